From an optimization exercise on the open Yosys and OpenROAD flow, aimed at small area and a short achievable clock period; shortcuts taken in it are not production practice.
Function was checked by simulation only, so behaviour that the tests miss may differ from the original.
Runs are listed by start time; runs that overlapped did not see each other's results, and the first one shown may already differ from the original design.
The series may have gaps, and a smaller design here may also do less where the tests do not look.

===== flow/run.sh =====
#!/bin/bash
# synth_recipe.tcl (not shown) runs the flow's synth.tcl, then flattens the netlist and writes it again
# the make line also repeats each setting of config.mk as NAME=value (left out here)
make -C /OpenROAD-flow-scripts/flow DESIGN_CONFIG=/design/flow/config.mk WORK_HOME=/design/flow/orfs CLKGATE_MAP_FILE= SYNTH_SCRIPT=/design/flow/synth_recipe.tcl finish

===== flow/config.mk =====
export PLATFORM = sky130hd
export DESIGN_NAME = iir_filter
export DESIGN_NICKNAME = iir_filter
export VERILOG_FILES = /design/flow/design.v
export SDC_FILE = /design/flow/constraint.sdc
export NUM_CORES = 4
export LEC_CHECK = 0
export CAP_MARGIN = 20
export CORE_MARGIN = 2
export CORE_UTILIZATION = 40
export PLACE_DENSITY = 0.6
export SLEW_MARGIN = 20

===== flow/constraint.sdc =====
create_clock -name core_clock -period 14.5 [get_ports {clk}]
set_input_delay 2.9000 -clock core_clock [delete_from_list [all_inputs] [get_ports {clk}]]
set_output_delay 2.9000 -clock core_clock [all_outputs]
set_load 0.01 [all_outputs]

===== flow/design.v =====
module mult_gen_0 (
    input  signed [11:0] A,
    input  signed [11:0] B,
    output signed [23:0] P
);
assign P = A * B;
endmodule
module ZeroParallel (
    input clk,
    input rst,
    input  [11:0] Xin,
    output [20:0] Xout  
);
reg signed [11:0] Xin_d;
reg signed [11:0] Xin_Reg [6:0];
wire signed [11:0] coe[3:0];
assign coe[0]= 9'd26 ;
assign coe[1]= 9'd129;
assign coe[2]= 9'd316;
assign coe[3]= 9'd478;
always @(posedge clk or posedge rst) begin:yiwei
    integer i,j;
    if(rst) begin
        Xin_d <= 'd0;
        for(i = 0;i<7;i=i+1 ) begin
            Xin_Reg[i] <= 'd0;
        end
    end
    else begin
        Xin_d <= Xin;                
        for(j = 0;j<6;j=j+1)begin
            Xin_Reg[j+1] <= Xin_Reg[j];
        end
        Xin_Reg[0] <= Xin_d;
    end
end
wire signed [12:0]Add_Reg [3:0];
assign Add_Reg[0]  = {Xin_d[11],Xin_d}+{Xin_Reg[6][11],Xin_Reg[6]};
assign Add_Reg[1]  = {Xin_Reg[0][11],Xin_Reg[0]}+{Xin_Reg[5][11],Xin_Reg[5]};
assign Add_Reg[2]  = {Xin_Reg[1][11],Xin_Reg[1]}+{Xin_Reg[4][11],Xin_Reg[4]};
assign Add_Reg[3]  = {Xin_Reg[2][11],Xin_Reg[2]}+{Xin_Reg[3][11],Xin_Reg[3]};
wire signed [20:0] Mult_Reg[3:0];
assign Mult_Reg[0] = Add_Reg[0] * coe[0]; 
assign Mult_Reg[1] = Add_Reg[1] * coe[1];
assign Mult_Reg[2] = Add_Reg[2] * coe[2];
assign Mult_Reg[3] = Add_Reg[3] * coe[3];
assign Xout = Mult_Reg[0]+Mult_Reg[1]+Mult_Reg[2]+Mult_Reg[3];
endmodule
module PoleParallel (
    input clk,
    input rst,
    input signed [11:0] Yin,
    output signed [25:0] Yout   
);
wire signed [11:0] coe[6:0];
wire signed [23:0] Mult_Reg[6:0];
assign coe[0]= 12'd272;
assign coe[1]= 12'd609;
assign coe[2]= 12'd250;
assign coe[3]= 12'd189;
assign coe[4]= 12'd49;
assign coe[5]= 12'd13;
assign coe[6]= 12'd1;
reg signed [11:0] Yin_Reg [6:0];
always @(posedge clk or posedge rst) begin:Y_pole
    integer m,n;
    if(rst) begin
        for (m = 0; m<7; m=m+1) begin
            Yin_Reg[m] <= 'd0;
        end
    end
    else begin
        for (n = 0; n<6; n=n+1) begin
            Yin_Reg[n+1] <= Yin_Reg[n];
        end
        Yin_Reg[0] <= Yin;
    end
end
genvar h;
generate
    for (h = 0; h<7; h=h+1) begin
        mult_gen_0 u0 (
        .A(Yin_Reg[h]),   
        .B(coe[h]),   
        .P(Mult_Reg[h])   
        );
    end
endgenerate
assign Yout = {{2{Mult_Reg[0][23]}},Mult_Reg[0]} 
            + {{2{Mult_Reg[1][23]}},Mult_Reg[1]}
            + {{2{Mult_Reg[2][23]}},Mult_Reg[2]}
            + {{2{Mult_Reg[3][23]}},Mult_Reg[3]}
            + {{2{Mult_Reg[4][23]}},Mult_Reg[4]}
            + {{2{Mult_Reg[5][23]}},Mult_Reg[5]}
            + {{2{Mult_Reg[6][23]}},Mult_Reg[6]};       
endmodule
`timescale 1ns / 1ps
module iir_filter(
    input clk,
    input rst,
    input signed [11:0] signal_i,
    output signed [11:0] signal_o 
    );
wire signed [11:0] Xin;   
wire signed [20:0] Xout; 
assign Xin = signal_i;
ZeroParallel ZeroParallel_initial (
    .clk (clk),
    .rst (rst),
    .Xin (Xin),
    .Xout(Xout)  
);
wire signed [11:0] Yin;
wire signed [25:0] Yout;
PoleParallel PoleParallel_initial (
    .clk  (clk),
    .rst  (rst),
    .Yin  (Yin),
    .Yout (Yout)  
);
wire signed [25:0] Ysum;
wire signed [25:0] Ydiv;
assign Ysum = {{5{Xout[20]}},Xout}-Yout;
assign Ydiv = {{9{Ysum[25]}},Ysum[25:9]};
assign Yin = rst?12'd0:Ydiv[11:0];
assign signal_o = Yin;
endmodule

==> flow_summary.toml, run 1 <==
[timing]
fin_crit_sh_pct = 96.4
slew-limit-headroom_pct = 40.3
slew_viol_final = 0
final_hold_viol_count = 0
clock.fmax_mhz = 71.5
period_minus_slack_ps = 13990
skew_ps = 17.0
setup_violations = 0
worstMarginPinSlew_ps = 896

[die]
start_util_pct = 40.2
io_pins = 26
fp.dieH_um = 266
core_area_mm2 = 0.0682
fp.dieArea_mm2 = 0.0707
num_rows = 96
die_w_um = 266

[place]
gp_congestion = 0.901
portBuffers = 25
dp_hpwl_mm = 52.2
dp_cells = 3562
placed_area_mm2 = 0.0290

[min_path]
min_to = "ZeroParallel_initial.Xin_Reg[2][11]$_DFF_PP0_"
whs_path_depth = 0
holdCritPathClass = "register to register"
hold_start = "ZeroParallel_initial.Xin_Reg[1][11]$_DFF_PP0_"

[synth]
netlist_area_mm2 = 0.0274
synth_edf_count = 0
synth_most_common_cell = "inv_1"
synth_area_leader_cell = "fa_1"
synth.top_cell.area_share_pct = 32.0
syn_area_per_cell_um2 = 10.4
ys_async_sr_fraction_pct = 100
synth_nets = 3607
synthFlopType = "dfrtp_1"
seq_area_frac_synth_pct = 16.4
yosys-top-cells-count = "793 x inv_1, 527 x ha_1, 438 x fa_1"
synth_cell_type_count = 67
synth_cells = 2628
yosys-top-cells-area = "fa_1 32%, ha_1 24%, dfrtp_1 16%"
ys_ff_latch = 180
yosys_warnings = 5

[critical_path]
cp_data_required_time_ps = 11600
critical-path-slowest-cell = "fa_1"
cp_common_cell = "fa_1"
reg2reg_to = "PoleParallel_initial.Yin_Reg[0][11]$_DFF_PP0_"
path_max_fanout = 4
max_stage_delay_ps = 540
cp-end-kind = "primary output"
reg2reg_from = "ZeroParallel_initial.Xin_Reg[1][0]$_DFF_PP0_"
ff2ff_setup_slack_ps = 3860
ff2ff_path_depth = 42
worstSetupPathType = "register to primary output"
critPathLaunchType = "register"
arrival_ps = 11090

[layout]
drive_gt1_share_pct = 5.83
synthToLayoutAreaGrowth_pct = 9.66
finalInstanceArea_mm2 = 0.0301
num-fill-cells = 6421
layout.cells.non_filler = 3613
finalNetCount = 3694
final_core_util_pct = 44.1

[clock_network]
clock_sinks = 180
path_clk_slew_ps = 90
htree_levels = 4
holdBufCountCts = 0
cts_buffer_depth = 2
cts_tree = "yes"
cts_buffers = 17
root_buffer = "clkbuf_16"
clk_latency_ps = 500

[global_route]
antenna_found_initial = 1
grt_overflow = 0
grt_first_pass_wirelength_mm = 100
gr-usage-all-layers_pct = 18.3
grt_max_degree = 120
grt_pass1_vias = 19379

[drt]
drcViolationCount = 0
wire_per_inst_um = 16.5
vias_per_cell = 4.76
drtPass1Iterations = 5
routed_wl_mm = 59.7
dr_total_vias = 17197
drtAntennaViolNets = 0
drtIter0Drc = 661

[job]
cap_violations = 0

[run_status]
status = "finished clean"
==> worst max path at each step <==
stage	startpoint	to	slack (ps)	cells after the start
2_1_floorplan	ZeroParallel_initial.Xin_Reg[3][1]$_DFF_PP0_	signal_o[11]	1230	42
6_report	ZeroParallel_initial.Xin_Reg[1][0]$_DFF_PP0_	signal_o[11]	510	42
3_3_place_gp	ZeroParallel_initial.Xin_Reg[3][0]$_DFF_PP0_	signal_o[11]	170	47
3_5_place_dp	ZeroParallel_initial.Xin_Reg[3][0]$_DFF_PP0_	signal_o[11]	-160	47
4_1_cts	ZeroParallel_initial.Xin_Reg[3][1]$_DFF_PP0_	signal_o[10]	30	45
5_1_grt	ZeroParallel_initial.Xin_Reg[3][0]$_DFF_PP0_	signal_o[11]	-100	46
==> repair_timing <==
action / in CTS / in global routing
setup buffers: 2 / 14
resized for setup: 14 / 62
pin swaps: 7 / 39
endpoints found under the setup margin: 3 / 6
==> kinds of logic after synthesis <==
group / share of synthesized area [%]
fa+ha+maj: 56.0
flops: 16.4
mux: 0.0730
simple gates: 4.22
compound gates: 6.06
buf+inv: 11.0
xor+xnor: 6.27
==> per-layer routing <==
layer | share of wire (%) | GRT usage, % | wire length [µm] | vias up
met1 | 45 | 23.9 | 26800 | 8662
met5 | 0 | 0 | 0 | -
met3 | 2.6 | 2.51 | 1540 | 80
li1 | - | - | - | 8248
met2 | 50 | 31.8 | 29900 | 207
met4 | 2.7 | 5.15 | 1590 | 0
==> worst max-delay path: cells and delay by family, from the launching register on <==
kind / cells / cell delay [ps]
AOI/OAI and AO/OA: 9 / 1520
adders and majority gates: 12 / 5030
buffers and inverters: 8 / 840
DFF: 1 / 450
and+or+nand+nor: 3 / 760
xor gates and xnor gates: 10 / 1990
==> cell usage in the layout, fill, tap and decap left out, drive strengths merged, types with 4 or more instances in the layout <==
| master | Yosys | final |
|---|---|---|
| ha | 527 | 527 |
| and2 | 9 | 9 |
| nand2 | 50 | 50 |
| a31oi | 12 | 12 |
| nand3 | 10 | 10 |
| nor2b | 13 | 13 |
| or2 | 5 | 5 |
| xnor2 | 136 | 136 |
| a21boi | 8 | 8 |
| or3 | 9 | 9 |
| nand4 | 4 | 4 |
| o21bai | 24 | 24 |
| clkbuf | 4 | 18 |
| dfrtp | 180 | 180 |
| o21a | 10 | 10 |
| a21o | 35 | 35 |
| inv | 794 | 802 |
| a21oi | 75 | 75 |
| and3 | 9 | 9 |
| buf | 2 | 50 |
| o21ai | 60 | 60 |
| nor4 | 4 | 4 |
| fa | 438 | 438 |
| nor3 | 23 | 23 |
| a211oi | 11 | 11 |
| clkdlybuf4s50 | 0 | 23 |
| nand2b | 16 | 16 |
| nor2 | 70 | 70 |
| xor2 | 48 | 48 |
==> registers in the layout, indices dropped and copies added (netlist names) <==
signal and flops:
PoleParallel_initial.Yin_Reg 84, ZeroParallel_initial.Xin_Reg 84, ZeroParallel_initial.Xin_d 12
==> final cells by class <==
class | count | area [µm²] | area share, %
tap | 882 | 1100 | 3.67
antenna | 3 | 7.51 | 0.0249
clock buffer | 18 | 439 | 1.46
clock inverter | 14 | 181 | 0.603
timing repair buffer | 74 | 622 | 2.07
sequential | 180 | 4510 | 15.0
multi-input combinational | 1648 | 20200 | 67.3
inverter | 794 | 2990 | 9.93
==> stage by stage <==
step / setup TNS (ps) / worst slack (ps) / hold WS (ps)
after global routing: -240 / -103 / 394
final: 0 / 515 / 382
after floorplan: 0 / 1230 / 357
after detailed placement: -165 / -165 / 367
after CTS: 0 / 32.1 / 384
after global placement: 0 / 167 / 363
Power of run 1 is not shown: default switching activity piles up to over one toggle a cycle in this logic, so the estimate is an artifact.
==> run 2, diff against run 1 <==
==> flow/design.v (replaced) <==
module iir_filter(
    input clk,
    input rst,
    input signed [11:0] signal_i,
    output signed [11:0] signal_o
    );
reg [11:0] yr, y1, y2, y3, y4, y5;    
reg [11:0] x1, x2, x3, x4, x5, x6;    
reg [20:0] q;
wire [12:0] p1 = {x1[11], x1} + {x4[11], x4};
wire [12:0] p2 = {x2[11], x2} + {x3[11], x3};
wire ya1, ya2;
iir_fa uya1 (.a(q[3]), .b(signal_i[0]), .c(signal_i[2]), .s(ya1), .co(ya2));
wire ya3, ya4;
assign ya3 = ~(q[4] ^ ~yr[0]);
assign ya4 = q[4] | ~yr[0];
wire ya5, ya6;
iir_fa uya5 (.a(ya3), .b(signal_i[0]), .c(signal_i[1]), .s(ya5), .co(ya6));
wire ya7, ya8;
iir_fa uya7 (.a(signal_i[3]), .b(ya2), .c(ya5), .s(ya7), .co(ya8));
wire ya9, ya10;
iir_fa uya9 (.a(q[5]), .b(~yr[1]), .c(ya4), .s(ya9), .co(ya10));
wire ya11, ya12;
iir_fa uya11 (.a(ya9), .b(signal_i[1]), .c(signal_i[2]), .s(ya11), .co(ya12));
wire ya13, ya14;
iir_fa uya13 (.a(signal_i[4]), .b(ya6), .c(ya11), .s(ya13), .co(ya14));
wire ya15, ya16;
iir_fa uya15 (.a(q[6]), .b(~yr[2]), .c(ya10), .s(ya15), .co(ya16));
wire ya17, ya18;
iir_fa uya17 (.a(ya15), .b(signal_i[2]), .c(signal_i[3]), .s(ya17), .co(ya18));
wire ya19, ya20;
iir_fa uya19 (.a(signal_i[5]), .b(ya12), .c(ya17), .s(ya19), .co(ya20));
wire ya21, ya22;
iir_fa uya21 (.a(q[7]), .b(~yr[3]), .c(ya16), .s(ya21), .co(ya22));
wire ya23, ya24;
iir_fa uya23 (.a(ya21), .b(signal_i[3]), .c(signal_i[4]), .s(ya23), .co(ya24));
wire ya25, ya26;
iir_fa uya25 (.a(signal_i[6]), .b(ya18), .c(ya23), .s(ya25), .co(ya26));
wire ya27, ya28;
assign ya27 = ~(q[8] ^ ~yr[0]);
assign ya28 = q[8] | ~yr[0];
wire ya29, ya30;
iir_fa uya29 (.a(~yr[4]), .b(ya27), .c(ya22), .s(ya29), .co(ya30));
wire ya31, ya32;
iir_fa uya31 (.a(ya29), .b(signal_i[4]), .c(signal_i[5]), .s(ya31), .co(ya32));
wire ya33, ya34;
iir_fa uya33 (.a(signal_i[7]), .b(ya24), .c(ya31), .s(ya33), .co(ya34));
wire ya35, ya36;
iir_fa uya35 (.a(~q[9]), .b(yr[1]), .c(yr[5]), .s(ya35), .co(ya36));
wire ya37, ya38;
iir_fa uya37 (.a(ya28), .b(~ya35), .c(ya30), .s(ya37), .co(ya38));
wire ya39, ya40;
iir_fa uya39 (.a(ya37), .b(signal_i[5]), .c(signal_i[6]), .s(ya39), .co(ya40));
wire ya41, ya42;
iir_fa uya41 (.a(signal_i[8]), .b(ya32), .c(ya39), .s(ya41), .co(ya42));
wire ya43, ya44;
iir_fa uya43 (.a(yr[2]), .b(yr[6]), .c(ya36), .s(ya43), .co(ya44));
wire ya45, ya46;
iir_fa uya45 (.a(q[10]), .b(ya38), .c(signal_i[6]), .s(ya45), .co(ya46));
wire ya47, ya48;
iir_fa uya47 (.a(signal_i[7]), .b(signal_i[9]), .c(ya40), .s(ya47), .co(ya48));
wire ya49, ya50;
iir_fa uya49 (.a(ya45), .b(ya42), .c(ya47), .s(ya49), .co(ya50));
wire ya51, ya52;
iir_fa uya51 (.a(~q[11]), .b(yr[3]), .c(yr[7]), .s(ya51), .co(ya52));
wire ya53, ya54;
iir_fa uya53 (.a(signal_i[7]), .b(signal_i[8]), .c(signal_i[10]), .s(ya53), .co(ya54));
wire ya55, ya56;
iir_fa uya55 (.a(ya46), .b(ya53), .c(ya48), .s(ya55), .co(ya56));
wire ya57, ya58;
iir_fa uya57 (.a(ya51), .b(ya44), .c(~ya55), .s(ya57), .co(ya58));
wire ya59, ya60;
assign ya59 = ~(q[12] ^ ~yr[4]);
assign ya60 = q[12] | ~yr[4];
wire ya61, ya62;
iir_fa uya61 (.a(yr[8]), .b(~ya59), .c(ya52), .s(ya61), .co(ya62));
wire ya63, ya64;
iir_fa uya63 (.a(signal_i[8]), .b(signal_i[9]), .c(ya54), .s(ya63), .co(ya64));
wire ya65, ya66;
iir_fa uya65 (.a(ya61), .b(signal_i[11]), .c(~ya63), .s(ya65), .co(ya66));
wire ya67, ya68;
iir_fa uya67 (.a(~ya56), .b(ya65), .c(ya58), .s(ya67), .co(ya68));
wire ya69, ya70;
assign ya69 = ~(q[13] ^ ~yr[5]);
assign ya70 = q[13] | ~yr[5];
wire ya71, ya72;
iir_fa uya71 (.a(~yr[9]), .b(ya60), .c(ya69), .s(ya71), .co(ya72));
wire ya73, ya74;
iir_fa uya73 (.a(ya71), .b(signal_i[9]), .c(signal_i[10]), .s(ya73), .co(ya74));
wire ya75, ya76;
iir_fa uya75 (.a(~ya62), .b(ya73), .c(ya64), .s(ya75), .co(ya76));
wire ya77, ya78;
iir_fa uya77 (.a(~ya75), .b(ya66), .c(ya68), .s(ya77), .co(ya78));
wire ya79, ya80;
iir_fa uya79 (.a(~q[14]), .b(yr[6]), .c(yr[10]), .s(ya79), .co(ya80));
wire ya81, ya82;
iir_fa uya81 (.a(ya70), .b(~ya79), .c(ya72), .s(ya81), .co(ya82));
wire ya83, ya84;
iir_fa uya83 (.a(ya81), .b(signal_i[10]), .c(ya74), .s(ya83), .co(ya84));
wire ya85, ya86;
iir_fa uya85 (.a(~signal_i[11]), .b(ya83), .c(ya76), .s(ya85), .co(ya86));
wire ya87, ya88;
assign ya87 = ~(q[15] ^ ~yr[7]);
assign ya88 = q[15] | ~yr[7];
wire ya89, ya90;
iir_fa uya89 (.a(yr[11]), .b(ya87), .c(~ya80), .s(ya89), .co(ya90));
wire ya91, ya92;
iir_fa uya91 (.a(ya89), .b(ya82), .c(~signal_i[11]), .s(ya91), .co(ya92));
wire ya93, ya94;
iir_fa uya93 (.a(ya91), .b(ya84), .c(ya86), .s(ya93), .co(ya94));
wire ya95, ya96;
iir_fa uya95 (.a(q[16]), .b(~yr[8]), .c(ya88), .s(ya95), .co(ya96));
wire ya97, ya98;
iir_fa uya97 (.a(ya95), .b(ya90), .c(ya92), .s(ya97), .co(ya98));
wire ya99, ya100;
assign ya99 = ~(q[17] ^ ~yr[9]);
assign ya100 = q[17] | ~yr[9];
wire ya101, ya102;
iir_fa uya101 (.a(ya99), .b(ya96), .c(ya98), .s(ya101), .co(ya102));
wire ya103, ya104;
assign ya103 = ~(q[18] ^ ~yr[10]);
assign ya104 = q[18] | ~yr[10];
wire ya105, ya106;
iir_fa uya105 (.a(ya100), .b(ya103), .c(ya102), .s(ya105), .co(ya106));
wire ya107, ya108;
iir_fa uya107 (.a(q[19]), .b(yr[11]), .c(ya104), .s(ya107), .co(ya108));
wire ya109, ya110;
assign ya109 = ~(q[20] ^ ya108);
assign ya110 = q[20] | ya108;
wire [20:0] ysum = {ya109, ya106, ya105, ya101, ya94, ya93, ~ya78, ~ya77, ~ya67, ya50, ~ya43, ya34, ya26, ya20, ya14, ya8, ya7, ya1, q[2], q[1], q[0]} + {1'b0, ya107, 1'b0, 1'b0, ya97, 1'b0, ya85, 1'b0, 1'b0, ~ya57, ya49, ya41, ya33, ya25, ya19, ya13, 1'b0, 1'b0, signal_i[1], signal_i[0], 1'b0};
wire qa1, qa2;
assign qa1 = ~(x5[0] ^ ~yr[0]);
assign qa2 = x5[0] | ~yr[0];
wire qa3, qa4;
iir_fa uqa3 (.a(y2[0]), .b(y3[0]), .c(y4[0]), .s(qa3), .co(qa4));
wire qa5, qa6;
iir_fa uqa5 (.a(y5[0]), .b(~qa1), .c(qa3), .s(qa5), .co(qa6));
wire qa7, qa8;
assign qa7 = ~(x5[1] ^ x6[0]);
assign qa8 = x5[1] | x6[0];
wire qa9, qa10;
iir_fa uqa9 (.a(yr[1]), .b(y2[1]), .c(y3[1]), .s(qa9), .co(qa10));
wire qa11, qa12;
iir_fa uqa11 (.a(y1[0]), .b(qa2), .c(qa7), .s(qa11), .co(qa12));
wire qa13, qa14;
iir_fa uqa13 (.a(y4[1]), .b(y5[1]), .c(qa4), .s(qa13), .co(qa14));
wire qa15, qa16;
iir_fa uqa15 (.a(qa9), .b(qa6), .c(qa13), .s(qa15), .co(qa16));
wire qa17, qa18;
iir_fa uqa17 (.a(~qa11), .b(p2[0]), .c(qa15), .s(qa17), .co(qa18));
wire qa19, qa20;
assign qa19 = ~(x5[2] ^ x6[1]);
assign qa20 = x5[2] | x6[1];
wire qa21, qa22;
iir_fa uqa21 (.a(yr[2]), .b(y2[2]), .c(y3[2]), .s(qa21), .co(qa22));
wire qa23, qa24;
iir_fa uqa23 (.a(y1[0]), .b(y1[1]), .c(y2[0]), .s(qa23), .co(qa24));
wire qa25, qa26;
iir_fa uqa25 (.a(y4[0]), .b(y4[2]), .c(y5[2]), .s(qa25), .co(qa26));
wire qa27, qa28;
iir_fa uqa27 (.a(qa8), .b(qa19), .c(qa23), .s(qa27), .co(qa28));
wire qa29, qa30;
iir_fa uqa29 (.a(qa10), .b(qa21), .c(qa25), .s(qa29), .co(qa30));
wire qa31, qa32;
iir_fa uqa31 (.a(qa14), .b(qa29), .c(p1[0]), .s(qa31), .co(qa32));
wire qa33, qa34;
iir_fa uqa33 (.a(p2[1]), .b(qa16), .c(qa31), .s(qa33), .co(qa34));
wire qa35, qa36;
iir_fa uqa35 (.a(qa12), .b(qa27), .c(~qa18), .s(qa35), .co(qa36));
wire qa37, qa38;
iir_fa uqa37 (.a(~qa33), .b(qa35), .c(signal_i[2]), .s(qa37), .co(qa38));
wire qa39, qa40;
iir_fa uqa39 (.a(x5[3]), .b(x6[0]), .c(x6[2]), .s(qa39), .co(qa40));
wire qa41, qa42;
iir_fa uqa41 (.a(yr[3]), .b(y2[3]), .c(y3[3]), .s(qa41), .co(qa42));
wire qa43, qa44;
iir_fa uqa43 (.a(y1[1]), .b(y1[2]), .c(y2[1]), .s(qa43), .co(qa44));
wire qa45, qa46;
iir_fa uqa45 (.a(y4[0]), .b(y4[1]), .c(y4[3]), .s(qa45), .co(qa46));
wire qa47, qa48;
iir_fa uqa47 (.a(y5[3]), .b(qa22), .c(qa26), .s(qa47), .co(qa48));
wire qa49, qa50;
iir_fa uqa49 (.a(qa20), .b(qa24), .c(qa39), .s(qa49), .co(qa50));
wire qa51, qa52;
iir_fa uqa51 (.a(qa41), .b(qa45), .c(qa30), .s(qa51), .co(qa52));
wire qa53, qa54;
iir_fa uqa53 (.a(qa43), .b(qa28), .c(qa49), .s(qa53), .co(qa54));
wire qa55, qa56;
iir_fa uqa55 (.a(qa47), .b(p1[1]), .c(p2[2]), .s(qa55), .co(qa56));
wire qa57, qa58;
iir_fa uqa57 (.a(qa51), .b(qa32), .c(qa55), .s(qa57), .co(qa58));
wire qa59, qa60;
iir_fa uqa59 (.a(qa53), .b(~qa34), .c(qa36), .s(qa59), .co(qa60));
wire qa61, qa62;
iir_fa uqa61 (.a(qa59), .b(signal_i[3]), .c(qa38), .s(qa61), .co(qa62));
wire qa63, qa64;
iir_fa uqa63 (.a(x5[4]), .b(x6[0]), .c(x6[1]), .s(qa63), .co(qa64));
wire qa65, qa66;
iir_fa uqa65 (.a(x6[3]), .b(y1[2]), .c(y1[3]), .s(qa65), .co(qa66));
wire qa67, qa68;
iir_fa uqa67 (.a(yr[4]), .b(y2[4]), .c(y3[0]), .s(qa67), .co(qa68));
wire qa69, qa70;
iir_fa uqa69 (.a(y3[4]), .b(y4[1]), .c(y4[2]), .s(qa69), .co(qa70));
wire qa71, qa72;
iir_fa uqa71 (.a(y2[2]), .b(qa40), .c(qa44), .s(qa71), .co(qa72));
wire qa73, qa74;
iir_fa uqa73 (.a(y4[4]), .b(y5[4]), .c(qa42), .s(qa73), .co(qa74));
wire qa75, qa76;
iir_fa uqa75 (.a(qa46), .b(qa67), .c(qa69), .s(qa75), .co(qa76));
wire qa77, qa78;
iir_fa uqa77 (.a(qa63), .b(qa65), .c(qa50), .s(qa77), .co(qa78));
wire qa79, qa80;
iir_fa uqa79 (.a(qa48), .b(qa73), .c(qa75), .s(qa79), .co(qa80));
wire qa81, qa82;
iir_fa uqa81 (.a(p1[2]), .b(p2[3]), .c(qa52), .s(qa81), .co(qa82));
wire qa83, qa84;
iir_fa uqa83 (.a(qa71), .b(qa77), .c(qa54), .s(qa83), .co(qa84));
wire qa85, qa86;
iir_fa uqa85 (.a(qa79), .b(qa56), .c(qa81), .s(qa85), .co(qa86));
wire qa87, qa88;
iir_fa uqa87 (.a(~qa83), .b(qa58), .c(qa85), .s(qa87), .co(qa88));
wire qa89, qa90;
iir_fa uqa89 (.a(qa60), .b(~qa87), .c(signal_i[4]), .s(qa89), .co(qa90));
wire qa91, qa92;
iir_fa uqa91 (.a(x5[5]), .b(x6[1]), .c(x6[2]), .s(qa91), .co(qa92));
wire qa93, qa94;
iir_fa uqa93 (.a(x6[4]), .b(y1[3]), .c(y1[4]), .s(qa93), .co(qa94));
wire qa95, qa96;
iir_fa uqa95 (.a(yr[0]), .b(yr[5]), .c(y2[5]), .s(qa95), .co(qa96));
wire qa97, qa98;
iir_fa uqa97 (.a(y3[0]), .b(y3[1]), .c(y3[5]), .s(qa97), .co(qa98));
wire qa99, qa100;
iir_fa uqa99 (.a(y4[2]), .b(y4[3]), .c(y4[5]), .s(qa99), .co(qa100));
wire qa101, qa102;
iir_fa uqa101 (.a(y2[3]), .b(qa64), .c(qa66), .s(qa101), .co(qa102));
wire qa103, qa104;
iir_fa uqa103 (.a(y5[5]), .b(qa68), .c(qa70), .s(qa103), .co(qa104));
wire qa105, qa106;
iir_fa uqa105 (.a(qa95), .b(qa97), .c(qa99), .s(qa105), .co(qa106));
wire qa107, qa108;
iir_fa uqa107 (.a(qa91), .b(qa93), .c(qa72), .s(qa107), .co(qa108));
wire qa109, qa110;
iir_fa uqa109 (.a(qa74), .b(qa76), .c(qa103), .s(qa109), .co(qa110));
wire qa111, qa112;
iir_fa uqa111 (.a(qa105), .b(p1[3]), .c(p2[0]), .s(qa111), .co(qa112));
wire qa113, qa114;
iir_fa uqa113 (.a(qa101), .b(qa78), .c(qa107), .s(qa113), .co(qa114));
wire qa115, qa116;
iir_fa uqa115 (.a(p2[4]), .b(qa109), .c(qa80), .s(qa115), .co(qa116));
wire qa117, qa118;
iir_fa uqa117 (.a(qa82), .b(qa111), .c(qa115), .s(qa117), .co(qa118));
wire qa119, qa120;
iir_fa uqa119 (.a(qa86), .b(qa117), .c(qa88), .s(qa119), .co(qa120));
wire qa121, qa122;
iir_fa uqa121 (.a(qa84), .b(qa113), .c(signal_i[5]), .s(qa121), .co(qa122));
wire qa123, qa124;
iir_fa uqa123 (.a(~qa119), .b(qa90), .c(qa121), .s(qa123), .co(qa124));
wire qa125, qa126;
iir_fa uqa125 (.a(x5[6]), .b(x6[2]), .c(x6[3]), .s(qa125), .co(qa126));
wire qa127, qa128;
iir_fa uqa127 (.a(x6[5]), .b(y1[4]), .c(y1[5]), .s(qa127), .co(qa128));
wire qa129, qa130;
iir_fa uqa129 (.a(yr[0]), .b(yr[1]), .c(yr[6]), .s(qa129), .co(qa130));
wire qa131, qa132;
iir_fa uqa131 (.a(y2[0]), .b(y2[6]), .c(y3[1]), .s(qa131), .co(qa132));
wire qa133, qa134;
iir_fa uqa133 (.a(y3[2]), .b(y3[6]), .c(y4[3]), .s(qa133), .co(qa134));
wire qa135, qa136;
iir_fa uqa135 (.a(y4[4]), .b(y4[6]), .c(y5[6]), .s(qa135), .co(qa136));
wire qa137, qa138;
iir_fa uqa137 (.a(y2[4]), .b(qa92), .c(qa94), .s(qa137), .co(qa138));
wire qa139, qa140;
iir_fa uqa139 (.a(qa96), .b(qa98), .c(qa100), .s(qa139), .co(qa140));
wire qa141, qa142;
iir_fa uqa141 (.a(qa129), .b(qa131), .c(qa133), .s(qa141), .co(qa142));
wire qa143, qa144;
iir_fa uqa143 (.a(qa125), .b(qa127), .c(qa102), .s(qa143), .co(qa144));
wire qa145, qa146;
iir_fa uqa145 (.a(qa135), .b(qa104), .c(qa106), .s(qa145), .co(qa146));
wire qa147, qa148;
iir_fa uqa147 (.a(qa137), .b(p1[0]), .c(qa108), .s(qa147), .co(qa148));
wire qa149, qa150;
iir_fa uqa149 (.a(qa139), .b(qa141), .c(p1[4]), .s(qa149), .co(qa150));
wire qa151, qa152;
iir_fa uqa151 (.a(p2[1]), .b(p2[5]), .c(qa110), .s(qa151), .co(qa152));
wire qa153, qa154;
iir_fa uqa153 (.a(qa143), .b(qa114), .c(qa147), .s(qa153), .co(qa154));
wire qa155, qa156;
iir_fa uqa155 (.a(qa145), .b(qa112), .c(qa149), .s(qa155), .co(qa156));
wire qa157, qa158;
iir_fa uqa157 (.a(qa116), .b(qa151), .c(qa155), .s(qa157), .co(qa158));
wire qa159, qa160;
iir_fa uqa159 (.a(qa118), .b(qa157), .c(qa120), .s(qa159), .co(qa160));
wire qa161, qa162;
iir_fa uqa161 (.a(qa153), .b(signal_i[6]), .c(qa122), .s(qa161), .co(qa162));
wire qa163, qa164;
iir_fa uqa163 (.a(~qa159), .b(qa124), .c(qa161), .s(qa163), .co(qa164));
wire qa165, qa166;
assign qa165 = ~(x5[0] ^ x5[7]);
assign qa166 = x5[0] | x5[7];
wire qa167, qa168;
iir_fa uqa167 (.a(x6[3]), .b(x6[4]), .c(x6[6]), .s(qa167), .co(qa168));
wire qa169, qa170;
iir_fa uqa169 (.a(yr[1]), .b(yr[2]), .c(yr[7]), .s(qa169), .co(qa170));
wire qa171, qa172;
iir_fa uqa171 (.a(y1[5]), .b(y1[6]), .c(y2[5]), .s(qa171), .co(qa172));
wire qa173, qa174;
iir_fa uqa173 (.a(y2[0]), .b(y2[1]), .c(y2[7]), .s(qa173), .co(qa174));
wire qa175, qa176;
iir_fa uqa175 (.a(y3[2]), .b(y3[3]), .c(y3[7]), .s(qa175), .co(qa176));
wire qa177, qa178;
iir_fa uqa177 (.a(y4[4]), .b(y4[5]), .c(y4[7]), .s(qa177), .co(qa178));
wire qa179, qa180;
iir_fa uqa179 (.a(y5[7]), .b(qa130), .c(qa132), .s(qa179), .co(qa180));
wire qa181, qa182;
iir_fa uqa181 (.a(qa165), .b(qa126), .c(qa128), .s(qa181), .co(qa182));
wire qa183, qa184;
iir_fa uqa183 (.a(qa134), .b(qa136), .c(qa169), .s(qa183), .co(qa184));
wire qa185, qa186;
iir_fa uqa185 (.a(qa173), .b(qa175), .c(qa177), .s(qa185), .co(qa186));
wire qa187, qa188;
iir_fa uqa187 (.a(qa167), .b(qa171), .c(qa138), .s(qa187), .co(qa188));
wire qa189, qa190;
iir_fa uqa189 (.a(qa140), .b(qa142), .c(qa179), .s(qa189), .co(qa190));
wire qa191, qa192;
iir_fa uqa191 (.a(qa181), .b(p1[1]), .c(qa144), .s(qa191), .co(qa192));
wire qa193, qa194;
iir_fa uqa193 (.a(qa183), .b(qa185), .c(p1[5]), .s(qa193), .co(qa194));
wire qa195, qa196;
iir_fa uqa195 (.a(p2[2]), .b(p2[6]), .c(qa146), .s(qa195), .co(qa196));
wire qa197, qa198;
iir_fa uqa197 (.a(qa187), .b(qa148), .c(qa191), .s(qa197), .co(qa198));
wire qa199, qa200;
iir_fa uqa199 (.a(qa189), .b(qa150), .c(qa152), .s(qa199), .co(qa200));
wire qa201, qa202;
iir_fa uqa201 (.a(qa193), .b(qa195), .c(qa156), .s(qa201), .co(qa202));
wire qa203, qa204;
iir_fa uqa203 (.a(qa199), .b(qa158), .c(qa201), .s(qa203), .co(qa204));
wire qa205, qa206;
iir_fa uqa205 (.a(qa154), .b(qa197), .c(signal_i[0]), .s(qa205), .co(qa206));
wire qa207, qa208;
iir_fa uqa207 (.a(signal_i[7]), .b(qa205), .c(qa162), .s(qa207), .co(qa208));
wire qa209, qa210;
iir_fa uqa209 (.a(qa203), .b(qa160), .c(~qa207), .s(qa209), .co(qa210));
wire qa211, qa212;
iir_fa uqa211 (.a(x5[1]), .b(x5[8]), .c(x6[4]), .s(qa211), .co(qa212));
wire qa213, qa214;
iir_fa uqa213 (.a(x6[5]), .b(x6[7]), .c(y1[6]), .s(qa213), .co(qa214));
wire qa215, qa216;
iir_fa uqa215 (.a(yr[2]), .b(yr[3]), .c(yr[8]), .s(qa215), .co(qa216));
wire qa217, qa218;
iir_fa uqa217 (.a(y1[0]), .b(y2[1]), .c(y2[2]), .s(qa217), .co(qa218));
wire qa219, qa220;
iir_fa uqa219 (.a(y2[8]), .b(y3[3]), .c(y3[4]), .s(qa219), .co(qa220));
wire qa221, qa222;
iir_fa uqa221 (.a(y3[8]), .b(y4[5]), .c(y4[6]), .s(qa221), .co(qa222));
wire qa223, qa224;
iir_fa uqa223 (.a(y1[7]), .b(y2[6]), .c(qa166), .s(qa223), .co(qa224));
wire qa225, qa226;
iir_fa uqa225 (.a(y4[8]), .b(y5[8]), .c(qa170), .s(qa225), .co(qa226));
wire qa227, qa228;
iir_fa uqa227 (.a(qa174), .b(qa176), .c(qa178), .s(qa227), .co(qa228));
wire qa229, qa230;
iir_fa uqa229 (.a(qa168), .b(qa172), .c(qa211), .s(qa229), .co(qa230));
wire qa231, qa232;
iir_fa uqa231 (.a(qa215), .b(qa217), .c(qa219), .s(qa231), .co(qa232));
wire qa233, qa234;
iir_fa uqa233 (.a(qa213), .b(qa223), .c(qa182), .s(qa233), .co(qa234));
wire qa235, qa236;
iir_fa uqa235 (.a(qa221), .b(qa180), .c(qa184), .s(qa235), .co(qa236));
wire qa237, qa238;
iir_fa uqa237 (.a(qa186), .b(qa225), .c(qa227), .s(qa237), .co(qa238));
wire qa239, qa240;
iir_fa uqa239 (.a(qa229), .b(p1[0]), .c(p1[2]), .s(qa239), .co(qa240));
wire qa241, qa242;
iir_fa uqa241 (.a(qa231), .b(p1[6]), .c(p2[3]), .s(qa241), .co(qa242));
wire qa243, qa244;
iir_fa uqa243 (.a(p2[7]), .b(qa190), .c(qa235), .s(qa243), .co(qa244));
wire qa245, qa246;
iir_fa uqa245 (.a(qa188), .b(qa233), .c(qa192), .s(qa245), .co(qa246));
wire qa247, qa248;
iir_fa uqa247 (.a(qa237), .b(qa194), .c(qa196), .s(qa247), .co(qa248));
wire qa249, qa250;
iir_fa uqa249 (.a(qa239), .b(qa198), .c(qa245), .s(qa249), .co(qa250));
wire qa251, qa252;
iir_fa uqa251 (.a(qa241), .b(qa243), .c(qa200), .s(qa251), .co(qa252));
wire qa253, qa254;
iir_fa uqa253 (.a(qa247), .b(qa202), .c(qa251), .s(qa253), .co(qa254));
wire qa255, qa256;
iir_fa uqa255 (.a(qa249), .b(signal_i[1]), .c(signal_i[8]), .s(qa255), .co(qa256));
wire qa257, qa258;
iir_fa uqa257 (.a(qa204), .b(qa253), .c(~qa206), .s(qa257), .co(qa258));
wire qa259, qa260;
iir_fa uqa259 (.a(qa255), .b(~qa257), .c(qa208), .s(qa259), .co(qa260));
wire qa261, qa262;
iir_fa uqa261 (.a(x5[2]), .b(x5[9]), .c(x6[5]), .s(qa261), .co(qa262));
wire qa263, qa264;
iir_fa uqa263 (.a(x6[6]), .b(x6[8]), .c(y1[7]), .s(qa263), .co(qa264));
wire qa265, qa266;
iir_fa uqa265 (.a(yr[0]), .b(yr[3]), .c(yr[4]), .s(qa265), .co(qa266));
wire qa267, qa268;
iir_fa uqa267 (.a(yr[9]), .b(y1[1]), .c(y2[2]), .s(qa267), .co(qa268));
wire qa269, qa270;
iir_fa uqa269 (.a(y2[3]), .b(y2[9]), .c(y3[4]), .s(qa269), .co(qa270));
wire qa271, qa272;
iir_fa uqa271 (.a(y3[5]), .b(y3[9]), .c(y4[6]), .s(qa271), .co(qa272));
wire qa273, qa274;
iir_fa uqa273 (.a(y4[7]), .b(y4[9]), .c(y5[9]), .s(qa273), .co(qa274));
wire qa275, qa276;
iir_fa uqa275 (.a(y1[8]), .b(y2[7]), .c(qa212), .s(qa275), .co(qa276));
wire qa277, qa278;
iir_fa uqa277 (.a(qa216), .b(qa218), .c(qa220), .s(qa277), .co(qa278));
wire qa279, qa280;
iir_fa uqa279 (.a(qa214), .b(qa261), .c(qa263), .s(qa279), .co(qa280));
wire qa281, qa282;
iir_fa uqa281 (.a(qa222), .b(qa265), .c(qa267), .s(qa281), .co(qa282));
wire qa283, qa284;
iir_fa uqa283 (.a(qa269), .b(qa271), .c(qa273), .s(qa283), .co(qa284));
wire qa285, qa286;
iir_fa uqa285 (.a(qa224), .b(qa230), .c(qa275), .s(qa285), .co(qa286));
wire qa287, qa288;
iir_fa uqa287 (.a(qa226), .b(qa228), .c(qa232), .s(qa287), .co(qa288));
wire qa289, qa290;
iir_fa uqa289 (.a(qa277), .b(qa281), .c(qa283), .s(qa289), .co(qa290));
wire qa291, qa292;
iir_fa uqa291 (.a(qa279), .b(p1[1]), .c(p1[3]), .s(qa291), .co(qa292));
wire qa293, qa294;
iir_fa uqa293 (.a(p1[7]), .b(p2[4]), .c(p2[8]), .s(qa293), .co(qa294));
wire qa295, qa296;
iir_fa uqa295 (.a(p2[0]), .b(qa234), .c(qa285), .s(qa295), .co(qa296));
wire qa297, qa298;
iir_fa uqa297 (.a(qa236), .b(qa238), .c(qa287), .s(qa297), .co(qa298));
wire qa299, qa300;
iir_fa uqa299 (.a(qa289), .b(qa242), .c(qa293), .s(qa299), .co(qa300));
wire qa301, qa302;
iir_fa uqa301 (.a(qa240), .b(qa291), .c(qa295), .s(qa301), .co(qa302));
wire qa303, qa304;
iir_fa uqa303 (.a(qa244), .b(qa297), .c(qa248), .s(qa303), .co(qa304));
wire qa305, qa306;
iir_fa uqa305 (.a(qa246), .b(qa301), .c(qa250), .s(qa305), .co(qa306));
wire qa307, qa308;
iir_fa uqa307 (.a(qa299), .b(qa252), .c(qa303), .s(qa307), .co(qa308));
wire qa309, qa310;
iir_fa uqa309 (.a(signal_i[2]), .b(signal_i[9]), .c(qa305), .s(qa309), .co(qa310));
wire qa311, qa312;
iir_fa uqa311 (.a(qa254), .b(qa307), .c(qa258), .s(qa311), .co(qa312));
wire qa313, qa314;
iir_fa uqa313 (.a(qa256), .b(qa309), .c(qa260), .s(qa313), .co(qa314));
wire qa315, qa316;
assign qa315 = ~(x5[3] ^ x5[10]);
assign qa316 = x5[3] | x5[10];
wire qa317, qa318;
iir_fa uqa317 (.a(x6[6]), .b(x6[7]), .c(x6[9]), .s(qa317), .co(qa318));
wire qa319, qa320;
iir_fa uqa319 (.a(yr[1]), .b(yr[4]), .c(yr[5]), .s(qa319), .co(qa320));
wire qa321, qa322;
iir_fa uqa321 (.a(yr[10]), .b(y1[2]), .c(y2[3]), .s(qa321), .co(qa322));
wire qa323, qa324;
iir_fa uqa323 (.a(y1[8]), .b(y1[9]), .c(y2[8]), .s(qa323), .co(qa324));
wire qa325, qa326;
iir_fa uqa325 (.a(y2[4]), .b(y2[10]), .c(y3[5]), .s(qa325), .co(qa326));
wire qa327, qa328;
iir_fa uqa327 (.a(y3[6]), .b(y3[10]), .c(y4[7]), .s(qa327), .co(qa328));
wire qa329, qa330;
iir_fa uqa329 (.a(y4[8]), .b(y4[10]), .c(y5[10]), .s(qa329), .co(qa330));
wire qa331, qa332;
iir_fa uqa331 (.a(qa315), .b(qa262), .c(qa264), .s(qa331), .co(qa332));
wire qa333, qa334;
iir_fa uqa333 (.a(qa266), .b(qa268), .c(qa270), .s(qa333), .co(qa334));
wire qa335, qa336;
iir_fa uqa335 (.a(qa272), .b(qa274), .c(qa319), .s(qa335), .co(qa336));
wire qa337, qa338;
iir_fa uqa337 (.a(qa321), .b(qa325), .c(qa327), .s(qa337), .co(qa338));
wire qa339, qa340;
iir_fa uqa339 (.a(qa317), .b(qa323), .c(qa276), .s(qa339), .co(qa340));
wire qa341, qa342;
iir_fa uqa341 (.a(qa329), .b(qa278), .c(qa282), .s(qa341), .co(qa342));
wire qa343, qa344;
iir_fa uqa343 (.a(qa284), .b(qa333), .c(qa335), .s(qa343), .co(qa344));
wire qa345, qa346;
iir_fa uqa345 (.a(qa280), .b(qa331), .c(p1[2]), .s(qa345), .co(qa346));
wire qa347, qa348;
iir_fa uqa347 (.a(qa337), .b(p1[8]), .c(p2[5]), .s(qa347), .co(qa348));
wire qa349, qa350;
iir_fa uqa349 (.a(p1[4]), .b(p2[1]), .c(qa286), .s(qa349), .co(qa350));
wire qa351, qa352;
iir_fa uqa351 (.a(p2[9]), .b(qa288), .c(qa341), .s(qa351), .co(qa352));
wire qa353, qa354;
iir_fa uqa353 (.a(qa290), .b(qa343), .c(qa294), .s(qa353), .co(qa354));
wire qa355, qa356;
iir_fa uqa355 (.a(qa339), .b(qa292), .c(qa345), .s(qa355), .co(qa356));
wire qa357, qa358;
iir_fa uqa357 (.a(qa347), .b(qa298), .c(qa351), .s(qa357), .co(qa358));
wire qa359, qa360;
iir_fa uqa359 (.a(qa296), .b(qa349), .c(qa355), .s(qa359), .co(qa360));
wire qa361, qa362;
iir_fa uqa361 (.a(qa300), .b(qa353), .c(qa357), .s(qa361), .co(qa362));
wire qa363, qa364;
iir_fa uqa363 (.a(qa302), .b(qa359), .c(signal_i[3]), .s(qa363), .co(qa364));
wire qa365, qa366;
iir_fa uqa365 (.a(qa304), .b(qa361), .c(qa308), .s(qa365), .co(qa366));
wire qa367, qa368;
iir_fa uqa367 (.a(signal_i[10]), .b(qa306), .c(qa363), .s(qa367), .co(qa368));
wire qa369, qa370;
iir_fa uqa369 (.a(qa310), .b(~qa365), .c(qa367), .s(qa369), .co(qa370));
wire qa371, qa372;
iir_fa uqa371 (.a(~qa312), .b(qa369), .c(qa314), .s(qa371), .co(qa372));
wire qa373, qa374;
assign qa373 = ~(x5[4] ^ ~x5[11]);
assign qa374 = x5[4] | ~x5[11];
wire qa375, qa376;
iir_fa uqa375 (.a(x6[7]), .b(x6[8]), .c(x6[10]), .s(qa375), .co(qa376));
wire qa377, qa378;
iir_fa uqa377 (.a(yr[2]), .b(yr[5]), .c(yr[6]), .s(qa377), .co(qa378));
wire qa379, qa380;
iir_fa uqa379 (.a(yr[11]), .b(y1[9]), .c(y1[10]), .s(qa379), .co(qa380));
wire qa381, qa382;
iir_fa uqa381 (.a(y1[3]), .b(y2[4]), .c(y2[5]), .s(qa381), .co(qa382));
wire qa383, qa384;
iir_fa uqa383 (.a(y2[9]), .b(y2[11]), .c(y3[11]), .s(qa383), .co(qa384));
wire qa385, qa386;
iir_fa uqa385 (.a(y3[6]), .b(y3[7]), .c(y4[8]), .s(qa385), .co(qa386));
wire qa387, qa388;
iir_fa uqa387 (.a(y4[11]), .b(y5[11]), .c(qa316), .s(qa387), .co(qa388));
wire qa389, qa390;
iir_fa uqa389 (.a(y4[9]), .b(qa320), .c(qa322), .s(qa389), .co(qa390));
wire qa391, qa392;
iir_fa uqa391 (.a(qa373), .b(qa318), .c(qa324), .s(qa391), .co(qa392));
wire qa393, qa394;
iir_fa uqa393 (.a(qa326), .b(qa328), .c(qa330), .s(qa393), .co(qa394));
wire qa395, qa396;
iir_fa uqa395 (.a(qa375), .b(qa379), .c(qa383), .s(qa395), .co(qa396));
wire qa397, qa398;
iir_fa uqa397 (.a(qa377), .b(qa381), .c(qa385), .s(qa397), .co(qa398));
wire qa399, qa400;
iir_fa uqa399 (.a(qa387), .b(qa332), .c(qa391), .s(qa399), .co(qa400));
wire qa401, qa402;
iir_fa uqa401 (.a(qa334), .b(qa336), .c(qa338), .s(qa401), .co(qa402));
wire qa403, qa404;
iir_fa uqa403 (.a(qa389), .b(qa393), .c(qa397), .s(qa403), .co(qa404));
wire qa405, qa406;
iir_fa uqa405 (.a(qa395), .b(p1[3]), .c(p1[5]), .s(qa405), .co(qa406));
wire qa407, qa408;
iir_fa uqa407 (.a(p1[9]), .b(p2[6]), .c(p2[10]), .s(qa407), .co(qa408));
wire qa409, qa410;
iir_fa uqa409 (.a(p2[2]), .b(qa340), .c(qa399), .s(qa409), .co(qa410));
wire qa411, qa412;
iir_fa uqa411 (.a(qa342), .b(qa401), .c(qa344), .s(qa411), .co(qa412));
wire qa413, qa414;
iir_fa uqa413 (.a(qa403), .b(qa348), .c(qa407), .s(qa413), .co(qa414));
wire qa415, qa416;
iir_fa uqa415 (.a(qa346), .b(qa350), .c(qa405), .s(qa415), .co(qa416));
wire qa417, qa418;
iir_fa uqa417 (.a(qa352), .b(qa411), .c(qa354), .s(qa417), .co(qa418));
wire qa419, qa420;
iir_fa uqa419 (.a(qa409), .b(qa356), .c(qa415), .s(qa419), .co(qa420));
wire qa421, qa422;
iir_fa uqa421 (.a(qa413), .b(qa358), .c(qa417), .s(qa421), .co(qa422));
wire qa423, qa424;
iir_fa uqa423 (.a(qa360), .b(qa419), .c(signal_i[4]), .s(qa423), .co(qa424));
wire qa425, qa426;
iir_fa uqa425 (.a(qa362), .b(signal_i[11]), .c(qa421), .s(qa425), .co(qa426));
wire qa427, qa428;
iir_fa uqa427 (.a(qa364), .b(qa423), .c(qa368), .s(qa427), .co(qa428));
wire qa429, qa430;
iir_fa uqa429 (.a(qa366), .b(qa425), .c(~qa370), .s(qa429), .co(qa430));
wire qa431, qa432;
iir_fa uqa431 (.a(qa427), .b(~qa429), .c(qa372), .s(qa431), .co(qa432));
wire qa433, qa434;
iir_fa uqa433 (.a(x5[5]), .b(x6[8]), .c(x6[9]), .s(qa433), .co(qa434));
wire qa435, qa436;
iir_fa uqa435 (.a(x6[11]), .b(yr[3]), .c(yr[6]), .s(qa435), .co(qa436));
wire qa437, qa438;
iir_fa uqa437 (.a(yr[7]), .b(y1[4]), .c(y1[11]), .s(qa437), .co(qa438));
wire qa439, qa440;
iir_fa uqa439 (.a(y2[5]), .b(y2[6]), .c(y3[7]), .s(qa439), .co(qa440));
wire qa441, qa442;
iir_fa uqa441 (.a(y3[8]), .b(y4[9]), .c(y4[10]), .s(qa441), .co(qa442));
wire qa443, qa444;
iir_fa uqa443 (.a(y1[10]), .b(y2[10]), .c(qa374), .s(qa443), .co(qa444));
wire qa445, qa446;
iir_fa uqa445 (.a(qa376), .b(qa380), .c(qa384), .s(qa445), .co(qa446));
wire qa447, qa448;
iir_fa uqa447 (.a(qa378), .b(qa382), .c(qa386), .s(qa447), .co(qa448));
wire qa449, qa450;
iir_fa uqa449 (.a(qa435), .b(qa437), .c(qa439), .s(qa449), .co(qa450));
wire qa451, qa452;
iir_fa uqa451 (.a(qa433), .b(qa388), .c(qa443), .s(qa451), .co(qa452));
wire qa453, qa454;
iir_fa uqa453 (.a(qa441), .b(qa390), .c(qa394), .s(qa453), .co(qa454));
wire qa455, qa456;
iir_fa uqa455 (.a(qa392), .b(qa396), .c(qa445), .s(qa455), .co(qa456));
wire qa457, qa458;
iir_fa uqa457 (.a(qa398), .b(qa447), .c(qa449), .s(qa457), .co(qa458));
wire qa459, qa460;
iir_fa uqa459 (.a(qa451), .b(p1[4]), .c(p1[6]), .s(qa459), .co(qa460));
wire qa461, qa462;
iir_fa uqa461 (.a(p1[10]), .b(p2[7]), .c(p2[11]), .s(qa461), .co(qa462));
wire qa463, qa464;
iir_fa uqa463 (.a(p2[3]), .b(qa400), .c(qa455), .s(qa463), .co(qa464));
wire qa465, qa466;
iir_fa uqa465 (.a(qa402), .b(qa453), .c(qa404), .s(qa465), .co(qa466));
wire qa467, qa468;
iir_fa uqa467 (.a(qa457), .b(qa408), .c(qa461), .s(qa467), .co(qa468));
wire qa469, qa470;
iir_fa uqa469 (.a(qa406), .b(qa459), .c(qa410), .s(qa469), .co(qa470));
wire qa471, qa472;
iir_fa uqa471 (.a(qa412), .b(qa465), .c(qa414), .s(qa471), .co(qa472));
wire qa473, qa474;
iir_fa uqa473 (.a(qa463), .b(qa416), .c(qa469), .s(qa473), .co(qa474));
wire qa475, qa476;
iir_fa uqa475 (.a(qa467), .b(qa418), .c(qa471), .s(qa475), .co(qa476));
wire qa477, qa478;
iir_fa uqa477 (.a(qa420), .b(qa473), .c(signal_i[5]), .s(qa477), .co(qa478));
wire qa479, qa480;
iir_fa uqa479 (.a(qa422), .b(qa475), .c(qa426), .s(qa479), .co(qa480));
wire qa481, qa482;
iir_fa uqa481 (.a(qa424), .b(qa477), .c(qa428), .s(qa481), .co(qa482));
wire qa483, qa484;
iir_fa uqa483 (.a(qa479), .b(qa430), .c(~qa481), .s(qa483), .co(qa484));
wire qa485, qa486;
assign qa485 = ~(x5[6] ^ x6[9]);
assign qa486 = x5[6] | x6[9];
wire qa487, qa488;
iir_fa uqa487 (.a(yr[4]), .b(yr[7]), .c(yr[8]), .s(qa487), .co(qa488));
wire qa489, qa490;
iir_fa uqa489 (.a(y1[5]), .b(y1[11]), .c(y2[6]), .s(qa489), .co(qa490));
wire qa491, qa492;
iir_fa uqa491 (.a(y2[7]), .b(y2[11]), .c(y3[8]), .s(qa491), .co(qa492));
wire qa493, qa494;
iir_fa uqa493 (.a(x6[10]), .b(y4[11]), .c(qa485), .s(qa493), .co(qa494));
wire qa495, qa496;
iir_fa uqa495 (.a(y3[9]), .b(y4[10]), .c(qa436), .s(qa495), .co(qa496));
wire qa497, qa498;
iir_fa uqa497 (.a(qa438), .b(qa440), .c(qa442), .s(qa497), .co(qa498));
wire qa499, qa500;
iir_fa uqa499 (.a(qa487), .b(qa489), .c(qa491), .s(qa499), .co(qa500));
wire qa501, qa502;
iir_fa uqa501 (.a(qa434), .b(qa444), .c(qa493), .s(qa501), .co(qa502));
wire qa503, qa504;
iir_fa uqa503 (.a(qa448), .b(qa450), .c(qa495), .s(qa503), .co(qa504));
wire qa505, qa506;
iir_fa uqa505 (.a(qa446), .b(qa452), .c(qa501), .s(qa505), .co(qa506));
wire qa507, qa508;
iir_fa uqa507 (.a(qa497), .b(qa499), .c(p1[11]), .s(qa507), .co(qa508));
wire qa509, qa510;
iir_fa uqa509 (.a(p1[5]), .b(p1[7]), .c(p2[4]), .s(qa509), .co(qa510));
wire qa511, qa512;
iir_fa uqa511 (.a(p2[8]), .b(qa454), .c(qa503), .s(qa511), .co(qa512));
wire qa513, qa514;
iir_fa uqa513 (.a(p2[12]), .b(qa456), .c(qa460), .s(qa513), .co(qa514));
wire qa515, qa516;
iir_fa uqa515 (.a(qa458), .b(qa462), .c(qa507), .s(qa515), .co(qa516));
wire qa517, qa518;
iir_fa uqa517 (.a(qa505), .b(qa509), .c(qa464), .s(qa517), .co(qa518));
wire qa519, qa520;
iir_fa uqa519 (.a(qa466), .b(qa511), .c(qa468), .s(qa519), .co(qa520));
wire qa521, qa522;
iir_fa uqa521 (.a(qa513), .b(qa470), .c(qa517), .s(qa521), .co(qa522));
wire qa523, qa524;
iir_fa uqa523 (.a(qa515), .b(qa472), .c(qa519), .s(qa523), .co(qa524));
wire qa525, qa526;
iir_fa uqa525 (.a(qa474), .b(qa521), .c(signal_i[6]), .s(qa525), .co(qa526));
wire qa527, qa528;
iir_fa uqa527 (.a(qa476), .b(qa523), .c(~qa478), .s(qa527), .co(qa528));
wire qa529, qa530;
iir_fa uqa529 (.a(~qa525), .b(qa527), .c(qa480), .s(qa529), .co(qa530));
wire qa531, qa532;
iir_fa uqa531 (.a(qa529), .b(~qa482), .c(qa484), .s(qa531), .co(qa532));
wire qa533, qa534;
assign qa533 = ~(x5[7] ^ x6[10]);
assign qa534 = x5[7] | x6[10];
wire qa535, qa536;
iir_fa uqa535 (.a(x6[11]), .b(yr[5]), .c(yr[8]), .s(qa535), .co(qa536));
wire qa537, qa538;
iir_fa uqa537 (.a(yr[9]), .b(y1[6]), .c(y2[7]), .s(qa537), .co(qa538));
wire qa539, qa540;
iir_fa uqa539 (.a(y2[8]), .b(y3[9]), .c(y3[10]), .s(qa539), .co(qa540));
wire qa541, qa542;
iir_fa uqa541 (.a(y4[11]), .b(qa486), .c(qa533), .s(qa541), .co(qa542));
wire qa543, qa544;
iir_fa uqa543 (.a(qa488), .b(qa490), .c(qa492), .s(qa543), .co(qa544));
wire qa545, qa546;
iir_fa uqa545 (.a(qa535), .b(qa537), .c(qa539), .s(qa545), .co(qa546));
wire qa547, qa548;
iir_fa uqa547 (.a(qa496), .b(qa498), .c(qa500), .s(qa547), .co(qa548));
wire qa549, qa550;
iir_fa uqa549 (.a(qa494), .b(qa541), .c(qa502), .s(qa549), .co(qa550));
wire qa551, qa552;
iir_fa uqa551 (.a(qa543), .b(qa545), .c(p2[9]), .s(qa551), .co(qa552));
wire qa553, qa554;
iir_fa uqa553 (.a(p1[6]), .b(p1[8]), .c(p1[12]), .s(qa553), .co(qa554));
wire qa555, qa556;
iir_fa uqa555 (.a(p2[5]), .b(qa549), .c(qa506), .s(qa555), .co(qa556));
wire qa557, qa558;
iir_fa uqa557 (.a(qa504), .b(qa547), .c(qa508), .s(qa557), .co(qa558));
wire qa559, qa560;
iir_fa uqa559 (.a(qa510), .b(qa553), .c(qa514), .s(qa559), .co(qa560));
wire qa561, qa562;
iir_fa uqa561 (.a(qa551), .b(qa512), .c(qa516), .s(qa561), .co(qa562));
wire qa563, qa564;
iir_fa uqa563 (.a(qa555), .b(qa518), .c(qa559), .s(qa563), .co(qa564));
wire qa565, qa566;
iir_fa uqa565 (.a(qa557), .b(qa520), .c(qa561), .s(qa565), .co(qa566));
wire qa567, qa568;
iir_fa uqa567 (.a(qa522), .b(signal_i[7]), .c(qa563), .s(qa567), .co(qa568));
wire qa569, qa570;
iir_fa uqa569 (.a(qa524), .b(qa565), .c(qa528), .s(qa569), .co(qa570));
wire qa571, qa572;
iir_fa uqa571 (.a(qa526), .b(qa567), .c(~qa569), .s(qa571), .co(qa572));
wire qa573, qa574;
iir_fa uqa573 (.a(qa530), .b(~qa571), .c(qa532), .s(qa573), .co(qa574));
wire qa575, qa576;
iir_fa uqa575 (.a(x6[11]), .b(yr[6]), .c(yr[9]), .s(qa575), .co(qa576));
wire qa577, qa578;
iir_fa uqa577 (.a(yr[10]), .b(y1[7]), .c(y2[8]), .s(qa577), .co(qa578));
wire qa579, qa580;
iir_fa uqa579 (.a(x5[8]), .b(y3[11]), .c(qa534), .s(qa579), .co(qa580));
wire qa581, qa582;
iir_fa uqa581 (.a(y2[9]), .b(y3[10]), .c(qa536), .s(qa581), .co(qa582));
wire qa583, qa584;
iir_fa uqa583 (.a(qa538), .b(qa540), .c(qa575), .s(qa583), .co(qa584));
wire qa585, qa586;
iir_fa uqa585 (.a(qa577), .b(qa544), .c(qa546), .s(qa585), .co(qa586));
wire qa587, qa588;
iir_fa uqa587 (.a(qa542), .b(qa579), .c(p1[7]), .s(qa587), .co(qa588));
wire qa589, qa590;
iir_fa uqa589 (.a(qa581), .b(qa583), .c(p2[10]), .s(qa589), .co(qa590));
wire qa591, qa592;
iir_fa uqa591 (.a(p1[9]), .b(p2[6]), .c(qa550), .s(qa591), .co(qa592));
wire qa593, qa594;
iir_fa uqa593 (.a(qa548), .b(qa585), .c(qa552), .s(qa593), .co(qa594));
wire qa595, qa596;
iir_fa uqa595 (.a(qa554), .b(qa587), .c(qa556), .s(qa595), .co(qa596));
wire qa597, qa598;
iir_fa uqa597 (.a(qa589), .b(qa558), .c(qa593), .s(qa597), .co(qa598));
wire qa599, qa600;
iir_fa uqa599 (.a(qa591), .b(qa560), .c(qa595), .s(qa599), .co(qa600));
wire qa601, qa602;
iir_fa uqa601 (.a(qa562), .b(qa597), .c(qa566), .s(qa601), .co(qa602));
wire qa603, qa604;
iir_fa uqa603 (.a(signal_i[8]), .b(qa564), .c(qa599), .s(qa603), .co(qa604));
wire qa605, qa606;
iir_fa uqa605 (.a(qa568), .b(~qa601), .c(qa603), .s(qa605), .co(qa606));
wire qa607, qa608;
iir_fa uqa607 (.a(qa605), .b(~qa570), .c(qa572), .s(qa607), .co(qa608));
wire qa609, qa610;
assign qa609 = ~(x5[9] ^ ~yr[7]);
assign qa610 = x5[9] | ~yr[7];
wire qa611, qa612;
iir_fa uqa611 (.a(yr[10]), .b(y1[8]), .c(y2[9]), .s(qa611), .co(qa612));
wire qa613, qa614;
iir_fa uqa613 (.a(yr[11]), .b(y3[11]), .c(qa609), .s(qa613), .co(qa614));
wire qa615, qa616;
iir_fa uqa615 (.a(y2[10]), .b(qa576), .c(qa578), .s(qa615), .co(qa616));
wire qa617, qa618;
iir_fa uqa617 (.a(qa611), .b(qa582), .c(qa584), .s(qa617), .co(qa618));
wire qa619, qa620;
iir_fa uqa619 (.a(qa580), .b(qa613), .c(p1[8]), .s(qa619), .co(qa620));
wire qa621, qa622;
iir_fa uqa621 (.a(qa615), .b(p2[11]), .c(qa586), .s(qa621), .co(qa622));
wire qa623, qa624;
iir_fa uqa623 (.a(p1[10]), .b(p2[7]), .c(qa588), .s(qa623), .co(qa624));
wire qa625, qa626;
iir_fa uqa625 (.a(qa617), .b(qa590), .c(qa621), .s(qa625), .co(qa626));
wire qa627, qa628;
iir_fa uqa627 (.a(qa619), .b(qa592), .c(qa623), .s(qa627), .co(qa628));
wire qa629, qa630;
iir_fa uqa629 (.a(qa594), .b(qa625), .c(qa598), .s(qa629), .co(qa630));
wire qa631, qa632;
iir_fa uqa631 (.a(qa596), .b(qa627), .c(signal_i[9]), .s(qa631), .co(qa632));
wire qa633, qa634;
iir_fa uqa633 (.a(qa600), .b(qa631), .c(qa604), .s(qa633), .co(qa634));
wire qa635, qa636;
iir_fa uqa635 (.a(qa629), .b(qa602), .c(~qa606), .s(qa635), .co(qa636));
wire qa637, qa638;
iir_fa uqa637 (.a(qa633), .b(~qa635), .c(qa608), .s(qa637), .co(qa638));
wire qa639, qa640;
iir_fa uqa639 (.a(x5[10]), .b(yr[11]), .c(y2[11]), .s(qa639), .co(qa640));
wire qa641, qa642;
iir_fa uqa641 (.a(yr[8]), .b(y1[9]), .c(y2[10]), .s(qa641), .co(qa642));
wire qa643, qa644;
iir_fa uqa643 (.a(qa610), .b(qa639), .c(qa614), .s(qa643), .co(qa644));
wire qa645, qa646;
iir_fa uqa645 (.a(qa612), .b(qa641), .c(qa616), .s(qa645), .co(qa646));
wire qa647, qa648;
iir_fa uqa647 (.a(qa643), .b(p1[9]), .c(p1[11]), .s(qa647), .co(qa648));
wire qa649, qa650;
iir_fa uqa649 (.a(p2[8]), .b(p2[12]), .c(qa620), .s(qa649), .co(qa650));
wire qa651, qa652;
iir_fa uqa651 (.a(qa618), .b(qa645), .c(qa622), .s(qa651), .co(qa652));
wire qa653, qa654;
iir_fa uqa653 (.a(qa647), .b(qa624), .c(qa649), .s(qa653), .co(qa654));
wire qa655, qa656;
iir_fa uqa655 (.a(qa628), .b(qa653), .c(signal_i[10]), .s(qa655), .co(qa656));
wire qa657, qa658;
iir_fa uqa657 (.a(qa626), .b(qa651), .c(qa630), .s(qa657), .co(qa658));
wire qa659, qa660;
iir_fa uqa659 (.a(qa632), .b(qa655), .c(qa634), .s(qa659), .co(qa660));
wire qa661, qa662;
iir_fa uqa661 (.a(qa657), .b(qa636), .c(~qa659), .s(qa661), .co(qa662));
wire qa663, qa664;
assign qa663 = ~(~x5[11] ^ ~yr[9]);
assign qa664 = ~x5[11] | ~yr[9];
wire qa665, qa666;
iir_fa uqa665 (.a(y2[11]), .b(qa663), .c(qa640), .s(qa665), .co(qa666));
wire qa667, qa668;
iir_fa uqa667 (.a(y1[10]), .b(qa642), .c(p1[12]), .s(qa667), .co(qa668));
wire qa669, qa670;
iir_fa uqa669 (.a(qa665), .b(qa644), .c(p1[10]), .s(qa669), .co(qa670));
wire qa671, qa672;
iir_fa uqa671 (.a(p2[9]), .b(qa648), .c(qa669), .s(qa671), .co(qa672));
wire qa673, qa674;
iir_fa uqa673 (.a(qa646), .b(qa667), .c(qa652), .s(qa673), .co(qa674));
wire qa675, qa676;
iir_fa uqa675 (.a(qa650), .b(qa671), .c(qa654), .s(qa675), .co(qa676));
wire qa677, qa678;
iir_fa uqa677 (.a(qa673), .b(signal_i[11]), .c(qa658), .s(qa677), .co(qa678));
wire qa679, qa680;
iir_fa uqa679 (.a(qa675), .b(qa656), .c(qa660), .s(qa679), .co(qa680));
wire qa681, qa682;
iir_fa uqa681 (.a(qa677), .b(qa662), .c(~qa679), .s(qa681), .co(qa682));
wire qa683, qa684;
assign qa683 = ~(~yr[10] ^ y1[11]);
assign qa684 = ~yr[10] | y1[11];
wire qa685, qa686;
iir_fa uqa685 (.a(qa664), .b(qa683), .c(qa666), .s(qa685), .co(qa686));
wire qa687, qa688;
iir_fa uqa687 (.a(p1[11]), .b(p2[10]), .c(qa685), .s(qa687), .co(qa688));
wire qa689, qa690;
iir_fa uqa689 (.a(qa670), .b(qa687), .c(qa672), .s(qa689), .co(qa690));
wire qa691, qa692;
iir_fa uqa691 (.a(qa668), .b(qa674), .c(~qa689), .s(qa691), .co(qa692));
wire qa693, qa694;
iir_fa uqa693 (.a(~qa676), .b(qa691), .c(qa678), .s(qa693), .co(qa694));
wire qa695, qa696;
iir_fa uqa695 (.a(qa693), .b(~qa680), .c(qa682), .s(qa695), .co(qa696));
wire qa697, qa698;
assign qa697 = ~(yr[11] ^ qa684);
assign qa698 = yr[11] | qa684;
wire qa699, qa700;
iir_fa uqa699 (.a(qa697), .b(p2[11]), .c(qa686), .s(qa699), .co(qa700));
wire qa701, qa702;
iir_fa uqa701 (.a(~p1[12]), .b(qa688), .c(qa699), .s(qa701), .co(qa702));
wire qa703, qa704;
iir_fa uqa703 (.a(qa701), .b(qa690), .c(~qa692), .s(qa703), .co(qa704));
wire qa705, qa706;
iir_fa uqa705 (.a(~qa703), .b(qa694), .c(qa696), .s(qa705), .co(qa706));
wire [20:0] qsum = {~qa705, ~qa695, ~qa681, qa638, qa637, ~qa574, ~qa573, ~qa531, qa432, qa431, qa371, ~qa311, ~qa210, qa164, qa163, qa123, qa62, ~qa57, qa37, signal_i[1], signal_i[0]} + {1'b0, 1'b0, 1'b0, ~qa661, 1'b0, qa607, 1'b0, 1'b0, ~qa483, 1'b0, 1'b0, qa313, qa259, ~qa209, 1'b0, 1'b0, qa89, qa61, 1'b0, ~qa17, ~qa5};
always @(posedge clk or posedge rst) begin
    if (rst) begin
        yr <= 12'd0; y1 <= 12'd0; y2 <= 12'd0; y3 <= 12'd0; y4 <= 12'd0; y5 <= 12'd0;
        x1 <= 12'd0; x2 <= 12'd0; x3 <= 12'd0; x4 <= 12'd0; x5 <= 12'd0; x6 <= 12'd0;
        q <= 21'd0;
    end else begin
        yr <= ysum[20:9]; y1 <= yr; y2 <= y1; y3 <= y2; y4 <= y3; y5 <= y4;
        x1 <= signal_i; x2 <= x1; x3 <= x2; x4 <= x3; x5 <= x4; x6 <= x5;
        q <= qsum;
    end
end
assign signal_o = rst ? 12'd0 : yr;
endmodule
module iir_fa(input a, input b, input c, output s, output co);
assign s = a ^ b ^ c;
assign co = (a & b) | (c & (a ^ b));
endmodule
--- a/flow/config.mk
+++ b/flow/config.mk
@@ -10,3 +10,4 @@
 export CORE_UTILIZATION = 40
 export PLACE_DENSITY = 0.6
 export SLEW_MARGIN = 20
+export SYNTH_HIERARCHICAL = 1
==> run 2 against run 1 <==
  * Clock-buffer cell count up 2
  * Clock skew decreased by 6.7 ps
  * Final cell count decreased by 58%
  * Highest routed layer unchanged
  * Register-to-register slack better by 2900 ps
  * Via count is 56% lower
  * Area after synthesis down 47%
  * Utilization increased by 0.42 points
==> flow_summary.toml, run 2 <==
[global_route]
grt_first_pass_wirelength_mm = 53.7
grt_overflow = 0
antenna_found_initial = 1
grt_pass1_vias = 8865
gr-usage-all-layers_pct = 19.7
grt_max_degree = 92

[drt]
drtAntennaViolNets = 0
vias_per_cell = 5.01
routed_wl_mm = 33.5
drtIter0Drc = 434
wire_per_inst_um = 22.2
drtPass1Iterations = 5
drcViolationCount = 0
dr_total_vias = 7544

[timing]
final_hold_viol_count = 0
whs_ps = 381
fin_crit_sh_pct = 53.6
worstMarginPinSlew_ps = 1050
clock.fmax_mhz = 129
slew-limit-headroom_pct = 29.8
fin_setup_tns_ps = 0
slew_viol_final = 0
skew_ps = 10.3
period_minus_slack_ps = 7770
setup_violations = 0
rsz0062_at_grt = "no"

[critical_path]
critPathLaunchType = "register"
reg2reg_from = "x2[0]$_DFF_PP0_"
cp_data_required_time_ps = 14820
cp-end-kind = "register"
worstSetupPathType = "register to register"
crit_path_start = "x2[0]$_DFF_PP0_"
arrival_ps = 8090
path_max_fanout = 4

[run_status]
status = "finished clean"

[clock_network]
clock_sinks = 164
post-cts-setup-buffers = 0
htree_levels = 4
cts_tree = "yes"
cts_buffer_depth = 2
clk_latency_ps = 440
holdBufCountCts = 0
cts_buffers = 17
cts_resized = 0
path_clk_slew_ps = 70
root_buffer = "clkbuf_16"

[synth]
synthFlopType = "dfrtp_1"
synth_area_leader_cell = "fa_1"
yosys.area_share.simple_pct = 3.73
synth_top_family_by_area = "adder cells"
seq_area_frac_synth_pct = 28.0
synthAdderAreaFrac_pct = 58.6
yosys-top-cells-count = "391 x fa_1, 164 x dfrtp_1, 125 x inv_1"
synth_mux_area_share_pct = 0.136
syn_area_per_cell_um2 = 15.1
yosys_warnings = 7
synth_most_common_cell = "fa_1"
synth_cells = 974
synth_nets = 1441
synth.top_cell.area_share_pct = 53.3
synth_edf_count = 0
netlist_area_mm2 = 0.0147
synth_cell_type_count = 41
ys_async_sr_fraction_pct = 100
ys_ff_latch = 164
yosys-top-cells-area = "fa_1 53%, dfrtp_1 28%, ha_1 5.3%"
synth-compound-area-share_pct = 3.52
synthXorXnorAreaFrac_pct = 2.80

[die]
io_pins = 26
fp.dieArea_mm2 = 0.0382
start_util_pct = 40.4
die_w_um = 196
core_area_mm2 = 0.0363
num_rows = 70
fp.dieH_um = 196

[layout]
layout_commonest_cell = "fa_1"
top_register = "q"
final_cell_mix = "391 x fa_1, 164 x dfrtp_1, 124 x inv_1"
diodes = 0
largest_reg_flops = 20
finalNetCount = 1493
synthToLayoutAreaGrowth_pct = 10.3
num-fill-cells = 3187
drive_gt1_share_pct = 4.72
layout.cells.non_filler = 1507

[min_path]
holdCritPathClass = "register to register"
hold_start = "x1[0]$_DFF_PP0_"

[place]
dp_cells = 1475
gp_congestion = 0.879
dp_hpwl_mm = 28.0
portBuffers = 25

[job]
cap_violations = 0
run 2: logic make-up (layout without fill, tap and decap cells):
group	Yosys count	after routing
AO/OA/AOI/OAI	73	73
XOR/XNOR	47	47
adder cells (fa/ha/maj)	453	453
buffers and inverters	126	191
flip-flops	164	164
multiplexers	2	2
AND/OR/NAND/NOR	109	109
run 2: per-module statistics from Yosys (local to each module, per instance):
module	cells inside	times used
iir_fa	1	388
iir_filter	586	1
run 2: final timing paths:
| check | endpoint | depth (start not counted) | slack (ps) |
|---|---|---|---|
| hold reg to reg | x2[0]$_DFF_PP0_ | 0 | 380 |
| min in group asynchronous | q[5]$_DFF_PP0_ | 2 | 3460 |
| max in group asynchronous | x3[9]$_DFF_PP0_ | 3 | 9570 |
| setup / recovery | q[20]$_DFF_PP0_ | 25 | 6730 |
| hold / removal | x2[0]$_DFF_PP0_ | 0 | 380 |
| setup reg to reg | q[20]$_DFF_PP0_ | 25 | 6730 |
run 2: layout make-up:
type,instances,area [µm²],area share (%)
Sequential cell,164,4100,25.4
Clock inverter,12,145,0.897
Inverter,125,474,2.93
Tap cell,468,586,3.62
Multi-Input combinational cell,684,10100,62.4
Timing Repair Buffer,34,318,1.96
Clock buffer,20,457,2.82
run 2: per-layer routing:
layer	track usage [%]	vias to the layer above	wire length, µm
met1	26.7	4210	14100
met4	6.39	0	907
li1	-	3147	-
met3	2.80	34	1190
met2	32.9	153	17300
met5	0	-	0
run 2: worst max-delay path: stages (launching register included):
cell	delay (ps)
dfrtp_1	380
ha_1	230
fa_1	410
a21o_1	180
a21oi_1	220
nor2b_1	90
o21a_1	210
o211ai_1	250
or4b_1	450
o311ai_0	120
buf_4	240
fa_1	470
fa_1	410
fa_1	410
fa_1	500
fa_1	430
fa_1	500
inv_1	50
fa_1	390
fa_1	450
ha_1	200
nor3_1	340
o211ai_1	180
a31oi_1	300
nor3_1	100
xnor2_1	130
run 2: per-stage QoR:
step / util [%] / area, µm² / worst slack [ps]
final: 44.5 / 16200 / 6730
after global routing: 44.5 / 16200 / 6250
after floorplan: - / 14700 / 6970
after CTS: 44.5 / 16200 / 6700
after detailed placement: 42.9 / 15600 / 6550
after global placement: 42.9 / 15600 / 6590
Power of run 2 is left out for the same reason.
--- run 3: outline of the changes from run 2 ---
flow/design.v: 866 -> 924 lines; modules unchanged: 1
  iir_filter: edited, 862 -> 920 lines, shown in part
==> module iir_filter, changes in run 3, first 49 of 1579 lines <==
@@ -4,859 +4,917 @@
     input signed [11:0] signal_i,
     output signed [11:0] signal_o
     );
-reg [11:0] yr, y1, y2, y3, y4, y5;    
-reg [11:0] x1, x2, x3, x4, x5, x6;    
-reg [20:0] q;
-wire [12:0] p1 = {x1[11], x1} + {x4[11], x4};
-wire [12:0] p2 = {x2[11], x2} + {x3[11], x3};
+reg [11:0] yr, y1, y2, y3, y4;    
+reg [11:0] x1, x2, x3, x4, x5;    
+reg [20:0] q, r;
+wire [12:0] p = {x1[11], x1} + {x2[11], x2};
+wire wa1, wa2;
+assign wa1 = ~(q[4] ^ x1[4]);
+assign wa2 = q[4] | x1[4];
+wire wa3, wa4;
+iir_fa uwa3 (.a(q[5]), .b(x1[5]), .c(wa2), .s(wa3), .co(wa4));
+wire wa5, wa6;
+iir_fa uwa5 (.a(q[6]), .b(x1[6]), .c(~yr[2]), .s(wa5), .co(wa6));
+wire wa7, wa8;
+iir_fa uwa7 (.a(q[7]), .b(x1[0]), .c(x1[7]), .s(wa7), .co(wa8));
+wire wa9, wa10;
+iir_fa uwa9 (.a(~yr[3]), .b(wa6), .c(wa7), .s(wa9), .co(wa10));
+wire wa11, wa12;
+assign wa11 = ~(q[8] ^ x1[1]);
+assign wa12 = q[8] | x1[1];
+wire wa13, wa14;
+iir_fa uwa13 (.a(x1[8]), .b(wa11), .c(wa8), .s(wa13), .co(wa14));
+wire wa15, wa16;
+iir_fa uwa15 (.a(yr[0]), .b(yr[4]), .c(~wa10), .s(wa15), .co(wa16));
+wire wa17, wa18;
+iir_fa uwa17 (.a(q[9]), .b(x1[2]), .c(x1[9]), .s(wa17), .co(wa18));
+wire wa19, wa20;
+iir_fa uwa19 (.a(yr[1]), .b(yr[5]), .c(~wa12), .s(wa19), .co(wa20));
+wire wa21, wa22;
+iir_fa uwa21 (.a(wa17), .b(~wa19), .c(wa14), .s(wa21), .co(wa22));
+wire wa23, wa24;
+iir_fa uwa23 (.a(q[10]), .b(x1[3]), .c(x1[10]), .s(wa23), .co(wa24));
+wire wa25, wa26;
+iir_fa uwa25 (.a(yr[2]), .b(yr[6]), .c(wa20), .s(wa25), .co(wa26));
+wire wa27, wa28;
+iir_fa uwa27 (.a(wa18), .b(wa23), .c(wa22), .s(wa27), .co(wa28));
+wire wa29, wa30;
+assign wa29 = ~(q[11] ^ x1[4]);
+assign wa30 = q[11] | x1[4];
+wire wa31, wa32;
+iir_fa uwa31 (.a(x1[11]), .b(yr[3]), .c(yr[7]), .s(wa31), .co(wa32));
+wire wa33, wa34;
==> run 3 against run 2 <==
  * Register-to-register slack worse by 220 ps
  * Utilization increased by 0.17 points
  * Sequential cell count shrank 2
  * Maximum frequency is 2.7% lower
==> flow_summary.toml, run 3 <==
[run_status]
status = "finished clean"

[die]
core_area_mm2 = 0.0388
io_pins = 26
fp.dieH_um = 203
num_rows = 72
die_w_um = 203
fp.dieArea_mm2 = 0.0412
start_util_pct = 40.8

[critical_path]
path_delay_family = "adder cells"
cp-end-kind = "register"
path_max_fanout = 8
max_stage_delay_ps = 570
path_buf_inv = 1
ff2ff_path_depth = 23
crit_chain = "ha_1, inv_1, fa_1, nor2b_1, o21ai_0, a21boi_0, o21a_1, nor2_1, xnor2_1, fa_1, fa_1, fa_1, fa_1, fa_1, fa_1, fa_1, fa_1, fa_1, fa_1, nor4_1, nand2_1, o31a_1, xnor2_1"
reg2reg_from = "x1[0]$_DFF_PP0_"
cp_data_required_time_ps = 14870
reg2reg_to = "r[20]$_DFF_PP0_"
critical-path-slowest-cell = "dfrtp_1"
critPathLaunchType = "register"
worstSetupPathType = "register to register"
ff2ff_setup_slack_ps = 6520
critical_path_cell_count = 23
cp_common_cell = "fa_1"
arrival_ps = 8350

[timing]
fin_crit_sh_pct = 55.0
clock.fmax_mhz = 125
final_hold_viol_count = 0
slew_viol_final = 0
rsz0062_at_grt = "no"
worstMarginPinSlew_ps = 815
skew_ps = 15.9
slew-limit-headroom_pct = 45.6
setup_violations = 0
fin_setup_tns_ps = 0
period_minus_slack_ps = 7980

[synth]
synth_area_leader_cell = "fa_1"
synth_cells = 1140
ys_async_sr_fraction_pct = 100
synthFlopType = "dfrtp_1"
synth_cell_type_count = 49
synth.top_cell.area_share_pct = 50.7
seq_area_frac_synth_pct = 25.6
yosys-top-cells-count = "401 x fa_1, 196 x inv_1, 162 x dfrtp_1"
netlist_area_mm2 = 0.0158
synth_edf_count = 0
ys_ff_latch = 162
synth_most_common_cell = "fa_1"
syn_area_per_cell_um2 = 13.9
synth_nets = 1640
yosys-top-cells-area = "fa_1 51%, dfrtp_1 26%, ha_1 6.7%"
yosys_warnings = 7

[min_path]
min_to = "x3[3]$_DFF_PP0_"
holdCritPathClass = "register to register"
hold_start = "x2[3]$_DFF_PP0_"
whs_path_depth = 0

[place]
gp_congestion = 0.825
portBuffers = 25
dp_hpwl_mm = 27.9

[job]
cap_violations = 0

[drt]
routed_wl_mm = 33.6
drtAntennaViolNets = 0
drcViolationCount = 0
wire_per_inst_um = 19.6
vias_per_cell = 4.93
dr_total_vias = 8457
drtPass1Iterations = 7
drtIter0Drc = 463

[clock_network]
root_buffer = "clkbuf_16"
htree_levels = 4
post-cts-setup-buffers = 0
holdBufCountCts = 0
cts_buffer_depth = 2
clock_sinks = 162
path_clk_slew_ps = 80
clk_latency_ps = 440
cts_buffers = 17
cts_resized = 0
cts_tree = "yes"

[layout]
diodes = 0
synthToLayoutAreaGrowth_pct = 9.56
final_cell_mix = "401 x fa_1, 195 x inv_1, 162 x dfrtp_1"
finalNetCount = 1685
top_regs = "q x21, r x21"
drive_gt1_share_pct = 3.76
layout_commonest_cell = "fa_1"
num-fill-cells = 3487

[global_route]
grt_first_pass_wirelength_mm = 57.4
grt_pass1_vias = 10154
grt_max_degree = 84
grt_overflow = 0
gr-usage-all-layers_pct = 18.8
antenna_found_initial = 1
run 3: how the worst max path moves through the flow:
stage | from | to | slack (ps)
after detailed placement | x1[0]$_DFF_PP0_ | r[20]$_DFF_PP0_ | 6420
after floorplan | rst | q[0]$_DFF_PP0_ | 7220
after CTS | x1[0]$_DFF_PP0_ | r[20]$_DFF_PP0_ | 6400
after global routing | x1[0]$_DFF_PP0_ | r[20]$_DFF_PP0_ | 5950
after global placement | x1[0]$_DFF_PP0_ | r[20]$_DFF_PP0_ | 6580
final | x1[0]$_DFF_PP0_ | r[20]$_DFF_PP0_ | 6520
run 3: metal layers:
metal  up-vias  global-route usage, %  part of all wire [%]
li1       3637                      -                     -
met1      4641                   25.3                    44
met2       145                   31.7                    51
met3        32                   3.11                   3.6
met4         2                   4.95                   1.8
met5         -                      0                 0.027
run 3: modules after synthesis (local to each module, per instance):
module	flops+latches	copies in the design	cell area (µm²)
iir_fa	0	397	20.0
iir_filter	162	1	7890
run 3: final cells by class:
cell class	count	area [µm²]	share of cell area, %
Multi-Input combinational cell	782	11100	63.7
Tap cell	518	648	3.73
Sequential cell	162	4050	23.4
Timing Repair Buffer	26	262	1.51
Clock inverter	14	160	0.923
Clock buffer	18	439	2.53
Inverter	196	741	4.27
run 3: kinds of logic after synthesis:
| family | synth area share [%] |
|---|---|
| adders and majority gates | 57.4 |
| and+or+nand+nor | 3.61 |
| AOI/OAI and AO/OA | 4.60 |
| buffers and inverters | 4.64 |
| muxes | 0.0632 |
| DFF | 25.6 |
| xor gates and xnor gates | 4.09 |
run 3: metrics by stage:
| step | instance area [µm²] | hold slack, ps | cells | util (%) | setup slack, ps |
|---|---|---|---|---|---|
| 2_1_floorplan | 15800 | 357 | 1140 | - | 7220 |
| 3_3_place_gp | 16800 | 364 | 1684 | 43.1 | 6580 |
| 3_5_place_dp | 16800 | 365 | 1684 | 43.1 | 6420 |
| 4_1_cts | 17400 | 382 | 1716 | 44.7 | 6400 |
| 5_1_grt | 17400 | 396 | 1716 | 44.7 | 5950 |
| 6_report | 17400 | 380 | 1716 | 44.7 | 6520 |
Power of run 3 is left out for the same reason.
--- run 4: outline of the changes from run 3 ---
flow/design.v: 924 -> 892 lines; modules unchanged: 1
  iir_filter: edited, 920 -> 888 lines, shown in part
==> module iir_filter as of run 4, first 45 of 888 lines <==
module iir_filter(
    input clk,
    input rst,
    input signed [11:0] signal_i,
    output signed [11:0] signal_o
    );
reg [11:0] y0, y1, y2, y3, y4;    
reg [11:0] x1, x2, x3, x4, x5;    
reg [20:0] q, r;
wire [12:0] p = x1 + x2;
wire ws_1, ws_2;
iir_fa u_ws_1 (.a(x1[1]), .b(x1[8]), .c(y0[0]), .s(ws_1), .co(ws_2));
wire ws_3, ws_4;
iir_fa u_ws_3 (.a(x1[2]), .b(x1[9]), .c(y0[1]), .s(ws_3), .co(ws_4));
wire ws_5, ws_6;
iir_fa u_ws_5 (.a(x1[3]), .b(x1[10]), .c(y0[2]), .s(ws_5), .co(ws_6));
wire ws_7, ws_8;
iir_fa u_ws_7 (.a(x1[4]), .b(x1[11]), .c(y0[3]), .s(ws_7), .co(ws_8));
wire ws_9, ws_10;
iir_fa u_ws_9 (.a(x1[5]), .b(y0[4]), .c(y0[8]), .s(ws_9), .co(ws_10));
wire ws_11, ws_12;
iir_fa u_ws_11 (.a(x1[6]), .b(y0[5]), .c(y0[9]), .s(ws_11), .co(ws_12));
wire ws_13, ws_14;
iir_fa u_ws_13 (.a(x1[7]), .b(y0[6]), .c(y0[10]), .s(ws_13), .co(ws_14));
wire ws_15, ws_16;
iir_fa u_ws_15 (.a(x1[8]), .b(y0[7]), .c(y0[11]), .s(ws_15), .co(ws_16));
wire ws_17, ws_18;
iir_fa u_ws_17 (.a(x1[0]), .b(x1[7]), .c(y0[3]), .s(ws_17), .co(ws_18));
wire ws_19, ws_20;
iir_fa u_ws_19 (.a(y0[4]), .b(q[8]), .c(ws_1), .s(ws_19), .co(ws_20));
wire ws_21, ws_22;
iir_fa u_ws_21 (.a(y0[5]), .b(q[9]), .c(ws_2), .s(ws_21), .co(ws_22));
wire ws_23, ws_24;
iir_fa u_ws_23 (.a(y0[6]), .b(q[10]), .c(ws_4), .s(ws_23), .co(ws_24));
wire ws_25, ws_26;
iir_fa u_ws_25 (.a(y0[7]), .b(q[11]), .c(ws_6), .s(ws_25), .co(ws_26));
wire ws_27, ws_28;
iir_fa u_ws_27 (.a(q[12]), .b(ws_8), .c(ws_9), .s(ws_27), .co(ws_28));
wire ws_29, ws_30;
iir_fa u_ws_29 (.a(q[13]), .b(ws_10), .c(ws_11), .s(ws_29), .co(ws_30));
wire ws_31, ws_32;
iir_fa u_ws_31 (.a(q[14]), .b(ws_12), .c(ws_13), .s(ws_31), .co(ws_32));
wire ws_33, ws_34;
iir_fa u_ws_33 (.a(q[15]), .b(ws_14), .c(ws_15), .s(ws_33), .co(ws_34));
wire ws_35, ws_36;
==> run 4 against run 3 <==
  * Still clean on timing, DRC and antenna
  * Utilization fell by 0.60 points
  * Via count up 10%
  * Setup slack improved by 990 ps
  * Critical path type unchanged
==> flow_summary.toml, run 4 <==
[critical_path]
critical_path_cell_count = 24
max_stage_delay_ps = 660
path_buf_inv = 2
arrival_ps = 7370
cp_data_required_time_ps = 14880
ff2ff_path_depth = 24
path_max_fanout = 8
critical-path-slowest-cell = "dfrtp_1"
worstSetupPathType = "register to register"
reg2reg_from = "x1[0]$_DFF_PP0_"
crit_path_start = "x1[0]$_DFF_PP0_"
reg2reg_to = "r[18]$_DFF_PP1_"
crit_chain = "ha_1, inv_1, fa_1, nor2b_1, o21ai_0, a21boi_0, o21ai_0, nand2_1, nor2_1, nor2_1, inv_1, fa_1, fa_1, fa_1, fa_1, ha_1, a2111oi_0, o211ai_1, a2111oi_2, o21ai_0, o211ai_1, o21bai_1, a21oi_1, xnor2_1"
ff2ff_setup_slack_ps = 7510
crit_end = "r[18]$_DFF_PP1_"
cp-end-kind = "register"
cp_common_cell = "fa_1"
critPathLaunchType = "register"
path_delay_family = "adder cells"

[drt]
routed_wl_mm = 37.7
dr_total_vias = 9332
drtPass1Iterations = 5
drcViolationCount = 0
drtAntennaViolNets = 0
vias_per_cell = 5.17
drtIter0Drc = 707
wire_per_inst_um = 20.9

[die]
core_area_mm2 = 0.0406
fp.dieH_um = 206
fp.dieArea_mm2 = 0.0424
num_rows = 74
io_pins = 26
die_w_um = 206
start_util_pct = 40.2

[synth]
netlist_area_mm2 = 0.0163
synth.top_cell.area_share_pct = 46.0
syn_area_per_cell_um2 = 13.5
yosys-top-cells-area = "fa_1 46%, dfrtp_1 13%, dfstp_2 12%"
synth_cell_type_count = 60
synth_area_leader_cell = "fa_1"
seq_area_frac_synth_pct = 25.4
ys_ff_latch = 162
synthFlopType = "dfrtp_1"
ys_async_sr_fraction_pct = 100
synth_most_common_cell = "fa_1"
synth_nets = 1720
synth_cells = 1211
yosys_warnings = 7
synth_edf_count = 0
yosys-top-cells-count = "375 x fa_1, 143 x inv_1, 120 x ha_1"

[layout]
final_cell_mix = "375 x fa_1, 142 x inv_1, 120 x ha_1"
finalNetCount = 1770
diodes = 0
synthToLayoutAreaGrowth_pct = 9.55
layout_commonest_cell = "fa_1"
top_regs = "q x21, r x21"
finalInstanceArea_mm2 = 0.0179
drive_gt1_share_pct = 10.2

[clock_network]
cts_tree = "yes"
cts_buffer_depth = 2
holdBufCountCts = 0
post-cts-setup-buffers = 0
htree_levels = 4
path_clk_slew_ps = 70
clk_latency_ps = 450
clock_sinks = 162
cts_buffers = 17
cts_resized = 0
root_buffer = "clkbuf_16"

[timing]
rsz0062_at_grt = "no"
period_minus_slack_ps = 6990
setup_violations = 0
worstMarginPinSlew_ps = 748
final_hold_viol_count = 0
slew-limit-headroom_pct = 49.7
fin_setup_tns_ps = 0
clock.fmax_mhz = 143
slew_viol_final = 0
skew_ps = 8.37
fin_crit_sh_pct = 48.2

[global_route]
gr-usage-all-layers_pct = 19.8
grt_overflow = 0
grt_pass1_vias = 10540
grt_first_pass_wirelength_mm = 61.0
antenna_found_initial = 0
grt_max_degree = 61

[place]
placed_area_mm2 = 0.0173
dp_hpwl_mm = 31.0
portBuffers = 25
gp_congestion = 0.856

[job]
cap_violations = 0

[run_status]
status = "finished clean"

[min_path]
holdCritPathClass = "register to register"
## run 4: per-module statistics from Yosys (local to each module, per instance)
| module | cells | times used | flip-flops and latches |
|---|---|---|---|
| iir_fa | 1 | 372 | 0 |
| iir_filter | 839 | 1 | 162 |
## run 4: kinds of logic (layout without fill, tap and decap cells)
logic type,count (synthesis),count (layout),synth area share (%)
adder cells (fa/ha/maj),495,495,55.2
AND/OR/NAND/NOR,159,159,4.83
AO/OA/AOI/OAI,179,179,7.38
flip-flops,162,162,25.4
multiplexers,1,1,0.0613
buffers and inverters,145,208,3.36
XOR/XNOR,70,70,3.76
## run 4: worst min path at each step
stage,start,endpoint,slack [ps],cells past startpoint
finish,y3[11]$_DFF_PP0_,y4[11]$_DFF_PP0_,360,0
global route,y3[1]$_DFF_PP1_,y4[1]$_DFF_PP1_,360,0
CTS,y3[1]$_DFF_PP1_,y4[1]$_DFF_PP1_,360,0
detailed placement,y3[11]$_DFF_PP0_,y4[11]$_DFF_PP0_,340,0
global placement,y3[11]$_DFF_PP0_,y4[11]$_DFF_PP0_,330,0
floorplan,y3[11]$_DFF_PP0_,y4[11]$_DFF_PP0_,330,0
## run 4: metal layers
layer  vias to the layer above  share of wire [%]  global-route usage [%]
met3                        42                4.8                    3.31
met1                      5029                 43                    27.7
met4                         0                1.9                    4.97
met5                         -                  0                       0
li1                       4067                  -                       -
met2                       194                 50                    32.4
## run 4: layout make-up
cell class | count | area (µm²)
Timing Repair Buffer | 33 | 310
Inverter | 143 | 542
Tap cell | 532 | 666
Sequential cell | 162 | 4150
Clock buffer | 20 | 479
Fill cell | 3706 | 22700
Multi-Input combinational cell | 904 | 11600
Clock inverter | 12 | 110
## run 4: per-stage QoR
step | hold slack [ps] | util (%) | cells | setup slack [ps]
6_report | 355 | 44.1 | 1806 | 7510
5_1_grt | 359 | 44.1 | 1806 | 6930
4_1_cts | 357 | 44.1 | 1806 | 7550
3_5_place_dp | 345 | 42.6 | 1774 | 7610
3_3_place_gp | 333 | 42.6 | 1774 | 7680
2_1_floorplan | 331 | - | 1211 | 7350
Power of run 4 is left out for the same reason.
==> run 5, diff against run 4 <==
--- a/flow/design.v
+++ b/flow/design.v
@@ -7,7 +7,6 @@
 reg [11:0] y0, y1, y2, y3, y4;    
 reg [11:0] x1, x2, x3, x4, x5;    
 reg [20:0] q, r;
-wire [12:0] p = x1 + x2;
 wire ws_1, ws_2;
 iir_fa u_ws_1 (.a(x1[1]), .b(x1[8]), .c(y0[0]), .s(ws_1), .co(ws_2));
 wire ws_3, ws_4;
@@ -534,345 +533,411 @@
 iir_fa u_qs_381 (.a(qs_302), .b(qs_342), .c(qs_343), .s(qs_381), .co(qs_382));
 wire [20:0] qn = {qs_380, qs_378, qs_376, qs_374, qs_372, qs_370, qs_368, qs_366, qs_364, qs_362, qs_360, qs_358, qs_356, qs_354, qs_352, qs_350, qs_348, qs_346, qs_345, qs_304, r[0]} + {qs_381, qs_379, qs_377, qs_375, qs_373, qs_371, qs_369, qs_367, qs_365, qs_363, qs_361, qs_359, qs_357, qs_355, qs_353, qs_351, qs_349, qs_347, 1'b0, qs_305, qs_303};
 wire rs_1, rs_2;
-iir_fa u_rs_1 (.a(x3[1]), .b(x4[0]), .c(x4[7]), .s(rs_1), .co(rs_2));
+iir_fa u_rs_1 (.a(x4[5]), .b(x5[1]), .c(x5[2]), .s(rs_1), .co(rs_2));
 wire rs_3, rs_4;
-iir_fa u_rs_3 (.a(x3[0]), .b(x3[2]), .c(x4[1]), .s(rs_3), .co(rs_4));
+iir_fa u_rs_3 (.a(x3[0]), .b(x4[6]), .c(x5[2]), .s(rs_3), .co(rs_4));
 wire rs_5, rs_6;
-iir_fa u_rs_5 (.a(x4[8]), .b(x5[4]), .c(x5[5]), .s(rs_5), .co(rs_6));
+iir_fa u_rs_5 (.a(x3[1]), .b(x4[0]), .c(x4[7]), .s(rs_5), .co(rs_6));
 wire rs_7, rs_8;
-iir_fa u_rs_7 (.a(x3[1]), .b(x3[3]), .c(x4[2]), .s(rs_7), .co(rs_8));
+iir_fa u_rs_7 (.a(x5[3]), .b(x5[4]), .c(x5[6]), .s(rs_7), .co(rs_8));
 wire rs_9, rs_10;
-iir_fa u_rs_9 (.a(x4[9]), .b(x5[5]), .c(x5[6]), .s(rs_9), .co(rs_10));
+iir_fa u_rs_9 (.a(x3[0]), .b(x3[2]), .c(x4[1]), .s(rs_9), .co(rs_10));
 wire rs_11, rs_12;
-iir_fa u_rs_11 (.a(x3[2]), .b(x3[4]), .c(x4[3]), .s(rs_11), .co(rs_12));
+iir_fa u_rs_11 (.a(x4[8]), .b(x5[4]), .c(x5[5]), .s(rs_11), .co(rs_12));
 wire rs_13, rs_14;
-iir_fa u_rs_13 (.a(x4[10]), .b(x5[6]), .c(x5[7]), .s(rs_13), .co(rs_14));
+iir_fa u_rs_13 (.a(x1[3]), .b(x1[7]), .c(x2[3]), .s(rs_13), .co(rs_14));
 wire rs_15, rs_16;
-iir_fa u_rs_15 (.a(x5[9]), .b(y2[5]), .c(y2[6]), .s(rs_15), .co(rs_16));
+iir_fa u_rs_15 (.a(x1[0]), .b(x2[0]), .c(x3[1]), .s(rs_15), .co(rs_16));
 wire rs_17, rs_18;
-iir_fa u_rs_17 (.a(x3[3]), .b(x3[5]), .c(x4[4]), .s(rs_17), .co(rs_18));
+iir_fa u_rs_17 (.a(x3[3]), .b(x4[2]), .c(x4[9]), .s(rs_17), .co(rs_18));
 wire rs_19, rs_20;
-iir_fa u_rs_19 (.a(x4[11]), .b(x5[7]), .c(x5[8]), .s(rs_19), .co(rs_20));
+iir_fa u_rs_19 (.a(x5[5]), .b(x5[6]), .c(x5[8]), .s(rs_19), .co(rs_20));
 wire rs_21, rs_22;
-iir_fa u_rs_21 (.a(x5[10]), .b(y2[6]), .c(y2[7]), .s(rs_21), .co(rs_22));
+iir_fa u_rs_21 (.a(x1[4]), .b(x1[8]), .c(x2[4]), .s(rs_21), .co(rs_22));
 wire rs_23, rs_24;
-iir_fa u_rs_23 (.a(x3[4]), .b(x3[6]), .c(x4[5]), .s(rs_23), .co(rs_24));
+iir_fa u_rs_23 (.a(x1[1]), .b(x2[1]), .c(x3[2]), .s(rs_23), .co(rs_24));
 wire rs_25, rs_26;
-iir_fa u_rs_25 (.a(x5[8]), .b(x5[9]), .c(x5[11]), .s(rs_25), .co(rs_26));
+iir_fa u_rs_25 (.a(x3[4]), .b(x4[3]), .c(x4[10]), .s(rs_25), .co(rs_26));
 wire rs_27, rs_28;
-iir_fa u_rs_27 (.a(x4[4]), .b(x5[0]), .c(x5[1]), .s(rs_27), .co(rs_28));
+iir_fa u_rs_27 (.a(x5[6]), .b(x5[7]), .c(x5[9]), .s(rs_27), .co(rs_28));
 wire rs_29, rs_30;
-iir_fa u_rs_29 (.a(x4[5]), .b(x5[1]), .c(x5[2]), .s(rs_29), .co(rs_30));
+iir_fa u_rs_29 (.a(x1[5]), .b(x1[9]), .c(x2[5]), .s(rs_29), .co(rs_30));
 wire rs_31, rs_32;
-iir_fa u_rs_31 (.a(x5[4]), .b(y2[0]), .c(y2[1]), .s(rs_31), .co(rs_32));
+iir_fa u_rs_31 (.a(y2[5]), .b(y2[6]), .c(y2[10]), .s(rs_31), .co(rs_32));
 wire rs_33, rs_34;
-iir_fa u_rs_33 (.a(x3[0]), .b(x4[6]), .c(x5[2]), .s(rs_33), .co(rs_34));
+iir_fa u_rs_33 (.a(x1[2]), .b(x2[2]), .c(x3[3]), .s(rs_33), .co(rs_34));
 wire rs_35, rs_36;
-iir_fa u_rs_35 (.a(x5[3]), .b(x5[5]), .c(y2[1]), .s(rs_35), .co(rs_36));
+iir_fa u_rs_35 (.a(x3[5]), .b(x4[4]), .c(x4[11]), .s(rs_35), .co(rs_36));
 wire rs_37, rs_38;
-iir_fa u_rs_37 (.a(y2[2]), .b(y2[6]), .c(y4[6]), .s(rs_37), .co(rs_38));
+iir_fa u_rs_37 (.a(x5[7]), .b(x5[8]), .c(x5[10]), .s(rs_37), .co(rs_38));
 wire rs_39, rs_40;
-iir_fa u_rs_39 (.a(x5[3]), .b(x5[4]), .c(x5[6]), .s(rs_39), .co(rs_40));
+iir_fa u_rs_39 (.a(x1[6]), .b(x1[10]), .c(x2[6]), .s(rs_39), .co(rs_40));
 wire rs_41, rs_42;
-iir_fa u_rs_41 (.a(y2[2]), .b(y2[3]), .c(y2[7]), .s(rs_41), .co(rs_42));
+iir_fa u_rs_41 (.a(y2[6]), .b(y2[7]), .c(y2[11]), .s(rs_41), .co(rs_42));
 wire rs_43, rs_44;
-assign rs_43 = y4[7] ^ rs_1;
-assign rs_44 = y4[7] | rs_1;
+assign rs_43 = x2[10] ^ x3[9];
+assign rs_44 = x2[10] & x3[9];
 wire rs_45, rs_46;
-iir_fa u_rs_45 (.a(x5[7]), .b(y2[3]), .c(y2[4]), .s(rs_45), .co(rs_46));
+iir_fa u_rs_45 (.a(x1[3]), .b(x2[3]), .c(x3[4]), .s(rs_45), .co(rs_46));
 wire rs_47, rs_48;
-iir_fa u_rs_47 (.a(y2[8]), .b(y4[8]), .c(rs_2), .s(rs_47), .co(rs_48));
+iir_fa u_rs_47 (.a(x3[6]), .b(x4[5]), .c(x5[8]), .s(rs_47), .co(rs_48));
 wire rs_49, rs_50;
-assign rs_49 = rs_3 ^ rs_5;
-assign rs_50 = rs_3 | rs_5;
+iir_fa u_rs_49 (.a(x1[7]), .b(x1[11]), .c(x2[7]), .s(rs_49), .co(rs_50));
 wire rs_51, rs_52;
-iir_fa u_rs_51 (.a(x5[8]), .b(y2[4]), .c(y2[5]), .s(rs_51), .co(rs_52));
+iir_fa u_rs_51 (.a(x5[9]), .b(x5[11]), .c(y2[7]), .s(rs_51), .co(rs_52));
 wire rs_53, rs_54;
-iir_fa u_rs_53 (.a(y2[9]), .b(y4[9]), .c(rs_4), .s(rs_53), .co(rs_54));
+assign rs_53 = x2[11] ^ x3[10];
+assign rs_54 = x2[11] & x3[10];
 wire rs_55, rs_56;
-iir_fa u_rs_55 (.a(rs_6), .b(rs_7), .c(rs_9), .s(rs_55), .co(rs_56));
+iir_fa u_rs_55 (.a(x1[4]), .b(x2[4]), .c(x3[5]), .s(rs_55), .co(rs_56));
 wire rs_57, rs_58;
-iir_fa u_rs_57 (.a(y2[10]), .b(y4[10]), .c(rs_8), .s(rs_57), .co(rs_58));
+iir_fa u_rs_57 (.a(x3[7]), .b(x4[6]), .c(x5[9]), .s(rs_57), .co(rs_58));
 wire rs_59, rs_60;
-iir_fa u_rs_59 (.a(rs_10), .b(rs_11), .c(rs_13), .s(rs_59), .co(rs_60));
+iir_fa u_rs_59 (.a(x4[4]), .b(x5[0]), .c(x5[1]), .s(rs_59), .co(rs_60));
 wire rs_61, rs_62;
-assign rs_61 = rs_15 ^ x3[8];
-assign rs_62 = rs_15 | ~x3[8];
+iir_fa u_rs_61 (.a(x5[4]), .b(y2[0]), .c(y2[1]), .s(rs_61), .co(rs_62));
 wire rs_63, rs_64;
-iir_fa u_rs_63 (.a(y2[11]), .b(y4[11]), .c(rs_12), .s(rs_63), .co(rs_64));
+iir_fa u_rs_63 (.a(x1[0]), .b(x1[4]), .c(x2[0]), .s(rs_63), .co(rs_64));
 wire rs_65, rs_66;
-iir_fa u_rs_65 (.a(rs_14), .b(rs_16), .c(rs_17), .s(rs_65), .co(rs_66));
+iir_fa u_rs_65 (.a(x5[3]), .b(x5[5]), .c(y2[1]), .s(rs_65), .co(rs_66));
 wire rs_67, rs_68;
-assign rs_67 = rs_19 ^ rs_21;
-assign rs_68 = rs_19 | rs_21;
+iir_fa u_rs_67 (.a(x1[1]), .b(x1[5]), .c(x2[1]), .s(rs_67), .co(rs_68));
 wire rs_69, rs_70;
-iir_fa u_rs_69 (.a(y2[7]), .b(y2[8]), .c(rs_18), .s(rs_69), .co(rs_70));
+iir_fa u_rs_69 (.a(y2[2]), .b(y2[6]), .c(y4[6]), .s(rs_69), .co(rs_70));
 wire rs_71, rs_72;
-iir_fa u_rs_71 (.a(rs_20), .b(rs_22), .c(rs_23), .s(rs_71), .co(rs_72));
+iir_fa u_rs_71 (.a(y2[2]), .b(y2[3]), .c(y2[7]), .s(rs_71), .co(rs_72));
 wire rs_73, rs_74;
-assign rs_73 = rs_25 ^ x3[10];
-assign rs_74 = rs_25 | ~x3[10];
+iir_fa u_rs_73 (.a(x1[2]), .b(x1[6]), .c(x2[2]), .s(rs_73), .co(rs_74));
 wire rs_75, rs_76;
-iir_fa u_rs_75 (.a(x3[5]), .b(x3[7]), .c(x4[6]), .s(rs_75), .co(rs_76));
+iir_fa u_rs_75 (.a(y4[7]), .b(rs_4), .c(rs_5), .s(rs_75), .co(rs_76));
 wire rs_77, rs_78;
-iir_fa u_rs_77 (.a(x5[9]), .b(x5[10]), .c(y2[8]), .s(rs_77), .co(rs_78));
+assign rs_77 = x2[6] ^ x3[5];
+assign rs_78 = x2[6] & x3[5];
 wire rs_79, rs_80;
-iir_fa u_rs_79 (.a(y2[9]), .b(rs_24), .c(rs_26), .s(rs_79), .co(rs_80));
+iir_fa u_rs_79 (.a(x5[7]), .b(y2[3]), .c(y2[4]), .s(rs_79), .co(rs_80));
 wire rs_81, rs_82;
-iir_fa u_rs_81 (.a(x3[6]), .b(x3[8]), .c(x4[7]), .s(rs_81), .co(rs_82));
+iir_fa u_rs_81 (.a(y2[8]), .b(y4[8]), .c(rs_6), .s(rs_81), .co(rs_82));
 wire rs_83, rs_84;
-iir_fa u_rs_83 (.a(x5[10]), .b(x5[11]), .c(y2[9]), .s(rs_83), .co(rs_84));
+iir_fa u_rs_83 (.a(x2[7]), .b(x3[6]), .c(rs_13), .s(rs_83), .co(rs_84));
 wire rs_85, rs_86;
-iir_fa u_rs_85 (.a(x3[7]), .b(x3[9]), .c(x4[8]), .s(rs_85), .co(rs_86));
+iir_fa u_rs_85 (.a(rs_8), .b(rs_9), .c(rs_11), .s(rs_85), .co(rs_86));
 wire rs_87, rs_88;
-iir_fa u_rs_87 (.a(rs_46), .b(rs_48), .c(rs_50), .s(rs_87), .co(rs_88));
+iir_fa u_rs_87 (.a(y2[4]), .b(y2[5]), .c(y2[9]), .s(rs_87), .co(rs_88));
 wire rs_89, rs_90;
-iir_fa u_rs_89 (.a(rs_52), .b(rs_54), .c(rs_56), .s(rs_89), .co(rs_90));
+iir_fa u_rs_89 (.a(y4[9]), .b(rs_10), .c(rs_12), .s(rs_89), .co(rs_90));
 wire rs_91, rs_92;
-iir_fa u_rs_91 (.a(rs_58), .b(rs_60), .c(rs_62), .s(rs_91), .co(rs_92));
+iir_fa u_rs_91 (.a(x2[8]), .b(x3[7]), .c(rs_14), .s(rs_91), .co(rs_92));
 wire rs_93, rs_94;
-iir_fa u_rs_93 (.a(rs_64), .b(rs_66), .c(rs_68), .s(rs_93), .co(rs_94));
+iir_fa u_rs_93 (.a(rs_15), .b(rs_17), .c(rs_19), .s(rs_93), .co(rs_94));
 wire rs_95, rs_96;
-iir_fa u_rs_95 (.a(rs_70), .b(rs_72), .c(rs_74), .s(rs_95), .co(rs_96));
+iir_fa u_rs_95 (.a(y4[10]), .b(rs_16), .c(rs_18), .s(rs_95), .co(rs_96));
 wire rs_97, rs_98;
-iir_fa u_rs_97 (.a(x4[3]), .b(x5[0]), .c(x5[2]), .s(rs_97), .co(rs_98));
+iir_fa u_rs_97 (.a(rs_20), .b(rs_23), .c(rs_25), .s(rs_97), .co(rs_98));
 wire rs_99, rs_100;
-iir_fa u_rs_99 (.a(x5[3]), .b(y2[0]), .c(y2[4]), .s(rs_99), .co(rs_100));
+iir_fa u_rs_99 (.a(x2[9]), .b(x3[8]), .c(rs_22), .s(rs_99), .co(rs_100));
 wire rs_101, rs_102;
-assign rs_101 = x3[2] ^ p[3];
-assign rs_102 = x3[2] & p[3];
+assign rs_101 = rs_27 ^ rs_31;
+assign rs_102 = rs_27 | rs_31;
 wire rs_103, rs_104;
-iir_fa u_rs_103 (.a(y2[5]), .b(y4[5]), .c(rs_28), .s(rs_103), .co(rs_104));
+iir_fa u_rs_103 (.a(y4[11]), .b(rs_24), .c(rs_26), .s(rs_103), .co(rs_104));
 wire rs_105, rs_106;
-iir_fa u_rs_105 (.a(x3[3]), .b(p[0]), .c(p[4]), .s(rs_105), .co(rs_106));
+iir_fa u_rs_105 (.a(rs_28), .b(rs_32), .c(rs_33), .s(rs_105), .co(rs_106));
 wire rs_107, rs_108;
-iir_fa u_rs_107 (.a(rs_30), .b(rs_32), .c(rs_33), .s(rs_107), .co(rs_108));
+iir_fa u_rs_107 (.a(rs_30), .b(rs_39), .c(rs_43), .s(rs_107), .co(rs_108));
 wire rs_109, rs_110;
-iir_fa u_rs_109 (.a(x3[4]), .b(p[1]), .c(p[5]), .s(rs_109), .co(rs_110));
+iir_fa u_rs_109 (.a(rs_35), .b(rs_37), .c(rs_41), .s(rs_109), .co(rs_110));
 wire rs_111, rs_112;
-iir_fa u_rs_111 (.a(rs_34), .b(rs_36), .c(rs_38), .s(rs_111), .co(rs_112));
+iir_fa u_rs_111 (.a(y2[8]), .b(rs_34), .c(rs_36), .s(rs_111), .co(rs_112));
 wire rs_113, rs_114;
-iir_fa u_rs_113 (.a(x3[5]), .b(rs_43), .c(p[2]), .s(rs_113), .co(rs_114));
+iir_fa u_rs_113 (.a(rs_38), .b(rs_42), .c(rs_45), .s(rs_113), .co(rs_114));
 wire rs_115, rs_116;
-iir_fa u_rs_115 (.a(rs_39), .b(rs_41), .c(~p[6]), .s(rs_115), .co(rs_116));
+iir_fa u_rs_115 (.a(rs_40), .b(rs_44), .c(rs_49), .s(rs_115), .co(rs_116));
 wire rs_117, rs_118;
-iir_fa u_rs_117 (.a(rs_40), .b(rs_42), .c(rs_44), .s(rs_117), .co(rs_118));
+iir_fa u_rs_117 (.a(rs_47), .b(rs_51), .c(~rs_53), .s(rs_117), .co(rs_118));
 wire rs_119, rs_120;
-iir_fa u_rs_119 (.a(x3[6]), .b(rs_49), .c(p[3]), .s(rs_119), .co(rs_120));
+iir_fa u_rs_119 (.a(x5[10]), .b(y2[8]), .c(y2[9]), .s(rs_119), .co(rs_120));
 wire rs_121, rs_122;
-iir_fa u_rs_121 (.a(rs_45), .b(rs_47), .c(~p[7]), .s(rs_121), .co(rs_122));
+iir_fa u_rs_121 (.a(x1[8]), .b(x2[8]), .c(x3[11]), .s(rs_121), .co(rs_122));
 wire rs_123, rs_124;
-iir_fa u_rs_123 (.a(rs_51), .b(rs_53), .c(rs_55), .s(rs_123), .co(rs_124));
+iir_fa u_rs_123 (.a(rs_46), .b(rs_48), .c(rs_52), .s(rs_123), .co(rs_124));
 wire rs_125, rs_126;
-iir_fa u_rs_125 (.a(x3[7]), .b(p[4]), .c(p[8]), .s(rs_125), .co(rs_126));
+iir_fa u_rs_125 (.a(rs_55), .b(rs_57), .c(~rs_50), .s(rs_125), .co(rs_126));
 wire rs_127, rs_128;
-assign rs_127 = p[0] ^ rs_87;
-assign rs_128 = p[0] & rs_87;
+iir_fa u_rs_127 (.a(x1[5]), .b(x2[5]), .c(x3[6]), .s(rs_127), .co(rs_128));
 wire rs_129, rs_130;
-iir_fa u_rs_129 (.a(rs_57), .b(rs_59), .c(rs_61), .s(rs_129), .co(rs_130));
+iir_fa u_rs_129 (.a(x3[8]), .b(x4[7]), .c(x5[10]), .s(rs_129), .co(rs_130));
 wire rs_131, rs_132;
-iir_fa u_rs_131 (.a(p[1]), .b(rs_88), .c(rs_89), .s(rs_131), .co(rs_132));
+iir_fa u_rs_131 (.a(x5[11]), .b(y2[9]), .c(y2[10]), .s(rs_131), .co(rs_132));
 wire rs_133, rs_134;
-assign rs_133 = p[5] ^ p[9];
-assign rs_134 = p[5] | p[9];
+iir_fa u_rs_133 (.a(x1[9]), .b(x2[9]), .c(~rs_56), .s(rs_133), .co(rs_134));
 wire rs_135, rs_136;
-iir_fa u_rs_135 (.a(rs_63), .b(rs_65), .c(p[2]), .s(rs_135), .co(rs_136));
+iir_fa u_rs_135 (.a(x1[6]), .b(x2[6]), .c(x3[7]), .s(rs_135), .co(rs_136));
 wire rs_137, rs_138;
-iir_fa u_rs_137 (.a(x3[9]), .b(rs_67), .c(p[6]), .s(rs_137), .co(rs_138));
+iir_fa u_rs_137 (.a(x3[9]), .b(x4[8]), .c(x5[11]), .s(rs_137), .co(rs_138));
 wire rs_139, rs_140;
-iir_fa u_rs_139 (.a(~p[10]), .b(rs_90), .c(rs_91), .s(rs_139), .co(rs_140));
+iir_fa u_rs_139 (.a(y2[10]), .b(y2[11]), .c(~x1[10]), .s(rs_139), .co(rs_140));
 wire rs_141, rs_142;
-iir_fa u_rs_141 (.a(rs_69), .b(rs_71), .c(rs_73), .s(rs_141), .co(rs_142));
+iir_fa u_rs_141 (.a(x1[7]), .b(x2[7]), .c(x3[8]), .s(rs_141), .co(rs_142));
 wire rs_143, rs_144;
-iir_fa u_rs_143 (.a(p[3]), .b(rs_92), .c(rs_93), .s(rs_143), .co(rs_144));
+iir_fa u_rs_143 (.a(x4[2]), .b(x5[1]), .c(y2[2]), .s(rs_143), .co(rs_144));
 wire rs_145, rs_146;
-assign rs_145 = p[7] ^ p[11];
-assign rs_146 = p[7] | p[11];
+iir_fa u_rs_145 (.a(x4[3]), .b(x5[0]), .c(x5[2]), .s(rs_145), .co(rs_146));
 wire rs_147, rs_148;
-iir_fa u_rs_147 (.a(rs_75), .b(rs_77), .c(rs_79), .s(rs_147), .co(rs_148));
+iir_fa u_rs_147 (.a(x1[2]), .b(x2[2]), .c(x3[1]), .s(rs_147), .co(rs_148));
 wire rs_149, rs_150;
-iir_fa u_rs_149 (.a(x3[11]), .b(p[8]), .c(p[12]), .s(rs_149), .co(rs_150));
+iir_fa u_rs_149 (.a(x5[3]), .b(y2[0]), .c(y2[4]), .s(rs_149), .co(rs_150));
 wire rs_151, rs_152;
-iir_fa u_rs_151 (.a(p[4]), .b(rs_94), .c(rs_95), .s(rs_151), .co(rs_152));
+iir_fa u_rs_151 (.a(x1[3]), .b(x2[3]), .c(x3[2]), .s(rs_151), .co(rs_152));
 wire rs_153, rs_154;
-iir_fa u_rs_153 (.a(y2[10]), .b(rs_76), .c(rs_78), .s(rs_153), .co(rs_154));
+assign rs_153 = y4[4] ^ rs_59;
+assign rs_154 = y4[4] | rs_59;
 wire rs_155, rs_156;
-iir_fa u_rs_155 (.a(rs_80), .b(rs_81), .c(rs_83), .s(rs_155), .co(rs_156));
+iir_fa u_rs_155 (.a(y2[5]), .b(y4[5]), .c(rs_1), .s(rs_155), .co(rs_156));
 wire rs_157, rs_158;
-iir_fa u_rs_157 (.a(p[5]), .b(~p[9]), .c(rs_96), .s(rs_157), .co(rs_158));
+iir_fa u_rs_157 (.a(x2[4]), .b(x3[3]), .c(rs_63), .s(rs_157), .co(rs_158));
 wire rs_159, rs_160;
-iir_fa u_rs_159 (.a(x5[11]), .b(y2[10]), .c(y2[11]), .s(rs_159), .co(rs_160));
+assign rs_159 = rs_60 ^ rs_61;
+assign rs_160 = rs_60 | rs_61;
 wire rs_161, rs_162;
-iir_fa u_rs_161 (.a(rs_82), .b(rs_84), .c(rs_85), .s(rs_161), .co(rs_162));
+iir_fa u_rs_161 (.a(rs_2), .b(rs_3), .c(rs_62), .s(rs_161), .co(rs_162));
 wire rs_163, rs_164;
-assign rs_163 = p[6] ^ ~p[10];
-assign rs_164 = p[6] & ~p[10];
+iir_fa u_rs_163 (.a(x2[5]), .b(x3[4]), .c(rs_64), .s(rs_163), .co(rs_164));
 wire rs_165, rs_166;
-iir_fa u_rs_165 (.a(x3[8]), .b(x3[10]), .c(x4[9]), .s(rs_165), .co(rs_166));
+iir_fa u_rs_165 (.a(rs_65), .b(rs_69), .c(~rs_67), .s(rs_165), .co(rs_166));
 wire rs_167, rs_168;
-iir_fa u_rs_167 (.a(y2[11]), .b(rs_86), .c(p[7]), .s(rs_167), .co(rs_168));
+iir_fa u_rs_167 (.a(rs_7), .b(rs_66), .c(rs_70), .s(rs_167), .co(rs_168));
 wire rs_169, rs_170;
-iir_fa u_rs_169 (.a(x3[9]), .b(x3[11]), .c(x4[10]), .s(rs_169), .co(rs_170));
+iir_fa u_rs_169 (.a(rs_68), .b(rs_73), .c(rs_77), .s(rs_169), .co(rs_170));
 wire rs_171, rs_172;
-iir_fa u_rs_171 (.a(x4[1]), .b(x5[0]), .c(y2[1]), .s(rs_171), .co(rs_172));
+assign rs_171 = rs_71 ^ rs_75;
+assign rs_172 = rs_71 & rs_75;
 wire rs_173, rs_174;
-iir_fa u_rs_173 (.a(x4[2]), .b(x5[1]), .c(y2[2]), .s(rs_173), .co(rs_174));
+iir_fa u_rs_173 (.a(rs_72), .b(rs_76), .c(rs_79), .s(rs_173), .co(rs_174));
 wire rs_175, rs_176;
-iir_fa u_rs_175 (.a(~y4[2]), .b(x3[0]), .c(p[1]), .s(rs_175), .co(rs_176));
+iir_fa u_rs_175 (.a(rs_74), .b(rs_78), .c(rs_83), .s(rs_175), .co(rs_176));
 wire rs_177, rs_178;
-iir_fa u_rs_177 (.a(y2[3]), .b(y4[3]), .c(rs_97), .s(rs_177), .co(rs_178));
+assign rs_177 = rs_81 ^ rs_85;
+assign rs_178 = rs_81 | rs_85;
 wire rs_179, rs_180;
-assign rs_179 = x3[1] ^ p[2];
-assign rs_180 = x3[1] & p[2];
+iir_fa u_rs_179 (.a(rs_80), .b(rs_82), .c(rs_86), .s(rs_179), .co(rs_180));
 wire rs_181, rs_182;
-iir_fa u_rs_181 (.a(y4[4]), .b(rs_27), .c(rs_98), .s(rs_181), .co(rs_182));
+iir_fa u_rs_181 (.a(rs_21), .b(rs_84), .c(rs_91), .s(rs_181), .co(rs_182));
 wire rs_183, rs_184;
-assign rs_183 = rs_99 ^ ~rs_101;
-assign rs_184 = rs_99 & ~rs_101;
+iir_fa u_rs_183 (.a(rs_87), .b(rs_89), .c(rs_93), .s(rs_183), .co(rs_184));
 wire rs_185, rs_186;
-iir_fa u_rs_185 (.a(rs_29), .b(rs_31), .c(rs_100), .s(rs_185), .co(rs_186));
+iir_fa u_rs_185 (.a(rs_88), .b(rs_90), .c(rs_94), .s(rs_185), .co(rs_186));
 wire rs_187, rs_188;
-iir_fa u_rs_187 (.a(~rs_103), .b(rs_102), .c(rs_105), .s(rs_187), .co(rs_188));
+iir_fa u_rs_187 (.a(rs_29), .b(rs_92), .c(rs_99), .s(rs_187), .co(rs_188));
 wire rs_189, rs_190;
-iir_fa u_rs_189 (.a(rs_35), .b(rs_37), .c(rs_104), .s(rs_189), .co(rs_190));
+iir_fa u_rs_189 (.a(rs_95), .b(rs_97), .c(~rs_101), .s(rs_189), .co(rs_190));
 wire rs_191, rs_192;
-iir_fa u_rs_191 (.a(~rs_107), .b(rs_106), .c(rs_109), .s(rs_191), .co(rs_192));
+iir_fa u_rs_191 (.a(rs_96), .b(rs_98), .c(rs_102), .s(rs_191), .co(rs_192));
 wire rs_193, rs_194;
-iir_fa u_rs_193 (.a(rs_108), .b(rs_111), .c(rs_115), .s(rs_193), .co(rs_194));
+iir_fa u_rs_193 (.a(rs_103), .b(rs_105), .c(rs_109), .s(rs_193), .co(rs_194));
 wire rs_195, rs_196;
-assign rs_195 = rs_110 ^ rs_113;
-assign rs_196 = rs_110 | rs_113;
+assign rs_195 = rs_100 ^ rs_107;
+assign rs_196 = rs_100 | rs_107;
 wire rs_197, rs_198;
-iir_fa u_rs_197 (.a(rs_112), .b(rs_116), .c(rs_117), .s(rs_197), .co(rs_198));
+iir_fa u_rs_197 (.a(rs_104), .b(rs_106), .c(rs_110), .s(rs_197), .co(rs_198));
 wire rs_199, rs_200;
-iir_fa u_rs_199 (.a(~rs_121), .b(rs_114), .c(rs_119), .s(rs_199), .co(rs_200));
+iir_fa u_rs_199 (.a(rs_111), .b(rs_113), .c(rs_117), .s(rs_199), .co(rs_200));
 wire rs_201, rs_202;
-iir_fa u_rs_201 (.a(rs_118), .b(rs_122), .c(rs_123), .s(rs_201), .co(rs_202));
+assign rs_201 = rs_108 ^ rs_115;
+assign rs_202 = rs_108 | rs_115;
 wire rs_203, rs_204;
-iir_fa u_rs_203 (.a(~rs_127), .b(rs_120), .c(rs_125), .s(rs_203), .co(rs_204));
+iir_fa u_rs_203 (.a(rs_112), .b(rs_114), .c(rs_118), .s(rs_203), .co(rs_204));
 wire rs_205, rs_206;
-iir_fa u_rs_205 (.a(rs_124), .b(rs_128), .c(rs_129), .s(rs_205), .co(rs_206));
+iir_fa u_rs_205 (.a(rs_54), .b(rs_116), .c(rs_121), .s(rs_205), .co(rs_206));
 wire rs_207, rs_208;
-iir_fa u_rs_207 (.a(rs_131), .b(rs_133), .c(~rs_126), .s(rs_207), .co(rs_208));
+iir_fa u_rs_207 (.a(rs_119), .b(rs_123), .c(rs_125), .s(rs_207), .co(rs_208));
 wire rs_209, rs_210;
-iir_fa u_rs_209 (.a(rs_130), .b(rs_132), .c(rs_135), .s(rs_209), .co(rs_210));
+iir_fa u_rs_209 (.a(rs_58), .b(rs_120), .c(rs_124), .s(rs_209), .co(rs_210));
 wire rs_211, rs_212;
-iir_fa u_rs_211 (.a(~rs_139), .b(rs_134), .c(rs_137), .s(rs_211), .co(rs_212));
+iir_fa u_rs_211 (.a(rs_126), .b(rs_127), .c(rs_129), .s(rs_211), .co(rs_212));
 wire rs_213, rs_214;
-iir_fa u_rs_213 (.a(rs_136), .b(rs_140), .c(rs_141), .s(rs_213), .co(rs_214));
+iir_fa u_rs_213 (.a(~rs_131), .b(rs_122), .c(rs_133), .s(rs_213), .co(rs_214));
 wire rs_215, rs_216;
-iir_fa u_rs_215 (.a(rs_143), .b(rs_145), .c(~rs_138), .s(rs_215), .co(rs_216));
+iir_fa u_rs_215 (.a(rs_128), .b(rs_130), .c(rs_132), .s(rs_215), .co(rs_216));
 wire rs_217, rs_218;
-iir_fa u_rs_217 (.a(rs_142), .b(rs_144), .c(rs_147), .s(rs_217), .co(rs_218));
+iir_fa u_rs_217 (.a(rs_135), .b(rs_137), .c(rs_139), .s(rs_217), .co(rs_218));
 wire rs_219, rs_220;
-iir_fa u_rs_219 (.a(~rs_151), .b(rs_146), .c(rs_149), .s(rs_219), .co(rs_220));
+assign rs_219 = x2[10] ^ rs_134;
+assign rs_220 = x2[10] | rs_134;
 wire rs_221, rs_222;
-iir_fa u_rs_221 (.a(rs_148), .b(rs_152), .c(rs_153), .s(rs_221), .co(rs_222));
+iir_fa u_rs_221 (.a(x3[10]), .b(x4[9]), .c(y2[11]), .s(rs_221), .co(rs_222));
 wire rs_223, rs_224;
-iir_fa u_rs_223 (.a(rs_155), .b(rs_157), .c(~rs_150), .s(rs_223), .co(rs_224));
+iir_fa u_rs_223 (.a(rs_136), .b(rs_138), .c(rs_140), .s(rs_223), .co(rs_224));
 wire rs_225, rs_226;
-iir_fa u_rs_225 (.a(rs_154), .b(rs_156), .c(rs_158), .s(rs_225), .co(rs_226));
+iir_fa u_rs_225 (.a(x1[11]), .b(x2[11]), .c(~rs_141), .s(rs_225), .co(rs_226));
 wire rs_227, rs_228;
-iir_fa u_rs_227 (.a(rs_159), .b(rs_161), .c(rs_163), .s(rs_227), .co(rs_228));
+iir_fa u_rs_227 (.a(x1[8]), .b(x2[8]), .c(x3[9]), .s(rs_227), .co(rs_228));
 wire rs_229, rs_230;
-iir_fa u_rs_229 (.a(rs_160), .b(rs_162), .c(rs_164), .s(rs_229), .co(rs_230));
+iir_fa u_rs_229 (.a(x3[11]), .b(x4[10]), .c(rs_142), .s(rs_229), .co(rs_230));
 wire rs_231, rs_232;
-iir_fa u_rs_231 (.a(~p[11]), .b(rs_165), .c(rs_167), .s(rs_231), .co(rs_232));
+iir_fa u_rs_231 (.a(x1[9]), .b(x2[9]), .c(x3[10]), .s(rs_231), .co(rs_232));
 wire rs_233, rs_234;
-iir_fa u_rs_233 (.a(p[8]), .b(rs_166), .c(rs_168), .s(rs_233), .co(rs_234));
+iir_fa u_rs_233 (.a(x4[1]), .b(x5[0]), .c(y2[1]), .s(rs_233), .co(rs_234));
 wire rs_235, rs_236;
-assign rs_235 = rs_169 ^ ~p[12];
-assign rs_236 = rs_169 & ~p[12];
+iir_fa u_rs_235 (.a(x1[1]), .b(x2[1]), .c(x3[0]), .s(rs_235), .co(rs_236));
 wire rs_237, rs_238;
-iir_fa u_rs_237 (.a(x3[10]), .b(x4[11]), .c(p[9]), .s(rs_237), .co(rs_238));
+assign rs_237 = y4[2] ^ rs_143;
+assign rs_238 = y4[2] | rs_143;
 wire rs_239, rs_240;
-iir_fa u_rs_239 (.a(rs_170), .b(rs_234), .c(rs_236), .s(rs_239), .co(rs_240));
+iir_fa u_rs_239 (.a(y2[3]), .b(y4[3]), .c(rs_144), .s(rs_239), .co(rs_240));
 wire rs_241, rs_242;
-iir_fa u_rs_241 (.a(x4[0]), .b(y2[0]), .c(y4[0]), .s(rs_241), .co(rs_242));
+assign rs_241 = rs_145 ^ rs_147;
+assign rs_242 = rs_145 | ~rs_147;
 wire rs_243, rs_244;
-assign rs_243 = y4[1] ^ rs_171;
-assign rs_244 = y4[1] | rs_171;
+iir_fa u_rs_243 (.a(rs_148), .b(rs_151), .c(rs_153), .s(rs_243), .co(rs_244));
 wire rs_245, rs_246;
-iir_fa u_rs_245 (.a(rs_172), .b(rs_173), .c(~rs_175), .s(rs_245), .co(rs_246));
+assign rs_245 = rs_146 ^ rs_149;
+assign rs_246 = rs_146 & rs_149;
 wire rs_247, rs_248;
-iir_fa u_rs_247 (.a(rs_174), .b(rs_177), .c(~rs_176), .s(rs_247), .co(rs_248));
+iir_fa u_rs_247 (.a(rs_152), .b(rs_157), .c(rs_159), .s(rs_247), .co(rs_248));
 wire rs_249, rs_250;
-iir_fa u_rs_249 (.a(rs_178), .b(rs_181), .c(rs_183), .s(rs_249), .co(rs_250));
+iir_fa u_rs_249 (.a(rs_150), .b(rs_154), .c(rs_155), .s(rs_249), .co(rs_250));
 wire rs_251, rs_252;
-iir_fa u_rs_251 (.a(rs_182), .b(rs_184), .c(rs_185), .s(rs_251), .co(rs_252));
+iir_fa u_rs_251 (.a(rs_156), .b(rs_160), .c(rs_161), .s(rs_251), .co(rs_252));
 wire rs_253, rs_254;
-iir_fa u_rs_253 (.a(rs_186), .b(rs_189), .c(~rs_188), .s(rs_253), .co(rs_254));
+iir_fa u_rs_253 (.a(~rs_165), .b(rs_158), .c(rs_163), .s(rs_253), .co(rs_254));
 wire rs_255, rs_256;
-iir_fa u_rs_255 (.a(rs_190), .b(rs_193), .c(rs_195), .s(rs_255), .co(rs_256));
+iir_fa u_rs_255 (.a(rs_162), .b(rs_166), .c(rs_167), .s(rs_255), .co(rs_256));
 wire rs_257, rs_258;
-iir_fa u_rs_257 (.a(rs_194), .b(rs_197), .c(~rs_196), .s(rs_257), .co(rs_258));
+iir_fa u_rs_257 (.a(~rs_171), .b(rs_164), .c(rs_169), .s(rs_257), .co(rs_258));
 wire rs_259, rs_260;
-iir_fa u_rs_259 (.a(rs_198), .b(rs_201), .c(~rs_200), .s(rs_259), .co(rs_260));
+iir_fa u_rs_259 (.a(rs_170), .b(rs_175), .c(rs_177), .s(rs_259), .co(rs_260));
 wire rs_261, rs_262;
-iir_fa u_rs_261 (.a(rs_202), .b(rs_205), .c(rs_207), .s(rs_261), .co(rs_262));
+iir_fa u_rs_261 (.a(rs_168), .b(rs_172), .c(rs_173), .s(rs_261), .co(rs_262));
 wire rs_263, rs_264;
-iir_fa u_rs_263 (.a(rs_206), .b(rs_208), .c(rs_209), .s(rs_263), .co(rs_264));
+iir_fa u_rs_263 (.a(rs_174), .b(rs_178), .c(rs_179), .s(rs_263), .co(rs_264));
 wire rs_265, rs_266;
-iir_fa u_rs_265 (.a(rs_210), .b(rs_213), .c(rs_215), .s(rs_265), .co(rs_266));
+iir_fa u_rs_265 (.a(~rs_183), .b(rs_176), .c(rs_181), .s(rs_265), .co(rs_266));
 wire rs_267, rs_268;
-iir_fa u_rs_267 (.a(rs_214), .b(rs_216), .c(rs_217), .s(rs_267), .co(rs_268));
+iir_fa u_rs_267 (.a(rs_180), .b(rs_184), .c(rs_185), .s(rs_267), .co(rs_268));
 wire rs_269, rs_270;
-iir_fa u_rs_269 (.a(rs_218), .b(rs_221), .c(rs_223), .s(rs_269), .co(rs_270));
+iir_fa u_rs_269 (.a(~rs_189), .b(rs_182), .c(rs_187), .s(rs_269), .co(rs_270));
 wire rs_271, rs_272;
-iir_fa u_rs_271 (.a(rs_222), .b(rs_224), .c(rs_225), .s(rs_271), .co(rs_272));
+iir_fa u_rs_271 (.a(rs_186), .b(rs_190), .c(rs_191), .s(rs_271), .co(rs_272));
 wire rs_273, rs_274;
-iir_fa u_rs_273 (.a(rs_226), .b(rs_228), .c(rs_229), .s(rs_273), .co(rs_274));
+iir_fa u_rs_273 (.a(rs_193), .b(rs_195), .c(~rs_188), .s(rs_273), .co(rs_274));
 wire rs_275, rs_276;
-iir_fa u_rs_275 (.a(rs_230), .b(rs_232), .c(rs_233), .s(rs_275), .co(rs_276));
+iir_fa u_rs_275 (.a(rs_192), .b(rs_194), .c(rs_197), .s(rs_275), .co(rs_276));
 wire rs_277, rs_278;
-assign rs_277 = rs_237 ^ rs_239;
-assign rs_278 = rs_237 | rs_239;
+iir_fa u_rs_277 (.a(rs_199), .b(rs_201), .c(~rs_196), .s(rs_277), .co(rs_278));
 wire rs_279, rs_280;
-iir_fa u_rs_279 (.a(x3[11]), .b(p[10]), .c(rs_238), .s(rs_279), .co(rs_280));
+iir_fa u_rs_279 (.a(rs_198), .b(rs_200), .c(rs_203), .s(rs_279), .co(rs_280));
 wire rs_281, rs_282;
-iir_fa u_rs_281 (.a(p[0]), .b(~rs_242), .c(rs_243), .s(rs_281), .co(rs_282));
+iir_fa u_rs_281 (.a(~rs_207), .b(rs_202), .c(rs_205), .s(rs_281), .co(rs_282));
 wire rs_283, rs_284;
-assign rs_283 = rs_244 ^ rs_245;
-assign rs_284 = rs_244 & rs_245;
+iir_fa u_rs_283 (.a(rs_204), .b(rs_208), .c(rs_209), .s(rs_283), .co(rs_284));
 wire rs_285, rs_286;
-iir_fa u_rs_285 (.a(~rs_179), .b(rs_246), .c(rs_247), .s(rs_285), .co(rs_286));
+iir_fa u_rs_285 (.a(~rs_211), .b(rs_206), .c(rs_213), .s(rs_285), .co(rs_286));
 wire rs_287, rs_288;
-iir_fa u_rs_287 (.a(~rs_180), .b(rs_248), .c(rs_249), .s(rs_287), .co(rs_288));
+iir_fa u_rs_287 (.a(rs_210), .b(rs_212), .c(rs_215), .s(rs_287), .co(rs_288));
 wire rs_289, rs_290;
-iir_fa u_rs_289 (.a(~rs_187), .b(rs_250), .c(rs_251), .s(rs_289), .co(rs_290));
+iir_fa u_rs_289 (.a(rs_217), .b(rs_219), .c(~rs_214), .s(rs_289), .co(rs_290));
 wire rs_291, rs_292;
-iir_fa u_rs_291 (.a(~rs_191), .b(rs_252), .c(rs_253), .s(rs_291), .co(rs_292));
+iir_fa u_rs_291 (.a(rs_216), .b(rs_218), .c(rs_221), .s(rs_291), .co(rs_292));
 wire rs_293, rs_294;
-iir_fa u_rs_293 (.a(~rs_192), .b(rs_254), .c(rs_255), .s(rs_293), .co(rs_294));
+iir_fa u_rs_293 (.a(~rs_223), .b(rs_220), .c(rs_225), .s(rs_293), .co(rs_294));
 wire rs_295, rs_296;
-iir_fa u_rs_295 (.a(~rs_199), .b(rs_256), .c(rs_257), .s(rs_295), .co(rs_296));
+iir_fa u_rs_295 (.a(rs_222), .b(rs_224), .c(rs_227), .s(rs_295), .co(rs_296));
 wire rs_297, rs_298;
-iir_fa u_rs_297 (.a(~rs_203), .b(rs_258), .c(rs_259), .s(rs_297), .co(rs_298));
+assign rs_297 = rs_229 ^ ~rs_226;
+assign rs_298 = rs_229 & ~rs_226;
 wire rs_299, rs_300;
-iir_fa u_rs_299 (.a(~rs_204), .b(rs_260), .c(rs_261), .s(rs_299), .co(rs_300));
+iir_fa u_rs_299 (.a(x4[11]), .b(rs_228), .c(rs_230), .s(rs_299), .co(rs_300));
 wire rs_301, rs_302;
-iir_fa u_rs_301 (.a(~rs_211), .b(rs_262), .c(rs_263), .s(rs_301), .co(rs_302));
+iir_fa u_rs_301 (.a(x1[10]), .b(x2[10]), .c(x3[11]), .s(rs_301), .co(rs_302));
 wire rs_303, rs_304;
-iir_fa u_rs_303 (.a(~rs_212), .b(rs_264), .c(rs_265), .s(rs_303), .co(rs_304));
+iir_fa u_rs_303 (.a(rs_231), .b(rs_296), .c(rs_298), .s(rs_303), .co(rs_304));
 wire rs_305, rs_306;
-iir_fa u_rs_305 (.a(~rs_219), .b(rs_266), .c(rs_267), .s(rs_305), .co(rs_306));
+iir_fa u_rs_305 (.a(x4[0]), .b(y2[0]), .c(y4[0]), .s(rs_305), .co(rs_306));
 wire rs_307, rs_308;
-iir_fa u_rs_307 (.a(~rs_220), .b(rs_268), .c(rs_269), .s(rs_307), .co(rs_308));
+iir_fa u_rs_307 (.a(~y4[1]), .b(x1[0]), .c(x2[0]), .s(rs_307), .co(rs_308));
 wire rs_309, rs_310;
-iir_fa u_rs_309 (.a(rs_227), .b(rs_270), .c(rs_271), .s(rs_309), .co(rs_310));
+iir_fa u_rs_309 (.a(~rs_234), .b(rs_235), .c(rs_237), .s(rs_309), .co(rs_310));
 wire rs_311, rs_312;
-iir_fa u_rs_311 (.a(rs_231), .b(rs_272), .c(rs_273), .s(rs_311), .co(rs_312));
+iir_fa u_rs_311 (.a(rs_238), .b(rs_239), .c(rs_241), .s(rs_311), .co(rs_312));
 wire rs_313, rs_314;
-iir_fa u_rs_313 (.a(rs_235), .b(rs_274), .c(rs_275), .s(rs_313), .co(rs_314));
+iir_fa u_rs_313 (.a(rs_240), .b(rs_242), .c(rs_245), .s(rs_313), .co(rs_314));
 wire rs_315, rs_316;
-assign rs_315 = rs_276 ^ ~rs_277;
-assign rs_316 = rs_276 & ~rs_277;
+iir_fa u_rs_315 (.a(rs_246), .b(rs_249), .c(~rs_244), .s(rs_315), .co(rs_316));
 wire rs_317, rs_318;
-iir_fa u_rs_317 (.a(rs_240), .b(rs_278), .c(rs_279), .s(rs_317), .co(rs_318));
+iir_fa u_rs_317 (.a(rs_250), .b(rs_251), .c(~rs_248), .s(rs_317), .co(rs_318));
 wire rs_319, rs_320;
-assign rs_319 = p[11] ^ rs_280;
-assign rs_320 = p[11] | rs_280;
-wire [20:0] rn = {rs_318, rs_316, rs_314, rs_312, rs_310, rs_308, rs_306, rs_304, rs_302, rs_300, rs_298, rs_296, rs_294, rs_292, rs_290, rs_288, rs_286, rs_284, ~rs_282, ~rs_281, rs_241} + {~rs_319, rs_317, rs_315, rs_313, rs_311, rs_309, rs_307, rs_305, rs_303, rs_301, rs_299, rs_297, rs_295, rs_293, rs_291, rs_289, rs_287, rs_285, rs_283, 1'b0, 1'b1};
+iir_fa u_rs_319 (.a(rs_252), .b(rs_255), .c(~rs_254), .s(rs_319), .co(rs_320));
+wire rs_321, rs_322;
+iir_fa u_rs_321 (.a(rs_256), .b(rs_261), .c(~rs_258), .s(rs_321), .co(rs_322));
+wire rs_323, rs_324;
+iir_fa u_rs_323 (.a(rs_262), .b(rs_263), .c(~rs_260), .s(rs_323), .co(rs_324));
+wire rs_325, rs_326;
+iir_fa u_rs_325 (.a(rs_264), .b(rs_267), .c(~rs_266), .s(rs_325), .co(rs_326));
+wire rs_327, rs_328;
+iir_fa u_rs_327 (.a(rs_268), .b(rs_271), .c(rs_273), .s(rs_327), .co(rs_328));
+wire rs_329, rs_330;
+iir_fa u_rs_329 (.a(rs_272), .b(rs_274), .c(rs_275), .s(rs_329), .co(rs_330));
+wire rs_331, rs_332;
+iir_fa u_rs_331 (.a(rs_276), .b(rs_278), .c(rs_279), .s(rs_331), .co(rs_332));
+wire rs_333, rs_334;
+iir_fa u_rs_333 (.a(rs_280), .b(rs_283), .c(~rs_282), .s(rs_333), .co(rs_334));
+wire rs_335, rs_336;
+iir_fa u_rs_335 (.a(rs_284), .b(rs_287), .c(rs_289), .s(rs_335), .co(rs_336));
+wire rs_337, rs_338;
+iir_fa u_rs_337 (.a(rs_288), .b(rs_290), .c(rs_291), .s(rs_337), .co(rs_338));
+wire rs_339, rs_340;
+iir_fa u_rs_339 (.a(rs_292), .b(rs_295), .c(rs_297), .s(rs_339), .co(rs_340));
+wire rs_341, rs_342;
+assign rs_341 = rs_299 ^ rs_303;
+assign rs_342 = rs_299 | rs_303;
+wire rs_343, rs_344;
+iir_fa u_rs_343 (.a(rs_232), .b(rs_300), .c(rs_301), .s(rs_343), .co(rs_344));
+wire rs_345, rs_346;
+iir_fa u_rs_345 (.a(x1[11]), .b(x2[11]), .c(rs_302), .s(rs_345), .co(rs_346));
+wire rs_347, rs_348;
+iir_fa u_rs_347 (.a(rs_233), .b(rs_306), .c(~rs_307), .s(rs_347), .co(rs_348));
+wire rs_349, rs_350;
+assign rs_349 = rs_308 ^ rs_309;
+assign rs_350 = rs_308 | rs_309;
+wire rs_351, rs_352;
+iir_fa u_rs_351 (.a(rs_236), .b(~rs_311), .c(rs_310), .s(rs_351), .co(rs_352));
+wire rs_353, rs_354;
+iir_fa u_rs_353 (.a(~rs_243), .b(rs_312), .c(rs_313), .s(rs_353), .co(rs_354));
+wire rs_355, rs_356;
+iir_fa u_rs_355 (.a(~rs_247), .b(rs_314), .c(rs_315), .s(rs_355), .co(rs_356));
+wire rs_357, rs_358;
+iir_fa u_rs_357 (.a(~rs_253), .b(rs_316), .c(rs_317), .s(rs_357), .co(rs_358));
+wire rs_359, rs_360;
+iir_fa u_rs_359 (.a(~rs_257), .b(rs_318), .c(rs_319), .s(rs_359), .co(rs_360));
+wire rs_361, rs_362;
+iir_fa u_rs_361 (.a(~rs_259), .b(rs_320), .c(rs_321), .s(rs_361), .co(rs_362));
+wire rs_363, rs_364;
+iir_fa u_rs_363 (.a(~rs_265), .b(rs_322), .c(rs_323), .s(rs_363), .co(rs_364));
+wire rs_365, rs_366;
+iir_fa u_rs_365 (.a(~rs_269), .b(rs_324), .c(rs_325), .s(rs_365), .co(rs_366));
+wire rs_367, rs_368;
+iir_fa u_rs_367 (.a(~rs_270), .b(rs_326), .c(rs_327), .s(rs_367), .co(rs_368));
+wire rs_369, rs_370;
+iir_fa u_rs_369 (.a(rs_277), .b(rs_328), .c(rs_329), .s(rs_369), .co(rs_370));
+wire rs_371, rs_372;
+iir_fa u_rs_371 (.a(~rs_281), .b(rs_330), .c(rs_331), .s(rs_371), .co(rs_372));
+wire rs_373, rs_374;
+iir_fa u_rs_373 (.a(~rs_285), .b(rs_332), .c(rs_333), .s(rs_373), .co(rs_374));
+wire rs_375, rs_376;
+iir_fa u_rs_375 (.a(~rs_286), .b(rs_334), .c(rs_335), .s(rs_375), .co(rs_376));
+wire rs_377, rs_378;
+iir_fa u_rs_377 (.a(~rs_293), .b(rs_336), .c(rs_337), .s(rs_377), .co(rs_378));
+wire rs_379, rs_380;
+iir_fa u_rs_379 (.a(~rs_294), .b(rs_338), .c(rs_339), .s(rs_379), .co(rs_380));
+wire rs_381, rs_382;
+assign rs_381 = rs_340 ^ ~rs_341;
+assign rs_382 = rs_340 & ~rs_341;
+wire rs_383, rs_384;
+iir_fa u_rs_383 (.a(rs_304), .b(rs_342), .c(rs_343), .s(rs_383), .co(rs_384));
+wire rs_385, rs_386;
+assign rs_385 = rs_344 ^ rs_345;
+assign rs_386 = rs_344 | rs_345;
+wire [20:0] rn = {rs_384, rs_382, rs_380, rs_378, rs_376, rs_374, rs_372, rs_370, rs_368, rs_366, rs_364, rs_362, rs_360, rs_358, rs_356, rs_354, ~rs_352, ~rs_350, rs_348, rs_347, rs_305} + {~rs_385, rs_383, rs_381, rs_379, rs_377, rs_375, rs_373, rs_371, rs_369, rs_367, rs_365, rs_363, rs_361, rs_359, rs_357, rs_355, rs_353, ~rs_351, rs_349, 1'b0, 1'b1};
 always @(posedge clk or posedge rst) begin
     if (rst) begin
         y0 <= 12'h7ff; y1 <= 12'h7ff; y2 <= 12'h7ff; y3 <= 12'h7ff; y4 <= 12'h7ff;
==> run 5 against run 4 <==
  * Final area is 0.11% higher
  * Largest cell class unchanged
  * Sequential share of layout area hardly changed
  * Hold slack worse by 9.4 ps
  * Routed wire length is 7.2% lower
  * Global-route usage is 0.88 points lower
  * Clock skew is 3.3 ps higher
  * Final cell count is 4.5% lower
  * Setup slack better by 670 ps
  * Die area hardly changed
  * First-iteration DRC count is 36% lower
  * Synthesized cell count is 6.4% lower
==> flow_summary.toml, run 5 <==
[min_path]
hold_start = "y3[5]$_DFF_PP1_"
holdCritPathClass = "register to register"
min_to = "y4[5]$_DFF_PP1_"
whs_path_depth = 0

[clock_network]
cts_buffers = 17
clk_latency_ps = 450
cts_resized = 0
clock_sinks = 162
holdBufCountCts = 0
post-cts-setup-buffers = 0
htree_levels = 4
cts_tree = "yes"
root_buffer = "clkbuf_16"
path_clk_slew_ps = 80
cts_buffer_depth = 2

[layout]
final_cell_mix = "407 x fa_1, 146 x inv_1, 108 x ha_1"
top_regs = "q x21, r x21"
layout_commonest_cell = "fa_1"
synthToLayoutAreaGrowth_pct = 9.73
finalNetCount = 1715
diodes = 0
drive_gt1_share_pct = 11.4

[synth]
synth_nets = 1662
synth_edf_count = 0
syn_area_per_cell_um2 = 14.4
seq_area_frac_synth_pct = 25.4
synthFlopType = "dfrtp_1"
yosys_warnings = 7
synth_most_common_cell = "fa_1"
synth.top_cell.area_share_pct = 49.9
netlist_area_mm2 = 0.0163
synth_cell_type_count = 61
synth_cells = 1133
ys_ff_latch = 162
ys_async_sr_fraction_pct = 100
yosys-top-cells-count = "407 x fa_1, 147 x inv_1, 108 x ha_1"
synth_area_leader_cell = "fa_1"
yosys-top-cells-area = "fa_1 50%, dfrtp_1 13%, dfstp_2 12%"

[timing]
rsz0062_at_grt = "no"
skew_ps = 11.7
slew_viol_final = 0
worstMarginPinSlew_ps = 963
fin_crit_sh_pct = 43.6
fin_setup_tns_ps = 0
final_hold_viol_count = 0
period_minus_slack_ps = 6320
whs_ps = 346
slew-limit-headroom_pct = 35.8
clock.fmax_mhz = 158
setup_violations = 0

[drt]
drcViolationCount = 0
wire_per_inst_um = 20.3
routed.top_layer = "met4"
drtIter0Drc = 455
vias_per_cell = 5.00
wl_met3_mm = 2.17
wl_met1_mm = 15.1
drtPass1Iterations = 4
routed_wl_mm = 35.0
drtAntennaViolNets = 0
met2_length_mm = 17.3
dr_total_vias = 8623

[die]
fp.dieArea_mm2 = 0.0424
fp.dieH_um = 206
start_util_pct = 40.8
core_area_mm2 = 0.0400
num_rows = 73
io_pins = 26
die_w_um = 206

[critical_path]
reg2reg_to = "y0[11]$_DFF_PP0_"
arrival_ps = 6660
path_delay_family = "adder cells"
ff2ff_path_depth = 20
cp_data_required_time_ps = 14830
cp-end-kind = "register"
path_buf_inv = 1
max_stage_delay_ps = 610
worstSetupPathType = "primary input to register"
critPathLaunchType = "primary input"
critical-path-slowest-cell = "fa_1"
crit_chain = "clkdlybuf4s50_1, fa_1, fa_1, ha_1, and2_1, a221o_1, and2_0, a31oi_1, a21oi_1, a41o_1, o21ai_2, nor3_2, xor2_1"
cp_common_cell = "fa_1"
reg2reg_from = "x1[9]$_DFF_PP0_"
ff2ff_setup_slack_ps = 8510
path_max_fanout = 4

[job]
cap_violations = 0

[global_route]
antenna_found_initial = 0
grt_max_degree = 105
grt_first_pass_wirelength_mm = 58.1
grt_overflow = 0
gr-usage-all-layers_pct = 18.9
grt_pass1_vias = 10117

[place]
portBuffers = 25
gp_congestion = 0.891
dp_hpwl_mm = 28.8

[run_status]
status = "finished clean"
[run 5: changes by cell type after synthesis, sizes merged, moves of 6 or more]
cell    previous run  this run
fa               375       407
o21ai             38        19
a21oi             52        39
nand2             32        19
xnor2             51        38
ha               120       108
nor3              20         8
nor2              43        35
a211oi             9         2
nand3             12         6
xor2              19        25
[run 5: kinds of logic after synthesis]
group / count (synthesis) / synth area share [%]
adders and majority gates: 515 / 58.2
AOI/OAI and AO/OA: 135 / 6.09
and+or+nand+nor: 110 / 3.44
xor gates and xnor gates: 63 / 3.38
buffers and inverters: 148 / 3.43
DFF: 162 / 25.4
[run 5: how the worst max path moves through the flow]
| stage | from | endpoint | cells after the start |
|---|---|---|---|
| CTS | signal_i[5] | y0[11]$_DFF_PP0_ | 13 |
| floorplan | rst | q[0]$_DFF_PP0_ | 1 |
| finish | signal_i[5] | y0[11]$_DFF_PP0_ | 13 |
| global route | signal_i[5] | y0[11]$_DFF_PP0_ | 13 |
| global placement | signal_i[5] | y0[11]$_DFF_PP0_ | 13 |
| detailed placement | signal_i[5] | y0[11]$_DFF_PP0_ | 13 |
[run 5: area by class of cell]
cell class	instances	area (µm²)
flip-flops and latches	162	4150
clock buffers	17	425
inverters	147	557
multi-input cells	823	11600
fillers	3587	22100
clock inverters	15	181
well taps	525	657
repair buffers	35	325
[run 5: per-stage QoR]
| step | instance area, µm² | setup slack (ps) | utilization (%) | cells |
|---|---|---|---|---|
| 6_report | 17900 | 8180 | 44.7 | 1724 |
| 5_1_grt | 17900 | 8000 | 44.7 | 1724 |
| 4_1_cts | 17900 | 8200 | 44.7 | 1724 |
| 3_5_place_dp | 17300 | 7700 | 43.2 | 1692 |
| 3_3_place_gp | 17300 | 7780 | 43.2 | 1692 |
| 2_1_floorplan | 16300 | 7350 | - | 1133 |
[run 5: per-module statistics from Yosys (local to each module, per instance)]
| module | flops+latches | cells | copies in the design | cell area (µm²) |
|---|---|---|---|---|
| iir_filter | 162 | 728 | 1 | 8210 |
| iir_fa | 0 | 1 | 405 | 20.0 |
[run 5: metal layers]
metal / global-route usage [%] / up-vias
met3: 4.87 / 29
met5: 0 / -
met1: 26.4 / 4684
met4: 4.03 / 0
li1: - / 3730
met2: 30.0 / 180
Power of run 5 is left out for the same reason.
==> run 6, diff against run 5 <==
--- a/flow/config.mk
+++ b/flow/config.mk
@@ -7,7 +7,8 @@
 export LEC_CHECK = 0
 export CAP_MARGIN = 20
 export CORE_MARGIN = 2
-export CORE_UTILIZATION = 40
-export PLACE_DENSITY = 0.6
+export CORE_UTILIZATION = 60
+export CTS_BUF_LIST = sky130_fd_sc_hd__clkbuf_4 sky130_fd_sc_hd__clkbuf_8
+export PLACE_DENSITY = 0.8
 export SLEW_MARGIN = 20
 export SYNTH_HIERARCHICAL = 1
==> run 6 against run 5 <==
  * First-iteration DRC count rose by 46%
  * Die area shrank 33%
  * Sequential share of layout area grew 0.55 points
  * Critical path depth stayed put
  * Critical endpoint unchanged
  * Largest cell class unchanged
  * Highest routed layer unchanged
==> flow_summary.toml, run 6 <==
[run_status]
status = "finished clean"

[synth]
ys_ff_latch = 162
synthFlopType = "dfrtp_1"
syn_area_per_cell_um2 = 14.4
netlist_area_mm2 = 0.0163
ys_async_sr_fraction_pct = 100
yosys_warnings = 7
synth-compound-area-share_pct = 6.09
synth_cells = 1133
yosys-top-cells-area = "fa_1 50%, dfrtp_1 13%, dfstp_2 12%"
synth_edf_count = 0
yosys.area_share.simple_pct = 3.44
seq_area_frac_synth_pct = 25.4
yosys-top-cells-count = "407 x fa_1, 147 x inv_1, 108 x ha_1"
synth_top_family_by_area = "adder cells"
synthAdderAreaFrac_pct = 58.2
synth.top_cell.area_share_pct = 49.9
synthXorXnorAreaFrac_pct = 3.38
synth_most_common_cell = "fa_1"
synth_area_leader_cell = "fa_1"
synth_cell_type_count = 61
synth_mux_area_share_pct = 0
synth_nets = 1662

[place]
dp_hpwl_mm = 29.5
dp_cells = 1508
gp_congestion = 0.951
placed_area_mm2 = 0.0171
portBuffers = 25

[global_route]
antenna_found_initial = 0
grt_first_pass_wirelength_mm = 59.7
grt_overflow = 0
grt_pass1_vias = 10784
grt_max_degree = 87
gr-usage-all-layers_pct = 28.9

[job]
cap_violations = 0

[layout]
drive_gt1_share_pct = 11.4
top_regs = "q x21, r x21"
finalNetCount = 1715
synthToLayoutAreaGrowth_pct = 7.16
final_cell_mix = "407 x fa_1, 146 x inv_1, 108 x ha_1"
layout_commonest_cell = "fa_1"
layout.cells.non_filler = 1540
finalInstanceArea_mm2 = 0.0175
diodes = 0

[clock_network]
post-cts-setup-buffers = 0
holdBufCountCts = 0
cts_resized = 0
cts_tree = "yes"
clk_latency_ps = 490
clock_sinks = 162
cts_buffers = 17
cts_buffer_depth = 2
path_clk_slew_ps = 120
root_buffer = "clkbuf_8"
htree_levels = 4

[drt]
drcViolationCount = 0
vias_per_cell = 5.87
dr_total_vias = 9039
drtAntennaViolNets = 0
routed_wl_mm = 36.2
wire_per_inst_um = 23.5
drtIter0Drc = 664
drtPass1Iterations = 4

[timing]
final_hold_viol_count = 0
slew-limit-headroom_pct = 34.8
skew_ps = 28.6
setup_violations = 0
period_minus_slack_ps = 6340
clock.fmax_mhz = 158
fin_crit_sh_pct = 43.7
fin_setup_tns_ps = 0
rsz0062_at_grt = "no"
worstMarginPinSlew_ps = 971
slew_viol_final = 0

[critical_path]
path_max_fanout = 4
path_buf_inv = 1
worstSetupPathType = "primary input to register"
max_stage_delay_ps = 600
cp-end-kind = "register"
cp_data_required_time_ps = 14870
path_delay_family = "adder cells"
arrival_ps = 6710
crit_chain = "clkdlybuf4s50_1, fa_1, fa_1, ha_1, and2_1, a221o_1, and2_0, a31oi_1, a21oi_1, a41o_1, o21ai_2, nor3_2, xor2_1"
critical-path-slowest-cell = "fa_1"
critPathLaunchType = "primary input"
cp_common_cell = "fa_1"

[die]
start_util_pct = 60.9
die_w_um = 169
num_rows = 60
fp.dieArea_mm2 = 0.0285
core_area_mm2 = 0.0268
io_pins = 26
fp.dieH_um = 169

[min_path]
holdCritPathClass = "register to register"
==> run 6: cell types whose count changed in the layout (fill, tap and decap cells not counted) <==
cell       before  now
clkbuf_8        0   17
bufinv_16       0    1
clkinv_4        0    1
inv_8           3    2
inv_6           5    6
clkbuf_16      17    0
clkinv_8        6    4
==> run 6: metal layers <==
| metal | GRT usage (%) | share of wire [%] | routed length [µm] |
|---|---|---|---|
| met1 | 38.4 | 38 | 13800 |
| met2 | 47.9 | 52 | 18800 |
| met3 | 5.70 | 6.4 | 2320 |
| met4 | 10.8 | 3.5 | 1270 |
| met5 | 0 | 0 | 0 |
==> run 6: area by class of cell <==
class,instances,area [µm²]
multi-input cells,823,11600
inverters,147,557
repair buffers,35,325
clock inverters,15,185
clock buffers,17,234
flip-flops and latches,162,4150
fillers,1835,9320
well taps,341,427
==> run 6: path summary, 6_finish.rpt <==
check,startpoint,to,slack [ps],cells past startpoint
max,signal_i[5],y0[11]$_DFF_PP0_,8160,13
min,y3[3]$_DFF_PP1_,y4[3]$_DFF_PP1_,350,0
max reg2reg,x1[1]$_DFF_PP0_,y0[11]$_DFF_PP0_,8290,19
min reg2reg,y3[3]$_DFF_PP1_,y4[3]$_DFF_PP1_,350,0
max in group asynchronous,rst,x2[7]$_DFF_PP0_,10100,3
min in group asynchronous,rst,x1[2]$_DFF_PP0_,2930,2
==> run 6: cell families (layout without fill, tap and decap cells) <==
group,count (synthesis),in the layout
adders and majority gates,515,515
DFF,162,162
AOI/OAI and AO/OA,135,135
buffers and inverters,148,214
xor gates and xnor gates,63,63
and+or+nand+nor,110,110
==> run 6: per-module statistics from Yosys, one instance, submodules excluded <==
module / cell area (µm²) / times used / cells inside / flops+latches
iir_filter: 8210 / 1 / 728 / 162
iir_fa: 20.0 / 405 / 1 / 0
==> run 6: per-stage QoR <==
| step | util [%] | setup slack [ps] | hold WS, ps |
|---|---|---|---|
| floorplan | - | 7350 | 331 |
| global placement | 63.7 | 7810 | 332 |
| detailed placement | 63.7 | 7690 | 340 |
| CTS | 65.2 | 8210 | 354 |
| global route | 65.2 | 7900 | 355 |
| finish | 65.2 | 8160 | 347 |
Power of run 6 is left out for the same reason.
==> run 7, diff against run 6 <==
--- a/flow/design.v
+++ b/flow/design.v
@@ -139,7 +139,310 @@
 assign ys_46 = ys_20 & ys_21;
 wire ys_47, ys_48;
 iir_fa u_ys_47 (.a(w[15]), .b(~signal_i[11]), .c(ys_22), .s(ys_47), .co(ys_48));
-wire [20:0] ysum = {w[20], w[19], w[18], w[17], ys_48, ys_46, ys_44, ys_42, ys_40, ys_38, ys_36, ys_34, ys_32, ys_30, ys_28, ys_26, ys_24, ys_23, signal_i[1], signal_i[0], w[0]} + {1'b0, 1'b0, 1'b0, 1'b0, w[16], ys_47, ys_45, ys_43, ys_41, ys_39, ys_37, ys_35, ys_33, ys_31, ys_29, ys_27, ys_25, 1'b0, w[2], w[1], 1'b0};
+wire ysum_c1, ysum_c2;
+assign ysum_c1 = signal_i[0] ^ w[1];
+assign ysum_c2 = signal_i[0] & w[1];
+wire ysum_c3, ysum_c4;
+assign ysum_c3 = signal_i[1] ^ w[2];
+assign ysum_c4 = signal_i[1] & w[2];
+wire ysum_c5, ysum_c6;
+assign ysum_c5 = ys_24 ^ ys_25;
+assign ysum_c6 = ys_24 & ys_25;
+wire ysum_c7, ysum_c8;
+assign ysum_c7 = ys_26 ^ ys_27;
+assign ysum_c8 = ys_26 & ys_27;
+wire ysum_c9, ysum_c10;
+assign ysum_c9 = ys_28 ^ ys_29;
+assign ysum_c10 = ys_28 & ys_29;
+wire ysum_c11, ysum_c12;
+assign ysum_c11 = ys_30 ^ ys_31;
+assign ysum_c12 = ys_30 & ys_31;
+wire ysum_c13, ysum_c14;
+assign ysum_c13 = ys_32 ^ ys_33;
+assign ysum_c14 = ys_32 & ys_33;
+wire ysum_c15, ysum_c16;
+assign ysum_c15 = ys_34 ^ ys_35;
+assign ysum_c16 = ys_34 & ys_35;
+wire ysum_c17, ysum_c18;
+assign ysum_c17 = ys_36 ^ ys_37;
+assign ysum_c18 = ys_36 & ys_37;
+wire ysum_c19, ysum_c20;
+assign ysum_c19 = ys_38 ^ ys_39;
+assign ysum_c20 = ys_38 & ys_39;
+wire ysum_c21, ysum_c22;
+assign ysum_c21 = ys_40 ^ ys_41;
+assign ysum_c22 = ys_40 & ys_41;
+wire ysum_c23, ysum_c24;
+assign ysum_c23 = ys_42 ^ ys_43;
+assign ysum_c24 = ys_42 & ys_43;
+wire ysum_c25, ysum_c26;
+assign ysum_c25 = ys_44 ^ ys_45;
+assign ysum_c26 = ys_44 & ys_45;
+wire ysum_c27, ysum_c28;
+assign ysum_c27 = ys_46 ^ ys_47;
+assign ysum_c28 = ys_46 & ys_47;
+wire ysum_c29, ysum_c30;
+assign ysum_c29 = ys_48 ^ w[16];
+assign ysum_c30 = ys_48 & w[16];
+wire ysum_c31;
+iir_gc u_ysum_c31 (.gh(ysum_c14), .ph(ysum_c13), .gl(ysum_c12), .g(ysum_c31));
+wire ysum_c32;
+assign ysum_c32 = ysum_c13 & ysum_c11;
+wire ysum_c33;
+iir_gc u_ysum_c33 (.gh(ysum_c10), .ph(ysum_c9), .gl(ysum_c8), .g(ysum_c33));
+wire ysum_c34;
+assign ysum_c34 = ysum_c9 & ysum_c7;
+wire ysum_c35;
+iir_gc u_ysum_c35 (.gh(ysum_c31), .ph(ysum_c32), .gl(ysum_c33), .g(ysum_c35));
+wire ysum_c36;
+assign ysum_c36 = ysum_c32 & ysum_c34;
+wire ysum_c37;
+assign ysum_c37 = ysum_c5 & ys_23;
+wire ysum_c38;
+iir_gc u_ysum_c38 (.gh(ysum_c4), .ph(ysum_c3), .gl(ysum_c2), .g(ysum_c38));
+wire ysum_c39;
+assign ysum_c39 = ysum_c3 & ysum_c1;
+wire ysum_c40;
+iir_gc u_ysum_c40 (.gh(ysum_c6), .ph(ysum_c37), .gl(ysum_c38), .g(ysum_c40));
+wire ysum_c41;
+assign ysum_c41 = ysum_c37 & ysum_c39;
+wire ysum_c42;
+iir_gc u_ysum_c42 (.gh(ysum_c35), .ph(ysum_c36), .gl(ysum_c40), .g(ysum_c42));
+wire ysum_c43;
+assign ysum_c43 = ysum_c36 & ysum_c41;
+wire ysum_c44;
+iir_gc u_ysum_c44 (.gh(ysum_c16), .ph(ysum_c15), .gl(ysum_c14), .g(ysum_c44));
+wire ysum_c45;
+assign ysum_c45 = ysum_c15 & ysum_c13;
+wire ysum_c46;
+iir_gc u_ysum_c46 (.gh(ysum_c12), .ph(ysum_c11), .gl(ysum_c10), .g(ysum_c46));
+wire ysum_c47;
+assign ysum_c47 = ysum_c11 & ysum_c9;
+wire ysum_c48;
+iir_gc u_ysum_c48 (.gh(ysum_c44), .ph(ysum_c45), .gl(ysum_c46), .g(ysum_c48));
+wire ysum_c49;
+assign ysum_c49 = ysum_c45 & ysum_c47;
+wire ysum_c50;
+iir_gc u_ysum_c50 (.gh(ysum_c8), .ph(ysum_c7), .gl(ysum_c6), .g(ysum_c50));
+wire ysum_c51;
+assign ysum_c51 = ysum_c7 & ysum_c5;
+wire ysum_c52;
+assign ysum_c52 = ys_23 & ysum_c4;
+wire ysum_c53;
+assign ysum_c53 = ys_23 & ysum_c3;
+wire ysum_c54;
+iir_gc u_ysum_c54 (.gh(ysum_c50), .ph(ysum_c51), .gl(ysum_c52), .g(ysum_c54));
+wire ysum_c55;
+assign ysum_c55 = ysum_c51 & ysum_c53;
+wire ysum_c56;
+iir_gc u_ysum_c56 (.gh(ysum_c48), .ph(ysum_c49), .gl(ysum_c54), .g(ysum_c56));
+wire ysum_c57;
+assign ysum_c57 = ysum_c49 & ysum_c55;
+wire ysum_c58;
+iir_gc u_ysum_c58 (.gh(ysum_c56), .ph(ysum_c57), .gl(ysum_c2), .g(ysum_c58));
+wire ysum_c59;
+iir_gc u_ysum_c59 (.gh(ysum_c18), .ph(ysum_c17), .gl(ysum_c16), .g(ysum_c59));
+wire ysum_c60;
+assign ysum_c60 = ysum_c17 & ysum_c15;
+wire ysum_c61;
+iir_gc u_ysum_c61 (.gh(ysum_c59), .ph(ysum_c60), .gl(ysum_c31), .g(ysum_c61));
+wire ysum_c62;
+assign ysum_c62 = ysum_c60 & ysum_c32;
+wire ysum_c63;
+iir_gc u_ysum_c63 (.gh(ysum_c33), .ph(ysum_c34), .gl(ysum_c6), .g(ysum_c63));
+wire ysum_c64;
+assign ysum_c64 = ysum_c34 & ysum_c37;
+wire ysum_c65;
+iir_gc u_ysum_c65 (.gh(ysum_c61), .ph(ysum_c62), .gl(ysum_c63), .g(ysum_c65));
+wire ysum_c66;
+assign ysum_c66 = ysum_c62 & ysum_c64;
+wire ysum_c67;
+iir_gc u_ysum_c67 (.gh(ysum_c65), .ph(ysum_c66), .gl(ysum_c38), .g(ysum_c67));
+wire ysum_c68;
+iir_gc u_ysum_c68 (.gh(ysum_c20), .ph(ysum_c19), .gl(ysum_c18), .g(ysum_c68));
+wire ysum_c69;
+assign ysum_c69 = ysum_c19 & ysum_c17;
+wire ysum_c70;
+iir_gc u_ysum_c70 (.gh(ysum_c68), .ph(ysum_c69), .gl(ysum_c44), .g(ysum_c70));
+wire ysum_c71;
+assign ysum_c71 = ysum_c69 & ysum_c45;
+wire ysum_c72;
+iir_gc u_ysum_c72 (.gh(ysum_c46), .ph(ysum_c47), .gl(ysum_c50), .g(ysum_c72));
+wire ysum_c73;
+assign ysum_c73 = ysum_c47 & ysum_c51;
+wire ysum_c74;
+iir_gc u_ysum_c74 (.gh(ysum_c70), .ph(ysum_c71), .gl(ysum_c72), .g(ysum_c74));
+wire ysum_c75;
+assign ysum_c75 = ysum_c71 & ysum_c73;
+wire ysum_c76;
+iir_gc u_ysum_c76 (.gh(ysum_c52), .ph(ysum_c53), .gl(ysum_c2), .g(ysum_c76));
+wire ysum_c77;
+iir_gc u_ysum_c77 (.gh(ysum_c74), .ph(ysum_c75), .gl(ysum_c76), .g(ysum_c77));
+wire ysum_c78;
+iir_gc u_ysum_c78 (.gh(ysum_c22), .ph(ysum_c21), .gl(ysum_c20), .g(ysum_c78));
+wire ysum_c79;
+assign ysum_c79 = ysum_c21 & ysum_c19;
+wire ysum_c80;
+iir_gc u_ysum_c80 (.gh(ysum_c78), .ph(ysum_c79), .gl(ysum_c59), .g(ysum_c80));
+wire ysum_c81;
+assign ysum_c81 = ysum_c79 & ysum_c60;
+wire ysum_c82;
+iir_gc u_ysum_c82 (.gh(ysum_c80), .ph(ysum_c81), .gl(ysum_c35), .g(ysum_c82));
+wire ysum_c83;
+assign ysum_c83 = ysum_c81 & ysum_c36;
+wire ysum_c84;
+iir_gc u_ysum_c84 (.gh(ysum_c82), .ph(ysum_c83), .gl(ysum_c40), .g(ysum_c84));
+wire ysum_c85;
+iir_gc u_ysum_c85 (.gh(ysum_c24), .ph(ysum_c23), .gl(ysum_c22), .g(ysum_c85));
+wire ysum_c86;
+assign ysum_c86 = ysum_c23 & ysum_c21;
+wire ysum_c87;
+iir_gc u_ysum_c87 (.gh(ysum_c85), .ph(ysum_c86), .gl(ysum_c68), .g(ysum_c87));
+wire ysum_c88;
+assign ysum_c88 = ysum_c86 & ysum_c69;
+wire ysum_c89;
+iir_gc u_ysum_c89 (.gh(ysum_c87), .ph(ysum_c88), .gl(ysum_c48), .g(ysum_c89));
+wire ysum_c90;
+assign ysum_c90 = ysum_c88 & ysum_c49;
+wire ysum_c91;
+iir_gc u_ysum_c91 (.gh(ysum_c54), .ph(ysum_c55), .gl(ysum_c2), .g(ysum_c91));
+wire ysum_c92;
+iir_gc u_ysum_c92 (.gh(ysum_c89), .ph(ysum_c90), .gl(ysum_c91), .g(ysum_c92));
+wire ysum_c93;
+iir_gc u_ysum_c93 (.gh(ysum_c26), .ph(ysum_c25), .gl(ysum_c24), .g(ysum_c93));
+wire ysum_c94;
+assign ysum_c94 = ysum_c25 & ysum_c23;
+wire ysum_c95;
+iir_gc u_ysum_c95 (.gh(ysum_c93), .ph(ysum_c94), .gl(ysum_c78), .g(ysum_c95));
+wire ysum_c96;
+assign ysum_c96 = ysum_c94 & ysum_c79;
+wire ysum_c97;
+iir_gc u_ysum_c97 (.gh(ysum_c95), .ph(ysum_c96), .gl(ysum_c61), .g(ysum_c97));
+wire ysum_c98;
+assign ysum_c98 = ysum_c96 & ysum_c62;
+wire ysum_c99;
+iir_gc u_ysum_c99 (.gh(ysum_c63), .ph(ysum_c64), .gl(ysum_c38), .g(ysum_c99));
+wire ysum_c100;
+iir_gc u_ysum_c100 (.gh(ysum_c97), .ph(ysum_c98), .gl(ysum_c99), .g(ysum_c100));
+wire ysum_c101;
+iir_gc u_ysum_c101 (.gh(ysum_c28), .ph(ysum_c27), .gl(ysum_c26), .g(ysum_c101));
+wire ysum_c102;
+assign ysum_c102 = ysum_c27 & ysum_c25;
+wire ysum_c103;
+iir_gc u_ysum_c103 (.gh(ysum_c101), .ph(ysum_c102), .gl(ysum_c85), .g(ysum_c103));
+wire ysum_c104;
+assign ysum_c104 = ysum_c102 & ysum_c86;
+wire ysum_c105;
+iir_gc u_ysum_c105 (.gh(ysum_c103), .ph(ysum_c104), .gl(ysum_c70), .g(ysum_c105));
+wire ysum_c106;
+assign ysum_c106 = ysum_c104 & ysum_c71;
+wire ysum_c107;
+iir_gc u_ysum_c107 (.gh(ysum_c72), .ph(ysum_c73), .gl(ysum_c76), .g(ysum_c107));
+wire ysum_c108;
+iir_gc u_ysum_c108 (.gh(ysum_c105), .ph(ysum_c106), .gl(ysum_c107), .g(ysum_c108));
+wire ysum_c109;
+iir_gc u_ysum_c109 (.gh(ysum_c30), .ph(ysum_c29), .gl(ysum_c28), .g(ysum_c109));
+wire ysum_c110;
+assign ysum_c110 = ysum_c29 & ysum_c27;
+wire ysum_c111;
+iir_gc u_ysum_c111 (.gh(ysum_c109), .ph(ysum_c110), .gl(ysum_c93), .g(ysum_c111));
+wire ysum_c112;
+assign ysum_c112 = ysum_c110 & ysum_c94;
+wire ysum_c113;
+iir_gc u_ysum_c113 (.gh(ysum_c111), .ph(ysum_c112), .gl(ysum_c80), .g(ysum_c113));
+wire ysum_c114;
+assign ysum_c114 = ysum_c112 & ysum_c81;
+wire ysum_c115;
+iir_gc u_ysum_c115 (.gh(ysum_c113), .ph(ysum_c114), .gl(ysum_c42), .g(ysum_c115));
+wire ysum_c116;
+assign ysum_c116 = ysum_c114 & ysum_c43;
+wire ysum_c117;
+assign ysum_c117 = w[17] & ysum_c30;
+wire ysum_c118;
+assign ysum_c118 = w[17] & ysum_c29;
+wire ysum_c119;
+iir_gc u_ysum_c119 (.gh(ysum_c117), .ph(ysum_c118), .gl(ysum_c101), .g(ysum_c119));
+wire ysum_c120;
+assign ysum_c120 = ysum_c118 & ysum_c102;
+wire ysum_c121;
+iir_gc u_ysum_c121 (.gh(ysum_c119), .ph(ysum_c120), .gl(ysum_c87), .g(ysum_c121));
+wire ysum_c122;
+assign ysum_c122 = ysum_c120 & ysum_c88;
+wire ysum_c123;
+iir_gc u_ysum_c123 (.gh(ysum_c121), .ph(ysum_c122), .gl(ysum_c56), .g(ysum_c123));
+wire ysum_c124;
+assign ysum_c124 = ysum_c122 & ysum_c57;
+wire ysum_c125;
+iir_gc u_ysum_c125 (.gh(ysum_c123), .ph(ysum_c124), .gl(ysum_c2), .g(ysum_c125));
+wire ysum_c126;
+assign ysum_c126 = w[18] & w[17];
+wire ysum_c127;
+assign ysum_c127 = ysum_c126 & ysum_c109;
+wire ysum_c128;
+assign ysum_c128 = ysum_c126 & ysum_c110;
+wire ysum_c129;
+iir_gc u_ysum_c129 (.gh(ysum_c127), .ph(ysum_c128), .gl(ysum_c95), .g(ysum_c129));
+wire ysum_c130;
+assign ysum_c130 = ysum_c128 & ysum_c96;
+wire ysum_c131;
+iir_gc u_ysum_c131 (.gh(ysum_c129), .ph(ysum_c130), .gl(ysum_c65), .g(ysum_c131));
+wire ysum_c132;
+assign ysum_c132 = ysum_c130 & ysum_c66;
+wire ysum_c133;
+iir_gc u_ysum_c133 (.gh(ysum_c131), .ph(ysum_c132), .gl(ysum_c38), .g(ysum_c133));
+wire ysum_c134;
+assign ysum_c134 = w[19] & w[18];
+wire ysum_c135;
+assign ysum_c135 = ysum_c134 & ysum_c117;
+wire ysum_c136;
+assign ysum_c136 = ysum_c134 & ysum_c118;
+wire ysum_c137;
+iir_gc u_ysum_c137 (.gh(ysum_c135), .ph(ysum_c136), .gl(ysum_c103), .g(ysum_c137));
+wire ysum_c138;
+assign ysum_c138 = ysum_c136 & ysum_c104;
+wire ysum_c139;
+iir_gc u_ysum_c139 (.gh(ysum_c137), .ph(ysum_c138), .gl(ysum_c74), .g(ysum_c139));
+wire ysum_c140;
+assign ysum_c140 = ysum_c138 & ysum_c75;
+wire ysum_c141;
+iir_gc u_ysum_c141 (.gh(ysum_c139), .ph(ysum_c140), .gl(ysum_c76), .g(ysum_c141));
+wire ysum_c142;
+iir_xn u_ysum_c142 (.a(ysum_c15), .b(ysum_c42), .y(ysum_c142));
+wire ysum_c143;
+iir_xn u_ysum_c143 (.a(ysum_c17), .b(ysum_c58), .y(ysum_c143));
+wire ysum_c144;
+iir_xn u_ysum_c144 (.a(ysum_c19), .b(ysum_c67), .y(ysum_c144));
+wire ysum_c145;
+iir_xn u_ysum_c145 (.a(ysum_c21), .b(ysum_c77), .y(ysum_c145));
+wire ysum_c146;
+iir_xn u_ysum_c146 (.a(ysum_c23), .b(ysum_c84), .y(ysum_c146));
+wire ysum_c147;
+iir_xn u_ysum_c147 (.a(ysum_c25), .b(ysum_c92), .y(ysum_c147));
+wire ysum_c148;
+iir_xn u_ysum_c148 (.a(ysum_c27), .b(ysum_c100), .y(ysum_c148));
+wire ysum_c149;
+iir_xn u_ysum_c149 (.a(ysum_c29), .b(ysum_c108), .y(ysum_c149));
+wire ysum_c150;
+iir_xn u_ysum_c150 (.a(w[17]), .b(ysum_c115), .y(ysum_c150));
+wire ysum_c151;
+iir_xn u_ysum_c151 (.a(w[18]), .b(ysum_c125), .y(ysum_c151));
+wire ysum_c152;
+iir_xn u_ysum_c152 (.a(w[19]), .b(ysum_c133), .y(ysum_c152));
+wire ysum_c153;
+iir_x2 u_ysum_c153 (.a(w[20]), .b(ysum_c141), .y(ysum_c153));
+wire [20:9] ysum;
+assign ysum[9] = ysum_c142;
+assign ysum[10] = ysum_c143;
+assign ysum[11] = ysum_c144;
+assign ysum[12] = ysum_c145;
+assign ysum[13] = ysum_c146;
+assign ysum[14] = ysum_c147;
+assign ysum[15] = ysum_c148;
+assign ysum[16] = ysum_c149;
+assign ysum[17] = ysum_c150;
+assign ysum[18] = ysum_c151;
+assign ysum[19] = ysum_c152;
+assign ysum[20] = ysum_c153;
 wire qs_1, qs_2;
 iir_fa u_qs_1 (.a(x1[0]), .b(y0[0]), .c(y0[1]), .s(qs_1), .co(qs_2));
 wire qs_3, qs_4;
@@ -944,13 +1247,22 @@
         x1 <= 12'h800; x2 <= 12'h800; x3 <= 12'h800; x4 <= 12'h800; x5 <= 12'h800;
         q <= 21'h12a910; r <= 21'h6c543;
     end else begin
-        y0 <= {ysum[20], ~ysum[19:9]}; y1 <= y0; y2 <= y1; y3 <= y2; y4 <= y3;
+        y0 <= ysum[20:9]; y1 <= y0; y2 <= y1; y3 <= y2; y4 <= y3;
         x1 <= {~signal_i[11], signal_i[10:0]}; x2 <= x1; x3 <= x2; x4 <= x3; x5 <= x4;
         q <= qn; r <= rn;
     end
 end
 assign signal_o = {y0[11], ~y0[10:0]};
 endmodule
+module iir_x2(input a, input b, output y);
+assign y = a ^ b;
+endmodule
+module iir_xn(input a, input b, output y);
+assign y = ~(a ^ b);
+endmodule
+module iir_gc(input gh, input ph, input gl, output g);
+assign g = gh | (ph & gl);
+endmodule
 module iir_fa(input a, input b, input c, output s, output co);
 assign s = a ^ b ^ c;
 assign co = (a & b) | (c & (a ^ b));
--- a/flow/config.mk
+++ b/flow/config.mk
@@ -7,8 +7,8 @@
 export LEC_CHECK = 0
 export CAP_MARGIN = 20
 export CORE_MARGIN = 2
-export CORE_UTILIZATION = 60
+export CORE_UTILIZATION = 40
 export CTS_BUF_LIST = sky130_fd_sc_hd__clkbuf_4 sky130_fd_sc_hd__clkbuf_8
-export PLACE_DENSITY = 0.8
+export PLACE_DENSITY = 0.6
 export SLEW_MARGIN = 20
 export SYNTH_HIERARCHICAL = 1
==> run 7 against run 6 <==
  * Still clean
  * Clock-buffer cell count is 2 higher
  * Non-clock buffer count is 1 lower
  * Sequential cell count stayed put
==> flow_summary.toml, run 7 <==
[die]
fp.dieH_um = 211
die_w_um = 211
io_pins = 26
start_util_pct = 40.7
fp.dieArea_mm2 = 0.0444
core_area_mm2 = 0.0420
num_rows = 75

[timing]
worstMarginPinSlew_ps = 914
clock.fmax_mhz = 163
slew-limit-headroom_pct = 39.1
setup_violations = 0
skew_ps = 17.9
period_minus_slack_ps = 6130
fin_crit_sh_pct = 42.3
fin_setup_tns_ps = 0
slew_viol_final = 0
final_hold_viol_count = 0
whs_ps = 358
rsz0062_at_grt = "no"
worst_slack_ps = 8370

[global_route]
grt_pass1_vias = 11212
gr-usage-all-layers_pct = 20.5
antenna_found_initial = 0
grt_overflow = 0
grt_first_pass_wirelength_mm = 66.5
grt_max_degree = 74

[synth]
yosys_warnings = 7
seq_area_frac_synth_pct = 24.3
synth_nets = 1799
syn_area_per_cell_um2 = 13.5
ys_async_sr_fraction_pct = 100
synth_cells = 1270
yosys-top-cells-count = "407 x fa_1, 169 x inv_1, 108 x ha_1"
synth_area_leader_cell = "fa_1"
synth_edf_count = 0
synth_most_common_cell = "fa_1"
yosys-top-cells-area = "fa_1 48%, dfrtp_1 13%, dfstp_2 12%"
ys_ff_latch = 162
synth.top_cell.area_share_pct = 47.7
synthFlopType = "dfrtp_1"
netlist_area_mm2 = 0.0171
synth_cell_type_count = 55

[layout]
top_regs = "q x21, r x21"
final_cell_mix = "407 x fa_1, 168 x inv_1, 108 x ha_1"
diodes = 0
drive_gt1_share_pct = 10.1
synthToLayoutAreaGrowth_pct = 8.22
finalNetCount = 1850
layout.cells.non_filler = 1873
layout_commonest_cell = "fa_1"

[run_status]
status = "finished clean"

[critical_path]
cp_data_required_time_ps = 14860
arrival_ps = 6490
path_max_fanout = 9
worstSetupPathType = "register to register"
cp-end-kind = "register"
critPathLaunchType = "register"

[clock_network]
path_clk_slew_ps = 110
post-cts-setup-buffers = 0
holdBufCountCts = 0
root_buffer = "clkbuf_8"
clock_sinks = 162
cts_buffer_depth = 2
cts_buffers = 17
htree_levels = 4
clk_latency_ps = 490
cts_resized = 0
cts_tree = "yes"

[place]
dp_hpwl_mm = 33.2
portBuffers = 25
pre_cts_ws_ps = 8380
gp_congestion = 0.889
dp_cells = 1841

[drt]
drtIter0Drc = 627
wire_per_inst_um = 21.4
vias_per_cell = 5.15
dr_total_vias = 9644
routed_wl_mm = 40.1
drtAntennaViolNets = 0
drcViolationCount = 0
drtPass1Iterations = 5

[job]
cap_violations = 0

[min_path]
holdCritPathClass = "register to register"
==> run 7: changes by cell type after synthesis, moves of 5 or more <==
cell / previous run / this run
nor2b_1: 9 / 15
inv_1: 147 / 169
nand2_1: 19 / 42
xnor2_1: 38 / 45
o21ai_0: 12 / 23
a21o_1: 20 / 83
o21a_1: 12 / 5
o21ai_1: 5 / 0
xor2_1: 25 / 18
a21oi_1: 38 / 50
==> run 7: through the flow <==
stage / util [%] / instance area [µm²]
floorplan: - / 17100
global placement: 43.0 / 18100
detailed placement: 43.0 / 18100
CTS: 44.0 / 18500
global route: 44.0 / 18500
finish: 44.0 / 18500
==> run 7: cell type report <==
type | count | area [µm²]
clock buffer | 19 | 262
tap | 539 | 674
inverter | 169 | 639
fill | 3848 | 23500
clock inverter | 13 | 161
timing repair buffer | 34 | 318
multi-input combinational | 937 | 12300
sequential | 162 | 4150
==> run 7: final timing paths <==
kind / from / endpoint / slack (ps) / cells after the start
worst max-delay path: x1[8]$_DFF_PP0_ / y0[11]$_DFF_PP0_ / 8370 / 19
worst min-delay path: y3[5]$_DFF_PP1_ / y4[5]$_DFF_PP1_ / 360 / 0
worst max register to register: x1[8]$_DFF_PP0_ / y0[11]$_DFF_PP0_ / 8370 / 19
worst min register to register: y3[5]$_DFF_PP1_ / y4[5]$_DFF_PP1_ / 360 / 0
max in group asynchronous: rst / y4[11]$_DFF_PP0_ / 10490 / 3
min in group asynchronous: rst / x1[3]$_DFF_PP0_ / 2750 / 2
==> run 7: metal layers <==
layer | global-route usage (%) | vias up | wire length (µm)
met5 | 0 | - | 0
met2 | 32.0 | 176 | 18900
met3 | 3.48 | 24 | 1630
met1 | 30.5 | 5225 | 19100
met4 | 3.76 | 0 | 442
li1 | - | 4219 | -
==> run 7: worst max-delay path: stages, from the launching register on <==
cell      delay (ps)
dfrtp_1          870
fa_1             560
fa_1             400
fa_1             470
ha_1             390
a21oi_1          180
o211ai_1         110
o211a_1          310
o21a_1           200
nor2_1           130
xnor2_1          100
fa_1             410
fa_1             450
ha_1             380
and2_1           210
a21o_1           200
a21o_1           160
a21o_1           150
a21o_1           160
xor2_1           160
==> run 7: Yosys stat by module, one instance, submodules excluded <==
module	cells	flops+latches	copies in the design	area, µm²
iir_fa	1	0	405	20.0
iir_filter	796	162	1	8450
iir_gc	1	0	57	7.51
iir_x2	1	0	1	8.76
iir_xn	1	0	11	8.76
==> run 7: logic make-up after synthesis <==
group,synth area share [%]
compound gates,8.35
flops,24.3
simple gates,4.56
buf+inv,3.80
mux,0.0586
xor+xnor,3.39
fa+ha+maj,55.6
Power of run 7 is left out for the same reason.
==> run 8, diff against run 7 <==
==> flow/design.v: back to that of run 5 <==
==> run 8 against run 7 <==
  * Still clean on timing, DRC and antenna
  * Maximum frequency is 2.4% lower
  * Final area decreased by 4.3%
  * Synthesized cell count shrank 11%
  * Final cell count fell by 8.0%
  * Critical path type is now primary input to register
  * Critical endpoint unchanged
==> flow_summary.toml, run 8 <==
[run_status]
status = "finished clean"

[critical_path]
cp-end-kind = "register"
critical-path-slowest-cell = "fa_1"
path_max_fanout = 4
crit_chain = "clkdlybuf4s50_1, fa_1, fa_1, ha_1, and2_1, a221o_1, and2_0, a31oi_1, a21oi_1, a41o_1, o21ai_2, nor3_2, xor2_1"
cp_data_required_time_ps = 14880
worstSetupPathType = "primary input to register"
critPathLaunchType = "primary input"
arrival_ps = 6660
max_stage_delay_ps = 610
cp_common_cell = "fa_1"

[clock_network]
cts_buffer_depth = 2
clk_latency_ps = 500
cts_tree = "yes"
root_buffer = "clkbuf_8"
post-cts-setup-buffers = 0
path_clk_slew_ps = 110
cts_buffers = 17
htree_levels = 4
holdBufCountCts = 0
clock_sinks = 162
cts_resized = 0

[synth]
ys_ff_latch = 162
ys_async_sr_fraction_pct = 100
seq_area_frac_synth_pct = 25.4
synth_nets = 1662
synth_edf_count = 0
synth_mux_area_share_pct = 0
yosys-top-cells-area = "fa_1 50%, dfrtp_1 13%, dfstp_2 12%"
synth_top_family_by_area = "adder cells"
synthXorXnorAreaFrac_pct = 3.38
synth.top_cell.area_share_pct = 49.9
synth_cells = 1133
synth_area_leader_cell = "fa_1"
synth-compound-area-share_pct = 6.09
synth_cell_type_count = 61
synth_most_common_cell = "fa_1"
synthFlopType = "dfrtp_1"
synthAdderAreaFrac_pct = 58.2
yosys.area_share.simple_pct = 3.44
yosys_warnings = 7
syn_area_per_cell_um2 = 14.4
yosys-top-cells-count = "407 x fa_1, 147 x inv_1, 108 x ha_1"
netlist_area_mm2 = 0.0163

[die]
start_util_pct = 40.8
num_rows = 73
fp.dieH_um = 206
fp.dieArea_mm2 = 0.0424
io_pins = 26
die_w_um = 206
core_area_mm2 = 0.0400

[drt]
drtIter0Drc = 457
dr_total_vias = 8652
drtPass1Iterations = 4
wire_per_inst_um = 20.2
wl_met3_mm = 2.24
drtAntennaViolNets = 0
drcViolationCount = 0
routed.top_layer = "met4"
wl_met1_mm = 15.0
vias_per_cell = 5.02
met2_length_mm = 17.1
routed_wl_mm = 34.8

[timing]
worstMarginPinSlew_ps = 973
fin_setup_tns_ps = 0
final_hold_viol_count = 0
rsz0062_at_grt = "no"
slew-limit-headroom_pct = 35.1
fin_crit_sh_pct = 43.3
period_minus_slack_ps = 6280
slew_viol_final = 0
skew_ps = 19.6
setup_violations = 0
clock.fmax_mhz = 159

[layout]
top_regs = "q x21, r x21"
num-fill-cells = 3607
synthToLayoutAreaGrowth_pct = 8.55
drive_gt1_share_pct = 11.4
diodes = 0
layout_commonest_cell = "fa_1"
final_cell_mix = "407 x fa_1, 146 x inv_1, 108 x ha_1"
finalNetCount = 1715
finalInstanceArea_mm2 = 0.0177

[job]
cap_violations = 0

[place]
portBuffers = 25
dp_hpwl_mm = 28.8
gp_congestion = 0.891
placed_area_mm2 = 0.0173

[global_route]
grt_first_pass_wirelength_mm = 57.8
grt_max_degree = 105
grt_overflow = 0
grt_pass1_vias = 10038
antenna_found_initial = 0
gr-usage-all-layers_pct = 18.8

[min_path]
holdCritPathClass = "register to register"
==> run 8: per-stage QoR <==
stage	util, %	hold slack, ps	std cells	setup slack (ps)
finish	44.3	341	1724	8220
global route	44.3	339	1724	8060
CTS	44.3	342	1724	8260
detailed placement	43.2	336	1692	7700
global placement	43.2	332	1692	7780
floorplan	-	331	1133	7350
==> run 8: final cells by class <==
type | count | area (µm²) | share of cell area (%)
multi-input combinational | 823 | 11600 | 65.5
sequential | 162 | 4150 | 23.4
tap | 525 | 657 | 3.71
inverter | 147 | 557 | 3.14
timing repair buffer | 35 | 325 | 1.84
clock buffer | 17 | 234 | 1.32
clock inverter | 15 | 181 | 1.02
==> run 8: metal layers <==
metal  track usage, %  vias to the layer above
met4             3.85                        0
met2             29.9                      187
met3             4.71                       28
met5                0                        -
li1                 -                     3729
met1             26.4                     4708
==> run 8: logic make-up (layout without fill, tap and decap cells) <==
kind of cell | count (synthesis) | after routing
adders and majority gates | 515 | 515
DFF | 162 | 162
buffers and inverters | 148 | 214
AOI/OAI and AO/OA | 135 | 135
and+or+nand+nor | 110 | 110
xor gates and xnor gates | 63 | 63
==> run 8: worst max-delay path, delay by kind of cell <==
kind,cells,cell delay (ps)
adder cells (fa/ha/maj),3,1360
XOR/XNOR,1,140
buffers and inverters,1,550
AO/OA/AOI/OAI,5,1280
AND/OR/NAND/NOR,3,430
==> run 8: path summary, 6_finish.rpt <==
kind	from	slack, ps	depth (start not counted)	endpoint
max	signal_i[5]	8220	13	y0[11]$_DFF_PP0_
min	y3[5]$_DFF_PP1_	340	0	y4[5]$_DFF_PP1_
max reg2reg	x1[9]$_DFF_PP0_	8480	20	y0[11]$_DFF_PP0_
min reg2reg	y3[5]$_DFF_PP1_	340	0	y4[5]$_DFF_PP1_
max in group asynchronous	rst	10180	3	x3[6]$_DFF_PP0_
min in group asynchronous	rst	2960	2	x1[2]$_DFF_PP0_
==> run 8: per-module statistics from Yosys, one instance, submodules excluded <==
module,cells inside,times used
iir_fa,1,405
iir_filter,728,1
Power of run 8 is left out for the same reason.
==> run 9, diff against run 8 <==
--- a/flow/config.mk
+++ b/flow/config.mk
@@ -5,10 +5,10 @@
 export SDC_FILE = /design/flow/constraint.sdc
 export NUM_CORES = 4
 export LEC_CHECK = 0
-export CAP_MARGIN = 20
+export CAP_MARGIN = 0
 export CORE_MARGIN = 2
 export CORE_UTILIZATION = 40
 export CTS_BUF_LIST = sky130_fd_sc_hd__clkbuf_4 sky130_fd_sc_hd__clkbuf_8
 export PLACE_DENSITY = 0.6
-export SLEW_MARGIN = 20
+export SLEW_MARGIN = 0
 export SYNTH_HIERARCHICAL = 1
==> run 9 against run 8 <==
  * Clock-buffer cell count did not move
  * Final area did not move
  * Hold slack unchanged
  * Setup slack stayed put
  * Critical endpoint unchanged
  * Sequential share of layout area is the same
  * Global-route usage is the same
  * Highest routed layer unchanged
  * Sequential cell count stayed put
  * Final cell count did not move
  * Maximum frequency is the same
==> flow_summary.toml, run 9 <==
[synth]
synth_most_common_cell = "fa_1"
yosys-top-cells-count = "407 x fa_1, 147 x inv_1, 108 x ha_1"
syn_area_per_cell_um2 = 14.4
synth.top_cell.area_share_pct = 49.9
seq_area_frac_synth_pct = 25.4
synth_cell_type_count = 61
synth_edf_count = 0
synth_nets = 1662
ys_async_sr_fraction_pct = 100
yosys_warnings = 7
synthFlopType = "dfrtp_1"
yosys-top-cells-area = "fa_1 50%, dfrtp_1 13%, dfstp_2 12%"
netlist_area_mm2 = 0.0163
ys_ff_latch = 162
synth_area_leader_cell = "fa_1"
synth_cells = 1133

[timing]
fin_crit_sh_pct = 43.3
fin_setup_tns_ps = 0
slew_viol_final = 0
setup_violations = 0
slew-limit-headroom_pct = 35.1
skew_ps = 19.6
final_hold_viol_count = 0
rsz0062_at_grt = "no"
period_minus_slack_ps = 6280
worstMarginPinSlew_ps = 973
clock.fmax_mhz = 159

[drt]
drtPass1Iterations = 4
routed_wl_mm = 34.8
drtIter0Drc = 457
dr_total_vias = 8652
vias_per_cell = 5.02
wire_per_inst_um = 20.2
drcViolationCount = 0
drtAntennaViolNets = 0

[layout]
finalNetCount = 1715
final_cell_mix = "407 x fa_1, 146 x inv_1, 108 x ha_1"
top_regs = "q x21, r x21"
diodes = 0
drive_gt1_share_pct = 11.4
synthToLayoutAreaGrowth_pct = 8.55
layout_commonest_cell = "fa_1"
final_core_util_pct = 44.3

[place]
portBuffers = 25
dp_hpwl_mm = 28.8
gp_congestion = 0.891

[critical_path]
ff2ff_path_depth = 20
crit_chain = "clkdlybuf4s50_1, fa_1, fa_1, ha_1, and2_1, a221o_1, and2_0, a31oi_1, a21oi_1, a41o_1, o21ai_2, nor3_2, xor2_1"
max_stage_delay_ps = 610
worstSetupPathType = "primary input to register"
path_max_fanout = 4
cp_common_cell = "fa_1"
critPathLaunchType = "primary input"
cp_data_required_time_ps = 14880
arrival_ps = 6660
cp-end-kind = "register"
critical-path-slowest-cell = "fa_1"

[die]
fp.dieArea_mm2 = 0.0424
io_pins = 26
fp.dieH_um = 206
num_rows = 73
core_area_mm2 = 0.0400
die_w_um = 206
start_util_pct = 40.8

[min_path]
whs_path_depth = 0
holdCritPathClass = "register to register"

[clock_network]
htree_levels = 4
clock_sinks = 162
holdBufCountCts = 0
post-cts-setup-buffers = 0
clk_latency_ps = 500
cts_tree = "yes"
root_buffer = "clkbuf_8"
cts_resized = 0
path_clk_slew_ps = 110
cts_buffers = 17
cts_buffer_depth = 2

[global_route]
use_met1_pct = 26.4
grt_max_degree = 105
grt_first_pass_wirelength_mm = 57.8
gr-usage-all-layers_pct = 18.8
grt_use_met2_pct = 29.9
antenna_found_initial = 0
top_usage_layer = "met2"
grt_overflow = 0
use_met3_pct = 4.71
grt_pass1_vias = 10038

[job]
cap_violations = 0

[run_status]
status = "finished clean"
==> run 9: cell families (layout without fill, tap and decap cells) <==
group	after synthesis	in the layout	synth area share (%)
adders and majority gates	515	515	58.2
xor gates and xnor gates	63	63	3.38
and+or+nand+nor	110	110	3.44
buffers and inverters	148	214	3.43
DFF	162	162	25.4
AOI/OAI and AO/OA	135	135	6.09
==> run 9: worst paths after layout <==
path / endpoint / slack [ps] / from
worst max-delay path: y0[11]$_DFF_PP0_ / 8220 / signal_i[5]
worst min-delay path: y4[5]$_DFF_PP1_ / 340 / y3[5]$_DFF_PP1_
worst max register to register: y0[11]$_DFF_PP0_ / 8480 / x1[9]$_DFF_PP0_
worst min register to register: y4[5]$_DFF_PP1_ / 340 / y3[5]$_DFF_PP1_
max in group asynchronous: x3[6]$_DFF_PP0_ / 10180 / rst
min in group asynchronous: x1[2]$_DFF_PP0_ / 2960 / rst
==> run 9: worst max-delay path, delay by kind of cell <==
| kind | cells | cell delay (ps) |
|---|---|---|
| xor gates and xnor gates | 1 | 140 |
| adders and majority gates | 3 | 1360 |
| and+or+nand+nor | 3 | 430 |
| AOI/OAI and AO/OA | 5 | 1280 |
| buffers and inverters | 1 | 550 |
==> run 9: routing by layer <==
metal	part of all wire, %	up-vias
li1	-	3729
met4	1.3	0
met2	49	187
met1	43	4708
met5	0	-
met3	6.4	28
==> run 9: modules after synthesis (local to each module, per instance) <==
| module | cell area, µm² | times used |
|---|---|---|
| iir_fa | 20.0 | 405 |
| iir_filter | 8210 | 1 |
==> run 9: area by class of cell <==
type / count / area (µm²)
clock buffer: 17 / 234
clock inverter: 15 / 181
fill: 3607 / 22300
inverter: 147 / 557
multi-input combinational: 823 / 11600
sequential: 162 / 4150
tap: 525 / 657
timing repair buffer: 35 / 325
==> run 9: stage by stage <==
stage | std cells | instance area (µm²) | worst slack [ps] | hold slack (ps)
2_1_floorplan | 1133 | 16300 | 7350 | 331
3_3_place_gp | 1692 | 17300 | 7780 | 332
3_5_place_dp | 1692 | 17300 | 7700 | 336
4_1_cts | 1724 | 17700 | 8260 | 342
5_1_grt | 1724 | 17700 | 8060 | 339
6_report | 1724 | 17700 | 8220 | 341
Power of run 9 is left out for the same reason.
==> run 10, diff against run 9 <==
--- a/flow/config.mk
+++ b/flow/config.mk
@@ -5,10 +5,12 @@
 export SDC_FILE = /design/flow/constraint.sdc
 export NUM_CORES = 4
 export LEC_CHECK = 0
-export CAP_MARGIN = 0
+export CAP_MARGIN = 20
 export CORE_MARGIN = 2
 export CORE_UTILIZATION = 40
 export CTS_BUF_LIST = sky130_fd_sc_hd__clkbuf_4 sky130_fd_sc_hd__clkbuf_8
+export CTS_CLUSTER_DIAMETER = 150
+export CTS_CLUSTER_SIZE = 40
 export PLACE_DENSITY = 0.6
-export SLEW_MARGIN = 0
+export SLEW_MARGIN = 20
 export SYNTH_HIERARCHICAL = 1
==> run 10 against run 9 <==
  * Clock skew unchanged
  * Setup slack stayed put
  * Sequential cell count did not move
  * Critical path type unchanged
  * Utilization stayed put
  * Highest routed layer unchanged
  * Sequential share of layout area is the same
==> flow_summary.toml, run 10 <==
[critical_path]
arrival_ps = 6660
path_buf_inv = 1
worstSetupPathType = "primary input to register"
max_stage_delay_ps = 610
critPathLaunchType = "primary input"
cp_common_cell = "fa_1"
crit_path_start = "signal_i[5]"
reg2reg_from = "x1[9]$_DFF_PP0_"
path_delay_family = "adder cells"
crit_chain = "clkdlybuf4s50_1, fa_1, fa_1, ha_1, and2_1, a221o_1, and2_0, a31oi_1, a21oi_1, a41o_1, o21ai_2, nor3_2, xor2_1"
path_max_fanout = 4
cp_data_required_time_ps = 14880
cp-end-kind = "register"
critical-path-slowest-cell = "fa_1"

[die]
core_area_mm2 = 0.0400
die_w_um = 206
num_rows = 73
io_pins = 26
fp.dieH_um = 206
start_util_pct = 40.8
fp.dieArea_mm2 = 0.0424

[global_route]
grt_pass1_vias = 10038
grt_first_pass_wirelength_mm = 57.8
antenna_found_initial = 0
grt_overflow = 0
gr-usage-all-layers_pct = 18.8
grt_max_degree = 105

[clock_network]
clk_latency_ps = 500
root_buffer = "clkbuf_8"
cts_resized = 0
holdBufCountCts = 0
cts_buffers = 17
cts_buffer_depth = 2
clock_sinks = 162
post-cts-setup-buffers = 0
cts_tree = "yes"
htree_levels = 4
path_clk_slew_ps = 110

[timing]
worst_slack_ps = 8220
skew_ps = 19.6
worstMarginPinSlew_ps = 973
fin_setup_tns_ps = 0
final_hold_viol_count = 0
setup_violations = 0
slew_viol_final = 0
fin_crit_sh_pct = 43.3
clock.fmax_mhz = 159
slew-limit-headroom_pct = 35.1
period_minus_slack_ps = 6280
rsz0062_at_grt = "no"

[layout]
num-fill-cells = 3607
synthToLayoutAreaGrowth_pct = 8.55
drive_gt1_share_pct = 11.4
finalNetCount = 1715
top_regs = "q x21, r x21"
multiInputGateArea_mm2 = 0.0116
regArea_mm2 = 0.00415
final_cell_mix = "407 x fa_1, 146 x inv_1, 108 x ha_1"
layout_commonest_cell = "fa_1"
diodes = 0

[drt]
drcViolationCount = 0
drtIter0Drc = 457
wl_met3_mm = 2.24
drtAntennaViolNets = 0
routed.top_layer = "met4"
met2_length_mm = 17.1
drtPass1Iterations = 4
dr_total_vias = 8652
vias_per_cell = 5.02
routed_wl_mm = 34.8
wl_met1_mm = 15.0
wire_per_inst_um = 20.2

[synth]
ys_async_sr_fraction_pct = 100
yosys_warnings = 7
seq_area_frac_synth_pct = 25.4
synth_nets = 1662
syn_area_per_cell_um2 = 14.4
synth_cell_type_count = 61
synth_cells = 1133
synth_area_leader_cell = "fa_1"
synth.top_cell.area_share_pct = 49.9
yosys-top-cells-count = "407 x fa_1, 147 x inv_1, 108 x ha_1"
yosys-top-cells-area = "fa_1 50%, dfrtp_1 13%, dfstp_2 12%"
synth_edf_count = 0
netlist_area_mm2 = 0.0163
synthFlopType = "dfrtp_1"
ys_ff_latch = 162
synth_most_common_cell = "fa_1"

[job]
cap_violations = 0

[place]
pre_cts_ws_ps = 7700
portBuffers = 25
gp_congestion = 0.891
dp_hpwl_mm = 28.8

[run_status]
status = "finished clean"

[min_path]
hold_start = "y3[5]$_DFF_PP1_"
holdCritPathClass = "register to register"
==> run 10: Yosys stat by module, one instance, submodules excluded <==
module / flops+latches / cells inside / area (µm²)
iir_fa: 0 / 1 / 20.0
iir_filter: 162 / 728 / 8210
==> run 10: final timing paths <==
path	endpoint	cells past startpoint	slack [ps]
max in group asynchronous	x3[6]$_DFF_PP0_	3	10180
min	y4[5]$_DFF_PP1_	0	340
max	y0[11]$_DFF_PP0_	13	8220
max reg2reg	y0[11]$_DFF_PP0_	20	8480
min reg2reg	y4[5]$_DFF_PP1_	0	340
min in group asynchronous	x1[2]$_DFF_PP0_	2	2960
==> run 10: kinds of logic (layout without fill, tap and decap cells) <==
| logic type | Yosys count | after routing | synth area share (%) |
|---|---|---|---|
| compound gates | 135 | 135 | 6.09 |
| xor+xnor | 63 | 63 | 3.38 |
| fa+ha+maj | 515 | 515 | 58.2 |
| buf+inv | 148 | 214 | 3.43 |
| flops | 162 | 162 | 25.4 |
| simple gates | 110 | 110 | 3.44 |
==> run 10: per-layer routing <==
metal,global-route usage [%],up-vias
met5,0,-
met4,3.85,0
met3,4.71,28
met2,29.9,187
met1,26.4,4708
li1,-,3729
==> run 10: final cells by class <==
cell class | instances | area share, %
Clock buffer | 17 | 1.32
Timing Repair Buffer | 35 | 1.84
Clock inverter | 15 | 1.02
Multi-Input combinational cell | 823 | 65.5
Sequential cell | 162 | 23.4
Inverter | 147 | 3.14
Tap cell | 525 | 3.71
==> run 10: through the flow <==
step	util, %	cells	area, µm²	hold slack, ps
after global routing	44.3	1724	17700	339
after floorplan	-	1133	16300	331
after global placement	43.2	1692	17300	332
after detailed placement	43.2	1692	17300	336
after CTS	44.3	1724	17700	342
final	44.3	1724	17700	341
Power of run 10 is left out for the same reason.
==> run 11, diff against run 10 <==
--- a/flow/design.v
+++ b/flow/design.v
@@ -942,13 +942,14 @@
     if (rst) begin
         y0 <= 12'h7ff; y1 <= 12'h7ff; y2 <= 12'h7ff; y3 <= 12'h7ff; y4 <= 12'h7ff;
         x1 <= 12'h800; x2 <= 12'h800; x3 <= 12'h800; x4 <= 12'h800; x5 <= 12'h800;
-        q <= 21'h12a910; r <= 21'h6c543;
+        q <= 21'h12a910;
     end else begin
         y0 <= {ysum[20], ~ysum[19:9]}; y1 <= y0; y2 <= y1; y3 <= y2; y4 <= y3;
         x1 <= {~signal_i[11], signal_i[10:0]}; x2 <= x1; x3 <= x2; x4 <= x3; x5 <= x4;
-        q <= qn; r <= rn;
+        q <= qn;
     end
 end
+always @(posedge clk) r <= rn;
 assign signal_o = {y0[11], ~y0[10:0]};
 endmodule
 module iir_fa(input a, input b, input c, output s, output co);
--- a/flow/config.mk
+++ b/flow/config.mk
@@ -9,8 +9,6 @@
 export CORE_MARGIN = 2
 export CORE_UTILIZATION = 40
 export CTS_BUF_LIST = sky130_fd_sc_hd__clkbuf_4 sky130_fd_sc_hd__clkbuf_8
-export CTS_CLUSTER_DIAMETER = 150
-export CTS_CLUSTER_SIZE = 40
 export PLACE_DENSITY = 0.6
 export SLEW_MARGIN = 20
 export SYNTH_HIERARCHICAL = 1
==> run 11 against run 10 <==
  * Still clean on timing, DRC and antenna
  * Final cell count did not move
  * First-iteration DRC count down 4.4%
  * Sequential share of layout area shrank 0.48 points
  * Synthesized cell count did not move
  * Die area is 0.70% lower
  * Global-route usage is 0.074 points higher
  * Maximum frequency rose by 0.21%
  * Hold slack got worse by 1.6 ps
  * Clock-buffer cell count rose by 2
  * Non-clock buffer count unchanged
  * Critical path depth unchanged
  * Critical endpoint unchanged
  * Largest cell class unchanged
==> flow_summary.toml, run 11 <==
[global_route]
grt_overflow = 0
antenna_found_initial = 0
grt_pass1_vias = 10029
grt_max_degree = 82
grt_first_pass_wirelength_mm = 58.1
gr-usage-all-layers_pct = 18.9

[critical_path]
cp_data_required_time_ps = 14870
arrival_ps = 6640
ff2ff_setup_slack_ps = 8420
reg2reg_to = "y0[11]$_DFF_PP0_"
critPathLaunchType = "primary input"
cp-end-kind = "register"
path_max_fanout = 4
ff2ff_path_depth = 19
reg2reg_from = "x1[9]$_DFF_PP0_"
worstSetupPathType = "primary input to register"

[clock_network]
cts_buffer_depth = 2
holdBufCountCts = 0
clk_latency_ps = 500
cts_tree = "yes"
post-cts-setup-buffers = 0
path_clk_slew_ps = 110
root_buffer = "clkbuf_8"
cts_resized = 0
htree_levels = 4
clock_sinks = 162
cts_buffers = 17

[drt]
drtAntennaViolNets = 0
drtIter0Drc = 437
routed_wl_mm = 34.9
dr_total_vias = 8571
vias_per_cell = 4.97
wire_per_inst_um = 20.2
drtPass1Iterations = 7
drcViolationCount = 0

[place]
portBuffers = 25
gp_congestion = 0.883
pre_cts_ws_ps = 7700
dp_hpwl_mm = 28.8

[run_status]
status = "finished clean"

[synth]
netlist_area_mm2 = 0.0162
synth_edf_count = 0
ys_async_sr_fraction_pct = 87.0
synth_most_common_cell = "fa_1"
yosys_warnings = 7
syn_area_per_cell_um2 = 14.3
synth.top_cell.area_share_pct = 50.3
yosys-top-cells-count = "407 x fa_1, 147 x inv_1, 108 x ha_1"
synth_area_leader_cell = "fa_1"
synthFlopType = "dfrtp_1"
seq_area_frac_synth_pct = 24.9
synth_cells = 1133
yosys-top-cells-area = "fa_1 50%, dfrtp_1 11%, dfstp_2 11%"
synth_cell_type_count = 62
ys_ff_latch = 162
synth_nets = 1662

[timing]
fin_setup_tns_ps = 0
setup_violations = 0
worstMarginPinSlew_ps = 961
period_minus_slack_ps = 6260
worst_slack_ps = 8240
fin_crit_sh_pct = 43.2
slew-limit-headroom_pct = 35.5
rsz0062_at_grt = "no"
final_hold_viol_count = 0
slew_viol_final = 0
skew_ps = 19.9
clock.fmax_mhz = 160
whs_ps = 339

[layout]
synthToLayoutAreaGrowth_pct = 8.50
drive_gt1_share_pct = 10.7
layout_commonest_cell = "fa_1"
final_core_util_pct = 44.1
final_cell_mix = "407 x fa_1, 146 x inv_1, 108 x ha_1"
finalNetCount = 1715
top_regs = "q x21, r x21"
diodes = 0

[min_path]
holdCritPathClass = "register to register"
hold_start = "y3[6]$_DFF_PP1_"
whs_path_depth = 0
min_to = "y4[6]$_DFF_PP1_"

[die]
io_pins = 26
core_area_mm2 = 0.0398
die_w_um = 205
fp.dieH_um = 205
fp.dieArea_mm2 = 0.0421
start_util_pct = 40.7
num_rows = 73

[job]
cap_violations = 0
-- run 11: area by class of cell --
class | instances | area [µm²]
clock inverter | 13 | 141
multi-input combinational | 823 | 11600
sequential | 162 | 4030
fill | 3627 | 22300
clock buffer | 19 | 255
tap | 525 | 657
inverter | 147 | 557
timing repair buffer | 35 | 325
-- run 11: per-module statistics from Yosys, one instance, submodules excluded --
| module | flops+latches | area (µm²) | copies in the design | cells |
|---|---|---|---|---|
| iir_filter | 162 | 8090 | 1 | 728 |
| iir_fa | 0 | 20.0 | 405 | 1 |
-- run 11: metrics by stage --
step                instances  area (µm²)
global route             1724       17600
global placement         1692       17200
CTS                      1724       17600
floorplan                1133       16200
finish                   1724       17600
detailed placement       1692       17200
-- run 11: metal layers --
layer	track usage, %	up-vias	wire [µm]
li1	-	3720	-
met5	0	-	0
met1	27.0	4667	15900
met2	30.3	155	17100
met3	3.69	29	1440
met4	3.88	0	457
-- run 11: worst max-delay path, cell delays in order --
cell and delay (ps):
clkdlybuf4s50_1 540, fa_1 600, fa_1 430, ha_1 320, and2_1 200, a221o_1 340
and2_0 160, a31oi_1 220, a21oi_1 190, a41o_1 310, o21ai_2 210, nor3_2 70
xor2_1 150
-- run 11: how the worst max path moves through the flow --
stage / from / endpoint / slack, ps
global route: x1[9]$_DFF_PP0_ / y0[11]$_DFF_PP0_ / 8070
global placement: signal_i[5] / y0[11]$_DFF_PP0_ / 7800
detailed placement: signal_i[5] / y0[11]$_DFF_PP0_ / 7700
finish: signal_i[5] / y0[11]$_DFF_PP0_ / 8240
CTS: signal_i[5] / y0[11]$_DFF_PP0_ / 8240
floorplan: rst / q[0]$_DFF_PP0_ / 7930
-- run 11: cells by family (layout without fill, tap and decap cells) --
group	after synthesis	after routing	synth area share, %
AOI/OAI and AO/OA	135	135	6.13
buffers and inverters	148	214	3.45
adders and majority gates	515	515	58.6
xor gates and xnor gates	63	63	3.41
DFF	162	162	24.9
and+or+nand+nor	110	110	3.46
Power of run 11 is left out for the same reason.
==> run 12, diff against run 11 <==
--- a/flow/config.mk
+++ b/flow/config.mk
@@ -5,6 +5,7 @@
 export SDC_FILE = /design/flow/constraint.sdc
 export NUM_CORES = 4
 export LEC_CHECK = 0
+export ABC_AREA = 1
 export CAP_MARGIN = 20
 export CORE_MARGIN = 2
 export CORE_UTILIZATION = 40
==> run 12 against run 11 <==
  * Final area increased by 5.1%
  * Still clean
  * Setup slack gained 410 ps
  * Maximum frequency is 7.0% higher
  * Register-to-register slack improved by 230 ps
  * Highest routed layer unchanged
  * Sequential cell count is the same
  * Via count grew 23%
  * Area after synthesis up 5.6%
  * Die area is 5.5% higher
  * Critical path depth up 2
  * Clock-buffer cell count decreased by 2
  * First-iteration DRC count up 92%
  * Global-route usage is 2.8 points higher
==> flow_summary.toml, run 12 <==
[run_status]
status = "finished clean"

[synth]
synth_cells = 1435
seq_area_frac_synth_pct = 23.6
yosys-top-cells-area = "fa_1 48%, dfrtp_1 11%, dfstp_2 10%"
ys_ff_latch = 162
yosys-top-cells-count = "407 x fa_1, 215 x inv_1, 198 x nand2_1"
syn_area_per_cell_um2 = 11.9
synth_nets = 1964
synth_most_common_cell = "fa_1"
synth_cell_type_count = 35
yosys_warnings = 7
netlist_area_mm2 = 0.0171
synth_area_leader_cell = "fa_1"
synthFlopType = "dfrtp_1"
synth.top_cell.area_share_pct = 47.7
ys_async_sr_fraction_pct = 87.0
synth_edf_count = 0

[drt]
vias_per_cell = 5.19
wire_per_inst_um = 21.4
drtPass1Iterations = 8
routed_wl_mm = 43.7
drtAntennaViolNets = 0
dr_total_vias = 10578
drcViolationCount = 0
drtIter0Drc = 840

[global_route]
grt_overflow = 0
grt_pass1_vias = 11917
antenna_found_initial = 0
grt_first_pass_wirelength_mm = 69.9
gr-usage-all-layers_pct = 21.7
grt_max_degree = 80

[critical_path]
ff2ff_setup_slack_ps = 8650
arrival_ps = 6230
path_max_fanout = 9
cp_common_cell = "fa_1"
critPathLaunchType = "register"
path_delay_family = "adder cells"
crit_end = "r[16]$_DFF_P_"
reg2reg_to = "r[16]$_DFF_P_"
crit_chain = "fa_1, fa_1, inv_1, ha_1, fa_1, fa_1, fa_1, ha_1, a21oi_1, o21ai_0, nor2_1, o21ai_1, nand2_1, nand2_1, xor2_1"
crit_path_start = "x1[6]$_DFF_PP0_"
worstSetupPathType = "register to register"
cp-end-kind = "register"
ff2ff_path_depth = 15
reg2reg_from = "x1[6]$_DFF_PP0_"
path_buf_inv = 1
max_stage_delay_ps = 1040
cp_data_required_time_ps = 14870
critical_path_cell_count = 15
critical-path-slowest-cell = "dfrtp_1"

[layout]
diodes = 0
regArea_mm2 = 0.00403
finalNetCount = 2015
final_cell_mix = "407 x fa_1, 214 x inv_1, 198 x nand2_1"
final_core_util_pct = 44.0
top_regs = "q x21, r x21"
num-fill-cells = 3925
layout_commonest_cell = "fa_1"
multiInputGateArea_mm2 = 0.0122
finalInstanceArea_mm2 = 0.0185
synthToLayoutAreaGrowth_pct = 8.06
drive_gt1_share_pct = 8.61

[clock_network]
path_clk_slew_ps = 110
cts_tree = "yes"
post-cts-setup-buffers = 0
cts_buffers = 17
root_buffer = "clkbuf_8"
cts_resized = 0
holdBufCountCts = 0
cts_buffer_depth = 2
clock_sinks = 162
clk_latency_ps = 480
htree_levels = 4

[timing]
slew_viol_final = 0
slew-limit-headroom_pct = 28.7
period_minus_slack_ps = 5850
final_hold_viol_count = 0
fin_setup_tns_ps = 0
skew_ps = 18.7
fin_crit_sh_pct = 40.4
clock.fmax_mhz = 171
setup_violations = 0
worstMarginPinSlew_ps = 1070
rsz0062_at_grt = "no"

[place]
gp_congestion = 0.925
portBuffers = 25
dp_hpwl_mm = 36.9
placed_area_mm2 = 0.0181

[die]
die_w_um = 211
fp.dieArea_mm2 = 0.0444
io_pins = 26
num_rows = 75
core_area_mm2 = 0.0420
start_util_pct = 40.7
fp.dieH_um = 211

[min_path]
holdCritPathClass = "register to register"
whs_path_depth = 0

[job]
cap_violations = 0
==> run 12: cell count changes after synthesis, sizes merged, moves of 7 or more <==
cell   previous run  this run
nand4             3        12
o21a             12         0
o21ai            19        41
inv             147       216
xor2             25        39
a21o             21         5
xnor2            38        24
nand3             6        39
nand2            19       204
nor2             35        69
and3              7         0
nor2b            10         0
a21oi            39        70
==> run 12: routing by layer <==
| metal | vias up | global-route usage (%) | wire, µm |
|---|---|---|---|
| met3 | 69 | 5.90 | 3200 |
| met5 | - | 0 | 0 |
| li1 | 4569 | - | - |
| met1 | 5590 | 30.2 | 19100 |
| met4 | 0 | 6.75 | 1210 |
| met2 | 350 | 33.2 | 20100 |
==> run 12: cells by family after synthesis <==
kind of cell,after synthesis,synth area share (%)
adders and majority gates,515,55.6
xor gates and xnor gates,63,3.23
and+or+nand+nor,339,8.28
AOI/OAI and AO/OA,138,4.54
DFF,162,23.6
buffers and inverters,218,4.81
==> run 12: worst min path at each step <==
stage | start | end | slack [ps]
finish | y3[1]$_DFF_PP1_ | y4[1]$_DFF_PP1_ | 360
global route | y3[0]$_DFF_PP1_ | y4[0]$_DFF_PP1_ | 370
CTS | y3[1]$_DFF_PP1_ | y4[1]$_DFF_PP1_ | 360
detailed placement | y3[7]$_DFF_PP1_ | y4[7]$_DFF_PP1_ | 350
global placement | y3[11]$_DFF_PP0_ | y4[11]$_DFF_PP0_ | 330
floorplan | y3[11]$_DFF_PP0_ | y4[11]$_DFF_PP0_ | 330
==> run 12: final cells by class <==
cell class                 count  area share (%)
clock buffer                  17            1.27
clock inverter                15           0.867
inverter                     216            4.41
multi-input combinational   1055            66.3
sequential                   162            21.8
tap                          539            3.65
timing repair buffer          34            1.72
==> run 12: through the flow <==
step,cells,setup WS [ps],hold WS [ps]
final,2038,8650,359
after CTS,2038,8640,360
after global placement,2006,8580,334
after floorplan,1435,7930,331
after global routing,2038,8310,365
after detailed placement,2006,8460,347
==> run 12: Yosys stat by module (local to each module, per instance) <==
module | cells inside | cell area [µm²] | flops+latches
iir_fa | 1 | 20.0 | 0
iir_filter | 1030 | 8990 | 162
Power of run 12 is left out for the same reason.
--- run 13: outline of the changes from run 12 ---
flow/design.v: 958 -> 965 lines; modules unchanged: 1
  iir_filter: edited, 954 -> 961 lines, shown in part
==> module iir_filter, changes in run 13, first 36 of 1289 lines <==
@@ -105,839 +105,846 @@
 wire ys_15, ys_16;
 iir_fa u_ys_15 (.a(signal_i[7]), .b(signal_i[8]), .c(signal_i[10]), .s(ys_15), .co(ys_16));
 wire ys_17, ys_18;
-iir_fa u_ys_17 (.a(signal_i[8]), .b(signal_i[9]), .c(w[12]), .s(ys_17), .co(ys_18));
+iir_fa u_ys_17 (.a(signal_i[8]), .b(signal_i[9]), .c(~signal_i[11]), .s(ys_17), .co(ys_18));
 wire ys_19, ys_20;
-iir_fa u_ys_19 (.a(signal_i[9]), .b(signal_i[10]), .c(w[13]), .s(ys_19), .co(ys_20));
+assign ys_19 = signal_i[9] ^ signal_i[10];
+assign ys_20 = signal_i[9] & signal_i[10];
 wire ys_21, ys_22;
-iir_fa u_ys_21 (.a(signal_i[10]), .b(w[14]), .c(~signal_i[11]), .s(ys_21), .co(ys_22));
+assign ys_21 = signal_i[10] ^ ~signal_i[11];
+assign ys_22 = signal_i[10] & ~signal_i[11];
 wire ys_23, ys_24;
 iir_fa u_ys_23 (.a(signal_i[0]), .b(signal_i[2]), .c(w[3]), .s(ys_23), .co(ys_24));
 wire ys_25, ys_26;
-assign ys_25 = w[4] ^ ys_1;
-assign ys_26 = w[4] & ys_1;
+assign ys_25 = ys_1 ^ w[4];
+assign ys_26 = ys_1 & w[4];
 wire ys_27, ys_28;
-iir_fa u_ys_27 (.a(w[5]), .b(ys_2), .c(ys_3), .s(ys_27), .co(ys_28));
+iir_fa u_ys_27 (.a(ys_2), .b(ys_3), .c(w[5]), .s(ys_27), .co(ys_28));
 wire ys_29, ys_30;
-iir_fa u_ys_29 (.a(w[6]), .b(ys_4), .c(ys_5), .s(ys_29), .co(ys_30));
+iir_fa u_ys_29 (.a(ys_4), .b(ys_5), .c(w[6]), .s(ys_29), .co(ys_30));
 wire ys_31, ys_32;
-iir_fa u_ys_31 (.a(w[7]), .b(ys_6), .c(ys_7), .s(ys_31), .co(ys_32));
+iir_fa u_ys_31 (.a(ys_6), .b(ys_7), .c(w[7]), .s(ys_31), .co(ys_32));
 wire ys_33, ys_34;
-iir_fa u_ys_33 (.a(w[8]), .b(ys_8), .c(ys_9), .s(ys_33), .co(ys_34));
+iir_fa u_ys_33 (.a(ys_8), .b(ys_9), .c(w[8]), .s(ys_33), .co(ys_34));
 wire ys_35, ys_36;
-iir_fa u_ys_35 (.a(w[9]), .b(ys_10), .c(ys_11), .s(ys_35), .co(ys_36));
+iir_fa u_ys_35 (.a(ys_10), .b(ys_11), .c(w[9]), .s(ys_35), .co(ys_36));
==> run 13 against run 12 <==
  * Die area down 0.45%
  * Area after synthesis decreased by 0.46%
  * Maximum frequency down 1.4%
  * Critical path type unchanged
  * Sequential share of layout area increased by 0.17 points
  * Clock skew rose by 1.0 ps
  * Via count is 2.3% lower
==> flow_summary.toml, run 13 <==
[run_status]
status = "finished clean"

[synth]
netlist_area_mm2 = 0.0170
synth_cell_type_count = 38
synth_cells = 1395
synth_area_leader_cell = "fa_1"
synth_most_common_cell = "fa_1"
synth_edf_count = 0
synth.top_cell.area_share_pct = 47.8
ys_async_sr_fraction_pct = 87.0
ys_ff_latch = 162
yosys_warnings = 7
syn_area_per_cell_um2 = 12.2
seq_area_frac_synth_pct = 23.7
yosys-top-cells-count = "406 x fa_1, 193 x inv_1, 185 x nand2_1"
synth_nets = 1927
synthFlopType = "dfrtp_1"
yosys-top-cells-area = "fa_1 48%, dfrtp_1 11%, dfstp_2 10%"

[timing]
setup_violations = 0
final_hold_viol_count = 0
rsz0062_at_grt = "no"
fin_setup_tns_ps = 0
skew_ps = 19.8
slew-limit-headroom_pct = 38.1
fin_crit_sh_pct = 40.9
worstMarginPinSlew_ps = 929
slew_viol_final = 0
period_minus_slack_ps = 5940
clock.fmax_mhz = 168

[min_path]
holdCritPathClass = "register to register"
hold_start = "y3[10]$_DFF_PP1_"
min_to = "y4[10]$_DFF_PP1_"
whs_path_depth = 0

[critical_path]
crit_path_start = "y1[6]$_DFF_PP1_"
cp_data_required_time_ps = 14900
critical_path_cell_count = 12
arrival_ps = 6340
cp_common_cell = "fa_1"
max_stage_delay_ps = 770
cp-end-kind = "register"
ff2ff_path_depth = 12
reg2reg_to = "r[18]$_DFF_P_"
ff2ff_setup_slack_ps = 8560
path_max_fanout = 8
worstSetupPathType = "register to register"
path_buf_inv = 0
critPathLaunchType = "register"
critical-path-slowest-cell = "dfstp_2"
reg2reg_from = "y1[6]$_DFF_PP1_"
path_delay_family = "adder cells"
crit_chain = "fa_1, fa_1, fa_1, fa_1, fa_1, fa_1, ha_1, nand2_1, nor3_1, nand4_1, o2111ai_1, xor2_1"

[clock_network]
holdBufCountCts = 0
cts_resized = 0
cts_buffers = 17
clk_latency_ps = 530
path_clk_slew_ps = 100
cts_buffer_depth = 2
cts_tree = "yes"
clock_sinks = 162
root_buffer = "clkbuf_8"
post-cts-setup-buffers = 0
htree_levels = 4

[die]
core_area_mm2 = 0.0419
fp.dieH_um = 210
start_util_pct = 40.6
io_pins = 26
fp.dieArea_mm2 = 0.0442
num_rows = 75
die_w_um = 210

[layout]
synthToLayoutAreaGrowth_pct = 7.73
top_regs = "q x21, r x21"
final_core_util_pct = 43.7
drive_gt1_share_pct = 8.67
layout.cells.non_filler = 1992
finalNetCount = 1972
diodes = 0
layout_commonest_cell = "fa_1"
final_cell_mix = "406 x fa_1, 192 x inv_1, 185 x nand2_1"

[global_route]
gr-usage-all-layers_pct = 22.4
grt_pass1_vias = 11548
grt_first_pass_wirelength_mm = 71.1
antenna_found_initial = 0
grt_max_degree = 76
grt_overflow = 0

[drt]
wire_per_inst_um = 22.3
dr_total_vias = 10338
drtPass1Iterations = 8
routed_wl_mm = 44.4
drcViolationCount = 0
vias_per_cell = 5.19
drtIter0Drc = 839
drtAntennaViolNets = 0

[place]
dp_hpwl_mm = 36.3
dp_cells = 1960
portBuffers = 25
gp_congestion = 0.933

[job]
cap_violations = 0
## run 13: how the worst max path moves through the flow
stage	to	slack, ps
after floorplan	q[0]$_DFF_PP0_	7930
after global placement	y0[11]$_DFF_PP0_	8370
after detailed placement	y0[11]$_DFF_PP0_	8370
after CTS	r[18]$_DFF_P_	8730
after global routing	y0[11]$_DFF_PP0_	8400
final	r[18]$_DFF_P_	8560
## run 13: Yosys stat by module (local to each module, per instance)
module,area [µm²],copies in the design
iir_filter,8930,1
iir_fa,20.0,404
## run 13: per-stage QoR
stage / hold WS [ps] / setup WS [ps] / area (µm²)
floorplan: 331 / 7930 / 17000
global placement: 332 / 8370 / 18000
detailed placement: 335 / 8370 / 18000
CTS: 353 / 8730 / 18300
global route: 362 / 8400 / 18300
finish: 351 / 8560 / 18300
## run 13: per-layer routing
layer	routed length (µm)	global-route usage [%]	share of wire (%)
met5	0	0	0
met4	694	4.87	1.6
met3	3570	5.72	8.0
met2	19900	33.2	45
met1	20200	33.3	45
## run 13: layout make-up
class,instances,area [µm²]
inverters,193,729
flip-flops and latches,162,4030
well taps,539,674
clock buffers,18,241
repair buffers,28,273
fillers,3875,23600
multi-input cells,1038,12300
clock inverters,14,135
## run 13: kinds of logic after synthesis
logic type | after synthesis | synth area share, %
AND/OR/NAND/NOR | 310 | 7.71
flip-flops | 162 | 23.7
adder cells (fa/ha/maj) | 518 | 56.0
XOR/XNOR | 65 | 3.34
buffers and inverters | 195 | 4.33
AO/OA/AOI/OAI | 145 | 4.93
Power of run 13 is left out for the same reason.
## Run 14: large edit since run 13, in outline
flow/design.v: 965 -> 957 lines; modules unchanged: 1
  iir_filter: edited, 961 -> 953 lines, shown in part
==> module iir_filter, changes in run 14, first 37 of 1388 lines <==
@@ -4,9 +4,9 @@
     input signed [11:0] signal_i,
     output signed [11:0] signal_o
     );
-reg [11:0] y0, y1, y2, y3, y4;    
-reg [11:0] x1, x2, x3, x4, x5;    
-reg [20:0] q, r;
+reg [11:0] y0, y1, y2, y3;    
+reg [11:0] x1, x2, x3, x4;    
+reg [20:0] q, r, s;
 wire ws_1, ws_2;
 iir_fa u_ws_1 (.a(x1[1]), .b(x1[8]), .c(y0[0]), .s(ws_1), .co(ws_2));
 wire ws_3, ws_4;
@@ -141,821 +141,813 @@
 iir_fa u_ys_47 (.a(~signal_i[11]), .b(ys_22), .c(w[15]), .s(ys_47), .co(ys_48));
 wire [20:0] ysum = {w[20], w[19], w[18], w[17], ys_48, ys_46, ys_44, ys_42, ys_40, ys_38, ys_36, ys_34, ys_32, ys_30, ys_28, ys_26, ys_24, ys_23, signal_i[1], signal_i[0], w[0]} + {1'b0, 1'b0, 1'b0, 1'b0, w[16], ys_47, ys_45, ys_43, ys_41, ys_39, ys_37, ys_35, ys_33, ys_31, ys_29, ys_27, ys_25, 1'b0, w[2], w[1], 1'b0};
 wire qs_1, qs_2;
-iir_fa u_qs_1 (.a(x1[0]), .b(x5[6]), .c(y0[0]), .s(qs_1), .co(qs_2));
+assign qs_1 = x1[6] ^ y1[6];
+assign qs_2 = x1[6] & y1[6];
 wire qs_3, qs_4;
-iir_fa u_qs_3 (.a(x1[1]), .b(x5[0]), .c(x5[7]), .s(qs_3), .co(qs_4));
+iir_fa u_qs_3 (.a(x1[1]), .b(x1[3]), .c(y0[0]), .s(qs_3), .co(qs_4));
 wire qs_5, qs_6;
-iir_fa u_qs_5 (.a(y0[1]), .b(y0[2]), .c(y0[7]), .s(qs_5), .co(qs_6));
+iir_fa u_qs_5 (.a(y0[3]), .b(y0[4]), .c(y0[9]), .s(qs_5), .co(qs_6));
 wire qs_7, qs_8;
-iir_fa u_qs_7 (.a(x1[0]), .b(x1[2]), .c(x5[1]), .s(qs_7), .co(qs_8));
+assign qs_7 = x1[8] ^ y1[8];
+assign qs_8 = x1[8] & y1[8];
 wire qs_9, qs_10;
-iir_fa u_qs_9 (.a(x5[8]), .b(y0[2]), .c(y0[3]), .s(qs_9), .co(qs_10));
+iir_fa u_qs_9 (.a(x1[2]), .b(x1[4]), .c(y0[1]), .s(qs_9), .co(qs_10));
 wire qs_11, qs_12;
-iir_fa u_qs_11 (.a(y0[8]), .b(y1[0]), .c(y4[5]), .s(qs_11), .co(qs_12));
+iir_fa u_qs_11 (.a(y0[4]), .b(y0[5]), .c(y0[10]), .s(qs_11), .co(qs_12));
 wire qs_13, qs_14;
==> run 14 against run 13 <==
  * Routed wire length fell by 5.0%
  * Clock skew rose by 0.61 ps
  * Maximum frequency up 3.5%
  * Setup slack gained 200 ps
  * Sequential share of layout area decreased by 1.1 points
  * Via count grew 4.7%
  * Critical path depth up 9
  * Register-to-register slack better by 200 ps
  * Clock-buffer cell count is the same
  * Final cell count rose by 6.9%
  * Non-clock buffer count up 1
  * First-iteration DRC count fell by 6.1%
==> flow_summary.toml, run 14 <==
[synth]
netlist_area_mm2 = 0.0175
synthXorXnorAreaFrac_pct = 4.00
synth_top_family_by_area = "adder cells"
synth-compound-area-share_pct = 5.89
yosys-top-cells-count = "390 x fa_1, 197 x inv_1, 179 x nand2_1"
yosys-top-cells-area = "fa_1 45%, dfrtp_1 10%, ha_1 9.9%"
seq_area_frac_synth_pct = 22.6
synthFlopType = "dfrtp_1"
synth_cells = 1485
yosys_warnings = 7
synth_cell_type_count = 42
synthAdderAreaFrac_pct = 54.5
synth_mux_area_share_pct = 0
syn_area_per_cell_um2 = 11.8
synth_edf_count = 0
ys_ff_latch = 159
synth.top_cell.area_share_pct = 44.5
ys_async_sr_fraction_pct = 86.8
synth_most_common_cell = "fa_1"
yosys.area_share.simple_pct = 8.66
synth_area_leader_cell = "fa_1"
synth_nets = 2028

[clock_network]
cts_buffer_depth = 2
cts_tree = "yes"
htree_levels = 4
clock_sinks = 159
root_buffer = "clkbuf_8"
holdBufCountCts = 0
cts_buffers = 17
clk_latency_ps = 510
cts_resized = 0
path_clk_slew_ps = 110
post-cts-setup-buffers = 0

[place]
placed_area_mm2 = 0.0185
gp_congestion = 1.04
portBuffers = 25
dp_hpwl_mm = 34.2

[critical_path]
crit_chain = "fa_1, fa_1, fa_1, ha_1, nand2_2, nor2_2, inv_2, o21ai_1, a31oi_1, xnor2_1, fa_1, ha_1, nand2_1, nor4_1, nand2_1, nand2_2, inv_1, nor2_2, nand3_2, nand2_1, nand2_1"
cp-end-kind = "register"
max_stage_delay_ps = 950
critical-path-slowest-cell = "dfrtp_1"
critical_path_cell_count = 21
crit_end = "y0[11]$_DFF_PP0_"
ff2ff_path_depth = 21
critPathLaunchType = "register"
worstSetupPathType = "register to register"
reg2reg_from = "x1[8]$_DFF_PP0_"
path_buf_inv = 2
cp_data_required_time_ps = 14890
path_delay_family = "adder cells"
ff2ff_setup_slack_ps = 8760
arrival_ps = 6130
path_max_fanout = 9
reg2reg_to = "y0[11]$_DFF_PP0_"
crit_path_start = "x1[8]$_DFF_PP0_"

[drt]
wire_per_inst_um = 19.8
vias_per_cell = 5.08
routed_wl_mm = 42.2
dr_total_vias = 10819
drtAntennaViolNets = 0
drtIter0Drc = 788
drcViolationCount = 0
drtPass1Iterations = 8

[die]
start_util_pct = 40.6
fp.dieH_um = 213
die_w_um = 213
fp.dieArea_mm2 = 0.0455
core_area_mm2 = 0.0432
num_rows = 76
io_pins = 26

[layout]
finalNetCount = 2075
top_regs = "q x21, r x21, s x21"
num-fill-cells = 4063
drive_gt1_share_pct = 10.0
layout_commonest_cell = "fa_1"
finalInstanceArea_mm2 = 0.0189
synthToLayoutAreaGrowth_pct = 8.00
final_cell_mix = "390 x fa_1, 196 x inv_1, 179 x nand2_1"
diodes = 0

[global_route]
grt_max_degree = 80
gr-usage-all-layers_pct = 20.4
antenna_found_initial = 0
grt_first_pass_wirelength_mm = 67.4
grt_overflow = 0
grt_pass1_vias = 11270

[timing]
setup_violations = 0
slew_viol_final = 0
clock.fmax_mhz = 174
worstMarginPinSlew_ps = 963
final_hold_viol_count = 0
period_minus_slack_ps = 5740
fin_setup_tns_ps = 0
slew-limit-headroom_pct = 35.8
rsz0062_at_grt = "no"
skew_ps = 20.4
whs_ps = 338
fin_crit_sh_pct = 39.6

[min_path]
holdCritPathClass = "register to register"

[job]
cap_violations = 0

[run_status]
status = "finished clean"
[run 14: cell types whose count changed in the layout (fill, tap and decap cells not counted), sizes merged, moves of 8 or more]
cell	before	now
o21ai	39	47
xor2	39	47
fa	406	390
nand3	28	49
a21oi	71	86
ha	112	139
[run 14: kinds of logic (layout without fill, tap and decap cells)]
logic type / Yosys count / in the layout
compound gates: 175 / 175
xor+xnor: 80 / 80
fa+ha+maj: 529 / 529
buf+inv: 206 / 266
flops: 159 / 159
simple gates: 336 / 336
[run 14: routing by layer]
layer | global-route usage, % | share of wire [%] | vias up
met5 | 0 | 0 | -
met4 | 3.23 | 0.72 | 0
met3 | 4.69 | 6.2 | 20
met2 | 30.2 | 46 | 291
met1 | 31.1 | 47 | 5704
li1 | - | - | 4804
[run 14: per-module statistics from Yosys, one instance, submodules excluded]
| module | times used | cell area [µm²] | cells inside |
|---|---|---|---|
| iir_fa | 386 | 20.0 | 1 |
| iir_filter | 1 | 9800 | 1099 |
[run 14: worst min-delay path by stage]
stage | to | cells after the start | from
after CTS | x4[3]$_DFF_PP0_ | 0 | x3[3]$_DFF_PP0_
after floorplan | x4[0]$_DFF_PP0_ | 0 | x3[0]$_DFF_PP0_
final | x4[3]$_DFF_PP0_ | 0 | x3[3]$_DFF_PP0_
after global routing | x4[3]$_DFF_PP0_ | 0 | x3[3]$_DFF_PP0_
after detailed placement | x4[7]$_DFF_PP0_ | 0 | x3[7]$_DFF_PP0_
after global placement | x4[10]$_DFF_PP0_ | 0 | x3[10]$_DFF_PP0_
[run 14: through the flow]
step                std cells  utilization (%)  setup slack (ps)
floorplan                1485                -              8010
global placement         2098             42.9              8520
detailed placement       2098             42.9              8480
CTS                      2130             43.9              8730
global route             2130             43.9              8370
finish                   2130             43.9              8760
[run 14: area by class of cell]
class	instances	area, µm²	area share [%]
clock buffers	18	248	1.31
flip-flops and latches	159	3960	20.9
repair buffers	29	280	1.48
well taps	585	732	3.87
multi-input cells	1120	12800	67.6
clock inverters	14	145	0.767
inverters	205	774	4.09
[run 14: worst reg2reg max path: stages, from the launching register on]
cell	delay, ps
dfrtp_1	950
fa_1	590
fa_1	400
fa_1	460
ha_1	380
nand2_2	90
nor2_2	150
inv_2	70
o21ai_1	250
a31oi_1	150
xnor2_1	260
fa_1	470
ha_1	400
nand2_1	120
nor4_1	280
nand2_1	110
nand2_2	110
inv_1	70
nor2_2	130
nand3_2	80
nand2_1	60
nand2_1	40
Power of run 14 is left out for the same reason.
==> run 15, diff against run 14 <==
--- a/flow/design.v
+++ b/flow/design.v
@@ -7,67 +7,68 @@
 reg [11:0] y0, y1, y2, y3;    
 reg [11:0] x1, x2, x3, x4;    
 reg [20:0] q, r, s;
+reg [11:0] x1w;    
 wire ws_1, ws_2;
-iir_fa u_ws_1 (.a(x1[1]), .b(x1[8]), .c(y0[0]), .s(ws_1), .co(ws_2));
+iir_fa u_ws_1 (.a(y0[0]), .b(y0[4]), .c(q[8]), .s(ws_1), .co(ws_2));
 wire ws_3, ws_4;
-iir_fa u_ws_3 (.a(x1[2]), .b(x1[9]), .c(y0[1]), .s(ws_3), .co(ws_4));
+iir_fa u_ws_3 (.a(y0[1]), .b(y0[5]), .c(q[9]), .s(ws_3), .co(ws_4));
 wire ws_5, ws_6;
-iir_fa u_ws_5 (.a(x1[3]), .b(x1[10]), .c(y0[2]), .s(ws_5), .co(ws_6));
+iir_fa u_ws_5 (.a(y0[2]), .b(y0[6]), .c(q[10]), .s(ws_5), .co(ws_6));
 wire ws_7, ws_8;
-iir_fa u_ws_7 (.a(x1[4]), .b(x1[11]), .c(y0[3]), .s(ws_7), .co(ws_8));
+iir_fa u_ws_7 (.a(y0[3]), .b(y0[7]), .c(q[11]), .s(ws_7), .co(ws_8));
 wire ws_9, ws_10;
-iir_fa u_ws_9 (.a(x1[5]), .b(y0[4]), .c(y0[8]), .s(ws_9), .co(ws_10));
+iir_fa u_ws_9 (.a(y0[4]), .b(y0[8]), .c(q[12]), .s(ws_9), .co(ws_10));
 wire ws_11, ws_12;
-iir_fa u_ws_11 (.a(x1[6]), .b(y0[5]), .c(y0[9]), .s(ws_11), .co(ws_12));
+iir_fa u_ws_11 (.a(y0[5]), .b(y0[9]), .c(q[13]), .s(ws_11), .co(ws_12));
 wire ws_13, ws_14;
-iir_fa u_ws_13 (.a(x1[7]), .b(y0[6]), .c(y0[10]), .s(ws_13), .co(ws_14));
+iir_fa u_ws_13 (.a(y0[6]), .b(y0[10]), .c(q[14]), .s(ws_13), .co(ws_14));
 wire ws_15, ws_16;
-iir_fa u_ws_15 (.a(x1[8]), .b(y0[7]), .c(y0[11]), .s(ws_15), .co(ws_16));
+iir_fa u_ws_15 (.a(y0[7]), .b(y0[11]), .c(q[15]), .s(ws_15), .co(ws_16));
 wire ws_17, ws_18;
-iir_fa u_ws_17 (.a(x1[0]), .b(x1[7]), .c(y0[3]), .s(ws_17), .co(ws_18));
+iir_fa u_ws_17 (.a(y0[3]), .b(q[7]), .c(~x1w[0]), .s(ws_17), .co(ws_18));
 wire ws_19, ws_20;
-iir_fa u_ws_19 (.a(y0[4]), .b(q[8]), .c(ws_1), .s(ws_19), .co(ws_20));
+iir_fa u_ws_19 (.a(x1w[1]), .b(x1w[8]), .c(~ws_1), .s(ws_19), .co(ws_20));
 wire ws_21, ws_22;
-iir_fa u_ws_21 (.a(y0[5]), .b(q[9]), .c(ws_2), .s(ws_21), .co(ws_22));
+iir_fa u_ws_21 (.a(x1w[2]), .b(x1w[9]), .c(~ws_2), .s(ws_21), .co(ws_22));
 wire ws_23, ws_24;
-iir_fa u_ws_23 (.a(y0[6]), .b(q[10]), .c(ws_4), .s(ws_23), .co(ws_24));
+iir_fa u_ws_23 (.a(x1w[3]), .b(x1w[10]), .c(~ws_4), .s(ws_23), .co(ws_24));
 wire ws_25, ws_26;
-iir_fa u_ws_25 (.a(y0[7]), .b(q[11]), .c(ws_6), .s(ws_25), .co(ws_26));
+iir_fa u_ws_25 (.a(x1w[4]), .b(x1w[11]), .c(~ws_6), .s(ws_25), .co(ws_26));
 wire ws_27, ws_28;
-iir_fa u_ws_27 (.a(q[12]), .b(ws_8), .c(ws_9), .s(ws_27), .co(ws_28));
+iir_fa u_ws_27 (.a(~x1w[5]), .b(ws_8), .c(ws_9), .s(ws_27), .co(ws_28));
 wire ws_29, ws_30;
-iir_fa u_ws_29 (.a(q[13]), .b(ws_10), .c(ws_11), .s(ws_29), .co(ws_30));
+iir_fa u_ws_29 (.a(~x1w[6]), .b(ws_10), .c(ws_11), .s(ws_29), .co(ws_30));
 wire ws_31, ws_32;
-iir_fa u_ws_31 (.a(q[14]), .b(ws_12), .c(ws_13), .s(ws_31), .co(ws_32));
+iir_fa u_ws_31 (.a(~x1w[7]), .b(ws_12), .c(ws_13), .s(ws_31), .co(ws_32));
 wire ws_33, ws_34;
-iir_fa u_ws_33 (.a(q[15]), .b(ws_14), .c(ws_15), .s(ws_33), .co(ws_34));
+iir_fa u_ws_33 (.a(~x1w[8]), .b(ws_14), .c(ws_15), .s(ws_33), .co(ws_34));
 wire ws_35, ws_36;
-iir_fa u_ws_35 (.a(x1[9]), .b(y0[8]), .c(q[16]), .s(ws_35), .co(ws_36));
+iir_fa u_ws_35 (.a(y0[8]), .b(q[16]), .c(ws_16), .s(ws_35), .co(ws_36));
 wire ws_37, ws_38;
-iir_fa u_ws_37 (.a(x1[10]), .b(y0[9]), .c(q[17]), .s(ws_37), .co(ws_38));
+iir_fa u_ws_37 (.a(y0[9]), .b(q[17]), .c(~x1w[10]), .s(ws_37), .co(ws_38));
 wire ws_39, ws_40;
-iir_fa u_ws_39 (.a(x1[11]), .b(y0[10]), .c(q[18]), .s(ws_39), .co(ws_40));
+iir_fa u_ws_39 (.a(y0[10]), .b(q[18]), .c(~x1w[11]), .s(ws_39), .co(ws_40));
 wire ws_41, ws_42;
-iir_fa u_ws_41 (.a(x1[4]), .b(y0[0]), .c(q[4]), .s(ws_41), .co(ws_42));
+iir_fa u_ws_41 (.a(y0[0]), .b(q[4]), .c(~x1w[4]), .s(ws_41), .co(ws_42));
 wire ws_43, ws_44;
-iir_fa u_ws_43 (.a(x1[5]), .b(y0[1]), .c(q[5]), .s(ws_43), .co(ws_44));
+iir_fa u_ws_43 (.a(y0[1]), .b(q[5]), .c(~x1w[5]), .s(ws_43), .co(ws_44));
 wire ws_45, ws_46;
-iir_fa u_ws_45 (.a(x1[6]), .b(y0[2]), .c(q[6]), .s(ws_45), .co(ws_46));
+iir_fa u_ws_45 (.a(y0[2]), .b(q[6]), .c(~x1w[6]), .s(ws_45), .co(ws_46));
 wire ws_47, ws_48;
-assign ws_47 = q[7] ^ ws_17;
-assign ws_48 = q[7] & ws_17;
+assign ws_47 = ws_17 ^ ~x1w[7];
+assign ws_48 = ws_17 & ~x1w[7];
 wire ws_49, ws_50;
-assign ws_49 = ws_18 ^ ws_19;
-assign ws_50 = ws_18 & ws_19;
+assign ws_49 = ws_18 ^ ~ws_19;
+assign ws_50 = ws_18 & ~ws_19;
 wire ws_51, ws_52;
-iir_fa u_ws_51 (.a(ws_3), .b(ws_20), .c(ws_21), .s(ws_51), .co(ws_52));
+iir_fa u_ws_51 (.a(~ws_3), .b(ws_20), .c(ws_21), .s(ws_51), .co(ws_52));
 wire ws_53, ws_54;
-iir_fa u_ws_53 (.a(ws_5), .b(ws_22), .c(ws_23), .s(ws_53), .co(ws_54));
+iir_fa u_ws_53 (.a(~ws_5), .b(ws_22), .c(ws_23), .s(ws_53), .co(ws_54));
 wire ws_55, ws_56;
-iir_fa u_ws_55 (.a(ws_7), .b(ws_24), .c(ws_25), .s(ws_55), .co(ws_56));
+iir_fa u_ws_55 (.a(~ws_7), .b(ws_24), .c(ws_25), .s(ws_55), .co(ws_56));
 wire ws_57, ws_58;
-assign ws_57 = ws_26 ^ ws_27;
-assign ws_58 = ws_26 & ws_27;
+assign ws_57 = ws_27 ^ ~ws_26;
+assign ws_58 = ws_27 & ~ws_26;
 wire ws_59, ws_60;
 assign ws_59 = ws_28 ^ ws_29;
 assign ws_60 = ws_28 & ws_29;
@@ -78,7 +79,7 @@
 assign ws_63 = ws_32 ^ ws_33;
 assign ws_64 = ws_32 & ws_33;
 wire ws_65, ws_66;
-iir_fa u_ws_65 (.a(ws_16), .b(ws_34), .c(ws_35), .s(ws_65), .co(ws_66));
+iir_fa u_ws_65 (.a(~x1w[9]), .b(ws_34), .c(ws_35), .s(ws_65), .co(ws_66));
 wire ws_67, ws_68;
 assign ws_67 = ws_36 ^ ws_37;
 assign ws_68 = ws_36 & ws_37;
@@ -87,7 +88,7 @@
 assign ws_70 = ws_38 & ws_39;
 wire ws_71, ws_72;
 iir_fa u_ws_71 (.a(y0[11]), .b(q[19]), .c(ws_40), .s(ws_71), .co(ws_72));
-wire [20:0] w = {ws_72, ws_70, ws_68, ws_66, ws_64, ws_62, ws_60, ws_58, ws_56, ws_54, ws_52, ws_50, ws_48, ws_46, ws_44, ws_42, ws_41, x1[3], x1[2], x1[1], x1[0]} + {q[20], ws_71, ws_69, ws_67, ws_65, ws_63, ws_61, ws_59, ws_57, ws_55, ws_53, ws_51, ws_49, ws_47, ws_45, ws_43, 1'b0, q[3], q[2], q[1], q[0]};
+wire [20:0] w = {ws_72, ws_70, ws_68, ws_66, ws_64, ws_62, ws_60, ws_58, ~ws_56, ~ws_54, ~ws_52, ws_50, ws_48, ws_46, ws_44, ws_42, ws_41, q[3], q[2], q[1], q[0]} + {q[20], ws_71, ws_69, ws_67, ws_65, ws_63, ws_61, ws_59, ws_57, ~ws_55, ~ws_53, ~ws_51, ws_49, ws_47, ws_45, ws_43, 1'b0, ~x1w[3], ~x1w[2], ~x1w[1], ~x1w[0]};
 wire ys_1, ys_2;
 iir_fa u_ys_1 (.a(signal_i[0]), .b(signal_i[1]), .c(signal_i[3]), .s(ys_1), .co(ys_2));
 wire ys_3, ys_4;
@@ -940,11 +941,12 @@
 always @(posedge clk or posedge rst) begin
     if (rst) begin
         y0 <= 12'h7ff; y1 <= 12'h7ff; y2 <= 12'h7ff; y3 <= 12'h7ff;
-        x1 <= 12'h800; x2 <= 12'h800; x3 <= 12'h800; x4 <= 12'h800;
+        x1 <= 12'h800; x2 <= 12'h800; x3 <= 12'h800; x4 <= 12'h800; x1w <= 12'h7ff;
         q <= 21'h12a910; r <= 21'h1936b8;
     end else begin
         y0 <= {ysum[20], ~ysum[19:9]}; y1 <= y0; y2 <= y1; y3 <= y2;
         x1 <= {~signal_i[11], signal_i[10:0]}; x2 <= x1; x3 <= x2; x4 <= x3;
+        x1w <= {signal_i[11], ~signal_i[10:0]};
         q <= qn; r <= rn;
     end
 end
==> run 15 against run 14 <==
  * Still clean
  * Critical path depth decreased by 7
  * Hold slack better by 18 ps
  * Clock-buffer cell count unchanged
  * Largest cell class unchanged
==> flow_summary.toml, run 15 <==
[critical_path]
cp-end-kind = "register"
path_max_fanout = 5
critPathLaunchType = "primary input"
worstSetupPathType = "primary input to register"
cp_data_required_time_ps = 14980
arrival_ps = 6120
ff2ff_setup_slack_ps = 8970
reg2reg_from = "y0[1]$_DFF_PP1_"
crit_path_start = "signal_i[2]"

[drt]
routed_wl_mm = 45.6
drtPass1Iterations = 5
vias_per_cell = 5.12
wire_per_inst_um = 20.6
drcViolationCount = 0
drtAntennaViolNets = 0
drtIter0Drc = 998
dr_total_vias = 11349

[clock_network]
cts_buffers = 17
clock_sinks = 171
clk_latency_ps = 530
post-cts-setup-buffers = 0
cts_buffer_depth = 2
root_buffer = "clkbuf_8"
cts_resized = 0
path_clk_slew_ps = 100
htree_levels = 4
cts_tree = "yes"
holdBufCountCts = 0

[synth]
synth_nets = 2113
synth.top_cell.area_share_pct = 43.4
synth_cell_type_count = 38
syn_area_per_cell_um2 = 11.5
ys_async_sr_fraction_pct = 87.7
yosys-top-cells-count = "390 x fa_1, 248 x inv_1, 222 x nand2_1"
synthFlopType = "dfstp_2"
synth_most_common_cell = "fa_1"
synth_area_leader_cell = "fa_1"
synth_cells = 1569
yosys-top-cells-area = "fa_1 43%, dfstp_2 11%, dfrtp_1 10%"
seq_area_frac_synth_pct = 23.7
netlist_area_mm2 = 0.0180
synth_edf_count = 0
ys_ff_latch = 171
yosys_warnings = 7

[die]
start_util_pct = 40.6
fp.dieH_um = 216
core_area_mm2 = 0.0443
die_w_um = 216
fp.dieArea_mm2 = 0.0467
num_rows = 77
io_pins = 26

[global_route]
grt_overflow = 0
grt_first_pass_wirelength_mm = 71.9
grt_max_degree = 97
antenna_found_initial = 0
gr-usage-all-layers_pct = 21.0
grt_pass1_vias = 12025

[place]
portBuffers = 25
gp_congestion = 0.940
dp_cells = 2186
dp_hpwl_mm = 37.2

[timing]
rsz0062_at_grt = "no"
fin_setup_tns_ps = 0
setup_violations = 0
fin_crit_sh_pct = 38.9
final_hold_viol_count = 0
skew_ps = 13.6
period_minus_slack_ps = 5650
clock.fmax_mhz = 177
whs_ps = 356
slew-limit-headroom_pct = 37.0
worstMarginPinSlew_ps = 944
slew_viol_final = 0

[layout]
synthToLayoutAreaGrowth_pct = 7.88
diodes = 0
layout.cells.non_filler = 2218
layout_commonest_cell = "fa_1"
final_cell_mix = "390 x fa_1, 247 x inv_1, 222 x nand2_1"
top_regs = "q x21, r x21, s x21"
num-fill-cells = 4203
drive_gt1_share_pct = 8.55
finalNetCount = 2157

[min_path]
holdCritPathClass = "register to register"
hold_start = "x3[10]$_DFF_PP0_"

[job]
cap_violations = 0

[run_status]
status = "finished clean"
==> run 15: routing by layer <==
| layer | track usage [%] | vias to the layer above | part of all wire, % |
|---|---|---|---|
| met4 | 5.57 | 0 | 1.8 |
| met1 | 31.5 | 5979 | 47 |
| met2 | 30.9 | 312 | 45 |
| met5 | 0 | - | 0 |
| met3 | 4.56 | 33 | 6.1 |
| li1 | - | 5025 | - |
==> run 15: cells by family after synthesis <==
family	Yosys count	share of synthesized area (%)
AND/OR/NAND/NOR	372	8.86
AO/OA/AOI/OAI	172	5.50
adder cells (fa/ha/maj)	530	53.1
flip-flops	171	23.7
XOR/XNOR	75	3.65
buffers and inverters	249	5.21
==> run 15: worst paths after layout <==
path                                          to  cells past startpoint
worst max-delay path             y0[5]$_DFF_PP1_                     14
worst max register to register   y0[9]$_DFF_PP1_                     21
min in group asynchronous        x1[1]$_DFF_PP0_                      2
worst min register to register  x4[10]$_DFF_PP0_                      0
worst min-delay path            x4[10]$_DFF_PP0_                      0
max in group asynchronous        x2[7]$_DFF_PP0_                      3
==> run 15: critical path, stage by stage <==
cell and delay, ps:
clkdlybuf4s50_1 680, fa_1 510, fa_1 470, ha_1 330, inv_1 50, nor2_1 120
a21boi_0 90, o21ai_0 440, nand3_1 130, nand2_1 150, nand2_1 90, nand2_1 60
nand2_1 40, nand2_1 60
==> run 15: area by class of cell <==
| cell class | count | area [µm²] | share of cell area (%) |
|---|---|---|---|
| Timing Repair Buffer | 26 | 258 | 1.33 |
| Clock buffer | 18 | 248 | 1.28 |
| Sequential cell | 171 | 4270 | 22.0 |
| Multi-Input combinational cell | 1149 | 12800 | 65.9 |
| Inverter | 248 | 936 | 4.82 |
| Clock inverter | 14 | 175 | 0.902 |
| Tap cell | 592 | 741 | 3.81 |
==> run 15: stage by stage <==
stage | worst slack (ps) | cell area [µm²] | utilization [%]
floorplan | 7690 | 18000 | -
global placement | 8330 | 19000 | 42.9
detailed placement | 8320 | 19000 | 42.9
CTS | 8900 | 19400 | 43.8
global route | 8660 | 19400 | 43.8
finish | 8850 | 19400 | 43.8
==> run 15: Yosys stat by module, one instance, submodules excluded <==
module      flip-flops and latches  copies in the design  cells inside
iir_filter                     171                     1          1183
iir_fa                           0                   386             1
Power of run 15 is left out for the same reason.
--- run 16: outline of the changes from run 15 ---
flow/design.v: 959 -> 979 lines; modules unchanged: 1
  iir_filter: edited, 955 -> 975 lines, shown in part
==> module iir_filter, changes in run 16, first 44 of 1000 lines <==
@@ -7,7 +7,6 @@
 reg [11:0] y0, y1, y2, y3;    
 reg [11:0] x1, x2, x3, x4;    
 reg [20:0] q, r, s;
-reg [11:0] x1w;    
 wire ws_1, ws_2;
 iir_fa u_ws_1 (.a(y0[0]), .b(y0[4]), .c(q[8]), .s(ws_1), .co(ws_2));
 wire ws_3, ws_4;
@@ -25,70 +24,18 @@
 wire ws_15, ws_16;
 iir_fa u_ws_15 (.a(y0[7]), .b(y0[11]), .c(q[15]), .s(ws_15), .co(ws_16));
 wire ws_17, ws_18;
-iir_fa u_ws_17 (.a(y0[3]), .b(q[7]), .c(~x1w[0]), .s(ws_17), .co(ws_18));
+assign ws_17 = y0[8] ^ q[16];
+assign ws_18 = y0[8] & q[16];
 wire ws_19, ws_20;
-iir_fa u_ws_19 (.a(x1w[1]), .b(x1w[8]), .c(~ws_1), .s(ws_19), .co(ws_20));
+assign ws_19 = y0[9] ^ q[17];
+assign ws_20 = y0[9] & q[17];
 wire ws_21, ws_22;
-iir_fa u_ws_21 (.a(x1w[2]), .b(x1w[9]), .c(~ws_2), .s(ws_21), .co(ws_22));
+assign ws_21 = y0[10] ^ q[18];
+assign ws_22 = y0[10] & q[18];
 wire ws_23, ws_24;
-iir_fa u_ws_23 (.a(x1w[3]), .b(x1w[10]), .c(~ws_4), .s(ws_23), .co(ws_24));
-wire ws_25, ws_26;
-iir_fa u_ws_25 (.a(x1w[4]), .b(x1w[11]), .c(~ws_6), .s(ws_25), .co(ws_26));
-wire ws_27, ws_28;
-iir_fa u_ws_27 (.a(~x1w[5]), .b(ws_8), .c(ws_9), .s(ws_27), .co(ws_28));
-wire ws_29, ws_30;
-iir_fa u_ws_29 (.a(~x1w[6]), .b(ws_10), .c(ws_11), .s(ws_29), .co(ws_30));
-wire ws_31, ws_32;
-iir_fa u_ws_31 (.a(~x1w[7]), .b(ws_12), .c(ws_13), .s(ws_31), .co(ws_32));
-wire ws_33, ws_34;
-iir_fa u_ws_33 (.a(~x1w[8]), .b(ws_14), .c(ws_15), .s(ws_33), .co(ws_34));
-wire ws_35, ws_36;
-iir_fa u_ws_35 (.a(y0[8]), .b(q[16]), .c(ws_16), .s(ws_35), .co(ws_36));
-wire ws_37, ws_38;
-iir_fa u_ws_37 (.a(y0[9]), .b(q[17]), .c(~x1w[10]), .s(ws_37), .co(ws_38));
-wire ws_39, ws_40;
-iir_fa u_ws_39 (.a(y0[10]), .b(q[18]), .c(~x1w[11]), .s(ws_39), .co(ws_40));
-wire ws_41, ws_42;
-iir_fa u_ws_41 (.a(y0[0]), .b(q[4]), .c(~x1w[4]), .s(ws_41), .co(ws_42));
-wire ws_43, ws_44;
==> run 16 against run 15 <==
  * Still clean on timing, DRC and antenna
  * Setup slack worse by 120 ps
  * Routed wire length is 3.9% lower
  * Non-clock buffer count stayed put
  * Area after synthesis is 3.1% lower
  * Critical path type is now register to register
  * Critical endpoint is now q[19]$_DFF_PP0_
  * Highest routed layer unchanged
==> flow_summary.toml, run 16 <==
[layout]
regArea_mm2 = 0.00393
drive_gt1_share_pct = 7.93
diodes = 0
finalNetCount = 2096
layout_commonest_cell = "fa_1"
layout.cells.non_filler = 2149
num-fill-cells = 4008
top_regs = "r x21, s x21, q x20"
final_cell_mix = "392 x fa_1, 224 x nand2_1, 186 x inv_1"
multiInputGateArea_mm2 = 0.0128
synthToLayoutAreaGrowth_pct = 7.84

[synth]
synthFlopType = "dfrtp_1"
synth.top_cell.area_share_pct = 45.0
synth_edf_count = 0
synth_cell_type_count = 39
synth_area_leader_cell = "fa_1"
netlist_area_mm2 = 0.0175
seq_area_frac_synth_pct = 22.5
ys_async_sr_fraction_pct = 86.7
synth_nets = 2052
yosys-top-cells-count = "392 x fa_1, 224 x nand2_1, 187 x inv_1"
yosys-top-cells-area = "fa_1 45%, dfstp_2 10%, dfrtp_1 10%"
synth_cells = 1507
ys_ff_latch = 158
yosys_warnings = 7
synth_most_common_cell = "fa_1"
syn_area_per_cell_um2 = 11.6

[critical_path]
ff2ff_setup_slack_ps = 8740
ff2ff_path_depth = 14
critical-path-slowest-cell = "dfrtp_1"
worstSetupPathType = "register to register"
arrival_ps = 6160
reg2reg_to = "q[19]$_DFF_PP0_"
critPathLaunchType = "register"
cp_data_required_time_ps = 14900
path_max_fanout = 7
max_stage_delay_ps = 800
crit_chain = "fa_1, fa_1, fa_1, fa_1, fa_1, fa_1, fa_1, ha_1, a21oi_1, a21boi_0, nand2_1, nand2_1, nand3_1, xor2_1"
reg2reg_from = "x1[4]$_DFF_PP0_"
cp-end-kind = "register"
cp_common_cell = "fa_1"

[drt]
routed_wl_mm = 43.8
drtPass1Iterations = 5
wire_per_inst_um = 20.4
vias_per_cell = 5.13
drtIter0Drc = 893
drtAntennaViolNets = 0
drcViolationCount = 0
dr_total_vias = 11031

[die]
core_area_mm2 = 0.0431
die_w_um = 213
fp.dieH_um = 213
num_rows = 76
io_pins = 26
start_util_pct = 40.5
fp.dieArea_mm2 = 0.0453

[clock_network]
htree_levels = 4
cts_tree = "yes"
path_clk_slew_ps = 90
clk_latency_ps = 520
post-cts-setup-buffers = 0
root_buffer = "clkbuf_8"
cts_buffer_depth = 2
clock_sinks = 158
cts_resized = 0
cts_buffers = 17
holdBufCountCts = 0

[timing]
final_hold_viol_count = 0
skew_ps = 13.6
clock.fmax_mhz = 174
worstMarginPinSlew_ps = 851
whs_ps = 350
fin_crit_sh_pct = 39.7
rsz0062_at_grt = "no"
fin_setup_tns_ps = 0
slew_viol_final = 0
period_minus_slack_ps = 5760
slew-limit-headroom_pct = 43.2
setup_violations = 0

[min_path]
whs_path_depth = 0
min_to = "x4[7]$_DFF_PP0_"
hold_start = "x3[7]$_DFF_PP0_"
holdCritPathClass = "register to register"

[place]
portBuffers = 25
dp_hpwl_mm = 35.1
dp_cells = 2117
gp_congestion = 0.880

[global_route]
grt_overflow = 0
grt_max_degree = 72
antenna_found_initial = 0
grt_first_pass_wirelength_mm = 70.2
gr-usage-all-layers_pct = 21.4
grt_pass1_vias = 11501

[run_status]
status = "finished clean"

[job]
cap_violations = 0
## run 16: metal layers
metal	routed length (µm)	track usage, %	share of wire (%)
met1	20700	32.9	47
met2	19600	31.0	45
met3	2890	4.69	6.6
met4	569	4.73	1.3
met5	0	0	0
## run 16: logic make-up after synthesis
family / share of synthesized area (%)
AOI/OAI and AO/OA: 5.38
DFF: 22.5
adders and majority gates: 54.9
and+or+nand+nor: 9.33
xor gates and xnor gates: 3.66
buffers and inverters: 4.17
## run 16: how the worst max path moves through the flow
stage                         start               end  cells after the start
global placement        signal_i[4]  y0[11]$_DFF_PP0_                     15
floorplan                       rst   q[10]$_DFF_PP0_                      1
global route        x1[4]$_DFF_PP0_   q[19]$_DFF_PP0_                     14
detailed placement      signal_i[5]  y0[11]$_DFF_PP0_                     15
CTS                 x1[4]$_DFF_PP0_   q[19]$_DFF_PP0_                     14
finish              x1[4]$_DFF_PP0_   q[19]$_DFF_PP0_                     14
## run 16: stage by stage
step	instance area (µm²)	util (%)	setup slack, ps
floorplan	17500	-	8040
global placement	18400	42.8	8330
detailed placement	18400	42.8	8300
CTS	18800	43.7	8720
global route	18800	43.7	8470
finish	18800	43.7	8740
## run 16: cell type report
type / instances / area share (%)
sequential: 158 / 20.9
clock inverter: 11 / 0.592
multi-input combinational: 1156 / 68.0
timing repair buffer: 26 / 1.37
inverter: 192 / 3.86
clock buffer: 21 / 1.44
tap: 585 / 3.89
## run 16: critical path: cells and delay by family, from the launching register on
kind / cells / cell delay (ps)
adder cells (fa/ha/maj): 8 / 3870
AND/OR/NAND/NOR: 3 / 300
AO/OA/AOI/OAI: 2 / 500
XOR/XNOR: 1 / 170
flip-flops: 1 / 800
## run 16: Yosys stat by module (local to each module, per instance)
| module | flip-flops and latches | area, µm² |
|---|---|---|
| iir_filter | 158 | 9690 |
| iir_fa | 0 | 20.0 |
Power of run 16 is left out for the same reason.
==> run 17, diff against run 16 <==
--- a/flow/design.v
+++ b/flow/design.v
@@ -8,34 +8,110 @@
 reg [11:0] x1, x2, x3, x4;    
 reg [20:0] q, r, s;
 wire ws_1, ws_2;
-iir_fa u_ws_1 (.a(y0[0]), .b(y0[4]), .c(q[8]), .s(ws_1), .co(ws_2));
+iir_fa u_ws_1 (.a(y0[0]), .b(y0[4]), .c(y2[0]), .s(ws_1), .co(ws_2));
 wire ws_3, ws_4;
-iir_fa u_ws_3 (.a(y0[1]), .b(y0[5]), .c(q[9]), .s(ws_3), .co(ws_4));
+iir_fa u_ws_3 (.a(y0[1]), .b(y0[5]), .c(y2[1]), .s(ws_3), .co(ws_4));
 wire ws_5, ws_6;
-iir_fa u_ws_5 (.a(y0[2]), .b(y0[6]), .c(q[10]), .s(ws_5), .co(ws_6));
+iir_fa u_ws_5 (.a(~q[9]), .b(y2[7]), .c(y2[8]), .s(ws_5), .co(ws_6));
 wire ws_7, ws_8;
-iir_fa u_ws_7 (.a(y0[3]), .b(y0[7]), .c(q[11]), .s(ws_7), .co(ws_8));
+iir_fa u_ws_7 (.a(y0[2]), .b(y0[6]), .c(y2[2]), .s(ws_7), .co(ws_8));
 wire ws_9, ws_10;
-iir_fa u_ws_9 (.a(y0[4]), .b(y0[8]), .c(q[12]), .s(ws_9), .co(ws_10));
+iir_fa u_ws_9 (.a(~q[10]), .b(y2[8]), .c(y2[9]), .s(ws_9), .co(ws_10));
 wire ws_11, ws_12;
-iir_fa u_ws_11 (.a(y0[5]), .b(y0[9]), .c(q[13]), .s(ws_11), .co(ws_12));
+iir_fa u_ws_11 (.a(y0[3]), .b(y0[7]), .c(y2[3]), .s(ws_11), .co(ws_12));
 wire ws_13, ws_14;
-iir_fa u_ws_13 (.a(y0[6]), .b(y0[10]), .c(q[14]), .s(ws_13), .co(ws_14));
+iir_fa u_ws_13 (.a(~q[11]), .b(y2[9]), .c(y2[10]), .s(ws_13), .co(ws_14));
 wire ws_15, ws_16;
-iir_fa u_ws_15 (.a(y0[7]), .b(y0[11]), .c(q[15]), .s(ws_15), .co(ws_16));
+iir_fa u_ws_15 (.a(y0[4]), .b(y0[8]), .c(y2[4]), .s(ws_15), .co(ws_16));
 wire ws_17, ws_18;
-assign ws_17 = y0[8] ^ q[16];
-assign ws_18 = y0[8] & q[16];
+iir_fa u_ws_17 (.a(~q[12]), .b(y2[10]), .c(y2[11]), .s(ws_17), .co(ws_18));
 wire ws_19, ws_20;
-assign ws_19 = y0[9] ^ q[17];
-assign ws_20 = y0[9] & q[17];
+iir_fa u_ws_19 (.a(y0[5]), .b(y0[9]), .c(y2[5]), .s(ws_19), .co(ws_20));
 wire ws_21, ws_22;
-assign ws_21 = y0[10] ^ q[18];
-assign ws_22 = y0[10] & q[18];
+assign ws_21 = q[13] ^ ~y2[11];
+assign ws_22 = q[13] & ~y2[11];
 wire ws_23, ws_24;
-assign ws_23 = y0[11] ^ q[19];
-assign ws_24 = y0[11] & q[19];
-wire [20:0] w = {ws_24, ws_22, ws_20, ws_18, ws_16, ws_14, ws_12, ws_10, ws_8, ws_6, ws_4, ws_2, ws_1, y0[3], y0[2], y0[1], y0[0], q[3], q[2], q[1], q[0]} + {q[20], ws_23, ws_21, ws_19, ws_17, ws_15, ws_13, ws_11, ws_9, ws_7, ws_5, ws_3, 1'b0, q[7], q[6], q[5], q[4], 1'b0, 1'b0, 1'b0, 1'b0};
+iir_fa u_ws_23 (.a(y0[6]), .b(y0[10]), .c(y2[6]), .s(ws_23), .co(ws_24));
+wire ws_25, ws_26;
+iir_fa u_ws_25 (.a(y0[7]), .b(y0[11]), .c(y2[7]), .s(ws_25), .co(ws_26));
+wire ws_27, ws_28;
+iir_fa u_ws_27 (.a(y0[0]), .b(q[4]), .c(~y2[2]), .s(ws_27), .co(ws_28));
+wire ws_29, ws_30;
+iir_fa u_ws_29 (.a(y0[1]), .b(q[5]), .c(~y2[3]), .s(ws_29), .co(ws_30));
+wire ws_31, ws_32;
+iir_fa u_ws_31 (.a(y0[2]), .b(q[6]), .c(~y2[4]), .s(ws_31), .co(ws_32));
+wire ws_33, ws_34;
+iir_fa u_ws_33 (.a(y0[3]), .b(q[7]), .c(~y2[5]), .s(ws_33), .co(ws_34));
+wire ws_35, ws_36;
+iir_fa u_ws_35 (.a(~q[8]), .b(y2[6]), .c(y2[7]), .s(ws_35), .co(ws_36));
+wire ws_37, ws_38;
+iir_fa u_ws_37 (.a(ws_2), .b(ws_3), .c(~ws_5), .s(ws_37), .co(ws_38));
+wire ws_39, ws_40;
+iir_fa u_ws_39 (.a(ws_4), .b(ws_7), .c(~ws_6), .s(ws_39), .co(ws_40));
+wire ws_41, ws_42;
+iir_fa u_ws_41 (.a(ws_8), .b(ws_11), .c(~ws_10), .s(ws_41), .co(ws_42));
+wire ws_43, ws_44;
+iir_fa u_ws_43 (.a(ws_12), .b(ws_15), .c(~ws_14), .s(ws_43), .co(ws_44));
+wire ws_45, ws_46;
+iir_fa u_ws_45 (.a(ws_16), .b(ws_19), .c(ws_21), .s(ws_45), .co(ws_46));
+wire ws_47, ws_48;
+iir_fa u_ws_47 (.a(q[14]), .b(ws_20), .c(ws_22), .s(ws_47), .co(ws_48));
+wire ws_49, ws_50;
+iir_fa u_ws_49 (.a(q[15]), .b(ws_24), .c(ws_25), .s(ws_49), .co(ws_50));
+wire ws_51, ws_52;
+iir_fa u_ws_51 (.a(y0[8]), .b(y2[8]), .c(q[16]), .s(ws_51), .co(ws_52));
+wire ws_53, ws_54;
+iir_fa u_ws_53 (.a(y0[9]), .b(y2[9]), .c(q[17]), .s(ws_53), .co(ws_54));
+wire ws_55, ws_56;
+iir_fa u_ws_55 (.a(y0[10]), .b(y2[10]), .c(q[18]), .s(ws_55), .co(ws_56));
+wire ws_57, ws_58;
+iir_fa u_ws_57 (.a(y0[11]), .b(y2[11]), .c(q[19]), .s(ws_57), .co(ws_58));
+wire ws_59, ws_60;
+iir_fa u_ws_59 (.a(~q[2]), .b(y2[0]), .c(y2[1]), .s(ws_59), .co(ws_60));
+wire ws_61, ws_62;
+iir_fa u_ws_61 (.a(~q[3]), .b(y2[1]), .c(y2[2]), .s(ws_61), .co(ws_62));
+wire ws_63, ws_64;
+assign ws_63 = ws_27 ^ ~y2[3];
+assign ws_64 = ws_27 & ~y2[3];
+wire ws_65, ws_66;
+iir_fa u_ws_65 (.a(~y2[4]), .b(ws_28), .c(ws_29), .s(ws_65), .co(ws_66));
+wire ws_67, ws_68;
+iir_fa u_ws_67 (.a(~y2[5]), .b(ws_30), .c(ws_31), .s(ws_67), .co(ws_68));
+wire ws_69, ws_70;
+iir_fa u_ws_69 (.a(~y2[6]), .b(ws_32), .c(ws_33), .s(ws_69), .co(ws_70));
+wire ws_71, ws_72;
+iir_fa u_ws_71 (.a(ws_1), .b(ws_34), .c(~ws_35), .s(ws_71), .co(ws_72));
+wire ws_73, ws_74;
+assign ws_73 = ws_37 ^ ~ws_36;
+assign ws_74 = ws_37 & ~ws_36;
+wire ws_75, ws_76;
+iir_fa u_ws_75 (.a(~ws_9), .b(ws_38), .c(ws_39), .s(ws_75), .co(ws_76));
+wire ws_77, ws_78;
+iir_fa u_ws_77 (.a(~ws_13), .b(ws_40), .c(ws_41), .s(ws_77), .co(ws_78));
+wire ws_79, ws_80;
+iir_fa u_ws_79 (.a(~ws_17), .b(ws_42), .c(ws_43), .s(ws_79), .co(ws_80));
+wire ws_81, ws_82;
+iir_fa u_ws_81 (.a(~ws_18), .b(ws_44), .c(ws_45), .s(ws_81), .co(ws_82));
+wire ws_83, ws_84;
+iir_fa u_ws_83 (.a(ws_23), .b(ws_46), .c(ws_47), .s(ws_83), .co(ws_84));
+wire ws_85, ws_86;
+assign ws_85 = ws_48 ^ ws_49;
+assign ws_86 = ws_48 & ws_49;
+wire ws_87, ws_88;
+iir_fa u_ws_87 (.a(ws_26), .b(ws_50), .c(ws_51), .s(ws_87), .co(ws_88));
+wire ws_89, ws_90;
+assign ws_89 = ws_52 ^ ws_53;
+assign ws_90 = ws_52 & ws_53;
+wire ws_91, ws_92;
+assign ws_91 = ws_54 ^ ws_55;
+assign ws_92 = ws_54 & ws_55;
+wire ws_93, ws_94;
+assign ws_93 = ws_56 ^ ws_57;
+assign ws_94 = ws_56 & ws_57;
+wire ws_95, ws_96;
+assign ws_95 = q[20] ^ ws_58;
+assign ws_96 = q[20] & ws_58;
+wire [20:0] w = {ws_94, ws_92, ws_90, ws_88, ws_86, ws_84, ws_82, ws_80, ws_78, ws_76, ws_74, ws_72, ws_70, ws_68, ws_66, ws_64, ~ws_62, ~ws_60, ~ws_59, q[1], q[0]} + {ws_95, ws_93, ws_91, ws_89, ws_87, ws_85, ws_83, ws_81, ws_79, ws_77, ws_75, ws_73, ws_71, ws_69, ws_67, ws_65, ws_63, ~ws_61, 1'b0, ~y2[0], 1'b0};
 wire ys_1, ys_2;
 iir_fa u_ys_1 (.a(signal_i[0]), .b(signal_i[1]), .c(signal_i[3]), .s(ys_1), .co(ys_2));
 wire ys_3, ys_4;
@@ -105,289 +181,219 @@
 wire qs_15, qs_16;
 iir_fa u_qs_15 (.a(x1[4]), .b(x1[6]), .c(y0[3]), .s(qs_15), .co(qs_16));
 wire qs_17, qs_18;
-iir_fa u_qs_17 (.a(y0[6]), .b(y0[7]), .c(y1[4]), .s(qs_17), .co(qs_18));
+iir_fa u_qs_17 (.a(y0[6]), .b(y0[7]), .c(r[12]), .s(qs_17), .co(qs_18));
 wire qs_19, qs_20;
 iir_fa u_qs_19 (.a(x1[5]), .b(x1[7]), .c(y0[4]), .s(qs_19), .co(qs_20));
 wire qs_21, qs_22;
-iir_fa u_qs_21 (.a(x1[0]), .b(y0[0]), .c(y0[1]), .s(qs_21), .co(qs_22));
+iir_fa u_qs_21 (.a(y0[7]), .b(y0[8]), .c(r[13]), .s(qs_21), .co(qs_22));
 wire qs_23, qs_24;
-iir_fa u_qs_23 (.a(x1[1]), .b(y0[1]), .c(y0[2]), .s(qs_23), .co(qs_24));
+iir_fa u_qs_23 (.a(x1[6]), .b(x1[8]), .c(y0[5]), .s(qs_23), .co(qs_24));
 wire qs_25, qs_26;
-iir_fa u_qs_25 (.a(x1[5]), .b(y1[5]), .c(y1[6]), .s(qs_25), .co(qs_26));
+iir_fa u_qs_25 (.a(x1[7]), .b(x1[9]), .c(y0[6]), .s(qs_25), .co(qs_26));
 wire qs_27, qs_28;
-iir_fa u_qs_27 (.a(y0[3]), .b(y0[8]), .c(y1[0]), .s(qs_27), .co(qs_28));
+iir_fa u_qs_27 (.a(x1[8]), .b(x1[10]), .c(y0[7]), .s(qs_27), .co(qs_28));
 wire qs_29, qs_30;
-iir_fa u_qs_29 (.a(x1[6]), .b(y1[6]), .c(y1[7]), .s(qs_29), .co(qs_30));
+iir_fa u_qs_29 (.a(x1[0]), .b(y0[0]), .c(y0[1]), .s(qs_29), .co(qs_30));
 wire qs_31, qs_32;
-iir_fa u_qs_31 (.a(y1[1]), .b(r[9]), .c(qs_2), .s(qs_31), .co(qs_32));
+iir_fa u_qs_31 (.a(x1[1]), .b(y0[1]), .c(y0[2]), .s(qs_31), .co(qs_32));
 wire qs_33, qs_34;
-iir_fa u_qs_33 (.a(x1[7]), .b(y1[7]), .c(y1[8]), .s(qs_33), .co(qs_34));
+iir_fa u_qs_33 (.a(y0[7]), .b(r[7]), .c(~x1[5]), .s(qs_33), .co(qs_34));
 wire qs_35, qs_36;
-iir_fa u_qs_35 (.a(y1[2]), .b(r[10]), .c(qs_4), .s(qs_35), .co(qs_36));
+iir_fa u_qs_35 (.a(y0[3]), .b(y0[8]), .c(r[8]), .s(qs_35), .co(qs_36));
 wire qs_37, qs_38;
-iir_fa u_qs_37 (.a(x1[8]), .b(y1[8]), .c(y1[9]), .s(qs_37), .co(qs_38));
+assign qs_37 = qs_1 ^ ~x1[6];
+assign qs_38 = qs_1 & ~x1[6];
 wire qs_39, qs_40;
-iir_fa u_qs_39 (.a(qs_6), .b(qs_7), .c(qs_9), .s(qs_39), .co(qs_40));
+iir_fa u_qs_39 (.a(r[9]), .b(qs_2), .c(qs_3), .s(qs_39), .co(qs_40));
 wire qs_41, qs_42;
-iir_fa u_qs_41 (.a(y1[3]), .b(r[11]), .c(qs_8), .s(qs_41), .co(qs_42));
+assign qs_41 = qs_5 ^ ~x1[7];
+assign qs_42 = qs_5 & ~x1[7];
 wire qs_43, qs_44;
-iir_fa u_qs_43 (.a(x1[9]), .b(y1[9]), .c(y1[10]), .s(qs_43), .co(qs_44));
+iir_fa u_qs_43 (.a(r[10]), .b(qs_4), .c(qs_6), .s(qs_43), .co(qs_44));
 wire qs_45, qs_46;
-iir_fa u_qs_45 (.a(qs_10), .b(qs_11), .c(qs_13), .s(qs_45), .co(qs_46));
+iir_fa u_qs_45 (.a(~x1[8]), .b(qs_7), .c(qs_9), .s(qs_45), .co(qs_46));
 wire qs_47, qs_48;
-iir_fa u_qs_47 (.a(r[12]), .b(qs_12), .c(qs_14), .s(qs_47), .co(qs_48));
+iir_fa u_qs_47 (.a(r[11]), .b(qs_8), .c(qs_10), .s(qs_47), .co(qs_48));
 wire qs_49, qs_50;
-iir_fa u_qs_49 (.a(x1[10]), .b(y1[10]), .c(y1[11]), .s(qs_49), .co(qs_50));
+iir_fa u_qs_49 (.a(~x1[9]), .b(qs_11), .c(qs_13), .s(qs_49), .co(qs_50));
 wire qs_51, qs_52;
-assign qs_51 = qs_15 ^ qs_17;
-assign qs_52 = qs_15 & qs_17;
+iir_fa u_qs_51 (.a(qs_12), .b(qs_14), .c(qs_15), .s(qs_51), .co(qs_52));
 wire qs_53, qs_54;
-iir_fa u_qs_53 (.a(y0[7]), .b(y0[8]), .c(y1[5]), .s(qs_53), .co(qs_54));
+assign qs_53 = qs_17 ^ ~x1[10];
+assign qs_54 = qs_17 & ~x1[10];
 wire qs_55, qs_56;
-iir_fa u_qs_55 (.a(r[13]), .b(qs_16), .c(qs_18), .s(qs_55), .co(qs_56));
+iir_fa u_qs_55 (.a(qs_16), .b(qs_18), .c(qs_19), .s(qs_55), .co(qs_56));
 wire qs_57, qs_58;
-iir_fa u_qs_57 (.a(x1[11]), .b(y1[11]), .c(~qs_19), .s(qs_57), .co(qs_58));
+assign qs_57 = qs_21 ^ ~x1[11];
+assign qs_58 = qs_21 & ~x1[11];
 wire qs_59, qs_60;
-iir_fa u_qs_59 (.a(x1[6]), .b(x1[8]), .c(y0[5]), .s(qs_59), .co(qs_60));
+iir_fa u_qs_59 (.a(y0[8]), .b(y0[9]), .c(r[14]), .s(qs_59), .co(qs_60));
 wire qs_61, qs_62;
-iir_fa u_qs_61 (.a(y0[8]), .b(y0[9]), .c(y1[6]), .s(qs_61), .co(qs_62));
+iir_fa u_qs_61 (.a(qs_20), .b(qs_22), .c(qs_23), .s(qs_61), .co(qs_62));
 wire qs_63, qs_64;
-assign qs_63 = r[14] ^ qs_20;
-assign qs_64 = r[14] & qs_20;
+iir_fa u_qs_63 (.a(y0[9]), .b(y0[10]), .c(r[15]), .s(qs_63), .co(qs_64));
 wire qs_65, qs_66;
-iir_fa u_qs_65 (.a(x1[7]), .b(x1[9]), .c(y0[6]), .s(qs_65), .co(qs_66));
+assign qs_65 = qs_24 ^ qs_25;
+assign qs_66 = qs_24 & qs_25;
 wire qs_67, qs_68;
-iir_fa u_qs_67 (.a(y0[9]), .b(y0[10]), .c(y1[7]), .s(qs_67), .co(qs_68));
+iir_fa u_qs_67 (.a(y0[10]), .b(y0[11]), .c(r[16]), .s(qs_67), .co(qs_68));
 wire qs_69, qs_70;
-iir_fa u_qs_69 (.a(x1[8]), .b(x1[10]), .c(y0[7]), .s(qs_69), .co(qs_70));
+assign qs_69 = qs_26 ^ qs_27;
+assign qs_70 = qs_26 & qs_27;
 wire qs_71, qs_72;
-iir_fa u_qs_71 (.a(y0[10]), .b(y0[11]), .c(y1[8]), .s(qs_71), .co(qs_72));
+iir_fa u_qs_71 (.a(x1[9]), .b(x1[11]), .c(y0[8]), .s(qs_71), .co(qs_72));
 wire qs_73, qs_74;
-iir_fa u_qs_73 (.a(x1[9]), .b(x1[11]), .c(y0[8]), .s(qs_73), .co(qs_74));
+iir_fa u_qs_73 (.a(y0[11]), .b(r[17]), .c(qs_28), .s(qs_73), .co(qs_74));
 wire qs_75, qs_76;
-iir_fa u_qs_75 (.a(x1[0]), .b(y1[0]), .c(y1[1]), .s(qs_75), .co(qs_76));
+iir_fa u_qs_75 (.a(x1[10]), .b(y0[9]), .c(r[18]), .s(qs_75), .co(qs_76));
 wire qs_77, qs_78;
-iir_fa u_qs_77 (.a(x1[1]), .b(y1[1]), .c(y1[2]), .s(qs_77), .co(qs_78));
+iir_fa u_qs_77 (.a(y0[0]), .b(y0[5]), .c(r[5]), .s(qs_77), .co(qs_78));
 wire qs_79, qs_80;
-iir_fa u_qs_79 (.a(x1[2]), .b(y1[2]), .c(y1[3]), .s(qs_79), .co(qs_80));
+iir_fa u_qs_79 (.a(y0[6]), .b(r[6]), .c(qs_29), .s(qs_79), .co(qs_80));
 wire qs_81, qs_82;
-iir_fa u_qs_81 (.a(x1[3]), .b(y1[3]), .c(y1[4]), .s(qs_81), .co(qs_82));
+iir_fa u_qs_81 (.a(qs_30), .b(qs_31), .c(qs_33), .s(qs_81), .co(qs_82));
 wire qs_83, qs_84;
-iir_fa u_qs_83 (.a(y0[0]), .b(y0[5]), .c(r[5]), .s(qs_83), .co(qs_84));
+iir_fa u_qs_83 (.a(qs_32), .b(qs_34), .c(qs_35), .s(qs_83), .co(qs_84));
 wire qs_85, qs_86;
-iir_fa u_qs_85 (.a(x1[4]), .b(y1[4]), .c(y1[5]), .s(qs_85), .co(qs_86));
+iir_fa u_qs_85 (.a(qs_36), .b(qs_38), .c(qs_39), .s(qs_85), .co(qs_86));
 wire qs_87, qs_88;
-iir_fa u_qs_87 (.a(y0[6]), .b(r[6]), .c(qs_21), .s(qs_87), .co(qs_88));
+iir_fa u_qs_87 (.a(qs_40), .b(qs_42), .c(qs_43), .s(qs_87), .co(qs_88));
 wire qs_89, qs_90;
-iir_fa u_qs_89 (.a(y0[7]), .b(r[7]), .c(qs_22), .s(qs_89), .co(qs_90));
+iir_fa u_qs_89 (.a(qs_44), .b(qs_46), .c(qs_47), .s(qs_89), .co(qs_90));
 wire qs_91, qs_92;
-assign qs_91 = qs_23 ^ ~qs_25;
-assign qs_92 = qs_23 & ~qs_25;
+iir_fa u_qs_91 (.a(qs_48), .b(qs_50), .c(qs_51), .s(qs_91), .co(qs_92));
 wire qs_93, qs_94;
-iir_fa u_qs_93 (.a(r[8]), .b(qs_1), .c(qs_24), .s(qs_93), .co(qs_94));
+iir_fa u_qs_93 (.a(qs_52), .b(qs_54), .c(qs_55), .s(qs_93), .co(qs_94));
 wire qs_95, qs_96;
-iir_fa u_qs_95 (.a(~qs_27), .b(qs_26), .c(qs_29), .s(qs_95), .co(qs_96));
+iir_fa u_qs_95 (.a(qs_56), .b(qs_58), .c(qs_59), .s(qs_95), .co(qs_96));
 wire qs_97, qs_98;
-iir_fa u_qs_97 (.a(qs_3), .b(qs_5), .c(qs_28), .s(qs_97), .co(qs_98));
+iir_fa u_qs_97 (.a(qs_60), .b(qs_62), .c(qs_63), .s(qs_97), .co(qs_98));
 wire qs_99, qs_100;
-iir_fa u_qs_99 (.a(~qs_31), .b(qs_30), .c(qs_33), .s(qs_99), .co(qs_100));
+iir_fa u_qs_99 (.a(qs_64), .b(qs_66), .c(qs_67), .s(qs_99), .co(qs_100));
 wire qs_101, qs_102;
-iir_fa u_qs_101 (.a(qs_32), .b(qs_35), .c(qs_39), .s(qs_101), .co(qs_102));
+iir_fa u_qs_101 (.a(qs_68), .b(qs_70), .c(qs_71), .s(qs_101), .co(qs_102));
 wire qs_103, qs_104;
-assign qs_103 = qs_34 ^ qs_37;
-assign qs_104 = qs_34 | qs_37;
+iir_fa u_qs_103 (.a(qs_72), .b(qs_74), .c(qs_75), .s(qs_103), .co(qs_104));
 wire qs_105, qs_106;
-iir_fa u_qs_105 (.a(qs_36), .b(qs_40), .c(qs_41), .s(qs_105), .co(qs_106));
+iir_fa u_qs_105 (.a(x1[11]), .b(y0[10]), .c(r[19]), .s(qs_105), .co(qs_106));
 wire qs_107, qs_108;
-iir_fa u_qs_107 (.a(~qs_45), .b(qs_38), .c(qs_43), .s(qs_107), .co(qs_108));
+iir_fa u_qs_107 (.a(y0[2]), .b(r[2]), .c(~x1[0]), .s(qs_107), .co(qs_108));
 wire qs_109, qs_110;
-iir_fa u_qs_109 (.a(qs_42), .b(qs_46), .c(qs_47), .s(qs_109), .co(qs_110));
+iir_fa u_qs_109 (.a(y0[3]), .b(r[3]), .c(~x1[1]), .s(qs_109), .co(qs_110));
 wire qs_111, qs_112;
-iir_fa u_qs_111 (.a(~qs_51), .b(qs_44), .c(qs_49), .s(qs_111), .co(qs_112));
+iir_fa u_qs_111 (.a(y0[4]), .b(r[4]), .c(~x1[2]), .s(qs_111), .co(qs_112));
 wire qs_113, qs_114;
-iir_fa u_qs_113 (.a(qs_48), .b(qs_52), .c(qs_53), .s(qs_113), .co(qs_114));
+assign qs_113 = qs_77 ^ ~x1[3];
+assign qs_114 = qs_77 & ~x1[3];
 wire qs_115, qs_116;
-iir_fa u_qs_115 (.a(~qs_55), .b(qs_50), .c(qs_57), .s(qs_115), .co(qs_116));
+iir_fa u_qs_115 (.a(~x1[4]), .b(qs_78), .c(qs_79), .s(qs_115), .co(qs_116));
 wire qs_117, qs_118;
-iir_fa u_qs_117 (.a(qs_54), .b(qs_56), .c(qs_59), .s(qs_117), .co(qs_118));
+assign qs_117 = qs_80 ^ qs_81;
+assign qs_118 = qs_80 & qs_81;
 wire qs_119, qs_120;
-iir_fa u_qs_119 (.a(qs_61), .b(qs_63), .c(~qs_58), .s(qs_119), .co(qs_120));
+iir_fa u_qs_119 (.a(qs_37), .b(qs_82), .c(qs_83), .s(qs_119), .co(qs_120));
 wire qs_121, qs_122;
-iir_fa u_qs_121 (.a(r[15]), .b(qs_60), .c(qs_62), .s(qs_121), .co(qs_122));
+iir_fa u_qs_121 (.a(qs_41), .b(qs_84), .c(qs_85), .s(qs_121), .co(qs_122));
 wire qs_123, qs_124;
-iir_fa u_qs_123 (.a(qs_64), .b(qs_65), .c(qs_67), .s(qs_123), .co(qs_124));
+iir_fa u_qs_123 (.a(qs_45), .b(qs_86), .c(qs_87), .s(qs_123), .co(qs_124));
 wire qs_125, qs_126;
-iir_fa u_qs_125 (.a(r[16]), .b(qs_66), .c(qs_68), .s(qs_125), .co(qs_126));
+iir_fa u_qs_125 (.a(qs_49), .b(qs_88), .c(qs_89), .s(qs_125), .co(qs_126));
 wire qs_127, qs_128;
-assign qs_127 = qs_69 ^ qs_71;
-assign qs_128 = qs_69 & qs_71;
+iir_fa u_qs_127 (.a(qs_53), .b(qs_90), .c(qs_91), .s(qs_127), .co(qs_128));
 wire qs_129, qs_130;
-iir_fa u_qs_129 (.a(y0[11]), .b(y1[9]), .c(r[17]), .s(qs_129), .co(qs_130));
+iir_fa u_qs_129 (.a(qs_57), .b(qs_92), .c(qs_93), .s(qs_129), .co(qs_130));
 wire qs_131, qs_132;
-iir_fa u_qs_131 (.a(qs_70), .b(qs_72), .c(qs_73), .s(qs_131), .co(qs_132));
+iir_fa u_qs_131 (.a(qs_61), .b(qs_94), .c(qs_95), .s(qs_131), .co(qs_132));
 wire qs_133, qs_134;
-iir_fa u_qs_133 (.a(x1[10]), .b(y0[9]), .c(y1[10]), .s(qs_133), .co(qs_134));
+iir_fa u_qs_133 (.a(qs_65), .b(qs_96), .c(qs_97), .s(qs_133), .co(qs_134));
 wire qs_135, qs_136;
-assign qs_135 = r[18] ^ qs_74;
-assign qs_136 = r[18] & qs_74;
+iir_fa u_qs_135 (.a(qs_69), .b(qs_98), .c(qs_99), .s(qs_135), .co(qs_136));
 wire qs_137, qs_138;
-iir_fa u_qs_137 (.a(x1[11]), .b(y0[10]), .c(y1[11]), .s(qs_137), .co(qs_138));
+iir_fa u_qs_137 (.a(qs_73), .b(qs_100), .c(qs_101), .s(qs_137), .co(qs_138));
 wire qs_139, qs_140;
-iir_fa u_qs_139 (.a(y0[3]), .b(r[3]), .c(~qs_76), .s(qs_139), .co(qs_140));
+assign qs_139 = qs_102 ^ qs_103;
+assign qs_140 = qs_102 & qs_103;
 wire qs_141, qs_142;
-iir_fa u_qs_141 (.a(y0[4]), .b(r[4]), .c(~qs_78), .s(qs_141), .co(qs_142));
+iir_fa u_qs_141 (.a(qs_76), .b(qs_104), .c(qs_105), .s(qs_141), .co(qs_142));
 wire qs_143, qs_144;
-iir_fa u_qs_143 (.a(~qs_83), .b(qs_80), .c(qs_81), .s(qs_143), .co(qs_144));
+iir_fa u_qs_143 (.a(y0[11]), .b(r[20]), .c(qs_106), .s(qs_143), .co(qs_144));
 wire qs_145, qs_146;
-iir_fa u_qs_145 (.a(qs_84), .b(qs_87), .c(~qs_82), .s(qs_145), .co(qs_146));
+iir_fa u_qs_145 (.a(qs_116), .b(qs_117), .c(signal_i[0]), .s(qs_145), .co(qs_146));
 wire qs_147, qs_148;
-iir_fa u_qs_147 (.a(qs_88), .b(qs_89), .c(qs_91), .s(qs_147), .co(qs_148));
+iir_fa u_qs_147 (.a(qs_118), .b(qs_119), .c(signal_i[1]), .s(qs_147), .co(qs_148));
 wire qs_149, qs_150;
-iir_fa u_qs_149 (.a(qs_90), .b(qs_92), .c(qs_93), .s(qs_149), .co(qs_150));
+iir_fa u_qs_149 (.a(qs_120), .b(qs_121), .c(signal_i[2]), .s(qs_149), .co(qs_150));
 wire qs_151, qs_152;
-iir_fa u_qs_151 (.a(qs_94), .b(qs_97), .c(~qs_96), .s(qs_151), .co(qs_152));
+iir_fa u_qs_151 (.a(qs_122), .b(qs_123), .c(signal_i[3]), .s(qs_151), .co(qs_152));
 wire qs_153, qs_154;
-iir_fa u_qs_153 (.a(qs_98), .b(qs_101), .c(qs_103), .s(qs_153), .co(qs_154));
+iir_fa u_qs_153 (.a(qs_124), .b(qs_125), .c(signal_i[4]), .s(qs_153), .co(qs_154));
 wire qs_155, qs_156;
-iir_fa u_qs_155 (.a(qs_102), .b(qs_105), .c(~qs_104), .s(qs_155), .co(qs_156));
+iir_fa u_qs_155 (.a(qs_126), .b(qs_127), .c(signal_i[5]), .s(qs_155), .co(qs_156));
 wire qs_157, qs_158;
-iir_fa u_qs_157 (.a(qs_106), .b(qs_109), .c(~qs_108), .s(qs_157), .co(qs_158));
+iir_fa u_qs_157 (.a(qs_128), .b(qs_129), .c(signal_i[6]), .s(qs_157), .co(qs_158));
 wire qs_159, qs_160;
-iir_fa u_qs_159 (.a(qs_110), .b(qs_113), .c(~qs_112), .s(qs_159), .co(qs_160));
+iir_fa u_qs_159 (.a(qs_130), .b(qs_131), .c(signal_i[7]), .s(qs_159), .co(qs_160));
 wire qs_161, qs_162;
-iir_fa u_qs_161 (.a(qs_114), .b(qs_117), .c(qs_119), .s(qs_161), .co(qs_162));
+iir_fa u_qs_161 (.a(qs_132), .b(qs_133), .c(signal_i[8]), .s(qs_161), .co(qs_162));
 wire qs_163, qs_164;
-iir_fa u_qs_163 (.a(qs_118), .b(qs_120), .c(qs_121), .s(qs_163), .co(qs_164));
+iir_fa u_qs_163 (.a(qs_134), .b(qs_135), .c(signal_i[9]), .s(qs_163), .co(qs_164));
 wire qs_165, qs_166;
-iir_fa u_qs_165 (.a(qs_122), .b(qs_124), .c(qs_125), .s(qs_165), .co(qs_166));
+iir_fa u_qs_165 (.a(qs_136), .b(qs_137), .c(signal_i[10]), .s(qs_165), .co(qs_166));
 wire qs_167, qs_168;
-iir_fa u_qs_167 (.a(qs_126), .b(qs_128), .c(qs_129), .s(qs_167), .co(qs_168));
+iir_fa u_qs_167 (.a(qs_138), .b(qs_139), .c(~signal_i[11]), .s(qs_167), .co(qs_168));
 wire qs_169, qs_170;
-iir_fa u_qs_169 (.a(qs_130), .b(qs_132), .c(qs_133), .s(qs_169), .co(qs_170));
+iir_fa u_qs_169 (.a(y0[0]), .b(r[0]), .c(signal_i[0]), .s(qs_169), .co(qs_170));
 wire qs_171, qs_172;
-iir_fa u_qs_171 (.a(r[19]), .b(qs_134), .c(qs_136), .s(qs_171), .co(qs_172));
+iir_fa u_qs_171 (.a(y0[1]), .b(r[1]), .c(signal_i[1]), .s(qs_171), .co(qs_172));
 wire qs_173, qs_174;
-iir_fa u_qs_173 (.a(y0[11]), .b(r[20]), .c(qs_138), .s(qs_173), .co(qs_174));
+assign qs_173 = qs_107 ^ signal_i[2];
+assign qs_174 = qs_107 & signal_i[2];
 wire qs_175, qs_176;
-iir_fa u_qs_175 (.a(y0[1]), .b(r[1]), .c(~y1[0]), .s(qs_175), .co(qs_176));
+iir_fa u_qs_175 (.a(qs_108), .b(qs_109), .c(signal_i[3]), .s(qs_175), .co(qs_176));
 wire qs_177, qs_178;
-iir_fa u_qs_177 (.a(y0[2]), .b(r[2]), .c(~qs_75), .s(qs_177), .co(qs_178));
+iir_fa u_qs_177 (.a(qs_110), .b(qs_111), .c(signal_i[4]), .s(qs_177), .co(qs_178));
 wire qs_179, qs_180;
-assign qs_179 = qs_139 ^ ~qs_77;
-assign qs_180 = qs_139 & ~qs_77;
+iir_fa u_qs_179 (.a(qs_112), .b(qs_113), .c(signal_i[5]), .s(qs_179), .co(qs_180));
 wire qs_181, qs_182;
-iir_fa u_qs_181 (.a(~qs_79), .b(qs_140), .c(qs_141), .s(qs_181), .co(qs_182));
+iir_fa u_qs_181 (.a(qs_114), .b(qs_115), .c(signal_i[6]), .s(qs_181), .co(qs_182));
 wire qs_183, qs_184;
-assign qs_183 = qs_142 ^ ~qs_143;
-assign qs_184 = qs_142 & ~qs_143;
+assign qs_183 = signal_i[7] ^ qs_145;
+assign qs_184 = signal_i[7] & qs_145;
 wire qs_185, qs_186;
-iir_fa u_qs_185 (.a(qs_85), .b(~qs_145), .c(qs_144), .s(qs_185), .co(qs_186));
+iir_fa u_qs_185 (.a(signal_i[8]), .b(qs_146), .c(qs_147), .s(qs_185), .co(qs_186));
 wire qs_187, qs_188;
-iir_fa u_qs_187 (.a(~qs_86), .b(qs_146), .c(qs_147), .s(qs_187), .co(qs_188));
+iir_fa u_qs_187 (.a(signal_i[9]), .b(qs_148), .c(qs_149), .s(qs_187), .co(qs_188));
 wire qs_189, qs_190;
-iir_fa u_qs_189 (.a(~qs_95), .b(qs_148), .c(qs_149), .s(qs_189), .co(qs_190));
+iir_fa u_qs_189 (.a(signal_i[10]), .b(qs_150), .c(qs_151), .s(qs_189), .co(qs_190));
 wire qs_191, qs_192;
-iir_fa u_qs_191 (.a(~qs_99), .b(qs_150), .c(qs_151), .s(qs_191), .co(qs_192));
+iir_fa u_qs_191 (.a(~signal_i[11]), .b(qs_152), .c(qs_153), .s(qs_191), .co(qs_192));
 wire qs_193, qs_194;
-iir_fa u_qs_193 (.a(~qs_100), .b(qs_152), .c(qs_153), .s(qs_193), .co(qs_194));
+assign qs_193 = qs_154 ^ qs_155;
+assign qs_194 = qs_154 & qs_155;
 wire qs_195, qs_196;
-iir_fa u_qs_195 (.a(~qs_107), .b(qs_154), .c(qs_155), .s(qs_195), .co(qs_196));
+assign qs_195 = qs_156 ^ qs_157;
+assign qs_196 = qs_156 & qs_157;
 wire qs_197, qs_198;
-iir_fa u_qs_197 (.a(~qs_111), .b(qs_156), .c(qs_157), .s(qs_197), .co(qs_198));
+assign qs_197 = qs_158 ^ qs_159;
+assign qs_198 = qs_158 & qs_159;
 wire qs_199, qs_200;
-iir_fa u_qs_199 (.a(~qs_115), .b(qs_158), .c(qs_159), .s(qs_199), .co(qs_200));
+assign qs_199 = qs_160 ^ qs_161;
+assign qs_200 = qs_160 & qs_161;
 wire qs_201, qs_202;
-iir_fa u_qs_201 (.a(~qs_116), .b(qs_160), .c(qs_161), .s(qs_201), .co(qs_202));
+assign qs_201 = qs_162 ^ qs_163;
+assign qs_202 = qs_162 & qs_163;
 wire qs_203, qs_204;
-iir_fa u_qs_203 (.a(qs_123), .b(qs_162), .c(qs_163), .s(qs_203), .co(qs_204));
+assign qs_203 = qs_164 ^ qs_165;
+assign qs_204 = qs_164 & qs_165;
 wire qs_205, qs_206;
-iir_fa u_qs_205 (.a(qs_127), .b(qs_164), .c(qs_165), .s(qs_205), .co(qs_206));
+assign qs_205 = qs_166 ^ qs_167;
+assign qs_206 = qs_166 & qs_167;
 wire qs_207, qs_208;
-iir_fa u_qs_207 (.a(qs_131), .b(qs_166), .c(qs_167), .s(qs_207), .co(qs_208));
+iir_fa u_qs_207 (.a(qs_140), .b(qs_141), .c(qs_168), .s(qs_207), .co(qs_208));
 wire qs_209, qs_210;
-iir_fa u_qs_209 (.a(qs_135), .b(qs_168), .c(qs_169), .s(qs_209), .co(qs_210));
-wire qs_211, qs_212;
-iir_fa u_qs_211 (.a(qs_137), .b(qs_170), .c(qs_171), .s(qs_211), .co(qs_212));
-wire qs_213, qs_214;
-assign qs_213 = qs_172 ^ qs_173;
-assign qs_214 = qs_172 & qs_173;
-wire qs_215, qs_216;
-iir_fa u_qs_215 (.a(qs_187), .b(signal_i[0]), .c(signal_i[7]), .s(qs_215), .co(qs_216));
-wire qs_217, qs_218;
-iir_fa u_qs_217 (.a(qs_188), .b(qs_189), .c(signal_i[1]), .s(qs_217), .co(qs_218));
-wire qs_219, qs_220;
-iir_fa u_qs_219 (.a(qs_190), .b(qs_191), .c(signal_i[2]), .s(qs_219), .co(qs_220));
-wire qs_221, qs_222;
-iir_fa u_qs_221 (.a(qs_192), .b(qs_193), .c(signal_i[3]), .s(qs_221), .co(qs_222));
-wire qs_223, qs_224;
-iir_fa u_qs_223 (.a(qs_194), .b(qs_195), .c(signal_i[4]), .s(qs_223), .co(qs_224));
-wire qs_225, qs_226;
-iir_fa u_qs_225 (.a(qs_196), .b(qs_197), .c(signal_i[5]), .s(qs_225), .co(qs_226));
-wire qs_227, qs_228;
-iir_fa u_qs_227 (.a(qs_198), .b(qs_199), .c(signal_i[6]), .s(qs_227), .co(qs_228));
-wire qs_229, qs_230;
-iir_fa u_qs_229 (.a(qs_200), .b(qs_201), .c(signal_i[7]), .s(qs_229), .co(qs_230));
-wire qs_231, qs_232;
-iir_fa u_qs_231 (.a(qs_202), .b(qs_203), .c(signal_i[8]), .s(qs_231), .co(qs_232));
-wire qs_233, qs_234;
-iir_fa u_qs_233 (.a(qs_204), .b(qs_205), .c(signal_i[9]), .s(qs_233), .co(qs_234));
-wire qs_235, qs_236;
-iir_fa u_qs_235 (.a(qs_206), .b(qs_207), .c(signal_i[10]), .s(qs_235), .co(qs_236));
-wire qs_237, qs_238;
-iir_fa u_qs_237 (.a(qs_208), .b(qs_209), .c(~signal_i[11]), .s(qs_237), .co(qs_238));
-wire qs_239, qs_240;
-iir_fa u_qs_239 (.a(y0[0]), .b(r[0]), .c(signal_i[0]), .s(qs_239), .co(qs_240));
-wire qs_241, qs_242;
-assign qs_241 = qs_175 ^ signal_i[1];
-assign qs_242 = qs_175 & signal_i[1];
-wire qs_243, qs_244;
-iir_fa u_qs_243 (.a(qs_176), .b(qs_177), .c(signal_i[2]), .s(qs_243), .co(qs_244));
-wire qs_245, qs_246;
-iir_fa u_qs_245 (.a(qs_178), .b(qs_179), .c(signal_i[3]), .s(qs_245), .co(qs_246));
-wire qs_247, qs_248;
-iir_fa u_qs_247 (.a(qs_180), .b(qs_181), .c(signal_i[4]), .s(qs_247), .co(qs_248));
-wire qs_249, qs_250;
-iir_fa u_qs_249 (.a(qs_182), .b(qs_183), .c(signal_i[5]), .s(qs_249), .co(qs_250));
-wire qs_251, qs_252;
-iir_fa u_qs_251 (.a(qs_184), .b(signal_i[6]), .c(~qs_185), .s(qs_251), .co(qs_252));
-wire qs_253, qs_254;
-assign qs_253 = qs_215 ^ ~qs_186;
-assign qs_254 = qs_215 & ~qs_186;
-wire qs_255, qs_256;
-iir_fa u_qs_255 (.a(signal_i[8]), .b(qs_216), .c(qs_217), .s(qs_255), .co(qs_256));
-wire qs_257, qs_258;
-iir_fa u_qs_257 (.a(signal_i[9]), .b(qs_218), .c(qs_219), .s(qs_257), .co(qs_258));
-wire qs_259, qs_260;
-iir_fa u_qs_259 (.a(signal_i[10]), .b(qs_220), .c(qs_221), .s(qs_259), .co(qs_260));
-wire qs_261, qs_262;
-iir_fa u_qs_261 (.a(~signal_i[11]), .b(qs_222), .c(qs_223), .s(qs_261), .co(qs_262));
-wire qs_263, qs_264;
-assign qs_263 = qs_224 ^ qs_225;
-assign qs_264 = qs_224 & qs_225;
-wire qs_265, qs_266;
-assign qs_265 = qs_226 ^ qs_227;
-assign qs_266 = qs_226 & qs_227;
-wire qs_267, qs_268;
-assign qs_267 = qs_228 ^ qs_229;
-assign qs_268 = qs_228 & qs_229;
-wire qs_269, qs_270;
-assign qs_269 = qs_230 ^ qs_231;
-assign qs_270 = qs_230 & qs_231;
-wire qs_271, qs_272;
-assign qs_271 = qs_232 ^ qs_233;
-assign qs_272 = qs_232 & qs_233;
-wire qs_273, qs_274;
-assign qs_273 = qs_234 ^ qs_235;
-assign qs_274 = qs_234 & qs_235;
-wire qs_275, qs_276;
-assign qs_275 = qs_236 ^ qs_237;
-assign qs_276 = qs_236 & qs_237;
-wire qs_277, qs_278;
-iir_fa u_qs_277 (.a(qs_210), .b(qs_211), .c(qs_238), .s(qs_277), .co(qs_278));
-wire qs_279, qs_280;
-assign qs_279 = qs_212 ^ qs_213;
-assign qs_280 = qs_212 & qs_213;
-wire [20:0] qn = {qs_278, qs_276, qs_274, qs_272, qs_270, qs_268, qs_266, qs_264, qs_262, qs_260, qs_258, qs_256, qs_254, qs_252, qs_250, qs_248, qs_246, qs_244, qs_242, qs_240, qs_239} + {qs_279, qs_277, qs_275, qs_273, qs_271, qs_269, qs_267, qs_265, qs_263, qs_261, qs_259, qs_257, qs_255, qs_253, qs_251, qs_249, qs_247, qs_245, qs_243, qs_241, 1'b0};
+assign qs_209 = qs_142 ^ qs_143;
+assign qs_210 = qs_142 & qs_143;
+wire [20:0] qn = {qs_208, qs_206, qs_204, qs_202, qs_200, qs_198, qs_196, qs_194, qs_192, qs_190, qs_188, qs_186, qs_184, qs_182, qs_180, qs_178, qs_176, qs_174, qs_172, qs_170, qs_169} + {qs_209, qs_207, qs_205, qs_203, qs_201, qs_199, qs_197, qs_195, qs_193, qs_191, qs_189, qs_187, qs_185, qs_183, qs_181, qs_179, qs_177, qs_175, qs_173, qs_171, 1'b0};
 wire rs_1, rs_2;
 assign rs_1 = x1[5] ^ x1[9];
 assign rs_2 = x1[5] & x1[9];
@@ -963,7 +969,7 @@
     if (rst) begin
         y0 <= 12'h7ff; y1 <= 12'h7ff; y2 <= 12'h7ff; y3 <= 12'h7ff;
         x1 <= 12'h800; x2 <= 12'h800; x3 <= 12'h800; x4 <= 12'h800;
-        q <= 21'h16b110; r <= 21'hd5475;
+        q <= 21'he8210; r <= 21'hd5475;
     end else begin
         y0 <= {ysum[20], ~ysum[19:9]}; y1 <= y0; y2 <= y1; y3 <= y2;
         x1 <= {~signal_i[11], signal_i[10:0]}; x2 <= x1; x3 <= x2; x4 <= x3;
==> run 17 against run 16 <==
  * Clock-buffer cell count decreased by 2
  * Final cell count is 1.7% higher
  * Non-clock buffer count did not move
  * Critical path depth down 1
  * Register-to-register slack improved by 200 ps
  * Synthesized cell count grew 2.5%
  * First-iteration DRC count down 17%
  * Setup slack better by 170 ps
  * Critical path type is now primary input to register
==> flow_summary.toml, run 17 <==
[min_path]
hold_start = "x3[9]$_DFF_PP0_"
whs_path_depth = 0
min_to = "x4[9]$_DFF_PP0_"
holdCritPathClass = "register to register"

[clock_network]
root_buffer = "clkbuf_8"
clk_latency_ps = 520
cts_buffers = 17
htree_levels = 4
path_clk_slew_ps = 100
clock_sinks = 158
cts_resized = 0
post-cts-setup-buffers = 0
holdBufCountCts = 0
cts_buffer_depth = 2
cts_tree = "yes"

[synth]
ys_async_sr_fraction_pct = 86.7
yosys-top-cells-count = "388 x fa_1, 223 x nand2_1, 217 x inv_1"
synth_nets = 2093
synth.top_cell.area_share_pct = 44.1
synth_most_common_cell = "fa_1"
ys_ff_latch = 158
netlist_area_mm2 = 0.0176
seq_area_frac_synth_pct = 22.3
synth_cells = 1544
synth_area_leader_cell = "fa_1"
synth_edf_count = 0
synth_cell_type_count = 37
syn_area_per_cell_um2 = 11.4
synthFlopType = "dfrtp_1"
yosys_warnings = 7
yosys-top-cells-area = "fa_1 44%, ha_1 10%, dfrtp_1 10%"

[critical_path]
reg2reg_to = "y0[11]$_DFF_PP0_"
path_delay_family = "adder cells"
reg2reg_from = "y0[6]$_DFF_PP1_"
path_buf_inv = 1
crit_chain = "clkdlybuf4s50_1, fa_1, fa_1, ha_1, a21oi_1, o21ai_0, nand2_1, nand2_1, a21oi_1, nor2_2, nand2_1, nand3_1, nand2_1"
arrival_ps = 6060
critical-path-slowest-cell = "clkdlybuf4s50_1"
cp-end-kind = "register"
worstSetupPathType = "primary input to register"
max_stage_delay_ps = 680
critPathLaunchType = "primary input"
cp_common_cell = "nand2_1"
ff2ff_path_depth = 20
path_max_fanout = 6
ff2ff_setup_slack_ps = 8940
cp_data_required_time_ps = 14960

[die]
start_util_pct = 40.7
fp.dieH_um = 214
io_pins = 26
die_w_um = 214
num_rows = 76
fp.dieArea_mm2 = 0.0458
core_area_mm2 = 0.0433

[timing]
setup_violations = 0
period_minus_slack_ps = 5600
skew_ps = 15.9
rsz0062_at_grt = "no"
slew_viol_final = 0
worstMarginPinSlew_ps = 768
slew-limit-headroom_pct = 48.8
fin_crit_sh_pct = 38.6
clock.fmax_mhz = 179
final_hold_viol_count = 0
worst_slack_ps = 8900
fin_setup_tns_ps = 0

[global_route]
grt_max_degree = 78
grt_pass1_vias = 12501
gr-usage-all-layers_pct = 21.9
grt_first_pass_wirelength_mm = 74.8
antenna_found_initial = 0
grt_overflow = 0

[layout]
layout_commonest_cell = "fa_1"
top_regs = "r x21, s x21, q x20"
num-fill-cells = 4102
drive_gt1_share_pct = 7.44
finalNetCount = 2136
final_cell_mix = "388 x fa_1, 223 x nand2_1, 216 x inv_1"
finalInstanceArea_mm2 = 0.0190
synthToLayoutAreaGrowth_pct = 7.92

[place]
dp_hpwl_mm = 39.1
pre_cts_ws_ps = 8370
gp_congestion = 0.892
placed_area_mm2 = 0.0186
portBuffers = 25

[drt]
drtIter0Drc = 744
routed_wl_mm = 46.4
vias_per_cell = 5.14
drtAntennaViolNets = 0
wire_per_inst_um = 21.2
drcViolationCount = 0
dr_total_vias = 11229
drtPass1Iterations = 5

[job]
cap_violations = 0

[run_status]
status = "finished clean"
[run 17: cells by family (layout without fill, tap and decap cells)]
group	count (synthesis)	count (layout)	share of synthesized area (%)
other	0	1	0
AOI/OAI and AO/OA	170	170	5.42
DFF	158	158	22.3
xor gates and xnor gates	81	81	4.02
buffers and inverters	220	276	4.71
and+or+nand+nor	380	380	9.04
adders and majority gates	535	535	54.5
[run 17: layout make-up]
class                   count  area (µm²)  area share [%]
diodes                      1        2.50          0.0132
clock buffers              19         262            1.37
clock inverters            13         150           0.789
well taps                 585         732            3.85
flip-flops and latches    158        3930            20.7
inverters                 218         823            4.33
multi-input cells        1166       12900            67.6
repair buffers             26         258            1.35
[run 17: per-stage QoR]
stage          hold slack (ps)  utilization [%]  instances
6_report                   357             44.0       2186
5_1_grt                    364             44.0       2185
4_1_cts                    359             44.0       2185
3_5_place_dp               335             43.0       2153
3_3_place_gp               331             43.0       2153
2_1_floorplan              331                -       1544
[run 17: worst max path at each step]
stage               cells past startpoint       startpoint          endpoint
floorplan                               1              rst   q[10]$_DFF_PP0_
global placement                       15      signal_i[5]  y0[11]$_DFF_PP0_
global route                           21  y0[6]$_DFF_PP1_  y0[11]$_DFF_PP0_
detailed placement                     13      signal_i[8]  y0[10]$_DFF_PP1_
finish                                 13      signal_i[8]  y0[10]$_DFF_PP1_
CTS                                    13      signal_i[8]  y0[10]$_DFF_PP1_
[run 17: metal layers]
layer  routed length, µm  track usage, %
met4                 934            5.57
met5                   0               0
met3                2090            3.31
met1               20400            30.1
met2               23000            36.6
[run 17: Yosys stat by module, one instance, submodules excluded]
module / cells inside / flops+latches
iir_filter: 1159 / 158
iir_fa: 1 / 0
Power of run 17 is left out for the same reason.
==> run 18, diff against run 17 <==
--- a/flow/design.v
+++ b/flow/design.v
@@ -53,9 +53,9 @@
 wire ws_43, ws_44;
 iir_fa u_ws_43 (.a(ws_12), .b(ws_15), .c(~ws_14), .s(ws_43), .co(ws_44));
 wire ws_45, ws_46;
-iir_fa u_ws_45 (.a(ws_16), .b(ws_19), .c(ws_21), .s(ws_45), .co(ws_46));
+iir_fa u_ws_45 (.a(ws_21), .b(ws_16), .c(ws_19), .s(ws_45), .co(ws_46));
 wire ws_47, ws_48;
-iir_fa u_ws_47 (.a(q[14]), .b(ws_20), .c(ws_22), .s(ws_47), .co(ws_48));
+iir_fa u_ws_47 (.a(q[14]), .b(ws_22), .c(ws_20), .s(ws_47), .co(ws_48));
 wire ws_49, ws_50;
 iir_fa u_ws_49 (.a(q[15]), .b(ws_24), .c(ws_25), .s(ws_49), .co(ws_50));
 wire ws_51, ws_52;
@@ -91,14 +91,14 @@
 wire ws_79, ws_80;
 iir_fa u_ws_79 (.a(~ws_17), .b(ws_42), .c(ws_43), .s(ws_79), .co(ws_80));
 wire ws_81, ws_82;
-iir_fa u_ws_81 (.a(~ws_18), .b(ws_44), .c(ws_45), .s(ws_81), .co(ws_82));
+iir_fa u_ws_81 (.a(~ws_18), .b(ws_45), .c(ws_44), .s(ws_81), .co(ws_82));
 wire ws_83, ws_84;
-iir_fa u_ws_83 (.a(ws_23), .b(ws_46), .c(ws_47), .s(ws_83), .co(ws_84));
+iir_fa u_ws_83 (.a(ws_23), .b(ws_47), .c(ws_46), .s(ws_83), .co(ws_84));
 wire ws_85, ws_86;
 assign ws_85 = ws_48 ^ ws_49;
 assign ws_86 = ws_48 & ws_49;
 wire ws_87, ws_88;
-iir_fa u_ws_87 (.a(ws_26), .b(ws_50), .c(ws_51), .s(ws_87), .co(ws_88));
+iir_fa u_ws_87 (.a(ws_26), .b(ws_51), .c(ws_50), .s(ws_87), .co(ws_88));
 wire ws_89, ws_90;
 assign ws_89 = ws_52 ^ ws_53;
 assign ws_90 = ws_52 & ws_53;
@@ -139,30 +139,30 @@
 wire ys_23, ys_24;
 iir_fa u_ys_23 (.a(signal_i[0]), .b(signal_i[2]), .c(w[3]), .s(ys_23), .co(ys_24));
 wire ys_25, ys_26;
-assign ys_25 = ys_1 ^ w[4];
-assign ys_26 = ys_1 & w[4];
+assign ys_25 = w[4] ^ ys_1;
+assign ys_26 = w[4] & ys_1;
 wire ys_27, ys_28;
-iir_fa u_ys_27 (.a(ys_2), .b(ys_3), .c(w[5]), .s(ys_27), .co(ys_28));
+iir_fa u_ys_27 (.a(w[5]), .b(ys_2), .c(ys_3), .s(ys_27), .co(ys_28));
 wire ys_29, ys_30;
-iir_fa u_ys_29 (.a(ys_4), .b(ys_5), .c(w[6]), .s(ys_29), .co(ys_30));
+iir_fa u_ys_29 (.a(w[6]), .b(ys_4), .c(ys_5), .s(ys_29), .co(ys_30));
 wire ys_31, ys_32;
-iir_fa u_ys_31 (.a(ys_6), .b(ys_7), .c(w[7]), .s(ys_31), .co(ys_32));
+iir_fa u_ys_31 (.a(w[7]), .b(ys_6), .c(ys_7), .s(ys_31), .co(ys_32));
 wire ys_33, ys_34;
-iir_fa u_ys_33 (.a(ys_8), .b(ys_9), .c(w[8]), .s(ys_33), .co(ys_34));
+iir_fa u_ys_33 (.a(w[8]), .b(ys_8), .c(ys_9), .s(ys_33), .co(ys_34));
 wire ys_35, ys_36;
-iir_fa u_ys_35 (.a(ys_10), .b(ys_11), .c(w[9]), .s(ys_35), .co(ys_36));
+iir_fa u_ys_35 (.a(w[9]), .b(ys_10), .c(ys_11), .s(ys_35), .co(ys_36));
 wire ys_37, ys_38;
-iir_fa u_ys_37 (.a(ys_12), .b(ys_13), .c(w[10]), .s(ys_37), .co(ys_38));
+iir_fa u_ys_37 (.a(w[10]), .b(ys_12), .c(ys_13), .s(ys_37), .co(ys_38));
 wire ys_39, ys_40;
-iir_fa u_ys_39 (.a(ys_14), .b(ys_15), .c(w[11]), .s(ys_39), .co(ys_40));
+iir_fa u_ys_39 (.a(w[11]), .b(ys_14), .c(ys_15), .s(ys_39), .co(ys_40));
 wire ys_41, ys_42;
-iir_fa u_ys_41 (.a(ys_16), .b(ys_17), .c(w[12]), .s(ys_41), .co(ys_42));
+iir_fa u_ys_41 (.a(w[12]), .b(ys_16), .c(ys_17), .s(ys_41), .co(ys_42));
 wire ys_43, ys_44;
-iir_fa u_ys_43 (.a(ys_18), .b(ys_19), .c(w[13]), .s(ys_43), .co(ys_44));
+iir_fa u_ys_43 (.a(ys_19), .b(w[13]), .c(ys_18), .s(ys_43), .co(ys_44));
 wire ys_45, ys_46;
 iir_fa u_ys_45 (.a(ys_20), .b(ys_21), .c(w[14]), .s(ys_45), .co(ys_46));
 wire ys_47, ys_48;
-iir_fa u_ys_47 (.a(~signal_i[11]), .b(ys_22), .c(w[15]), .s(ys_47), .co(ys_48));
+iir_fa u_ys_47 (.a(ys_22), .b(~signal_i[11]), .c(w[15]), .s(ys_47), .co(ys_48));
 wire [20:0] ysum = {w[20], w[19], w[18], w[17], ys_48, ys_46, ys_44, ys_42, ys_40, ys_38, ys_36, ys_34, ys_32, ys_30, ys_28, ys_26, ys_24, ys_23, signal_i[1], signal_i[0], w[0]} + {1'b0, 1'b0, 1'b0, 1'b0, w[16], ys_47, ys_45, ys_43, ys_41, ys_39, ys_37, ys_35, ys_33, ys_31, ys_29, ys_27, ys_25, 1'b0, w[2], w[1], 1'b0};
 wire qs_1, qs_2;
 iir_fa u_qs_1 (.a(x1[0]), .b(x1[2]), .c(y0[2]), .s(qs_1), .co(qs_2));
@@ -253,27 +253,27 @@
 wire qs_81, qs_82;
 iir_fa u_qs_81 (.a(qs_30), .b(qs_31), .c(qs_33), .s(qs_81), .co(qs_82));
 wire qs_83, qs_84;
-iir_fa u_qs_83 (.a(qs_32), .b(qs_34), .c(qs_35), .s(qs_83), .co(qs_84));
+iir_fa u_qs_83 (.a(qs_37), .b(qs_32), .c(qs_34), .s(qs_83), .co(qs_84));
 wire qs_85, qs_86;
-iir_fa u_qs_85 (.a(qs_36), .b(qs_38), .c(qs_39), .s(qs_85), .co(qs_86));
+iir_fa u_qs_85 (.a(qs_38), .b(qs_41), .c(qs_36), .s(qs_85), .co(qs_86));
 wire qs_87, qs_88;
-iir_fa u_qs_87 (.a(qs_40), .b(qs_42), .c(qs_43), .s(qs_87), .co(qs_88));
+iir_fa u_qs_87 (.a(qs_42), .b(qs_40), .c(qs_43), .s(qs_87), .co(qs_88));
 wire qs_89, qs_90;
-iir_fa u_qs_89 (.a(qs_44), .b(qs_46), .c(qs_47), .s(qs_89), .co(qs_90));
+iir_fa u_qs_89 (.a(qs_44), .b(qs_47), .c(qs_46), .s(qs_89), .co(qs_90));
 wire qs_91, qs_92;
-iir_fa u_qs_91 (.a(qs_48), .b(qs_50), .c(qs_51), .s(qs_91), .co(qs_92));
+iir_fa u_qs_91 (.a(qs_53), .b(qs_48), .c(qs_51), .s(qs_91), .co(qs_92));
 wire qs_93, qs_94;
-iir_fa u_qs_93 (.a(qs_52), .b(qs_54), .c(qs_55), .s(qs_93), .co(qs_94));
+iir_fa u_qs_93 (.a(qs_54), .b(qs_57), .c(qs_52), .s(qs_93), .co(qs_94));
 wire qs_95, qs_96;
-iir_fa u_qs_95 (.a(qs_56), .b(qs_58), .c(qs_59), .s(qs_95), .co(qs_96));
+iir_fa u_qs_95 (.a(qs_58), .b(qs_59), .c(qs_56), .s(qs_95), .co(qs_96));
 wire qs_97, qs_98;
-iir_fa u_qs_97 (.a(qs_60), .b(qs_62), .c(qs_63), .s(qs_97), .co(qs_98));
+iir_fa u_qs_97 (.a(qs_65), .b(qs_60), .c(qs_63), .s(qs_97), .co(qs_98));
 wire qs_99, qs_100;
-iir_fa u_qs_99 (.a(qs_64), .b(qs_66), .c(qs_67), .s(qs_99), .co(qs_100));
+iir_fa u_qs_99 (.a(qs_66), .b(qs_69), .c(qs_64), .s(qs_99), .co(qs_100));
 wire qs_101, qs_102;
-iir_fa u_qs_101 (.a(qs_68), .b(qs_70), .c(qs_71), .s(qs_101), .co(qs_102));
+iir_fa u_qs_101 (.a(qs_70), .b(qs_68), .c(qs_71), .s(qs_101), .co(qs_102));
 wire qs_103, qs_104;
-iir_fa u_qs_103 (.a(qs_72), .b(qs_74), .c(qs_75), .s(qs_103), .co(qs_104));
+iir_fa u_qs_103 (.a(qs_72), .b(qs_75), .c(qs_74), .s(qs_103), .co(qs_104));
 wire qs_105, qs_106;
 iir_fa u_qs_105 (.a(x1[11]), .b(y0[10]), .c(r[19]), .s(qs_105), .co(qs_106));
 wire qs_107, qs_108;
@@ -291,34 +291,34 @@
 assign qs_117 = qs_80 ^ qs_81;
 assign qs_118 = qs_80 & qs_81;
 wire qs_119, qs_120;
-iir_fa u_qs_119 (.a(qs_37), .b(qs_82), .c(qs_83), .s(qs_119), .co(qs_120));
+iir_fa u_qs_119 (.a(qs_35), .b(qs_83), .c(qs_82), .s(qs_119), .co(qs_120));
 wire qs_121, qs_122;
-iir_fa u_qs_121 (.a(qs_41), .b(qs_84), .c(qs_85), .s(qs_121), .co(qs_122));
+iir_fa u_qs_121 (.a(qs_85), .b(qs_84), .c(qs_39), .s(qs_121), .co(qs_122));
 wire qs_123, qs_124;
-iir_fa u_qs_123 (.a(qs_45), .b(qs_86), .c(qs_87), .s(qs_123), .co(qs_124));
+iir_fa u_qs_123 (.a(qs_86), .b(qs_45), .c(qs_87), .s(qs_123), .co(qs_124));
 wire qs_125, qs_126;
 iir_fa u_qs_125 (.a(qs_49), .b(qs_88), .c(qs_89), .s(qs_125), .co(qs_126));
 wire qs_127, qs_128;
-iir_fa u_qs_127 (.a(qs_53), .b(qs_90), .c(qs_91), .s(qs_127), .co(qs_128));
+iir_fa u_qs_127 (.a(qs_50), .b(qs_91), .c(qs_90), .s(qs_127), .co(qs_128));
 wire qs_129, qs_130;
-iir_fa u_qs_129 (.a(qs_57), .b(qs_92), .c(qs_93), .s(qs_129), .co(qs_130));
+iir_fa u_qs_129 (.a(qs_55), .b(qs_93), .c(qs_92), .s(qs_129), .co(qs_130));
 wire qs_131, qs_132;
 iir_fa u_qs_131 (.a(qs_61), .b(qs_94), .c(qs_95), .s(qs_131), .co(qs_132));
 wire qs_133, qs_134;
-iir_fa u_qs_133 (.a(qs_65), .b(qs_96), .c(qs_97), .s(qs_133), .co(qs_134));
+iir_fa u_qs_133 (.a(qs_62), .b(qs_97), .c(qs_96), .s(qs_133), .co(qs_134));
 wire qs_135, qs_136;
-iir_fa u_qs_135 (.a(qs_69), .b(qs_98), .c(qs_99), .s(qs_135), .co(qs_136));
+iir_fa u_qs_135 (.a(qs_67), .b(qs_99), .c(qs_98), .s(qs_135), .co(qs_136));
 wire qs_137, qs_138;
-iir_fa u_qs_137 (.a(qs_73), .b(qs_100), .c(qs_101), .s(qs_137), .co(qs_138));
+iir_fa u_qs_137 (.a(qs_100), .b(qs_73), .c(qs_101), .s(qs_137), .co(qs_138));
 wire qs_139, qs_140;
 assign qs_139 = qs_102 ^ qs_103;
 assign qs_140 = qs_102 & qs_103;
 wire qs_141, qs_142;
-iir_fa u_qs_141 (.a(qs_76), .b(qs_104), .c(qs_105), .s(qs_141), .co(qs_142));
+iir_fa u_qs_141 (.a(qs_76), .b(qs_105), .c(qs_104), .s(qs_141), .co(qs_142));
 wire qs_143, qs_144;
 iir_fa u_qs_143 (.a(y0[11]), .b(r[20]), .c(qs_106), .s(qs_143), .co(qs_144));
 wire qs_145, qs_146;
-iir_fa u_qs_145 (.a(qs_116), .b(qs_117), .c(signal_i[0]), .s(qs_145), .co(qs_146));
+iir_fa u_qs_145 (.a(qs_117), .b(qs_116), .c(signal_i[0]), .s(qs_145), .co(qs_146));
 wire qs_147, qs_148;
 iir_fa u_qs_147 (.a(qs_118), .b(qs_119), .c(signal_i[1]), .s(qs_147), .co(qs_148));
 wire qs_149, qs_150;
@@ -334,13 +334,13 @@
 wire qs_159, qs_160;
 iir_fa u_qs_159 (.a(qs_130), .b(qs_131), .c(signal_i[7]), .s(qs_159), .co(qs_160));
 wire qs_161, qs_162;
-iir_fa u_qs_161 (.a(qs_132), .b(qs_133), .c(signal_i[8]), .s(qs_161), .co(qs_162));
+iir_fa u_qs_161 (.a(qs_133), .b(qs_132), .c(signal_i[8]), .s(qs_161), .co(qs_162));
 wire qs_163, qs_164;
-iir_fa u_qs_163 (.a(qs_134), .b(qs_135), .c(signal_i[9]), .s(qs_163), .co(qs_164));
+iir_fa u_qs_163 (.a(qs_135), .b(qs_134), .c(signal_i[9]), .s(qs_163), .co(qs_164));
 wire qs_165, qs_166;
 iir_fa u_qs_165 (.a(qs_136), .b(qs_137), .c(signal_i[10]), .s(qs_165), .co(qs_166));
 wire qs_167, qs_168;
-iir_fa u_qs_167 (.a(qs_138), .b(qs_139), .c(~signal_i[11]), .s(qs_167), .co(qs_168));
+iir_fa u_qs_167 (.a(qs_139), .b(qs_138), .c(~signal_i[11]), .s(qs_167), .co(qs_168));
 wire qs_169, qs_170;
 iir_fa u_qs_169 (.a(y0[0]), .b(r[0]), .c(signal_i[0]), .s(qs_169), .co(qs_170));
 wire qs_171, qs_172;
@@ -353,7 +353,7 @@
 wire qs_177, qs_178;
 iir_fa u_qs_177 (.a(qs_110), .b(qs_111), .c(signal_i[4]), .s(qs_177), .co(qs_178));
 wire qs_179, qs_180;
-iir_fa u_qs_179 (.a(qs_112), .b(qs_113), .c(signal_i[5]), .s(qs_179), .co(qs_180));
+iir_fa u_qs_179 (.a(qs_113), .b(qs_112), .c(signal_i[5]), .s(qs_179), .co(qs_180));
 wire qs_181, qs_182;
 iir_fa u_qs_181 (.a(qs_114), .b(qs_115), .c(signal_i[6]), .s(qs_181), .co(qs_182));
 wire qs_183, qs_184;
@@ -391,8 +391,8 @@
 wire qs_207, qs_208;
 iir_fa u_qs_207 (.a(qs_140), .b(qs_141), .c(qs_168), .s(qs_207), .co(qs_208));
 wire qs_209, qs_210;
-assign qs_209 = qs_142 ^ qs_143;
-assign qs_210 = qs_142 & qs_143;
+assign qs_209 = qs_143 ^ qs_142;
+assign qs_210 = qs_143 & qs_142;
 wire [20:0] qn = {qs_208, qs_206, qs_204, qs_202, qs_200, qs_198, qs_196, qs_194, qs_192, qs_190, qs_188, qs_186, qs_184, qs_182, qs_180, qs_178, qs_176, qs_174, qs_172, qs_170, qs_169} + {qs_209, qs_207, qs_205, qs_203, qs_201, qs_199, qs_197, qs_195, qs_193, qs_191, qs_189, qs_187, qs_185, qs_183, qs_181, qs_179, qs_177, qs_175, qs_173, qs_171, 1'b0};
 wire rs_1, rs_2;
 assign rs_1 = x1[5] ^ x1[9];
@@ -508,7 +508,7 @@
 wire rs_99, rs_100;
 iir_fa u_rs_99 (.a(rs_32), .b(rs_36), .c(rs_38), .s(rs_99), .co(rs_100));
 wire rs_101, rs_102;
-iir_fa u_rs_101 (.a(rs_4), .b(rs_34), .c(rs_39), .s(rs_101), .co(rs_102));
+iir_fa u_rs_101 (.a(rs_4), .b(rs_39), .c(rs_34), .s(rs_101), .co(rs_102));
 wire rs_103, rs_104;
 iir_fa u_rs_103 (.a(rs_41), .b(rs_45), .c(~rs_43), .s(rs_103), .co(rs_104));
 wire rs_105, rs_106;
@@ -568,43 +568,43 @@
 wire rs_155, rs_156;
 iir_fa u_rs_155 (.a(rs_64), .b(rs_68), .c(rs_69), .s(rs_155), .co(rs_156));
 wire rs_157, rs_158;
-iir_fa u_rs_157 (.a(rs_66), .b(rs_71), .c(rs_73), .s(rs_157), .co(rs_158));
+iir_fa u_rs_157 (.a(rs_73), .b(rs_66), .c(rs_71), .s(rs_157), .co(rs_158));
 wire rs_159, rs_160;
-iir_fa u_rs_159 (.a(rs_72), .b(rs_74), .c(rs_75), .s(rs_159), .co(rs_160));
+iir_fa u_rs_159 (.a(rs_74), .b(rs_79), .c(rs_72), .s(rs_159), .co(rs_160));
 wire rs_161, rs_162;
-iir_fa u_rs_161 (.a(~rs_79), .b(rs_70), .c(rs_77), .s(rs_161), .co(rs_162));
+iir_fa u_rs_161 (.a(rs_70), .b(~rs_75), .c(rs_77), .s(rs_161), .co(rs_162));
 wire rs_163, rs_164;
-iir_fa u_rs_163 (.a(rs_76), .b(rs_80), .c(rs_83), .s(rs_163), .co(rs_164));
+iir_fa u_rs_163 (.a(rs_80), .b(rs_85), .c(rs_76), .s(rs_163), .co(rs_164));
 wire rs_165, rs_166;
-iir_fa u_rs_165 (.a(~rs_85), .b(rs_78), .c(rs_81), .s(rs_165), .co(rs_166));
+iir_fa u_rs_165 (.a(rs_81), .b(rs_78), .c(~rs_83), .s(rs_165), .co(rs_166));
 wire rs_167, rs_168;
-iir_fa u_rs_167 (.a(rs_84), .b(rs_86), .c(rs_87), .s(rs_167), .co(rs_168));
+iir_fa u_rs_167 (.a(rs_86), .b(rs_91), .c(rs_84), .s(rs_167), .co(rs_168));
 wire rs_169, rs_170;
-iir_fa u_rs_169 (.a(rs_89), .b(rs_91), .c(~rs_82), .s(rs_169), .co(rs_170));
+iir_fa u_rs_169 (.a(~rs_82), .b(rs_87), .c(rs_89), .s(rs_169), .co(rs_170));
 wire rs_171, rs_172;
-iir_fa u_rs_171 (.a(rs_88), .b(rs_90), .c(rs_93), .s(rs_171), .co(rs_172));
+iir_fa u_rs_171 (.a(rs_88), .b(rs_93), .c(rs_90), .s(rs_171), .co(rs_172));
 wire rs_173, rs_174;
-iir_fa u_rs_173 (.a(~rs_97), .b(rs_92), .c(rs_95), .s(rs_173), .co(rs_174));
+iir_fa u_rs_173 (.a(rs_92), .b(rs_95), .c(~rs_97), .s(rs_173), .co(rs_174));
 wire rs_175, rs_176;
-iir_fa u_rs_175 (.a(rs_94), .b(rs_98), .c(rs_99), .s(rs_175), .co(rs_176));
+iir_fa u_rs_175 (.a(rs_94), .b(rs_99), .c(rs_98), .s(rs_175), .co(rs_176));
 wire rs_177, rs_178;
-iir_fa u_rs_177 (.a(~rs_103), .b(rs_96), .c(rs_101), .s(rs_177), .co(rs_178));
+iir_fa u_rs_177 (.a(rs_101), .b(rs_96), .c(~rs_103), .s(rs_177), .co(rs_178));
 wire rs_179, rs_180;
-iir_fa u_rs_179 (.a(rs_100), .b(rs_104), .c(rs_105), .s(rs_179), .co(rs_180));
+iir_fa u_rs_179 (.a(rs_105), .b(rs_100), .c(rs_109), .s(rs_179), .co(rs_180));
 wire rs_181, rs_182;
-iir_fa u_rs_181 (.a(~rs_109), .b(rs_102), .c(rs_107), .s(rs_181), .co(rs_182));
+iir_fa u_rs_181 (.a(rs_102), .b(rs_107), .c(~rs_104), .s(rs_181), .co(rs_182));
 wire rs_183, rs_184;
-iir_fa u_rs_183 (.a(rs_106), .b(rs_110), .c(rs_111), .s(rs_183), .co(rs_184));
+iir_fa u_rs_183 (.a(rs_115), .b(rs_106), .c(rs_111), .s(rs_183), .co(rs_184));
 wire rs_185, rs_186;
-iir_fa u_rs_185 (.a(~rs_115), .b(rs_108), .c(rs_113), .s(rs_185), .co(rs_186));
+iir_fa u_rs_185 (.a(rs_113), .b(~rs_110), .c(rs_108), .s(rs_185), .co(rs_186));
 wire rs_187, rs_188;
-iir_fa u_rs_187 (.a(rs_112), .b(rs_116), .c(rs_117), .s(rs_187), .co(rs_188));
+iir_fa u_rs_187 (.a(rs_116), .b(rs_112), .c(rs_117), .s(rs_187), .co(rs_188));
 wire rs_189, rs_190;
 iir_fa u_rs_189 (.a(~rs_119), .b(rs_114), .c(rs_121), .s(rs_189), .co(rs_190));
 wire rs_191, rs_192;
-iir_fa u_rs_191 (.a(rs_118), .b(rs_120), .c(rs_123), .s(rs_191), .co(rs_192));
+iir_fa u_rs_191 (.a(rs_127), .b(rs_118), .c(rs_120), .s(rs_191), .co(rs_192));
 wire rs_193, rs_194;
-iir_fa u_rs_193 (.a(rs_125), .b(rs_127), .c(~rs_122), .s(rs_193), .co(rs_194));
+iir_fa u_rs_193 (.a(rs_123), .b(rs_125), .c(~rs_122), .s(rs_193), .co(rs_194));
 wire rs_195, rs_196;
 iir_fa u_rs_195 (.a(rs_124), .b(rs_126), .c(rs_129), .s(rs_195), .co(rs_196));
 wire rs_197, rs_198;
@@ -613,7 +613,7 @@
 wire rs_199, rs_200;
 iir_fa u_rs_199 (.a(x4[11]), .b(y1[11]), .c(s[18]), .s(rs_199), .co(rs_200));
 wire rs_201, rs_202;
-iir_fa u_rs_201 (.a(rs_130), .b(rs_132), .c(~rs_133), .s(rs_201), .co(rs_202));
+iir_fa u_rs_201 (.a(~rs_133), .b(rs_130), .c(rs_132), .s(rs_201), .co(rs_202));
 wire rs_203, rs_204;
 iir_fa u_rs_203 (.a(x1[10]), .b(x2[10]), .c(s[19]), .s(rs_203), .co(rs_204));
 wire rs_205, rs_206;
@@ -629,41 +629,41 @@
 wire rs_213, rs_214;
 iir_fa u_rs_213 (.a(rs_138), .b(rs_141), .c(~rs_139), .s(rs_213), .co(rs_214));
 wire rs_215, rs_216;
-iir_fa u_rs_215 (.a(rs_142), .b(rs_145), .c(~rs_140), .s(rs_215), .co(rs_216));
+iir_fa u_rs_215 (.a(rs_142), .b(~rs_140), .c(rs_145), .s(rs_215), .co(rs_216));
 wire rs_217, rs_218;
-iir_fa u_rs_217 (.a(rs_146), .b(rs_149), .c(~rs_144), .s(rs_217), .co(rs_218));
+iir_fa u_rs_217 (.a(rs_146), .b(~rs_144), .c(rs_149), .s(rs_217), .co(rs_218));
 wire rs_219, rs_220;
-iir_fa u_rs_219 (.a(rs_150), .b(rs_153), .c(~rs_148), .s(rs_219), .co(rs_220));
+iir_fa u_rs_219 (.a(rs_153), .b(rs_150), .c(~rs_148), .s(rs_219), .co(rs_220));
 wire rs_221, rs_222;
-iir_fa u_rs_221 (.a(rs_154), .b(rs_157), .c(~rs_152), .s(rs_221), .co(rs_222));
+iir_fa u_rs_221 (.a(rs_154), .b(~rs_152), .c(rs_157), .s(rs_221), .co(rs_222));
 wire rs_223, rs_224;
-iir_fa u_rs_223 (.a(rs_158), .b(rs_159), .c(~rs_156), .s(rs_223), .co(rs_224));
+iir_fa u_rs_223 (.a(rs_159), .b(rs_158), .c(~rs_156), .s(rs_223), .co(rs_224));
 wire rs_225, rs_226;
 iir_fa u_rs_225 (.a(rs_160), .b(rs_163), .c(~rs_162), .s(rs_225), .co(rs_226));
 wire rs_227, rs_228;
 iir_fa u_rs_227 (.a(rs_164), .b(rs_167), .c(rs_169), .s(rs_227), .co(rs_228));
 wire rs_229, rs_230;
-iir_fa u_rs_229 (.a(rs_168), .b(rs_170), .c(rs_171), .s(rs_229), .co(rs_230));
+iir_fa u_rs_229 (.a(rs_168), .b(rs_171), .c(rs_170), .s(rs_229), .co(rs_230));
 wire rs_231, rs_232;
 iir_fa u_rs_231 (.a(rs_172), .b(rs_175), .c(~rs_174), .s(rs_231), .co(rs_232));
 wire rs_233, rs_234;
-iir_fa u_rs_233 (.a(rs_176), .b(rs_179), .c(~rs_178), .s(rs_233), .co(rs_234));
+iir_fa u_rs_233 (.a(rs_176), .b(rs_179), .c(~rs_181), .s(rs_233), .co(rs_234));
 wire rs_235, rs_236;
-iir_fa u_rs_235 (.a(rs_180), .b(rs_183), .c(~rs_182), .s(rs_235), .co(rs_236));
+iir_fa u_rs_235 (.a(rs_183), .b(rs_180), .c(~rs_182), .s(rs_235), .co(rs_236));
 wire rs_237, rs_238;
 iir_fa u_rs_237 (.a(rs_184), .b(rs_187), .c(~rs_186), .s(rs_237), .co(rs_238));
 wire rs_239, rs_240;
 iir_fa u_rs_239 (.a(rs_188), .b(rs_191), .c(rs_193), .s(rs_239), .co(rs_240));
 wire rs_241, rs_242;
-iir_fa u_rs_241 (.a(rs_192), .b(rs_194), .c(rs_195), .s(rs_241), .co(rs_242));
+iir_fa u_rs_241 (.a(rs_197), .b(rs_192), .c(rs_195), .s(rs_241), .co(rs_242));
 wire rs_243, rs_244;
-iir_fa u_rs_243 (.a(rs_196), .b(rs_198), .c(rs_199), .s(rs_243), .co(rs_244));
+iir_fa u_rs_243 (.a(rs_198), .b(rs_199), .c(rs_196), .s(rs_243), .co(rs_244));
 wire rs_245, rs_246;
-iir_fa u_rs_245 (.a(rs_134), .b(rs_200), .c(rs_202), .s(rs_245), .co(rs_246));
+iir_fa u_rs_245 (.a(rs_134), .b(rs_200), .c(rs_203), .s(rs_245), .co(rs_246));
 wire rs_247, rs_248;
-iir_fa u_rs_247 (.a(s[20]), .b(rs_204), .c(~rs_205), .s(rs_247), .co(rs_248));
+iir_fa u_rs_247 (.a(s[20]), .b(~rs_205), .c(rs_204), .s(rs_247), .co(rs_248));
 wire rs_249, rs_250;
-iir_fa u_rs_249 (.a(~rs_137), .b(rs_210), .c(rs_211), .s(rs_249), .co(rs_250));
+iir_fa u_rs_249 (.a(~rs_137), .b(rs_211), .c(rs_210), .s(rs_249), .co(rs_250));
 wire rs_251, rs_252;
 assign rs_251 = rs_213 ^ ~rs_212;
 assign rs_252 = rs_213 & ~rs_212;
@@ -676,9 +676,9 @@
 wire rs_259, rs_260;
 iir_fa u_rs_259 (.a(~rs_155), .b(rs_220), .c(rs_221), .s(rs_259), .co(rs_260));
 wire rs_261, rs_262;
-iir_fa u_rs_261 (.a(~rs_161), .b(rs_222), .c(rs_223), .s(rs_261), .co(rs_262));
+iir_fa u_rs_261 (.a(rs_222), .b(~rs_161), .c(rs_223), .s(rs_261), .co(rs_262));
 wire rs_263, rs_264;
-iir_fa u_rs_263 (.a(~rs_165), .b(rs_224), .c(rs_225), .s(rs_263), .co(rs_264));
+iir_fa u_rs_263 (.a(rs_224), .b(~rs_165), .c(rs_225), .s(rs_263), .co(rs_264));
 wire rs_265, rs_266;
 iir_fa u_rs_265 (.a(~rs_166), .b(rs_226), .c(rs_227), .s(rs_265), .co(rs_266));
 wire rs_267, rs_268;
@@ -686,19 +686,19 @@
 wire rs_269, rs_270;
 iir_fa u_rs_269 (.a(~rs_177), .b(rs_230), .c(rs_231), .s(rs_269), .co(rs_270));
 wire rs_271, rs_272;
-iir_fa u_rs_271 (.a(~rs_181), .b(rs_232), .c(rs_233), .s(rs_271), .co(rs_272));
+iir_fa u_rs_271 (.a(~rs_178), .b(rs_232), .c(rs_233), .s(rs_271), .co(rs_272));
 wire rs_273, rs_274;
-iir_fa u_rs_273 (.a(~rs_185), .b(rs_234), .c(rs_235), .s(rs_273), .co(rs_274));
+iir_fa u_rs_273 (.a(~rs_185), .b(rs_235), .c(rs_234), .s(rs_273), .co(rs_274));
 wire rs_275, rs_276;
-iir_fa u_rs_275 (.a(~rs_189), .b(rs_236), .c(rs_237), .s(rs_275), .co(rs_276));
+iir_fa u_rs_275 (.a(~rs_189), .b(rs_237), .c(rs_236), .s(rs_275), .co(rs_276));
 wire rs_277, rs_278;
-iir_fa u_rs_277 (.a(~rs_190), .b(rs_238), .c(rs_239), .s(rs_277), .co(rs_278));
+iir_fa u_rs_277 (.a(~rs_190), .b(rs_239), .c(rs_238), .s(rs_277), .co(rs_278));
 wire rs_279, rs_280;
-iir_fa u_rs_279 (.a(rs_197), .b(rs_240), .c(rs_241), .s(rs_279), .co(rs_280));
+iir_fa u_rs_279 (.a(rs_194), .b(rs_241), .c(rs_240), .s(rs_279), .co(rs_280));
 wire rs_281, rs_282;
-iir_fa u_rs_281 (.a(rs_201), .b(rs_242), .c(rs_243), .s(rs_281), .co(rs_282));
+iir_fa u_rs_281 (.a(rs_201), .b(rs_243), .c(rs_242), .s(rs_281), .co(rs_282));
 wire rs_283, rs_284;
-iir_fa u_rs_283 (.a(rs_203), .b(rs_244), .c(rs_245), .s(rs_283), .co(rs_284));
+iir_fa u_rs_283 (.a(rs_202), .b(rs_245), .c(rs_244), .s(rs_283), .co(rs_284));
 wire rs_285, rs_286;
 assign rs_285 = rs_246 ^ rs_247;
 assign rs_286 = rs_246 & rs_247;
@@ -837,55 +837,55 @@
 wire ss_129, ss_130;
 iir_fa u_ss_129 (.a(y3[3]), .b(~x2[1]), .c(ss_61), .s(ss_129), .co(ss_130));
 wire ss_131, ss_132;
-iir_fa u_ss_131 (.a(ss_1), .b(ss_62), .c(ss_63), .s(ss_131), .co(ss_132));
+iir_fa u_ss_131 (.a(ss_62), .b(ss_1), .c(ss_63), .s(ss_131), .co(ss_132));
 wire ss_133, ss_134;
 assign ss_133 = ss_65 ^ ~x2[2];
 assign ss_134 = ss_65 & ~x2[2];
 wire ss_135, ss_136;
-iir_fa u_ss_135 (.a(ss_5), .b(ss_64), .c(ss_66), .s(ss_135), .co(ss_136));
+iir_fa u_ss_135 (.a(ss_64), .b(ss_66), .c(ss_5), .s(ss_135), .co(ss_136));
 wire ss_137, ss_138;
 iir_fa u_ss_137 (.a(~x2[3]), .b(ss_67), .c(ss_69), .s(ss_137), .co(ss_138));
 wire ss_139, ss_140;
-iir_fa u_ss_139 (.a(ss_11), .b(ss_68), .c(ss_70), .s(ss_139), .co(ss_140));
+iir_fa u_ss_139 (.a(ss_68), .b(ss_11), .c(ss_71), .s(ss_139), .co(ss_140));
 wire ss_141, ss_142;
-iir_fa u_ss_141 (.a(~x2[4]), .b(ss_71), .c(ss_73), .s(ss_141), .co(ss_142));
+iir_fa u_ss_141 (.a(~x2[4]), .b(ss_70), .c(ss_73), .s(ss_141), .co(ss_142));
 wire ss_143, ss_144;
-iir_fa u_ss_143 (.a(ss_72), .b(ss_74), .c(ss_75), .s(ss_143), .co(ss_144));
+iir_fa u_ss_143 (.a(ss_72), .b(ss_75), .c(ss_74), .s(ss_143), .co(ss_144));
 wire ss_145, ss_146;
 assign ss_145 = ss_77 ^ ss_79;
 assign ss_146 = ss_77 & ss_79;
 wire ss_147, ss_148;
-iir_fa u_ss_147 (.a(ss_76), .b(ss_78), .c(ss_80), .s(ss_147), .co(ss_148));
+iir_fa u_ss_147 (.a(ss_85), .b(ss_76), .c(ss_78), .s(ss_147), .co(ss_148));
 wire ss_149, ss_150;
-iir_fa u_ss_149 (.a(ss_81), .b(ss_83), .c(ss_85), .s(ss_149), .co(ss_150));
+iir_fa u_ss_149 (.a(ss_81), .b(ss_80), .c(ss_83), .s(ss_149), .co(ss_150));
 wire ss_151, ss_152;
-iir_fa u_ss_151 (.a(ss_82), .b(ss_84), .c(ss_86), .s(ss_151), .co(ss_152));
+iir_fa u_ss_151 (.a(ss_86), .b(ss_82), .c(ss_84), .s(ss_151), .co(ss_152));
 wire ss_153, ss_154;
 iir_fa u_ss_153 (.a(ss_87), .b(ss_89), .c(ss_91), .s(ss_153), .co(ss_154));
 wire ss_155, ss_156;
-iir_fa u_ss_155 (.a(ss_88), .b(ss_90), .c(ss_92), .s(ss_155), .co(ss_156));
+iir_fa u_ss_155 (.a(ss_88), .b(ss_90), .c(ss_93), .s(ss_155), .co(ss_156));
 wire ss_157, ss_158;
-iir_fa u_ss_157 (.a(ss_93), .b(ss_95), .c(ss_97), .s(ss_157), .co(ss_158));
+iir_fa u_ss_157 (.a(ss_92), .b(ss_95), .c(ss_97), .s(ss_157), .co(ss_158));
 wire ss_159, ss_160;
-iir_fa u_ss_159 (.a(ss_94), .b(ss_96), .c(ss_98), .s(ss_159), .co(ss_160));
+iir_fa u_ss_159 (.a(ss_94), .b(ss_96), .c(ss_99), .s(ss_159), .co(ss_160));
 wire ss_161, ss_162;
-iir_fa u_ss_161 (.a(ss_99), .b(ss_101), .c(ss_103), .s(ss_161), .co(ss_162));
+iir_fa u_ss_161 (.a(ss_98), .b(ss_101), .c(ss_103), .s(ss_161), .co(ss_162));
 wire ss_163, ss_164;
-iir_fa u_ss_163 (.a(ss_100), .b(ss_102), .c(ss_104), .s(ss_163), .co(ss_164));
+iir_fa u_ss_163 (.a(ss_109), .b(ss_100), .c(ss_102), .s(ss_163), .co(ss_164));
 wire ss_165, ss_166;
-iir_fa u_ss_165 (.a(ss_105), .b(ss_107), .c(ss_109), .s(ss_165), .co(ss_166));
+iir_fa u_ss_165 (.a(ss_105), .b(ss_104), .c(ss_107), .s(ss_165), .co(ss_166));
 wire ss_167, ss_168;
-iir_fa u_ss_167 (.a(ss_106), .b(ss_108), .c(ss_110), .s(ss_167), .co(ss_168));
+iir_fa u_ss_167 (.a(ss_110), .b(ss_115), .c(ss_111), .s(ss_167), .co(ss_168));
 wire ss_169, ss_170;
-iir_fa u_ss_169 (.a(ss_111), .b(ss_113), .c(ss_115), .s(ss_169), .co(ss_170));
+iir_fa u_ss_169 (.a(ss_106), .b(ss_108), .c(ss_113), .s(ss_169), .co(ss_170));
 wire ss_171, ss_172;
-iir_fa u_ss_171 (.a(ss_112), .b(ss_114), .c(ss_116), .s(ss_171), .co(ss_172));
+iir_fa u_ss_171 (.a(ss_116), .b(ss_117), .c(ss_119), .s(ss_171), .co(ss_172));
 wire ss_173, ss_174;
-iir_fa u_ss_173 (.a(ss_117), .b(ss_119), .c(ss_121), .s(ss_173), .co(ss_174));
+iir_fa u_ss_173 (.a(ss_112), .b(ss_114), .c(ss_121), .s(ss_173), .co(ss_174));
 wire ss_175, ss_176;
 iir_fa u_ss_175 (.a(y1[10]), .b(y1[11]), .c(ss_118), .s(ss_175), .co(ss_176));
 wire ss_177, ss_178;
-iir_fa u_ss_177 (.a(ss_120), .b(ss_122), .c(ss_123), .s(ss_177), .co(ss_178));
+iir_fa u_ss_177 (.a(ss_120), .b(ss_123), .c(ss_122), .s(ss_177), .co(ss_178));
 wire ss_179, ss_180;
 iir_fa u_ss_179 (.a(x2[8]), .b(x2[10]), .c(y1[11]), .s(ss_179), .co(ss_180));
 wire ss_181, ss_182;
@@ -895,31 +895,31 @@
 wire ss_185, ss_186;
 iir_fa u_ss_185 (.a(ss_126), .b(ss_127), .c(ss_129), .s(ss_185), .co(ss_186));
 wire ss_187, ss_188;
-iir_fa u_ss_187 (.a(ss_128), .b(ss_130), .c(ss_131), .s(ss_187), .co(ss_188));
+iir_fa u_ss_187 (.a(ss_133), .b(ss_128), .c(ss_130), .s(ss_187), .co(ss_188));
 wire ss_189, ss_190;
-iir_fa u_ss_189 (.a(ss_132), .b(ss_134), .c(ss_135), .s(ss_189), .co(ss_190));
+iir_fa u_ss_189 (.a(ss_134), .b(ss_132), .c(ss_135), .s(ss_189), .co(ss_190));
 wire ss_191, ss_192;
-iir_fa u_ss_191 (.a(ss_136), .b(ss_138), .c(ss_139), .s(ss_191), .co(ss_192));
+iir_fa u_ss_191 (.a(ss_136), .b(ss_139), .c(ss_138), .s(ss_191), .co(ss_192));
 wire ss_193, ss_194;
-iir_fa u_ss_193 (.a(ss_140), .b(ss_142), .c(ss_143), .s(ss_193), .co(ss_194));
+iir_fa u_ss_193 (.a(ss_145), .b(ss_140), .c(ss_143), .s(ss_193), .co(ss_194));
 wire ss_195, ss_196;
-iir_fa u_ss_195 (.a(ss_144), .b(ss_146), .c(ss_147), .s(ss_195), .co(ss_196));
+iir_fa u_ss_195 (.a(ss_146), .b(ss_144), .c(ss_147), .s(ss_195), .co(ss_196));
 wire ss_197, ss_198;
-iir_fa u_ss_197 (.a(ss_148), .b(ss_150), .c(ss_151), .s(ss_197), .co(ss_198));
+iir_fa u_ss_197 (.a(ss_148), .b(ss_151), .c(ss_150), .s(ss_197), .co(ss_198));
 wire ss_199, ss_200;
-iir_fa u_ss_199 (.a(ss_152), .b(ss_154), .c(ss_155), .s(ss_199), .co(ss_200));
+iir_fa u_ss_199 (.a(ss_152), .b(ss_155), .c(ss_154), .s(ss_199), .co(ss_200));
 wire ss_201, ss_202;
-iir_fa u_ss_201 (.a(ss_156), .b(ss_158), .c(ss_159), .s(ss_201), .co(ss_202));
+iir_fa u_ss_201 (.a(ss_156), .b(ss_159), .c(ss_158), .s(ss_201), .co(ss_202));
 wire ss_203, ss_204;
-iir_fa u_ss_203 (.a(ss_160), .b(ss_162), .c(ss_163), .s(ss_203), .co(ss_204));
+iir_fa u_ss_203 (.a(ss_160), .b(ss_163), .c(ss_162), .s(ss_203), .co(ss_204));
 wire ss_205, ss_206;
-iir_fa u_ss_205 (.a(ss_164), .b(ss_166), .c(ss_167), .s(ss_205), .co(ss_206));
+iir_fa u_ss_205 (.a(ss_167), .b(ss_164), .c(ss_166), .s(ss_205), .co(ss_206));
 wire ss_207, ss_208;
-iir_fa u_ss_207 (.a(ss_168), .b(ss_170), .c(ss_171), .s(ss_207), .co(ss_208));
+iir_fa u_ss_207 (.a(ss_171), .b(ss_168), .c(ss_170), .s(ss_207), .co(ss_208));
 wire ss_209, ss_210;
-iir_fa u_ss_209 (.a(ss_172), .b(ss_174), .c(ss_175), .s(ss_209), .co(ss_210));
+iir_fa u_ss_209 (.a(ss_175), .b(ss_172), .c(ss_177), .s(ss_209), .co(ss_210));
 wire ss_211, ss_212;
-iir_fa u_ss_211 (.a(ss_124), .b(ss_176), .c(ss_178), .s(ss_211), .co(ss_212));
+iir_fa u_ss_211 (.a(ss_124), .b(ss_179), .c(ss_176), .s(ss_211), .co(ss_212));
 wire ss_213, ss_214;
 iir_fa u_ss_213 (.a(x2[9]), .b(x2[11]), .c(ss_180), .s(ss_213), .co(ss_214));
 wire ss_215, ss_216;
@@ -933,13 +933,13 @@
 assign ss_221 = ss_184 ^ ss_185;
 assign ss_222 = ss_184 & ss_185;
 wire ss_223, ss_224;
-iir_fa u_ss_223 (.a(ss_133), .b(ss_186), .c(ss_187), .s(ss_223), .co(ss_224));
+iir_fa u_ss_223 (.a(ss_131), .b(ss_186), .c(ss_187), .s(ss_223), .co(ss_224));
 wire ss_225, ss_226;
-iir_fa u_ss_225 (.a(ss_137), .b(ss_188), .c(ss_189), .s(ss_225), .co(ss_226));
+iir_fa u_ss_225 (.a(ss_188), .b(ss_137), .c(ss_189), .s(ss_225), .co(ss_226));
 wire ss_227, ss_228;
-iir_fa u_ss_227 (.a(ss_141), .b(ss_190), .c(ss_191), .s(ss_227), .co(ss_228));
+iir_fa u_ss_227 (.a(ss_190), .b(ss_141), .c(ss_191), .s(ss_227), .co(ss_228));
 wire ss_229, ss_230;
-iir_fa u_ss_229 (.a(ss_145), .b(ss_192), .c(ss_193), .s(ss_229), .co(ss_230));
+iir_fa u_ss_229 (.a(ss_142), .b(ss_192), .c(ss_193), .s(ss_229), .co(ss_230));
 wire ss_231, ss_232;
 iir_fa u_ss_231 (.a(ss_149), .b(ss_194), .c(ss_195), .s(ss_231), .co(ss_232));
 wire ss_233, ss_234;
@@ -953,14 +953,14 @@
 wire ss_241, ss_242;
 iir_fa u_ss_241 (.a(ss_169), .b(ss_204), .c(ss_205), .s(ss_241), .co(ss_242));
 wire ss_243, ss_244;
-iir_fa u_ss_243 (.a(ss_173), .b(ss_206), .c(ss_207), .s(ss_243), .co(ss_244));
+iir_fa u_ss_243 (.a(ss_173), .b(ss_207), .c(ss_206), .s(ss_243), .co(ss_244));
 wire ss_245, ss_246;
-iir_fa u_ss_245 (.a(ss_177), .b(ss_208), .c(ss_209), .s(ss_245), .co(ss_246));
+iir_fa u_ss_245 (.a(ss_174), .b(ss_209), .c(ss_208), .s(ss_245), .co(ss_246));
 wire ss_247, ss_248;
-iir_fa u_ss_247 (.a(ss_179), .b(ss_210), .c(ss_211), .s(ss_247), .co(ss_248));
+iir_fa u_ss_247 (.a(ss_211), .b(ss_178), .c(ss_210), .s(ss_247), .co(ss_248));
 wire ss_249, ss_250;
-assign ss_249 = ss_212 ^ ss_213;
-assign ss_250 = ss_212 & ss_213;
+assign ss_249 = ss_213 ^ ss_212;
+assign ss_250 = ss_213 & ss_212;
 wire ss_251, ss_252;
 assign ss_251 = x2[10] ^ ss_214;
 assign ss_252 = x2[10] & ss_214;
==> run 18 against run 17 <==
  * Still clean on timing, DRC and antenna
  * Clock-buffer cell count is 2 higher
  * Maximum frequency shrank 1.9%
  * Global-route usage up 0.16 points
  * Hold slack worse by 2.2 ps
  * Sequential cell count unchanged
  * Routed wire length is 1.2% higher
  * Register-to-register slack better by 180 ps
  * Non-clock buffer count is 1 higher
  * Clock skew rose by 1.6 ps
  * Largest cell class unchanged
==> flow_summary.toml, run 18 <==
[run_status]
status = "finished clean"

[synth]
ys_async_sr_fraction_pct = 86.7
synthFlopType = "dfrtp_1"
synth_edf_count = 0
yosys-top-cells-count = "388 x fa_1, 218 x nand2_1, 208 x inv_1"
yosys-top-cells-area = "fa_1 44%, ha_1 10%, dfrtp_1 10%"
netlist_area_mm2 = 0.0177
synth.top_cell.area_share_pct = 44.0
synth_cells = 1541
ys_ff_latch = 158
yosys_warnings = 7
synth_area_leader_cell = "fa_1"
synth_cell_type_count = 40
syn_area_per_cell_um2 = 11.5
synth_nets = 2090
synth_most_common_cell = "fa_1"
seq_area_frac_synth_pct = 22.2

[clock_network]
cts_buffers = 17
cts_resized = 0
post-cts-setup-buffers = 0
holdBufCountCts = 0
path_clk_slew_ps = 90
cts_tree = "yes"
clock_sinks = 158
htree_levels = 4
clk_latency_ps = 520
root_buffer = "clkbuf_8"
cts_buffer_depth = 2

[layout]
final_cell_mix = "388 x fa_1, 218 x nand2_1, 207 x inv_1"
drive_gt1_share_pct = 8.76
top_regs = "r x21, s x21, q x20"
finalInstanceArea_mm2 = 0.0191
layout_commonest_cell = "fa_1"
synthToLayoutAreaGrowth_pct = 8.09
layout.cells.non_filler = 2190
finalNetCount = 2134
diodes = 0
final_core_util_pct = 43.5

[timing]
fin_setup_tns_ps = 0
period_minus_slack_ps = 5710
rsz0062_at_grt = "no"
final_hold_viol_count = 0
skew_ps = 17.5
slew_viol_final = 0
setup_violations = 0
fin_crit_sh_pct = 39.4
clock.fmax_mhz = 175
worstMarginPinSlew_ps = 880
slew-limit-headroom_pct = 41.4

[place]
dp_cells = 2158
dp_hpwl_mm = 39.3
placed_area_mm2 = 0.0187
gp_congestion = 0.929
portBuffers = 25

[global_route]
gr-usage-all-layers_pct = 22.1
grt_pass1_vias = 12164
antenna_found_initial = 0
grt_max_degree = 76
grt_first_pass_wirelength_mm = 74.8
grt_overflow = 0

[critical_path]
reg2reg_to = "q[19]$_DFF_PP1_"
ff2ff_path_depth = 12
worstSetupPathType = "primary input to register"
arrival_ps = 6140
reg2reg_from = "x1[4]$_DFF_PP0_"
ff2ff_setup_slack_ps = 9120
critPathLaunchType = "primary input"
cp-end-kind = "register"
path_max_fanout = 6
cp_data_required_time_ps = 14930

[drt]
routed_wl_mm = 47.0
wire_per_inst_um = 21.4
dr_total_vias = 11174
drtAntennaViolNets = 0
drtPass1Iterations = 7
drtIter0Drc = 733
drcViolationCount = 0
vias_per_cell = 5.10

[min_path]
whs_path_depth = 0
holdCritPathClass = "register to register"
min_to = "x4[0]$_DFF_PP0_"
hold_start = "x3[0]$_DFF_PP0_"

[die]
die_w_um = 214
fp.dieH_um = 214
num_rows = 77
io_pins = 26
core_area_mm2 = 0.0439
start_util_pct = 40.2
fp.dieArea_mm2 = 0.0459

[job]
cap_violations = 0
-- run 18: cell types whose count changed in the layout (fill, tap and decap cells not counted), sizes merged, moves of 2 or more --
cell / before / now
clkbuf: 19 / 21
nor2: 67 / 74
a21boi: 5 / 3
xnor2: 32 / 29
nand3: 52 / 54
nand2: 230 / 226
inv: 225 / 216
bufinv: 1 / 3
xor2: 49 / 53
o21ai: 45 / 50
o21a: 4 / 2
-- run 18: per-stage QoR --
stage	worst slack (ps)	hold WS [ps]
2_1_floorplan	8040	331
3_3_place_gp	8270	332
3_5_place_dp	8310	336
4_1_cts	8860	357
5_1_grt	8680	359
6_report	8790	355
-- run 18: modules after synthesis (local to each module, per instance) --
module | cells inside | times used | area [µm²] | flops+latches
iir_filter | 1156 | 1 | 9960 | 158
iir_fa | 1 | 385 | 20.0 | 0
-- run 18: area by class of cell --
class | count | area, µm²
multi-input cells | 1169 | 12900
well taps | 592 | 741
clock buffers | 21 | 277
clock inverters | 11 | 155
flip-flops and latches | 158 | 3930
inverters | 212 | 801
repair buffers | 27 | 265
fillers | 4220 | 24800
-- run 18: logic make-up after synthesis --
| kind of cell | share of synthesized area [%] |
|---|---|
| fa+ha+maj | 54.4 |
| simple gates | 9.26 |
| buf+inv | 4.57 |
| compound gates | 5.50 |
| flops | 22.2 |
| xor+xnor | 4.06 |
-- run 18: worst max-delay path by stage --
stage,end,slack [ps],depth (start not counted),startpoint
global placement,q[19]$_DFF_PP1_,8270,9,signal_i[4]
CTS,q[19]$_DFF_PP1_,8860,9,signal_i[4]
global route,y0[6]$_DFF_PP1_,8680,13,signal_i[5]
detailed placement,q[19]$_DFF_PP1_,8310,9,signal_i[4]
finish,q[19]$_DFF_PP1_,8790,9,signal_i[4]
floorplan,q[10]$_DFF_PP0_,8040,1,rst
-- run 18: worst max-delay path, cell delays in order --
cell and delay, ps:
clkdlybuf4s50_1 750, fa_1 520, fa_1 450, ha_1 390, nand2_1 150, nor3_1 390, nand4_1 210, nand3_1 190
xor2_1 200
-- run 18: layer usage --
layer / wire length, µm / GRT usage (%) / share of wire [%] / up-vias
met4: 768 / 5.30 / 1.6 / 0
met2: 23400 / 36.5 / 50 / 278
met3: 2100 / 3.18 / 4.5 / 37
met5: 0 / 0 / 0 / -
li1: - / - / - / 4971
met1: 20600 / 30.9 / 44 / 5888
Power of run 18 is left out for the same reason.
--- run 19: outline of the changes from run 18 ---
flow/design.v: 985 -> 1058 lines; modules unchanged: 1
  iir_filter: edited, 981 -> 1054 lines, shown in part
==> module iir_filter as of run 19, first 48 of 1054 lines <==
module iir_filter(
    input clk,
    input rst,
    input signed [11:0] signal_i,
    output signed [11:0] signal_o
    );
reg [11:0] y0, y1, y2, y3, y4, y5;    
reg [11:0] x1, x2, x3, x4, x5, x6;    
reg [20:0] qa, qb;
wire qs_1, qs_2;
assign qs_1 = x1[5] ^ x2[2];
assign qs_2 = x1[5] & x2[2];
wire qs_3, qs_4;
assign qs_3 = x1[6] ^ x2[3];
assign qs_4 = x1[6] & x2[3];
wire qs_5, qs_6;
iir_fa u_qs_5 (.a(x1[0]), .b(x1[2]), .c(x4[0]), .s(qs_5), .co(qs_6));
wire qs_7, qs_8;
iir_fa u_qs_7 (.a(x4[2]), .b(x5[1]), .c(x5[8]), .s(qs_7), .co(qs_8));
wire qs_9, qs_10;
iir_fa u_qs_9 (.a(x1[1]), .b(x1[3]), .c(x2[0]), .s(qs_9), .co(qs_10));
wire qs_11, qs_12;
iir_fa u_qs_11 (.a(x3[0]), .b(x4[1]), .c(x4[3]), .s(qs_11), .co(qs_12));
wire qs_13, qs_14;
iir_fa u_qs_13 (.a(x5[2]), .b(x5[9]), .c(x6[5]), .s(qs_13), .co(qs_14));
wire qs_15, qs_16;
iir_fa u_qs_15 (.a(x6[6]), .b(x6[8]), .c(y0[0]), .s(qs_15), .co(qs_16));
wire qs_17, qs_18;
iir_fa u_qs_17 (.a(y0[3]), .b(y0[4]), .c(y0[9]), .s(qs_17), .co(qs_18));
wire qs_19, qs_20;
assign qs_19 = x1[8] ^ x2[5];
assign qs_20 = x1[8] & x2[5];
wire qs_21, qs_22;
iir_fa u_qs_21 (.a(x1[2]), .b(x1[4]), .c(x2[1]), .s(qs_21), .co(qs_22));
wire qs_23, qs_24;
iir_fa u_qs_23 (.a(x3[1]), .b(x4[2]), .c(x4[4]), .s(qs_23), .co(qs_24));
wire qs_25, qs_26;
iir_fa u_qs_25 (.a(x5[3]), .b(x5[10]), .c(x6[6]), .s(qs_25), .co(qs_26));
wire qs_27, qs_28;
iir_fa u_qs_27 (.a(x6[7]), .b(x6[9]), .c(y0[1]), .s(qs_27), .co(qs_28));
wire qs_29, qs_30;
iir_fa u_qs_29 (.a(y0[4]), .b(y0[5]), .c(y0[10]), .s(qs_29), .co(qs_30));
wire qs_31, qs_32;
iir_fa u_qs_31 (.a(y1[2]), .b(y2[3]), .c(y2[4]), .s(qs_31), .co(qs_32));
wire qs_33, qs_34;
assign qs_33 = x1[9] ^ x2[6];
assign qs_34 = x1[9] & x2[6];
wire qs_35, qs_36;
==> run 19 against run 18 <==
  * Hold slack gained 62 ps
  * Sequential share of layout area increased by 5.4 points
  * Utilization increased by 0.29 points
  * Critical endpoint is now y0[11]$_DFF_PP0_
  * Area after synthesis shrank 9.2%
  * Via count fell by 26%
  * Largest cell class unchanged
==> flow_summary.toml, run 19 <==
[clock_network]
root_buffer = "clkbuf_8"
path_clk_slew_ps = 110
holdBufCountCts = 0
clock_sinks = 185
cts_resized = 0
cts_tree = "yes"
cts_buffer_depth = 2
post-cts-setup-buffers = 0
htree_levels = 4
clk_latency_ps = 530
cts_buffers = 17

[drt]
dr_total_vias = 8314
wire_per_inst_um = 23.7
vias_per_cell = 4.95
drtAntennaViolNets = 0
drtPass1Iterations = 6
drcViolationCount = 0
drtIter0Drc = 493
routed_wl_mm = 39.8

[timing]
setup_violations = 0
final_hold_viol_count = 0
worstMarginPinSlew_ps = 904
rsz0062_at_grt = "no"
whs_ps = 417
period_minus_slack_ps = 5750
fin_crit_sh_pct = 39.7
fin_setup_tns_ps = 0
slew_viol_final = 0
clock.fmax_mhz = 174
skew_ps = 15.8
slew-limit-headroom_pct = 39.7

[synth]
synth.top_cell.area_share_pct = 55.2
ys_async_sr_fraction_pct = 77.8
yosys-top-cells-count = "442 x fa_1, 138 x inv_1, 119 x nand2_1"
seq_area_frac_synth_pct = 28.1
ys_ff_latch = 185
synth_most_common_cell = "fa_1"
syn_area_per_cell_um2 = 14.6
yosys-top-cells-area = "fa_1 55%, dfstp_2 12%, dfrtp_1 11%"
synthFlopType = "dfstp_2"
synth_nets = 1621
synth_area_leader_cell = "fa_1"
synth_edf_count = 0
synth_cell_type_count = 31
yosys_warnings = 7
synth_cells = 1098
netlist_area_mm2 = 0.0160

[global_route]
grt_max_degree = 75
grt_pass1_vias = 9576
gr-usage-all-layers_pct = 21.3
grt_first_pass_wirelength_mm = 62.0
antenna_found_initial = 1
grt_overflow = 0

[layout]
layout_commonest_cell = "fa_1"
finalNetCount = 1665
drive_gt1_share_pct = 10.6
largest_reg_flops = 21
top_regs = "qa x21, qb x20"
synthToLayoutAreaGrowth_pct = 8.17
final_cell_mix = "442 x fa_1, 137 x inv_1, 119 x nand2_1"
top_register = "qa"
layout.cells.non_filler = 1681

[job]
cap_violations = 0

[critical_path]
reg2reg_to = "y0[11]$_DFF_PP0_"
reg2reg_from = "y0[1]$_DFF_PP1_"
arrival_ps = 6180
ff2ff_setup_slack_ps = 8750
critPathLaunchType = "register"
cp-end-kind = "register"
cp_data_required_time_ps = 14930
path_max_fanout = 8
worstSetupPathType = "register to register"
ff2ff_path_depth = 21

[die]
core_area_mm2 = 0.0396
fp.dieArea_mm2 = 0.0417
die_w_um = 204
io_pins = 26
fp.dieH_um = 204
start_util_pct = 40.5
num_rows = 73

[min_path]
min_to = "x4[11]$_DFF_PP1_"
whs_path_depth = 0
hold_start = "x3[11]$_DFF_PP1_"
holdCritPathClass = "register to register"

[place]
portBuffers = 25
gp_congestion = 0.937
dp_hpwl_mm = 34.3
dp_cells = 1648

[run_status]
status = "finished clean"
-- run 19: cell types whose count changed after synthesis, moves of 20 or more --
cell / before / now
nor2_1: 64 / 22
nand3_1: 50 / 15
dfxtp_1: 21 / 41
o21ai_0: 36 / 16
nand2_1: 218 / 119
inv_1: 208 / 138
fa_1: 388 / 442
a21oi_1: 88 / 32
xor2_1: 53 / 13
ha_1: 147 / 67
-- run 19: metrics by stage --
stage	worst slack, ps	util [%]	area, µm²
2_1_floorplan	7850	-	16000
3_5_place_dp	8510	42.8	17000
4_1_cts	8750	43.8	17400
6_report	8750	43.8	17400
3_3_place_gp	8570	42.8	17000
5_1_grt	8390	43.8	17400
-- run 19: critical path: stages, from the launching register on --
cell	delay, ps
dfstp_2	810
fa_1	500
fa_1	510
fa_1	420
ha_1	360
nand2_1	120
nor2_2	150
inv_2	50
nor2_4	110
nand2_1	60
nand3_1	140
a31oi_1	130
xnor2_1	390
fa_1	510
ha_1	360
a21o_1	190
a21boi_0	160
o21ai_0	110
a21oi_1	280
nor2_2	100
nand3_1	110
nand2_1	60
-- run 19: Yosys stat by module, one instance, submodules excluded --
module	area [µm²]	flops+latches
iir_fa	20.0	0
iir_filter	7190	185
-- run 19: per-layer routing --
metal	GRT usage, %	vias to the layer above	share of wire [%]
met5	0	-	0
met3	5.40	42	5.9
li1	-	3438	-
met4	4.89	0	1.7
met1	30.1	4600	44
met2	33.4	234	49
-- run 19: worst max-delay path by stage --
stage / from / to / cells after the start / slack, ps
floorplan: rst / x1[0]$_DFF_PP0_ / 1 / 7850
global placement: signal_i[2] / y0[11]$_DFF_PP0_ / 14 / 8570
detailed placement: signal_i[2] / y0[4]$_DFF_PP1_ / 13 / 8510
CTS: y0[1]$_DFF_PP1_ / y0[11]$_DFF_PP0_ / 22 / 8750
global route: y0[1]$_DFF_PP1_ / y0[11]$_DFF_PP0_ / 22 / 8390
finish: y0[1]$_DFF_PP1_ / y0[11]$_DFF_PP0_ / 21 / 8750
-- run 19: cell type report --
| cell class | count | area, µm² |
|---|---|---|
| Multi-Input combinational cell | 772 | 11000 |
| Clock buffer | 17 | 234 |
| Clock inverter | 15 | 163 |
| Fill cell | 3621 | 22300 |
| Sequential cell | 185 | 4510 |
| Antenna cell | 1 | 2.50 |
| Timing Repair Buffer | 26 | 258 |
| Tap cell | 525 | 657 |
| Inverter | 140 | 531 |
-- run 19: kinds of logic after synthesis --
logic type / Yosys count / synth area share, %
xor gates and xnor gates: 24 / 1.31
AOI/OAI and AO/OA: 60 / 2.04
adders and majority gates: 509 / 60.4
DFF: 185 / 28.1
and+or+nand+nor: 179 / 4.80
buffers and inverters: 141 / 3.32
Power of run 19 is left out for the same reason.
## Run 20: large edit since run 19, in outline
flow/design.v: 1058 -> 1071 lines; modules unchanged: 1
  iir_filter: edited, 1054 -> 1067 lines, shown in part
==> module iir_filter, changes in run 20, first 33 of 765 lines <==
@@ -536,416 +536,425 @@
 wire qs_517, qs_518;
 iir_fa u_qs_517 (.a(x1[11]), .b(x2[10]), .c(x3[10]), .s(qs_517), .co(qs_518));
 wire qs_519, qs_520;
-assign qs_519 = x5[0] ^ y0[0];
-assign qs_520 = x5[0] | y0[0];
+iir_fa u_qs_519 (.a(y2[1]), .b(y3[1]), .c(y4[1]), .s(qs_519), .co(qs_520));
 wire qs_521, qs_522;
-iir_fa u_qs_521 (.a(y2[1]), .b(y3[1]), .c(y4[1]), .s(qs_521), .co(qs_522));
+iir_fa u_qs_521 (.a(y4[2]), .b(y5[2]), .c(qs_225), .s(qs_521), .co(qs_522));
 wire qs_523, qs_524;
-iir_fa u_qs_523 (.a(x2[0]), .b(x3[0]), .c(y1[0]), .s(qs_523), .co(qs_524));
+iir_fa u_qs_523 (.a(y1[1]), .b(y2[0]), .c(qs_223), .s(qs_523), .co(qs_524));
 wire qs_525, qs_526;
-iir_fa u_qs_525 (.a(y4[2]), .b(y5[2]), .c(qs_225), .s(qs_525), .co(qs_526));
+iir_fa u_qs_525 (.a(qs_227), .b(qs_398), .c(qs_233), .s(qs_525), .co(qs_526));
 wire qs_527, qs_528;
-iir_fa u_qs_527 (.a(y1[1]), .b(y2[0]), .c(qs_223), .s(qs_527), .co(qs_528));
+iir_fa u_qs_527 (.a(qs_400), .b(qs_231), .c(qs_401), .s(qs_527), .co(qs_528));
 wire qs_529, qs_530;
-iir_fa u_qs_529 (.a(qs_396), .b(qs_399), .c(~qs_397), .s(qs_529), .co(qs_530));
+iir_fa u_qs_529 (.a(qs_402), .b(qs_237), .c(qs_241), .s(qs_529), .co(qs_530));
 wire qs_531, qs_532;
-iir_fa u_qs_531 (.a(qs_227), .b(qs_398), .c(qs_233), .s(qs_531), .co(qs_532));
+iir_fa u_qs_531 (.a(qs_404), .b(qs_243), .c(qs_411), .s(qs_531), .co(qs_532));
 wire qs_533, qs_534;
-iir_fa u_qs_533 (.a(qs_400), .b(qs_231), .c(qs_401), .s(qs_533), .co(qs_534));
+iir_fa u_qs_533 (.a(qs_407), .b(qs_406), .c(qs_409), .s(qs_533), .co(qs_534));
 wire qs_535, qs_536;
-assign qs_535 = qs_405 ^ ~qs_403;
-assign qs_536 = qs_405 & ~qs_403;
+iir_fa u_qs_535 (.a(qs_408), .b(qs_410), .c(qs_253), .s(qs_535), .co(qs_536));
 wire qs_537, qs_538;
==> run 20 against run 19 <==
  * Final cell count is 0.65% lower
  * Sequential share of layout area is 0.93 points higher
  * Clock skew is 5.9 ps higher
  * Critical path type is now primary input to register
  * Critical path depth is 5 lower
  * Still clean on timing, DRC and antenna
  * First-iteration DRC count is 27% higher
  * Global-route usage is 0.14 points lower
  * Sequential cell count stayed put
  * Final area is 1.5% higher
  * Utilization is 0.24 points higher
==> flow_summary.toml, run 20 <==
[timing]
fin_setup_tns_ps = 0
slew-limit-headroom_pct = 36.6
skew_ps = 21.8
final_hold_viol_count = 0
clock.fmax_mhz = 175
fin_crit_sh_pct = 39.5
period_minus_slack_ps = 5720
slew_viol_final = 0
rsz0062_at_grt = "no"
setup_violations = 0
whs_ps = 412
worstMarginPinSlew_ps = 952

[synth]
syn_area_per_cell_um2 = 15.0
ys_ff_latch = 185
synth_most_common_cell = "fa_1"
synthFlopType = "dfrtp_1"
ys_async_sr_fraction_pct = 100
synth_cells = 1090
synth_cell_type_count = 31
netlist_area_mm2 = 0.0163
synth_area_leader_cell = "fa_1"
seq_area_frac_synth_pct = 29.1
synth.top_cell.area_share_pct = 54.4
synth_nets = 1615
yosys-top-cells-area = "fa_1 54%, dfstp_2 15%, dfrtp_1 14%"
synth_edf_count = 0
yosys_warnings = 7
yosys-top-cells-count = "443 x fa_1, 117 x inv_1, 113 x nand2_1"

[critical_path]
cp_data_required_time_ps = 14910
reg2reg_to = "qb[12]$_DFF_PP1_"
cp-end-kind = "register"
critPathLaunchType = "primary input"
ff2ff_path_depth = 9
arrival_ps = 6140
path_max_fanout = 6
reg2reg_from = "y0[11]$_DFF_PP0_"
ff2ff_setup_slack_ps = 9110
worstSetupPathType = "primary input to register"

[clock_network]
clock_sinks = 185
cts_buffer_depth = 2
clk_latency_ps = 520
cts_tree = "yes"
cts_resized = 0
holdBufCountCts = 0
post-cts-setup-buffers = 0
htree_levels = 4
cts_buffers = 17
path_clk_slew_ps = 100
root_buffer = "clkbuf_8"

[place]
dp_hpwl_mm = 34.0
gp_congestion = 0.932
portBuffers = 25

[drt]
wire_per_inst_um = 24.1
routed_wl_mm = 40.2
drtPass1Iterations = 5
dr_total_vias = 8465
drtIter0Drc = 624
vias_per_cell = 5.07
drcViolationCount = 0
drtAntennaViolNets = 0

[run_status]
status = "finished clean"

[die]
fp.dieArea_mm2 = 0.0424
num_rows = 73
io_pins = 26
fp.dieH_um = 206
core_area_mm2 = 0.0400
start_util_pct = 40.8
die_w_um = 206

[global_route]
antenna_found_initial = 0
grt_overflow = 0
gr-usage-all-layers_pct = 21.2
grt_first_pass_wirelength_mm = 62.6
grt_pass1_vias = 10008
grt_max_degree = 112

[min_path]
whs_path_depth = 0
holdCritPathClass = "register to register"
hold_start = "y3[10]$_DFF_PP1_"
min_to = "y4[10]$_DFF_PP1_"

[layout]
diodes = 0
final_cell_mix = "443 x fa_1, 116 x inv_1, 113 x nand2_1"
finalNetCount = 1657
final_core_util_pct = 44.0
largest_reg_flops = 21
top_regs = "qa x21, qb x20"
synthToLayoutAreaGrowth_pct = 8.00
layout_commonest_cell = "fa_1"
top_register = "qa"
drive_gt1_share_pct = 13.7

[job]
cap_violations = 0
## run 20: cell count changes in the layout (fill, tap and decap cells not counted), moves of 6 or more
cell,before,now
dfstp_2,72,91
dfxtp_1,41,0
inv_1,137,116
inv_2,2,8
dfrtp_1,72,94
nand2_1,119,113
a21oi_1,32,26
## run 20: worst max-delay path: stages
cell and delay, ps:
clkdlybuf4s50_1 780, fa_1 520, fa_1 440, ha_1 330
nand2_1 100, inv_1 40, nand2_1 40, nand2_1 50
nor2_1 70, nand2_1 80, nand2_1 100, nand2_1 110
a21oi_2 320, nor2_4 90, nand3_1 90, nand2_1 50
## run 20: kinds of logic after synthesis
kind of cell    share of synthesized area [%]
fa+ha+maj                                59.6
simple gates                             4.99
flops                                    29.1
buf+inv                                  2.97
compound gates                           1.93
xor+xnor                                 1.40
## run 20: modules after synthesis (local to each module, per instance)
module      times used  area (µm²)  cells  flip-flops and latches
iir_fa             442        20.0      1                       0
iir_filter           1        7450    648                     185
## run 20: worst max-delay path by stage
| stage | startpoint | to | slack (ps) | cells past startpoint |
|---|---|---|---|---|
| after floorplan | rst | qa[11]$_DFF_PP0_ | 6720 | 1 |
| after global placement | signal_i[2] | y0[11]$_DFF_PP0_ | 8350 | 16 |
| after detailed placement | signal_i[3] | y0[11]$_DFF_PP0_ | 8310 | 16 |
| after CTS | signal_i[3] | y0[11]$_DFF_PP0_ | 8840 | 16 |
| after global routing | signal_i[2] | y0[11]$_DFF_PP0_ | 8570 | 16 |
| final | signal_i[3] | y0[11]$_DFF_PP0_ | 8780 | 16 |
## run 20: layer usage
metal / global-route usage [%] / share of wire (%)
met1: 29.2 / 42
met4: 6.25 / 2.5
met5: 0 / 0
met2: 34.0 / 50
met3: 4.49 / 5.5
## run 20: area by class of cell
cell class / instances / area, µm²
tap: 525 / 657
sequential: 185 / 4740
multi-input combinational: 777 / 11100
clock buffer: 20 / 256
fill: 3589 / 22400
timing repair buffer: 26 / 258
inverter: 125 / 477
clock inverter: 12 / 140
## run 20: per-stage QoR
| step | worst slack [ps] | area, µm² | cells |
|---|---|---|---|
| floorplan | 6720 | 16300 | 1090 |
| global placement | 8350 | 17200 | 1638 |
| detailed placement | 8310 | 17200 | 1638 |
| CTS | 8840 | 17600 | 1670 |
| global route | 8570 | 17600 | 1670 |
| finish | 8780 | 17600 | 1670 |
Power of run 20 is left out for the same reason.
==> run 21, diff against run 20 <==
==> flow/design.v: back to that of run 19 <==
--- a/flow/config.mk
+++ b/flow/config.mk
@@ -8,8 +8,8 @@
 export ABC_AREA = 1
 export CAP_MARGIN = 20
 export CORE_MARGIN = 2
-export CORE_UTILIZATION = 40
+export CORE_UTILIZATION = 50
 export CTS_BUF_LIST = sky130_fd_sc_hd__clkbuf_4 sky130_fd_sc_hd__clkbuf_8
-export PLACE_DENSITY = 0.6
+export PLACE_DENSITY = 0.75
 export SLEW_MARGIN = 20
 export SYNTH_HIERARCHICAL = 1
==> run 21 against run 20 <==
  * Sequential cell count did not move
  * Maximum frequency fell by 0.69%
  * Hold slack improved by 3.0 ps
  * Sequential share of layout area fell by 0.66 points
  * Via count rose by 1.0%
  * Clock skew fell by 0.85 ps
  * Final area fell by 2.4%
  * Global-route usage rose by 4.8 points
  * Highest routed layer unchanged
==> flow_summary.toml, run 21 <==
[run_status]
status = "finished clean"

[die]
fp.dieArea_mm2 = 0.0335
core_area_mm2 = 0.0316
die_w_um = 183
start_util_pct = 50.8
io_pins = 26
fp.dieH_um = 183
num_rows = 65

[synth]
yosys_warnings = 7
seq_area_frac_synth_pct = 28.1
synth_area_leader_cell = "fa_1"
netlist_area_mm2 = 0.0160
yosys-top-cells-count = "442 x fa_1, 138 x inv_1, 119 x nand2_1"
synth_edf_count = 0
yosys-top-cells-area = "fa_1 55%, dfstp_2 12%, dfrtp_1 11%"
synth_most_common_cell = "fa_1"
synth_cell_type_count = 31
synth_cells = 1098
syn_area_per_cell_um2 = 14.6
ys_async_sr_fraction_pct = 77.8
ys_ff_latch = 185
synth.top_cell.area_share_pct = 55.2
synthFlopType = "dfstp_2"
synth_nets = 1621

[critical_path]
arrival_ps = 6200
path_max_fanout = 8
cp_data_required_time_ps = 14930
critPathLaunchType = "register"
worstSetupPathType = "register to register"
cp-end-kind = "register"

[layout]
drive_gt1_share_pct = 10.6
finalNetCount = 1665
top_register = "qa"
final_cell_mix = "442 x fa_1, 137 x inv_1, 119 x nand2_1"
largest_reg_flops = 21
layout_commonest_cell = "fa_1"
num-fill-cells = 2539
top_regs = "qa x21, qb x20"
diodes = 0
synthToLayoutAreaGrowth_pct = 7.09

[clock_network]
cts_resized = 0
holdBufCountCts = 0
clock_sinks = 185
root_buffer = "clkbuf_8"
post-cts-setup-buffers = 0
clk_latency_ps = 490
path_clk_slew_ps = 120
cts_tree = "yes"
cts_buffers = 17
htree_levels = 4
cts_buffer_depth = 2

[drt]
routed_wl_mm = 39.1
wire_per_inst_um = 25.1
drtAntennaViolNets = 0
dr_total_vias = 8552
vias_per_cell = 5.49
drtPass1Iterations = 5
drcViolationCount = 0
drtIter0Drc = 615

[global_route]
grt_first_pass_wirelength_mm = 61.3
grt_pass1_vias = 9906
grt_max_degree = 87
grt_overflow = 0
antenna_found_initial = 0
gr-usage-all-layers_pct = 26.0

[job]
cap_violations = 0

[place]
gp_congestion = 0.975
dp_hpwl_mm = 33.0
portBuffers = 25

[timing]
rsz0062_at_grt = "no"
slew-limit-headroom_pct = 44.5
skew_ps = 20.9
fin_setup_tns_ps = 0
final_hold_viol_count = 0
fin_crit_sh_pct = 39.8
period_minus_slack_ps = 5760
slew_viol_final = 0
worstMarginPinSlew_ps = 832
setup_violations = 0
clock.fmax_mhz = 173

[min_path]
holdCritPathClass = "register to register"
[run 21: cell types whose count changed after synthesis, moves of 6 or more]
cell,delta
dfxtp_1,+41
dfrtp_1,-22
inv_1,+21
dfstp_2,-19
a21oi_1,+6
inv_2,-6
nand2_1,+6
[run 21: cell families after synthesis]
kind of cell | synth area share [%]
adder cells (fa/ha/maj) | 60.4
flip-flops | 28.1
AND/OR/NAND/NOR | 4.80
buffers and inverters | 3.32
AO/OA/AOI/OAI | 2.04
XOR/XNOR | 1.31
[run 21: final timing paths]
path                                  start               end  slack [ps]  cells after the start
setup / recovery            y0[2]$_DFF_PP1_  y0[11]$_DFF_PP0_        8740                     21
hold / removal             x3[11]$_DFF_PP1_  x4[11]$_DFF_PP1_         420                      0
setup reg to reg            y0[2]$_DFF_PP1_  y0[11]$_DFF_PP0_        8740                     21
hold reg to reg            x3[11]$_DFF_PP1_  x4[11]$_DFF_PP1_         420                      0
max in group asynchronous               rst   x2[2]$_DFF_PP0_       10230                      3
min in group asynchronous               rst   x2[0]$_DFF_PP0_        2970                      2
[run 21: critical path, stage by stage, from the launching register on]
cell	delay (ps)
dfstp_2	850
fa_1	520
fa_1	510
fa_1	420
ha_1	380
nand2_1	90
nor2_1	200
inv_1	60
o21ai_1	330
a21oi_1	140
xnor2_1	320
fa_1	490
ha_1	350
nand2_1	90
inv_1	50
a21boi_0	150
o21ai_0	100
a21oi_1	320
nor2_2	110
nand2_1	100
nand2_1	60
nand2_1	50
[run 21: routing by layer]
layer  part of all wire (%)  global-route usage, %  vias up
met3                    8.4                   8.18       61
met4                    2.7                   7.10        0
met5                      0                      0        -
li1                       -                      -     3441
met1                     41                   36.1     4730
met2                     48                   40.2      320
[run 21: Yosys stat by module (local to each module, per instance)]
module	times used	cells inside	cell area [µm²]	flip-flops and latches
iir_filter	1	656	7190	185
iir_fa	442	1	20.0	0
[run 21: metrics by stage]
step                cells  util, %  hold slack (ps)  setup slack (ps)  area [µm²]
floorplan            1098        -              378              7850       16000
global placement     1525     53.2              398              8560       16800
detailed placement   1525     53.2              400              8470       16800
CTS                  1557     54.4              413              8830       17200
global route         1557     54.4              423              8440       17200
finish               1557     54.4              415              8740       17200
[run 21: area by class of cell]
type | instances | area, µm² | area share [%]
multi-input cells | 772 | 11000 | 64.0
repair buffers | 26 | 258 | 1.50
inverters | 140 | 531 | 3.09
well taps | 402 | 503 | 2.93
clock buffers | 18 | 248 | 1.44
flip-flops and latches | 185 | 4510 | 26.3
clock inverters | 14 | 131 | 0.765
Power of run 21 is left out for the same reason.
==> run 22, diff against run 21 <==
--- a/flow/design.v
+++ b/flow/design.v
@@ -824,180 +824,222 @@
 iir_fa u_qs_791 (.a(qs_704), .b(qs_749), .c(qs_748), .s(qs_791), .co(qs_792));
 wire qs_793, qs_794;
 iir_fa u_qs_793 (.a(qs_708), .b(qs_751), .c(qs_750), .s(qs_793), .co(qs_794));
-wire ws_1, ws_2;
-iir_fa u_ws_1 (.a(x1[0]), .b(x1[7]), .c(y0[3]), .s(ws_1), .co(ws_2));
-wire ws_3, ws_4;
-iir_fa u_ws_3 (.a(x1[1]), .b(x1[8]), .c(y0[0]), .s(ws_3), .co(ws_4));
-wire ws_5, ws_6;
-iir_fa u_ws_5 (.a(y0[4]), .b(qa[8]), .c(qb[8]), .s(ws_5), .co(ws_6));
-wire ws_7, ws_8;
-iir_fa u_ws_7 (.a(x1[2]), .b(x1[9]), .c(y0[1]), .s(ws_7), .co(ws_8));
-wire ws_9, ws_10;
-iir_fa u_ws_9 (.a(y0[5]), .b(qa[9]), .c(qb[9]), .s(ws_9), .co(ws_10));
-wire ws_11, ws_12;
-iir_fa u_ws_11 (.a(x1[3]), .b(x1[10]), .c(y0[2]), .s(ws_11), .co(ws_12));
-wire ws_13, ws_14;
-iir_fa u_ws_13 (.a(y0[6]), .b(qa[10]), .c(qb[10]), .s(ws_13), .co(ws_14));
-wire ws_15, ws_16;
-iir_fa u_ws_15 (.a(x1[4]), .b(x1[11]), .c(y0[3]), .s(ws_15), .co(ws_16));
-wire ws_17, ws_18;
-iir_fa u_ws_17 (.a(y0[7]), .b(qa[11]), .c(qb[11]), .s(ws_17), .co(ws_18));
-wire ws_19, ws_20;
-iir_fa u_ws_19 (.a(x1[5]), .b(y0[4]), .c(y0[8]), .s(ws_19), .co(ws_20));
-wire ws_21, ws_22;
-assign ws_21 = qa[12] ^ qb[12];
-assign ws_22 = qa[12] & qb[12];
-wire ws_23, ws_24;
-iir_fa u_ws_23 (.a(x1[6]), .b(y0[5]), .c(y0[9]), .s(ws_23), .co(ws_24));
-wire ws_25, ws_26;
-assign ws_25 = qa[13] ^ qb[13];
-assign ws_26 = qa[13] & qb[13];
-wire ws_27, ws_28;
-iir_fa u_ws_27 (.a(x1[7]), .b(y0[6]), .c(y0[10]), .s(ws_27), .co(ws_28));
-wire ws_29, ws_30;
-assign ws_29 = qa[14] ^ qb[14];
-assign ws_30 = qa[14] & qb[14];
-wire ws_31, ws_32;
-iir_fa u_ws_31 (.a(x1[8]), .b(y0[7]), .c(y0[11]), .s(ws_31), .co(ws_32));
-wire ws_33, ws_34;
-assign ws_33 = qa[15] ^ qb[15];
-assign ws_34 = qa[15] & qb[15];
-wire ws_35, ws_36;
-iir_fa u_ws_35 (.a(x1[9]), .b(y0[8]), .c(qa[16]), .s(ws_35), .co(ws_36));
-wire ws_37, ws_38;
-iir_fa u_ws_37 (.a(x1[10]), .b(y0[9]), .c(qa[17]), .s(ws_37), .co(ws_38));
-wire ws_39, ws_40;
-iir_fa u_ws_39 (.a(x1[11]), .b(y0[10]), .c(qa[18]), .s(ws_39), .co(ws_40));
-wire ws_41, ws_42;
-iir_fa u_ws_41 (.a(x1[4]), .b(y0[0]), .c(qa[4]), .s(ws_41), .co(ws_42));
-wire ws_43, ws_44;
-iir_fa u_ws_43 (.a(x1[5]), .b(y0[1]), .c(qa[5]), .s(ws_43), .co(ws_44));
-wire ws_45, ws_46;
-iir_fa u_ws_45 (.a(x1[6]), .b(y0[2]), .c(qa[6]), .s(ws_45), .co(ws_46));
-wire ws_47, ws_48;
-iir_fa u_ws_47 (.a(qa[7]), .b(qb[7]), .c(ws_1), .s(ws_47), .co(ws_48));
-wire ws_49, ws_50;
-iir_fa u_ws_49 (.a(ws_2), .b(ws_3), .c(ws_5), .s(ws_49), .co(ws_50));
-wire ws_51, ws_52;
-iir_fa u_ws_51 (.a(ws_4), .b(ws_6), .c(ws_7), .s(ws_51), .co(ws_52));
-wire ws_53, ws_54;
-iir_fa u_ws_53 (.a(ws_8), .b(ws_10), .c(ws_11), .s(ws_53), .co(ws_54));
-wire ws_55, ws_56;
-iir_fa u_ws_55 (.a(ws_12), .b(ws_14), .c(ws_15), .s(ws_55), .co(ws_56));
-wire ws_57, ws_58;
-iir_fa u_ws_57 (.a(ws_21), .b(ws_16), .c(ws_18), .s(ws_57), .co(ws_58));
-wire ws_59, ws_60;
-iir_fa u_ws_59 (.a(ws_22), .b(ws_25), .c(ws_20), .s(ws_59), .co(ws_60));
-wire ws_61, ws_62;
-iir_fa u_ws_61 (.a(ws_26), .b(ws_29), .c(ws_24), .s(ws_61), .co(ws_62));
-wire ws_63, ws_64;
-iir_fa u_ws_63 (.a(ws_30), .b(ws_33), .c(ws_28), .s(ws_63), .co(ws_64));
-wire ws_65, ws_66;
-iir_fa u_ws_65 (.a(qb[16]), .b(ws_34), .c(ws_32), .s(ws_65), .co(ws_66));
-wire ws_67, ws_68;
-iir_fa u_ws_67 (.a(qb[17]), .b(ws_36), .c(ws_37), .s(ws_67), .co(ws_68));
-wire ws_69, ws_70;
-iir_fa u_ws_69 (.a(qb[18]), .b(ws_38), .c(ws_39), .s(ws_69), .co(ws_70));
-wire ws_71, ws_72;
-iir_fa u_ws_71 (.a(y0[11]), .b(qa[19]), .c(qb[19]), .s(ws_71), .co(ws_72));
-wire ws_73, ws_74;
-iir_fa u_ws_73 (.a(x1[1]), .b(qa[1]), .c(qb[1]), .s(ws_73), .co(ws_74));
-wire ws_75, ws_76;
-iir_fa u_ws_75 (.a(x1[2]), .b(qa[2]), .c(qb[2]), .s(ws_75), .co(ws_76));
-wire ws_77, ws_78;
-iir_fa u_ws_77 (.a(x1[3]), .b(qa[3]), .c(qb[3]), .s(ws_77), .co(ws_78));
-wire ws_79, ws_80;
-assign ws_79 = qb[4] ^ ws_41;
-assign ws_80 = qb[4] & ws_41;
-wire ws_81, ws_82;
-iir_fa u_ws_81 (.a(qb[5]), .b(ws_42), .c(ws_43), .s(ws_81), .co(ws_82));
-wire ws_83, ws_84;
-iir_fa u_ws_83 (.a(qb[6]), .b(ws_44), .c(ws_45), .s(ws_83), .co(ws_84));
-wire ws_85, ws_86;
-assign ws_85 = ws_46 ^ ws_47;
-assign ws_86 = ws_46 & ws_47;
-wire ws_87, ws_88;
-assign ws_87 = ws_48 ^ ws_49;
-assign ws_88 = ws_48 & ws_49;
-wire ws_89, ws_90;
-iir_fa u_ws_89 (.a(ws_9), .b(ws_50), .c(ws_51), .s(ws_89), .co(ws_90));
-wire ws_91, ws_92;
-iir_fa u_ws_91 (.a(ws_13), .b(ws_52), .c(ws_53), .s(ws_91), .co(ws_92));
-wire ws_93, ws_94;
-iir_fa u_ws_93 (.a(ws_17), .b(ws_54), .c(ws_55), .s(ws_93), .co(ws_94));
-wire ws_95, ws_96;
-iir_fa u_ws_95 (.a(ws_19), .b(ws_56), .c(ws_57), .s(ws_95), .co(ws_96));
-wire ws_97, ws_98;
-iir_fa u_ws_97 (.a(ws_23), .b(ws_59), .c(ws_58), .s(ws_97), .co(ws_98));
-wire ws_99, ws_100;
-iir_fa u_ws_99 (.a(ws_27), .b(ws_60), .c(ws_61), .s(ws_99), .co(ws_100));
-wire ws_101, ws_102;
-iir_fa u_ws_101 (.a(ws_31), .b(ws_62), .c(ws_63), .s(ws_101), .co(ws_102));
-wire ws_103, ws_104;
-iir_fa u_ws_103 (.a(ws_35), .b(ws_64), .c(ws_65), .s(ws_103), .co(ws_104));
-wire ws_105, ws_106;
-assign ws_105 = ws_66 ^ ws_67;
-assign ws_106 = ws_66 & ws_67;
-wire ws_107, ws_108;
-assign ws_107 = ws_68 ^ ws_69;
-assign ws_108 = ws_68 & ws_69;
-wire ws_109, ws_110;
-iir_fa u_ws_109 (.a(ws_40), .b(ws_71), .c(ws_70), .s(ws_109), .co(ws_110));
-wire ws_111, ws_112;
-iir_fa u_ws_111 (.a(qa[20]), .b(qb[20]), .c(ws_72), .s(ws_111), .co(ws_112));
-wire [20:0] w = {ws_110, ws_108, ws_106, ws_104, ws_102, ws_100, ws_98, ws_96, ws_94, ws_92, ws_90, ws_88, ws_86, ws_84, ws_82, ws_80, ws_78, ws_76, ws_74, ws_73, x1[0]} + {ws_111, ws_109, ws_107, ws_105, ws_103, ws_101, ws_99, ws_97, ws_95, ws_93, ws_91, ws_89, ws_87, ws_85, ws_83, ws_81, ws_79, ws_77, ws_75, 1'b0, qa[0]};
 wire ys_1, ys_2;
-iir_fa u_ys_1 (.a(signal_i[0]), .b(signal_i[1]), .c(signal_i[3]), .s(ys_1), .co(ys_2));
+iir_fa u_ys_1 (.a(x1[0]), .b(x1[7]), .c(y0[3]), .s(ys_1), .co(ys_2));
 wire ys_3, ys_4;
-iir_fa u_ys_3 (.a(signal_i[1]), .b(signal_i[2]), .c(signal_i[4]), .s(ys_3), .co(ys_4));
+iir_fa u_ys_3 (.a(x1[1]), .b(x1[8]), .c(y0[0]), .s(ys_3), .co(ys_4));
 wire ys_5, ys_6;
-iir_fa u_ys_5 (.a(signal_i[2]), .b(signal_i[3]), .c(signal_i[5]), .s(ys_5), .co(ys_6));
+iir_fa u_ys_5 (.a(y0[4]), .b(qa[8]), .c(qb[8]), .s(ys_5), .co(ys_6));
 wire ys_7, ys_8;
-iir_fa u_ys_7 (.a(signal_i[3]), .b(signal_i[4]), .c(signal_i[6]), .s(ys_7), .co(ys_8));
+iir_fa u_ys_7 (.a(x1[2]), .b(x1[9]), .c(y0[1]), .s(ys_7), .co(ys_8));
 wire ys_9, ys_10;
-iir_fa u_ys_9 (.a(signal_i[4]), .b(signal_i[5]), .c(signal_i[7]), .s(ys_9), .co(ys_10));
+iir_fa u_ys_9 (.a(y0[5]), .b(qa[9]), .c(qb[9]), .s(ys_9), .co(ys_10));
 wire ys_11, ys_12;
-iir_fa u_ys_11 (.a(signal_i[5]), .b(signal_i[6]), .c(signal_i[8]), .s(ys_11), .co(ys_12));
+iir_fa u_ys_11 (.a(x1[3]), .b(x1[10]), .c(y0[2]), .s(ys_11), .co(ys_12));
 wire ys_13, ys_14;
-iir_fa u_ys_13 (.a(signal_i[6]), .b(signal_i[7]), .c(signal_i[9]), .s(ys_13), .co(ys_14));
+iir_fa u_ys_13 (.a(y0[6]), .b(qa[10]), .c(qb[10]), .s(ys_13), .co(ys_14));
 wire ys_15, ys_16;
-iir_fa u_ys_15 (.a(signal_i[7]), .b(signal_i[8]), .c(signal_i[10]), .s(ys_15), .co(ys_16));
+iir_fa u_ys_15 (.a(x1[4]), .b(x1[11]), .c(y0[3]), .s(ys_15), .co(ys_16));
 wire ys_17, ys_18;
-iir_fa u_ys_17 (.a(signal_i[8]), .b(signal_i[9]), .c(~signal_i[11]), .s(ys_17), .co(ys_18));
+iir_fa u_ys_17 (.a(y0[7]), .b(qa[11]), .c(qb[11]), .s(ys_17), .co(ys_18));
 wire ys_19, ys_20;
-assign ys_19 = signal_i[9] ^ signal_i[10];
-assign ys_20 = signal_i[9] & signal_i[10];
+iir_fa u_ys_19 (.a(x1[5]), .b(y0[4]), .c(y0[8]), .s(ys_19), .co(ys_20));
 wire ys_21, ys_22;
-assign ys_21 = signal_i[10] ^ ~signal_i[11];
-assign ys_22 = signal_i[10] & ~signal_i[11];
+assign ys_21 = qa[12] ^ qb[12];
+assign ys_22 = qa[12] & qb[12];
 wire ys_23, ys_24;
-iir_fa u_ys_23 (.a(signal_i[0]), .b(signal_i[2]), .c(w[3]), .s(ys_23), .co(ys_24));
+iir_fa u_ys_23 (.a(x1[6]), .b(y0[5]), .c(y0[9]), .s(ys_23), .co(ys_24));
 wire ys_25, ys_26;
-assign ys_25 = w[4] ^ ys_1;
-assign ys_26 = w[4] & ys_1;
+assign ys_25 = qa[13] ^ qb[13];
+assign ys_26 = qa[13] & qb[13];
 wire ys_27, ys_28;
-iir_fa u_ys_27 (.a(w[5]), .b(ys_2), .c(ys_3), .s(ys_27), .co(ys_28));
+iir_fa u_ys_27 (.a(x1[7]), .b(y0[6]), .c(y0[10]), .s(ys_27), .co(ys_28));
 wire ys_29, ys_30;
-iir_fa u_ys_29 (.a(w[6]), .b(ys_4), .c(ys_5), .s(ys_29), .co(ys_30));
+assign ys_29 = qa[14] ^ qb[14];
+assign ys_30 = qa[14] & qb[14];
 wire ys_31, ys_32;
-iir_fa u_ys_31 (.a(w[7]), .b(ys_6), .c(ys_7), .s(ys_31), .co(ys_32));
+iir_fa u_ys_31 (.a(x1[8]), .b(y0[7]), .c(y0[11]), .s(ys_31), .co(ys_32));
 wire ys_33, ys_34;
-iir_fa u_ys_33 (.a(w[8]), .b(ys_8), .c(ys_9), .s(ys_33), .co(ys_34));
+assign ys_33 = qa[15] ^ qb[15];
+assign ys_34 = qa[15] & qb[15];
 wire ys_35, ys_36;
-iir_fa u_ys_35 (.a(w[9]), .b(ys_10), .c(ys_11), .s(ys_35), .co(ys_36));
+iir_fa u_ys_35 (.a(x1[9]), .b(y0[8]), .c(qa[16]), .s(ys_35), .co(ys_36));
 wire ys_37, ys_38;
-iir_fa u_ys_37 (.a(w[10]), .b(ys_12), .c(ys_13), .s(ys_37), .co(ys_38));
+iir_fa u_ys_37 (.a(x1[10]), .b(y0[9]), .c(qa[17]), .s(ys_37), .co(ys_38));
 wire ys_39, ys_40;
-iir_fa u_ys_39 (.a(w[11]), .b(ys_14), .c(ys_15), .s(ys_39), .co(ys_40));
+iir_fa u_ys_39 (.a(x1[11]), .b(y0[10]), .c(qa[18]), .s(ys_39), .co(ys_40));
 wire ys_41, ys_42;
-iir_fa u_ys_41 (.a(w[12]), .b(ys_16), .c(ys_17), .s(ys_41), .co(ys_42));
+iir_fa u_ys_41 (.a(x1[4]), .b(y0[0]), .c(qa[4]), .s(ys_41), .co(ys_42));
 wire ys_43, ys_44;
-iir_fa u_ys_43 (.a(ys_19), .b(w[13]), .c(ys_18), .s(ys_43), .co(ys_44));
+iir_fa u_ys_43 (.a(x1[5]), .b(y0[1]), .c(qa[5]), .s(ys_43), .co(ys_44));
 wire ys_45, ys_46;
-iir_fa u_ys_45 (.a(ys_20), .b(ys_21), .c(w[14]), .s(ys_45), .co(ys_46));
+iir_fa u_ys_45 (.a(x1[6]), .b(y0[2]), .c(qa[6]), .s(ys_45), .co(ys_46));
 wire ys_47, ys_48;
-iir_fa u_ys_47 (.a(ys_22), .b(~signal_i[11]), .c(w[15]), .s(ys_47), .co(ys_48));
-wire [20:0] ysum = {w[20], w[19], w[18], w[17], ys_48, ys_46, ys_44, ys_42, ys_40, ys_38, ys_36, ys_34, ys_32, ys_30, ys_28, ys_26, ys_24, ys_23, signal_i[1], signal_i[0], w[0]} + {1'b0, 1'b0, 1'b0, 1'b0, w[16], ys_47, ys_45, ys_43, ys_41, ys_39, ys_37, ys_35, ys_33, ys_31, ys_29, ys_27, ys_25, 1'b0, w[2], w[1], 1'b0};
+iir_fa u_ys_47 (.a(qa[7]), .b(qb[7]), .c(ys_1), .s(ys_47), .co(ys_48));
+wire ys_49, ys_50;
+iir_fa u_ys_49 (.a(ys_2), .b(ys_3), .c(ys_5), .s(ys_49), .co(ys_50));
+wire ys_51, ys_52;
+iir_fa u_ys_51 (.a(ys_4), .b(ys_6), .c(ys_7), .s(ys_51), .co(ys_52));
+wire ys_53, ys_54;
+iir_fa u_ys_53 (.a(ys_8), .b(ys_10), .c(ys_11), .s(ys_53), .co(ys_54));
+wire ys_55, ys_56;
+iir_fa u_ys_55 (.a(ys_12), .b(ys_14), .c(ys_15), .s(ys_55), .co(ys_56));
+wire ys_57, ys_58;
+iir_fa u_ys_57 (.a(ys_21), .b(ys_16), .c(ys_18), .s(ys_57), .co(ys_58));
+wire ys_59, ys_60;
+iir_fa u_ys_59 (.a(ys_22), .b(ys_25), .c(ys_20), .s(ys_59), .co(ys_60));
+wire ys_61, ys_62;
+iir_fa u_ys_61 (.a(ys_26), .b(ys_29), .c(ys_24), .s(ys_61), .co(ys_62));
+wire ys_63, ys_64;
+iir_fa u_ys_63 (.a(ys_30), .b(ys_33), .c(ys_28), .s(ys_63), .co(ys_64));
+wire ys_65, ys_66;
+iir_fa u_ys_65 (.a(qb[16]), .b(ys_34), .c(ys_32), .s(ys_65), .co(ys_66));
+wire ys_67, ys_68;
+iir_fa u_ys_67 (.a(qb[17]), .b(ys_36), .c(ys_37), .s(ys_67), .co(ys_68));
+wire ys_69, ys_70;
+iir_fa u_ys_69 (.a(qb[18]), .b(ys_38), .c(ys_39), .s(ys_69), .co(ys_70));
+wire ys_71, ys_72;
+iir_fa u_ys_71 (.a(y0[11]), .b(qa[19]), .c(qb[19]), .s(ys_71), .co(ys_72));
+wire ys_73, ys_74;
+iir_fa u_ys_73 (.a(x1[1]), .b(qa[1]), .c(qb[1]), .s(ys_73), .co(ys_74));
+wire ys_75, ys_76;
+iir_fa u_ys_75 (.a(x1[2]), .b(qa[2]), .c(qb[2]), .s(ys_75), .co(ys_76));
+wire ys_77, ys_78;
+iir_fa u_ys_77 (.a(x1[3]), .b(qa[3]), .c(qb[3]), .s(ys_77), .co(ys_78));
+wire ys_79, ys_80;
+assign ys_79 = qb[4] ^ ys_41;
+assign ys_80 = qb[4] & ys_41;
+wire ys_81, ys_82;
+iir_fa u_ys_81 (.a(qb[5]), .b(ys_42), .c(ys_43), .s(ys_81), .co(ys_82));
+wire ys_83, ys_84;
+iir_fa u_ys_83 (.a(qb[6]), .b(ys_44), .c(ys_45), .s(ys_83), .co(ys_84));
+wire ys_85, ys_86;
+assign ys_85 = ys_46 ^ ys_47;
+assign ys_86 = ys_46 & ys_47;
+wire ys_87, ys_88;
+assign ys_87 = ys_48 ^ ys_49;
+assign ys_88 = ys_48 & ys_49;
+wire ys_89, ys_90;
+iir_fa u_ys_89 (.a(ys_9), .b(ys_50), .c(ys_51), .s(ys_89), .co(ys_90));
+wire ys_91, ys_92;
+iir_fa u_ys_91 (.a(ys_13), .b(ys_52), .c(ys_53), .s(ys_91), .co(ys_92));
+wire ys_93, ys_94;
+iir_fa u_ys_93 (.a(ys_17), .b(ys_54), .c(ys_55), .s(ys_93), .co(ys_94));
+wire ys_95, ys_96;
+iir_fa u_ys_95 (.a(ys_19), .b(ys_56), .c(ys_57), .s(ys_95), .co(ys_96));
+wire ys_97, ys_98;
+iir_fa u_ys_97 (.a(ys_23), .b(ys_59), .c(ys_58), .s(ys_97), .co(ys_98));
+wire ys_99, ys_100;
+iir_fa u_ys_99 (.a(ys_27), .b(ys_60), .c(ys_61), .s(ys_99), .co(ys_100));
+wire ys_101, ys_102;
+iir_fa u_ys_101 (.a(ys_31), .b(ys_62), .c(ys_63), .s(ys_101), .co(ys_102));
+wire ys_103, ys_104;
+iir_fa u_ys_103 (.a(ys_35), .b(ys_64), .c(ys_65), .s(ys_103), .co(ys_104));
+wire ys_105, ys_106;
+assign ys_105 = ys_66 ^ ys_67;
+assign ys_106 = ys_66 & ys_67;
+wire ys_107, ys_108;
+assign ys_107 = ys_68 ^ ys_69;
+assign ys_108 = ys_68 & ys_69;
+wire ys_109, ys_110;
+iir_fa u_ys_109 (.a(ys_40), .b(ys_71), .c(ys_70), .s(ys_109), .co(ys_110));
+wire ys_111, ys_112;
+iir_fa u_ys_111 (.a(qa[20]), .b(qb[20]), .c(ys_72), .s(ys_111), .co(ys_112));
+wire ys_113, ys_114;
+iir_fa u_ys_113 (.a(ys_79), .b(ys_78), .c(signal_i[0]), .s(ys_113), .co(ys_114));
+wire ys_115, ys_116;
+iir_fa u_ys_115 (.a(ys_80), .b(ys_81), .c(signal_i[1]), .s(ys_115), .co(ys_116));
+wire ys_117, ys_118;
+iir_fa u_ys_117 (.a(ys_82), .b(ys_83), .c(signal_i[2]), .s(ys_117), .co(ys_118));
+wire ys_119, ys_120;
+iir_fa u_ys_119 (.a(ys_85), .b(ys_84), .c(signal_i[3]), .s(ys_119), .co(ys_120));
+wire ys_121, ys_122;
+iir_fa u_ys_121 (.a(ys_86), .b(ys_87), .c(signal_i[4]), .s(ys_121), .co(ys_122));
+wire ys_123, ys_124;
+iir_fa u_ys_123 (.a(ys_88), .b(ys_89), .c(signal_i[5]), .s(ys_123), .co(ys_124));
+wire ys_125, ys_126;
+iir_fa u_ys_125 (.a(ys_90), .b(ys_91), .c(signal_i[6]), .s(ys_125), .co(ys_126));
+wire ys_127, ys_128;
+iir_fa u_ys_127 (.a(ys_92), .b(ys_93), .c(signal_i[7]), .s(ys_127), .co(ys_128));
+wire ys_129, ys_130;
+iir_fa u_ys_129 (.a(ys_94), .b(ys_95), .c(signal_i[8]), .s(ys_129), .co(ys_130));
+wire ys_131, ys_132;
+iir_fa u_ys_131 (.a(ys_96), .b(ys_97), .c(signal_i[9]), .s(ys_131), .co(ys_132));
+wire ys_133, ys_134;
+iir_fa u_ys_133 (.a(ys_98), .b(ys_99), .c(signal_i[10]), .s(ys_133), .co(ys_134));
+wire ys_135, ys_136;
+iir_fa u_ys_135 (.a(ys_76), .b(ys_77), .c(signal_i[0]), .s(ys_135), .co(ys_136));
+wire ys_137, ys_138;
+iir_fa u_ys_137 (.a(signal_i[1]), .b(signal_i[3]), .c(ys_113), .s(ys_137), .co(ys_138));
+wire ys_139, ys_140;
+iir_fa u_ys_139 (.a(signal_i[2]), .b(signal_i[4]), .c(ys_114), .s(ys_139), .co(ys_140));
+wire ys_141, ys_142;
+iir_fa u_ys_141 (.a(signal_i[3]), .b(signal_i[5]), .c(ys_116), .s(ys_141), .co(ys_142));
+wire ys_143, ys_144;
+iir_fa u_ys_143 (.a(signal_i[4]), .b(signal_i[6]), .c(ys_118), .s(ys_143), .co(ys_144));
+wire ys_145, ys_146;
+iir_fa u_ys_145 (.a(signal_i[5]), .b(signal_i[7]), .c(ys_120), .s(ys_145), .co(ys_146));
+wire ys_147, ys_148;
+iir_fa u_ys_147 (.a(signal_i[6]), .b(signal_i[8]), .c(ys_122), .s(ys_147), .co(ys_148));
+wire ys_149, ys_150;
+iir_fa u_ys_149 (.a(signal_i[7]), .b(signal_i[9]), .c(ys_124), .s(ys_149), .co(ys_150));
+wire ys_151, ys_152;
+iir_fa u_ys_151 (.a(signal_i[8]), .b(signal_i[10]), .c(ys_126), .s(ys_151), .co(ys_152));
+wire ys_153, ys_154;
+iir_fa u_ys_153 (.a(signal_i[9]), .b(ys_128), .c(ys_129), .s(ys_153), .co(ys_154));
+wire ys_155, ys_156;
+iir_fa u_ys_155 (.a(signal_i[10]), .b(ys_130), .c(ys_131), .s(ys_155), .co(ys_156));
+wire ys_157, ys_158;
+iir_fa u_ys_157 (.a(~signal_i[11]), .b(ys_132), .c(ys_133), .s(ys_157), .co(ys_158));
+wire ys_159, ys_160;
+iir_fa u_ys_159 (.a(ys_100), .b(ys_101), .c(ys_134), .s(ys_159), .co(ys_160));
+wire ys_161, ys_162;
+iir_fa u_ys_161 (.a(ys_74), .b(ys_75), .c(signal_i[1]), .s(ys_161), .co(ys_162));
+wire ys_163, ys_164;
+assign ys_163 = signal_i[2] ^ ys_135;
+assign ys_164 = signal_i[2] & ys_135;
+wire ys_165, ys_166;
+assign ys_165 = ys_136 ^ ys_137;
+assign ys_166 = ys_136 & ys_137;
+wire ys_167, ys_168;
+iir_fa u_ys_167 (.a(ys_115), .b(ys_138), .c(ys_139), .s(ys_167), .co(ys_168));
+wire ys_169, ys_170;
+iir_fa u_ys_169 (.a(ys_117), .b(ys_140), .c(ys_141), .s(ys_169), .co(ys_170));
+wire ys_171, ys_172;
+iir_fa u_ys_171 (.a(ys_119), .b(ys_142), .c(ys_143), .s(ys_171), .co(ys_172));
+wire ys_173, ys_174;
+iir_fa u_ys_173 (.a(ys_121), .b(ys_144), .c(ys_145), .s(ys_173), .co(ys_174));
+wire ys_175, ys_176;
+iir_fa u_ys_175 (.a(ys_123), .b(ys_146), .c(ys_147), .s(ys_175), .co(ys_176));
+wire ys_177, ys_178;
+iir_fa u_ys_177 (.a(ys_125), .b(ys_148), .c(ys_149), .s(ys_177), .co(ys_178));
+wire ys_179, ys_180;
+iir_fa u_ys_179 (.a(ys_127), .b(ys_150), .c(ys_151), .s(ys_179), .co(ys_180));
+wire ys_181, ys_182;
+iir_fa u_ys_181 (.a(~signal_i[11]), .b(ys_152), .c(ys_153), .s(ys_181), .co(ys_182));
+wire ys_183, ys_184;
+assign ys_183 = ys_154 ^ ys_155;
+assign ys_184 = ys_154 & ys_155;
+wire ys_185, ys_186;
+assign ys_185 = ys_156 ^ ys_157;
+assign ys_186 = ys_156 & ys_157;
+wire ys_187, ys_188;
+iir_fa u_ys_187 (.a(~signal_i[11]), .b(ys_159), .c(ys_158), .s(ys_187), .co(ys_188));
+wire ys_189, ys_190;
+iir_fa u_ys_189 (.a(ys_102), .b(ys_103), .c(ys_160), .s(ys_189), .co(ys_190));
+wire ys_191, ys_192;
+assign ys_191 = ys_105 ^ ys_104;
+assign ys_192 = ys_105 & ys_104;
+wire ys_193, ys_194;
+assign ys_193 = ys_106 ^ ys_107;
+assign ys_194 = ys_106 & ys_107;
+wire ys_195, ys_196;
+assign ys_195 = ys_108 ^ ys_109;
+assign ys_196 = ys_108 & ys_109;
+wire ys_197, ys_198;
+assign ys_197 = ys_111 ^ ys_110;
+assign ys_198 = ys_111 & ys_110;
+wire [20:0] ysum = {ys_196, ys_194, ys_192, ys_190, ys_188, ys_186, ys_184, ys_182, ys_180, ys_178, ys_176, ys_174, ys_172, ys_170, ys_168, ys_166, ys_164, ys_162, ys_161, ys_73, x1[0]} + {ys_197, ys_195, ys_193, ys_191, ys_189, ys_187, ys_185, ys_183, ys_181, ys_179, ys_177, ys_175, ys_173, ys_171, ys_169, ys_167, ys_165, ys_163, 1'b0, signal_i[0], qa[0]};
 always @(posedge clk or posedge rst) begin
     if (rst) begin
         y0 <= 12'h7ff; y1 <= 12'h7ff; y2 <= 12'h7ff; y3 <= 12'h7ff; y4 <= 12'h7ff; y5 <= 12'h7ff;
--- a/flow/config.mk
+++ b/flow/config.mk
@@ -8,8 +8,8 @@
 export ABC_AREA = 1
 export CAP_MARGIN = 20
 export CORE_MARGIN = 2
-export CORE_UTILIZATION = 50
+export CORE_UTILIZATION = 40
 export CTS_BUF_LIST = sky130_fd_sc_hd__clkbuf_4 sky130_fd_sc_hd__clkbuf_8
-export PLACE_DENSITY = 0.75
+export PLACE_DENSITY = 0.6
 export SLEW_MARGIN = 20
 export SYNTH_HIERARCHICAL = 1
==> run 22 against run 21 <==
  * Die area grew 22%
  * Area after synthesis is 2.3% lower
  * Via count decreased by 11%
  * Critical path depth fell by 10
  * Critical path type is now primary input to register
  * Largest cell class unchanged
  * Highest routed layer unchanged
==> flow_summary.toml, run 22 <==
[job]
cap_violations = 0

[die]
start_util_pct = 40.6
fp.dieH_um = 202
die_w_um = 202
num_rows = 72
io_pins = 26
core_area_mm2 = 0.0386
fp.dieArea_mm2 = 0.0408

[global_route]
grt_max_degree = 87
grt_pass1_vias = 9291
grt_overflow = 0
grt_first_pass_wirelength_mm = 58.1
antenna_found_initial = 1
gr-usage-all-layers_pct = 20.2

[timing]
setup_violations = 0
fin_setup_tns_ps = 0
final_hold_viol_count = 0
slew-limit-headroom_pct = 43.7
fin_crit_sh_pct = 39.2
rsz0062_at_grt = "no"
worstMarginPinSlew_ps = 844
period_minus_slack_ps = 5680
slew_viol_final = 0
skew_ps = 22.2
clock.fmax_mhz = 176

[layout]
drive_gt1_share_pct = 13.0
top_register = "qa"
layout_commonest_cell = "fa_1"
synthToLayoutAreaGrowth_pct = 8.22
largest_reg_flops = 21
finalNetCount = 1561
finalInstanceArea_mm2 = 0.0170
layout.cells.non_filler = 1566
final_cell_mix = "456 x fa_1, 117 x inv_1, 89 x nand2_1"
top_regs = "qa x21, qb x20"
diodes = 0

[critical_path]
critical-path-slowest-cell = "clkdlybuf4s50_1"
arrival_ps = 6090
critPathLaunchType = "primary input"
crit_chain = "clkdlybuf4s50_1, fa_1, fa_1, fa_1, ha_1, a21oi_1, nand2_1, a21oi_1, nand3_2, nand2_1, nand2_1"
max_stage_delay_ps = 660
worstSetupPathType = "primary input to register"
path_max_fanout = 6
cp_data_required_time_ps = 14910
cp-end-kind = "register"

[clock_network]
htree_levels = 4
cts_buffer_depth = 2
cts_tree = "yes"
holdBufCountCts = 0
cts_buffers = 17
root_buffer = "clkbuf_8"
post-cts-setup-buffers = 0
clock_sinks = 185
clk_latency_ps = 510
path_clk_slew_ps = 100
cts_resized = 0

[synth]
synthXorXnorAreaFrac_pct = 0.391
ys_ff_latch = 185
synth_area_leader_cell = "fa_1"
synth-compound-area-share_pct = 0.758
seq_area_frac_synth_pct = 28.8
synth_edf_count = 0
synth_mux_area_share_pct = 0
ys_async_sr_fraction_pct = 77.8
synth_cell_type_count = 25
synth_cells = 990
syn_area_per_cell_um2 = 15.8
synth_top_family_by_area = "adder cells"
yosys_warnings = 7
netlist_area_mm2 = 0.0157
synthFlopType = "dfstp_2"
synth_most_common_cell = "fa_1"
yosys-top-cells-count = "456 x fa_1, 118 x inv_1, 89 x nand2_1"
synth_nets = 1516
synth.top_cell.area_share_pct = 58.2
synthAdderAreaFrac_pct = 62.7
yosys-top-cells-area = "fa_1 58%, dfstp_2 12%, dfrtp_1 11%"
yosys.area_share.simple_pct = 4.38

[drt]
vias_per_cell = 4.88
wire_per_inst_um = 23.8
dr_total_vias = 7635
routed_wl_mm = 37.2
drtIter0Drc = 379
drtPass1Iterations = 5
drcViolationCount = 0
drtAntennaViolNets = 0

[place]
dp_cells = 1534
portBuffers = 25
placed_area_mm2 = 0.0166
gp_congestion = 0.912
dp_hpwl_mm = 31.7

[run_status]
status = "finished clean"

[min_path]
holdCritPathClass = "register to register"
run 22: cell types whose count changed after synthesis, moves of 5 or more:
cell      previous run  this run
xor2_1              13         0
nand3b_1             0         6
nand3_1             15         9
nand2_2              4         9
fa_1               442       456
ha_1                67        56
a21oi_1             32        13
inv_1              138       118
nor2_1              22        11
o21ai_0             16         0
nand2_1            119        89
run 22: Yosys stat by module (local to each module, per instance):
module      copies in the design  flops+latches  cells  cell area [µm²]
iir_fa                       456              0      1             20.0
iir_filter                     1            185    534             6550
run 22: cells by family after synthesis:
| family | count (synthesis) |
|---|---|
| buffers and inverters | 123 |
| AOI/OAI and AO/OA | 20 |
| and+or+nand+nor | 143 |
| DFF | 185 |
| adders and majority gates | 512 |
| xor gates and xnor gates | 7 |
run 22: final timing paths:
check,endpoint,cells past startpoint,start,slack (ps)
min in group asynchronous,x2[8]$_DFF_PP0_,2,rst,2950
worst min-delay path,y5[10]$_DFF_PP1_,0,y4[10]$_DFF_PP1_,400
worst min register to register,y5[10]$_DFF_PP1_,0,y4[10]$_DFF_PP1_,400
worst max register to register,y0[9]$_DFF_PP1_,15,y0[3]$_DFF_PP1_,9580
max in group asynchronous,x2[1]$_DFF_PP0_,3,rst,10290
worst max-delay path,y0[11]$_DFF_PP0_,11,signal_i[10],8820
run 22: metal layers:
layer	track usage [%]	share of wire, %	vias to the layer above
met5	0	0	-
li1	-	-	3086
met4	5.96	2.3	0
met2	33.7	52	182
met3	3.97	4.7	38
met1	27.1	41	4329
run 22: final cells by class:
class	instances	area, µm²
Tap cell	518	648
Clock buffer	20	263
Sequential cell	185	4510
Clock inverter	12	115
Inverter	122	463
Timing Repair Buffer	27	265
Fill cell	3445	21700
Multi-Input combinational cell	682	10700
run 22: per-stage QoR:
step	hold slack (ps)	worst slack (ps)	utilization (%)
2_1_floorplan	378	7850	-
3_3_place_gp	406	8340	42.9
3_5_place_dp	406	8300	42.9
4_1_cts	407	8860	43.9
5_1_grt	417	8660	43.9
6_report	401	8820	43.9
run 22: worst max-delay path: cells and delay by family:
kind	cells	cell delay, ps
buf+inv	1	660
compound gates	2	480
simple gates	4	300
fa+ha+maj	4	1730
Power of run 22 is left out for the same reason.
==> run 23, diff against run 22 <==
--- a/flow/design.v
+++ b/flow/design.v
@@ -1042,55 +1042,58 @@
 wire [20:0] ysum = {ys_196, ys_194, ys_192, ys_190, ys_188, ys_186, ys_184, ys_182, ys_180, ys_178, ys_176, ys_174, ys_172, ys_170, ys_168, ys_166, ys_164, ys_162, ys_161, ys_73, x1[0]} + {ys_197, ys_195, ys_193, ys_191, ys_189, ys_187, ys_185, ys_183, ys_181, ys_179, ys_177, ys_175, ys_173, ys_171, ys_169, ys_167, ys_165, ys_163, 1'b0, signal_i[0], qa[0]};
 always @(posedge clk or posedge rst) begin
     if (rst) begin
-        y0 <= 12'h7ff; y1 <= 12'h7ff; y2 <= 12'h7ff; y3 <= 12'h7ff; y4 <= 12'h7ff; y5 <= 12'h7ff;
-        x1 <= 12'h800; x2 <= 12'h800; x3 <= 12'h800; x4 <= 12'h800; x5 <= 12'h800; x6 <= 12'h800;
+        y0 <= 12'h7ff; y2 <= 12'h7ff; y4 <= 12'h7ff;
+        x1 <= 12'h800; x3 <= 12'h800; x5 <= 12'h800;
+        qa <= 21'h15529a; qb <= 21'h1d5676;
     end else begin
-        y0 <= {ysum[20], ~ysum[19:9]}; y1 <= y0; y2 <= y1; y3 <= y2; y4 <= y3; y5 <= y4;
-        x1 <= {~signal_i[11], signal_i[10:0]}; x2 <= x1; x3 <= x2; x4 <= x3; x5 <= x4; x6 <= x5;
+        y0 <= {ysum[20], ~ysum[19:9]}; y2 <= y1; y4 <= y3;
+        x1 <= {~signal_i[11], signal_i[10:0]}; x3 <= x2; x5 <= x4;
+        qa[0] <= qs_753;
+        qa[1] <= qs_754;
+        qb[1] <= qs_755;
+        qa[2] <= qs_756;
+        qb[2] <= qs_757;
+        qa[3] <= qs_758;
+        qb[3] <= qs_759;
+        qa[4] <= qs_760;
+        qb[4] <= qs_761;
+        qa[5] <= qs_762;
+        qb[5] <= qs_763;
+        qa[6] <= qs_764;
+        qb[6] <= qs_765;
+        qa[7] <= qs_766;
+        qb[7] <= qs_767;
+        qa[8] <= qs_768;
+        qb[8] <= qs_769;
+        qa[9] <= qs_770;
+        qb[9] <= qs_771;
+        qa[10] <= qs_772;
+        qb[10] <= qs_773;
+        qa[11] <= qs_774;
+        qb[11] <= qs_775;
+        qa[12] <= qs_776;
+        qb[12] <= qs_777;
+        qa[13] <= qs_778;
+        qb[13] <= qs_779;
+        qa[14] <= qs_780;
+        qb[14] <= qs_781;
+        qa[15] <= qs_782;
+        qb[15] <= qs_783;
+        qa[16] <= qs_784;
+        qb[16] <= qs_785;
+        qa[17] <= qs_786;
+        qb[17] <= qs_787;
+        qa[18] <= qs_788;
+        qb[18] <= qs_789;
+        qa[19] <= qs_790;
+        qb[19] <= qs_791;
+        qa[20] <= qs_792;
+        qb[20] <= qs_793;
     end
 end
 always @(posedge clk) begin
-    qa[0] <= qs_753;
-    qa[1] <= qs_754;
-    qb[1] <= qs_755;
-    qa[2] <= qs_756;
-    qb[2] <= qs_757;
-    qa[3] <= qs_758;
-    qb[3] <= qs_759;
-    qa[4] <= qs_760;
-    qb[4] <= qs_761;
-    qa[5] <= qs_762;
-    qb[5] <= qs_763;
-    qa[6] <= qs_764;
-    qb[6] <= qs_765;
-    qa[7] <= qs_766;
-    qb[7] <= qs_767;
-    qa[8] <= qs_768;
-    qb[8] <= qs_769;
-    qa[9] <= qs_770;
-    qb[9] <= qs_771;
-    qa[10] <= qs_772;
-    qb[10] <= qs_773;
-    qa[11] <= qs_774;
-    qb[11] <= qs_775;
-    qa[12] <= qs_776;
-    qb[12] <= qs_777;
-    qa[13] <= qs_778;
-    qb[13] <= qs_779;
-    qa[14] <= qs_780;
-    qb[14] <= qs_781;
-    qa[15] <= qs_782;
-    qb[15] <= qs_783;
-    qa[16] <= qs_784;
-    qb[16] <= qs_785;
-    qa[17] <= qs_786;
-    qb[17] <= qs_787;
-    qa[18] <= qs_788;
-    qb[18] <= qs_789;
-    qa[19] <= qs_790;
-    qb[19] <= qs_791;
-    qa[20] <= qs_792;
-    qb[20] <= qs_793;
+    y1 <= y0; y3 <= y2; y5 <= y4;
+    x2 <= x1; x4 <= x3; x6 <= x5;
 end
 assign signal_o = {y0[11], ~y0[10:0]};
 endmodule
==> run 23 against run 22 <==
  * Critical path depth is 2 higher
  * Setup slack worse by 6.4 ps
  * Die area is 1.1% lower
  * First-iteration DRC count is 13% lower
  * Largest cell class unchanged
==> flow_summary.toml, run 23 <==
[drt]
drtAntennaViolNets = 0
drtPass1Iterations = 4
drtIter0Drc = 331
wire_per_inst_um = 23.5
routed_wl_mm = 36.8
drcViolationCount = 0
dr_total_vias = 7530
vias_per_cell = 4.81

[die]
start_util_pct = 40.3
fp.dieArea_mm2 = 0.0404
fp.dieH_um = 201
die_w_um = 201
io_pins = 26
num_rows = 72
core_area_mm2 = 0.0385

[timing]
fin_setup_tns_ps = 0
skew_ps = 27.7
period_minus_slack_ps = 5680
slew-limit-headroom_pct = 34.8
worstMarginPinSlew_ps = 979
clock.fmax_mhz = 176
setup_violations = 0
slew_viol_final = 0
final_hold_viol_count = 0
fin_crit_sh_pct = 39.2
rsz0062_at_grt = "no"

[layout]
synthToLayoutAreaGrowth_pct = 8.51
diodes = 0
final_cell_mix = "456 x fa_1, 117 x inv_1, 89 x nand2_1"
layout_commonest_cell = "fa_1"
finalNetCount = 1561
top_register = "qa"
drive_gt1_share_pct = 11.7
top_regs = "qa x21, qb x20"
layout.cells.non_filler = 1566
largest_reg_flops = 21

[critical_path]
ff2ff_setup_slack_ps = 9570
reg2reg_from = "y0[5]$_DFF_PP1_"
ff2ff_path_depth = 10
cp-end-kind = "register"
arrival_ps = 6120
reg2reg_to = "qb[13]$_DFF_PP0_"
worstSetupPathType = "primary input to register"
cp_data_required_time_ps = 14930
path_max_fanout = 5
critPathLaunchType = "primary input"

[synth]
synth_most_common_cell = "fa_1"
ys_ff_latch = 185
netlist_area_mm2 = 0.0155
yosys-top-cells-count = "456 x fa_1, 118 x inv_1, 89 x nand2_1"
synth.top_cell.area_share_pct = 58.9
synthFlopType = "dfxtp_1"
synth_edf_count = 0
synth_area_leader_cell = "fa_1"
syn_area_per_cell_um2 = 15.7
ys_async_sr_fraction_pct = 61.1
yosys_warnings = 7
synth_nets = 1516
seq_area_frac_synth_pct = 28.0
yosys-top-cells-area = "fa_1 59%, dfstp_2 10%, dfxtp_1 9.3%"
synth_cells = 990
synth_cell_type_count = 25

[global_route]
gr-usage-all-layers_pct = 20.0
grt_overflow = 0
grt_first_pass_wirelength_mm = 57.2
grt_pass1_vias = 9167
antenna_found_initial = 2
grt_max_degree = 71

[place]
gp_congestion = 0.895
dp_hpwl_mm = 31.5
portBuffers = 25
dp_cells = 1534

[clock_network]
post-cts-setup-buffers = 0
cts_buffer_depth = 2
path_clk_slew_ps = 110
clk_latency_ps = 490
holdBufCountCts = 0
cts_resized = 0
root_buffer = "clkbuf_8"
clock_sinks = 185
cts_buffers = 17
cts_tree = "yes"
htree_levels = 4

[min_path]
holdCritPathClass = "register to register"
whs_path_depth = 0
hold_start = "y1[9]$_DFF_P_"
min_to = "y2[9]$_DFF_PP1_"

[job]
cap_violations = 0

[run_status]
status = "finished clean"
[run 23: kinds of logic (layout without fill, tap and decap cells)]
kind of cell / Yosys count / after routing / synth area share (%)
AOI/OAI and AO/OA: 20 / 20 / 0.767
xor gates and xnor gates: 7 / 7 / 0.395
and+or+nand+nor: 143 / 143 / 4.43
buffers and inverters: 123 / 181 / 3.00
DFF: 185 / 185 / 28.0
adders and majority gates: 512 / 512 / 63.4
[run 23: how the worst max path moves through the flow]
stage            startpoint              end  cells past startpoint
6_report        signal_i[8]  y0[9]$_DFF_PP1_                     13
4_1_cts         signal_i[8]  y0[9]$_DFF_PP1_                     13
2_1_floorplan           rst  qa[0]$_DFF_PP0_                      1
5_1_grt        signal_i[10]  y0[8]$_DFF_PP1_                     11
3_3_place_gp    signal_i[8]  y0[9]$_DFF_PP1_                     13
3_5_place_dp    signal_i[8]  y0[9]$_DFF_PP1_                     13
[run 23: critical path, stage by stage]
cell and delay [ps]:
clkdlybuf4s50_1 660, fa_1 490, fa_1 510, fa_1 410
ha_1 360, nand2_2 170, inv_2 50, a21oi_2 170
inv_1 70, a21oi_2 140, nand2_1 70, nand2_1 60
nand2_1 60
[run 23: metrics by stage]
stage,worst slack [ps],area (µm²),utilization (%),hold WS [ps]
final,8820,16800,43.7,406
after global routing,8700,16800,43.7,426
after CTS,8860,16800,43.7,407
after detailed placement,8330,16400,42.7,398
after global placement,8350,16400,42.7,391
after floorplan,8710,15500,-,360
[run 23: area by class of cell]
type,count,area (µm²)
multi-input cells,682,10700
fillers,3461,21600
well taps,518,648
inverters,122,460
clock inverters,15,176
clock buffers,17,234
flip-flops and latches,185,4340
repair buffers,27,265
[run 23: routing by layer]
metal	up-vias	track usage [%]	routed length, µm
met4	0	5.93	890
met3	44	3.60	1840
met1	4217	27.1	15300
met5	-	0	0
met2	184	33.3	18800
li1	3085	-	-
[run 23: Yosys stat by module, one instance, submodules excluded]
| module | cells inside | flip-flops and latches | area, µm² | times used |
|---|---|---|---|---|
| iir_fa | 1 | 0 | 20.0 | 456 |
| iir_filter | 534 | 185 | 6380 | 1 |
Power of run 23 is left out for the same reason.

afterwards: timing with drivers on the ports:
How much do the figures lean on ideal ports? The routed layouts below were timed once more, with nothing changed but the port constraints.
Step 1 sets driving cells, clkbuf_16 on the clock port and buf_2 on the other inputs (assumed; they add their load-dependent delay and slew).
Step 2 moves the port delays by t, midway between the first and last clock arrival at a register: inputs arrive t later, outputs are due t later. That takes back most of the time a late clock gives input paths.
Slacks: no drivers / after step 1 / after step 2; pairs: no drivers / after step 1.
run | t (ns) | setup slack, ns | slew at the worst register clock pin (ns) | worst slew at a driven data input, ns
run 1 | 0.550 | 0.515 / 0.455 / 1.005 | 0.09 / 0.09 | 0.03
run 2 | 0.490 | 6.734 / 6.734 / 6.562 | 0.07 / 0.07 | 0.04
run 3 | 0.489 | 6.519 / 6.519 / 6.519 | 0.08 / 0.08 | 0.03
run 4 | 0.499 | 7.509 / 7.509 / 7.509 | 0.07 / 0.07 | 0.04
run 5 | 0.502 | 8.176 / 8.211 / 7.709 | 0.08 / 0.08 | 0.04
run 6 | 0.526 | 8.158 / 8.184 / 7.658 | 0.12 / 0.12 | 0.04
run 7 | 0.538 | 8.373 / 8.373 / 8.373 | 0.11 / 0.11 | 0.03
run 8 | 0.536 | 8.223 / 8.253 / 7.717 | 0.11 / 0.11 | 0.04
run 9 | 0.536 | 8.223 / 8.253 / 7.717 | 0.11 / 0.11 | 0.04
run 10 | 0.536 | 8.223 / 8.253 / 7.717 | 0.11 / 0.11 | 0.04
run 11 | 0.543 | 8.236 / 8.266 / 7.723 | 0.11 / 0.11 | 0.04
run 12 | 0.520 | 8.647 / 8.647 / 8.501 | 0.11 / 0.11 | 0.03
run 13 | 0.569 | 8.564 / 8.564 / 8.357 | 0.11 / 0.11 | 0.03
run 14 | 0.540 | 8.763 / 8.763 / 8.454 | 0.11 / 0.11 | 0.03
run 15 | 0.571 | 8.854 / 8.861 / 8.290 | 0.11 / 0.11 | 0.04
run 16 | 0.559 | 8.737 / 8.737 / 8.274 | 0.09 / 0.09 | 0.04
run 17 | 0.569 | 8.902 / 8.935 / 8.366 | 0.10 / 0.10 | 0.04
run 18 | 0.564 | 8.792 / 8.818 / 8.254 | 0.10 / 0.10 | 0.04
run 19 | 0.569 | 8.750 / 8.750 / 8.532 | 0.11 / 0.11 | 0.03
run 20 | 0.555 | 8.775 / 8.787 / 8.232 | 0.11 / 0.11 | 0.04
run 21 | 0.528 | 8.736 / 8.736 / 8.448 | 0.12 / 0.12 | 0.04
run 22 | 0.547 | 8.822 / 8.847 / 8.300 | 0.12 / 0.12 | 0.04
run 23 | 0.530 | 8.816 / 8.838 / 8.307 | 0.12 / 0.12 | 0.04
After both steps every run listed still meets setup and hold. The setup slack of run 15, which loses most, moves by +0.007 ns with the drivers and by -0.564 ns with both steps.
